This is an optimization exercise on Yosys and OpenROAD, whose aim is small area and a short achievable clock period, not a production implementation.
Function was checked by simulation only, so behaviour that the tests miss may differ from the original.
The runs stand in the order in which they began. Some may have run side by side, so a run need not build on the results above it, and the first need not be the original design.
The series may have gaps, and a smaller design here may also do less where the tests do not look.
The clock cells of runs 9 to 17 come from the design's own scripts or RTL, not from TritonCTS.
The clock port is modelled as an ideal driver, which makes a skipped or thinned clock tree look cheaper than it is; a real chip needs a root buffer or a tree.
Power is estimated from default activity; no workload was simulated.

### design/flow/run.sh
#!/bin/bash
# synth_recipe.tcl (not shown) runs the flow's synth.tcl, then flattens the netlist and writes it again
# the make line also repeats each setting of config.mk as NAME=value (left out here)
make -C /OpenROAD-flow-scripts/flow DESIGN_CONFIG=/design/flow/config.mk WORK_HOME=/design/flow/orfs CLKGATE_MAP_FILE= SYNTH_SCRIPT=/design/flow/synth_recipe.tcl finish
### design/flow/config.mk
export PLATFORM = sky130hd
export DESIGN_NAME = matrix_alu
export DESIGN_NICKNAME = matrix_alu
export VERILOG_FILES = /design/flow/design.v
export SDC_FILE = /design/flow/constraint.sdc
export NUM_CORES = 4
export LEC_CHECK = 0
export CAP_MARGIN = 20
export CORE_MARGIN = 2
export CORE_UTILIZATION = 40
export SLEW_MARGIN = 20
### design/flow/constraint.sdc
create_clock -name core_clock -period 6.5 [get_ports {clk}]
set_input_delay 1.3000 -clock core_clock [delete_from_list [all_inputs] [get_ports {clk}]]
set_output_delay 1.3000 -clock core_clock [all_outputs]
set_load 0.01 [all_outputs]
### design/flow/design.v
module matrix_add_sub #(parameter word_size = 32,
                            parameter Amatrixrownum = 2,
                            parameter Amatrixcolnum = 2,
                            parameter Bmatrixrownum = 2,
                            parameter Bmatrixcolnum = 2)(
    input   wire        op,                            
    input   wire        [(Amatrixcolnum * Amatrixrownum) * word_size - 1 : 0]A,
    input   wire        [(Bmatrixcolnum * Bmatrixrownum) * word_size - 1 : 0]B,
    output  wire        [(Amatrixrownum *Bmatrixcolnum) * word_size - 1 : 0]ASP
);
    wire    [(word_size-1):0] Amatrix [0:Amatrixrownum - 1][0:Amatrixcolnum - 1];
    wire     [(word_size-1):0] Bmatrix [0:Bmatrixrownum - 1][0:Bmatrixcolnum - 1];
    wire    [(word_size-1):0] add_sub_wire[0:Amatrixrownum - 1][0:Bmatrixcolnum - 1];
genvar x, y;
genvar i, j;
genvar Amatrixrowindex, Amatrixcolindex;
genvar Bmatrixrowindex, Bmatrixcolindex;
generate
    for (Amatrixrowindex = 0; Amatrixrowindex < Amatrixrownum; Amatrixrowindex = Amatrixrowindex + 1) begin : add_sub_mat_A_gen_block_1
        for (Amatrixcolindex = 0; Amatrixcolindex < Amatrixcolnum; Amatrixcolindex = Amatrixcolindex + 1) begin : add_sub_mat_A_gen_block_2
                assign Amatrix[Amatrixrowindex][Amatrixcolindex] = A[(Amatrixcolnum * Amatrixrownum) * word_size - 1 - (Amatrixcolnum * Amatrixrowindex + Amatrixcolindex) * word_size : (Amatrixcolnum * Amatrixrownum) * word_size -1 - (Amatrixcolnum * Amatrixrowindex + Amatrixcolindex) * word_size  - (word_size-1)]; 
        end
    end
    for (Bmatrixrowindex = 0; Bmatrixrowindex < Bmatrixrownum; Bmatrixrowindex = Bmatrixrowindex + 1) begin : add_sub_mat_B_gen_block_1
        for (Bmatrixcolindex = 0; Bmatrixcolindex < Bmatrixcolnum; Bmatrixcolindex = Bmatrixcolindex + 1) begin : add_sub_mat_B_gen_block_2
                assign Bmatrix[Bmatrixrowindex][Bmatrixcolindex] = B[(Bmatrixcolnum * Bmatrixrownum) * word_size - 1 - (Bmatrixcolnum * Bmatrixrowindex + Bmatrixcolindex) * word_size : (Bmatrixcolnum * Bmatrixrownum) * word_size -1 - (Bmatrixcolnum * Bmatrixrowindex + Bmatrixcolindex) * word_size  - (word_size-1)];   
        end
    end
    for(x=0; x<Amatrixrownum; x=x+1) begin : add_sub_mat_abb_sub_wire_gen_block_1
        for(y=0; y<Amatrixcolnum; y=y+1) begin : add_sub_mat_abb_sub_wire_gen_block_2
            assign add_sub_wire[x][y] = (op == 1'b0) ? Amatrix[x][y] + Bmatrix[x][y] : Amatrix[x][y] - Bmatrix[x][y];
        end
    end
    for(i=0; i<Amatrixrownum; i=i+1)begin : add_sub_mat_ASP_gen_block_1
        for(j=0; j<Bmatrixcolnum; j=j+1)begin : add_sub_mat_ASP_gen_block_2
                assign ASP[(Amatrixrownum*Bmatrixcolnum*word_size-1)-(Bmatrixcolnum*i+j)*word_size:(Amatrixrownum*Bmatrixcolnum*word_size-1)-(Bmatrixcolnum*i+j) * word_size - (word_size-1)] = add_sub_wire[i][j];
        end
    end
endgenerate
endmodule
module matrix_mul #(parameter word_size = 32,
                        parameter Amatrixrownum = 2,
                        parameter Amatrixcolnum = 2,
                        parameter Bmatrixrownum = 2,
                        parameter Bmatrixcolnum = 1)(
    input   wire        [(Amatrixcolnum * Amatrixrownum) * word_size - 1 : 0]A,
    input   wire        [(Bmatrixcolnum * Bmatrixrownum) * word_size - 1 : 0]B,
    output  wire        [(Amatrixrownum * Bmatrixcolnum) * word_size - 1 : 0]MP
);
    wire    [(word_size-1):0] Amatrix [0:Amatrixrownum - 1][0:Amatrixcolnum - 1];
    wire    [(word_size-1):0] Bmatrix [0:Bmatrixrownum - 1][0:Bmatrixcolnum - 1];
    wire    [(word_size-1):0] matrixproduct_wire[0:Amatrixrownum - 1][0:Bmatrixcolnum - 1];   
genvar i, j;
genvar Amatrixrowindex, Amatrixcolindex;
genvar Bmatrixrowindex, Bmatrixcolindex;
genvar x, y, z, w; 
generate
    for (Amatrixrowindex = 0; Amatrixrowindex < Amatrixrownum; Amatrixrowindex = Amatrixrowindex + 1) begin : mul_mat_A_gen_block_1
        for (Amatrixcolindex = 0; Amatrixcolindex < Amatrixcolnum; Amatrixcolindex = Amatrixcolindex + 1) begin : mul_mat_A_gen_block_2
                assign Amatrix[Amatrixrowindex][Amatrixcolindex] = A[(Amatrixcolnum * Amatrixrownum) * word_size - 1 - (Amatrixcolnum * Amatrixrowindex + Amatrixcolindex) * word_size : (Amatrixcolnum * Amatrixrownum) * word_size -1 - (Amatrixcolnum * Amatrixrowindex + Amatrixcolindex) * word_size  - (word_size-1)]; 
        end
    end
    for (Bmatrixrowindex = 0; Bmatrixrowindex < Bmatrixrownum; Bmatrixrowindex = Bmatrixrowindex + 1) begin : mul_mat_B_gen_block_1
        for (Bmatrixcolindex = 0; Bmatrixcolindex < Bmatrixcolnum; Bmatrixcolindex = Bmatrixcolindex + 1) begin : mul_mat_B_gen_block_2
                assign Bmatrix[Bmatrixrowindex][Bmatrixcolindex] = B[(Bmatrixcolnum * Bmatrixrownum) * word_size - 1 - (Bmatrixcolnum * Bmatrixrowindex + Bmatrixcolindex) * word_size : (Bmatrixcolnum * Bmatrixrownum) * word_size -1 - (Bmatrixcolnum * Bmatrixrowindex + Bmatrixcolindex) * word_size  - (word_size-1)];   
        end
    end
    reg     [word_size-1 : 0] temp_res0 [Amatrixcolnum-1:0][Amatrixrownum*Bmatrixcolnum-1:0];
    wire    [word_size-1 : 0] temp_res1 [Amatrixcolnum-1:0][Amatrixrownum*Bmatrixcolnum-1:0];
    for(x=0; x<Amatrixrownum; x=x+1) begin : mul_mat_matrixproduct_wire_gen_block_1
        for(w=0; w<Bmatrixcolnum; w=w+1)begin : mul_mat_matrixproduct_wire_gen_block_2
            for(y=0; y<Amatrixcolnum; y=y+1) begin : mul_mat_matrixproduct_wire_gen_block_3
                wire    [word_size-1 : 0] temp_res0_w;
                assign temp_res0_w = Amatrix[x][y] * Bmatrix[y][w];
                always@(temp_res0_w) begin
                    temp_res0[y][Bmatrixcolnum*x+w] = temp_res0_w;
                end
            end
            for(z=0; z<Amatrixcolnum-1; z=z+1)begin : mul_mat_matrixproduct_wire_gen_block_4
                if (z == 0) begin : mul_mat_matrixproduct_wire_gen_block_5
                    assign temp_res1[0][Bmatrixcolnum*x+w] = temp_res0[0][Bmatrixcolnum*x+w] + temp_res0[1][Bmatrixcolnum*x+w];
                end else begin : mul_mat_matrixproduct_wire_gen_block_6
                    assign temp_res1[z][Bmatrixcolnum*x+w] = temp_res1[z-1][Bmatrixcolnum*x+w] + temp_res0[z+1][Bmatrixcolnum*x+w];
                end
            end
            assign matrixproduct_wire[x][w] = temp_res1[Amatrixcolnum-2][Bmatrixcolnum*x+w];
        end
    end    
    for(i=0; i<Amatrixrownum; i=i+1)begin : mul_mat_MP_gen_block_1
        for(j=0; j<Bmatrixcolnum; j=j+1)begin : mul_mat_MP_gen_block_2
                assign MP[(Amatrixrownum*Bmatrixcolnum*word_size-1)-(Bmatrixcolnum*i+j)*word_size:(Amatrixrownum*Bmatrixcolnum*word_size-1)-(Bmatrixcolnum*i+j)*word_size - (word_size-1)] = matrixproduct_wire[i][j];
        end
    end
endgenerate
endmodule
module matrix_kronecker #(parameter word_size = 32,
                        parameter Amatrixrownum = 2,
                        parameter Amatrixcolnum = 2,
                        parameter Bmatrixrownum = 2,
                        parameter Bmatrixcolnum = 2)(
    input   wire [(Amatrixcolnum * Amatrixrownum) * word_size - 1 : 0]A,
    input   wire [(Bmatrixcolnum * Bmatrixrownum) * word_size - 1 : 0]B,
    output  wire [(Amatrixcolnum * Amatrixrownum) * (Bmatrixcolnum * Bmatrixrownum) * word_size - 1 : 0]TP
);
    wire    [(word_size-1):0] Amatrix [0:Amatrixrownum - 1][0:Amatrixcolnum - 1];
    wire    [(word_size-1):0] Bmatrix [0:Bmatrixrownum - 1][0:Bmatrixcolnum - 1];
    wire    [(word_size-1):0] tensorproduct[Amatrixrownum * Bmatrixrownum - 1:0][ Bmatrixcolnum * Amatrixcolnum - 1:0];
genvar x, y, z, w;
genvar i, j;
genvar Amatrixrowindex, Amatrixcolindex;
genvar Bmatrixrowindex, Bmatrixcolindex;
generate
    for (Amatrixrowindex = 0; Amatrixrowindex < Amatrixrownum; Amatrixrowindex = Amatrixrowindex + 1) begin : kron_mat_A_gen_block_1
        for (Amatrixcolindex = 0; Amatrixcolindex < Amatrixcolnum; Amatrixcolindex = Amatrixcolindex + 1) begin : kron_mat_A_gen_block_2
                assign Amatrix[Amatrixrowindex][Amatrixcolindex] = A[(Amatrixcolnum * Amatrixrownum) * word_size - 1 - (Amatrixcolnum * Amatrixrowindex + Amatrixcolindex) * word_size : (Amatrixcolnum * Amatrixrownum) * word_size -1 - (Amatrixcolnum * Amatrixrowindex + Amatrixcolindex) * word_size  - (word_size-1)]; 
        end
    end
    for (Bmatrixrowindex = 0; Bmatrixrowindex < Bmatrixrownum; Bmatrixrowindex = Bmatrixrowindex + 1) begin : kron_mat_B_gen_block_1
        for (Bmatrixcolindex = 0; Bmatrixcolindex < Bmatrixcolnum; Bmatrixcolindex = Bmatrixcolindex + 1) begin : kron_mat_B_gen_block_2
                assign Bmatrix[Bmatrixrowindex][Bmatrixcolindex] = B[(Bmatrixcolnum * Bmatrixrownum) * word_size - 1 - (Bmatrixcolnum * Bmatrixrowindex + Bmatrixcolindex) * word_size : (Bmatrixcolnum * Bmatrixrownum) * word_size -1 - (Bmatrixcolnum * Bmatrixrowindex + Bmatrixcolindex) * word_size  - (word_size-1)];   
        end
    end
    for(x=0; x<Amatrixrownum; x=x+1) begin : kron_mat_tensorproduct_gen_block_1
        for(y=0; y<Amatrixcolnum; y=y+1) begin : kron_mat_tensorproduct_gen_block_2
            for(z=0; z<Bmatrixrownum; z=z+1) begin : kron_mat_tensorproduct_gen_block_3
                    for(w=0; w<Bmatrixcolnum; w=w+1)begin : kron_mat_tensorproduct_gen_block_4
                    assign tensorproduct[x*Bmatrixrownum+z][y*Bmatrixcolnum+w] = Amatrix[x][y] * Bmatrix[z][w]; 
                end
            end
        end
    end
    for(i=0; i<Amatrixrownum*Amatrixcolnum; i=i+1)begin : kron_mat_TP_gen_block_1
        for(j=0; j<Bmatrixrownum*Bmatrixcolnum; j=j+1)begin : kron_mat_TP_gen_block_2
            assign TP[(Amatrixcolnum * Bmatrixcolnum * Amatrixcolnum * Bmatrixcolnum * word_size - 1) - (((Amatrixcolnum * Bmatrixcolnum) * i) + j) * word_size : (Amatrixcolnum * Bmatrixcolnum * Amatrixcolnum * Bmatrixcolnum * word_size - 1) - (((Amatrixcolnum * Bmatrixcolnum) * i) + j) * word_size  - (word_size-1)] = tensorproduct[i][j];
        end
    end
endgenerate
endmodule
module matrix_alu #(parameter word_size = 8,
                    parameter Amatrixrownum = 2,
                    parameter Amatrixcolnum = 2,
                    parameter Bmatrixrownum = 2,
                    parameter Bmatrixcolnum = 2)(
input   wire        clk,
input   wire        resetn,                    
input   wire        [(Amatrixcolnum * Amatrixrownum) * word_size - 1 : 0]A,
input   wire        [(Bmatrixcolnum * Bmatrixrownum) * word_size - 1 : 0]B,
input   wire        [1:0] op,
output  wire        [(Amatrixcolnum * Amatrixrownum) * (Bmatrixcolnum * Bmatrixrownum) * word_size - 1 : 0] C 
);
wire    [(Amatrixrownum * Bmatrixcolnum) * word_size - 1 : 0] m_add, m_sub, m_mul;
wire    [(Amatrixcolnum * Amatrixrownum) * (Bmatrixcolnum * Bmatrixrownum) * word_size - 1 : 0] m_kro;
reg     [(Amatrixcolnum * Amatrixrownum) * (Bmatrixcolnum * Bmatrixrownum) * word_size - 1 : 0] C_reg;
always@(posedge clk or negedge resetn)begin
    if(!resetn)begin
        C_reg = 'd0;
    end else begin
        if(op==2'b00) begin
            C_reg = {{(((Amatrixcolnum * Amatrixrownum) * (Bmatrixcolnum * Bmatrixrownum) - 1)* word_size - 1){1'b0}},m_add};
        end else if (op==2'b01) begin
            C_reg = {{(((Amatrixcolnum * Amatrixrownum) * (Bmatrixcolnum * Bmatrixrownum) - 1)* word_size - 1){1'b0}},m_sub};
        end else if (op==2'b10) begin
            C_reg = {{(((Amatrixcolnum * Amatrixrownum) * (Bmatrixcolnum * Bmatrixrownum) - 1)* word_size - 1){1'b0}},m_mul};
        end else if (op==2'b11) begin
            C_reg = m_kro;
        end
    end
end
assign C = C_reg;
matrix_add_sub #(.word_size(word_size),
                 .Amatrixrownum(Amatrixrownum),
                 .Amatrixcolnum(Amatrixcolnum),
                 .Bmatrixrownum(Bmatrixrownum),
                 .Bmatrixcolnum(Bmatrixcolnum))mat_add(
.op(1'b0),                            
.A(A),
.B(B),
.ASP(m_add)
);
matrix_add_sub #(.word_size(word_size),
                 .Amatrixrownum(Amatrixrownum),
                 .Amatrixcolnum(Amatrixcolnum),
                 .Bmatrixrownum(Bmatrixrownum),
                 .Bmatrixcolnum(Bmatrixcolnum))mat_sub(
.op(1'b1),                            
.A(A),
.B(B),
.ASP(m_sub)
);
matrix_mul #(.word_size(word_size),
                 .Amatrixrownum(Amatrixrownum),
                 .Amatrixcolnum(Amatrixcolnum),
                 .Bmatrixrownum(Bmatrixrownum),
                 .Bmatrixcolnum(Bmatrixcolnum))mat_mul(
.A(A),
.B(B),
.MP(m_mul)
);
matrix_kronecker #(.word_size(word_size),
                 .Amatrixrownum(Amatrixrownum),
                 .Amatrixcolnum(Amatrixcolnum),
                 .Bmatrixrownum(Bmatrixrownum),
                 .Bmatrixcolnum(Bmatrixcolnum))mat_kron(
.A(A),
.B(B),
.TP(m_kro)
);                    
endmodule                 
==> results by group, run 1 <==
Outcome
  • Outcome: no timing/DRC/antenna violations

Setup path
  • CP Cell Sequence: clkdlybuf4s50_1, buf_4, nand2_1, fa_1, inv_1, ha_1, inv_1, fa_1, fa_1, inv_1, ha_1, xnor2_1, ha_1, a21oi_1, o21ai_0, xor2_1, o21ai_1, o21ai_1
  • Worst Setup End Kind: flop
  • WP data arrival: around 6.2 ns
  • Worst Setup Start Kind: input pin
  • CP max-delay cell: clkdlybuf4s50_1
  • CP Class: in -> reg
  • CP max FO: 13
  • CP peak stage delay: 0.72 ns
  • CP Data Required Time: about 6.8 ns

Timing
  • Final Slew Violations: 0
  • Slew margin rel.: 0.3430
  • Unrepaired setup endpoints after global routing: no
  • Worst-Margin Slew: slightly below 1 ns
  • Min Tclk post-route: approximately 6 ns
  • Total negative slack: 0 ns
  • Final Cycle Share: 0.9081
  • Fmax achieved: 169.4 MHz
  • Final hold slack: about 0.83 ns
  • Hold Vio Cnt, Final: 0
  • Setup violators final: 0

Power and ir drop
  • Total power: about 6.4 mW
  • Leakage: between 10 and 15 nW
  • Pwr/cell area: ~250 nW/um^2
  • IR Drop Worst-Case VDD: approximately 0.20 mV

Flow run
  • Max cap viols: 0

Finish
  • Nets: about 3300
  • Area Overhead vs Synth: 18.99%
  • Commonest non-fill, non-tap cell in the layout: inv_1
  • End-of-flow core utilization: 0.4829
  • FILL cells: 5061
  • Share of post-route cells with drive strength above 1: 0.06664
  • Max reg flops: between 100 and 150
  • Most frequent cells in the layout: inv_1, ha_1, nand2_1

GRT
  • Gr busiest metal: met2
  • Number of global-route vias before repair: about 19000
  • Global-route wire length before repair: 110500 um
  • Initial antenna violation count: 2
  • Total track usage: 0.2662
  • Largest net degree at the start of global routing: 96
  • M1 GR Usage: 0.3648
  • GR Layer Usage met3: 0.04620
  • GR Overflow Total: 0
  • Met2 Track Usage GR: 0.4179

Clocking
  • # resized after CTS: 0
  • Setup Fix Bufs, Post-CTS: 0
  • Hold buffer count at CTS: 0
  • Worst-path clk slew: 0.07 ns
  • Clock tree buffer depth: 2
  • Root buf cell: clkbuf_16
  • CTS tree: done
  • TritonCTS buffer count: 17
  • H-tree Lvls: 4
  • Clock Sinks: around 130

Routing
  • Routed wire per std cell: roughly 21 um
  • Via density per instance: slightly above 5
  • DRT iter0 DRCs: approximately 1200
  • 1st-pass router iterations: 5
  • Final wirelength: about 70000 um
  • Vias: around 18000
  • Final ANT Viol Nets: 0
  • Post-route DRC: 0

Logic synthesis
  • Primary FF master, synth: dfrtp_1
  • Post-Syn Nets: around 3100
  • Synth Cell Area: 21410 um^2
  • Synth Instances: between 2000 and 2500
  • Post-synth ARST share: 1.000
  • Syn Area/Cell: around 8.6 um^2
  • Synthesized flop and latch total: roughly 130
  • Synth Warn #: 5
  • Register area share after synthesis: 0.1496
  • Synth unique cells: 42
  • Post-synth EDFFs: 0

Floorplanning
  • Starting density of the core: 0.4058
  • Num rows: 84
  • Die Height: approximately 240 um
  • Core area: roughly 53000 um^2
  • Die Area: 55390 um^2
  • Die Wd: approximately 240 um
  • Ports: 196

Place
  • Final Wtd Congestion: around 0.96
  • Dpl hpwl: slightly below 60000 um
  • I/O Buffers: between 150 and 200

Worst hold path
  • HP Class: in -> async
==> critical path: cells and delay by family <==
kind                       cells  cell delay, ns
buffers and inverters          5            1.19
adders and majority gates      6            2.40
xor gates and xnor gates       2            0.75
and+or+nand+nor                1            0.12
AOI/OAI and AO/OA              4            0.49
==> metrics by stage <==
step | instances | setup slack [ns] | instance area [um^2]
floorplan | 2494 | 0.8629 | 21410
detailed placement | 3402 | 0.1437 | 24840
CTS | 3434 | 0.6486 | 25470
global route | 3434 | 0.3938 | 25470
global placement | 3401 | 0.2034 | 24820
finish | 3435 | 0.5976 | 25480
==> area by class of cell <==
| cell class | count | area (um^2) | share of cell area |
|---|---|---|---|
| Timing Repair Buffer | 330 | 2992 | 0.1174 |
| Tap cell | 688 | 860.8 | 0.03379 |
| Multi-Input combinational cell | 1860 | 16300 | 0.6399 |
| Antenna cell | 1 | 2.502 | 0.00009823 |
| Clock inverter | 13 | 186.4 | 0.007318 |
| Clock buffer | 19 | 442.9 | 0.01739 |
| Inverter | 396 | 1486 | 0.05835 |
| Sequential cell | 128 | 3203 | 0.1257 |
==> cells by family (layout without fill, tap and decap cells) <==
kind of cell             count (synthesis)  count (layout)  synth area share
multiplexers                            15              15          0.007422
AO/OA/AOI/OAI                          253             253           0.07077
AND/OR/NAND/NOR                        753             753            0.1656
XOR/XNOR                               295             295            0.1277
flip-flops                             128             128            0.1496
adder cells (fa/ha/maj)                544             544            0.3894
other                                    0               1                 0
buffers and inverters                  506             758           0.08947
==> worst max-delay path by stage <==
stage          startpoint                     to  slack (ns)  depth (start not counted)
3_3_place_gp         B[2]  C_reg[21]$_DFFE_PN0P_        0.20                         16
3_5_place_dp         B[2]  C_reg[21]$_DFFE_PN0P_        0.14                         16
2_1_floorplan        A[1]   C_reg[7]$_DFFE_PN0P_        0.86                         20
4_1_cts              B[2]  C_reg[21]$_DFFE_PN0P_        0.65                         16
5_1_grt             B[10]  C_reg[15]$_DFFE_PN0P_        0.39                         19
6_report            A[27]  C_reg[23]$_DFFE_PN0P_        0.60                         18
==> cell usage after synthesis (2+ instances only) <==
cell	count	share of area
inv_1	369	0.065
nand2b_1	11	0.0032
o211ai_1	6	0.0021
o21bai_1	13	0.0046
o21ai_1	14	0.0033
o31a_1	2	0.00082
o21ba_2	2	0.00094
mux2i_1	8	0.0037
fa_1	204	0.19
nor2_1	222	0.039
nor3_1	7	0.0016
and2_1	194	0.057
a21o_1	55	0.019
xor2_1	71	0.029
o21ai_0	50	0.012
inv_2	3	0.00053
clkinv_1	24	0.0042
and3_1	56	0.016
nor2b_1	20	0.0058
xnor3_1	11	0.012
a222oi_1	2	0.00094
mux2_2	7	0.0037
ha_1	340	0.20
a211oi_1	3	0.0011
xnor2_1	213	0.087
nand2_1	239	0.042
clkbuf_1	95	0.017
a31o_1	2	0.00082
buf_1	4	0.00070
dfrtp_1	128	0.15
nand3_1	3	0.00070
a21oi_1	97	0.023
buf_2	10	0.0023
==> report_power, final <==
group	leakage, nW	internal [mW]	switching, mW	total, mW
clock network	0.307	0.652	0.410	1.06
registers	1.68	0.959	0.0666	1.03
logic	11.1	2.02	2.31	4.33
==> per-layer routing <==
metal / share of wire / wire length [um]
met5: 0.00014 / 10
met2: 0.45 / 32100
met3: 0.069 / 4968
met1: 0.45 / 32240
met4: 0.039 / 2796
==> run 2: too many edits to list; what changed since run 1 <==
design/flow/design.v: 208 -> 2938 lines; modules unchanged: 0
  matrix_alu: edited, 70 -> 2930 lines, shown in part
  fa: new, 4 lines
  ha: new, 4 lines
  removed: matrix_add_sub, matrix_mul, matrix_kronecker
==> module matrix_alu, changes in run 2, first 35 of 2998 lines <==
@@ -1,70 +1,2930 @@
-module matrix_alu #(parameter word_size = 8,
-                    parameter Amatrixrownum = 2,
-                    parameter Amatrixcolnum = 2,
-                    parameter Bmatrixrownum = 2,
-                    parameter Bmatrixcolnum = 2)(
-input   wire        clk,
-input   wire        resetn,                    
-input   wire        [(Amatrixcolnum * Amatrixrownum) * word_size - 1 : 0]A,
-input   wire        [(Bmatrixcolnum * Bmatrixrownum) * word_size - 1 : 0]B,
-input   wire        [1:0] op,
-output  wire        [(Amatrixcolnum * Amatrixrownum) * (Bmatrixcolnum * Bmatrixrownum) * word_size - 1 : 0] C 
+module matrix_alu (
+    input  wire         clk,
+    input  wire         resetn,
+    input  wire [31:0]  A,
+    input  wire [31:0]  B,
+    input  wire [1:0]   op,
+    output wire [127:0] C
 );
-wire    [(Amatrixrownum * Bmatrixcolnum) * word_size - 1 : 0] m_add, m_sub, m_mul;
-wire    [(Amatrixcolnum * Amatrixrownum) * (Bmatrixcolnum * Bmatrixrownum) * word_size - 1 : 0] m_kro;
-reg     [(Amatrixcolnum * Amatrixrownum) * (Bmatrixcolnum * Bmatrixrownum) * word_size - 1 : 0] C_reg;
-always@(posedge clk or negedge resetn)begin
-    if(!resetn)begin
-        C_reg = 'd0;
-    end else begin
-        if(op==2'b00) begin
-            C_reg = {{(((Amatrixcolnum * Amatrixrownum) * (Bmatrixcolnum * Bmatrixrownum) - 1)* word_size - 1){1'b0}},m_add};
-        end else if (op==2'b01) begin
-            C_reg = {{(((Amatrixcolnum * Amatrixrownum) * (Bmatrixcolnum * Bmatrixrownum) - 1)* word_size - 1){1'b0}},m_sub};
-        end else if (op==2'b10) begin
-            C_reg = {{(((Amatrixcolnum * Amatrixrownum) * (Bmatrixcolnum * Bmatrixrownum) - 1)* word_size - 1){1'b0}},m_mul};
-        end else if (op==2'b11) begin
-            C_reg = m_kro;
==> module fa as of run 2 <==
module fa (input wire a, input wire b, input wire ci, output wire s, output wire co);
    assign s  = a ^ b ^ ci;
    assign co = (a & b) | (ci & (a ^ b));
endmodule
==> module ha as of run 2 <==
module ha (input wire a, input wire b, output wire s, output wire co);
    assign s  = a ^ b;
    assign co = a & b;
endmodule
--- a/design/flow/config.mk
+++ b/design/flow/config.mk
@@ -11 +11,3 @@
 export SLEW_MARGIN = 20
+export SYNTH_HIERARCHICAL = 1
+export SYNTH_MINIMUM_KEEP_SIZE = 0
==> run 2 against run 1 <==
  * Still clean
  * Core utilization grew 1.9 points
  * Area after synthesis shrank 29%
  * Setup slack lost 0.42 ns
  * Power shrank 14%
  * Non-clock buffer count shrank 14
  * Fmax shrank 6.7%
  * Worst hold slack gained 0.33 ns
  * Die area shrank 29%
  * First-iteration DRC count shrank 12%
  * Largest cell class unchanged
==> results by group, run 2 <==
Place
  • I/O Buffers: 195 (unchanged)
  • Placed cells: 2396 (-30%)
  • Dpl hpwl: 40350 um (-31%)
  • Final Wtd Congestion: 0.9050 (-5.6%)

Logic synthesis
  • Synth cell count leaders: nand2_1, fa_1, xnor2_1
  • Area contributors post-synth: fa_1, nand2_1, xnor2_1
  • Primary FF master, synth: dfxtp_1
  • Count leader, synth: nand2_1
  • Synth Instances: 1714 (-31%)
  • Syn Area/Cell: 8.852 um^2 (+3.1%)
  • Synth Warn #: 7 (+2)
  • Area share of the largest cell type after synthesis: 0.3853 (+0.1866)
  • Synth unique cells: 22 (-48%)
  • Post-synth EDFFs: 0 (unchanged)
  • Synth Cell Area: 15170 um^2 (-29%)
  • Post-Syn Nets: 2174 (-30%)
  • Synth area leader: fa_1
  • Register area share after synthesis: 0.09104 (-0.05856)
  • Post-synth ARST share: 0.05882 (-0.9412)
  • Synthesized flop and latch total: 68 (-47%)

Clocking
  • Worst-path clk slew: 0.07 ns (about the same)
  • Clock Sinks: 68 (-47%)
  • Hold buffer count at CTS: 0 (unchanged)
  • Root buf cell: clkbuf_16
  • H-tree Lvls: 3 (-1)
  • TritonCTS buffer count: 9 (-8)
  • Clock tree buffer depth: 2 (unchanged)
  • CTS tree: done

GRT
  • Number of global-route vias before repair: 13428 (-28%)
  • M1 GR Usage: 0.3633 (-0.001504)
  • GR Layer Usage met3: 0.04544 (-0.0007616)
  • Met2 Track Usage GR: 0.4346 (+0.01665)
  • Total track usage: 0.2654 (-0.0008088)
  • Global-route wire length before repair: 78230 um (-29%)
  • Gr busiest metal: met2
  • GR Overflow Total: 0 (unchanged)
  • Largest net degree at the start of global routing: 70 (-27%)
  • Initial antenna violation count: 0 (-2)

Power and ir drop
  • Switching power: 2.493 mW (-11%)
  • Pwr/cell area: 294.9 nW/um^2 (+17%)
  • Leakage: 8.025 nW (-39%)
  • Net Sw Frac: 0.4497 (+0.01472)
  • Logic pwr share: 0.810 (+0.135)
  • Clk network pwr share: 0.092 (-0.073)
  • IR Drop Worst-Case VDD: 0.2368 mV (+16%)
  • Int Power: 3.051 mW (-16%)
  • Total power: 5.545 mW (-14%)
  • Seq pwr share: 0.098 (-0.062)

Timing
  • Worst-Margin Slew: 1.046 ns (+0.06023 ns)
  • Fmax achieved: 158.1 MHz (-6.7%)
  • Final Cycle Share: 0.9732 (+0.06511)
  • Final Slew Violations: 0 (unchanged)
  • Unrepaired setup endpoints after global routing: yes
  • Final hold slack: 1.160 ns (+0.3253 ns)
  • Slew margin rel.: 0.3021 (-0.04092)
  • Hold Vio Cnt, Final: 0 (unchanged)
  • Min Tclk post-route: 6.326 ns (+0.4232 ns)
  • Setup violators final: 0 (unchanged)

Finish
  • Commonest non-fill, non-tap cell in the layout: nand2_1
  • Area Overhead vs Synth: 23.93%
  • Post-route insts no fill: 2415 (-30%)
  • Area occupied by multi-input gates: 12750 um^2 (-22%)
  • End-of-flow core utilization: 0.5016 (+0.01872)
  • Share of post-route cells with drive strength above 1: 0.09296 (+0.02632)
  • Most frequent cells in the layout: nand2_1, fa_1, xnor2_1
  • FILL cells: 3614 (-29%)
  • Nets: 2359 (-29%)
  • Reg area: 1454 um^2 (-55%)
  • Number of antenna diodes: 0 (-1)

Routing
  • Vias: 12448 (-30%)
  • DRT iter0 DRCs: 1060 (-12%)
  • Via density per instance: 5.154 (+0.18%)
  • Final ANT Viol Nets: 0 (unchanged)
  • 1st-pass router iterations: 5 (unchanged)
  • Routed wire per std cell: 20.88 um (-0.53%)
  • Final wirelength: 50430 um (-30%)
  • Post-route DRC: 0 (unchanged)

Setup path
  • CP peak stage delay: 0.62 ns (-0.10 ns)
  • CP max FO: 12 (-1)
  • CP Cell Sequence: buf_12, nand2_1, fa_1, inv_1, ha_1, inv_1, fa_1, fa_1, fa_1, fa_1, fa_1, o21ai_0, clkdlybuf4s50_1
  • CP max-delay cell: clkdlybuf4s50_1
  • Worst Setup End Kind: primary output
  • CP Data Required Time: 5.20 ns (-1.64 ns)
  • Worst Setup Start Kind: flop
  • CP Class: reg -> out
  • Worst path most repeated cell: fa_1
  • WP data arrival: 5.03 ns (-1.21 ns)

Floorplanning
  • Core area: 37490 um^2 (-29%)
  • Ports: 196 (unchanged)
  • Num rows: 71 (-15%)
  • Die Area: 39500 um^2 (-29%)
  • Starting density of the core: 0.4047 (-0.001093)
  • Die Height: 198.8 um (-16%)
  • Die Wd: 198.8 um (-16%)

Worst hold path
  • HP Class: in -> async

Outcome
  • Outcome: no timing/DRC/antenna violations

Flow run
  • Max cap viols: 0 (unchanged)
run 2: cell count changes in the layout (fill, tap and decap cells not counted), sizes merged, moves of 31 or more:
cell	previous run	this run
and3	56	12
dfrtp	128	4
fa	204	292
and2	194	125
ha	340	100
a21oi	97	0
a22oi	1	32
nor2	222	1
dfxtp	0	64
o21ai	64	28
inv	373	137
xor2	71	28
a21o	55	0
nand2	239	533
run 2: repair_timing:
item / 4_1_cts / 5_1_grt
cloned: 0 / 1
setup buffers: 0 / 3
gates resized for setup: 32 / 75
pin swaps: 2 / 14
endpoints found under the setup margin: 13 / 19
run 2: metrics by stage:
step / worst slack, ns / instance area (um^2) / TNS, ns
5_1_grt: -0.04160 / 18800 / -0.04160
6_report: 0.1744 / 18800 / 0
3_3_place_gp: 0.04160 / 18190 / 0
4_1_cts: 0.003415 / 18550 / 0
3_5_place_dp: 0.02735 / 18190 / 0
2_1_floorplan: 0.4524 / 15170 / 0
run 2: layer usage:
layer,wire length (um),vias to the layer above
met5,0,-
met4,1287,0
met3,4091,83
met2,23560,581
met1,21500,6309
li1,-,5475
run 2: modules after synthesis (local to each module, per instance):
module	flip-flops and latches	times used	cells inside	cell area, um^2
matrix_alu	68	1	1422	9326
fa	0	292	1	20.02
run 2: cell families (layout without fill, tap and decap cells):
family	after synthesis	count (layout)	share of synthesized area
and+or+nand+nor	675	675	0.1903
adders and majority gates	392	392	0.4678
buffers and inverters	277	467	0.07150
xor gates and xnor gates	242	242	0.1544
DFF	68	68	0.09104
AOI/OAI and AO/OA	60	60	0.02507
run 2: power groups by stage:
stage | logic, mW | registers [mW] | clock network [mW]
floorplan | 2.93 | 0.490 | 0
global placement | 4.39 | 0.543 | 0
detailed placement | 4.43 | 0.543 | 0
CTS | 4.47 | 0.536 | 0.516
global route | 5.02 | 0.543 | 0.537
finish | 4.49 | 0.541 | 0.510
run 2: critical path, delay by kind of cell, from the launching register on:
family,cells,cell delay [ns]
AND/OR/NAND/NOR,1,0.08
AO/OA/AOI/OAI,1,0.31
buffers and inverters,4,0.88
adder cells (fa/ha/maj),7,3.00
flip-flops,1,0.41
run 2: cell type report:
cell class | count | area share
timing repair buffer | 316 | 0.1676
sequential | 68 | 0.07732
multi-input combinational | 1369 | 0.6781
tap | 511 | 0.03400
clock buffer | 10 | 0.01218
clock inverter | 6 | 0.003859
inverter | 135 | 0.02695
run 2: path summary, 6_finish.rpt:
kind / slack [ns] / from / endpoint
min in group core_clock: 1.39 / A[25] / a_q[25]$_DFF_P_
max in group asynchronous: 5.13 / resetn / kro_q$_DFF_PN0_
hold / removal: 1.16 / resetn / sub_q$_DFF_PN0_
setup / recovery: 0.17 / b_q[16]$_DFF_P_ / C[22]
==> run 3: too many edits to list; what changed since run 2 <==
design/flow/design.v: 2938 -> 2084 lines; modules unchanged: 2
  matrix_alu: edited, 2930 -> 2051 lines, shown in part
  xnor2m: new, 3 lines
  or2m: new, 3 lines
  ao22m: new, 3 lines
  aoi21m: new, 3 lines
  add8: new, 13 lines
==> module matrix_alu, changes in run 3, first 43 of 4612 lines <==
@@ -8,8 +8,3 @@
 );
-    reg [31:0] a_q, b_q;
     reg        as_q, sub_q, mul_q, kro_q;
-    always @(posedge clk) begin
-        a_q <= A;
-        b_q <= (op == 2'b01) ? ~B : B;    
-    end
     always @(posedge clk or negedge resetn) begin
@@ -27,2904 +22,2030 @@
     end
-    wire [7:0] a0 = a_q[31:24], a1 = a_q[23:16], a2 = a_q[15:8], a3 = a_q[7:0];
-    wire [7:0] b0 = b_q[31:24], b1 = b_q[23:16], b2 = b_q[15:8], b3 = b_q[7:0];
+    wire [31:0] bx = (op == 2'b01) ? ~B : B;
+    reg [7:0] a_q [0:3];
+    reg [7:0] t_q [0:3];
+    reg [3:0] d1_q [0:3], d2_q [0:3], d3_q [0:3];
+    genvar gi, gk;
+    generate
+        for (gi = 0; gi < 4; gi = gi + 1) begin : g_in
+            wire [7:0] ai = A[31-8*gi -: 8];
+            wire [7:0] bi = bx[31-8*gi -: 8];
+            always @(posedge clk) begin
+                a_q[gi] <= ai;
+                t_q[gi] <= ai + {ai[6:0], 1'b0};
+            end
+            for (gk = 0; gk < 4; gk = gk + 1) begin : g_dig
+                always @(posedge clk) begin
+                    d1_q[gi][gk] <= (bi[2*gk+1 -: 2] == 2'd1);
+                    d2_q[gi][gk] <= (bi[2*gk+1 -: 2] == 2'd2);
+                    d3_q[gi][gk] <= (bi[2*gk+1 -: 2] == 2'd3);
+                end
+            end
+        end
+    endgenerate
+    wire [7:0] a0 = a_q[0], a1 = a_q[1], a2 = a_q[2], a3 = a_q[3];
+    wire [7:0] t0 = t_q[0], t1 = t_q[1], t2 = t_q[2], t3 = t_q[3];
+    wire [3:0] d1_0 = d1_q[0], d1_1 = d1_q[1], d1_2 = d1_q[2], d1_3 = d1_q[3];
+    wire [3:0] d2_0 = d2_q[0], d2_1 = d2_q[1], d2_2 = d2_q[2], d2_3 = d2_q[3];
+    wire [3:0] d3_0 = d3_q[0], d3_1 = d3_q[1], d3_2 = d3_q[2], d3_3 = d3_q[3];
+    wire [7:0] b0, b1, b2, b3;
+    generate
+        for (gk = 0; gk < 4; gk = gk + 1) begin : g_b
==> module xnor2m as of run 3 <==
module xnor2m (input wire a, input wire b, output wire y);
    assign y = ~(a ^ b);
endmodule
==> module or2m as of run 3 <==
module or2m (input wire a, input wire b, output wire y);
    assign y = a | b;
endmodule
==> module ao22m as of run 3 <==
module ao22m (input wire a1, input wire a2, input wire b1, input wire b2, output wire y);
    assign y = (a1 & a2) | (b1 & b2);
endmodule
==> module aoi21m as of run 3 <==
module aoi21m (input wire a1, input wire a2, input wire b, output wire y);
    assign y = ~((a1 & a2) | b);
endmodule
==> module add8 as of run 3 <==
module add8 (input wire [7:0] x, input wire [7:0] y, output wire [7:0] s);
    wire [7:0] g0 = x & y, p0 = x ^ y;
    wire [7:0] g1, p1, g2, p2, g3;
    assign g1[0] = g0[0]; assign p1[0] = p0[0];
    assign g1[7:1] = g0[7:1] | (p0[7:1] & g0[6:0]);
    assign p1[7:1] = p0[7:1] & p0[6:0];
    assign g2[1:0] = g1[1:0]; assign p2[1:0] = p1[1:0];
    assign g2[7:2] = g1[7:2] | (p1[7:2] & g1[5:0]);
    assign p2[7:2] = p1[7:2] & p1[5:0];
    assign g3[3:0] = g2[3:0];
    assign g3[7:4] = g2[7:4] | (p2[7:4] & g2[3:0]);
    assign s = p0 ^ {g3[6:0], 1'b0};
endmodule
removed: design/flow/run.sh
==> design/flow/flow/run.sh (new file) <==
#!/bin/bash
# Own layout flow: the standard ORFS flow (standard synthesis unchanged),
# with small, fast port buffers (buf_2 instead of the default delay buffer).
set -euo pipefail
bash standard.sh BUFFER_PORTS_ARGS="-buffer_cell sky130_fd_sc_hd__buf_2" finish > orfs_flow.log 2>&1
==> design/flow/standard.sh (new file) <==
#!/bin/bash
# synth_recipe.tcl (not shown) runs the flow's synth.tcl, then flattens the netlist and writes it again
# the make line also repeats each setting of config.mk as NAME=value (left out here)
make -C /OpenROAD-flow-scripts/flow DESIGN_CONFIG=/design/flow/config.mk WORK_HOME=/design/flow/orfs CLKGATE_MAP_FILE= SYNTH_SCRIPT=/design/flow/synth_recipe.tcl "${@:-finish}"
--- a/design/flow/config.mk
+++ b/design/flow/config.mk
@@ -10,2 +10,3 @@
 export CORE_UTILIZATION = 40
+export SETUP_SLACK_MARGIN = 1.0
 export SLEW_MARGIN = 20
==> run 3 against run 2 <==
  * Power down 9.7%
  * Core utilization is 2.3 points lower
  * Sequential share of layout area rose by 6.0 points
  * Via count grew 27%
  * Fmax increased by 16%
  * Routed wire length increased by 29%
  * Critical path type unchanged
  * Largest cell class unchanged
  * Largest power group unchanged
==> results by group, run 3 <==
Timing
  • Final Cycle Share: 0.8377 (-0.1354)
  • Final Slew Violations: 0 (unchanged)
  • Worst-Margin Slew: 0.9826 ns (-0.06314 ns)
  • Total negative slack: 0 ns (unchanged)
  • Unrepaired setup endpoints after global routing: yes
  • Setup violators final: 0 (unchanged)
  • Hold Vio Cnt, Final: 0 (unchanged)
  • Min Tclk post-route: 5.445 ns (-0.8803 ns)
  • Slew margin rel.: 0.3442 (+0.04214)
  • Fmax achieved: 183.6 MHz (+16%)

Setup path
  • CP Class: reg -> out
  • CP Cell Sequence: buf_4, a21oi_1, fa_1, fa_1, or2_1, xor2_1, xnor2_1, xnor2_1, xor2_1, xnor2_2, o221ai_2, buf_2
  • Worst Setup End Kind: primary output
  • CP Data Required Time: 5.20 ns (about the same)
  • Worst Setup Start Kind: flop
  • WP data arrival: 4.15 ns (-0.88 ns)
  • CP max FO: 7 (-5)
  • CP max-delay cell: dfxtp_1
  • CP peak stage delay: 0.68 ns (+0.06 ns)

Logic synthesis
  • Synth Cell Area: 14780 um^2 (-2.6%)
  • Synth area leader: a22o_1
  • Primary FF master, synth: dfxtp_1
  • Synth Warn #: 12 (+5)
  • Synth Instances: 1831 (+6.8%)
  • Post-synth ARST share: 0.03571 (-0.02311)
  • Syn Area/Cell: 8.070 um^2 (-8.8%)
  • Count leader, synth: a21oi_1
  • Post-synth EDFFs: 0 (unchanged)
  • Post-Syn Nets: 2087 (-4.0%)
  • Synth unique cells: 39 (+77%)
  • Register area share after synthesis: 0.1531 (+0.06206)
  • Synth cell count leaders: a21oi_1, a22o_1, xnor2_1
  • Area share of the largest cell type after synthesis: 0.1517 (-0.2335)
  • Area contributors post-synth: a22o_1, fa_1, dfxtp_1
  • Synthesized flop and latch total: 112 (+65%)

Floorplanning
  • Die Area: 38490 um^2 (-2.6%)
  • Die Height: 196.2 um (-1.3%)
  • Num rows: 70 (-1.4%)
  • Ports: 196 (unchanged)
  • Die Wd: 196.2 um (-1.3%)
  • Core area: 36520 um^2 (-2.6%)
  • Starting density of the core: 0.4046 (about the same)

Place
  • Final Wtd Congestion: 1.014 (+12%)
  • Dpl hpwl: 48200 um (+19%)
  • Placed cell areas: 16680 um^2 (-8.3%)
  • I/O Buffers: 195 (unchanged)

Finish
  • Most frequent cells in the layout: a21oi_1, a22o_1, buf_2
  • Max reg flops: 32
  • Area Overhead vs Synth: 18.22%
  • Cell area after layout: 17470 um^2 (-7.1%)
  • Number of antenna diodes: 0 (unchanged)
  • Share of post-route cells with drive strength above 1: 0.2104 (+0.1174)
  • End-of-flow core utilization: 0.4782 (-0.02332)
  • Commonest non-fill, non-tap cell in the layout: a21oi_1
  • Nets: 2314 (-1.9%)

Clocking
  • Worst-path clk slew: 0.08 ns (about the same)
  • Clock Sinks: 112 (+65%)
  • TritonCTS buffer count: 9 (unchanged)
  • Root buf cell: clkbuf_16
  • Hold buffer count at CTS: 0 (unchanged)
  • Clock tree buffer depth: 2 (unchanged)
  • H-tree Lvls: 3 (unchanged)
  • CTS tree: done

Routing
  • Final wirelength: 65300 um (+29%)
  • Post-route DRC: 0 (unchanged)
  • DR WL met3: 8372 um (+100%)
  • Wl on met1: 26500 um (+23%)
  • Metal2 WL: 26900 um (+14%)
  • Final ANT Viol Nets: 0 (unchanged)
  • Vias: 15749 (+27%)
  • Routed wire per std cell: 25.80 um (+24%)
  • DRT iter0 DRCs: 1742 (+64%)
  • Via density per instance: 6.222 (+21%)
  • 1st-pass router iterations: 6 (+1)
  • Max layer used: met4

GRT
  • GR Overflow Total: 0 (unchanged)
  • Number of global-route vias before repair: 15402 (+15%)
  • Largest net degree at the start of global routing: 66 (-5.7%)
  • Initial antenna violation count: 0 (unchanged)
  • Total track usage: 0.3336 (+0.06822)
  • Global-route wire length before repair: 96670 um (+24%)

Power and ir drop
  • Total power: 5.009 mW (-9.7%)
  • IR Drop Worst-Case VDD: 0.1555 mV (-34%)
  • Leakage: 7.630 nW (-4.9%)
  • Pwr/cell area: 286.7 nW/um^2 (-2.8%)

Worst hold path
  • HP Class: in -> async

Flow run
  • Max cap viols: 0 (unchanged)

Outcome
  • Outcome: no timing/DRC/antenna violations
## run 3: cell count changes in the layout (fill, tap and decap cells not counted), moves of 183 or more
cell             change
nand2_1            -380
a21oi_1            +283
a22o_1             +256
buf_2              +195
clkdlybuf4s50_1    -185
fa_1               -183
## run 3: stage by stage
stage / hold slack [ns] / cells / worst slack, ns
floorplan: 1.004 / 1831 / 1.572
global placement: 1.128 / 2497 / 0.9980
detailed placement: 1.131 / 2497 / 0.9097
CTS: 0.7292 / 2513 / 0.9899
global route: 0.7268 / 2531 / 0.9825
finish: 0.7417 / 2531 / 1.055
## run 3: power breakdown
part / total, mW / switching [mW] / internal, mW
sequential: 0.992 / 0.237 / 0.755
combinational: 3.46 / 1.93 / 1.53
clock: 0.558 / 0.291 / 0.267
total: 5.01 / 2.45 / 2.55
## run 3: layout make-up
class / instances / area, um^2
Fill cell: 3681 / 19060
Multi-Input combinational cell: 1533 / 11930
Sequential cell: 112 / 2402
Timing Repair Buffer: 308 / 1917
Tap cell: 468 / 585.6
Inverter: 94 / 352.8
Clock buffer: 10 / 229.0
Clock inverter: 6 / 52.55
## run 3: critical path: cells and delay by family (launching register included)
kind / cells / cell delay, ns
fa+ha+maj: 2 / 0.93
xor+xnor: 5 / 1.01
compound gates: 2 / 0.41
buf+inv: 2 / 0.48
flops: 1 / 0.68
simple gates: 1 / 0.25
## run 3: worst paths after layout
check | start | slack (ns) | depth (start not counted) | to
max | t_q[1][3]$_DFF_P_ | 1.05 | 12 | C[31]
min | resetn | 0.74 | 1 | kro_q$_DFF_PN0_
max in group asynchronous | resetn | 5.60 | 1 | sub_q$_DFF_PN0_
min in group core_clock | A[0] | 1.05 | 1 | t_q[3][0]$_DFF_P_
## run 3: layer usage
metal / vias up / global-route usage
li1: 6935 / -
met1: 7443 / 0.4496
met2: 1142 / 0.4932
met3: 229 / 0.08974
met4: 0 / 0.1619
met5: - / 0
## run 3: cells by family (layout without fill, tap and decap cells)
logic type | after synthesis | count (layout) | share of synthesized area
compound gates | 694 | 694 | 0.3201
flops | 112 | 112 | 0.1531
buf+inv | 186 | 418 | 0.04878
simple gates | 427 | 427 | 0.1281
xor+xnor | 224 | 224 | 0.1338
fa+ha+maj | 188 | 188 | 0.2161
## run 3: Yosys stat by module (local to each module, per instance)
module	area [um^2]	cells inside	copies in the design
fa	20.02	1	96
or2m	6.256	1	48
matrix_alu	9891	1383	1
xnor2m	8.758	1	48
ao22m	8.758	1	256
## run 3: repair_timing
action | CTS | global route
buffers inserted | 0 | 18
pin swaps | 4 | 14
endpoints found under the setup margin | 7 | 5
gates resized for setup | 52 | 88
==> run 4: changes to the inputs <==
--- a/design/flow/design.v
+++ b/design/flow/design.v
@@ -8,50 +8,34 @@
 );
-    reg        as_q, sub_q, mul_q, kro_q;
+    wire [127:0] c_d;
+    reg  [127:0] c_q;
+    assign C = c_q;
     always @(posedge clk or negedge resetn) begin
-        if (!resetn) begin
-            as_q  <= 1'b0;
-            sub_q <= 1'b0;
-            mul_q <= 1'b0;
-            kro_q <= 1'b0;
-        end else begin
-            as_q  <= ~op[1];
-            sub_q <= (op == 2'b01);
-            mul_q <= (op == 2'b10);
-            kro_q <= (op == 2'b11);
-        end
+        if (!resetn) c_q <= 128'd0;
+        else         c_q <= c_d;
     end
-    wire [31:0] bx = (op == 2'b01) ? ~B : B;
-    reg [7:0] a_q [0:3];
-    reg [7:0] t_q [0:3];
-    reg [3:0] d1_q [0:3], d2_q [0:3], d3_q [0:3];
-    genvar gi, gk;
-    generate
-        for (gi = 0; gi < 4; gi = gi + 1) begin : g_in
-            wire [7:0] ai = A[31-8*gi -: 8];
-            wire [7:0] bi = bx[31-8*gi -: 8];
-            always @(posedge clk) begin
-                a_q[gi] <= ai;
-                t_q[gi] <= ai + {ai[6:0], 1'b0};
-            end
-            for (gk = 0; gk < 4; gk = gk + 1) begin : g_dig
-                always @(posedge clk) begin
-                    d1_q[gi][gk] <= (bi[2*gk+1 -: 2] == 2'd1);
-                    d2_q[gi][gk] <= (bi[2*gk+1 -: 2] == 2'd2);
-                    d3_q[gi][gk] <= (bi[2*gk+1 -: 2] == 2'd3);
-                end
-            end
-        end
-    endgenerate
-    wire [7:0] a0 = a_q[0], a1 = a_q[1], a2 = a_q[2], a3 = a_q[3];
-    wire [7:0] t0 = t_q[0], t1 = t_q[1], t2 = t_q[2], t3 = t_q[3];
-    wire [3:0] d1_0 = d1_q[0], d1_1 = d1_q[1], d1_2 = d1_q[2], d1_3 = d1_q[3];
-    wire [3:0] d2_0 = d2_q[0], d2_1 = d2_q[1], d2_2 = d2_q[2], d2_3 = d2_q[3];
-    wire [3:0] d3_0 = d3_q[0], d3_1 = d3_q[1], d3_2 = d3_q[2], d3_3 = d3_q[3];
-    wire [7:0] b0, b1, b2, b3;
+    wire is_as  = ~op[1];
+    wire is_mul = (op == 2'b10);
+    wire is_kro = (op == 2'b11);
+    wire [7:0] a0 = A[31:24], a1 = A[23:16], a2 = A[15:8], a3 = A[7:0];
+    wire [7:0] b0 = B[31:24], b1 = B[23:16], b2 = B[15:8], b3 = B[7:0];
+    wire [7:0] t0 = a0 + {a0[6:0], 1'b0};
+    wire [7:0] t1 = a1 + {a1[6:0], 1'b0};
+    wire [7:0] t2 = a2 + {a2[6:0], 1'b0};
+    wire [7:0] t3 = a3 + {a3[6:0], 1'b0};
+    wire [3:0] d1_0, d2_0, d3_0, d1_1, d2_1, d3_1, d1_2, d2_2, d3_2, d1_3, d2_3, d3_3;
+    genvar gk;
     generate
-        for (gk = 0; gk < 4; gk = gk + 1) begin : g_b
-            assign b0[2*gk] = d1_0[gk] | d3_0[gk];  assign b0[2*gk+1] = d2_0[gk] | d3_0[gk];
-            assign b1[2*gk] = d1_1[gk] | d3_1[gk];  assign b1[2*gk+1] = d2_1[gk] | d3_1[gk];
-            assign b2[2*gk] = d1_2[gk] | d3_2[gk];  assign b2[2*gk+1] = d2_2[gk] | d3_2[gk];
-            assign b3[2*gk] = d1_3[gk] | d3_3[gk];  assign b3[2*gk+1] = d2_3[gk] | d3_3[gk];
+        for (gk = 0; gk < 4; gk = gk + 1) begin : g_dig
+            assign d1_0[gk] = b0[2*gk] & ~b0[2*gk+1];
+            assign d2_0[gk] = ~b0[2*gk] & b0[2*gk+1];
+            assign d3_0[gk] = b0[2*gk] & b0[2*gk+1];
+            assign d1_1[gk] = b1[2*gk] & ~b1[2*gk+1];
+            assign d2_1[gk] = ~b1[2*gk] & b1[2*gk+1];
+            assign d3_1[gk] = b1[2*gk] & b1[2*gk+1];
+            assign d1_2[gk] = b2[2*gk] & ~b2[2*gk+1];
+            assign d2_2[gk] = ~b2[2*gk] & b2[2*gk+1];
+            assign d3_2[gk] = b2[2*gk] & b2[2*gk+1];
+            assign d1_3[gk] = b3[2*gk] & ~b3[2*gk+1];
+            assign d2_3[gk] = ~b3[2*gk] & b3[2*gk+1];
+            assign d3_3[gk] = b3[2*gk] & b3[2*gk+1];
         end
@@ -140,17 +124,17 @@
     wire m00_k2;
-    xnor2m u_m00_h1 (.a(m00_pp0_2), .b(m00_pp1_0), .y(m00_h1));
-    or2m u_m00_k2 (.a(m00_pp0_2), .b(m00_pp1_0), .y(m00_k2));
+    xnor2m u_m00_h1 (.a(m00_pp1_0), .b(m00_pp0_2), .y(m00_h1));
+    or2m u_m00_k2 (.a(m00_pp1_0), .b(m00_pp0_2), .y(m00_k2));
     wire m00_s3;
     wire m00_c4;
-    fa u_m00_s3 (.a(m00_pp0_3), .b(m00_pp1_1), .ci(m00_k2), .s(m00_s3), .co(m00_c4));
+    fa u_m00_s3 (.a(m00_pp1_1), .b(m00_pp0_3), .ci(m00_k2), .s(m00_s3), .co(m00_c4));
     wire m00_s5;
     wire m00_c6;
-    fa u_m00_s5 (.a(m00_pp0_4), .b(m00_pp1_2), .ci(m00_pp2_0), .s(m00_s5), .co(m00_c6));
+    fa u_m00_s5 (.a(m00_pp2_0), .b(m00_pp1_2), .ci(m00_pp0_4), .s(m00_s5), .co(m00_c6));
     wire m00_h7;
     wire m00_k8;
-    xnor2m u_m00_h7 (.a(m00_s5), .b(m00_c4), .y(m00_h7));
-    or2m u_m00_k8 (.a(m00_s5), .b(m00_c4), .y(m00_k8));
+    xnor2m u_m00_h7 (.a(m00_c4), .b(m00_s5), .y(m00_h7));
+    or2m u_m00_k8 (.a(m00_c4), .b(m00_s5), .y(m00_k8));
     wire m00_s9;
     wire m00_c10;
-    fa u_m00_s9 (.a(m00_pp0_5), .b(m00_pp1_3), .ci(m00_pp2_1), .s(m00_s9), .co(m00_c10));
+    fa u_m00_s9 (.a(m00_pp2_1), .b(m00_pp1_3), .ci(m00_pp0_5), .s(m00_s9), .co(m00_c10));
     wire m00_s11;
@@ -160,6 +144,6 @@
     wire m00_c14;
-    fa u_m00_s13 (.a(m00_pp0_6), .b(m00_pp1_4), .ci(m00_pp2_2), .s(m00_s13), .co(m00_c14));
+    fa u_m00_s13 (.a(m00_pp3_0), .b(m00_pp2_2), .ci(m00_pp1_4), .s(m00_s13), .co(m00_c14));
     wire m00_s15;
     wire m00_c16;
-    fa u_m00_s15 (.a(m00_pp3_0), .b(m00_c10), .ci(m00_s13), .s(m00_s15), .co(m00_c16));
+    fa u_m00_s15 (.a(m00_pp0_6), .b(m00_s13), .ci(m00_c10), .s(m00_s15), .co(m00_c16));
     wire m00_h17;
@@ -169,9 +153,9 @@
     wire m00_x19;
-    assign m00_x19 = m00_pp0_7 ^ m00_pp1_5;
+    assign m00_x19 = m00_pp3_1 ^ m00_pp2_3;
     wire m00_x20;
-    assign m00_x20 = m00_pp2_3 ^ m00_pp3_1;
+    assign m00_x20 = m00_x19 ^ m00_pp1_5;
     wire m00_x21;
-    assign m00_x21 = m00_x19 ^ m00_x20;
+    assign m00_x21 = m00_x20 ^ m00_pp0_7;
     wire m00_x22;
-    assign m00_x22 = m00_x21 ^ m00_c14;
+    assign m00_x22 = m00_c14 ^ m00_x21;
     wire m00_x23;
@@ -263,17 +247,17 @@
     wire m01_k26;
-    xnor2m u_m01_h25 (.a(m01_pp0_2), .b(m01_pp1_0), .y(m01_h25));
-    or2m u_m01_k26 (.a(m01_pp0_2), .b(m01_pp1_0), .y(m01_k26));
+    xnor2m u_m01_h25 (.a(m01_pp1_0), .b(m01_pp0_2), .y(m01_h25));
+    or2m u_m01_k26 (.a(m01_pp1_0), .b(m01_pp0_2), .y(m01_k26));
     wire m01_s27;
     wire m01_c28;
-    fa u_m01_s27 (.a(m01_pp0_3), .b(m01_pp1_1), .ci(m01_k26), .s(m01_s27), .co(m01_c28));
+    fa u_m01_s27 (.a(m01_pp1_1), .b(m01_pp0_3), .ci(m01_k26), .s(m01_s27), .co(m01_c28));
     wire m01_s29;
     wire m01_c30;
-    fa u_m01_s29 (.a(m01_pp0_4), .b(m01_pp1_2), .ci(m01_pp2_0), .s(m01_s29), .co(m01_c30));
+    fa u_m01_s29 (.a(m01_pp2_0), .b(m01_pp1_2), .ci(m01_pp0_4), .s(m01_s29), .co(m01_c30));
     wire m01_h31;
     wire m01_k32;
-    xnor2m u_m01_h31 (.a(m01_s29), .b(m01_c28), .y(m01_h31));
-    or2m u_m01_k32 (.a(m01_s29), .b(m01_c28), .y(m01_k32));
+    xnor2m u_m01_h31 (.a(m01_c28), .b(m01_s29), .y(m01_h31));
+    or2m u_m01_k32 (.a(m01_c28), .b(m01_s29), .y(m01_k32));
     wire m01_s33;
     wire m01_c34;
-    fa u_m01_s33 (.a(m01_pp0_5), .b(m01_pp1_3), .ci(m01_pp2_1), .s(m01_s33), .co(m01_c34));
+    fa u_m01_s33 (.a(m01_pp2_1), .b(m01_pp1_3), .ci(m01_pp0_5), .s(m01_s33), .co(m01_c34));
     wire m01_s35;
@@ -283,6 +267,6 @@
     wire m01_c38;
-    fa u_m01_s37 (.a(m01_pp0_6), .b(m01_pp1_4), .ci(m01_pp2_2), .s(m01_s37), .co(m01_c38));
+    fa u_m01_s37 (.a(m01_pp3_0), .b(m01_pp2_2), .ci(m01_pp1_4), .s(m01_s37), .co(m01_c38));
     wire m01_s39;
     wire m01_c40;
-    fa u_m01_s39 (.a(m01_pp3_0), .b(m01_c34), .ci(m01_s37), .s(m01_s39), .co(m01_c40));
+    fa u_m01_s39 (.a(m01_pp0_6), .b(m01_s37), .ci(m01_c34), .s(m01_s39), .co(m01_c40));
     wire m01_h41;
@@ -292,9 +276,9 @@
     wire m01_x43;
-    assign m01_x43 = m01_pp0_7 ^ m01_pp1_5;
+    assign m01_x43 = m01_pp3_1 ^ m01_pp2_3;
     wire m01_x44;
-    assign m01_x44 = m01_pp2_3 ^ m01_pp3_1;
+    assign m01_x44 = m01_x43 ^ m01_pp1_5;
     wire m01_x45;
-    assign m01_x45 = m01_x43 ^ m01_x44;
+    assign m01_x45 = m01_x44 ^ m01_pp0_7;
     wire m01_x46;
-    assign m01_x46 = m01_x45 ^ m01_c38;
+    assign m01_x46 = m01_c38 ^ m01_x45;
     wire m01_x47;
@@ -386,17 +370,17 @@
     wire m02_k50;
-    xnor2m u_m02_h49 (.a(m02_pp0_2), .b(m02_pp1_0), .y(m02_h49));
-    or2m u_m02_k50 (.a(m02_pp0_2), .b(m02_pp1_0), .y(m02_k50));
+    xnor2m u_m02_h49 (.a(m02_pp1_0), .b(m02_pp0_2), .y(m02_h49));
+    or2m u_m02_k50 (.a(m02_pp1_0), .b(m02_pp0_2), .y(m02_k50));
     wire m02_s51;
     wire m02_c52;
-    fa u_m02_s51 (.a(m02_pp0_3), .b(m02_pp1_1), .ci(m02_k50), .s(m02_s51), .co(m02_c52));
+    fa u_m02_s51 (.a(m02_pp1_1), .b(m02_pp0_3), .ci(m02_k50), .s(m02_s51), .co(m02_c52));
     wire m02_s53;
     wire m02_c54;
-    fa u_m02_s53 (.a(m02_pp0_4), .b(m02_pp1_2), .ci(m02_pp2_0), .s(m02_s53), .co(m02_c54));
+    fa u_m02_s53 (.a(m02_pp2_0), .b(m02_pp1_2), .ci(m02_pp0_4), .s(m02_s53), .co(m02_c54));
     wire m02_h55;
     wire m02_k56;
-    xnor2m u_m02_h55 (.a(m02_s53), .b(m02_c52), .y(m02_h55));
-    or2m u_m02_k56 (.a(m02_s53), .b(m02_c52), .y(m02_k56));
+    xnor2m u_m02_h55 (.a(m02_c52), .b(m02_s53), .y(m02_h55));
+    or2m u_m02_k56 (.a(m02_c52), .b(m02_s53), .y(m02_k56));
     wire m02_s57;
     wire m02_c58;
-    fa u_m02_s57 (.a(m02_pp0_5), .b(m02_pp1_3), .ci(m02_pp2_1), .s(m02_s57), .co(m02_c58));
+    fa u_m02_s57 (.a(m02_pp2_1), .b(m02_pp1_3), .ci(m02_pp0_5), .s(m02_s57), .co(m02_c58));
     wire m02_s59;
@@ -406,6 +390,6 @@
     wire m02_c62;
-    fa u_m02_s61 (.a(m02_pp0_6), .b(m02_pp1_4), .ci(m02_pp2_2), .s(m02_s61), .co(m02_c62));
+    fa u_m02_s61 (.a(m02_pp3_0), .b(m02_pp2_2), .ci(m02_pp1_4), .s(m02_s61), .co(m02_c62));
     wire m02_s63;
     wire m02_c64;
-    fa u_m02_s63 (.a(m02_pp3_0), .b(m02_c58), .ci(m02_s61), .s(m02_s63), .co(m02_c64));
+    fa u_m02_s63 (.a(m02_pp0_6), .b(m02_s61), .ci(m02_c58), .s(m02_s63), .co(m02_c64));
     wire m02_h65;
@@ -415,9 +399,9 @@
     wire m02_x67;
-    assign m02_x67 = m02_pp0_7 ^ m02_pp1_5;
+    assign m02_x67 = m02_pp3_1 ^ m02_pp2_3;
     wire m02_x68;
-    assign m02_x68 = m02_pp2_3 ^ m02_pp3_1;
+    assign m02_x68 = m02_x67 ^ m02_pp1_5;
     wire m02_x69;
-    assign m02_x69 = m02_x67 ^ m02_x68;
+    assign m02_x69 = m02_x68 ^ m02_pp0_7;
     wire m02_x70;
-    assign m02_x70 = m02_x69 ^ m02_c62;
+    assign m02_x70 = m02_c62 ^ m02_x69;
     wire m02_x71;
@@ -509,17 +493,17 @@
     wire m03_k74;
-    xnor2m u_m03_h73 (.a(m03_pp0_2), .b(m03_pp1_0), .y(m03_h73));
-    or2m u_m03_k74 (.a(m03_pp0_2), .b(m03_pp1_0), .y(m03_k74));
+    xnor2m u_m03_h73 (.a(m03_pp1_0), .b(m03_pp0_2), .y(m03_h73));
+    or2m u_m03_k74 (.a(m03_pp1_0), .b(m03_pp0_2), .y(m03_k74));
     wire m03_s75;
     wire m03_c76;
-    fa u_m03_s75 (.a(m03_pp0_3), .b(m03_pp1_1), .ci(m03_k74), .s(m03_s75), .co(m03_c76));
+    fa u_m03_s75 (.a(m03_pp1_1), .b(m03_pp0_3), .ci(m03_k74), .s(m03_s75), .co(m03_c76));
     wire m03_s77;
     wire m03_c78;
-    fa u_m03_s77 (.a(m03_pp0_4), .b(m03_pp1_2), .ci(m03_pp2_0), .s(m03_s77), .co(m03_c78));
+    fa u_m03_s77 (.a(m03_pp2_0), .b(m03_pp1_2), .ci(m03_pp0_4), .s(m03_s77), .co(m03_c78));
     wire m03_h79;
     wire m03_k80;
-    xnor2m u_m03_h79 (.a(m03_s77), .b(m03_c76), .y(m03_h79));
-    or2m u_m03_k80 (.a(m03_s77), .b(m03_c76), .y(m03_k80));
+    xnor2m u_m03_h79 (.a(m03_c76), .b(m03_s77), .y(m03_h79));
+    or2m u_m03_k80 (.a(m03_c76), .b(m03_s77), .y(m03_k80));
     wire m03_s81;
     wire m03_c82;
-    fa u_m03_s81 (.a(m03_pp0_5), .b(m03_pp1_3), .ci(m03_pp2_1), .s(m03_s81), .co(m03_c82));
+    fa u_m03_s81 (.a(m03_pp2_1), .b(m03_pp1_3), .ci(m03_pp0_5), .s(m03_s81), .co(m03_c82));
     wire m03_s83;
@@ -529,6 +513,6 @@
     wire m03_c86;
-    fa u_m03_s85 (.a(m03_pp0_6), .b(m03_pp1_4), .ci(m03_pp2_2), .s(m03_s85), .co(m03_c86));
+    fa u_m03_s85 (.a(m03_pp3_0), .b(m03_pp2_2), .ci(m03_pp1_4), .s(m03_s85), .co(m03_c86));
     wire m03_s87;
     wire m03_c88;
-    fa u_m03_s87 (.a(m03_pp3_0), .b(m03_c82), .ci(m03_s85), .s(m03_s87), .co(m03_c88));
+    fa u_m03_s87 (.a(m03_pp0_6), .b(m03_s85), .ci(m03_c82), .s(m03_s87), .co(m03_c88));
     wire m03_h89;
@@ -538,9 +522,9 @@
     wire m03_x91;
-    assign m03_x91 = m03_pp0_7 ^ m03_pp1_5;
+    assign m03_x91 = m03_pp3_1 ^ m03_pp2_3;
     wire m03_x92;
-    assign m03_x92 = m03_pp2_3 ^ m03_pp3_1;
+    assign m03_x92 = m03_x91 ^ m03_pp1_5;
     wire m03_x93;
-    assign m03_x93 = m03_x91 ^ m03_x92;
+    assign m03_x93 = m03_x92 ^ m03_pp0_7;
     wire m03_x94;
-    assign m03_x94 = m03_x93 ^ m03_c86;
+    assign m03_x94 = m03_c86 ^ m03_x93;
     wire m03_x95;
@@ -632,17 +616,17 @@
     wire m10_k98;
-    xnor2m u_m10_h97 (.a(m10_pp0_2), .b(m10_pp1_0), .y(m10_h97));
-    or2m u_m10_k98 (.a(m10_pp0_2), .b(m10_pp1_0), .y(m10_k98));
+    xnor2m u_m10_h97 (.a(m10_pp1_0), .b(m10_pp0_2), .y(m10_h97));
+    or2m u_m10_k98 (.a(m10_pp1_0), .b(m10_pp0_2), .y(m10_k98));
     wire m10_s99;
     wire m10_c100;
-    fa u_m10_s99 (.a(m10_pp0_3), .b(m10_pp1_1), .ci(m10_k98), .s(m10_s99), .co(m10_c100));
+    fa u_m10_s99 (.a(m10_pp1_1), .b(m10_pp0_3), .ci(m10_k98), .s(m10_s99), .co(m10_c100));
     wire m10_s101;
     wire m10_c102;
-    fa u_m10_s101 (.a(m10_pp0_4), .b(m10_pp1_2), .ci(m10_pp2_0), .s(m10_s101), .co(m10_c102));
+    fa u_m10_s101 (.a(m10_pp2_0), .b(m10_pp1_2), .ci(m10_pp0_4), .s(m10_s101), .co(m10_c102));
     wire m10_h103;
     wire m10_k104;
-    xnor2m u_m10_h103 (.a(m10_s101), .b(m10_c100), .y(m10_h103));
-    or2m u_m10_k104 (.a(m10_s101), .b(m10_c100), .y(m10_k104));
+    xnor2m u_m10_h103 (.a(m10_c100), .b(m10_s101), .y(m10_h103));
+    or2m u_m10_k104 (.a(m10_c100), .b(m10_s101), .y(m10_k104));
     wire m10_s105;
     wire m10_c106;
-    fa u_m10_s105 (.a(m10_pp0_5), .b(m10_pp1_3), .ci(m10_pp2_1), .s(m10_s105), .co(m10_c106));
+    fa u_m10_s105 (.a(m10_pp2_1), .b(m10_pp1_3), .ci(m10_pp0_5), .s(m10_s105), .co(m10_c106));
     wire m10_s107;
@@ -652,6 +636,6 @@
     wire m10_c110;
-    fa u_m10_s109 (.a(m10_pp0_6), .b(m10_pp1_4), .ci(m10_pp2_2), .s(m10_s109), .co(m10_c110));
+    fa u_m10_s109 (.a(m10_pp3_0), .b(m10_pp2_2), .ci(m10_pp1_4), .s(m10_s109), .co(m10_c110));
     wire m10_s111;
     wire m10_c112;
-    fa u_m10_s111 (.a(m10_pp3_0), .b(m10_c106), .ci(m10_s109), .s(m10_s111), .co(m10_c112));
+    fa u_m10_s111 (.a(m10_pp0_6), .b(m10_s109), .ci(m10_c106), .s(m10_s111), .co(m10_c112));
     wire m10_h113;
@@ -661,9 +645,9 @@
     wire m10_x115;
-    assign m10_x115 = m10_pp0_7 ^ m10_pp1_5;
+    assign m10_x115 = m10_pp3_1 ^ m10_pp2_3;
     wire m10_x116;
-    assign m10_x116 = m10_pp2_3 ^ m10_pp3_1;
+    assign m10_x116 = m10_x115 ^ m10_pp1_5;
     wire m10_x117;
-    assign m10_x117 = m10_x115 ^ m10_x116;
+    assign m10_x117 = m10_x116 ^ m10_pp0_7;
     wire m10_x118;
-    assign m10_x118 = m10_x117 ^ m10_c110;
+    assign m10_x118 = m10_c110 ^ m10_x117;
     wire m10_x119;
@@ -755,17 +739,17 @@
     wire m11_k122;
-    xnor2m u_m11_h121 (.a(m11_pp0_2), .b(m11_pp1_0), .y(m11_h121));
-    or2m u_m11_k122 (.a(m11_pp0_2), .b(m11_pp1_0), .y(m11_k122));
+    xnor2m u_m11_h121 (.a(m11_pp1_0), .b(m11_pp0_2), .y(m11_h121));
+    or2m u_m11_k122 (.a(m11_pp1_0), .b(m11_pp0_2), .y(m11_k122));
     wire m11_s123;
     wire m11_c124;
-    fa u_m11_s123 (.a(m11_pp0_3), .b(m11_pp1_1), .ci(m11_k122), .s(m11_s123), .co(m11_c124));
+    fa u_m11_s123 (.a(m11_pp1_1), .b(m11_pp0_3), .ci(m11_k122), .s(m11_s123), .co(m11_c124));
     wire m11_s125;
     wire m11_c126;
-    fa u_m11_s125 (.a(m11_pp0_4), .b(m11_pp1_2), .ci(m11_pp2_0), .s(m11_s125), .co(m11_c126));
+    fa u_m11_s125 (.a(m11_pp2_0), .b(m11_pp1_2), .ci(m11_pp0_4), .s(m11_s125), .co(m11_c126));
     wire m11_h127;
     wire m11_k128;
-    xnor2m u_m11_h127 (.a(m11_s125), .b(m11_c124), .y(m11_h127));
-    or2m u_m11_k128 (.a(m11_s125), .b(m11_c124), .y(m11_k128));
+    xnor2m u_m11_h127 (.a(m11_c124), .b(m11_s125), .y(m11_h127));
+    or2m u_m11_k128 (.a(m11_c124), .b(m11_s125), .y(m11_k128));
     wire m11_s129;
     wire m11_c130;
-    fa u_m11_s129 (.a(m11_pp0_5), .b(m11_pp1_3), .ci(m11_pp2_1), .s(m11_s129), .co(m11_c130));
+    fa u_m11_s129 (.a(m11_pp2_1), .b(m11_pp1_3), .ci(m11_pp0_5), .s(m11_s129), .co(m11_c130));
     wire m11_s131;
@@ -775,6 +759,6 @@
     wire m11_c134;
-    fa u_m11_s133 (.a(m11_pp0_6), .b(m11_pp1_4), .ci(m11_pp2_2), .s(m11_s133), .co(m11_c134));
+    fa u_m11_s133 (.a(m11_pp3_0), .b(m11_pp2_2), .ci(m11_pp1_4), .s(m11_s133), .co(m11_c134));
     wire m11_s135;
     wire m11_c136;
-    fa u_m11_s135 (.a(m11_pp3_0), .b(m11_c130), .ci(m11_s133), .s(m11_s135), .co(m11_c136));
+    fa u_m11_s135 (.a(m11_pp0_6), .b(m11_s133), .ci(m11_c130), .s(m11_s135), .co(m11_c136));
     wire m11_h137;
@@ -784,9 +768,9 @@
     wire m11_x139;
-    assign m11_x139 = m11_pp0_7 ^ m11_pp1_5;
+    assign m11_x139 = m11_pp3_1 ^ m11_pp2_3;
     wire m11_x140;
-    assign m11_x140 = m11_pp2_3 ^ m11_pp3_1;
+    assign m11_x140 = m11_x139 ^ m11_pp1_5;
     wire m11_x141;
-    assign m11_x141 = m11_x139 ^ m11_x140;
+    assign m11_x141 = m11_x140 ^ m11_pp0_7;
     wire m11_x142;
-    assign m11_x142 = m11_x141 ^ m11_c134;
+    assign m11_x142 = m11_c134 ^ m11_x141;
     wire m11_x143;
@@ -878,17 +862,17 @@
     wire m12_k146;
-    xnor2m u_m12_h145 (.a(m12_pp0_2), .b(m12_pp1_0), .y(m12_h145));
-    or2m u_m12_k146 (.a(m12_pp0_2), .b(m12_pp1_0), .y(m12_k146));
+    xnor2m u_m12_h145 (.a(m12_pp1_0), .b(m12_pp0_2), .y(m12_h145));
+    or2m u_m12_k146 (.a(m12_pp1_0), .b(m12_pp0_2), .y(m12_k146));
     wire m12_s147;
     wire m12_c148;
-    fa u_m12_s147 (.a(m12_pp0_3), .b(m12_pp1_1), .ci(m12_k146), .s(m12_s147), .co(m12_c148));
+    fa u_m12_s147 (.a(m12_pp1_1), .b(m12_pp0_3), .ci(m12_k146), .s(m12_s147), .co(m12_c148));
     wire m12_s149;
     wire m12_c150;
-    fa u_m12_s149 (.a(m12_pp0_4), .b(m12_pp1_2), .ci(m12_pp2_0), .s(m12_s149), .co(m12_c150));
+    fa u_m12_s149 (.a(m12_pp2_0), .b(m12_pp1_2), .ci(m12_pp0_4), .s(m12_s149), .co(m12_c150));
     wire m12_h151;
     wire m12_k152;
-    xnor2m u_m12_h151 (.a(m12_s149), .b(m12_c148), .y(m12_h151));
-    or2m u_m12_k152 (.a(m12_s149), .b(m12_c148), .y(m12_k152));
+    xnor2m u_m12_h151 (.a(m12_c148), .b(m12_s149), .y(m12_h151));
+    or2m u_m12_k152 (.a(m12_c148), .b(m12_s149), .y(m12_k152));
     wire m12_s153;
     wire m12_c154;
-    fa u_m12_s153 (.a(m12_pp0_5), .b(m12_pp1_3), .ci(m12_pp2_1), .s(m12_s153), .co(m12_c154));
+    fa u_m12_s153 (.a(m12_pp2_1), .b(m12_pp1_3), .ci(m12_pp0_5), .s(m12_s153), .co(m12_c154));
     wire m12_s155;
@@ -898,6 +882,6 @@
     wire m12_c158;
-    fa u_m12_s157 (.a(m12_pp0_6), .b(m12_pp1_4), .ci(m12_pp2_2), .s(m12_s157), .co(m12_c158));
+    fa u_m12_s157 (.a(m12_pp3_0), .b(m12_pp2_2), .ci(m12_pp1_4), .s(m12_s157), .co(m12_c158));
     wire m12_s159;
     wire m12_c160;
-    fa u_m12_s159 (.a(m12_pp3_0), .b(m12_c154), .ci(m12_s157), .s(m12_s159), .co(m12_c160));
+    fa u_m12_s159 (.a(m12_pp0_6), .b(m12_s157), .ci(m12_c154), .s(m12_s159), .co(m12_c160));
     wire m12_h161;
@@ -907,9 +891,9 @@
     wire m12_x163;
-    assign m12_x163 = m12_pp0_7 ^ m12_pp1_5;
+    assign m12_x163 = m12_pp3_1 ^ m12_pp2_3;
     wire m12_x164;
-    assign m12_x164 = m12_pp2_3 ^ m12_pp3_1;
+    assign m12_x164 = m12_x163 ^ m12_pp1_5;
     wire m12_x165;
-    assign m12_x165 = m12_x163 ^ m12_x164;
+    assign m12_x165 = m12_x164 ^ m12_pp0_7;
     wire m12_x166;
-    assign m12_x166 = m12_x165 ^ m12_c158;
+    assign m12_x166 = m12_c158 ^ m12_x165;
     wire m12_x167;
@@ -1001,17 +985,17 @@
     wire m13_k170;
-    xnor2m u_m13_h169 (.a(m13_pp0_2), .b(m13_pp1_0), .y(m13_h169));
-    or2m u_m13_k170 (.a(m13_pp0_2), .b(m13_pp1_0), .y(m13_k170));
+    xnor2m u_m13_h169 (.a(m13_pp1_0), .b(m13_pp0_2), .y(m13_h169));
+    or2m u_m13_k170 (.a(m13_pp1_0), .b(m13_pp0_2), .y(m13_k170));
     wire m13_s171;
     wire m13_c172;
-    fa u_m13_s171 (.a(m13_pp0_3), .b(m13_pp1_1), .ci(m13_k170), .s(m13_s171), .co(m13_c172));
+    fa u_m13_s171 (.a(m13_pp1_1), .b(m13_pp0_3), .ci(m13_k170), .s(m13_s171), .co(m13_c172));
     wire m13_s173;
     wire m13_c174;
-    fa u_m13_s173 (.a(m13_pp0_4), .b(m13_pp1_2), .ci(m13_pp2_0), .s(m13_s173), .co(m13_c174));
+    fa u_m13_s173 (.a(m13_pp2_0), .b(m13_pp1_2), .ci(m13_pp0_4), .s(m13_s173), .co(m13_c174));
     wire m13_h175;
     wire m13_k176;
-    xnor2m u_m13_h175 (.a(m13_s173), .b(m13_c172), .y(m13_h175));
-    or2m u_m13_k176 (.a(m13_s173), .b(m13_c172), .y(m13_k176));
+    xnor2m u_m13_h175 (.a(m13_c172), .b(m13_s173), .y(m13_h175));
+    or2m u_m13_k176 (.a(m13_c172), .b(m13_s173), .y(m13_k176));
     wire m13_s177;
     wire m13_c178;
-    fa u_m13_s177 (.a(m13_pp0_5), .b(m13_pp1_3), .ci(m13_pp2_1), .s(m13_s177), .co(m13_c178));
+    fa u_m13_s177 (.a(m13_pp2_1), .b(m13_pp1_3), .ci(m13_pp0_5), .s(m13_s177), .co(m13_c178));
     wire m13_s179;
@@ -1021,6 +1005,6 @@
     wire m13_c182;
-    fa u_m13_s181 (.a(m13_pp0_6), .b(m13_pp1_4), .ci(m13_pp2_2), .s(m13_s181), .co(m13_c182));
+    fa u_m13_s181 (.a(m13_pp3_0), .b(m13_pp2_2), .ci(m13_pp1_4), .s(m13_s181), .co(m13_c182));
     wire m13_s183;
     wire m13_c184;
-    fa u_m13_s183 (.a(m13_pp3_0), .b(m13_c178), .ci(m13_s181), .s(m13_s183), .co(m13_c184));
+    fa u_m13_s183 (.a(m13_pp0_6), .b(m13_s181), .ci(m13_c178), .s(m13_s183), .co(m13_c184));
     wire m13_h185;
@@ -1030,9 +1014,9 @@
     wire m13_x187;
-    assign m13_x187 = m13_pp0_7 ^ m13_pp1_5;
+    assign m13_x187 = m13_pp3_1 ^ m13_pp2_3;
     wire m13_x188;
-    assign m13_x188 = m13_pp2_3 ^ m13_pp3_1;
+    assign m13_x188 = m13_x187 ^ m13_pp1_5;
     wire m13_x189;
-    assign m13_x189 = m13_x187 ^ m13_x188;
+    assign m13_x189 = m13_x188 ^ m13_pp0_7;
     wire m13_x190;
-    assign m13_x190 = m13_x189 ^ m13_c182;
+    assign m13_x190 = m13_c182 ^ m13_x189;
     wire m13_x191;
@@ -1124,17 +1108,17 @@
     wire m20_k194;
-    xnor2m u_m20_h193 (.a(m20_pp0_2), .b(m20_pp1_0), .y(m20_h193));
-    or2m u_m20_k194 (.a(m20_pp0_2), .b(m20_pp1_0), .y(m20_k194));
+    xnor2m u_m20_h193 (.a(m20_pp1_0), .b(m20_pp0_2), .y(m20_h193));
+    or2m u_m20_k194 (.a(m20_pp1_0), .b(m20_pp0_2), .y(m20_k194));
     wire m20_s195;
     wire m20_c196;
-    fa u_m20_s195 (.a(m20_pp0_3), .b(m20_pp1_1), .ci(m20_k194), .s(m20_s195), .co(m20_c196));
+    fa u_m20_s195 (.a(m20_pp1_1), .b(m20_pp0_3), .ci(m20_k194), .s(m20_s195), .co(m20_c196));
     wire m20_s197;
     wire m20_c198;
-    fa u_m20_s197 (.a(m20_pp0_4), .b(m20_pp1_2), .ci(m20_pp2_0), .s(m20_s197), .co(m20_c198));
+    fa u_m20_s197 (.a(m20_pp2_0), .b(m20_pp1_2), .ci(m20_pp0_4), .s(m20_s197), .co(m20_c198));
     wire m20_h199;
     wire m20_k200;
-    xnor2m u_m20_h199 (.a(m20_s197), .b(m20_c196), .y(m20_h199));
-    or2m u_m20_k200 (.a(m20_s197), .b(m20_c196), .y(m20_k200));
+    xnor2m u_m20_h199 (.a(m20_c196), .b(m20_s197), .y(m20_h199));
+    or2m u_m20_k200 (.a(m20_c196), .b(m20_s197), .y(m20_k200));
     wire m20_s201;
     wire m20_c202;
-    fa u_m20_s201 (.a(m20_pp0_5), .b(m20_pp1_3), .ci(m20_pp2_1), .s(m20_s201), .co(m20_c202));
+    fa u_m20_s201 (.a(m20_pp2_1), .b(m20_pp1_3), .ci(m20_pp0_5), .s(m20_s201), .co(m20_c202));
     wire m20_s203;
@@ -1144,6 +1128,6 @@
     wire m20_c206;
-    fa u_m20_s205 (.a(m20_pp0_6), .b(m20_pp1_4), .ci(m20_pp2_2), .s(m20_s205), .co(m20_c206));
+    fa u_m20_s205 (.a(m20_pp3_0), .b(m20_pp2_2), .ci(m20_pp1_4), .s(m20_s205), .co(m20_c206));
     wire m20_s207;
     wire m20_c208;
-    fa u_m20_s207 (.a(m20_pp3_0), .b(m20_c202), .ci(m20_s205), .s(m20_s207), .co(m20_c208));
+    fa u_m20_s207 (.a(m20_pp0_6), .b(m20_s205), .ci(m20_c202), .s(m20_s207), .co(m20_c208));
     wire m20_h209;
@@ -1153,9 +1137,9 @@
     wire m20_x211;
-    assign m20_x211 = m20_pp0_7 ^ m20_pp1_5;
+    assign m20_x211 = m20_pp3_1 ^ m20_pp2_3;
     wire m20_x212;
-    assign m20_x212 = m20_pp2_3 ^ m20_pp3_1;
+    assign m20_x212 = m20_x211 ^ m20_pp1_5;
     wire m20_x213;
-    assign m20_x213 = m20_x211 ^ m20_x212;
+    assign m20_x213 = m20_x212 ^ m20_pp0_7;
     wire m20_x214;
-    assign m20_x214 = m20_x213 ^ m20_c206;
+    assign m20_x214 = m20_c206 ^ m20_x213;
     wire m20_x215;
@@ -1247,17 +1231,17 @@
     wire m21_k218;
-    xnor2m u_m21_h217 (.a(m21_pp0_2), .b(m21_pp1_0), .y(m21_h217));
-    or2m u_m21_k218 (.a(m21_pp0_2), .b(m21_pp1_0), .y(m21_k218));
+    xnor2m u_m21_h217 (.a(m21_pp1_0), .b(m21_pp0_2), .y(m21_h217));
+    or2m u_m21_k218 (.a(m21_pp1_0), .b(m21_pp0_2), .y(m21_k218));
     wire m21_s219;
     wire m21_c220;
-    fa u_m21_s219 (.a(m21_pp0_3), .b(m21_pp1_1), .ci(m21_k218), .s(m21_s219), .co(m21_c220));
+    fa u_m21_s219 (.a(m21_pp1_1), .b(m21_pp0_3), .ci(m21_k218), .s(m21_s219), .co(m21_c220));
     wire m21_s221;
     wire m21_c222;
-    fa u_m21_s221 (.a(m21_pp0_4), .b(m21_pp1_2), .ci(m21_pp2_0), .s(m21_s221), .co(m21_c222));
+    fa u_m21_s221 (.a(m21_pp2_0), .b(m21_pp1_2), .ci(m21_pp0_4), .s(m21_s221), .co(m21_c222));
     wire m21_h223;
     wire m21_k224;
-    xnor2m u_m21_h223 (.a(m21_s221), .b(m21_c220), .y(m21_h223));
-    or2m u_m21_k224 (.a(m21_s221), .b(m21_c220), .y(m21_k224));
+    xnor2m u_m21_h223 (.a(m21_c220), .b(m21_s221), .y(m21_h223));
+    or2m u_m21_k224 (.a(m21_c220), .b(m21_s221), .y(m21_k224));
     wire m21_s225;
     wire m21_c226;
-    fa u_m21_s225 (.a(m21_pp0_5), .b(m21_pp1_3), .ci(m21_pp2_1), .s(m21_s225), .co(m21_c226));
+    fa u_m21_s225 (.a(m21_pp2_1), .b(m21_pp1_3), .ci(m21_pp0_5), .s(m21_s225), .co(m21_c226));
     wire m21_s227;
@@ -1267,6 +1251,6 @@
     wire m21_c230;
-    fa u_m21_s229 (.a(m21_pp0_6), .b(m21_pp1_4), .ci(m21_pp2_2), .s(m21_s229), .co(m21_c230));
+    fa u_m21_s229 (.a(m21_pp3_0), .b(m21_pp2_2), .ci(m21_pp1_4), .s(m21_s229), .co(m21_c230));
     wire m21_s231;
     wire m21_c232;
-    fa u_m21_s231 (.a(m21_pp3_0), .b(m21_c226), .ci(m21_s229), .s(m21_s231), .co(m21_c232));
+    fa u_m21_s231 (.a(m21_pp0_6), .b(m21_s229), .ci(m21_c226), .s(m21_s231), .co(m21_c232));
     wire m21_h233;
@@ -1276,9 +1260,9 @@
     wire m21_x235;
-    assign m21_x235 = m21_pp0_7 ^ m21_pp1_5;
+    assign m21_x235 = m21_pp3_1 ^ m21_pp2_3;
     wire m21_x236;
-    assign m21_x236 = m21_pp2_3 ^ m21_pp3_1;
+    assign m21_x236 = m21_x235 ^ m21_pp1_5;
     wire m21_x237;
-    assign m21_x237 = m21_x235 ^ m21_x236;
+    assign m21_x237 = m21_x236 ^ m21_pp0_7;
     wire m21_x238;
-    assign m21_x238 = m21_x237 ^ m21_c230;
+    assign m21_x238 = m21_c230 ^ m21_x237;
     wire m21_x239;
@@ -1370,17 +1354,17 @@
     wire m22_k242;
-    xnor2m u_m22_h241 (.a(m22_pp0_2), .b(m22_pp1_0), .y(m22_h241));
-    or2m u_m22_k242 (.a(m22_pp0_2), .b(m22_pp1_0), .y(m22_k242));
+    xnor2m u_m22_h241 (.a(m22_pp1_0), .b(m22_pp0_2), .y(m22_h241));
+    or2m u_m22_k242 (.a(m22_pp1_0), .b(m22_pp0_2), .y(m22_k242));
     wire m22_s243;
     wire m22_c244;
-    fa u_m22_s243 (.a(m22_pp0_3), .b(m22_pp1_1), .ci(m22_k242), .s(m22_s243), .co(m22_c244));
+    fa u_m22_s243 (.a(m22_pp1_1), .b(m22_pp0_3), .ci(m22_k242), .s(m22_s243), .co(m22_c244));
     wire m22_s245;
     wire m22_c246;
-    fa u_m22_s245 (.a(m22_pp0_4), .b(m22_pp1_2), .ci(m22_pp2_0), .s(m22_s245), .co(m22_c246));
+    fa u_m22_s245 (.a(m22_pp2_0), .b(m22_pp1_2), .ci(m22_pp0_4), .s(m22_s245), .co(m22_c246));
     wire m22_h247;
     wire m22_k248;
-    xnor2m u_m22_h247 (.a(m22_s245), .b(m22_c244), .y(m22_h247));
-    or2m u_m22_k248 (.a(m22_s245), .b(m22_c244), .y(m22_k248));
+    xnor2m u_m22_h247 (.a(m22_c244), .b(m22_s245), .y(m22_h247));
+    or2m u_m22_k248 (.a(m22_c244), .b(m22_s245), .y(m22_k248));
     wire m22_s249;
     wire m22_c250;
-    fa u_m22_s249 (.a(m22_pp0_5), .b(m22_pp1_3), .ci(m22_pp2_1), .s(m22_s249), .co(m22_c250));
+    fa u_m22_s249 (.a(m22_pp2_1), .b(m22_pp1_3), .ci(m22_pp0_5), .s(m22_s249), .co(m22_c250));
     wire m22_s251;
@@ -1390,6 +1374,6 @@
     wire m22_c254;
-    fa u_m22_s253 (.a(m22_pp0_6), .b(m22_pp1_4), .ci(m22_pp2_2), .s(m22_s253), .co(m22_c254));
+    fa u_m22_s253 (.a(m22_pp3_0), .b(m22_pp2_2), .ci(m22_pp1_4), .s(m22_s253), .co(m22_c254));
     wire m22_s255;
     wire m22_c256;
-    fa u_m22_s255 (.a(m22_pp3_0), .b(m22_c250), .ci(m22_s253), .s(m22_s255), .co(m22_c256));
+    fa u_m22_s255 (.a(m22_pp0_6), .b(m22_s253), .ci(m22_c250), .s(m22_s255), .co(m22_c256));
     wire m22_h257;
@@ -1399,9 +1383,9 @@
     wire m22_x259;
-    assign m22_x259 = m22_pp0_7 ^ m22_pp1_5;
+    assign m22_x259 = m22_pp3_1 ^ m22_pp2_3;
     wire m22_x260;
-    assign m22_x260 = m22_pp2_3 ^ m22_pp3_1;
+    assign m22_x260 = m22_x259 ^ m22_pp1_5;
     wire m22_x261;
-    assign m22_x261 = m22_x259 ^ m22_x260;
+    assign m22_x261 = m22_x260 ^ m22_pp0_7;
     wire m22_x262;
-    assign m22_x262 = m22_x261 ^ m22_c254;
+    assign m22_x262 = m22_c254 ^ m22_x261;
     wire m22_x263;
@@ -1493,17 +1477,17 @@
     wire m23_k266;
-    xnor2m u_m23_h265 (.a(m23_pp0_2), .b(m23_pp1_0), .y(m23_h265));
-    or2m u_m23_k266 (.a(m23_pp0_2), .b(m23_pp1_0), .y(m23_k266));
+    xnor2m u_m23_h265 (.a(m23_pp1_0), .b(m23_pp0_2), .y(m23_h265));
+    or2m u_m23_k266 (.a(m23_pp1_0), .b(m23_pp0_2), .y(m23_k266));
     wire m23_s267;
     wire m23_c268;
-    fa u_m23_s267 (.a(m23_pp0_3), .b(m23_pp1_1), .ci(m23_k266), .s(m23_s267), .co(m23_c268));
+    fa u_m23_s267 (.a(m23_pp1_1), .b(m23_pp0_3), .ci(m23_k266), .s(m23_s267), .co(m23_c268));
     wire m23_s269;
     wire m23_c270;
-    fa u_m23_s269 (.a(m23_pp0_4), .b(m23_pp1_2), .ci(m23_pp2_0), .s(m23_s269), .co(m23_c270));
+    fa u_m23_s269 (.a(m23_pp2_0), .b(m23_pp1_2), .ci(m23_pp0_4), .s(m23_s269), .co(m23_c270));
     wire m23_h271;
     wire m23_k272;
-    xnor2m u_m23_h271 (.a(m23_s269), .b(m23_c268), .y(m23_h271));
-    or2m u_m23_k272 (.a(m23_s269), .b(m23_c268), .y(m23_k272));
+    xnor2m u_m23_h271 (.a(m23_c268), .b(m23_s269), .y(m23_h271));
+    or2m u_m23_k272 (.a(m23_c268), .b(m23_s269), .y(m23_k272));
     wire m23_s273;
     wire m23_c274;
-    fa u_m23_s273 (.a(m23_pp0_5), .b(m23_pp1_3), .ci(m23_pp2_1), .s(m23_s273), .co(m23_c274));
+    fa u_m23_s273 (.a(m23_pp2_1), .b(m23_pp1_3), .ci(m23_pp0_5), .s(m23_s273), .co(m23_c274));
     wire m23_s275;
@@ -1513,6 +1497,6 @@
     wire m23_c278;
-    fa u_m23_s277 (.a(m23_pp0_6), .b(m23_pp1_4), .ci(m23_pp2_2), .s(m23_s277), .co(m23_c278));
+    fa u_m23_s277 (.a(m23_pp3_0), .b(m23_pp2_2), .ci(m23_pp1_4), .s(m23_s277), .co(m23_c278));
     wire m23_s279;
     wire m23_c280;
-    fa u_m23_s279 (.a(m23_pp3_0), .b(m23_c274), .ci(m23_s277), .s(m23_s279), .co(m23_c280));
+    fa u_m23_s279 (.a(m23_pp0_6), .b(m23_s277), .ci(m23_c274), .s(m23_s279), .co(m23_c280));
     wire m23_h281;
@@ -1522,9 +1506,9 @@
     wire m23_x283;
-    assign m23_x283 = m23_pp0_7 ^ m23_pp1_5;
+    assign m23_x283 = m23_pp3_1 ^ m23_pp2_3;
     wire m23_x284;
-    assign m23_x284 = m23_pp2_3 ^ m23_pp3_1;
+    assign m23_x284 = m23_x283 ^ m23_pp1_5;
     wire m23_x285;
-    assign m23_x285 = m23_x283 ^ m23_x284;
+    assign m23_x285 = m23_x284 ^ m23_pp0_7;
     wire m23_x286;
-    assign m23_x286 = m23_x285 ^ m23_c278;
+    assign m23_x286 = m23_c278 ^ m23_x285;
     wire m23_x287;
@@ -1616,17 +1600,17 @@
     wire m30_k290;
-    xnor2m u_m30_h289 (.a(m30_pp0_2), .b(m30_pp1_0), .y(m30_h289));
-    or2m u_m30_k290 (.a(m30_pp0_2), .b(m30_pp1_0), .y(m30_k290));
+    xnor2m u_m30_h289 (.a(m30_pp1_0), .b(m30_pp0_2), .y(m30_h289));
+    or2m u_m30_k290 (.a(m30_pp1_0), .b(m30_pp0_2), .y(m30_k290));
     wire m30_s291;
     wire m30_c292;
-    fa u_m30_s291 (.a(m30_pp0_3), .b(m30_pp1_1), .ci(m30_k290), .s(m30_s291), .co(m30_c292));
+    fa u_m30_s291 (.a(m30_pp1_1), .b(m30_pp0_3), .ci(m30_k290), .s(m30_s291), .co(m30_c292));
     wire m30_s293;
     wire m30_c294;
-    fa u_m30_s293 (.a(m30_pp0_4), .b(m30_pp1_2), .ci(m30_pp2_0), .s(m30_s293), .co(m30_c294));
+    fa u_m30_s293 (.a(m30_pp2_0), .b(m30_pp1_2), .ci(m30_pp0_4), .s(m30_s293), .co(m30_c294));
     wire m30_h295;
     wire m30_k296;
-    xnor2m u_m30_h295 (.a(m30_s293), .b(m30_c292), .y(m30_h295));
-    or2m u_m30_k296 (.a(m30_s293), .b(m30_c292), .y(m30_k296));
+    xnor2m u_m30_h295 (.a(m30_c292), .b(m30_s293), .y(m30_h295));
+    or2m u_m30_k296 (.a(m30_c292), .b(m30_s293), .y(m30_k296));
     wire m30_s297;
     wire m30_c298;
-    fa u_m30_s297 (.a(m30_pp0_5), .b(m30_pp1_3), .ci(m30_pp2_1), .s(m30_s297), .co(m30_c298));
+    fa u_m30_s297 (.a(m30_pp2_1), .b(m30_pp1_3), .ci(m30_pp0_5), .s(m30_s297), .co(m30_c298));
     wire m30_s299;
@@ -1636,6 +1620,6 @@
     wire m30_c302;
-    fa u_m30_s301 (.a(m30_pp0_6), .b(m30_pp1_4), .ci(m30_pp2_2), .s(m30_s301), .co(m30_c302));
+    fa u_m30_s301 (.a(m30_pp3_0), .b(m30_pp2_2), .ci(m30_pp1_4), .s(m30_s301), .co(m30_c302));
     wire m30_s303;
     wire m30_c304;
-    fa u_m30_s303 (.a(m30_pp3_0), .b(m30_c298), .ci(m30_s301), .s(m30_s303), .co(m30_c304));
+    fa u_m30_s303 (.a(m30_pp0_6), .b(m30_s301), .ci(m30_c298), .s(m30_s303), .co(m30_c304));
     wire m30_h305;
@@ -1645,9 +1629,9 @@
     wire m30_x307;
-    assign m30_x307 = m30_pp0_7 ^ m30_pp1_5;
+    assign m30_x307 = m30_pp3_1 ^ m30_pp2_3;
     wire m30_x308;
-    assign m30_x308 = m30_pp2_3 ^ m30_pp3_1;
+    assign m30_x308 = m30_x307 ^ m30_pp1_5;
     wire m30_x309;
-    assign m30_x309 = m30_x307 ^ m30_x308;
+    assign m30_x309 = m30_x308 ^ m30_pp0_7;
     wire m30_x310;
-    assign m30_x310 = m30_x309 ^ m30_c302;
+    assign m30_x310 = m30_c302 ^ m30_x309;
     wire m30_x311;
@@ -1739,17 +1723,17 @@
     wire m31_k314;
-    xnor2m u_m31_h313 (.a(m31_pp0_2), .b(m31_pp1_0), .y(m31_h313));
-    or2m u_m31_k314 (.a(m31_pp0_2), .b(m31_pp1_0), .y(m31_k314));
+    xnor2m u_m31_h313 (.a(m31_pp1_0), .b(m31_pp0_2), .y(m31_h313));
+    or2m u_m31_k314 (.a(m31_pp1_0), .b(m31_pp0_2), .y(m31_k314));
     wire m31_s315;
     wire m31_c316;
-    fa u_m31_s315 (.a(m31_pp0_3), .b(m31_pp1_1), .ci(m31_k314), .s(m31_s315), .co(m31_c316));
+    fa u_m31_s315 (.a(m31_pp1_1), .b(m31_pp0_3), .ci(m31_k314), .s(m31_s315), .co(m31_c316));
     wire m31_s317;
     wire m31_c318;
-    fa u_m31_s317 (.a(m31_pp0_4), .b(m31_pp1_2), .ci(m31_pp2_0), .s(m31_s317), .co(m31_c318));
+    fa u_m31_s317 (.a(m31_pp2_0), .b(m31_pp1_2), .ci(m31_pp0_4), .s(m31_s317), .co(m31_c318));
     wire m31_h319;
     wire m31_k320;
-    xnor2m u_m31_h319 (.a(m31_s317), .b(m31_c316), .y(m31_h319));
-    or2m u_m31_k320 (.a(m31_s317), .b(m31_c316), .y(m31_k320));
+    xnor2m u_m31_h319 (.a(m31_c316), .b(m31_s317), .y(m31_h319));
+    or2m u_m31_k320 (.a(m31_c316), .b(m31_s317), .y(m31_k320));
     wire m31_s321;
     wire m31_c322;
-    fa u_m31_s321 (.a(m31_pp0_5), .b(m31_pp1_3), .ci(m31_pp2_1), .s(m31_s321), .co(m31_c322));
+    fa u_m31_s321 (.a(m31_pp2_1), .b(m31_pp1_3), .ci(m31_pp0_5), .s(m31_s321), .co(m31_c322));
     wire m31_s323;
@@ -1759,6 +1743,6 @@
     wire m31_c326;
-    fa u_m31_s325 (.a(m31_pp0_6), .b(m31_pp1_4), .ci(m31_pp2_2), .s(m31_s325), .co(m31_c326));
+    fa u_m31_s325 (.a(m31_pp3_0), .b(m31_pp2_2), .ci(m31_pp1_4), .s(m31_s325), .co(m31_c326));
     wire m31_s327;
     wire m31_c328;
-    fa u_m31_s327 (.a(m31_pp3_0), .b(m31_c322), .ci(m31_s325), .s(m31_s327), .co(m31_c328));
+    fa u_m31_s327 (.a(m31_pp0_6), .b(m31_s325), .ci(m31_c322), .s(m31_s327), .co(m31_c328));
     wire m31_h329;
@@ -1768,9 +1752,9 @@
     wire m31_x331;
-    assign m31_x331 = m31_pp0_7 ^ m31_pp1_5;
+    assign m31_x331 = m31_pp3_1 ^ m31_pp2_3;
     wire m31_x332;
-    assign m31_x332 = m31_pp2_3 ^ m31_pp3_1;
+    assign m31_x332 = m31_x331 ^ m31_pp1_5;
     wire m31_x333;
-    assign m31_x333 = m31_x331 ^ m31_x332;
+    assign m31_x333 = m31_x332 ^ m31_pp0_7;
     wire m31_x334;
-    assign m31_x334 = m31_x333 ^ m31_c326;
+    assign m31_x334 = m31_c326 ^ m31_x333;
     wire m31_x335;
@@ -1862,17 +1846,17 @@
     wire m32_k338;
-    xnor2m u_m32_h337 (.a(m32_pp0_2), .b(m32_pp1_0), .y(m32_h337));
-    or2m u_m32_k338 (.a(m32_pp0_2), .b(m32_pp1_0), .y(m32_k338));
+    xnor2m u_m32_h337 (.a(m32_pp1_0), .b(m32_pp0_2), .y(m32_h337));
+    or2m u_m32_k338 (.a(m32_pp1_0), .b(m32_pp0_2), .y(m32_k338));
     wire m32_s339;
     wire m32_c340;
-    fa u_m32_s339 (.a(m32_pp0_3), .b(m32_pp1_1), .ci(m32_k338), .s(m32_s339), .co(m32_c340));
+    fa u_m32_s339 (.a(m32_pp1_1), .b(m32_pp0_3), .ci(m32_k338), .s(m32_s339), .co(m32_c340));
     wire m32_s341;
     wire m32_c342;
-    fa u_m32_s341 (.a(m32_pp0_4), .b(m32_pp1_2), .ci(m32_pp2_0), .s(m32_s341), .co(m32_c342));
+    fa u_m32_s341 (.a(m32_pp2_0), .b(m32_pp1_2), .ci(m32_pp0_4), .s(m32_s341), .co(m32_c342));
     wire m32_h343;
     wire m32_k344;
-    xnor2m u_m32_h343 (.a(m32_s341), .b(m32_c340), .y(m32_h343));
-    or2m u_m32_k344 (.a(m32_s341), .b(m32_c340), .y(m32_k344));
+    xnor2m u_m32_h343 (.a(m32_c340), .b(m32_s341), .y(m32_h343));
+    or2m u_m32_k344 (.a(m32_c340), .b(m32_s341), .y(m32_k344));
     wire m32_s345;
     wire m32_c346;
-    fa u_m32_s345 (.a(m32_pp0_5), .b(m32_pp1_3), .ci(m32_pp2_1), .s(m32_s345), .co(m32_c346));
+    fa u_m32_s345 (.a(m32_pp2_1), .b(m32_pp1_3), .ci(m32_pp0_5), .s(m32_s345), .co(m32_c346));
     wire m32_s347;
@@ -1882,6 +1866,6 @@
     wire m32_c350;
-    fa u_m32_s349 (.a(m32_pp0_6), .b(m32_pp1_4), .ci(m32_pp2_2), .s(m32_s349), .co(m32_c350));
+    fa u_m32_s349 (.a(m32_pp3_0), .b(m32_pp2_2), .ci(m32_pp1_4), .s(m32_s349), .co(m32_c350));
     wire m32_s351;
     wire m32_c352;
-    fa u_m32_s351 (.a(m32_pp3_0), .b(m32_c346), .ci(m32_s349), .s(m32_s351), .co(m32_c352));
+    fa u_m32_s351 (.a(m32_pp0_6), .b(m32_s349), .ci(m32_c346), .s(m32_s351), .co(m32_c352));
     wire m32_h353;
@@ -1891,9 +1875,9 @@
     wire m32_x355;
-    assign m32_x355 = m32_pp0_7 ^ m32_pp1_5;
+    assign m32_x355 = m32_pp3_1 ^ m32_pp2_3;
     wire m32_x356;
-    assign m32_x356 = m32_pp2_3 ^ m32_pp3_1;
+    assign m32_x356 = m32_x355 ^ m32_pp1_5;
     wire m32_x357;
-    assign m32_x357 = m32_x355 ^ m32_x356;
+    assign m32_x357 = m32_x356 ^ m32_pp0_7;
     wire m32_x358;
-    assign m32_x358 = m32_x357 ^ m32_c350;
+    assign m32_x358 = m32_c350 ^ m32_x357;
     wire m32_x359;
@@ -1985,17 +1969,17 @@
     wire m33_k362;
-    xnor2m u_m33_h361 (.a(m33_pp0_2), .b(m33_pp1_0), .y(m33_h361));
-    or2m u_m33_k362 (.a(m33_pp0_2), .b(m33_pp1_0), .y(m33_k362));
+    xnor2m u_m33_h361 (.a(m33_pp1_0), .b(m33_pp0_2), .y(m33_h361));
+    or2m u_m33_k362 (.a(m33_pp1_0), .b(m33_pp0_2), .y(m33_k362));
     wire m33_s363;
     wire m33_c364;
-    fa u_m33_s363 (.a(m33_pp0_3), .b(m33_pp1_1), .ci(m33_k362), .s(m33_s363), .co(m33_c364));
+    fa u_m33_s363 (.a(m33_pp1_1), .b(m33_pp0_3), .ci(m33_k362), .s(m33_s363), .co(m33_c364));
     wire m33_s365;
     wire m33_c366;
-    fa u_m33_s365 (.a(m33_pp0_4), .b(m33_pp1_2), .ci(m33_pp2_0), .s(m33_s365), .co(m33_c366));
+    fa u_m33_s365 (.a(m33_pp2_0), .b(m33_pp1_2), .ci(m33_pp0_4), .s(m33_s365), .co(m33_c366));
     wire m33_h367;
     wire m33_k368;
-    xnor2m u_m33_h367 (.a(m33_s365), .b(m33_c364), .y(m33_h367));
-    or2m u_m33_k368 (.a(m33_s365), .b(m33_c364), .y(m33_k368));
+    xnor2m u_m33_h367 (.a(m33_c364), .b(m33_s365), .y(m33_h367));
+    or2m u_m33_k368 (.a(m33_c364), .b(m33_s365), .y(m33_k368));
     wire m33_s369;
     wire m33_c370;
-    fa u_m33_s369 (.a(m33_pp0_5), .b(m33_pp1_3), .ci(m33_pp2_1), .s(m33_s369), .co(m33_c370));
+    fa u_m33_s369 (.a(m33_pp2_1), .b(m33_pp1_3), .ci(m33_pp0_5), .s(m33_s369), .co(m33_c370));
     wire m33_s371;
@@ -2005,6 +1989,6 @@
     wire m33_c374;
-    fa u_m33_s373 (.a(m33_pp0_6), .b(m33_pp1_4), .ci(m33_pp2_2), .s(m33_s373), .co(m33_c374));
+    fa u_m33_s373 (.a(m33_pp3_0), .b(m33_pp2_2), .ci(m33_pp1_4), .s(m33_s373), .co(m33_c374));
     wire m33_s375;
     wire m33_c376;
-    fa u_m33_s375 (.a(m33_pp3_0), .b(m33_c370), .ci(m33_s373), .s(m33_s375), .co(m33_c376));
+    fa u_m33_s375 (.a(m33_pp0_6), .b(m33_s373), .ci(m33_c370), .s(m33_s375), .co(m33_c376));
     wire m33_h377;
@@ -2014,9 +1998,9 @@
     wire m33_x379;
-    assign m33_x379 = m33_pp0_7 ^ m33_pp1_5;
+    assign m33_x379 = m33_pp3_1 ^ m33_pp2_3;
     wire m33_x380;
-    assign m33_x380 = m33_pp2_3 ^ m33_pp3_1;
+    assign m33_x380 = m33_x379 ^ m33_pp1_5;
     wire m33_x381;
-    assign m33_x381 = m33_x379 ^ m33_x380;
+    assign m33_x381 = m33_x380 ^ m33_pp0_7;
     wire m33_x382;
-    assign m33_x382 = m33_x381 ^ m33_c374;
+    assign m33_x382 = m33_c374 ^ m33_x381;
     wire m33_x383;
@@ -2030,22 +2014,22 @@
     wire [7:0] mm3 = p21 + p33;
-    assign C[127:120] = {8{kro_q}} & p00;
-    assign C[119:112] = {8{kro_q}} & p01;
-    assign C[111:104] = {8{kro_q}} & p10;
-    assign C[103:96] = {8{kro_q}} & p11;
-    assign C[95:88] = {8{kro_q}} & p02;
-    assign C[87:80] = {8{kro_q}} & p03;
-    assign C[79:72] = {8{kro_q}} & p12;
-    assign C[71:64] = {8{kro_q}} & p13;
-    assign C[63:56] = {8{kro_q}} & p20;
-    assign C[55:48] = {8{kro_q}} & p21;
-    assign C[47:40] = {8{kro_q}} & p30;
-    assign C[39:32] = {8{kro_q}} & p31;
-    wire [7:0] s0 = a0 + b0 + {7'd0, sub_q};
-    assign C[31:24] = ({8{as_q}} & s0) | ({8{mul_q}} & mm0) | ({8{kro_q}} & p22);
-    wire [7:0] s1 = a1 + b1 + {7'd0, sub_q};
-    assign C[23:16] = ({8{as_q}} & s1) | ({8{mul_q}} & mm1) | ({8{kro_q}} & p23);
-    wire [7:0] s2 = a2 + b2 + {7'd0, sub_q};
-    assign C[15:8] = ({8{as_q}} & s2) | ({8{mul_q}} & mm2) | ({8{kro_q}} & p32);
-    wire [7:0] s3 = a3 + b3 + {7'd0, sub_q};
-    assign C[7:0] = ({8{as_q}} & s3) | ({8{mul_q}} & mm3) | ({8{kro_q}} & p33);
+    assign c_d[127:120] = {8{is_kro}} & p00;
+    assign c_d[119:112] = {8{is_kro}} & p01;
+    assign c_d[111:104] = {8{is_kro}} & p10;
+    assign c_d[103:96] = {8{is_kro}} & p11;
+    assign c_d[95:88] = {8{is_kro}} & p02;
+    assign c_d[87:80] = {8{is_kro}} & p03;
+    assign c_d[79:72] = {8{is_kro}} & p12;
+    assign c_d[71:64] = {8{is_kro}} & p13;
+    assign c_d[63:56] = {8{is_kro}} & p20;
+    assign c_d[55:48] = {8{is_kro}} & p21;
+    assign c_d[47:40] = {8{is_kro}} & p30;
+    assign c_d[39:32] = {8{is_kro}} & p31;
+    wire [7:0] s0 = a0 + (b0 ^ {8{op[0]}}) + {7'd0, op[0]};
+    assign c_d[31:24] = ({8{is_as}} & s0) | ({8{is_mul}} & mm0) | ({8{is_kro}} & p22);
+    wire [7:0] s1 = a1 + (b1 ^ {8{op[0]}}) + {7'd0, op[0]};
+    assign c_d[23:16] = ({8{is_as}} & s1) | ({8{is_mul}} & mm1) | ({8{is_kro}} & p23);
+    wire [7:0] s2 = a2 + (b2 ^ {8{op[0]}}) + {7'd0, op[0]};
+    assign c_d[15:8] = ({8{is_as}} & s2) | ({8{is_mul}} & mm2) | ({8{is_kro}} & p32);
+    wire [7:0] s3 = a3 + (b3 ^ {8{op[0]}}) + {7'd0, op[0]};
+    assign c_d[7:0] = ({8{is_as}} & s3) | ({8{is_mul}} & mm3) | ({8{is_kro}} & p33);
 endmodule
==> run 4 against run 3 <==
  * Still clean on timing, DRC and antenna
  * First-iteration DRC count is 3.1% higher
  * Via count is 0.97% higher
  * Die area is 8.8% higher
  * Routed wire length is 0.34% higher
  * Area after synthesis is 9.0% higher
  * Count of clock-buffer cells in the layout is 7 higher
  * Largest cell class unchanged
==> results by group, run 4 <==
Logic synthesis
  • Syn Area/Cell: 8.802 um^2 (+9.1%)
  • Synth unique cells: 58 (+49%)
  • Post-synth ARST share: 1.000 (+0.9643)
  • Count leader, synth: a21oi_1
  • Area share of the largest cell type after synthesis: 0.1989 (+0.04710)
  • Synth area leader: dfrtp_1
  • Synth cell count leaders: a21oi_1, a22o_1, xnor2_1
  • Primary FF master, synth: dfrtp_1
  • Register area share after synthesis: 0.1989 (+0.04575)
  • Post-Syn Nets: 2082 (-0.24%)
  • Synthesized flop and latch total: 128 (+14%)
  • Synth Warn #: 7 (-5)
  • Synth Instances: 1830 (-0.055%)
  • Post-synth EDFFs: 0 (unchanged)
  • Area contributors post-synth: dfrtp_1, a22o_1, fa_1
  • Synth Cell Area: 16110 um^2 (+9.0%)

Clocking
  • Hold buffer count at CTS: 0 (unchanged)
  • TritonCTS buffer count: 17 (+8)
  • H-tree Lvls: 4 (+1)
  • Clock Sinks: 128 (+14%)
  • Worst-path clk slew: 0.08 ns (about the same)
  • Root buf cell: clkbuf_16
  • CTS tree: done
  • Clock tree buffer depth: 2 (unchanged)

GRT
  • Total track usage: 0.3126 (-0.02104)
  • GR Overflow Total: 0 (unchanged)
  • Global-route wire length before repair: 97210 um (+0.56%)
  • Number of global-route vias before repair: 15469 (+0.44%)
  • Largest net degree at the start of global routing: 81 (+23%)
  • Initial antenna violation count: 7 (+7)

Routing
  • Final wirelength: 65520 um (+0.34%)
  • Post-route DRC: 0 (unchanged)
  • DRT iter0 DRCs: 1796 (+3.1%)
  • Via density per instance: 6.120 (-1.6%)
  • Final ANT Viol Nets: 0 (unchanged)
  • Routed wire per std cell: 25.22 um (-2.3%)
  • 1st-pass router iterations: 5 (-1)
  • Vias: 15901 (+0.97%)

Worst hold path
  • HP Class: in -> async

Timing
  • Unrepaired setup endpoints after global routing: no
  • Fmax achieved: 187.4 MHz (+2.0%)
  • Final Slew Violations: 0 (unchanged)
  • Hold Vio Cnt, Final: 0 (unchanged)
  • Slew margin rel.: 0.3729 (+0.02870)
  • Total negative slack: 0 ns (unchanged)
  • Setup violators final: 0 (unchanged)
  • Min Tclk post-route: 5.338 ns (-0.1077 ns)
  • Final Cycle Share: 0.8212 (-0.01658)
  • Worst setup margin: 1.162 ns (+0.1077 ns)
  • Worst-Margin Slew: 0.9407 ns (-0.04198 ns)

Floorplanning
  • Starting density of the core: 0.4054 (+0.0008601)
  • Die Wd: 204.7 um (+4.3%)
  • Die Area: 41890 um^2 (+8.8%)
  • Ports: 196 (unchanged)
  • Core area: 39730 um^2 (+8.8%)
  • Num rows: 73 (+4.3%)
  • Die Height: 204.7 um (+4.3%)

Finish
  • Share of post-route cells with drive strength above 1: 0.1825 (-0.02785)
  • Area Overhead vs Synth: 17.34%
  • Most frequent cells in the layout: a22o_1, a21oi_1, buf_2
  • Max reg flops: 128 (+300%)
  • Commonest non-fill, non-tap cell in the layout: a22o_1
  • End-of-flow core utilization: 0.4757 (-0.002541)
  • Nets: 2310 (-0.17%)
  • FILL cells: 3940 (+7.0%)

Setup path
  • WP data arrival: 5.65 ns (+1.50 ns)
  • CP Data Required Time: 6.81 ns (+1.61 ns)
  • Worst Setup End Kind: flop
  • CP max FO: 5 (-2)
  • CP Class: in -> reg
  • Worst Setup Start Kind: input pin

Place
  • Dpl hpwl: 48040 um (-0.33%)
  • I/O Buffers: 195 (unchanged)
  • Pre-CTS worst setup slack: 0.4152 ns (-0.4946 ns)
  • Final Wtd Congestion: 1.028 (+1.4%)

Power and ir drop
  • Leakage: 8.609 nW (+13%)
  • IR Drop Worst-Case VDD: 0.2029 mV (+30%)
  • Pwr/cell area: 279.3 nW/um^2 (-2.6%)

Outcome
  • Outcome: no timing/DRC/antenna violations

Flow run
  • Max cap viols: 0 (unchanged)
==> run 4: cell types whose count changed after synthesis, sizes merged, moves of 24 or more <==
cell and change:
a21oi -33, dfrtp +124, dfxtp -108, inv -30, nand2 -62, nor2b +37, or2 -24
==> run 4: layout make-up <==
class | count | area (um^2) | share of cell area
Clock inverter | 15 | 176.4 | 0.009334
Clock buffer | 17 | 425.4 | 0.02251
Antenna cell | 2 | 5.005 | 0.0002648
Sequential cell | 128 | 3203 | 0.1695
Inverter | 65 | 244.0 | 0.01291
Tap cell | 525 | 656.9 | 0.03475
Timing Repair Buffer | 302 | 1844 | 0.09758
Multi-Input combinational cell | 1544 | 12350 | 0.6532
==> run 4: metal layers <==
layer  global-route usage  wire length, um  vias up
met5                    0               63        -
met4               0.1379             2854       10
met3              0.07461             7340      185
met2               0.4648            28250      973
met1               0.4301            27010     7695
li1                     -                -     7038
==> run 4: where the power goes <==
part           leakage, nW  total (mW)  switching (mW)  internal (mW)
combinational         6.64        3.29            1.86           1.43
clock                0.295        1.01           0.432          0.577
sequential            1.68       0.984          0.0473          0.936
total                 8.61        5.28            2.34           2.94
==> run 4: path summary, 6_finish.rpt <==
check / from / end / slack (ns) / depth (start not counted)
max: A[25] / c_q[31]$_DFF_PN0_ / 1.16 / 20
min: resetn / c_q[109]$_DFF_PN0_ / 0.82 / 1
max in group asynchronous: resetn / c_q[56]$_DFF_PN0_ / 4.44 / 2
min in group core_clock: B[8] / c_q[72]$_DFF_PN0_ / 1.24 / 2
==> run 4: cell families (layout without fill, tap and decap cells) <==
logic type	after synthesis	in the layout	synth area share
adders and majority gates	184	184	0.1933
buffers and inverters	158	399	0.04125
and+or+nand+nor	438	438	0.1338
other	0	2	0
DFF	128	128	0.1989
muxes	24	24	0.01585
xor gates and xnor gates	236	236	0.1339
AOI/OAI and AO/OA	662	662	0.2831
==> run 4: metrics by stage <==
| step | cells | power, mW | hold WS, ns | area [um^2] |
|---|---|---|---|---|
| after floorplan | 1830 | 3.165 | 1.004 | 16130 |
| after global placement | 2558 | 4.144 | 1.338 | 18160 |
| after detailed placement | 2558 | 4.192 | 1.347 | 18160 |
| after CTS | 2590 | 5.231 | 0.8371 | 18760 |
| after global routing | 2597 | 5.624 | 0.8850 | 18900 |
| final | 2598 | 5.279 | 0.8186 | 18900 |
==> run 4: critical path, cell delays in order <==
cell      delay (ns)
buf_2           0.14
ha_1            0.20
inv_1           0.08
fa_2            0.51
buf_4           0.19
nor2_1          0.11
nor2_1          0.08
or2_1           0.25
fa_1            0.41
or2_1           0.31
fa_1            0.42
xnor2_1         0.18
buf_4           0.17
inv_1           0.05
ha_1            0.31
o21ai_0         0.12
a21oi_2         0.23
xor2_1          0.23
mux2i_1         0.21
o221ai_1        0.12
==> run 4: what timing repair did <==
item                                    4_1_cts  5_1_grt
gates cloned                                  0        0
setup buffers                                 0        6
pin swaps                                     0        3
resized for setup                             2       21
endpoints found under the setup margin        2        7
hold endpoints to repair                      0        0
==> run 4: Yosys stat by module (local to each module, per instance) <==
module      area [um^2]  copies in the design  flip-flops and latches
or2m              6.256                    48                       0
fa                20.02                    96                       0
ao22m             8.758                   256                       0
xnor2m            8.758                    48                       0
matrix_alu        11220                     1                     128
==> run 5: changes to the inputs <==
--- a/design/flow/design.v
+++ b/design/flow/design.v
@@ -8,34 +8,50 @@
 );
-    wire [127:0] c_d;
-    reg  [127:0] c_q;
-    assign C = c_q;
+    reg        as_q, sub_q, mul_q, kro_q;
     always @(posedge clk or negedge resetn) begin
-        if (!resetn) c_q <= 128'd0;
-        else         c_q <= c_d;
+        if (!resetn) begin
+            as_q  <= 1'b0;
+            sub_q <= 1'b0;
+            mul_q <= 1'b0;
+            kro_q <= 1'b0;
+        end else begin
+            as_q  <= ~op[1];
+            sub_q <= (op == 2'b01);
+            mul_q <= (op == 2'b10);
+            kro_q <= (op == 2'b11);
+        end
     end
-    wire is_as  = ~op[1];
-    wire is_mul = (op == 2'b10);
-    wire is_kro = (op == 2'b11);
-    wire [7:0] a0 = A[31:24], a1 = A[23:16], a2 = A[15:8], a3 = A[7:0];
-    wire [7:0] b0 = B[31:24], b1 = B[23:16], b2 = B[15:8], b3 = B[7:0];
-    wire [7:0] t0 = a0 + {a0[6:0], 1'b0};
-    wire [7:0] t1 = a1 + {a1[6:0], 1'b0};
-    wire [7:0] t2 = a2 + {a2[6:0], 1'b0};
-    wire [7:0] t3 = a3 + {a3[6:0], 1'b0};
-    wire [3:0] d1_0, d2_0, d3_0, d1_1, d2_1, d3_1, d1_2, d2_2, d3_2, d1_3, d2_3, d3_3;
-    genvar gk;
+    wire [31:0] bx = (op == 2'b01) ? ~B : B;
+    reg [7:0] a_q [0:3];
+    reg [7:0] t_q [0:3];
+    reg [3:0] d1_q [0:3], d2_q [0:3], d3_q [0:3];
+    genvar gi, gk;
+    generate
+        for (gi = 0; gi < 4; gi = gi + 1) begin : g_in
+            wire [7:0] ai = A[31-8*gi -: 8];
+            wire [7:0] bi = bx[31-8*gi -: 8];
+            always @(posedge clk) begin
+                a_q[gi] <= ai;
+                t_q[gi] <= ai + {ai[6:0], 1'b0};
+            end
+            for (gk = 0; gk < 4; gk = gk + 1) begin : g_dig
+                always @(posedge clk) begin
+                    d1_q[gi][gk] <= (bi[2*gk+1 -: 2] == 2'd1);
+                    d2_q[gi][gk] <= (bi[2*gk+1 -: 2] == 2'd2);
+                    d3_q[gi][gk] <= (bi[2*gk+1 -: 2] == 2'd3);
+                end
+            end
+        end
+    endgenerate
+    wire [7:0] a0 = a_q[0], a1 = a_q[1], a2 = a_q[2], a3 = a_q[3];
+    wire [7:0] t0 = t_q[0], t1 = t_q[1], t2 = t_q[2], t3 = t_q[3];
+    wire [3:0] d1_0 = d1_q[0], d1_1 = d1_q[1], d1_2 = d1_q[2], d1_3 = d1_q[3];
+    wire [3:0] d2_0 = d2_q[0], d2_1 = d2_q[1], d2_2 = d2_q[2], d2_3 = d2_q[3];
+    wire [3:0] d3_0 = d3_q[0], d3_1 = d3_q[1], d3_2 = d3_q[2], d3_3 = d3_q[3];
+    wire [7:0] b0, b1, b2, b3;
     generate
-        for (gk = 0; gk < 4; gk = gk + 1) begin : g_dig
-            assign d1_0[gk] = b0[2*gk] & ~b0[2*gk+1];
-            assign d2_0[gk] = ~b0[2*gk] & b0[2*gk+1];
-            assign d3_0[gk] = b0[2*gk] & b0[2*gk+1];
-            assign d1_1[gk] = b1[2*gk] & ~b1[2*gk+1];
-            assign d2_1[gk] = ~b1[2*gk] & b1[2*gk+1];
-            assign d3_1[gk] = b1[2*gk] & b1[2*gk+1];
-            assign d1_2[gk] = b2[2*gk] & ~b2[2*gk+1];
-            assign d2_2[gk] = ~b2[2*gk] & b2[2*gk+1];
-            assign d3_2[gk] = b2[2*gk] & b2[2*gk+1];
-            assign d1_3[gk] = b3[2*gk] & ~b3[2*gk+1];
-            assign d2_3[gk] = ~b3[2*gk] & b3[2*gk+1];
-            assign d3_3[gk] = b3[2*gk] & b3[2*gk+1];
+        for (gk = 0; gk < 4; gk = gk + 1) begin : g_b
+            assign b0[2*gk] = d1_0[gk] | d3_0[gk];  assign b0[2*gk+1] = d2_0[gk] | d3_0[gk];
+            assign b1[2*gk] = d1_1[gk] | d3_1[gk];  assign b1[2*gk+1] = d2_1[gk] | d3_1[gk];
+            assign b2[2*gk] = d1_2[gk] | d3_2[gk];  assign b2[2*gk+1] = d2_2[gk] | d3_2[gk];
+            assign b3[2*gk] = d1_3[gk] | d3_3[gk];  assign b3[2*gk+1] = d2_3[gk] | d3_3[gk];
         end
@@ -124,17 +140,17 @@
     wire m00_k2;
-    xnor2m u_m00_h1 (.a(m00_pp1_0), .b(m00_pp0_2), .y(m00_h1));
-    or2m u_m00_k2 (.a(m00_pp1_0), .b(m00_pp0_2), .y(m00_k2));
+    xnor2m u_m00_h1 (.a(m00_pp0_2), .b(m00_pp1_0), .y(m00_h1));
+    or2m u_m00_k2 (.a(m00_pp0_2), .b(m00_pp1_0), .y(m00_k2));
     wire m00_s3;
     wire m00_c4;
-    fa u_m00_s3 (.a(m00_pp1_1), .b(m00_pp0_3), .ci(m00_k2), .s(m00_s3), .co(m00_c4));
+    fa u_m00_s3 (.a(m00_pp0_3), .b(m00_pp1_1), .ci(m00_k2), .s(m00_s3), .co(m00_c4));
     wire m00_s5;
     wire m00_c6;
-    fa u_m00_s5 (.a(m00_pp2_0), .b(m00_pp1_2), .ci(m00_pp0_4), .s(m00_s5), .co(m00_c6));
+    fa u_m00_s5 (.a(m00_pp0_4), .b(m00_pp1_2), .ci(m00_pp2_0), .s(m00_s5), .co(m00_c6));
     wire m00_h7;
     wire m00_k8;
-    xnor2m u_m00_h7 (.a(m00_c4), .b(m00_s5), .y(m00_h7));
-    or2m u_m00_k8 (.a(m00_c4), .b(m00_s5), .y(m00_k8));
+    xnor2m u_m00_h7 (.a(m00_s5), .b(m00_c4), .y(m00_h7));
+    or2m u_m00_k8 (.a(m00_s5), .b(m00_c4), .y(m00_k8));
     wire m00_s9;
     wire m00_c10;
-    fa u_m00_s9 (.a(m00_pp2_1), .b(m00_pp1_3), .ci(m00_pp0_5), .s(m00_s9), .co(m00_c10));
+    fa u_m00_s9 (.a(m00_pp0_5), .b(m00_pp1_3), .ci(m00_pp2_1), .s(m00_s9), .co(m00_c10));
     wire m00_s11;
@@ -144,6 +160,6 @@
     wire m00_c14;
-    fa u_m00_s13 (.a(m00_pp3_0), .b(m00_pp2_2), .ci(m00_pp1_4), .s(m00_s13), .co(m00_c14));
+    fa u_m00_s13 (.a(m00_pp0_6), .b(m00_pp1_4), .ci(m00_pp2_2), .s(m00_s13), .co(m00_c14));
     wire m00_s15;
     wire m00_c16;
-    fa u_m00_s15 (.a(m00_pp0_6), .b(m00_s13), .ci(m00_c10), .s(m00_s15), .co(m00_c16));
+    fa u_m00_s15 (.a(m00_pp3_0), .b(m00_c10), .ci(m00_s13), .s(m00_s15), .co(m00_c16));
     wire m00_h17;
@@ -153,9 +169,9 @@
     wire m00_x19;
-    assign m00_x19 = m00_pp3_1 ^ m00_pp2_3;
+    assign m00_x19 = m00_pp0_7 ^ m00_pp1_5;
     wire m00_x20;
-    assign m00_x20 = m00_x19 ^ m00_pp1_5;
+    assign m00_x20 = m00_pp2_3 ^ m00_pp3_1;
     wire m00_x21;
-    assign m00_x21 = m00_x20 ^ m00_pp0_7;
+    assign m00_x21 = m00_x19 ^ m00_x20;
     wire m00_x22;
-    assign m00_x22 = m00_c14 ^ m00_x21;
+    assign m00_x22 = m00_x21 ^ m00_c14;
     wire m00_x23;
@@ -247,17 +263,17 @@
     wire m01_k26;
-    xnor2m u_m01_h25 (.a(m01_pp1_0), .b(m01_pp0_2), .y(m01_h25));
-    or2m u_m01_k26 (.a(m01_pp1_0), .b(m01_pp0_2), .y(m01_k26));
+    xnor2m u_m01_h25 (.a(m01_pp0_2), .b(m01_pp1_0), .y(m01_h25));
+    or2m u_m01_k26 (.a(m01_pp0_2), .b(m01_pp1_0), .y(m01_k26));
     wire m01_s27;
     wire m01_c28;
-    fa u_m01_s27 (.a(m01_pp1_1), .b(m01_pp0_3), .ci(m01_k26), .s(m01_s27), .co(m01_c28));
+    fa u_m01_s27 (.a(m01_pp0_3), .b(m01_pp1_1), .ci(m01_k26), .s(m01_s27), .co(m01_c28));
     wire m01_s29;
     wire m01_c30;
-    fa u_m01_s29 (.a(m01_pp2_0), .b(m01_pp1_2), .ci(m01_pp0_4), .s(m01_s29), .co(m01_c30));
+    fa u_m01_s29 (.a(m01_pp0_4), .b(m01_pp1_2), .ci(m01_pp2_0), .s(m01_s29), .co(m01_c30));
     wire m01_h31;
     wire m01_k32;
-    xnor2m u_m01_h31 (.a(m01_c28), .b(m01_s29), .y(m01_h31));
-    or2m u_m01_k32 (.a(m01_c28), .b(m01_s29), .y(m01_k32));
+    xnor2m u_m01_h31 (.a(m01_s29), .b(m01_c28), .y(m01_h31));
+    or2m u_m01_k32 (.a(m01_s29), .b(m01_c28), .y(m01_k32));
     wire m01_s33;
     wire m01_c34;
-    fa u_m01_s33 (.a(m01_pp2_1), .b(m01_pp1_3), .ci(m01_pp0_5), .s(m01_s33), .co(m01_c34));
+    fa u_m01_s33 (.a(m01_pp0_5), .b(m01_pp1_3), .ci(m01_pp2_1), .s(m01_s33), .co(m01_c34));
     wire m01_s35;
@@ -267,6 +283,6 @@
     wire m01_c38;
-    fa u_m01_s37 (.a(m01_pp3_0), .b(m01_pp2_2), .ci(m01_pp1_4), .s(m01_s37), .co(m01_c38));
+    fa u_m01_s37 (.a(m01_pp0_6), .b(m01_pp1_4), .ci(m01_pp2_2), .s(m01_s37), .co(m01_c38));
     wire m01_s39;
     wire m01_c40;
-    fa u_m01_s39 (.a(m01_pp0_6), .b(m01_s37), .ci(m01_c34), .s(m01_s39), .co(m01_c40));
+    fa u_m01_s39 (.a(m01_pp3_0), .b(m01_c34), .ci(m01_s37), .s(m01_s39), .co(m01_c40));
     wire m01_h41;
@@ -276,9 +292,9 @@
     wire m01_x43;
-    assign m01_x43 = m01_pp3_1 ^ m01_pp2_3;
+    assign m01_x43 = m01_pp0_7 ^ m01_pp1_5;
     wire m01_x44;
-    assign m01_x44 = m01_x43 ^ m01_pp1_5;
+    assign m01_x44 = m01_pp2_3 ^ m01_pp3_1;
     wire m01_x45;
-    assign m01_x45 = m01_x44 ^ m01_pp0_7;
+    assign m01_x45 = m01_x43 ^ m01_x44;
     wire m01_x46;
-    assign m01_x46 = m01_c38 ^ m01_x45;
+    assign m01_x46 = m01_x45 ^ m01_c38;
     wire m01_x47;
@@ -370,17 +386,17 @@
     wire m02_k50;
-    xnor2m u_m02_h49 (.a(m02_pp1_0), .b(m02_pp0_2), .y(m02_h49));
-    or2m u_m02_k50 (.a(m02_pp1_0), .b(m02_pp0_2), .y(m02_k50));
+    xnor2m u_m02_h49 (.a(m02_pp0_2), .b(m02_pp1_0), .y(m02_h49));
+    or2m u_m02_k50 (.a(m02_pp0_2), .b(m02_pp1_0), .y(m02_k50));
     wire m02_s51;
     wire m02_c52;
-    fa u_m02_s51 (.a(m02_pp1_1), .b(m02_pp0_3), .ci(m02_k50), .s(m02_s51), .co(m02_c52));
+    fa u_m02_s51 (.a(m02_pp0_3), .b(m02_pp1_1), .ci(m02_k50), .s(m02_s51), .co(m02_c52));
     wire m02_s53;
     wire m02_c54;
-    fa u_m02_s53 (.a(m02_pp2_0), .b(m02_pp1_2), .ci(m02_pp0_4), .s(m02_s53), .co(m02_c54));
+    fa u_m02_s53 (.a(m02_pp0_4), .b(m02_pp1_2), .ci(m02_pp2_0), .s(m02_s53), .co(m02_c54));
     wire m02_h55;
     wire m02_k56;
-    xnor2m u_m02_h55 (.a(m02_c52), .b(m02_s53), .y(m02_h55));
-    or2m u_m02_k56 (.a(m02_c52), .b(m02_s53), .y(m02_k56));
+    xnor2m u_m02_h55 (.a(m02_s53), .b(m02_c52), .y(m02_h55));
+    or2m u_m02_k56 (.a(m02_s53), .b(m02_c52), .y(m02_k56));
     wire m02_s57;
     wire m02_c58;
-    fa u_m02_s57 (.a(m02_pp2_1), .b(m02_pp1_3), .ci(m02_pp0_5), .s(m02_s57), .co(m02_c58));
+    fa u_m02_s57 (.a(m02_pp0_5), .b(m02_pp1_3), .ci(m02_pp2_1), .s(m02_s57), .co(m02_c58));
     wire m02_s59;
@@ -390,6 +406,6 @@
     wire m02_c62;
-    fa u_m02_s61 (.a(m02_pp3_0), .b(m02_pp2_2), .ci(m02_pp1_4), .s(m02_s61), .co(m02_c62));
+    fa u_m02_s61 (.a(m02_pp0_6), .b(m02_pp1_4), .ci(m02_pp2_2), .s(m02_s61), .co(m02_c62));
     wire m02_s63;
     wire m02_c64;
-    fa u_m02_s63 (.a(m02_pp0_6), .b(m02_s61), .ci(m02_c58), .s(m02_s63), .co(m02_c64));
+    fa u_m02_s63 (.a(m02_pp3_0), .b(m02_c58), .ci(m02_s61), .s(m02_s63), .co(m02_c64));
     wire m02_h65;
@@ -399,9 +415,9 @@
     wire m02_x67;
-    assign m02_x67 = m02_pp3_1 ^ m02_pp2_3;
+    assign m02_x67 = m02_pp0_7 ^ m02_pp1_5;
     wire m02_x68;
-    assign m02_x68 = m02_x67 ^ m02_pp1_5;
+    assign m02_x68 = m02_pp2_3 ^ m02_pp3_1;
     wire m02_x69;
-    assign m02_x69 = m02_x68 ^ m02_pp0_7;
+    assign m02_x69 = m02_x67 ^ m02_x68;
     wire m02_x70;
-    assign m02_x70 = m02_c62 ^ m02_x69;
+    assign m02_x70 = m02_x69 ^ m02_c62;
     wire m02_x71;
@@ -493,17 +509,17 @@
     wire m03_k74;
-    xnor2m u_m03_h73 (.a(m03_pp1_0), .b(m03_pp0_2), .y(m03_h73));
-    or2m u_m03_k74 (.a(m03_pp1_0), .b(m03_pp0_2), .y(m03_k74));
+    xnor2m u_m03_h73 (.a(m03_pp0_2), .b(m03_pp1_0), .y(m03_h73));
+    or2m u_m03_k74 (.a(m03_pp0_2), .b(m03_pp1_0), .y(m03_k74));
     wire m03_s75;
     wire m03_c76;
-    fa u_m03_s75 (.a(m03_pp1_1), .b(m03_pp0_3), .ci(m03_k74), .s(m03_s75), .co(m03_c76));
+    fa u_m03_s75 (.a(m03_pp0_3), .b(m03_pp1_1), .ci(m03_k74), .s(m03_s75), .co(m03_c76));
     wire m03_s77;
     wire m03_c78;
-    fa u_m03_s77 (.a(m03_pp2_0), .b(m03_pp1_2), .ci(m03_pp0_4), .s(m03_s77), .co(m03_c78));
+    fa u_m03_s77 (.a(m03_pp0_4), .b(m03_pp1_2), .ci(m03_pp2_0), .s(m03_s77), .co(m03_c78));
     wire m03_h79;
     wire m03_k80;
-    xnor2m u_m03_h79 (.a(m03_c76), .b(m03_s77), .y(m03_h79));
-    or2m u_m03_k80 (.a(m03_c76), .b(m03_s77), .y(m03_k80));
+    xnor2m u_m03_h79 (.a(m03_s77), .b(m03_c76), .y(m03_h79));
+    or2m u_m03_k80 (.a(m03_s77), .b(m03_c76), .y(m03_k80));
     wire m03_s81;
     wire m03_c82;
-    fa u_m03_s81 (.a(m03_pp2_1), .b(m03_pp1_3), .ci(m03_pp0_5), .s(m03_s81), .co(m03_c82));
+    fa u_m03_s81 (.a(m03_pp0_5), .b(m03_pp1_3), .ci(m03_pp2_1), .s(m03_s81), .co(m03_c82));
     wire m03_s83;
@@ -513,6 +529,6 @@
     wire m03_c86;
-    fa u_m03_s85 (.a(m03_pp3_0), .b(m03_pp2_2), .ci(m03_pp1_4), .s(m03_s85), .co(m03_c86));
+    fa u_m03_s85 (.a(m03_pp0_6), .b(m03_pp1_4), .ci(m03_pp2_2), .s(m03_s85), .co(m03_c86));
     wire m03_s87;
     wire m03_c88;
-    fa u_m03_s87 (.a(m03_pp0_6), .b(m03_s85), .ci(m03_c82), .s(m03_s87), .co(m03_c88));
+    fa u_m03_s87 (.a(m03_pp3_0), .b(m03_c82), .ci(m03_s85), .s(m03_s87), .co(m03_c88));
     wire m03_h89;
@@ -522,9 +538,9 @@
     wire m03_x91;
-    assign m03_x91 = m03_pp3_1 ^ m03_pp2_3;
+    assign m03_x91 = m03_pp0_7 ^ m03_pp1_5;
     wire m03_x92;
-    assign m03_x92 = m03_x91 ^ m03_pp1_5;
+    assign m03_x92 = m03_pp2_3 ^ m03_pp3_1;
     wire m03_x93;
-    assign m03_x93 = m03_x92 ^ m03_pp0_7;
+    assign m03_x93 = m03_x91 ^ m03_x92;
     wire m03_x94;
-    assign m03_x94 = m03_c86 ^ m03_x93;
+    assign m03_x94 = m03_x93 ^ m03_c86;
     wire m03_x95;
@@ -616,17 +632,17 @@
     wire m10_k98;
-    xnor2m u_m10_h97 (.a(m10_pp1_0), .b(m10_pp0_2), .y(m10_h97));
-    or2m u_m10_k98 (.a(m10_pp1_0), .b(m10_pp0_2), .y(m10_k98));
+    xnor2m u_m10_h97 (.a(m10_pp0_2), .b(m10_pp1_0), .y(m10_h97));
+    or2m u_m10_k98 (.a(m10_pp0_2), .b(m10_pp1_0), .y(m10_k98));
     wire m10_s99;
     wire m10_c100;
-    fa u_m10_s99 (.a(m10_pp1_1), .b(m10_pp0_3), .ci(m10_k98), .s(m10_s99), .co(m10_c100));
+    fa u_m10_s99 (.a(m10_pp0_3), .b(m10_pp1_1), .ci(m10_k98), .s(m10_s99), .co(m10_c100));
     wire m10_s101;
     wire m10_c102;
-    fa u_m10_s101 (.a(m10_pp2_0), .b(m10_pp1_2), .ci(m10_pp0_4), .s(m10_s101), .co(m10_c102));
+    fa u_m10_s101 (.a(m10_pp0_4), .b(m10_pp1_2), .ci(m10_pp2_0), .s(m10_s101), .co(m10_c102));
     wire m10_h103;
     wire m10_k104;
-    xnor2m u_m10_h103 (.a(m10_c100), .b(m10_s101), .y(m10_h103));
-    or2m u_m10_k104 (.a(m10_c100), .b(m10_s101), .y(m10_k104));
+    xnor2m u_m10_h103 (.a(m10_s101), .b(m10_c100), .y(m10_h103));
+    or2m u_m10_k104 (.a(m10_s101), .b(m10_c100), .y(m10_k104));
     wire m10_s105;
     wire m10_c106;
-    fa u_m10_s105 (.a(m10_pp2_1), .b(m10_pp1_3), .ci(m10_pp0_5), .s(m10_s105), .co(m10_c106));
+    fa u_m10_s105 (.a(m10_pp0_5), .b(m10_pp1_3), .ci(m10_pp2_1), .s(m10_s105), .co(m10_c106));
     wire m10_s107;
@@ -636,6 +652,6 @@
     wire m10_c110;
-    fa u_m10_s109 (.a(m10_pp3_0), .b(m10_pp2_2), .ci(m10_pp1_4), .s(m10_s109), .co(m10_c110));
+    fa u_m10_s109 (.a(m10_pp0_6), .b(m10_pp1_4), .ci(m10_pp2_2), .s(m10_s109), .co(m10_c110));
     wire m10_s111;
     wire m10_c112;
-    fa u_m10_s111 (.a(m10_pp0_6), .b(m10_s109), .ci(m10_c106), .s(m10_s111), .co(m10_c112));
+    fa u_m10_s111 (.a(m10_pp3_0), .b(m10_c106), .ci(m10_s109), .s(m10_s111), .co(m10_c112));
     wire m10_h113;
@@ -645,9 +661,9 @@
     wire m10_x115;
-    assign m10_x115 = m10_pp3_1 ^ m10_pp2_3;
+    assign m10_x115 = m10_pp0_7 ^ m10_pp1_5;
     wire m10_x116;
-    assign m10_x116 = m10_x115 ^ m10_pp1_5;
+    assign m10_x116 = m10_pp2_3 ^ m10_pp3_1;
     wire m10_x117;
-    assign m10_x117 = m10_x116 ^ m10_pp0_7;
+    assign m10_x117 = m10_x115 ^ m10_x116;
     wire m10_x118;
-    assign m10_x118 = m10_c110 ^ m10_x117;
+    assign m10_x118 = m10_x117 ^ m10_c110;
     wire m10_x119;
@@ -739,17 +755,17 @@
     wire m11_k122;
-    xnor2m u_m11_h121 (.a(m11_pp1_0), .b(m11_pp0_2), .y(m11_h121));
-    or2m u_m11_k122 (.a(m11_pp1_0), .b(m11_pp0_2), .y(m11_k122));
+    xnor2m u_m11_h121 (.a(m11_pp0_2), .b(m11_pp1_0), .y(m11_h121));
+    or2m u_m11_k122 (.a(m11_pp0_2), .b(m11_pp1_0), .y(m11_k122));
     wire m11_s123;
     wire m11_c124;
-    fa u_m11_s123 (.a(m11_pp1_1), .b(m11_pp0_3), .ci(m11_k122), .s(m11_s123), .co(m11_c124));
+    fa u_m11_s123 (.a(m11_pp0_3), .b(m11_pp1_1), .ci(m11_k122), .s(m11_s123), .co(m11_c124));
     wire m11_s125;
     wire m11_c126;
-    fa u_m11_s125 (.a(m11_pp2_0), .b(m11_pp1_2), .ci(m11_pp0_4), .s(m11_s125), .co(m11_c126));
+    fa u_m11_s125 (.a(m11_pp0_4), .b(m11_pp1_2), .ci(m11_pp2_0), .s(m11_s125), .co(m11_c126));
     wire m11_h127;
     wire m11_k128;
-    xnor2m u_m11_h127 (.a(m11_c124), .b(m11_s125), .y(m11_h127));
-    or2m u_m11_k128 (.a(m11_c124), .b(m11_s125), .y(m11_k128));
+    xnor2m u_m11_h127 (.a(m11_s125), .b(m11_c124), .y(m11_h127));
+    or2m u_m11_k128 (.a(m11_s125), .b(m11_c124), .y(m11_k128));
     wire m11_s129;
     wire m11_c130;
-    fa u_m11_s129 (.a(m11_pp2_1), .b(m11_pp1_3), .ci(m11_pp0_5), .s(m11_s129), .co(m11_c130));
+    fa u_m11_s129 (.a(m11_pp0_5), .b(m11_pp1_3), .ci(m11_pp2_1), .s(m11_s129), .co(m11_c130));
     wire m11_s131;
@@ -759,6 +775,6 @@
     wire m11_c134;
-    fa u_m11_s133 (.a(m11_pp3_0), .b(m11_pp2_2), .ci(m11_pp1_4), .s(m11_s133), .co(m11_c134));
+    fa u_m11_s133 (.a(m11_pp0_6), .b(m11_pp1_4), .ci(m11_pp2_2), .s(m11_s133), .co(m11_c134));
     wire m11_s135;
     wire m11_c136;
-    fa u_m11_s135 (.a(m11_pp0_6), .b(m11_s133), .ci(m11_c130), .s(m11_s135), .co(m11_c136));
+    fa u_m11_s135 (.a(m11_pp3_0), .b(m11_c130), .ci(m11_s133), .s(m11_s135), .co(m11_c136));
     wire m11_h137;
@@ -768,9 +784,9 @@
     wire m11_x139;
-    assign m11_x139 = m11_pp3_1 ^ m11_pp2_3;
+    assign m11_x139 = m11_pp0_7 ^ m11_pp1_5;
     wire m11_x140;
-    assign m11_x140 = m11_x139 ^ m11_pp1_5;
+    assign m11_x140 = m11_pp2_3 ^ m11_pp3_1;
     wire m11_x141;
-    assign m11_x141 = m11_x140 ^ m11_pp0_7;
+    assign m11_x141 = m11_x139 ^ m11_x140;
     wire m11_x142;
-    assign m11_x142 = m11_c134 ^ m11_x141;
+    assign m11_x142 = m11_x141 ^ m11_c134;
     wire m11_x143;
@@ -862,17 +878,17 @@
     wire m12_k146;
-    xnor2m u_m12_h145 (.a(m12_pp1_0), .b(m12_pp0_2), .y(m12_h145));
-    or2m u_m12_k146 (.a(m12_pp1_0), .b(m12_pp0_2), .y(m12_k146));
+    xnor2m u_m12_h145 (.a(m12_pp0_2), .b(m12_pp1_0), .y(m12_h145));
+    or2m u_m12_k146 (.a(m12_pp0_2), .b(m12_pp1_0), .y(m12_k146));
     wire m12_s147;
     wire m12_c148;
-    fa u_m12_s147 (.a(m12_pp1_1), .b(m12_pp0_3), .ci(m12_k146), .s(m12_s147), .co(m12_c148));
+    fa u_m12_s147 (.a(m12_pp0_3), .b(m12_pp1_1), .ci(m12_k146), .s(m12_s147), .co(m12_c148));
     wire m12_s149;
     wire m12_c150;
-    fa u_m12_s149 (.a(m12_pp2_0), .b(m12_pp1_2), .ci(m12_pp0_4), .s(m12_s149), .co(m12_c150));
+    fa u_m12_s149 (.a(m12_pp0_4), .b(m12_pp1_2), .ci(m12_pp2_0), .s(m12_s149), .co(m12_c150));
     wire m12_h151;
     wire m12_k152;
-    xnor2m u_m12_h151 (.a(m12_c148), .b(m12_s149), .y(m12_h151));
-    or2m u_m12_k152 (.a(m12_c148), .b(m12_s149), .y(m12_k152));
+    xnor2m u_m12_h151 (.a(m12_s149), .b(m12_c148), .y(m12_h151));
+    or2m u_m12_k152 (.a(m12_s149), .b(m12_c148), .y(m12_k152));
     wire m12_s153;
     wire m12_c154;
-    fa u_m12_s153 (.a(m12_pp2_1), .b(m12_pp1_3), .ci(m12_pp0_5), .s(m12_s153), .co(m12_c154));
+    fa u_m12_s153 (.a(m12_pp0_5), .b(m12_pp1_3), .ci(m12_pp2_1), .s(m12_s153), .co(m12_c154));
     wire m12_s155;
@@ -882,6 +898,6 @@
     wire m12_c158;
-    fa u_m12_s157 (.a(m12_pp3_0), .b(m12_pp2_2), .ci(m12_pp1_4), .s(m12_s157), .co(m12_c158));
+    fa u_m12_s157 (.a(m12_pp0_6), .b(m12_pp1_4), .ci(m12_pp2_2), .s(m12_s157), .co(m12_c158));
     wire m12_s159;
     wire m12_c160;
-    fa u_m12_s159 (.a(m12_pp0_6), .b(m12_s157), .ci(m12_c154), .s(m12_s159), .co(m12_c160));
+    fa u_m12_s159 (.a(m12_pp3_0), .b(m12_c154), .ci(m12_s157), .s(m12_s159), .co(m12_c160));
     wire m12_h161;
@@ -891,9 +907,9 @@
     wire m12_x163;
-    assign m12_x163 = m12_pp3_1 ^ m12_pp2_3;
+    assign m12_x163 = m12_pp0_7 ^ m12_pp1_5;
     wire m12_x164;
-    assign m12_x164 = m12_x163 ^ m12_pp1_5;
+    assign m12_x164 = m12_pp2_3 ^ m12_pp3_1;
     wire m12_x165;
-    assign m12_x165 = m12_x164 ^ m12_pp0_7;
+    assign m12_x165 = m12_x163 ^ m12_x164;
     wire m12_x166;
-    assign m12_x166 = m12_c158 ^ m12_x165;
+    assign m12_x166 = m12_x165 ^ m12_c158;
     wire m12_x167;
@@ -985,17 +1001,17 @@
     wire m13_k170;
-    xnor2m u_m13_h169 (.a(m13_pp1_0), .b(m13_pp0_2), .y(m13_h169));
-    or2m u_m13_k170 (.a(m13_pp1_0), .b(m13_pp0_2), .y(m13_k170));
+    xnor2m u_m13_h169 (.a(m13_pp0_2), .b(m13_pp1_0), .y(m13_h169));
+    or2m u_m13_k170 (.a(m13_pp0_2), .b(m13_pp1_0), .y(m13_k170));
     wire m13_s171;
     wire m13_c172;
-    fa u_m13_s171 (.a(m13_pp1_1), .b(m13_pp0_3), .ci(m13_k170), .s(m13_s171), .co(m13_c172));
+    fa u_m13_s171 (.a(m13_pp0_3), .b(m13_pp1_1), .ci(m13_k170), .s(m13_s171), .co(m13_c172));
     wire m13_s173;
     wire m13_c174;
-    fa u_m13_s173 (.a(m13_pp2_0), .b(m13_pp1_2), .ci(m13_pp0_4), .s(m13_s173), .co(m13_c174));
+    fa u_m13_s173 (.a(m13_pp0_4), .b(m13_pp1_2), .ci(m13_pp2_0), .s(m13_s173), .co(m13_c174));
     wire m13_h175;
     wire m13_k176;
-    xnor2m u_m13_h175 (.a(m13_c172), .b(m13_s173), .y(m13_h175));
-    or2m u_m13_k176 (.a(m13_c172), .b(m13_s173), .y(m13_k176));
+    xnor2m u_m13_h175 (.a(m13_s173), .b(m13_c172), .y(m13_h175));
+    or2m u_m13_k176 (.a(m13_s173), .b(m13_c172), .y(m13_k176));
     wire m13_s177;
     wire m13_c178;
-    fa u_m13_s177 (.a(m13_pp2_1), .b(m13_pp1_3), .ci(m13_pp0_5), .s(m13_s177), .co(m13_c178));
+    fa u_m13_s177 (.a(m13_pp0_5), .b(m13_pp1_3), .ci(m13_pp2_1), .s(m13_s177), .co(m13_c178));
     wire m13_s179;
@@ -1005,6 +1021,6 @@
     wire m13_c182;
-    fa u_m13_s181 (.a(m13_pp3_0), .b(m13_pp2_2), .ci(m13_pp1_4), .s(m13_s181), .co(m13_c182));
+    fa u_m13_s181 (.a(m13_pp0_6), .b(m13_pp1_4), .ci(m13_pp2_2), .s(m13_s181), .co(m13_c182));
     wire m13_s183;
     wire m13_c184;
-    fa u_m13_s183 (.a(m13_pp0_6), .b(m13_s181), .ci(m13_c178), .s(m13_s183), .co(m13_c184));
+    fa u_m13_s183 (.a(m13_pp3_0), .b(m13_c178), .ci(m13_s181), .s(m13_s183), .co(m13_c184));
     wire m13_h185;
@@ -1014,9 +1030,9 @@
     wire m13_x187;
-    assign m13_x187 = m13_pp3_1 ^ m13_pp2_3;
+    assign m13_x187 = m13_pp0_7 ^ m13_pp1_5;
     wire m13_x188;
-    assign m13_x188 = m13_x187 ^ m13_pp1_5;
+    assign m13_x188 = m13_pp2_3 ^ m13_pp3_1;
     wire m13_x189;
-    assign m13_x189 = m13_x188 ^ m13_pp0_7;
+    assign m13_x189 = m13_x187 ^ m13_x188;
     wire m13_x190;
-    assign m13_x190 = m13_c182 ^ m13_x189;
+    assign m13_x190 = m13_x189 ^ m13_c182;
     wire m13_x191;
@@ -1108,17 +1124,17 @@
     wire m20_k194;
-    xnor2m u_m20_h193 (.a(m20_pp1_0), .b(m20_pp0_2), .y(m20_h193));
-    or2m u_m20_k194 (.a(m20_pp1_0), .b(m20_pp0_2), .y(m20_k194));
+    xnor2m u_m20_h193 (.a(m20_pp0_2), .b(m20_pp1_0), .y(m20_h193));
+    or2m u_m20_k194 (.a(m20_pp0_2), .b(m20_pp1_0), .y(m20_k194));
     wire m20_s195;
     wire m20_c196;
-    fa u_m20_s195 (.a(m20_pp1_1), .b(m20_pp0_3), .ci(m20_k194), .s(m20_s195), .co(m20_c196));
+    fa u_m20_s195 (.a(m20_pp0_3), .b(m20_pp1_1), .ci(m20_k194), .s(m20_s195), .co(m20_c196));
     wire m20_s197;
     wire m20_c198;
-    fa u_m20_s197 (.a(m20_pp2_0), .b(m20_pp1_2), .ci(m20_pp0_4), .s(m20_s197), .co(m20_c198));
+    fa u_m20_s197 (.a(m20_pp0_4), .b(m20_pp1_2), .ci(m20_pp2_0), .s(m20_s197), .co(m20_c198));
     wire m20_h199;
     wire m20_k200;
-    xnor2m u_m20_h199 (.a(m20_c196), .b(m20_s197), .y(m20_h199));
-    or2m u_m20_k200 (.a(m20_c196), .b(m20_s197), .y(m20_k200));
+    xnor2m u_m20_h199 (.a(m20_s197), .b(m20_c196), .y(m20_h199));
+    or2m u_m20_k200 (.a(m20_s197), .b(m20_c196), .y(m20_k200));
     wire m20_s201;
     wire m20_c202;
-    fa u_m20_s201 (.a(m20_pp2_1), .b(m20_pp1_3), .ci(m20_pp0_5), .s(m20_s201), .co(m20_c202));
+    fa u_m20_s201 (.a(m20_pp0_5), .b(m20_pp1_3), .ci(m20_pp2_1), .s(m20_s201), .co(m20_c202));
     wire m20_s203;
@@ -1128,6 +1144,6 @@
     wire m20_c206;
-    fa u_m20_s205 (.a(m20_pp3_0), .b(m20_pp2_2), .ci(m20_pp1_4), .s(m20_s205), .co(m20_c206));
+    fa u_m20_s205 (.a(m20_pp0_6), .b(m20_pp1_4), .ci(m20_pp2_2), .s(m20_s205), .co(m20_c206));
     wire m20_s207;
     wire m20_c208;
-    fa u_m20_s207 (.a(m20_pp0_6), .b(m20_s205), .ci(m20_c202), .s(m20_s207), .co(m20_c208));
+    fa u_m20_s207 (.a(m20_pp3_0), .b(m20_c202), .ci(m20_s205), .s(m20_s207), .co(m20_c208));
     wire m20_h209;
@@ -1137,9 +1153,9 @@
     wire m20_x211;
-    assign m20_x211 = m20_pp3_1 ^ m20_pp2_3;
+    assign m20_x211 = m20_pp0_7 ^ m20_pp1_5;
     wire m20_x212;
-    assign m20_x212 = m20_x211 ^ m20_pp1_5;
+    assign m20_x212 = m20_pp2_3 ^ m20_pp3_1;
     wire m20_x213;
-    assign m20_x213 = m20_x212 ^ m20_pp0_7;
+    assign m20_x213 = m20_x211 ^ m20_x212;
     wire m20_x214;
-    assign m20_x214 = m20_c206 ^ m20_x213;
+    assign m20_x214 = m20_x213 ^ m20_c206;
     wire m20_x215;
@@ -1231,17 +1247,17 @@
     wire m21_k218;
-    xnor2m u_m21_h217 (.a(m21_pp1_0), .b(m21_pp0_2), .y(m21_h217));
-    or2m u_m21_k218 (.a(m21_pp1_0), .b(m21_pp0_2), .y(m21_k218));
+    xnor2m u_m21_h217 (.a(m21_pp0_2), .b(m21_pp1_0), .y(m21_h217));
+    or2m u_m21_k218 (.a(m21_pp0_2), .b(m21_pp1_0), .y(m21_k218));
     wire m21_s219;
     wire m21_c220;
-    fa u_m21_s219 (.a(m21_pp1_1), .b(m21_pp0_3), .ci(m21_k218), .s(m21_s219), .co(m21_c220));
+    fa u_m21_s219 (.a(m21_pp0_3), .b(m21_pp1_1), .ci(m21_k218), .s(m21_s219), .co(m21_c220));
     wire m21_s221;
     wire m21_c222;
-    fa u_m21_s221 (.a(m21_pp2_0), .b(m21_pp1_2), .ci(m21_pp0_4), .s(m21_s221), .co(m21_c222));
+    fa u_m21_s221 (.a(m21_pp0_4), .b(m21_pp1_2), .ci(m21_pp2_0), .s(m21_s221), .co(m21_c222));
     wire m21_h223;
     wire m21_k224;
-    xnor2m u_m21_h223 (.a(m21_c220), .b(m21_s221), .y(m21_h223));
-    or2m u_m21_k224 (.a(m21_c220), .b(m21_s221), .y(m21_k224));
+    xnor2m u_m21_h223 (.a(m21_s221), .b(m21_c220), .y(m21_h223));
+    or2m u_m21_k224 (.a(m21_s221), .b(m21_c220), .y(m21_k224));
     wire m21_s225;
     wire m21_c226;
-    fa u_m21_s225 (.a(m21_pp2_1), .b(m21_pp1_3), .ci(m21_pp0_5), .s(m21_s225), .co(m21_c226));
+    fa u_m21_s225 (.a(m21_pp0_5), .b(m21_pp1_3), .ci(m21_pp2_1), .s(m21_s225), .co(m21_c226));
     wire m21_s227;
@@ -1251,6 +1267,6 @@
     wire m21_c230;
-    fa u_m21_s229 (.a(m21_pp3_0), .b(m21_pp2_2), .ci(m21_pp1_4), .s(m21_s229), .co(m21_c230));
+    fa u_m21_s229 (.a(m21_pp0_6), .b(m21_pp1_4), .ci(m21_pp2_2), .s(m21_s229), .co(m21_c230));
     wire m21_s231;
     wire m21_c232;
-    fa u_m21_s231 (.a(m21_pp0_6), .b(m21_s229), .ci(m21_c226), .s(m21_s231), .co(m21_c232));
+    fa u_m21_s231 (.a(m21_pp3_0), .b(m21_c226), .ci(m21_s229), .s(m21_s231), .co(m21_c232));
     wire m21_h233;
@@ -1260,9 +1276,9 @@
     wire m21_x235;
-    assign m21_x235 = m21_pp3_1 ^ m21_pp2_3;
+    assign m21_x235 = m21_pp0_7 ^ m21_pp1_5;
     wire m21_x236;
-    assign m21_x236 = m21_x235 ^ m21_pp1_5;
+    assign m21_x236 = m21_pp2_3 ^ m21_pp3_1;
     wire m21_x237;
-    assign m21_x237 = m21_x236 ^ m21_pp0_7;
+    assign m21_x237 = m21_x235 ^ m21_x236;
     wire m21_x238;
-    assign m21_x238 = m21_c230 ^ m21_x237;
+    assign m21_x238 = m21_x237 ^ m21_c230;
     wire m21_x239;
@@ -1354,17 +1370,17 @@
     wire m22_k242;
-    xnor2m u_m22_h241 (.a(m22_pp1_0), .b(m22_pp0_2), .y(m22_h241));
-    or2m u_m22_k242 (.a(m22_pp1_0), .b(m22_pp0_2), .y(m22_k242));
+    xnor2m u_m22_h241 (.a(m22_pp0_2), .b(m22_pp1_0), .y(m22_h241));
+    or2m u_m22_k242 (.a(m22_pp0_2), .b(m22_pp1_0), .y(m22_k242));
     wire m22_s243;
     wire m22_c244;
-    fa u_m22_s243 (.a(m22_pp1_1), .b(m22_pp0_3), .ci(m22_k242), .s(m22_s243), .co(m22_c244));
+    fa u_m22_s243 (.a(m22_pp0_3), .b(m22_pp1_1), .ci(m22_k242), .s(m22_s243), .co(m22_c244));
     wire m22_s245;
     wire m22_c246;
-    fa u_m22_s245 (.a(m22_pp2_0), .b(m22_pp1_2), .ci(m22_pp0_4), .s(m22_s245), .co(m22_c246));
+    fa u_m22_s245 (.a(m22_pp0_4), .b(m22_pp1_2), .ci(m22_pp2_0), .s(m22_s245), .co(m22_c246));
     wire m22_h247;
     wire m22_k248;
-    xnor2m u_m22_h247 (.a(m22_c244), .b(m22_s245), .y(m22_h247));
-    or2m u_m22_k248 (.a(m22_c244), .b(m22_s245), .y(m22_k248));
+    xnor2m u_m22_h247 (.a(m22_s245), .b(m22_c244), .y(m22_h247));
+    or2m u_m22_k248 (.a(m22_s245), .b(m22_c244), .y(m22_k248));
     wire m22_s249;
     wire m22_c250;
-    fa u_m22_s249 (.a(m22_pp2_1), .b(m22_pp1_3), .ci(m22_pp0_5), .s(m22_s249), .co(m22_c250));
+    fa u_m22_s249 (.a(m22_pp0_5), .b(m22_pp1_3), .ci(m22_pp2_1), .s(m22_s249), .co(m22_c250));
     wire m22_s251;
@@ -1374,6 +1390,6 @@
     wire m22_c254;
-    fa u_m22_s253 (.a(m22_pp3_0), .b(m22_pp2_2), .ci(m22_pp1_4), .s(m22_s253), .co(m22_c254));
+    fa u_m22_s253 (.a(m22_pp0_6), .b(m22_pp1_4), .ci(m22_pp2_2), .s(m22_s253), .co(m22_c254));
     wire m22_s255;
     wire m22_c256;
-    fa u_m22_s255 (.a(m22_pp0_6), .b(m22_s253), .ci(m22_c250), .s(m22_s255), .co(m22_c256));
+    fa u_m22_s255 (.a(m22_pp3_0), .b(m22_c250), .ci(m22_s253), .s(m22_s255), .co(m22_c256));
     wire m22_h257;
@@ -1383,9 +1399,9 @@
     wire m22_x259;
-    assign m22_x259 = m22_pp3_1 ^ m22_pp2_3;
+    assign m22_x259 = m22_pp0_7 ^ m22_pp1_5;
     wire m22_x260;
-    assign m22_x260 = m22_x259 ^ m22_pp1_5;
+    assign m22_x260 = m22_pp2_3 ^ m22_pp3_1;
     wire m22_x261;
-    assign m22_x261 = m22_x260 ^ m22_pp0_7;
+    assign m22_x261 = m22_x259 ^ m22_x260;
     wire m22_x262;
-    assign m22_x262 = m22_c254 ^ m22_x261;
+    assign m22_x262 = m22_x261 ^ m22_c254;
     wire m22_x263;
@@ -1477,17 +1493,17 @@
     wire m23_k266;
-    xnor2m u_m23_h265 (.a(m23_pp1_0), .b(m23_pp0_2), .y(m23_h265));
-    or2m u_m23_k266 (.a(m23_pp1_0), .b(m23_pp0_2), .y(m23_k266));
+    xnor2m u_m23_h265 (.a(m23_pp0_2), .b(m23_pp1_0), .y(m23_h265));
+    or2m u_m23_k266 (.a(m23_pp0_2), .b(m23_pp1_0), .y(m23_k266));
     wire m23_s267;
     wire m23_c268;
-    fa u_m23_s267 (.a(m23_pp1_1), .b(m23_pp0_3), .ci(m23_k266), .s(m23_s267), .co(m23_c268));
+    fa u_m23_s267 (.a(m23_pp0_3), .b(m23_pp1_1), .ci(m23_k266), .s(m23_s267), .co(m23_c268));
     wire m23_s269;
     wire m23_c270;
-    fa u_m23_s269 (.a(m23_pp2_0), .b(m23_pp1_2), .ci(m23_pp0_4), .s(m23_s269), .co(m23_c270));
+    fa u_m23_s269 (.a(m23_pp0_4), .b(m23_pp1_2), .ci(m23_pp2_0), .s(m23_s269), .co(m23_c270));
     wire m23_h271;
     wire m23_k272;
-    xnor2m u_m23_h271 (.a(m23_c268), .b(m23_s269), .y(m23_h271));
-    or2m u_m23_k272 (.a(m23_c268), .b(m23_s269), .y(m23_k272));
+    xnor2m u_m23_h271 (.a(m23_s269), .b(m23_c268), .y(m23_h271));
+    or2m u_m23_k272 (.a(m23_s269), .b(m23_c268), .y(m23_k272));
     wire m23_s273;
     wire m23_c274;
-    fa u_m23_s273 (.a(m23_pp2_1), .b(m23_pp1_3), .ci(m23_pp0_5), .s(m23_s273), .co(m23_c274));
+    fa u_m23_s273 (.a(m23_pp0_5), .b(m23_pp1_3), .ci(m23_pp2_1), .s(m23_s273), .co(m23_c274));
     wire m23_s275;
@@ -1497,6 +1513,6 @@
     wire m23_c278;
-    fa u_m23_s277 (.a(m23_pp3_0), .b(m23_pp2_2), .ci(m23_pp1_4), .s(m23_s277), .co(m23_c278));
+    fa u_m23_s277 (.a(m23_pp0_6), .b(m23_pp1_4), .ci(m23_pp2_2), .s(m23_s277), .co(m23_c278));
     wire m23_s279;
     wire m23_c280;
-    fa u_m23_s279 (.a(m23_pp0_6), .b(m23_s277), .ci(m23_c274), .s(m23_s279), .co(m23_c280));
+    fa u_m23_s279 (.a(m23_pp3_0), .b(m23_c274), .ci(m23_s277), .s(m23_s279), .co(m23_c280));
     wire m23_h281;
@@ -1506,9 +1522,9 @@
     wire m23_x283;
-    assign m23_x283 = m23_pp3_1 ^ m23_pp2_3;
+    assign m23_x283 = m23_pp0_7 ^ m23_pp1_5;
     wire m23_x284;
-    assign m23_x284 = m23_x283 ^ m23_pp1_5;
+    assign m23_x284 = m23_pp2_3 ^ m23_pp3_1;
     wire m23_x285;
-    assign m23_x285 = m23_x284 ^ m23_pp0_7;
+    assign m23_x285 = m23_x283 ^ m23_x284;
     wire m23_x286;
-    assign m23_x286 = m23_c278 ^ m23_x285;
+    assign m23_x286 = m23_x285 ^ m23_c278;
     wire m23_x287;
@@ -1600,17 +1616,17 @@
     wire m30_k290;
-    xnor2m u_m30_h289 (.a(m30_pp1_0), .b(m30_pp0_2), .y(m30_h289));
-    or2m u_m30_k290 (.a(m30_pp1_0), .b(m30_pp0_2), .y(m30_k290));
+    xnor2m u_m30_h289 (.a(m30_pp0_2), .b(m30_pp1_0), .y(m30_h289));
+    or2m u_m30_k290 (.a(m30_pp0_2), .b(m30_pp1_0), .y(m30_k290));
     wire m30_s291;
     wire m30_c292;
-    fa u_m30_s291 (.a(m30_pp1_1), .b(m30_pp0_3), .ci(m30_k290), .s(m30_s291), .co(m30_c292));
+    fa u_m30_s291 (.a(m30_pp0_3), .b(m30_pp1_1), .ci(m30_k290), .s(m30_s291), .co(m30_c292));
     wire m30_s293;
     wire m30_c294;
-    fa u_m30_s293 (.a(m30_pp2_0), .b(m30_pp1_2), .ci(m30_pp0_4), .s(m30_s293), .co(m30_c294));
+    fa u_m30_s293 (.a(m30_pp0_4), .b(m30_pp1_2), .ci(m30_pp2_0), .s(m30_s293), .co(m30_c294));
     wire m30_h295;
     wire m30_k296;
-    xnor2m u_m30_h295 (.a(m30_c292), .b(m30_s293), .y(m30_h295));
-    or2m u_m30_k296 (.a(m30_c292), .b(m30_s293), .y(m30_k296));
+    xnor2m u_m30_h295 (.a(m30_s293), .b(m30_c292), .y(m30_h295));
+    or2m u_m30_k296 (.a(m30_s293), .b(m30_c292), .y(m30_k296));
     wire m30_s297;
     wire m30_c298;
-    fa u_m30_s297 (.a(m30_pp2_1), .b(m30_pp1_3), .ci(m30_pp0_5), .s(m30_s297), .co(m30_c298));
+    fa u_m30_s297 (.a(m30_pp0_5), .b(m30_pp1_3), .ci(m30_pp2_1), .s(m30_s297), .co(m30_c298));
     wire m30_s299;
@@ -1620,6 +1636,6 @@
     wire m30_c302;
-    fa u_m30_s301 (.a(m30_pp3_0), .b(m30_pp2_2), .ci(m30_pp1_4), .s(m30_s301), .co(m30_c302));
+    fa u_m30_s301 (.a(m30_pp0_6), .b(m30_pp1_4), .ci(m30_pp2_2), .s(m30_s301), .co(m30_c302));
     wire m30_s303;
     wire m30_c304;
-    fa u_m30_s303 (.a(m30_pp0_6), .b(m30_s301), .ci(m30_c298), .s(m30_s303), .co(m30_c304));
+    fa u_m30_s303 (.a(m30_pp3_0), .b(m30_c298), .ci(m30_s301), .s(m30_s303), .co(m30_c304));
     wire m30_h305;
@@ -1629,9 +1645,9 @@
     wire m30_x307;
-    assign m30_x307 = m30_pp3_1 ^ m30_pp2_3;
+    assign m30_x307 = m30_pp0_7 ^ m30_pp1_5;
     wire m30_x308;
-    assign m30_x308 = m30_x307 ^ m30_pp1_5;
+    assign m30_x308 = m30_pp2_3 ^ m30_pp3_1;
     wire m30_x309;
-    assign m30_x309 = m30_x308 ^ m30_pp0_7;
+    assign m30_x309 = m30_x307 ^ m30_x308;
     wire m30_x310;
-    assign m30_x310 = m30_c302 ^ m30_x309;
+    assign m30_x310 = m30_x309 ^ m30_c302;
     wire m30_x311;
@@ -1723,17 +1739,17 @@
     wire m31_k314;
-    xnor2m u_m31_h313 (.a(m31_pp1_0), .b(m31_pp0_2), .y(m31_h313));
-    or2m u_m31_k314 (.a(m31_pp1_0), .b(m31_pp0_2), .y(m31_k314));
+    xnor2m u_m31_h313 (.a(m31_pp0_2), .b(m31_pp1_0), .y(m31_h313));
+    or2m u_m31_k314 (.a(m31_pp0_2), .b(m31_pp1_0), .y(m31_k314));
     wire m31_s315;
     wire m31_c316;
-    fa u_m31_s315 (.a(m31_pp1_1), .b(m31_pp0_3), .ci(m31_k314), .s(m31_s315), .co(m31_c316));
+    fa u_m31_s315 (.a(m31_pp0_3), .b(m31_pp1_1), .ci(m31_k314), .s(m31_s315), .co(m31_c316));
     wire m31_s317;
     wire m31_c318;
-    fa u_m31_s317 (.a(m31_pp2_0), .b(m31_pp1_2), .ci(m31_pp0_4), .s(m31_s317), .co(m31_c318));
+    fa u_m31_s317 (.a(m31_pp0_4), .b(m31_pp1_2), .ci(m31_pp2_0), .s(m31_s317), .co(m31_c318));
     wire m31_h319;
     wire m31_k320;
-    xnor2m u_m31_h319 (.a(m31_c316), .b(m31_s317), .y(m31_h319));
-    or2m u_m31_k320 (.a(m31_c316), .b(m31_s317), .y(m31_k320));
+    xnor2m u_m31_h319 (.a(m31_s317), .b(m31_c316), .y(m31_h319));
+    or2m u_m31_k320 (.a(m31_s317), .b(m31_c316), .y(m31_k320));
     wire m31_s321;
     wire m31_c322;
-    fa u_m31_s321 (.a(m31_pp2_1), .b(m31_pp1_3), .ci(m31_pp0_5), .s(m31_s321), .co(m31_c322));
+    fa u_m31_s321 (.a(m31_pp0_5), .b(m31_pp1_3), .ci(m31_pp2_1), .s(m31_s321), .co(m31_c322));
     wire m31_s323;
@@ -1743,6 +1759,6 @@
     wire m31_c326;
-    fa u_m31_s325 (.a(m31_pp3_0), .b(m31_pp2_2), .ci(m31_pp1_4), .s(m31_s325), .co(m31_c326));
+    fa u_m31_s325 (.a(m31_pp0_6), .b(m31_pp1_4), .ci(m31_pp2_2), .s(m31_s325), .co(m31_c326));
     wire m31_s327;
     wire m31_c328;
-    fa u_m31_s327 (.a(m31_pp0_6), .b(m31_s325), .ci(m31_c322), .s(m31_s327), .co(m31_c328));
+    fa u_m31_s327 (.a(m31_pp3_0), .b(m31_c322), .ci(m31_s325), .s(m31_s327), .co(m31_c328));
     wire m31_h329;
@@ -1752,9 +1768,9 @@
     wire m31_x331;
-    assign m31_x331 = m31_pp3_1 ^ m31_pp2_3;
+    assign m31_x331 = m31_pp0_7 ^ m31_pp1_5;
     wire m31_x332;
-    assign m31_x332 = m31_x331 ^ m31_pp1_5;
+    assign m31_x332 = m31_pp2_3 ^ m31_pp3_1;
     wire m31_x333;
-    assign m31_x333 = m31_x332 ^ m31_pp0_7;
+    assign m31_x333 = m31_x331 ^ m31_x332;
     wire m31_x334;
-    assign m31_x334 = m31_c326 ^ m31_x333;
+    assign m31_x334 = m31_x333 ^ m31_c326;
     wire m31_x335;
@@ -1846,17 +1862,17 @@
     wire m32_k338;
-    xnor2m u_m32_h337 (.a(m32_pp1_0), .b(m32_pp0_2), .y(m32_h337));
-    or2m u_m32_k338 (.a(m32_pp1_0), .b(m32_pp0_2), .y(m32_k338));
+    xnor2m u_m32_h337 (.a(m32_pp0_2), .b(m32_pp1_0), .y(m32_h337));
+    or2m u_m32_k338 (.a(m32_pp0_2), .b(m32_pp1_0), .y(m32_k338));
     wire m32_s339;
     wire m32_c340;
-    fa u_m32_s339 (.a(m32_pp1_1), .b(m32_pp0_3), .ci(m32_k338), .s(m32_s339), .co(m32_c340));
+    fa u_m32_s339 (.a(m32_pp0_3), .b(m32_pp1_1), .ci(m32_k338), .s(m32_s339), .co(m32_c340));
     wire m32_s341;
     wire m32_c342;
-    fa u_m32_s341 (.a(m32_pp2_0), .b(m32_pp1_2), .ci(m32_pp0_4), .s(m32_s341), .co(m32_c342));
+    fa u_m32_s341 (.a(m32_pp0_4), .b(m32_pp1_2), .ci(m32_pp2_0), .s(m32_s341), .co(m32_c342));
     wire m32_h343;
     wire m32_k344;
-    xnor2m u_m32_h343 (.a(m32_c340), .b(m32_s341), .y(m32_h343));
-    or2m u_m32_k344 (.a(m32_c340), .b(m32_s341), .y(m32_k344));
+    xnor2m u_m32_h343 (.a(m32_s341), .b(m32_c340), .y(m32_h343));
+    or2m u_m32_k344 (.a(m32_s341), .b(m32_c340), .y(m32_k344));
     wire m32_s345;
     wire m32_c346;
-    fa u_m32_s345 (.a(m32_pp2_1), .b(m32_pp1_3), .ci(m32_pp0_5), .s(m32_s345), .co(m32_c346));
+    fa u_m32_s345 (.a(m32_pp0_5), .b(m32_pp1_3), .ci(m32_pp2_1), .s(m32_s345), .co(m32_c346));
     wire m32_s347;
@@ -1866,6 +1882,6 @@
     wire m32_c350;
-    fa u_m32_s349 (.a(m32_pp3_0), .b(m32_pp2_2), .ci(m32_pp1_4), .s(m32_s349), .co(m32_c350));
+    fa u_m32_s349 (.a(m32_pp0_6), .b(m32_pp1_4), .ci(m32_pp2_2), .s(m32_s349), .co(m32_c350));
     wire m32_s351;
     wire m32_c352;
-    fa u_m32_s351 (.a(m32_pp0_6), .b(m32_s349), .ci(m32_c346), .s(m32_s351), .co(m32_c352));
+    fa u_m32_s351 (.a(m32_pp3_0), .b(m32_c346), .ci(m32_s349), .s(m32_s351), .co(m32_c352));
     wire m32_h353;
@@ -1875,9 +1891,9 @@
     wire m32_x355;
-    assign m32_x355 = m32_pp3_1 ^ m32_pp2_3;
+    assign m32_x355 = m32_pp0_7 ^ m32_pp1_5;
     wire m32_x356;
-    assign m32_x356 = m32_x355 ^ m32_pp1_5;
+    assign m32_x356 = m32_pp2_3 ^ m32_pp3_1;
     wire m32_x357;
-    assign m32_x357 = m32_x356 ^ m32_pp0_7;
+    assign m32_x357 = m32_x355 ^ m32_x356;
     wire m32_x358;
-    assign m32_x358 = m32_c350 ^ m32_x357;
+    assign m32_x358 = m32_x357 ^ m32_c350;
     wire m32_x359;
@@ -1969,17 +1985,17 @@
     wire m33_k362;
-    xnor2m u_m33_h361 (.a(m33_pp1_0), .b(m33_pp0_2), .y(m33_h361));
-    or2m u_m33_k362 (.a(m33_pp1_0), .b(m33_pp0_2), .y(m33_k362));
+    xnor2m u_m33_h361 (.a(m33_pp0_2), .b(m33_pp1_0), .y(m33_h361));
+    or2m u_m33_k362 (.a(m33_pp0_2), .b(m33_pp1_0), .y(m33_k362));
     wire m33_s363;
     wire m33_c364;
-    fa u_m33_s363 (.a(m33_pp1_1), .b(m33_pp0_3), .ci(m33_k362), .s(m33_s363), .co(m33_c364));
+    fa u_m33_s363 (.a(m33_pp0_3), .b(m33_pp1_1), .ci(m33_k362), .s(m33_s363), .co(m33_c364));
     wire m33_s365;
     wire m33_c366;
-    fa u_m33_s365 (.a(m33_pp2_0), .b(m33_pp1_2), .ci(m33_pp0_4), .s(m33_s365), .co(m33_c366));
+    fa u_m33_s365 (.a(m33_pp0_4), .b(m33_pp1_2), .ci(m33_pp2_0), .s(m33_s365), .co(m33_c366));
     wire m33_h367;
     wire m33_k368;
-    xnor2m u_m33_h367 (.a(m33_c364), .b(m33_s365), .y(m33_h367));
-    or2m u_m33_k368 (.a(m33_c364), .b(m33_s365), .y(m33_k368));
+    xnor2m u_m33_h367 (.a(m33_s365), .b(m33_c364), .y(m33_h367));
+    or2m u_m33_k368 (.a(m33_s365), .b(m33_c364), .y(m33_k368));
     wire m33_s369;
     wire m33_c370;
-    fa u_m33_s369 (.a(m33_pp2_1), .b(m33_pp1_3), .ci(m33_pp0_5), .s(m33_s369), .co(m33_c370));
+    fa u_m33_s369 (.a(m33_pp0_5), .b(m33_pp1_3), .ci(m33_pp2_1), .s(m33_s369), .co(m33_c370));
     wire m33_s371;
@@ -1989,6 +2005,6 @@
     wire m33_c374;
-    fa u_m33_s373 (.a(m33_pp3_0), .b(m33_pp2_2), .ci(m33_pp1_4), .s(m33_s373), .co(m33_c374));
+    fa u_m33_s373 (.a(m33_pp0_6), .b(m33_pp1_4), .ci(m33_pp2_2), .s(m33_s373), .co(m33_c374));
     wire m33_s375;
     wire m33_c376;
-    fa u_m33_s375 (.a(m33_pp0_6), .b(m33_s373), .ci(m33_c370), .s(m33_s375), .co(m33_c376));
+    fa u_m33_s375 (.a(m33_pp3_0), .b(m33_c370), .ci(m33_s373), .s(m33_s375), .co(m33_c376));
     wire m33_h377;
@@ -1998,9 +2014,9 @@
     wire m33_x379;
-    assign m33_x379 = m33_pp3_1 ^ m33_pp2_3;
+    assign m33_x379 = m33_pp0_7 ^ m33_pp1_5;
     wire m33_x380;
-    assign m33_x380 = m33_x379 ^ m33_pp1_5;
+    assign m33_x380 = m33_pp2_3 ^ m33_pp3_1;
     wire m33_x381;
-    assign m33_x381 = m33_x380 ^ m33_pp0_7;
+    assign m33_x381 = m33_x379 ^ m33_x380;
     wire m33_x382;
-    assign m33_x382 = m33_c374 ^ m33_x381;
+    assign m33_x382 = m33_x381 ^ m33_c374;
     wire m33_x383;
@@ -2010,26 +2026,26 @@
     wire [7:0] p33 = {~m33_x384, ~m33_h377, ~m33_s371, ~m33_h367, ~m33_s363, ~m33_h361, ~m33_pp0_1, ~m33_pp0_0};
-    wire [7:0] mm0 = p00 + p12;
-    wire [7:0] mm1 = p01 + p13;
-    wire [7:0] mm2 = p20 + p32;
-    wire [7:0] mm3 = p21 + p33;
-    assign c_d[127:120] = {8{is_kro}} & p00;
-    assign c_d[119:112] = {8{is_kro}} & p01;
-    assign c_d[111:104] = {8{is_kro}} & p10;
-    assign c_d[103:96] = {8{is_kro}} & p11;
-    assign c_d[95:88] = {8{is_kro}} & p02;
-    assign c_d[87:80] = {8{is_kro}} & p03;
-    assign c_d[79:72] = {8{is_kro}} & p12;
-    assign c_d[71:64] = {8{is_kro}} & p13;
-    assign c_d[63:56] = {8{is_kro}} & p20;
-    assign c_d[55:48] = {8{is_kro}} & p21;
-    assign c_d[47:40] = {8{is_kro}} & p30;
-    assign c_d[39:32] = {8{is_kro}} & p31;
-    wire [7:0] s0 = a0 + (b0 ^ {8{op[0]}}) + {7'd0, op[0]};
-    assign c_d[31:24] = ({8{is_as}} & s0) | ({8{is_mul}} & mm0) | ({8{is_kro}} & p22);
-    wire [7:0] s1 = a1 + (b1 ^ {8{op[0]}}) + {7'd0, op[0]};
-    assign c_d[23:16] = ({8{is_as}} & s1) | ({8{is_mul}} & mm1) | ({8{is_kro}} & p23);
-    wire [7:0] s2 = a2 + (b2 ^ {8{op[0]}}) + {7'd0, op[0]};
-    assign c_d[15:8] = ({8{is_as}} & s2) | ({8{is_mul}} & mm2) | ({8{is_kro}} & p32);
-    wire [7:0] s3 = a3 + (b3 ^ {8{op[0]}}) + {7'd0, op[0]};
-    assign c_d[7:0] = ({8{is_as}} & s3) | ({8{is_mul}} & mm3) | ({8{is_kro}} & p33);
+    assign C[127:120] = {8{kro_q}} & p00;
+    assign C[119:112] = {8{kro_q}} & p01;
+    assign C[111:104] = {8{kro_q}} & p10;
+    assign C[103:96] = {8{kro_q}} & p11;
+    assign C[95:88] = {8{kro_q}} & p02;
+    assign C[87:80] = {8{kro_q}} & p03;
+    assign C[79:72] = {8{kro_q}} & p12;
+    assign C[71:64] = {8{kro_q}} & p13;
+    assign C[63:56] = {8{kro_q}} & p20;
+    assign C[55:48] = {8{kro_q}} & p21;
+    assign C[47:40] = {8{kro_q}} & p30;
+    assign C[39:32] = {8{kro_q}} & p31;
+    wire [7:0] x0 = ({8{mul_q}} & p00) | ({8{as_q}} & a0);
+    wire [7:0] y0 = ({8{mul_q}} & p12) | ({8{kro_q}} & p22) | ({8{as_q}} & b0);
+    assign C[31:24] = x0 + y0 + {7'd0, sub_q};
+    wire [7:0] x1 = ({8{mul_q}} & p01) | ({8{as_q}} & a1);
+    wire [7:0] y1 = ({8{mul_q}} & p13) | ({8{kro_q}} & p23) | ({8{as_q}} & b1);
+    assign C[23:16] = x1 + y1 + {7'd0, sub_q};
+    wire [7:0] x2 = ({8{mul_q}} & p20) | ({8{as_q}} & a2);
+    wire [7:0] y2 = ({8{mul_q | kro_q}} & p32) | ({8{as_q}} & b2);
+    assign C[15:8] = x2 + y2 + {7'd0, sub_q};
+    wire [7:0] x3 = ({8{mul_q}} & p21) | ({8{as_q}} & a3);
+    wire [7:0] y3 = ({8{mul_q | kro_q}} & p33) | ({8{as_q}} & b3);
+    assign C[7:0] = x3 + y3 + {7'd0, sub_q};
 endmodule
==> run 5 against run 4 <==
  * Still clean
  * Die area is 13% lower
  * First-iteration DRC count is 23% higher
  * Sequential share of layout area is 2.5 points lower
  * Core utilization is 1.2 points higher
  * Flip-flop and latch count is 16 lower
  * Largest cell class unchanged
  * Largest power group unchanged
==> results by group, run 5 <==
Power and ir drop
  • Leakage: 7.074 nW (-18%)
  • Pwr/cell area: 254.3 nW/um^2 (-9.0%)
  • IR Drop Worst-Case VDD: 0.1624 mV (-20%)

Setup path
  • Worst path most repeated cell: or2_1
  • CP peak stage delay: 0.46 ns (-0.05 ns)
  • CP max-delay cell: fa_1
  • Worst Setup End Kind: primary output
  • WP data arrival: 4.20 ns (-1.45 ns)
  • CP Cell Sequence: buf_8, a22o_1, a21oi_2, fa_1, or2_1, fa_2, or2_1, xor2_1, xnor2_1, xnor3_1, and2_4, a2111o_1, nand3_4, xnor2_4, buf_2
  • CP max FO: 8 (+3)
  • CP Data Required Time: 5.20 ns (-1.61 ns)
  • Worst Setup Start Kind: flop
  • CP Class: reg -> out

Floorplanning
  • Starting density of the core: 0.4054 (about the same)
  • Die Area: 36440 um^2 (-13%)
  • Ports: 196 (unchanged)
  • Die Wd: 190.9 um (-6.7%)
  • Num rows: 68 (-6.8%)
  • Core area: 34460 um^2 (-13%)
  • Die Height: 190.9 um (-6.7%)

Routing
  • Post-route DRC: 0 (unchanged)
  • 1st-pass router iterations: 6 (+1)
  • Vias: 15183 (-4.5%)
  • Routed wire per std cell: 25.18 um (-0.14%)
  • Final wirelength: 60790 um (-7.2%)
  • DRT iter0 DRCs: 2208 (+23%)
  • Final ANT Viol Nets: 0 (unchanged)
  • Via density per instance: 6.290 (+2.8%)

Place
  • Final Wtd Congestion: 0.9417 (-8.4%)
  • Pre-CTS worst setup slack: 0.7707 ns (+0.3555 ns)
  • Placed cell areas: 15760 um^2 (-13%)
  • Dpl hpwl: 44090 um (-8.2%)
  • I/O Buffers: 195 (unchanged)

Logic synthesis
  • Count leader, synth: a21oi_1
  • Primary FF master, synth: dfxtp_1
  • Synth area leader: a22o_1
  • Synth unique cells: 43 (-26%)
  • Post-synth ARST share: 0.03571 (-0.9643)
  • Syn Area/Cell: 8.099 um^2 (-8.0%)
  • Post-Syn Nets: 1949 (-6.4%)
  • Post-synth EDFFs: 0 (unchanged)
  • Synth Warn #: 12 (+5)
  • Synth Cell Area: 13970 um^2 (-13%)
  • Synth Instances: 1725 (-5.7%)
  • Register area share after synthesis: 0.1619 (-0.03693)
  • Synthesized flop and latch total: 112 (-13%)
  • Area contributors post-synth: a22o_1, dfxtp_1, fa_1
  • Area share of the largest cell type after synthesis: 0.1630 (-0.03586)
  • Synth cell count leaders: a21oi_1, a22o_1, o21ai_0

Timing
  • Hold Vio Cnt, Final: 0 (unchanged)
  • Slew margin rel.: 0.4686 (+0.09575)
  • Worst-Margin Slew: 0.7970 ns (-0.1436 ns)
  • Unrepaired setup endpoints after global routing: yes
  • Worst setup margin: 0.9950 ns (-0.1675 ns)
  • Min Tclk post-route: 5.505 ns (+0.1675 ns)
  • Setup violators final: 0 (unchanged)
  • Final Slew Violations: 0 (unchanged)
  • Total negative slack: 0 ns (unchanged)
  • Fmax achieved: 181.7 MHz (-3.0%)
  • Final Cycle Share: 0.8469 (+0.02576)

Finish
  • End-of-flow core utilization: 0.4882 (+0.01249)
  • Number of antenna diodes: 0 (-2)
  • Share of post-route cells with drive strength above 1: 0.2226 (+0.04004)
  • Most frequent cells in the layout: a21oi_1, a22o_1, buf_2
  • Max reg flops: 32 (-75%)
  • Cell area after layout: 16820 um^2 (-11%)
  • Commonest non-fill, non-tap cell in the layout: a21oi_1
  • Nets: 2178 (-5.7%)
  • Area Overhead vs Synth: 20.41%

Clocking
  • Clock tree buffer depth: 2 (unchanged)
  • CTS tree: done
  • Worst-path clk slew: 0.08 ns (about the same)
  • Hold buffer count at CTS: 0 (unchanged)
  • TritonCTS buffer count: 9 (-8)
  • H-tree Lvls: 3 (-1)
  • Root buf cell: clkbuf_16
  • Clock Sinks: 112 (-13%)

GRT
  • Global-route wire length before repair: 87690 um (-9.8%)
  • Number of global-route vias before repair: 14036 (-9.3%)
  • Largest net degree at the start of global routing: 71 (-12%)
  • Total track usage: 0.3199 (+0.007292)
  • Initial antenna violation count: 1 (-6)
  • GR Overflow Total: 0 (unchanged)

Worst hold path
  • HP Class: in -> async

Outcome
  • Outcome: no timing/DRC/antenna violations

Flow run
  • Max cap viols: 0 (unchanged)
run 5: changes by cell type after synthesis, sizes merged, moves of 25 or more:
cell | before | now
nand2 | 89 | 123
ha | 76 | 48
nor2b | 39 | 8
nor2 | 154 | 129
dfrtp | 128 | 4
dfxtp | 0 | 108
xnor2 | 174 | 129
o21ai | 40 | 156
run 5: final cells by class:
type	count	area [um^2]
Multi-Input combinational cell	1466	11260
Clock inverter	7	67.56
Timing Repair Buffer	316	2093
Tap cell	455	569.3
Clock buffer	9	225.2
Sequential cell	112	2427
Inverter	49	183.9
Fill cell	3452	17640
run 5: final timing paths:
check                               endpoint          startpoint  slack (ns)
max                                    C[23]  d2_q[3][0]$_DFF_P_         1.0
min                          kro_q$_DFF_PN0_              resetn        0.75
max in group asynchronous     as_q$_DFF_PN0_              resetn        5.62
min in group core_clock    a_q[3][7]$_DFF_P_                A[7]        1.07
run 5: worst max-delay path, delay by kind of cell (launching register included):
kind | cells | cell delay, ns
AO/OA/AOI/OAI | 3 | 0.76
XOR/XNOR | 4 | 0.75
adder cells (fa/ha/maj) | 2 | 0.86
buffers and inverters | 2 | 0.29
flip-flops | 1 | 0.39
AND/OR/NAND/NOR | 4 | 0.80
run 5: logic make-up (layout without fill, tap and decap cells):
logic type | count (synthesis) | after routing | share of synthesized area
simple gates | 373 | 373 | 0.1207
compound gates | 755 | 755 | 0.3538
flops | 112 | 112 | 0.1619
xor+xnor | 182 | 182 | 0.1239
buf+inv | 147 | 381 | 0.04191
fa+ha+maj | 156 | 156 | 0.1977
run 5: stage by stage:
step	cells	power (mW)	hold slack [ns]
after floorplan	1725	2.611	1.004
after global placement	2358	3.470	1.112
after detailed placement	2358	3.483	1.112
after CTS	2388	4.090	0.7371
after global routing	2414	4.521	0.7348
final	2414	4.278	0.7471
run 5: power by group:
group          switching (mW)  internal, mW  total [mW]  leakage (nW)
combinational            1.43          1.26        2.69          5.95
sequential              0.274         0.755        1.03         0.975
clock                   0.288         0.274       0.562         0.146
total                    1.99          2.28        4.28          7.07
run 5: timing repair:
item | CTS | global route
gates resized for setup | 68 | 81
setup endpoints to repair | 6 | 5
buffers inserted | 12 | 24
cloned | 2 | 2
pin swaps | 1 | 12
run 5: modules after synthesis, one instance, submodules excluded:
module      flip-flops and latches  cells inside  times used
matrix_alu                     112          1277           1
fa                               0             1          96
ao22m                            0             1         256
xnor2m                           0             1          48
or2m                             0             1          48
run 5: per-layer routing:
layer  track usage  part of all wire  vias up
met5             0           0.00018        -
met4        0.1348             0.045        2
met3       0.09455              0.14      201
met2        0.4540              0.41     1102
met1        0.4481              0.41     7190
li1              -                 -     6688
==> run 6: changes to the inputs <==
--- a/design/flow/design.v
+++ b/design/flow/design.v
@@ -2026,2 +2026,6 @@
     wire [7:0] p33 = {~m33_x384, ~m33_h377, ~m33_s371, ~m33_h367, ~m33_s363, ~m33_h361, ~m33_pp0_1, ~m33_pp0_0};
+    wire [7:0] mm0 = p00 + p12;
+    wire [7:0] mm1 = p01 + p13;
+    wire [7:0] mm2 = p20 + p32;
+    wire [7:0] mm3 = p21 + p33;
     assign C[127:120] = {8{kro_q}} & p00;
@@ -2038,14 +2042,10 @@
     assign C[39:32] = {8{kro_q}} & p31;
-    wire [7:0] x0 = ({8{mul_q}} & p00) | ({8{as_q}} & a0);
-    wire [7:0] y0 = ({8{mul_q}} & p12) | ({8{kro_q}} & p22) | ({8{as_q}} & b0);
-    assign C[31:24] = x0 + y0 + {7'd0, sub_q};
-    wire [7:0] x1 = ({8{mul_q}} & p01) | ({8{as_q}} & a1);
-    wire [7:0] y1 = ({8{mul_q}} & p13) | ({8{kro_q}} & p23) | ({8{as_q}} & b1);
-    assign C[23:16] = x1 + y1 + {7'd0, sub_q};
-    wire [7:0] x2 = ({8{mul_q}} & p20) | ({8{as_q}} & a2);
-    wire [7:0] y2 = ({8{mul_q | kro_q}} & p32) | ({8{as_q}} & b2);
-    assign C[15:8] = x2 + y2 + {7'd0, sub_q};
-    wire [7:0] x3 = ({8{mul_q}} & p21) | ({8{as_q}} & a3);
-    wire [7:0] y3 = ({8{mul_q | kro_q}} & p33) | ({8{as_q}} & b3);
-    assign C[7:0] = x3 + y3 + {7'd0, sub_q};
+    wire [7:0] s0 = a0 + b0 + {7'd0, sub_q};
+    assign C[31:24] = ({8{as_q}} & s0) | ({8{mul_q}} & mm0) | ({8{kro_q}} & p22);
+    wire [7:0] s1 = a1 + b1 + {7'd0, sub_q};
+    assign C[23:16] = ({8{as_q}} & s1) | ({8{mul_q}} & mm1) | ({8{kro_q}} & p23);
+    wire [7:0] s2 = a2 + b2 + {7'd0, sub_q};
+    assign C[15:8] = ({8{as_q}} & s2) | ({8{mul_q}} & mm2) | ({8{kro_q}} & p32);
+    wire [7:0] s3 = a3 + b3 + {7'd0, sub_q};
+    assign C[7:0] = ({8{as_q}} & s3) | ({8{mul_q}} & mm3) | ({8{kro_q}} & p33);
 endmodule
--- a/design/flow/config.mk
+++ b/design/flow/config.mk
@@ -10,3 +10,3 @@
 export CORE_UTILIZATION = 40
-export SETUP_SLACK_MARGIN = 1.0
+export SETUP_SLACK_MARGIN = 1.6
 export SLEW_MARGIN = 20
==> run 6 against run 5 <==
  * Still clean
  * Power is 29% higher
  * Die area is 5.6% higher
  * Routed wire length is 11% higher
  * Cell area is 11% higher
  * Global-route usage is 2.3 points higher
  * Fmax is 3.9% higher
  * Sequential share of layout area is 1.4 points lower
  * Flip-flop and latch count stayed put
  * Clock power is about 10% higher
  * First-iteration DRC count is 2.5% lower
  * Sequential power is 7% lower
  * Setup slack better by 0.21 ns
  * Critical path type unchanged
  * Highest routed layer is now met4
==> results by group, run 6 <==
Outcome
  • Outcome: no timing/DRC/antenna violations

Routing
  • Max layer used: met4
  • Via density per instance: 6.218 (-1.1%)
  • Post-route DRC: 0 (unchanged)
  • Final wirelength: 67460 um (+11%)
  • DR WL met3: 8652 um (+4.5%)
  • DRT iter0 DRCs: 2153 (-2.5%)
  • 1st-pass router iterations: 5 (-1)
  • Final ANT Viol Nets: 0 (unchanged)
  • Routed wire per std cell: 25.89 um (+2.8%)
  • Metal2 WL: 27930 um (+12%)
  • Vias: 16204 (+6.7%)
  • Wl on met1: 27480 um (+10%)

Finish
  • Reg area: 2436 um^2 (+0.36%)
  • Area occupied by multi-input gates: 12300 um^2 (+9.3%)
  • Area Overhead vs Synth: 26.30%
  • Share of post-route cells with drive strength above 1: 0.2755 (+0.05293)
  • Commonest non-fill, non-tap cell in the layout: a22o_1
  • Most frequent cells in the layout: a22o_1, a21oi_1, buf_2
  • Post-route insts no fill: 2606 (+8.0%)
  • Max reg flops: 32 (unchanged)
  • Cell area after layout: 18660 um^2 (+11%)
  • FILL cells: 3535 (+2.4%)
  • Nets: 2389 (+9.7%)
  • Number of antenna diodes: 0 (unchanged)

Place
  • Placed cell areas: 16780 um^2 (+6.5%)
  • Dpl hpwl: 49800 um (+13%)
  • Pre-CTS worst setup slack: 0.8758 ns (+0.1051 ns)
  • Final Wtd Congestion: 1.008 (+7.0%)
  • Placed cells: 2507 (+6.3%)
  • I/O Buffers: 195 (unchanged)

Clocking
  • Root buf cell: clkbuf_16
  • TritonCTS buffer count: 9 (unchanged)
  • H-tree Lvls: 3 (unchanged)
  • Worst-path clk slew: 0.08 ns (about the same)
  • Hold buffer count at CTS: 0 (unchanged)
  • Clock tree buffer depth: 2 (unchanged)
  • Clock Sinks: 112 (unchanged)
  • CTS tree: done

Logic synthesis
  • Area contributors post-synth: a22o_1, fa_1, dfxtp_1
  • Synth Area in Compound Gates: 0.3201 (-0.03366)
  • XOR/XNOR Fraction of Synth Area: 0.1338 (+0.009849)
  • Synth unique cells: 39 (-9.3%)
  • Syn Area/Cell: 8.070 um^2 (-0.36%)
  • Adder-Cell Fraction of Synth Area: 0.2161 (+0.01836)
  • Synth Area in Simple Gates: 0.1281 (+0.007399)
  • Post-synthesis mux area share: 0 (unchanged)
  • Synth Cell Area: 14780 um^2 (+5.8%)
  • Post-Syn Nets: 2087 (+7.1%)
  • Synth Warn #: 12 (unchanged)
  • Post-synth ARST share: 0.03571 (unchanged)
  • Synthesized flop and latch total: 112 (unchanged)
  • Largest family of logic cells by synthesized area: compound AO/OA/AOI/OAI gates
  • Synth cell count leaders: a21oi_1, a22o_1, xnor2_1
  • Synth Instances: 1831 (+6.1%)
  • Count leader, synth: a21oi_1
  • Primary FF master, synth: dfxtp_1
  • Post-synth EDFFs: 0 (unchanged)
  • Register area share after synthesis: 0.1531 (-0.008817)
  • Area share of the largest cell type after synthesis: 0.1517 (-0.01125)
  • Synth area leader: a22o_1

Timing
  • Hold Vio Cnt, Final: 0 (unchanged)
  • Slew margin rel.: 0.3200 (-0.1486)
  • Min Tclk post-route: 5.298 ns (-0.2073 ns)
  • Worst setup margin: 1.202 ns (+0.2073 ns)
  • Final Slew Violations: 0 (unchanged)
  • Total negative slack: 0 ns (unchanged)
  • Final Cycle Share: 0.8150 (-0.03190)
  • Unrepaired setup endpoints after global routing: yes
  • Worst-Margin Slew: 1.019 ns (+0.2218 ns)
  • Setup violators final: 0 (unchanged)
  • Fmax achieved: 188.8 MHz (+3.9%)

GRT
  • Number of global-route vias before repair: 15479 (+10%)
  • Largest net degree at the start of global routing: 66 (-7.0%)
  • Total track usage: 0.3425 (+0.02261)
  • Initial antenna violation count: 1 (unchanged)
  • GR Overflow Total: 0 (unchanged)
  • Global-route wire length before repair: 98830 um (+13%)

Floorplanning
  • Ports: 196 (unchanged)
  • Starting density of the core: 0.4046 (-0.0008903)
  • Num rows: 70 (+2.9%)
  • Die Height: 196.2 um (+2.8%)
  • Core area: 36520 um^2 (+6.0%)
  • Die Area: 38490 um^2 (+5.6%)
  • Die Wd: 196.2 um (+2.8%)

Setup path
  • CP Data Required Time: 5.20 ns (about the same)
  • WP data arrival: 4.00 ns (-0.20 ns)
  • Worst Setup Start Kind: flop
  • Worst Setup End Kind: primary output
  • CP Class: reg -> out
  • Worst setup path startpoint: d2_q[1][0]$_DFF_P_
  • CP max FO: 5 (-3)

Power and ir drop
  • Leakage: 8.174 nW (+16%)
  • IR Drop Worst-Case VDD: 0.1522 mV (-6.3%)
  • Total power: 5.528 mW (+29%)
  • Pwr/cell area: 296.2 nW/um^2 (+16%)

Flow run
  • Max cap viols: 0 (unchanged)

Worst hold path
  • HP Class: in -> async
## run 6: cell count changes after synthesis, sizes merged, moves of 12 or more
cell / change
o21ai: -106
xnor2: +47
inv: +45
ha: +28
nand2: +28
or2: +20
nor2: +18
a22oi: +13
buf: -12
## run 6: through the flow
step | utilization | hold WS, ns
floorplan | - | 1.004
global placement | 0.4594 | 1.115
detailed placement | 0.4594 | 1.117
CTS | 0.4989 | 0.7278
global route | 0.5110 | 0.7224
finish | 0.5110 | 0.7294
## run 6: routing by layer
metal  vias up  track usage
met1      7700       0.4756
met4         0       0.1543
li1       7094            -
met3       206      0.08922
met5         -            0
met2      1204       0.4970
## run 6: worst max path at each step
stage	end	slack, ns
6_report	C[23]	1.20
4_1_cts	C[23]	1.30
3_5_place_dp	C[23]	0.88
2_1_floorplan	C[15]	1.60
3_3_place_gp	C[23]	0.93
5_1_grt	C[31]	1.13
## run 6: layout make-up
| class | count | share of cell area |
|---|---|---|
| Tap cell | 468 | 0.03138 |
| Timing Repair Buffer | 383 | 0.1427 |
| Clock inverter | 7 | 0.005364 |
| Sequential cell | 112 | 0.1305 |
| Clock buffer | 9 | 0.01207 |
| Inverter | 94 | 0.01891 |
| Multi-Input combinational cell | 1533 | 0.6591 |
## run 6: worst max-delay path, cell delays in order (launching register included)
cell	delay (ns)
dfxtp_2	0.36
buf_6	0.15
a22o_1	0.14
a21oi_1	0.06
or2_1	0.24
fa_1	0.40
or2_1	0.28
fa_2	0.39
xnor2_2	0.20
inv_1	0.08
ha_2	0.22
a2111oi_4	0.34
nor3_2	0.11
xnor2_1	0.16
o221ai_2	0.30
buf_2	0.20
## run 6: logic make-up (layout without fill, tap and decap cells)
| group | Yosys count | after routing |
|---|---|---|
| AOI/OAI and AO/OA | 694 | 694 |
| xor gates and xnor gates | 224 | 224 |
| DFF | 112 | 112 |
| buffers and inverters | 186 | 493 |
| and+or+nand+nor | 427 | 427 |
| adders and majority gates | 188 | 188 |
## run 6: modules after synthesis, one instance, submodules excluded
module      cells inside  cell area, um^2  flops+latches  copies in the design
matrix_alu          1383             9891            112                     1
fa                     1            20.02              0                    96
ao22m                  1            8.758              0                   256
xnor2m                 1            8.758              0                    48
or2m                   1            6.256              0                    48
## run 6: timing repair
item                                   CTS  global route
buffers inserted                        66            16
setup endpoints to repair               26            22
pin swaps                               54            44
resized for setup                      200            64
endpoints found under the hold margin    0             0
## run 6: report_power, final
part	leakage (nW)	internal [mW]	switching, mW
combinational	7.04	1.82	2.13
clock	0.161	0.343	0.278
sequential	0.977	0.754	0.204
==> run 7: changes to the inputs <==
--- a/design/flow/design.v
+++ b/design/flow/design.v
@@ -2026,6 +2026,2 @@
     wire [7:0] p33 = {~m33_x384, ~m33_h377, ~m33_s371, ~m33_h367, ~m33_s363, ~m33_h361, ~m33_pp0_1, ~m33_pp0_0};
-    wire [7:0] mm0 = p00 + p12;
-    wire [7:0] mm1 = p01 + p13;
-    wire [7:0] mm2 = p20 + p32;
-    wire [7:0] mm3 = p21 + p33;
     assign C[127:120] = {8{kro_q}} & p00;
@@ -2042,10 +2038,122 @@
     assign C[39:32] = {8{kro_q}} & p31;
-    wire [7:0] s0 = a0 + b0 + {7'd0, sub_q};
-    assign C[31:24] = ({8{as_q}} & s0) | ({8{mul_q}} & mm0) | ({8{kro_q}} & p22);
-    wire [7:0] s1 = a1 + b1 + {7'd0, sub_q};
-    assign C[23:16] = ({8{as_q}} & s1) | ({8{mul_q}} & mm1) | ({8{kro_q}} & p23);
-    wire [7:0] s2 = a2 + b2 + {7'd0, sub_q};
-    assign C[15:8] = ({8{as_q}} & s2) | ({8{mul_q}} & mm2) | ({8{kro_q}} & p32);
-    wire [7:0] s3 = a3 + b3 + {7'd0, sub_q};
-    assign C[7:0] = ({8{as_q}} & s3) | ({8{mul_q}} & mm3) | ({8{kro_q}} & p33);
+    wire [7:0] x0 = ({8{mul_q}} & p00) | ({8{as_q}} & a0);
+    wire [7:0] y0 = ({8{mul_q}} & p12) | ({8{kro_q}} & p22) | ({8{as_q}} & b0);
+    wire [7:0] rh0;
+    wire [7:0] rg0 = x0 & y0;
+    wire [8:0] rc0;
+    assign rc0[0] = sub_q;
+    xor2m u_rh0_0 (.a(x0[0]), .b(y0[0]), .y(rh0[0]));
+    assign rc0[1] = rg0[0] | (rh0[0] & rc0[0]);
+    xor2m u_rh0_1 (.a(x0[1]), .b(y0[1]), .y(rh0[1]));
+    assign rc0[2] = rg0[1] | (rh0[1] & rc0[1]);
+    xor2m u_rh0_2 (.a(x0[2]), .b(y0[2]), .y(rh0[2]));
+    assign rc0[3] = rg0[2] | (rh0[2] & rc0[2]);
+    xor2m u_rh0_3 (.a(x0[3]), .b(y0[3]), .y(rh0[3]));
+    assign rc0[4] = rg0[3] | (rh0[3] & rc0[3]);
+    xor2m u_rh0_4 (.a(x0[4]), .b(y0[4]), .y(rh0[4]));
+    assign rc0[5] = rg0[4] | (rh0[4] & rc0[4]);
+    xor2m u_rh0_5 (.a(x0[5]), .b(y0[5]), .y(rh0[5]));
+    assign rc0[6] = rg0[5] | (rh0[5] & rc0[5]);
+    xor2m u_rh0_6 (.a(x0[6]), .b(y0[6]), .y(rh0[6]));
+    assign rc0[7] = rg0[6] | (rh0[6] & rc0[6]);
+    xor2m u_rh0_7 (.a(x0[7]), .b(y0[7]), .y(rh0[7]));
+    assign rc0[8] = rg0[7] | (rh0[7] & rc0[7]);
+    xor2m u_rs0_0 (.a(rh0[0]), .b(rc0[0]), .y(C[24]));
+    xor2m u_rs0_1 (.a(rh0[1]), .b(rc0[1]), .y(C[25]));
+    xor2m u_rs0_2 (.a(rh0[2]), .b(rc0[2]), .y(C[26]));
+    xor2m u_rs0_3 (.a(rh0[3]), .b(rc0[3]), .y(C[27]));
+    xor2m u_rs0_4 (.a(rh0[4]), .b(rc0[4]), .y(C[28]));
+    xor2m u_rs0_5 (.a(rh0[5]), .b(rc0[5]), .y(C[29]));
+    xor2m u_rs0_6 (.a(rh0[6]), .b(rc0[6]), .y(C[30]));
+    xor2m u_rs0_7 (.a(rh0[7]), .b(rc0[7]), .y(C[31]));
+    wire [7:0] x1 = ({8{mul_q}} & p01) | ({8{as_q}} & a1);
+    wire [7:0] y1 = ({8{mul_q}} & p13) | ({8{kro_q}} & p23) | ({8{as_q}} & b1);
+    wire [7:0] rh1;
+    wire [7:0] rg1 = x1 & y1;
+    wire [8:0] rc1;
+    assign rc1[0] = sub_q;
+    xor2m u_rh1_0 (.a(x1[0]), .b(y1[0]), .y(rh1[0]));
+    assign rc1[1] = rg1[0] | (rh1[0] & rc1[0]);
+    xor2m u_rh1_1 (.a(x1[1]), .b(y1[1]), .y(rh1[1]));
+    assign rc1[2] = rg1[1] | (rh1[1] & rc1[1]);
+    xor2m u_rh1_2 (.a(x1[2]), .b(y1[2]), .y(rh1[2]));
+    assign rc1[3] = rg1[2] | (rh1[2] & rc1[2]);
+    xor2m u_rh1_3 (.a(x1[3]), .b(y1[3]), .y(rh1[3]));
+    assign rc1[4] = rg1[3] | (rh1[3] & rc1[3]);
+    xor2m u_rh1_4 (.a(x1[4]), .b(y1[4]), .y(rh1[4]));
+    assign rc1[5] = rg1[4] | (rh1[4] & rc1[4]);
+    xor2m u_rh1_5 (.a(x1[5]), .b(y1[5]), .y(rh1[5]));
+    assign rc1[6] = rg1[5] | (rh1[5] & rc1[5]);
+    xor2m u_rh1_6 (.a(x1[6]), .b(y1[6]), .y(rh1[6]));
+    assign rc1[7] = rg1[6] | (rh1[6] & rc1[6]);
+    xor2m u_rh1_7 (.a(x1[7]), .b(y1[7]), .y(rh1[7]));
+    assign rc1[8] = rg1[7] | (rh1[7] & rc1[7]);
+    xor2m u_rs1_0 (.a(rh1[0]), .b(rc1[0]), .y(C[16]));
+    xor2m u_rs1_1 (.a(rh1[1]), .b(rc1[1]), .y(C[17]));
+    xor2m u_rs1_2 (.a(rh1[2]), .b(rc1[2]), .y(C[18]));
+    xor2m u_rs1_3 (.a(rh1[3]), .b(rc1[3]), .y(C[19]));
+    xor2m u_rs1_4 (.a(rh1[4]), .b(rc1[4]), .y(C[20]));
+    xor2m u_rs1_5 (.a(rh1[5]), .b(rc1[5]), .y(C[21]));
+    xor2m u_rs1_6 (.a(rh1[6]), .b(rc1[6]), .y(C[22]));
+    xor2m u_rs1_7 (.a(rh1[7]), .b(rc1[7]), .y(C[23]));
+    wire [7:0] x2 = ({8{mul_q}} & p20) | ({8{as_q}} & a2);
+    wire [7:0] y2 = ({8{mul_q | kro_q}} & p32) | ({8{as_q}} & b2);
+    wire [7:0] rh2;
+    wire [7:0] rg2 = x2 & y2;
+    wire [8:0] rc2;
+    assign rc2[0] = sub_q;
+    xor2m u_rh2_0 (.a(x2[0]), .b(y2[0]), .y(rh2[0]));
+    assign rc2[1] = rg2[0] | (rh2[0] & rc2[0]);
+    xor2m u_rh2_1 (.a(x2[1]), .b(y2[1]), .y(rh2[1]));
+    assign rc2[2] = rg2[1] | (rh2[1] & rc2[1]);
+    xor2m u_rh2_2 (.a(x2[2]), .b(y2[2]), .y(rh2[2]));
+    assign rc2[3] = rg2[2] | (rh2[2] & rc2[2]);
+    xor2m u_rh2_3 (.a(x2[3]), .b(y2[3]), .y(rh2[3]));
+    assign rc2[4] = rg2[3] | (rh2[3] & rc2[3]);
+    xor2m u_rh2_4 (.a(x2[4]), .b(y2[4]), .y(rh2[4]));
+    assign rc2[5] = rg2[4] | (rh2[4] & rc2[4]);
+    xor2m u_rh2_5 (.a(x2[5]), .b(y2[5]), .y(rh2[5]));
+    assign rc2[6] = rg2[5] | (rh2[5] & rc2[5]);
+    xor2m u_rh2_6 (.a(x2[6]), .b(y2[6]), .y(rh2[6]));
+    assign rc2[7] = rg2[6] | (rh2[6] & rc2[6]);
+    xor2m u_rh2_7 (.a(x2[7]), .b(y2[7]), .y(rh2[7]));
+    assign rc2[8] = rg2[7] | (rh2[7] & rc2[7]);
+    xor2m u_rs2_0 (.a(rh2[0]), .b(rc2[0]), .y(C[8]));
+    xor2m u_rs2_1 (.a(rh2[1]), .b(rc2[1]), .y(C[9]));
+    xor2m u_rs2_2 (.a(rh2[2]), .b(rc2[2]), .y(C[10]));
+    xor2m u_rs2_3 (.a(rh2[3]), .b(rc2[3]), .y(C[11]));
+    xor2m u_rs2_4 (.a(rh2[4]), .b(rc2[4]), .y(C[12]));
+    xor2m u_rs2_5 (.a(rh2[5]), .b(rc2[5]), .y(C[13]));
+    xor2m u_rs2_6 (.a(rh2[6]), .b(rc2[6]), .y(C[14]));
+    xor2m u_rs2_7 (.a(rh2[7]), .b(rc2[7]), .y(C[15]));
+    wire [7:0] x3 = ({8{mul_q}} & p21) | ({8{as_q}} & a3);
+    wire [7:0] y3 = ({8{mul_q | kro_q}} & p33) | ({8{as_q}} & b3);
+    wire [7:0] rh3;
+    wire [7:0] rg3 = x3 & y3;
+    wire [8:0] rc3;
+    assign rc3[0] = sub_q;
+    xor2m u_rh3_0 (.a(x3[0]), .b(y3[0]), .y(rh3[0]));
+    assign rc3[1] = rg3[0] | (rh3[0] & rc3[0]);
+    xor2m u_rh3_1 (.a(x3[1]), .b(y3[1]), .y(rh3[1]));
+    assign rc3[2] = rg3[1] | (rh3[1] & rc3[1]);
+    xor2m u_rh3_2 (.a(x3[2]), .b(y3[2]), .y(rh3[2]));
+    assign rc3[3] = rg3[2] | (rh3[2] & rc3[2]);
+    xor2m u_rh3_3 (.a(x3[3]), .b(y3[3]), .y(rh3[3]));
+    assign rc3[4] = rg3[3] | (rh3[3] & rc3[3]);
+    xor2m u_rh3_4 (.a(x3[4]), .b(y3[4]), .y(rh3[4]));
+    assign rc3[5] = rg3[4] | (rh3[4] & rc3[4]);
+    xor2m u_rh3_5 (.a(x3[5]), .b(y3[5]), .y(rh3[5]));
+    assign rc3[6] = rg3[5] | (rh3[5] & rc3[5]);
+    xor2m u_rh3_6 (.a(x3[6]), .b(y3[6]), .y(rh3[6]));
+    assign rc3[7] = rg3[6] | (rh3[6] & rc3[6]);
+    xor2m u_rh3_7 (.a(x3[7]), .b(y3[7]), .y(rh3[7]));
+    assign rc3[8] = rg3[7] | (rh3[7] & rc3[7]);
+    xor2m u_rs3_0 (.a(rh3[0]), .b(rc3[0]), .y(C[0]));
+    xor2m u_rs3_1 (.a(rh3[1]), .b(rc3[1]), .y(C[1]));
+    xor2m u_rs3_2 (.a(rh3[2]), .b(rc3[2]), .y(C[2]));
+    xor2m u_rs3_3 (.a(rh3[3]), .b(rc3[3]), .y(C[3]));
+    xor2m u_rs3_4 (.a(rh3[4]), .b(rc3[4]), .y(C[4]));
+    xor2m u_rs3_5 (.a(rh3[5]), .b(rc3[5]), .y(C[5]));
+    xor2m u_rs3_6 (.a(rh3[6]), .b(rc3[6]), .y(C[6]));
+    xor2m u_rs3_7 (.a(rh3[7]), .b(rc3[7]), .y(C[7]));
 endmodule
@@ -2059,2 +2167,5 @@
 endmodule
+module xor2m (input wire a, input wire b, output wire y);
+    assign y = a ^ b;
+endmodule
 module xnor2m (input wire a, input wire b, output wire y);
--- a/design/flow/config.mk
+++ b/design/flow/config.mk
@@ -10,3 +10,3 @@
 export CORE_UTILIZATION = 40
-export SETUP_SLACK_MARGIN = 1.6
+export SETUP_SLACK_MARGIN = 1.0
 export SLEW_MARGIN = 20
==> run 7 against run 6 <==
  * Flip-flop and latch count did not move
  * Cell area fell by 13%
  * Count of clock-buffer cells in the layout rose by 1
  * Critical path depth fell by 4
  * Area after synthesis fell by 6.4%
  * Cell count fell by 8.6%
  * Core utilization fell by 3.9 points
  * Worst hold slack got worse by 0.031 ns
  * First-iteration DRC count fell by 23%
  * Die area fell by 6.3%
==> results by group, run 7 <==
Outcome
  • Outcome: no timing/DRC/antenna violations

Setup path
  • CP max-delay cell: dfxtp_1
  • Worst path bufs/invs: 1 (-2)
  • CP Cell Sequence: o21ai_0, fa_1, or2_1, fa_1, o21ai_1, xor2_1, and4_1, a221o_1, a22o_1, xor2_1, buf_2
  • WP data arrival: 4.16 ns (+0.16 ns)
  • CP Data Required Time: 5.20 ns (about the same)
  • Worst Setup Start Kind: flop
  • Cell count along the critical path: 11 (-4)
  • Delay-heaviest family, CP: compound AO/OA/AOI/OAI gates
  • CP Class: reg -> out
  • CP peak stage delay: 0.80 ns (+0.40 ns)
  • Worst Setup End Kind: primary output
  • CP max FO: 12 (+7)

Clocking
  • H-tree Lvls: 3 (unchanged)
  • Clock tree buffer depth: 2 (unchanged)
  • TritonCTS buffer count: 9 (unchanged)
  • Root buf cell: clkbuf_16
  • Clock Sinks: 112 (unchanged)
  • CTS tree: done
  • Worst-path clk slew: 0.09 ns (about the same)

Logic synthesis
  • Post-synth EDFFs: 0 (unchanged)
  • Area contributors post-synth: a22o_1, dfxtp_1, fa_1
  • Synth area leader: a22o_1
  • Synth unique cells: 52 (+33%)
  • Synth Warn #: 12 (unchanged)
  • Syn Area/Cell: 8.047 um^2 (-0.28%)
  • Register area share after synthesis: 0.1636 (+0.01053)
  • Primary FF master, synth: dfxtp_1
  • Synth Instances: 1718 (-6.2%)
  • Post-synth ARST share: 0.03571 (unchanged)
  • Area share of the largest cell type after synthesis: 0.1723 (+0.02057)
  • Count leader, synth: a21oi_1
  • Post-Syn Nets: 1910 (-8.5%)
  • Synthesized flop and latch total: 112 (unchanged)
  • Synth Cell Area: 13820 um^2 (-6.4%)
  • Synth cell count leaders: a21oi_1, a22o_1, xnor2_1

Finish
  • Commonest non-fill, non-tap cell in the layout: a21oi_1
  • Number of antenna diodes: 0 (unchanged)
  • Cell area after layout: 16170 um^2 (-13%)
  • Nets: 2115 (-11%)
  • Post-route insts no fill: 2383 (-8.6%)
  • Share of post-route cells with drive strength above 1: 0.1914 (-0.08410)
  • Area occupied by multi-input gates: 11020 um^2 (-10%)
  • Max reg flops: 32 (unchanged)
  • Most frequent cells in the layout: a21oi_1, a22o_1, buf_2
  • Area Overhead vs Synth: 17.00%
  • FILL cells: 3403 (-3.7%)
  • End-of-flow core utilization: 0.4717 (-0.03924)
  • Reg area: 2361 um^2 (-3.1%)

Routing
  • 1st-pass router iterations: 6 (+1)
  • Routed wire per std cell: 24.17 um (-6.6%)
  • Post-route DRC: 0 (unchanged)
  • Vias: 14909 (-8.0%)
  • Via density per instance: 6.256 (+0.62%)
  • Final wirelength: 57610 um (-15%)
  • DRT iter0 DRCs: 1659 (-23%)
  • Final ANT Viol Nets: 0 (unchanged)

Floorplanning
  • Ports: 196 (unchanged)
  • Die Area: 36060 um^2 (-6.3%)
  • Core area: 34290 um^2 (-6.1%)
  • Die Height: 189.9 um (-3.2%)
  • Num rows: 68 (-2.9%)
  • Die Wd: 189.9 um (-3.2%)
  • Starting density of the core: 0.4032 (-0.001367)

Power and ir drop
  • IR Drop Worst-Case VDD: 0.1424 mV (-6.4%)
  • Switching power: 1.935 mW (-26%)
  • Pwr/cell area: 254.1 nW/um^2 (-14%)
  • Total power: 4.109 mW (-26%)
  • Net Sw Frac: 0.4710 (-0.001903)
  • Int Power: 2.174 mW (-25%)
  • Seq pwr share: 0.244 (+0.071)
  • Logic pwr share: 0.602 (-0.112)
  • Leakage: 6.729 nW (-18%)
  • Clk network pwr share: 0.154 (+0.042)

Worst hold path
  • HP Class: in -> async

Timing
  • Unrepaired setup endpoints after global routing: yes
  • Worst setup margin: 1.040 ns (-0.1622 ns)
  • Setup violators final: 0 (unchanged)
  • Min Tclk post-route: 5.460 ns (+0.1622 ns)
  • Total negative slack: 0 ns (unchanged)
  • Worst-Margin Slew: 0.8678 ns (-0.1511 ns)
  • Hold Vio Cnt, Final: 0 (unchanged)
  • Final Slew Violations: 0 (unchanged)
  • Fmax achieved: 183.2 MHz (-3.0%)
  • Final Cycle Share: 0.8400 (+0.02495)
  • Slew margin rel.: 0.4207 (+0.1007)
  • Final hold slack: 0.6982 ns (-0.03121 ns)

Place
  • Placed cells: 2355 (-6.1%)
  • Pre-CTS worst setup slack: 1.084 ns (+0.2081 ns)
  • Placed cell areas: 15590 um^2 (-7.1%)
  • I/O Buffers: 195 (unchanged)
  • Dpl hpwl: 41780 um (-16%)
  • Final Wtd Congestion: 0.9548 (-5.2%)

GRT
  • Initial antenna violation count: 0 (-1)
  • Largest net degree at the start of global routing: 66 (unchanged)
  • Number of global-route vias before repair: 14018 (-9.4%)
  • Total track usage: 0.3114 (-0.03111)
  • Global-route wire length before repair: 85390 um (-14%)
  • GR Overflow Total: 0 (unchanged)

Flow run
  • Max cap viols: 0 (unchanged)
-- run 7: cell count changes after synthesis, sizes merged, moves of 24 or more --
cell   delta
inv      -55
o21ai    +93
or2      -24
ha       -52
xnor2    -34
xor2     +42
nand2    -31
-- run 7: kinds of logic after synthesis --
logic type	synth area share
AO/OA/AOI/OAI	0.3658
AND/OR/NAND/NOR	0.1156
XOR/XNOR	0.1470
buffers and inverters	0.04145
adder cells (fa/ha/maj)	0.1665
flip-flops	0.1636
-- run 7: final cells by class --
cell class | count | share of cell area
Timing Repair Buffer | 291 | 0.1084
Tap cell | 455 | 0.03520
Inverter | 39 | 0.009360
Clock buffer | 10 | 0.01478
Sequential cell | 112 | 0.1460
Clock inverter | 6 | 0.005106
Multi-Input combinational cell | 1470 | 0.6812
-- run 7: modules after synthesis, one instance, submodules excluded --
| module | flip-flops and latches | copies in the design |
|---|---|---|
| ao22m | 0 | 256 |
| fa | 0 | 96 |
| matrix_alu | 112 | 1 |
| or2m | 0 | 48 |
| xnor2m | 0 | 48 |
| xor2m | 0 | 64 |
-- run 7: final timing paths --
path                                     from           endpoint  slack, ns
max                        d3_q[3][2]$_DFF_P_               C[7]       1.04
min                                    resetn    kro_q$_DFF_PN0_       0.70
max in group asynchronous              resetn     as_q$_DFF_PN0_       5.68
min in group core_clock                 A[23]  a_q[1][7]$_DFF_P_       1.03
-- run 7: timing repair --
action / CTS / global route
pin swaps: 0 / 2
setup buffers: 0 / 11
gates resized for setup: 29 / 48
setup endpoints to repair: 9 / 8
gates cloned: 0 / 0
hold buffers: 0 / 0
-- run 7: power by group through the flow --
| stage | Combinational (mW) | Clock, mW | Sequential (mW) |
|---|---|---|---|
| after CTS | 2.41 | 0.639 | 0.991 |
| after global placement | 2.37 | 0 | 1.00 |
| final | 2.47 | 0.634 | 1.00 |
| after global routing | 2.68 | 0.665 | 1.00 |
| after detailed placement | 2.40 | 0 | 1.00 |
| after floorplan | 1.71 | 0 | 0.871 |
-- run 7: routing by layer --
metal  track usage  part of all wire  vias to the layer above
met2        0.4764              0.44                     1019
met4        0.1616             0.051                        0
met1        0.4117              0.40                     7057
met3       0.06844              0.11                      212
li1              -                 -                     6621
met5             0                 0                        -
==> run 8: changes to the inputs <==
--- a/design/flow/config.mk
+++ b/design/flow/config.mk
@@ -10,3 +10,3 @@
 export CORE_UTILIZATION = 40
-export SETUP_SLACK_MARGIN = 1.0
+export SETUP_SLACK_MARGIN = 0.7
 export SLEW_MARGIN = 20
==> run 8 against run 7 <==
  * Sequential power is essentially flat
  * Critical path depth grew 1
  * Via count shrank 0.69%
  * Flip-flop and latch count is the same
  * Routed wire length shrank 0.38%
  * First-iteration DRC count shrank 6.4%
  * Cell count shrank 0.46%
  * Critical path type unchanged
  * Largest cell class unchanged
==> results by group, run 8 <==
Outcome
  • Outcome: no timing/DRC/antenna violations

Routing
  • 1st-pass router iterations: 6 (unchanged)
  • DRT iter0 DRCs: 1553 (-6.4%)
  • Final ANT Viol Nets: 0 (unchanged)
  • Final wirelength: 57390 um (-0.38%)
  • Post-route DRC: 0 (unchanged)
  • Routed wire per std cell: 24.19 um (about the same)
  • Via density per instance: 6.242 (-0.23%)
  • Vias: 14806 (-0.69%)

Logic synthesis
  • Primary FF master, synth: dfxtp_1
  • Post-synth EDFFs: 0 (unchanged)
  • Synth Cell Area: 13820 um^2 (unchanged)
  • Post-synth ARST share: 0.03571 (unchanged)
  • Synthesized flop and latch total: 112 (unchanged)
  • Register area share after synthesis: 0.1636 (unchanged)
  • Area share of the largest cell type after synthesis: 0.1723 (unchanged)
  • Syn Area/Cell: 8.047 um^2 (unchanged)
  • Synth cell count leaders: a21oi_1, a22o_1, xnor2_1
  • Synth area leader: a22o_1
  • Synth Instances: 1718 (unchanged)
  • Count leader, synth: a21oi_1
  • Area contributors post-synth: a22o_1, dfxtp_1, fa_1
  • Post-Syn Nets: 1910 (unchanged)
  • Synth Warn #: 12 (unchanged)
  • Synth unique cells: 52 (unchanged)

Finish
  • Area occupied by multi-input gates: 10990 um^2 (-0.26%)
  • Nets: 2104 (-0.52%)
  • Share of post-route cells with drive strength above 1: 0.1753 (-0.01612)
  • Reg area: 2293 um^2 (-2.9%)
  • FILL cells: 3429 (+0.76%)
  • End-of-flow core utilization: 0.4654 (-0.006276)
  • Area Overhead vs Synth: 15.44%
  • Number of antenna diodes: 0 (unchanged)
  • Most frequent cells in the layout: a21oi_1, a22o_1, buf_2
  • Max reg flops: 32 (unchanged)
  • Commonest non-fill, non-tap cell in the layout: a21oi_1

Timing
  • Min Tclk post-route: 5.786 ns (+0.3265 ns)
  • Total negative slack: 0 ns (unchanged)
  • Final Slew Violations: 0 (unchanged)
  • Final Cycle Share: 0.8902 (+0.05023)
  • Slew margin rel.: 0.3558 (-0.06484)
  • Setup violators final: 0 (unchanged)
  • Fmax achieved: 172.8 MHz (-5.6%)
  • Unrepaired setup endpoints after global routing: yes
  • Hold Vio Cnt, Final: 0 (unchanged)
  • Worst-Margin Slew: 0.9649 ns (+0.09712 ns)

Setup path
  • Worst Setup End Kind: primary output
  • WP data arrival: 4.49 ns (+0.33 ns)
  • CP Data Required Time: 5.20 ns (about the same)
  • CP max FO: 13 (+1)
  • CP Class: reg -> out
  • Worst Setup Start Kind: flop

GRT
  • Total track usage: 0.3114 (about the same)
  • GR Overflow Total: 0 (unchanged)
  • Number of global-route vias before repair: 14000 (-0.13%)
  • Largest net degree at the start of global routing: 66 (unchanged)
  • Global-route wire length before repair: 85390 um (unchanged)
  • Initial antenna violation count: 0 (unchanged)

Clocking
  • Worst-path clk slew: 0.09 ns (about the same)
  • Clock Sinks: 112 (unchanged)
  • TritonCTS buffer count: 9 (unchanged)
  • Hold buffer count at CTS: 0 (unchanged)
  • CTS tree: done
  • Clock tree buffer depth: 2 (unchanged)
  • H-tree Lvls: 3 (unchanged)
  • Setup Fix Bufs, Post-CTS: 0 (unchanged)
  • Root buf cell: clkbuf_16

Floorplanning
  • Die Area: 36060 um^2 (unchanged)
  • Starting density of the core: 0.4032 (unchanged)
  • Num rows: 68 (unchanged)
  • Ports: 196 (unchanged)
  • Die Wd: 189.9 um (unchanged)
  • Die Height: 189.9 um (unchanged)
  • Core area: 34290 um^2 (unchanged)

Flow run
  • Max cap viols: 0 (unchanged)

Place
  • Dpl hpwl: 41780 um (unchanged)
  • Final Wtd Congestion: 0.9548 (unchanged)
  • I/O Buffers: 195 (unchanged)

Worst hold path
  • HP Class: in -> async

Power and ir drop
  • IR Drop Worst-Case VDD: 0.1430 mV (+0.41%)
  • Leakage: 6.645 nW (-1.3%)
  • Pwr/cell area: 255.6 nW/um^2 (+0.62%)
  • Total power: 4.080 mW (-0.72%)
run 8: cell counts after synthesis:
No cell type changed its count.
run 8: Yosys stat by module (local to each module, per instance):
module,copies in the design,flops+latches,cell area (um^2)
or2m,48,0,6.256
matrix_alu,1,112,8379
ao22m,256,0,8.758
fa,96,0,20.02
xor2m,64,0,8.758
xnor2m,48,0,8.758
run 8: repair_timing:
action	CTS	global route
cloned	0	0
gates resized for setup	3	21
pin swaps	0	0
endpoints found under the hold margin	0	0
endpoints found under the setup margin	2	7
run 8: routing by layer:
layer	vias up	track usage	part of all wire
met5	-	0	0
li1	6589	-	-
met1	7032	0.4120	0.41
met3	200	0.06844	0.11
met2	985	0.4757	0.44
met4	0	0.1625	0.049
run 8: cell families (layout without fill, tap and decap cells):
| logic type | after synthesis | in the layout | share of synthesized area |
|---|---|---|---|
| AO/OA/AOI/OAI | 758 | 758 | 0.3658 |
| XOR/XNOR | 232 | 232 | 0.1470 |
| buffers and inverters | 136 | 335 | 0.04145 |
| AND/OR/NAND/NOR | 356 | 356 | 0.1156 |
| adder cells (fa/ha/maj) | 124 | 124 | 0.1665 |
| flip-flops | 112 | 112 | 0.1636 |
run 8: power breakdown:
group / internal, mW / switching, mW
sequential: 0.755 / 0.255
clock: 0.320 / 0.314
combinational: 1.08 / 1.35
total: 2.16 / 1.92
run 8: path summary, 6_finish.rpt:
kind,start,to,slack (ns),depth (start not counted)
worst max-delay path,d1_q[1][2]$_DFF_P_,C[7],0.71,12
min in group core_clock,A[23],a_q[1][7]$_DFF_P_,1.03,1
max in group asynchronous,resetn,as_q$_DFF_PN0_,5.68,1
worst min-delay path,resetn,kro_q$_DFF_PN0_,0.70,1
run 8: per-stage QoR:
stage / area, um^2 / setup slack (ns) / hold slack (ns) / instances
detailed placement: 15590 / 1.084 / 1.109 / 2355
CTS: 15920 / 0.7149 / 0.6942 / 2371
finish: 15960 / 0.7137 / 0.6952 / 2372
global placement: 15590 / 1.064 / 1.106 / 2355
global route: 15960 / 0.6918 / 0.7108 / 2372
floorplan: 13820 / 1.483 / 1.004 / 1718
run 8: final cells by class:
type,instances,share of cell area
sequential,112,0.1437
tap,455,0.03567
clock inverter,6,0.005174
multi-input combinational,1470,0.6886
timing repair buffer,280,0.1024
clock buffer,10,0.01497
inverter,39,0.009486
run 8: critical path, stage by stage, from the launching register on:
cell     delay [ns]
dfxtp_1        0.87
o21ai_0        0.30
fa_1           0.53
or2_1          0.24
fa_1           0.40
or2_1          0.25
xor2_1         0.16
xnor2_1        0.14
xnor2_1        0.36
a22o_1         0.21
xor2_1         0.24
xor2_1         0.24
buf_2          0.17
==> run 9: changes to the inputs <==
==> design/flow/flow/run.sh (replaced) <==
#!/bin/bash
# Own layout flow: the standard ORFS flow (standard synthesis unchanged),
# with small, fast port buffers (buf_2 instead of the default delay buffer),
# after CTS a one-level clock tree (flow/clock_tree.tcl), and clock nets
# routed on met3 and up.
set -euo pipefail
bash standard.sh BUFFER_PORTS_ARGS="-buffer_cell sky130_fd_sc_hd__buf_2" \
  POST_CTS_TCL="$PWD/flow/clock_tree.tcl" MIN_CLK_ROUTING_LAYER=met3 \
  finish > orfs_flow.log 2>&1
==> design/flow/flow/clock_tree.tcl (new file) <==
# POST_CTS hook: replace the clock tree that CTS built with a single level of
# buffers: the clock port drives NBUF clkbuf_16 cells, each placed at the
# centre of its group of registers and driving that group directly. Every
# register gets the same one-buffer clock path, so the tree adds less
# insertion delay than the two-level tree.
set nbuf 4
if { [info exists ::env(CLK_NBUF)] } { set nbuf $::env(CLK_NBUF) }
set block [ord::get_db_block]
set clk_port_net [[$block findBTerm clk] getNet]

# registers: every instance with a CLK pin
set sinks {}
foreach inst [$block getInsts] {
  set it [$inst findITerm CLK]
  if { $it != "NULL" && $it != "" } { lappend sinks $it }
}
# old tree: clock nets other than the port net, and the cells driving them
set old_insts {}
set old_nets {}
foreach net [$block getNets] {
  if { [$net getSigType] != "CLOCK" } { continue }
  if { $net == $clk_port_net } { continue }
  lappend old_nets $net
}
foreach net $old_nets {
  foreach it [$net getITerms] {
    set inst [$it getInst]
    if { [[$inst getMaster] getName] ne "" && [$inst findITerm CLK] == "NULL" } {
      if { [lsearch $old_insts $inst] < 0 } { lappend old_insts $inst }
    }
  }
}
foreach it [$clk_port_net getITerms] {
  set inst [$it getInst]
  if { [$inst findITerm CLK] == "NULL" && [lsearch $old_insts $inst] < 0 } { lappend old_insts $inst }
}
puts "clock_tree: [llength $sinks] registers, removing [llength $old_insts] cells and [llength $old_nets] nets"
foreach it $sinks { $it disconnect }
foreach inst $old_insts { odb::dbInst_destroy $inst }
foreach net $old_nets { odb::dbNet_destroy $net }

# group registers by x into nbuf equal slices, sorted by x then y
set pts {}
foreach it $sinks {
  set bb [[$it getInst] getBBox]
  lappend pts [list [expr {([$bb xMin] + [$bb xMax]) / 2}] [expr {([$bb yMin] + [$bb yMax]) / 2}] $it]
}
# recursive bisection: split each group in half along its wider side
proc split_groups { pts parts } {
  if { $parts <= 1 } { return [list $pts] }
  set xs {}; set ys {}
  foreach p $pts { lappend xs [lindex $p 0]; lappend ys [lindex $p 1] }
  set xs [lsort -integer $xs]; set ys [lsort -integer $ys]
  set dx [expr { [lindex $xs end] - [lindex $xs 0] }]
  set dy [expr { [lindex $ys end] - [lindex $ys 0] }]
  set idx [expr { $dx >= $dy ? 0 : 1 }]
  set pts [lsort -integer -index $idx $pts]
  set h [expr { [llength $pts] / 2 }]
  set k [expr { $parts / 2 }]
  return [concat [split_groups [lrange $pts 0 [expr {$h - 1}]] $k] \
                 [split_groups [lrange $pts $h end] $k]]
}
set groups [split_groups $pts $nbuf]
set master [[ord::get_db] findMaster sky130_fd_sc_hd__clkbuf_16]
set g 0
foreach grp $groups {
  set sx 0; set sy 0
  foreach p $grp { incr sx [lindex $p 0]; incr sy [lindex $p 1] }
  set cx [expr { $sx / [llength $grp] }]
  set cy [expr { $sy / [llength $grp] }]
  set inst [odb::dbInst_create $block $master clkbuf_one_$g]
  $inst setLocation $cx $cy
  $inst setPlacementStatus PLACED
  set net [odb::dbNet_create $block clknet_one_$g]
  $net setSigType CLOCK
  [$inst findITerm A] connect $clk_port_net
  [$inst findITerm X] connect $net
  foreach p $grp { [lindex $p 2] connect $net }
  incr g
}
detailed_placement
check_placement -verbose
estimate_parasitics -placement
global_connect
report_clock_skew
report_worst_slack
report_check_types -max_slew -max_capacitance
--- a/design/flow/config.mk
+++ b/design/flow/config.mk
@@ -9,4 +9,4 @@
 export CORE_MARGIN = 2
-export CORE_UTILIZATION = 40
-export SETUP_SLACK_MARGIN = 0.7
+export CORE_UTILIZATION = 55
+export SETUP_SLACK_MARGIN = 1.0
 export SLEW_MARGIN = 20
==> run 9 against run 8 <==
  * Clock power shrank 52%
  * Global-route usage rose by 8.7 points
  * Sequential share of layout area increased by 0.46 points
  * First-iteration DRC count grew 35%
  * Sequential power hardly changed
  * Cell count fell by 6.0%
  * Synthesized cell count did not move
  * Power shrank 8.9%
  * Cell area is 2.4% lower
  * Critical path depth up 2
  * Critical path type unchanged
  * Largest power group unchanged
==> results by group, run 9 <==
Outcome
  • Outcome: no timing/DRC/antenna violations

Setup path
  • CP Class: reg -> out
  • CP Data Required Time: 5.20 ns (about the same)
  • Worst Setup End Kind: primary output
  • CP max FO: 27 (+14)
  • Worst Setup Start Kind: flop
  • WP data arrival: 4.08 ns (-0.41 ns)

Logic synthesis
  • Post-Syn Nets: 1910 (unchanged)
  • Area share of the largest cell type after synthesis: 0.1723 (unchanged)
  • Primary FF master, synth: dfxtp_1
  • Synth cell count leaders: a21oi_1, a22o_1, xnor2_1
  • Synth Warn #: 12 (unchanged)
  • Post-synth ARST share: 0.03571 (unchanged)
  • Synth Cell Area: 13820 um^2 (unchanged)
  • Post-synth EDFFs: 0 (unchanged)
  • Synth area leader: a22o_1
  • Area contributors post-synth: a22o_1, dfxtp_1, fa_1
  • Synth Instances: 1718 (unchanged)
  • Synthesized flop and latch total: 112 (unchanged)
  • Synth unique cells: 52 (unchanged)
  • Syn Area/Cell: 8.047 um^2 (unchanged)
  • Count leader, synth: a21oi_1
  • Register area share after synthesis: 0.1636 (unchanged)

Place
  • Placed cells: 2224 (-5.6%)
  • Final Wtd Congestion: 0.9862 (+3.3%)
  • Dpl hpwl: 39200 um (-6.2%)
  • Pre-CTS worst setup slack: 1.080 ns (-0.003670 ns)
  • I/O Buffers: 195 (unchanged)

Routing
  • Vias: 14896 (+0.61%)
  • Via density per instance: 6.680 (+7.0%)
  • DRT iter0 DRCs: 2090 (+35%)
  • Final wirelength: 54090 um (-5.7%)
  • Post-route DRC: 0 (unchanged)
  • Routed wire per std cell: 24.26 um (+0.26%)
  • 1st-pass router iterations: 9 (+3)
  • Final ANT Viol Nets: 0 (unchanged)

Floorplanning
  • Ports: 196 (unchanged)
  • Num rows: 58 (-15%)
  • Starting density of the core: 0.5538 (+0.1506)
  • Core area: 24960 um^2 (-27%)
  • Die Area: 26420 um^2 (-27%)
  • Die Wd: 162.5 um (-14%)
  • Die Height: 162.5 um (-14%)

Finish
  • Most frequent cells in the layout: a21oi_1, a22o_1, buf_2
  • Nets: 2093 (-0.52%)
  • FILL cells: 2292 (-33%)
  • Max reg flops: 32 (unchanged)
  • Area occupied by multi-input gates: 10990 um^2 (about the same)
  • Area Overhead vs Synth: 12.62%
  • Commonest non-fill, non-tap cell in the layout: a21oi_1
  • Share of post-route cells with drive strength above 1: 0.1701 (-0.005184)
  • Reg area: 2308 um^2 (+0.65%)
  • Post-route insts no fill: 2230 (-6.0%)
  • End-of-flow core utilization: 0.6236 (+0.1582)

Timing
  • Min Tclk post-route: 5.379 ns (-0.4077 ns)
  • Setup violators final: 0 (unchanged)
  • Final Cycle Share: 0.8275 (-0.06272)
  • Unrepaired setup endpoints after global routing: yes
  • Slew margin rel.: 0.4064 (+0.05057)
  • Fmax achieved: 185.9 MHz (+7.6%)
  • Total negative slack: 0 ns (unchanged)
  • Worst-Margin Slew: 0.8892 ns (-0.07575 ns)
  • Final Slew Violations: 0 (unchanged)
  • Worst setup margin: 1.121 ns (+0.4077 ns)
  • Hold Vio Cnt, Final: 0 (unchanged)

Power and ir drop
  • IR Drop Worst-Case VDD: 0.2275 mV (+59%)
  • Pwr/cell area: 238.8 nW/um^2 (-6.6%)
  • Total power: 3.717 mW (-8.9%)
  • Leakage: 6.518 nW (-1.9%)

Clocking
  • Clock Sinks: 112 (unchanged)
  • Worst-path clk slew: 0.12 ns (+0.03 ns)

GRT
  • Initial antenna violation count: 0 (unchanged)
  • Number of global-route vias before repair: 13881 (-0.85%)
  • GR Overflow Total: 0 (unchanged)
  • Global-route wire length before repair: 80620 um (-5.6%)
  • Largest net degree at the start of global routing: 66 (unchanged)
  • Total track usage: 0.3984 (+0.08702)

Flow run
  • Max cap viols: 0 (unchanged)

Worst hold path
  • HP Class: in -> async
==> run 9: cell counts after synthesis <==
No cell type changed its count.
==> run 9: metal layers <==
layer / vias up / GRT usage / part of all wire
li1: 6578 / - / -
met1: 6970 / 0.5314 / 0.39
met2: 1099 / 0.5948 / 0.42
met3: 249 / 0.1082 / 0.13
met4: 0 / 0.1999 / 0.060
met5: - / 0 / 0
==> run 9: path summary, 6_finish.rpt <==
check | startpoint | end | slack, ns | cells past startpoint
min in group core_clock | A[0] | t_q[3][0]$_DFF_P_ | 1.23 | 1
hold / removal | resetn | sub_q$_DFF_PN0_ | 0.89 | 1
setup / recovery | t_q[3][0]$_DFF_P_ | C[15] | 1.12 | 14
max in group asynchronous | resetn | as_q$_DFF_PN0_ | 5.49 | 1
==> run 9: worst max-delay path: stages (launching register included) <==
cell and delay (ns):
dfxtp_1 0.51, buf_4 0.37, a22o_1 0.18, a21oi_1 0.06, fa_1 0.44, or2_1 0.25, fa_1 0.40, or2_1 0.25
xnor2_1 0.18, xnor2_1 0.16, xnor2_1 0.09, o21ai_0 0.41, xor2_1 0.27, xor2_1 0.16, buf_2 0.14
==> run 9: through the flow <==
stage | area [um^2] | hold WS, ns
floorplan | 13820 | 1.004
global placement | 15400 | 1.108
detailed placement | 15400 | 1.114
global route | 15570 | 0.8885
finish | 15570 | 0.8944
==> run 9: cell type report <==
| class | instances | area share |
|---|---|---|
| well taps | 330 | 0.02652 |
| flip-flops and latches | 112 | 0.1483 |
| multi-input cells | 1470 | 0.7060 |
| inverters | 39 | 0.009724 |
| repair buffers | 274 | 0.1029 |
| plain buffers | 4 | 0.006429 |
| diodes | 1 | 0.0001607 |
==> run 9: logic make-up after synthesis <==
logic type / share of synthesized area
AO/OA/AOI/OAI: 0.3658
buffers and inverters: 0.04145
flip-flops: 0.1636
XOR/XNOR: 0.1470
AND/OR/NAND/NOR: 0.1156
adder cells (fa/ha/maj): 0.1665
==> run 9: power by group <==
group          switching [mW]  total, mW  internal, mW  leakage [nW]
Combinational            1.32       2.40          1.08          5.51
Clock                   0.190      0.305         0.115        0.0493
Sequential              0.259       1.01         0.755         0.963
==> run 9: Yosys stat by module, one instance, submodules excluded <==
module | cell area (um^2) | flops+latches | times used
ao22m | 8.758 | 0 | 256
fa | 20.02 | 0 | 96
matrix_alu | 8379 | 112 | 1
or2m | 6.256 | 0 | 48
xnor2m | 8.758 | 0 | 48
xor2m | 8.758 | 0 | 64
==> run 10: changes to the inputs <==
--- a/design/flow/flow/run.sh
+++ b/design/flow/flow/run.sh
@@ -3,5 +3,6 @@
 # with small, fast port buffers (buf_2 instead of the default delay buffer),
-# after CTS a one-level clock tree (flow/clock_tree.tcl), and clock nets
-# routed on met3 and up.
+# after CTS a two-level clock tree of 4 root and 8 leaf buffers
+# (flow/clock_tree.tcl), and clock nets routed on met3 and up.
 set -euo pipefail
+export CLK_NBUF=4 CLK_LEVELS=2
 bash standard.sh BUFFER_PORTS_ARGS="-buffer_cell sky130_fd_sc_hd__buf_2" \
--- a/design/flow/flow/clock_tree.tcl
+++ b/design/flow/flow/clock_tree.tcl
@@ -7,2 +7,4 @@
 if { [info exists ::env(CLK_NBUF)] } { set nbuf $::env(CLK_NBUF) }
+set levels 1
+if { [info exists ::env(CLK_LEVELS)] } { set levels $::env(CLK_LEVELS) }
 set block [ord::get_db_block]
@@ -64,2 +66,8 @@
 set master [[ord::get_db] findMaster sky130_fd_sc_hd__clkbuf_16]
+# nleaf groups of registers, each driven by a leaf buffer at its centre;
+# with two levels, the port drives nbuf buffers that each drive
+# nleaf/nbuf leaf buffers
+set nleaf [expr { $nbuf * $levels }]
+set groups [split_groups $pts $nleaf]
+set leaves {}
 set g 0
@@ -70,11 +78,29 @@
   set cy [expr { $sy / [llength $grp] }]
-  set inst [odb::dbInst_create $block $master clkbuf_one_$g]
+  set inst [odb::dbInst_create $block $master clkbuf_leaf_$g]
   $inst setLocation $cx $cy
   $inst setPlacementStatus PLACED
-  set net [odb::dbNet_create $block clknet_one_$g]
+  set net [odb::dbNet_create $block clknet_leaf_$g]
   $net setSigType CLOCK
-  [$inst findITerm A] connect $clk_port_net
   [$inst findITerm X] connect $net
   foreach p $grp { [lindex $p 2] connect $net }
+  lappend leaves [list $cx $cy $inst]
   incr g
+}
+if { $levels == 1 } {
+  foreach l $leaves { [[lindex $l 2] findITerm A] connect $clk_port_net }
+} else {
+  set g 0
+  foreach grp [split_groups $leaves $nbuf] {
+    set sx 0; set sy 0
+    foreach p $grp { incr sx [lindex $p 0]; incr sy [lindex $p 1] }
+    set inst [odb::dbInst_create $block $master clkbuf_root_$g]
+    $inst setLocation [expr { $sx / [llength $grp] }] [expr { $sy / [llength $grp] }]
+    $inst setPlacementStatus PLACED
+    set net [odb::dbNet_create $block clknet_root_$g]
+    $net setSigType CLOCK
+    [$inst findITerm A] connect $clk_port_net
+    [$inst findITerm X] connect $net
+    foreach p $grp { [[lindex $p 2] findITerm A] connect $net }
+    incr g
+  }
 }
==> run 10 against run 9 <==
  * Via count increased by 0.47%
  * Die area stayed put
  * Cell area rose by 1.4%
  * Core utilization is 0.87 points higher
  * Combinational power barely moved
  * Power up 7.4%
  * Fmax down 1.0%
==> results by group, run 10 <==
Finish
  • Most frequent cells in the layout: a21oi_1, a22o_1, buf_2
  • Post-route insts no fill: 2237 (+0.31%)
  • Nets: 2100 (+0.33%)
  • End-of-flow core utilization: 0.6323 (+0.008671)
  • Commonest non-fill, non-tap cell in the layout: a21oi_1
  • Area Overhead vs Synth: 14.18%
  • Share of post-route cells with drive strength above 1: 0.1763 (+0.006196)
  • Max reg flops: 32 (unchanged)

Setup path
  • Worst Setup End Kind: primary output
  • Worst Setup Start Kind: flop
  • CP max FO: 12 (-56%)
  • WP data arrival: 4.13 ns (+0.05 ns)
  • CP Data Required Time: 5.20 ns (about the same)
  • CP Class: reg -> out

Power and ir drop
  • Switching power: 1.830 mW (+3.3%)
  • Int Power: 2.163 mW (+11%)
  • IR Drop Worst-Case VDD: 0.1901 mV (-16%)
  • Leakage: 6.615 nW (+1.5%)
  • Net Sw Frac: 0.4583 (-0.01804)
  • Clk network pwr share: 0.143 (+0.061)
  • Seq pwr share: 0.254 (-0.019)
  • Logic pwr share: 0.603 (-0.042)
  • Pwr/cell area: 253.0 nW/um^2 (+5.9%)

Timing
  • Final hold slack: 0.7922 ns (-0.1022 ns)
  • Unrepaired setup endpoints after global routing: yes
  • Worst setup margin: 1.066 ns (-0.05517 ns)
  • Hold Vio Cnt, Final: 0 (unchanged)
  • Setup violators final: 0 (unchanged)
  • Slew margin rel.: 0.3185 (-0.08786)
  • Final Cycle Share: 0.8360 (+0.008488)
  • Final Slew Violations: 0 (unchanged)
  • Fmax achieved: 184.0 MHz (-1.0%)
  • Min Tclk post-route: 5.434 ns (+0.05517 ns)
  • Worst-Margin Slew: 1.021 ns (+0.1319 ns)
  • Total negative slack: 0 ns (unchanged)

Logic synthesis
  • Post-synth ARST share: 0.03571 (unchanged)
  • Adder-Cell Fraction of Synth Area: 0.1665 (unchanged)
  • Synth Instances: 1718 (unchanged)
  • Synth Area in Simple Gates: 0.1156 (unchanged)
  • Synth unique cells: 52 (unchanged)
  • XOR/XNOR Fraction of Synth Area: 0.1470 (unchanged)
  • Synth area leader: a22o_1
  • Syn Area/Cell: 8.047 um^2 (unchanged)
  • Primary FF master, synth: dfxtp_1
  • Synthesized flop and latch total: 112 (unchanged)
  • Count leader, synth: a21oi_1
  • Synth Warn #: 12 (unchanged)
  • Post-synth EDFFs: 0 (unchanged)
  • Synth cell count leaders: a21oi_1, a22o_1, xnor2_1
  • Post-synthesis mux area share: 0 (unchanged)
  • Area share of the largest cell type after synthesis: 0.1723 (unchanged)
  • Post-Syn Nets: 1910 (unchanged)
  • Largest family of logic cells by synthesized area: compound AO/OA/AOI/OAI gates
  • Synth Area in Compound Gates: 0.3658 (unchanged)
  • Area contributors post-synth: a22o_1, dfxtp_1, fa_1
  • Register area share after synthesis: 0.1636 (unchanged)
  • Synth Cell Area: 13820 um^2 (unchanged)

GRT
  • Number of global-route vias before repair: 13902 (+0.15%)
  • GR Overflow Total: 0 (unchanged)
  • Global-route wire length before repair: 81010 um (+0.49%)
  • Initial antenna violation count: 1 (+1)
  • Largest net degree at the start of global routing: 66 (unchanged)
  • Total track usage: 0.4007 (+0.002279)

Routing
  • Via density per instance: 6.690 (+0.16%)
  • Final ANT Viol Nets: 0 (unchanged)
  • Vias: 14966 (+0.47%)
  • Post-route DRC: 0 (unchanged)
  • DRT iter0 DRCs: 2057 (-1.6%)
  • Routed wire per std cell: 24.27 um (about the same)
  • Final wirelength: 54290 um (+0.36%)
  • 1st-pass router iterations: 6 (-3)

Clocking
  • Worst-path clk slew: 0.08 ns (-0.04 ns)
  • Clock Sinks: 112 (unchanged)

Place
  • I/O Buffers: 195 (unchanged)
  • Dpl hpwl: 39200 um (unchanged)
  • Placed cells: 2224 (unchanged)
  • Final Wtd Congestion: 0.9862 (unchanged)
  • Pre-CTS worst setup slack: 1.080 ns (unchanged)

Floorplanning
  • Die Wd: 162.5 um (unchanged)
  • Starting density of the core: 0.5538 (unchanged)
  • Core area: 24960 um^2 (unchanged)
  • Die Area: 26420 um^2 (unchanged)
  • Ports: 196 (unchanged)
  • Num rows: 58 (unchanged)
  • Die Height: 162.5 um (unchanged)

Flow run
  • Max cap viols: 0 (unchanged)

Outcome
  • Outcome: no timing/DRC/antenna violations

Worst hold path
  • HP Class: in -> async
run 10: changes by cell type in the layout (fill, tap and decap cells not counted), sizes merged:
cell / previous run / this run
buf: 274 / 273
clkbuf: 4 / 12
run 10: kinds of logic (layout without fill, tap and decap cells):
group / count (synthesis) / in the layout
AOI/OAI and AO/OA: 758 / 758
xor gates and xnor gates: 232 / 232
adders and majority gates: 124 / 124
buffers and inverters: 136 / 324
DFF: 112 / 112
other: 0 / 1
and+or+nand+nor: 356 / 356
run 10: critical path, cell delays in order (launching register included):
cell	delay, ns
dfxtp_1	0.83
o21ai_0	0.30
fa_1	0.51
or2_1	0.24
fa_1	0.49
o21ai_0	0.26
xor2_1	0.16
and4_1	0.23
a221o_1	0.32
a22o_1	0.20
xor2_1	0.16
buf_2	0.15
run 10: power by group through the flow:
stage / Sequential [mW] / Combinational, mW / Clock, mW
after floorplan: 0.871 / 1.71 / 0
after detailed placement: 1.00 / 2.35 / 0
final: 1.01 / 2.41 / 0.572
after global routing: 1.01 / 2.61 / 0.605
after global placement: 1.01 / 2.33 / 0
run 10: metrics by stage:
stage                     total power [mW]  instance area, um^2
final                                3.993                15790
after global routing                 4.222                15780
after detailed placement             3.359                15400
after global placement               3.337                15400
after floorplan                      2.580                13820
run 10: final cells by class:
class | instances | area [um^2]
Inverter | 39 | 151.4
Sequential cell | 112 | 2318
Multi-Input combinational cell | 1470 | 11000
Buffer | 12 | 300.3
Tap cell | 330 | 412.9
Timing Repair Buffer | 273 | 1598
Antenna cell | 1 | 2.502
Fill cell | 2264 | 9179
run 10: final timing paths:
| check | start | end | slack (ns) | cells past startpoint |
|---|---|---|---|---|
| setup / recovery | d3_q[1][2]$_DFF_P_ | C[7] | 1.07 | 11 |
| hold / removal | resetn | sub_q$_DFF_PN0_ | 0.79 | 1 |
| max in group asynchronous | resetn | mul_q$_DFF_PN0_ | 5.58 | 1 |
| min in group core_clock | A[0] | t_q[3][0]$_DFF_P_ | 1.12 | 1 |
run 10: routing by layer:
metal | wire, um | up-vias | GRT usage
met5 | 0 | - | 0
met4 | 3159 | 0 | 0.2128
met3 | 7130 | 228 | 0.1164
met2 | 23100 | 1111 | 0.5925
met1 | 20900 | 7038 | 0.5297
li1 | - | 6589 | -
run 10: per-module statistics from Yosys (local to each module, per instance):
module	flops+latches	times used	cells inside	area [um^2]
ao22m	0	256	1	8.758
xnor2m	0	48	1	8.758
or2m	0	48	1	6.256
fa	0	96	1	20.02
matrix_alu	112	1	1206	8379
xor2m	0	64	1	8.758
==> run 11: changes to the inputs <==
--- a/design/flow/config.mk
+++ b/design/flow/config.mk
@@ -9,3 +9,3 @@
 export CORE_MARGIN = 2
-export CORE_UTILIZATION = 55
+export CORE_UTILIZATION = 65
 export SETUP_SLACK_MARGIN = 1.0
==> run 11 against run 10 <==
  * Sequential power is essentially flat
  * Area after synthesis is the same
  * Flip-flop and latch count is the same
  * Core utilization grew 12 points
  * Die area shrank 15%
  * Clock power is essentially flat
  * First-iteration DRC count grew 32%
  * Global-route usage grew 7.5 points
  * Worst hold slack gained 0.0045 ns
  * Combinational power grew 2%
  * Critical path depth grew 3
  * Critical path type unchanged
==> results by group, run 11 <==
Outcome
  • Outcome: no timing/DRC/antenna violations

Timing
  • Hold Vio Cnt, Final: 0 (unchanged)
  • Slew margin rel.: 0.3052 (-0.01331)
  • Setup violators final: 0 (unchanged)
  • Worst-Margin Slew: 1.041 ns (+0.01994 ns)
  • Min Tclk post-route: 5.421 ns (-0.01250 ns)
  • Fmax achieved: 184.5 MHz (+0.23%)
  • Unrepaired setup endpoints after global routing: yes
  • Final Cycle Share: 0.8341 (-0.001923)
  • Total negative slack: 0 ns (unchanged)
  • Final Slew Violations: 0 (unchanged)

Setup path
  • CP Data Required Time: 5.20 ns (about the same)
  • WP data arrival: 4.12 ns (about the same)
  • Worst path most repeated cell: xnor2_1
  • CP max FO: 13 (+1)
  • CP peak stage delay: 0.60 ns (-0.23 ns)
  • Worst setup path startpoint: d2_q[2][1]$_DFF_P_
  • Worst path bufs/invs: 2 (+1)
  • CP Cell Sequence: buf_4, a22o_1, a21oi_1, fa_1, or2_1, fa_1, or2_1, xnor2_1, xnor2_1, xnor2_1, o21ai_0, xor2_1, xor2_1, buf_2
  • Worst Setup End Kind: primary output
  • Delay-heaviest family, CP: adder cells
  • Worst Setup Start Kind: flop
  • CP max-delay cell: dfxtp_1
  • CP Class: reg -> out

Power and ir drop
  • Seq pwr share: 0.253 (about the same)
  • Logic pwr share: 0.605 (+0.002)
  • Clk network pwr share: 0.142 (about the same)
  • Int Power: 2.167 mW (+0.17%)
  • Switching power: 1.878 mW (+2.6%)
  • IR Drop Worst-Case VDD: 0.1910 mV (+0.48%)
  • Pwr/cell area: 257.5 nW/um^2 (+1.8%)
  • Leakage: 6.616 nW (about the same)
  • Net Sw Frac: 0.4642 (+0.005947)

GRT
  • Global-route wire length before repair: 82210 um (+1.5%)
  • Initial antenna violation count: 1 (unchanged)
  • Number of global-route vias before repair: 14988 (+7.8%)
  • Largest net degree at the start of global routing: 66 (unchanged)
  • Total track usage: 0.4755 (+0.07485)
  • GR Overflow Total: 0 (unchanged)

Finish
  • Area occupied by multi-input gates: 11000 um^2 (about the same)
  • Commonest non-fill, non-tap cell in the layout: a21oi_1
  • Area Overhead vs Synth: 13.60%
  • End-of-flow core utilization: 0.7495 (+0.1171)
  • Nets: 2102 (+0.095%)
  • FILL cells: 1680 (-26%)
  • Share of post-route cells with drive strength above 1: 0.1771 (+0.0008634)
  • Max reg flops: 32 (unchanged)
  • Reg area: 2323 um^2 (+0.22%)
  • Most frequent cells in the layout: a21oi_1, a22o_1, buf_2

Logic synthesis
  • Primary FF master, synth: dfxtp_1
  • Synth Warn #: 12 (unchanged)
  • Area contributors post-synth: a22o_1, dfxtp_1, fa_1
  • Post-Syn Nets: 1910 (unchanged)
  • Synth Cell Area: 13820 um^2 (unchanged)
  • Synth area leader: a22o_1
  • Post-synth EDFFs: 0 (unchanged)
  • Register area share after synthesis: 0.1636 (unchanged)
  • Synth unique cells: 52 (unchanged)
  • Syn Area/Cell: 8.047 um^2 (unchanged)
  • Post-synth ARST share: 0.03571 (unchanged)
  • Synthesized flop and latch total: 112 (unchanged)
  • Count leader, synth: a21oi_1
  • Synth Instances: 1718 (unchanged)
  • Synth cell count leaders: a21oi_1, a22o_1, xnor2_1
  • Area share of the largest cell type after synthesis: 0.1723 (unchanged)

Routing
  • Final ANT Viol Nets: 0 (unchanged)
  • Wl on met1: 18810 um (-10%)
  • DR WL met3: 8814 um (+24%)
  • Final wirelength: 54800 um (+0.95%)
  • Vias: 15624 (+4.4%)
  • DRT iter0 DRCs: 2713 (+32%)
  • Post-route DRC: 0 (unchanged)
  • Max layer used: met5
  • Metal2 WL: 22780 um (-1.4%)
  • Via density per instance: 7.154 (+6.9%)
  • 1st-pass router iterations: 8 (+2)
  • Routed wire per std cell: 25.09 um (+3.4%)

Floorplanning
  • Num rows: 53 (-8.6%)
  • Die Area: 22450 um^2 (-15%)
  • Die Height: 149.8 um (-7.8%)
  • Die Wd: 149.8 um (-7.8%)
  • Ports: 196 (unchanged)
  • Starting density of the core: 0.6597 (+0.1059)
  • Core area: 20960 um^2 (-16%)

Flow run
  • Max cap viols: 0 (unchanged)

Place
  • Final Wtd Congestion: 1.019 (+3.4%)
  • I/O Buffers: 195 (unchanged)
  • Dpl hpwl: 38280 um (-2.3%)

Clocking
  • Clock Sinks: 112 (unchanged)
  • Worst-path clk slew: 0.08 ns (about the same)

Worst hold path
  • HP Class: in -> async
[run 11: path summary, 6_finish.rpt]
kind                                      to  cells after the start
setup / recovery                       C[15]                     14
max in group asynchronous     as_q$_DFF_PN0_                      1
hold / removal               kro_q$_DFF_PN0_                      1
min in group core_clock    a_q[0][7]$_DFF_P_                      1
[run 11: per-module statistics from Yosys (local to each module, per instance)]
module | cells inside | times used | area [um^2]
matrix_alu | 1206 | 1 | 8379
ao22m | 1 | 256 | 8.758
xnor2m | 1 | 48 | 8.758
fa | 1 | 96 | 20.02
or2m | 1 | 48 | 6.256
xor2m | 1 | 64 | 8.758
[run 11: cell families after synthesis]
logic type / after synthesis / synth area share
AO/OA/AOI/OAI: 758 / 0.3658
buffers and inverters: 136 / 0.04145
adder cells (fa/ha/maj): 124 / 0.1665
AND/OR/NAND/NOR: 356 / 0.1156
flip-flops: 112 / 0.1636
XOR/XNOR: 232 / 0.1470
[run 11: power groups by stage]
stage	registers (mW)	clock network (mW)	logic, mW
5_1_grt	1.01	0.589	2.63
6_report	1.02	0.575	2.45
3_5_place_dp	1.00	0	2.35
2_1_floorplan	0.871	0	1.71
3_3_place_gp	1.00	0	2.30
[run 11: layer usage]
metal  up-vias  track usage
li1       6586            -
met3       437       0.1683
met5         -      0.04773
met1      7160       0.5919
met4         4       0.3028
met2      1437       0.6943
[run 11: area by class of cell]
| class | count | share of cell area |
|---|---|---|
| Antenna cell | 1 | 0.0001593 |
| Tap cell | 275 | 0.02191 |
| Buffer | 12 | 0.01912 |
| Multi-Input combinational cell | 1470 | 0.7006 |
| Inverter | 39 | 0.009640 |
| Sequential cell | 112 | 0.1479 |
| Timing Repair Buffer | 275 | 0.1006 |
[run 11: per-stage QoR]
step / setup slack (ns) / std cells / area, um^2 / total power [mW] / hold slack, ns
global route: 0.9824 / 2183 / 15700 / 4.225 / 0.8081
global placement: 1.192 / 2171 / 15330 / 3.298 / 1.105
finish: 1.079 / 2184 / 15710 / 4.045 / 0.7968
floorplan: 1.483 / 1718 / 13820 / 2.580 / 1.004
detailed placement: 1.113 / 2171 / 15330 / 3.354 / 1.111
==> run 12: changes to the inputs <==
==> design/flow/flow/run.sh (replaced) <==
#!/bin/bash
# Own layout flow: the standard ORFS flow (standard synthesis unchanged),
# with small, fast port buffers (buf_2 instead of the default delay buffer),
# after CTS a one-level clock tree (flow/clock_tree.tcl), and clock nets
# routed on met3 and up.
set -euo pipefail
bash standard.sh BUFFER_PORTS_ARGS="-buffer_cell sky130_fd_sc_hd__buf_2" \
  POST_CTS_TCL="$PWD/flow/clock_tree.tcl" MIN_CLK_ROUTING_LAYER=met3 \
  finish > orfs_flow.log 2>&1
==> run 12 against run 11 <==
  * Die area unchanged
  * Cell count fell by 0.32%
  * Cell area decreased by 1.4%
  * Critical endpoint unchanged
  * Largest cell class unchanged
==> results by group, run 12 <==
Outcome
  • Outcome: no timing/DRC/antenna violations

Timing
  • Total negative slack: 0 ns (unchanged)
  • Unrepaired setup endpoints after global routing: yes
  • Final hold slack: 0.8980 ns (+0.1013 ns)
  • Min Tclk post-route: 5.377 ns (-0.04477 ns)
  • Slew margin rel.: 0.3127 (+0.007433)
  • Hold Vio Cnt, Final: 0 (unchanged)
  • Final Cycle Share: 0.8272 (-0.006888)
  • Final Slew Violations: 0 (unchanged)
  • Setup violators final: 0 (unchanged)
  • Worst-Margin Slew: 1.030 ns (-0.01114 ns)
  • Fmax achieved: 186.0 MHz (+0.83%)
  • Worst setup margin: 1.123 ns (+0.04477 ns)

Logic synthesis
  • Post-Syn Nets: 1910 (unchanged)
  • Post-synthesis mux area share: 0 (unchanged)
  • Synth Area in Simple Gates: 0.1156 (unchanged)
  • Largest family of logic cells by synthesized area: compound AO/OA/AOI/OAI gates
  • Synthesized flop and latch total: 112 (unchanged)
  • Synth Warn #: 12 (unchanged)
  • Area contributors post-synth: a22o_1, dfxtp_1, fa_1
  • Area share of the largest cell type after synthesis: 0.1723 (unchanged)
  • Primary FF master, synth: dfxtp_1
  • Synth Instances: 1718 (unchanged)
  • Synth Cell Area: 13820 um^2 (unchanged)
  • Register area share after synthesis: 0.1636 (unchanged)
  • XOR/XNOR Fraction of Synth Area: 0.1470 (unchanged)
  • Synth Area in Compound Gates: 0.3658 (unchanged)
  • Post-synth ARST share: 0.03571 (unchanged)
  • Count leader, synth: a21oi_1
  • Syn Area/Cell: 8.047 um^2 (unchanged)
  • Adder-Cell Fraction of Synth Area: 0.1665 (unchanged)
  • Synth area leader: a22o_1
  • Post-synth EDFFs: 0 (unchanged)
  • Synth cell count leaders: a21oi_1, a22o_1, xnor2_1
  • Synth unique cells: 52 (unchanged)

Clocking
  • Worst-path clk slew: 0.12 ns (+0.04 ns)
  • Clock Sinks: 112 (unchanged)

Setup path
  • CP Cell Sequence: a21oi_1, or2_1, fa_1, or2_1, fa_1, o21ai_0, xor2_1, or3_1, o21ai_0, a31oi_1, xor2_1, buf_2
  • WP data arrival: 4.08 ns (-0.04 ns)
  • Worst path bufs/invs: 1 (-1)
  • CP peak stage delay: 0.81 ns (+0.21 ns)
  • Worst Setup End Kind: primary output
  • CP max FO: 8 (-5)
  • Delay-heaviest family, CP: simple AND/OR/NAND/NOR gates
  • CP Data Required Time: 5.20 ns (about the same)
  • CP max-delay cell: dfxtp_1
  • Worst Setup Start Kind: flop
  • CP Class: reg -> out

Finish
  • Commonest non-fill, non-tap cell in the layout: a21oi_1
  • Most frequent cells in the layout: a21oi_1, a22o_1, buf_2
  • Reg area: 2306 um^2 (-0.75%)
  • Area Overhead vs Synth: 11.98%
  • FILL cells: 1714 (+2.0%)
  • Max reg flops: 32 (unchanged)
  • Area occupied by multi-input gates: 11000 um^2 (about the same)
  • Share of post-route cells with drive strength above 1: 0.1721 (-0.005044)
  • Post-route insts no fill: 2177 (-0.32%)
  • Nets: 2094 (-0.38%)

Routing
  • Post-route DRC: 0 (unchanged)
  • Final wirelength: 54010 um (-1.5%)
  • DRT iter0 DRCs: 2627 (-3.2%)
  • 1st-pass router iterations: 8 (unchanged)
  • Routed wire per std cell: 24.81 um (-1.1%)
  • Via density per instance: 7.088 (-0.92%)
  • Vias: 15430 (-1.2%)
  • Final ANT Viol Nets: 0 (unchanged)

Floorplanning
  • Ports: 196 (unchanged)
  • Die Area: 22450 um^2 (unchanged)
  • Starting density of the core: 0.6597 (unchanged)
  • Die Wd: 149.8 um (unchanged)
  • Die Height: 149.8 um (unchanged)
  • Core area: 20960 um^2 (unchanged)
  • Num rows: 53 (unchanged)

Worst hold path
  • HP Class: in -> async

GRT
  • GR Overflow Total: 0 (unchanged)
  • Global-route wire length before repair: 81310 um (-1.1%)
  • Total track usage: 0.4704 (-0.005099)
  • Initial antenna violation count: 2 (+1)
  • Largest net degree at the start of global routing: 66 (unchanged)
  • Number of global-route vias before repair: 14807 (-1.2%)

Power and ir drop
  • Total power: 3.758 mW (-7.1%)
  • Seq pwr share: 0.272 (+0.019)
  • IR Drop Worst-Case VDD: 0.2580 mV (+35%)
  • Logic pwr share: 0.648 (+0.043)
  • Clk network pwr share: 0.080 (-0.062)
  • Leakage: 6.513 nW (-1.5%)
  • Switching power: 1.805 mW (-3.8%)
  • Int Power: 1.952 mW (-9.9%)
  • Pwr/cell area: 242.7 nW/um^2 (-5.7%)
  • Net Sw Frac: 0.4805 (+0.01622)

Flow run
  • Max cap viols: 0 (unchanged)

Place
  • Dpl hpwl: 38280 um (unchanged)
  • Placed cells: 2171 (unchanged)
  • I/O Buffers: 195 (unchanged)
  • Final Wtd Congestion: 1.019 (unchanged)
  • Pre-CTS worst setup slack: 1.113 ns (unchanged)
==> run 12: cell counts after synthesis <==
No cell type changed its count.
==> run 12: power by group through the flow <==
stage | sequential [mW] | combinational (mW) | clock [mW]
after floorplan | 0.871 | 1.71 | 0
after global placement | 1.00 | 2.30 | 0
after detailed placement | 1.00 | 2.35 | 0
after global routing | 1.01 | 2.62 | 0.314
final | 1.02 | 2.44 | 0.300
==> run 12: worst paths after layout <==
check	endpoint	slack [ns]	from	depth (start not counted)
max	C[15]	1.12	d3_q[0][0]$_DFF_P_	12
min	sub_q$_DFF_PN0_	0.90	resetn	1
max in group asynchronous	as_q$_DFF_PN0_	5.48	resetn	1
min in group core_clock	a_q[0][7]$_DFF_P_	1.23	A[31]	1
==> run 12: modules after synthesis (local to each module, per instance) <==
module | times used | cells inside | flip-flops and latches
fa | 96 | 1 | 0
or2m | 48 | 1 | 0
xnor2m | 48 | 1 | 0
xor2m | 64 | 1 | 0
ao22m | 256 | 1 | 0
matrix_alu | 1 | 1206 | 112
==> run 12: logic make-up (layout without fill, tap and decap cells) <==
group / count (synthesis) / after routing
other: 0 / 2
buffers and inverters: 136 / 318
flip-flops: 112 / 112
AND/OR/NAND/NOR: 356 / 356
adder cells (fa/ha/maj): 124 / 124
XOR/XNOR: 232 / 232
AO/OA/AOI/OAI: 758 / 758
==> run 12: per-layer routing <==
metal,part of all wire,wire (um),track usage,up-vias
li1,-,-,-,6576
met1,0.35,19060,0.5909,7075
met2,0.42,22670,0.6872,1371
met3,0.16,8414,0.1692,406
met4,0.071,3821,0.2882,2
met5,0.00083,45,0.01591,-
==> run 12: metrics by stage <==
stage | area [um^2] | utilization
finish | 15480 | 0.7388
global route | 15480 | 0.7387
detailed placement | 15330 | 0.7314
global placement | 15330 | 0.7314
floorplan | 13820 | -
==> run 12: layout make-up <==
class,instances,area share
buffer,4,0.006466
inverter,39,0.009779
timing repair buffer,275,0.1018
antenna,2,0.0003233
tap,275,0.02223
sequential,112,0.1490
multi-input combinational,1470,0.7104
==> run 13: changes to the inputs <==
--- a/design/flow/config.mk
+++ b/design/flow/config.mk
@@ -10,3 +10,3 @@
 export CORE_UTILIZATION = 65
-export SETUP_SLACK_MARGIN = 1.0
+export SETUP_SLACK_MARGIN = 1.2
 export SLEW_MARGIN = 20
==> run 13 against run 12 <==
  * Critical path depth rose by 2
  * Cell count up 0.37%
  * Largest power group unchanged
  * Via count up 0.69%
  * Global-route usage up 0.19 points
  * Synthesized cell count unchanged
  * Still clean
  * Die area unchanged
  * Combinational power about the same
  * First-iteration DRC count is 8.3% higher
==> results by group, run 13 <==
Timing
  • Total negative slack: 0 ns (unchanged)
  • Final Cycle Share: 0.7974 (-0.02980)
  • Final Slew Violations: 0 (unchanged)
  • Worst-Margin Slew: 1.049 ns (+0.01956 ns)
  • Unrepaired setup endpoints after global routing: yes
  • Setup violators final: 0 (unchanged)
  • Min Tclk post-route: 5.183 ns (-0.1937 ns)
  • Fmax achieved: 192.9 MHz (+3.7%)
  • Final hold slack: 0.8995 ns (+0.001486 ns)
  • Hold Vio Cnt, Final: 0 (unchanged)
  • Slew margin rel.: 0.2996 (-0.01306)

Place
  • I/O Buffers: 195 (unchanged)
  • Final Wtd Congestion: 1.019 (unchanged)
  • Dpl hpwl: 38280 um (unchanged)

Floorplanning
  • Starting density of the core: 0.6597 (unchanged)
  • Die Area: 22450 um^2 (unchanged)
  • Core area: 20960 um^2 (unchanged)
  • Die Wd: 149.8 um (unchanged)
  • Die Height: 149.8 um (unchanged)
  • Ports: 196 (unchanged)
  • Num rows: 53 (unchanged)

Routing
  • 1st-pass router iterations: 9 (+1)
  • Via density per instance: 7.110 (+0.32%)
  • Vias: 15536 (+0.69%)
  • Routed wire per std cell: 24.97 um (+0.65%)
  • Post-route DRC: 0 (unchanged)
  • Final wirelength: 54560 um (+1.0%)
  • Final ANT Viol Nets: 0 (unchanged)
  • DRT iter0 DRCs: 2844 (+8.3%)

GRT
  • Gr busiest metal: met2
  • M1 GR Usage: 0.5994 (+0.008557)
  • Total track usage: 0.4723 (+0.001851)
  • Met2 Track Usage GR: 0.6938 (+0.006621)
  • Global-route wire length before repair: 81720 um (+0.50%)
  • Number of global-route vias before repair: 14858 (+0.34%)
  • GR Layer Usage met3: 0.1561 (-0.01311)
  • GR Overflow Total: 0 (unchanged)
  • Initial antenna violation count: 1 (-1)
  • Largest net degree at the start of global routing: 66 (unchanged)

Outcome
  • Outcome: no timing/DRC/antenna violations

Finish
  • Max reg flops: 32 (unchanged)
  • Commonest non-fill, non-tap cell in the layout: a21oi_1
  • Most frequent cells in the layout: a21oi_1, a22o_1, buf_2
  • FILL cells: 1677 (-2.2%)
  • Area Overhead vs Synth: 13.60%
  • End-of-flow core utilization: 0.7495 (+0.01069)
  • Nets: 2103 (+0.43%)
  • Share of post-route cells with drive strength above 1: 0.1865 (+0.01438)

Power and ir drop
  • Total power: 3.787 mW (+0.78%)
  • IR Drop Worst-Case VDD: 0.2527 mV (-2.1%)
  • Leakage: 6.593 nW (+1.2%)
  • Pwr/cell area: 241.1 nW/um^2 (-0.65%)

Logic synthesis
  • Post-synth ARST share: 0.03571 (unchanged)
  • Synth unique cells: 52 (unchanged)
  • XOR/XNOR Fraction of Synth Area: 0.1470 (unchanged)
  • Post-Syn Nets: 1910 (unchanged)
  • Synth Warn #: 12 (unchanged)
  • Synth Area in Compound Gates: 0.3658 (unchanged)
  • Synth Instances: 1718 (unchanged)
  • Primary FF master, synth: dfxtp_1
  • Area share of the largest cell type after synthesis: 0.1723 (unchanged)
  • Adder-Cell Fraction of Synth Area: 0.1665 (unchanged)
  • Synth area leader: a22o_1
  • Count leader, synth: a21oi_1
  • Area contributors post-synth: a22o_1, dfxtp_1, fa_1
  • Largest family of logic cells by synthesized area: compound AO/OA/AOI/OAI gates
  • Post-synth EDFFs: 0 (unchanged)
  • Syn Area/Cell: 8.047 um^2 (unchanged)
  • Post-synthesis mux area share: 0 (unchanged)
  • Synth Cell Area: 13820 um^2 (unchanged)
  • Synth Area in Simple Gates: 0.1156 (unchanged)
  • Register area share after synthesis: 0.1636 (unchanged)
  • Synth cell count leaders: a21oi_1, a22o_1, xnor2_1
  • Synthesized flop and latch total: 112 (unchanged)

Setup path
  • CP Cell Sequence: buf_4, a22o_1, a21oi_1, fa_1, or2_1, fa_1, or2_1, xnor2_1, xnor2_1, xnor2_1, o21ai_0, xor2_1, xor2_1, buf_2
  • Worst path bufs/invs: 2 (+1)
  • Delay-heaviest family, CP: adder cells
  • CP max-delay cell: fa_1
  • CP max FO: 13 (+5)
  • CP Data Required Time: 5.20 ns (about the same)
  • Worst Setup End Kind: primary output
  • CP Class: reg -> out
  • Worst path most repeated cell: xnor2_1
  • CP peak stage delay: 0.48 ns (-0.33 ns)
  • WP data arrival: 3.88 ns (-0.20 ns)
  • Worst setup path startpoint: d2_q[2][1]$_DFF_P_
  • Worst Setup Start Kind: flop

Flow run
  • Max cap viols: 0 (unchanged)

Worst hold path
  • HP Class: in -> async

Clocking
  • Worst-path clk slew: 0.12 ns (about the same)
  • Clock Sinks: 112 (unchanged)
[run 13: cell counts after synthesis]
Identical to the previous run, type by type.
[run 13: power breakdown]
| part | internal [mW] | switching (mW) |
|---|---|---|
| Clock | 0.114 | 0.181 |
| Sequential | 0.754 | 0.264 |
| Combinational | 1.11 | 1.37 |
| Total | 1.97 | 1.81 |
[run 13: final timing paths]
path	endpoint	slack, ns	depth (start not counted)
max in group asynchronous	as_q$_DFF_PN0_	5.48	1
max	C[15]	1.32	14
min	sub_q$_DFF_PN0_	0.90	1
min in group core_clock	a_q[0][7]$_DFF_P_	1.23	1
[run 13: kinds of logic (layout without fill, tap and decap cells)]
family          Yosys count  count (layout)
fa+ha+maj               124             124
simple gates            356             356
compound gates          758             758
buf+inv                 136             327
other cells               0               1
flops                   112             112
xor+xnor                232             232
[run 13: cell type report]
| class | instances | area (um^2) | area share |
|---|---|---|---|
| multi-input combinational | 1470 | 11030 | 0.7022 |
| tap | 275 | 344.1 | 0.02191 |
| timing repair buffer | 284 | 1708 | 0.1087 |
| antenna | 1 | 2.502 | 0.0001593 |
| buffer | 4 | 100.1 | 0.006373 |
| sequential | 112 | 2371 | 0.1510 |
| inverter | 39 | 151.4 | 0.009640 |
[run 13: Yosys stat by module, one instance, submodules excluded]
module | copies in the design | flops+latches | cells
matrix_alu | 1 | 112 | 1206
fa | 96 | 0 | 1
ao22m | 256 | 0 | 1
xnor2m | 48 | 0 | 1
xor2m | 64 | 0 | 1
or2m | 48 | 0 | 1
[run 13: per-layer routing]
metal	routed length [um]	share of wire	up-vias
li1	-	-	6592
met1	19150	0.35	7148
met2	23000	0.42	1434
met3	8404	0.15	362
met4	4004	0.073	0
met5	0	0	-
[run 13: metrics by stage]
stage	setup slack (ns)	cells	instance area, um^2
final	1.317	2185	15710
after global routing	1.195	2184	15700
after detailed placement	1.113	2171	15330
after global placement	1.192	2171	15330
after floorplan	1.483	1718	13820
==> run 14: changes to the inputs <==
==> design/flow/flow/run.sh (replaced) <==
#!/bin/bash
# Own layout flow: the standard ORFS flow (standard synthesis unchanged),
# with small, fast port buffers (buf_1 instead of the default delay buffer),
# after CTS a one-level clock tree (flow/clock_tree.tcl), and clock nets
# routed on met3 and up.
set -euo pipefail
bash standard.sh BUFFER_PORTS_ARGS="-buffer_cell sky130_fd_sc_hd__buf_1" \
  POST_CTS_TCL="$PWD/flow/clock_tree.tcl" MIN_CLK_ROUTING_LAYER=met3 \
  finish > orfs_flow.log 2>&1
--- a/design/flow/config.mk
+++ b/design/flow/config.mk
@@ -10,3 +10,3 @@
 export CORE_UTILIZATION = 65
-export SETUP_SLACK_MARGIN = 1.2
+export SETUP_SLACK_MARGIN = 1.0
 export SLEW_MARGIN = 20
==> run 14 against run 13 <==
  * Synthesized cell count unchanged
  * Still clean on timing, DRC and antenna
  * Sequential power is essentially flat
  * First-iteration DRC count is 21% lower
  * Cell count down 0.32%
  * Area after synthesis unchanged
  * Cell area decreased by 2.5%
  * Power shrank 2.9%
  * Worst hold slack improved by 0.016 ns
  * Combinational power down 4%
  * Routed wire length shrank 2.8%
  * Fmax is 4.5% lower
  * Critical path depth down 1
==> results by group, run 14 <==
Timing
  • Final Cycle Share: 0.8349 (+0.03751)
  • Final Slew Violations: 0 (unchanged)
  • Final hold slack: 0.9151 ns (+0.01563 ns)
  • Unrepaired setup endpoints after global routing: yes
  • Setup violators final: 0 (unchanged)
  • Slew margin rel.: 0.3150 (+0.01542)
  • Hold Vio Cnt, Final: 0 (unchanged)
  • Fmax achieved: 184.3 MHz (-4.5%)
  • Min Tclk post-route: 5.427 ns (+0.2438 ns)
  • Total negative slack: 0 ns (unchanged)
  • Worst-Margin Slew: 1.026 ns (-0.02338 ns)

Routing
  • Final ANT Viol Nets: 0 (unchanged)
  • 1st-pass router iterations: 8 (-1)
  • Routed wire per std cell: 24.36 um (-2.4%)
  • Via density per instance: 6.980 (-1.8%)
  • Post-route DRC: 0 (unchanged)
  • Final wirelength: 53050 um (-2.8%)
  • DRT iter0 DRCs: 2252 (-21%)
  • Vias: 15203 (-2.1%)

Clocking
  • Clock Sinks: 112 (unchanged)
  • Worst-path clk slew: 0.12 ns (about the same)

Worst hold path
  • HP Class: in -> async

Finish
  • Commonest non-fill, non-tap cell in the layout: a21oi_1
  • Reg area: 2322 um^2 (-2.1%)
  • Area Overhead vs Synth: 10.81%
  • Area occupied by multi-input gates: 11010 um^2 (-0.16%)
  • Nets: 2097 (-0.29%)
  • Share of post-route cells with drive strength above 1: 0.07252 (-0.1140)
  • FILL cells: 1722 (+2.7%)
  • Number of antenna diodes: 0 (-1)
  • Most frequent cells in the layout: a21oi_1, a22o_1, buf_1
  • Cell area after layout: 15320 um^2 (-2.5%)
  • Max reg flops: 32 (unchanged)

Floorplanning
  • Die Wd: 149.8 um (unchanged)
  • Ports: 196 (unchanged)
  • Num rows: 53 (unchanged)
  • Die Area: 22450 um^2 (unchanged)
  • Starting density of the core: 0.6597 (unchanged)
  • Core area: 20960 um^2 (unchanged)
  • Die Height: 149.8 um (unchanged)

Logic synthesis
  • Register area share after synthesis: 0.1636 (unchanged)
  • Syn Area/Cell: 8.047 um^2 (unchanged)
  • Synth Cell Area: 13820 um^2 (unchanged)
  • Primary FF master, synth: dfxtp_1
  • Synth Warn #: 12 (unchanged)
  • Synth cell count leaders: a21oi_1, a22o_1, xnor2_1
  • Synth area leader: a22o_1
  • Area contributors post-synth: a22o_1, dfxtp_1, fa_1
  • Count leader, synth: a21oi_1
  • Synthesized flop and latch total: 112 (unchanged)
  • Post-synth ARST share: 0.03571 (unchanged)
  • Area share of the largest cell type after synthesis: 0.1723 (unchanged)
  • Post-Syn Nets: 1910 (unchanged)
  • Synth Instances: 1718 (unchanged)
  • Synth unique cells: 52 (unchanged)
  • Post-synth EDFFs: 0 (unchanged)

Setup path
  • Worst path bufs/invs: 2 (unchanged)
  • CP max-delay cell: dfxtp_1
  • CP Class: reg -> out
  • Delay-heaviest family, CP: compound AO/OA/AOI/OAI gates
  • CP peak stage delay: 0.74 ns (+0.26 ns)
  • CP max FO: 12 (-1)
  • CP Data Required Time: 5.20 ns (about the same)
  • Worst Setup End Kind: primary output
  • Worst Setup Start Kind: flop
  • CP Cell Sequence: a21oi_1, or2_1, fa_1, or2_1, fa_1, a2bb2oi_1, inv_1, xor2_1, o21ai_0, a22oi_2, a22o_1, xor2_1, buf_1
  • WP data arrival: 4.13 ns (+0.25 ns)

GRT
  • Largest net degree at the start of global routing: 66 (unchanged)
  • Initial antenna violation count: 1 (unchanged)
  • Total track usage: 0.4621 (-0.01018)
  • Number of global-route vias before repair: 14074 (-5.3%)
  • Global-route wire length before repair: 79490 um (-2.7%)
  • GR Overflow Total: 0 (unchanged)

Power and ir drop
  • Leakage: 5.871 nW (-11%)
  • Int Power: 1.893 mW (-4.1%)
  • Seq pwr share: 0.272 (+0.003)
  • Switching power: 1.785 mW (-1.5%)
  • IR Drop Worst-Case VDD: 0.2054 mV (-19%)
  • Clk network pwr share: 0.083 (+0.005)
  • Logic pwr share: 0.646 (-0.007)
  • Net Sw Frac: 0.4853 (+0.006578)
  • Pwr/cell area: 240.1 nW/um^2 (-0.41%)

Outcome
  • Outcome: no timing/DRC/antenna violations

Place
  • Final Wtd Congestion: 1.038 (+1.8%)
  • I/O Buffers: 195 (unchanged)
  • Placed cell areas: 15080 um^2 (-1.6%)
  • Dpl hpwl: 37870 um (-1.1%)

Flow run
  • Max cap viols: 0 (unchanged)
-- run 14: logic make-up after synthesis --
family,share of synthesized area
AO/OA/AOI/OAI,0.3658
XOR/XNOR,0.1470
adder cells (fa/ha/maj),0.1665
buffers and inverters,0.04145
flip-flops,0.1636
AND/OR/NAND/NOR,0.1156
-- run 14: modules after synthesis, one instance, submodules excluded --
module	flip-flops and latches	times used	cell area (um^2)
or2m	0	48	6.256
ao22m	0	256	8.758
xor2m	0	64	8.758
xnor2m	0	48	8.758
fa	0	96	20.02
matrix_alu	112	1	8379
-- run 14: final timing paths --
kind | from | end | slack (ns) | depth (start not counted)
setup / recovery | t_q[0][2]$_DFF_P_ | C[23] | 1.07 | 13
hold / removal | resetn | kro_q$_DFF_PN0_ | 0.92 | 1
max in group asynchronous | resetn | sub_q$_DFF_PN0_ | 5.41 | 1
min in group core_clock | A[0] | t_q[3][0]$_DFF_P_ | 1.24 | 1
-- run 14: area by class of cell --
type                    instances  area share
repair buffers                278     0.09075
inverters                      39    0.009883
multi-input cells            1470      0.7188
flip-flops and latches        112      0.1516
plain buffers                   4    0.006534
well taps                     275     0.02246
-- run 14: stage by stage --
stage	util	worst slack (ns)	instances	total power [mW]
detailed placement	0.7197	1.149	2171	3.278
global route	0.7310	0.9928	2178	3.890
global placement	0.7197	1.197	2171	3.231
floorplan	-	1.483	1718	2.580
finish	0.7310	1.073	2178	3.679
-- run 14: metal layers --
layer / GRT usage / routed length, um / vias to the layer above / part of all wire
li1: - / - / 6575 / -
met1: 0.6032 / 19020 / 7039 / 0.36
met2: 0.6808 / 22380 / 1291 / 0.42
met3: 0.1485 / 8219 / 296 / 0.15
met4: 0.2467 / 3416 / 2 / 0.064
met5: 0 / 12 / - / 0.00023
-- run 14: power by group through the flow --
stage	combinational [mW]	sequential, mW	clock (mW)
2_1_floorplan	1.71	0.871	0
3_3_place_gp	2.24	0.986	0
3_5_place_dp	2.29	0.985	0
5_1_grt	2.57	0.991	0.325
6_report	2.38	1.00	0.303
==> run 15: changes to the inputs <==
==> design/flow/flow/run.sh (replaced) <==
#!/bin/bash
# Own layout flow: the standard ORFS flow (standard synthesis unchanged),
# with small, fast port buffers (buf_2 instead of the default delay buffer),
# after CTS a one-level clock tree (flow/clock_tree.tcl), and clock nets
# routed on met3 and up.
set -euo pipefail
bash standard.sh BUFFER_PORTS_ARGS="-buffer_cell sky130_fd_sc_hd__buf_2" \
  POST_CTS_TCL="$PWD/flow/clock_tree.tcl" MIN_CLK_ROUTING_LAYER=met3 \
  finish > orfs_flow.log 2>&1
--- a/design/flow/config.mk
+++ b/design/flow/config.mk
@@ -10,3 +10,3 @@
 export CORE_UTILIZATION = 65
-export SETUP_SLACK_MARGIN = 1.0
+export SETUP_SLACK_MARGIN = 1.4
 export SLEW_MARGIN = 20
==> run 15 against run 14 <==
  * Global-route usage rose by 3.3 points
  * Setup slack gained 0.33 ns
  * Cell count grew 3.3%
  * Area after synthesis unchanged
  * Sequential power hardly changed
  * Sequential share of layout area fell by 0.45 points
  * Worst hold slack got worse by 0.021 ns
  * Power increased by 8.4%
  * Core utilization rose by 5.7 points
  * Critical endpoint is now C[7]
  * Largest power group unchanged
==> results by group, run 15 <==
Setup path
  • CP max-delay cell: fa_1
  • CP max FO: 6 (-6)
  • Delay-heaviest family, CP: adder cells
  • CP Cell Sequence: buf_8, buf_4, a22o_1, a21oi_2, fa_1, fa_1, or2_1, xor2_2, xnor2_2, xnor2_2, a22o_1, xor2_1, xor2_1, buf_2
  • CP Data Required Time: 5.20 ns (about the same)
  • CP peak stage delay: 0.51 ns (-0.23 ns)
  • Worst path bufs/invs: 3 (+1)
  • CP Class: reg -> out
  • Worst Setup End Kind: primary output
  • WP data arrival: 3.80 ns (-0.33 ns)
  • Worst Setup Start Kind: flop
  • Worst setup path startpoint: d2_q[1][0]$_DFF_P_

Routing
  • Final ANT Viol Nets: 0 (unchanged)
  • 1st-pass router iterations: 13 (+5)
  • DRT iter0 DRCs: 2899 (+29%)
  • Routed wire per std cell: 25.55 um (+4.9%)
  • Via density per instance: 7.216 (+3.4%)
  • Vias: 16229 (+6.7%)
  • Post-route DRC: 0 (unchanged)
  • Final wirelength: 57460 um (+8.3%)

Floorplanning
  • Die Wd: 149.8 um (unchanged)
  • Core area: 20960 um^2 (unchanged)
  • Num rows: 53 (unchanged)
  • Die Area: 22450 um^2 (unchanged)
  • Starting density of the core: 0.6597 (unchanged)
  • Die Height: 149.8 um (unchanged)
  • Ports: 196 (unchanged)

GRT
  • Largest net degree at the start of global routing: 66 (unchanged)
  • Number of global-route vias before repair: 15470 (+9.9%)
  • GR Overflow Total: 0 (unchanged)
  • Total track usage: 0.4948 (+0.03270)
  • Initial antenna violation count: 3 (+2)
  • Global-route wire length before repair: 85360 um (+7.4%)

Power and ir drop
  • IR Drop Worst-Case VDD: 0.2395 mV (+17%)
  • Int Power: 2.086 mW (+10%)
  • Logic pwr share: 0.671 (+0.025)
  • Switching power: 1.902 mW (+6.5%)
  • Leakage: 6.992 nW (+19%)
  • Seq pwr share: 0.253 (-0.019)
  • Clk network pwr share: 0.076 (-0.007)
  • Net Sw Frac: 0.4768 (-0.008495)
  • Pwr/cell area: 241.4 nW/um^2 (+0.51%)

Timing
  • Slew margin rel.: 0.2919 (-0.02316)
  • Final Cycle Share: 0.7843 (-0.05058)
  • Final hold slack: 0.8938 ns (-0.02135 ns)
  • Min Tclk post-route: 5.098 ns (-0.3287 ns)
  • Setup violators final: 0 (unchanged)
  • Worst setup margin: 1.402 ns (+0.3287 ns)
  • Unrepaired setup endpoints after global routing: yes
  • Worst-Margin Slew: 1.061 ns (+0.03497 ns)
  • Hold Vio Cnt, Final: 0 (unchanged)
  • Fmax achieved: 196.2 MHz (+6.4%)
  • Total negative slack: 0 ns (unchanged)
  • Final Slew Violations: 0 (unchanged)

Logic synthesis
  • Post-synth ARST share: 0.03571 (unchanged)
  • Synth cell count leaders: a21oi_1, a22o_1, xnor2_1
  • Synth area leader: a22o_1
  • Synth unique cells: 52 (unchanged)
  • Syn Area/Cell: 8.047 um^2 (unchanged)
  • Primary FF master, synth: dfxtp_1
  • Area share of the largest cell type after synthesis: 0.1723 (unchanged)
  • Count leader, synth: a21oi_1
  • Synth Instances: 1718 (unchanged)
  • Synthesized flop and latch total: 112 (unchanged)
  • Synth Warn #: 12 (unchanged)
  • Post-Syn Nets: 1910 (unchanged)
  • Register area share after synthesis: 0.1636 (unchanged)
  • Area contributors post-synth: a22o_1, dfxtp_1, fa_1
  • Synth Cell Area: 13820 um^2 (unchanged)
  • Post-synth EDFFs: 0 (unchanged)

Place
  • Pre-CTS worst setup slack: 1.113 ns (-0.03652 ns)
  • Placed cells: 2171 (unchanged)
  • Dpl hpwl: 38280 um (+1.1%)
  • I/O Buffers: 195 (unchanged)
  • Final Wtd Congestion: 1.019 (-1.8%)

Clocking
  • Clock Sinks: 112 (unchanged)
  • Worst-path clk slew: 0.12 ns (about the same)

Outcome
  • Outcome: no timing/DRC/antenna violations

Finish
  • Area occupied by multi-input gates: 11190 um^2 (+1.7%)
  • Max reg flops: 32 (unchanged)
  • Commonest non-fill, non-tap cell in the layout: a22o_1
  • Most frequent cells in the layout: a22o_1, a21oi_1, buf_2
  • Reg area: 2431 um^2 (+4.7%)
  • Post-route insts no fill: 2249 (+3.3%)
  • Area Overhead vs Synth: 19.51%
  • Share of post-route cells with drive strength above 1: 0.2423 (+0.1698)
  • FILL cells: 1507 (-12%)
  • Nets: 2167 (+3.3%)

Flow run
  • Max cap viols: 0 (unchanged)

Worst hold path
  • HP Class: in -> async
==> run 15: cell counts after synthesis <==
No cell type changed its count.
==> run 15: layout make-up <==
type | count | share of cell area
diodes | 1 | 0.0001515
plain buffers | 4 | 0.006058
inverters | 39 | 0.009163
multi-input cells | 1470 | 0.6775
flip-flops and latches | 112 | 0.1471
well taps | 275 | 0.02083
repair buffers | 348 | 0.1392
==> run 15: final timing paths <==
kind                       slack, ns  depth (start not counted)           endpoint
max                             1.40                         14               C[7]
min                             0.89                          1    sub_q$_DFF_PN0_
max in group asynchronous       5.48                          1     as_q$_DFF_PN0_
min in group core_clock         1.23                          1  a_q[0][7]$_DFF_P_
==> run 15: logic make-up (layout without fill, tap and decap cells) <==
| logic type | after synthesis | after routing | synth area share |
|---|---|---|---|
| other cells | 0 | 1 | 0 |
| xor+xnor | 232 | 232 | 0.1470 |
| compound gates | 758 | 758 | 0.3658 |
| fa+ha+maj | 124 | 124 | 0.1665 |
| buf+inv | 136 | 391 | 0.04145 |
| flops | 112 | 112 | 0.1636 |
| simple gates | 356 | 356 | 0.1156 |
==> run 15: power by group through the flow <==
stage | registers [mW] | clock network (mW) | logic (mW)
after detailed placement | 1.00 | 0 | 2.35
after global routing | 0.995 | 0.316 | 2.85
after global placement | 1.00 | 0 | 2.30
after floorplan | 0.871 | 0 | 1.71
final | 1.01 | 0.304 | 2.68
==> run 15: metrics by stage <==
stage / power (mW) / area (um^2) / util
finish: 3.988 / 16520 / 0.7885
global route: 4.161 / 16520 / 0.7883
detailed placement: 3.354 / 15330 / 0.7314
global placement: 3.298 / 15330 / 0.7314
floorplan: 2.580 / 13820 / -
==> run 15: per-module statistics from Yosys, one instance, submodules excluded <==
module,copies in the design,flops+latches
xor2m,64,0
fa,96,0
or2m,48,0
xnor2m,48,0
ao22m,256,0
matrix_alu,1,112
==> run 15: per-layer routing <==
layer  track usage  share of wire  vias up
met5       0.06364         0.0033        -
met4        0.3292          0.083        6
met3        0.1893           0.17      475
met2        0.7142           0.41     1568
met1        0.6069           0.34     7463
li1              -              -     6717
==> run 16: changes to the inputs <==
--- a/design/flow/config.mk
+++ b/design/flow/config.mk
@@ -10,3 +10,3 @@
 export CORE_UTILIZATION = 65
-export SETUP_SLACK_MARGIN = 1.4
+export SETUP_SLACK_MARGIN = 1.6
 export SLEW_MARGIN = 20
==> run 16 against run 15 <==
  * Routed wire length is 1.8% higher
  * Flip-flop and latch count unchanged
  * Die area is the same
  * Cell count is 0.89% higher
  * Area after synthesis is the same
  * Power is 3.1% higher
  * Critical path depth fell by 2
  * Highest routed layer unchanged
==> results by group, run 16 <==
Outcome
  • Outcome: no timing/DRC/antenna violations

Setup path
  • WP data arrival: 3.77 ns (-0.03 ns)
  • Worst Setup End Kind: primary output
  • CP Data Required Time: 5.20 ns (about the same)
  • Delay-heaviest family, CP: simple AND/OR/NAND/NOR gates
  • CP Cell Sequence: a21oi_1, or2_1, fa_1, or2_1, fa_2, o21ai_1, xor2_2, or3_1, o21ai_0, a31oi_1, xor2_1, buf_2
  • Worst Setup Start Kind: flop
  • CP peak stage delay: 0.58 ns (+0.07 ns)
  • Worst path most repeated cell: or2_1
  • CP max FO: 12 (+6)
  • CP max-delay cell: dfxtp_2
  • Worst path bufs/invs: 1 (-2)
  • CP Class: reg -> out

Timing
  • Min Tclk post-route: 5.073 ns (-0.02530 ns)
  • Final hold slack: 0.8917 ns (-0.002107 ns)
  • Slew margin rel.: 0.3190 (+0.02716)
  • Hold Vio Cnt, Final: 0 (unchanged)
  • Total negative slack: 0 ns (unchanged)
  • Fmax achieved: 197.1 MHz (+0.50%)
  • Final Cycle Share: 0.7804 (-0.003892)
  • Setup violators final: 0 (unchanged)
  • Worst setup margin: 1.427 ns (+0.02530 ns)
  • Worst-Margin Slew: 1.020 ns (-0.04070 ns)
  • Final Slew Violations: 0 (unchanged)
  • Unrepaired setup endpoints after global routing: yes

Logic synthesis
  • Syn Area/Cell: 8.047 um^2 (unchanged)
  • Synth Instances: 1718 (unchanged)
  • Synth unique cells: 52 (unchanged)
  • Synth cell count leaders: a21oi_1, a22o_1, xnor2_1
  • Synth Cell Area: 13820 um^2 (unchanged)
  • Area contributors post-synth: a22o_1, dfxtp_1, fa_1
  • Post-synth ARST share: 0.03571 (unchanged)
  • Count leader, synth: a21oi_1
  • Post-Syn Nets: 1910 (unchanged)
  • Primary FF master, synth: dfxtp_1
  • Synth Warn #: 12 (unchanged)
  • Post-synth EDFFs: 0 (unchanged)
  • Area share of the largest cell type after synthesis: 0.1723 (unchanged)
  • Register area share after synthesis: 0.1636 (unchanged)
  • Synthesized flop and latch total: 112 (unchanged)
  • Synth area leader: a22o_1

Place
  • Placed cell areas: 15270 um^2 (-0.33%)
  • Dpl hpwl: 36920 um (-3.6%)
  • I/O Buffers: 195 (unchanged)
  • Pre-CTS worst setup slack: 1.150 ns (+0.03698 ns)
  • Final Wtd Congestion: 0.9998 (-1.9%)

Floorplanning
  • Starting density of the core: 0.6597 (unchanged)
  • Ports: 196 (unchanged)
  • Die Wd: 149.8 um (unchanged)
  • Num rows: 53 (unchanged)
  • Die Height: 149.8 um (unchanged)
  • Die Area: 22450 um^2 (unchanged)
  • Core area: 20960 um^2 (unchanged)

Finish
  • Commonest non-fill, non-tap cell in the layout: a22o_1
  • Area Overhead vs Synth: 22.69%
  • Cell area after layout: 16960 um^2 (+2.7%)
  • Most frequent cells in the layout: a22o_1, a21oi_1, buf_2
  • Share of post-route cells with drive strength above 1: 0.2631 (+0.02078)
  • FILL cells: 1447 (-4.0%)
  • Nets: 2186 (+0.88%)
  • Max reg flops: 32 (unchanged)

GRT
  • Largest net degree at the start of global routing: 66 (unchanged)
  • GR Overflow Total: 0 (unchanged)
  • Initial antenna violation count: 3 (unchanged)
  • Total track usage: 0.5050 (+0.01016)
  • Global-route wire length before repair: 86370 um (+1.2%)
  • Number of global-route vias before repair: 15280 (-1.2%)

Routing
  • Routed wire per std cell: 25.79 um (+0.95%)
  • Vias: 16327 (+0.60%)
  • 1st-pass router iterations: 12 (-1)
  • Final wirelength: 58520 um (+1.8%)
  • Post-route DRC: 0 (unchanged)
  • Via density per instance: 7.196 (-0.28%)
  • DRT iter0 DRCs: 2933 (+1.2%)
  • Final ANT Viol Nets: 0 (unchanged)

Worst hold path
  • HP Class: in -> async

Flow run
  • Max cap viols: 0 (unchanged)

Clocking
  • Clock Sinks: 112 (unchanged)
  • Worst-path clk slew: 0.12 ns (about the same)

Power and ir drop
  • IR Drop Worst-Case VDD: 0.2025 mV (-15%)
  • Leakage: 7.172 nW (+2.6%)
  • Pwr/cell area: 242.3 nW/um^2 (+0.40%)
run 16: stage by stage:
| step | utilization | total power [mW] | instances |
|---|---|---|---|
| floorplan | - | 2.581 | 1718 |
| global placement | 0.7289 | 3.301 | 2162 |
| detailed placement | 0.7289 | 3.354 | 2162 |
| global route | 0.8092 | 4.287 | 2267 |
| finish | 0.8094 | 4.110 | 2269 |
run 16: area by class of cell:
class	instances	area (um^2)	area share
multi-input cells	1470	11320	0.6672
plain buffers	4	100.1	0.005901
flip-flops and latches	112	2459	0.1450
repair buffers	367	2586	0.1525
inverters	39	151.4	0.008926
well taps	275	344.1	0.02029
diodes	2	5.005	0.0002951
run 16: Yosys stat by module (local to each module, per instance):
module | copies in the design | area [um^2]
xnor2m | 48 | 8.758
fa | 96 | 20.02
ao22m | 256 | 8.758
or2m | 48 | 6.256
matrix_alu | 1 | 8379
xor2m | 64 | 8.758
run 16: logic make-up (layout without fill, tap and decap cells):
group	count (synthesis)	count (layout)	synth area share
buffers and inverters	136	410	0.04145
XOR/XNOR	232	232	0.1470
adder cells (fa/ha/maj)	124	124	0.1665
AO/OA/AOI/OAI	758	758	0.3658
other	0	2	0
flip-flops	112	112	0.1636
AND/OR/NAND/NOR	356	356	0.1156
run 16: per-layer routing:
layer,track usage,part of all wire,up-vias
met4,0.3264,0.092,2
li1,-,-,6757
met3,0.2348,0.18,517
met1,0.6206,0.34,7393
met2,0.7075,0.39,1658
met5,0,0.00022,-
run 16: where the power goes:
part / internal [mW] / total [mW] / leakage [nW] / switching [mW]
registers: 0.753 / 1.02 / 0.980 / 0.270
clock network: 0.115 / 0.302 / 0.0493 / 0.187
logic: 1.28 / 2.79 / 6.14 / 1.51
run 16: final timing paths:
kind,startpoint,end,slack (ns),cells past startpoint
setup / recovery,t_q[3][2]$_DFF_P_,C[15],1.43,12
hold / removal,resetn,sub_q$_DFF_PN0_,0.89,1
min in group core_clock,A[0],t_q[3][0]$_DFF_P_,1.23,1
max in group asynchronous,resetn,kro_q$_DFF_PN0_,5.50,1
==> run 17: changes to the inputs <==
--- a/design/flow/config.mk
+++ b/design/flow/config.mk
@@ -10,3 +10,3 @@
 export CORE_UTILIZATION = 65
-export SETUP_SLACK_MARGIN = 1.6
+export SETUP_SLACK_MARGIN = 1.3
 export SLEW_MARGIN = 20
==> run 17 against run 16 <==
  * Cell count shrank 2.1%
  * Critical path depth shrank 2
  * Combinational power shrank 7.2%
  * Sequential power is essentially flat
  * Routed wire length shrank 4.5%
  * Sequential share of layout area grew 0.34 points
==> results by group, run 17 <==
Routing
  • Post-route DRC: 0 (unchanged)
  • Final ANT Viol Nets: 0 (unchanged)
  • Via density per instance: 7.208 (+0.17%)
  • DRT iter0 DRCs: 3011 (+2.7%)
  • Routed wire per std cell: 25.17 um (-2.4%)
  • 1st-pass router iterations: 10 (-2)
  • Vias: 16008 (-2.0%)
  • Final wirelength: 55910 um (-4.5%)

Clocking
  • Worst-path clk slew: 0.12 ns (about the same)
  • Clock Sinks: 112 (unchanged)

Place
  • Placed cell areas: 15330 um^2 (+0.34%)
  • Dpl hpwl: 38280 um (+3.7%)
  • I/O Buffers: 195 (unchanged)
  • Final Wtd Congestion: 1.019 (+2.0%)

Logic synthesis
  • Primary FF master, synth: dfxtp_1
  • Synth Warn #: 12 (unchanged)
  • Synth cell count leaders: a21oi_1, a22o_1, xnor2_1
  • Count leader, synth: a21oi_1
  • Register area share after synthesis: 0.1636 (unchanged)
  • Area share of the largest cell type after synthesis: 0.1723 (unchanged)
  • Area contributors post-synth: a22o_1, dfxtp_1, fa_1
  • Synth unique cells: 52 (unchanged)
  • Synth Instances: 1718 (unchanged)
  • Post-Syn Nets: 1910 (unchanged)
  • Post-synth ARST share: 0.03571 (unchanged)
  • Syn Area/Cell: 8.047 um^2 (unchanged)
  • Synthesized flop and latch total: 112 (unchanged)
  • Post-synth EDFFs: 0 (unchanged)
  • Synth area leader: a22o_1
  • Synth Cell Area: 13820 um^2 (unchanged)

Finish
  • Reg area: 2392 um^2 (-2.7%)
  • Most frequent cells in the layout: a22o_1, a21oi_1, buf_2
  • Area Overhead vs Synth: 16.62%
  • FILL cells: 1610 (+11%)
  • Share of post-route cells with drive strength above 1: 0.2139 (-0.04917)
  • Nets: 2139 (-2.2%)
  • Commonest non-fill, non-tap cell in the layout: a22o_1
  • Area occupied by multi-input gates: 11080 um^2 (-2.1%)
  • Cell area after layout: 16120 um^2 (-5.0%)
  • End-of-flow core utilization: 0.7693 (-0.04006)
  • Max reg flops: 32 (unchanged)

Timing
  • Hold Vio Cnt, Final: 0 (unchanged)
  • Total negative slack: 0 ns (unchanged)
  • Slew margin rel.: 0.3167 (-0.002317)
  • Final Cycle Share: 0.7902 (+0.009815)
  • Worst-Margin Slew: 1.025 ns (+0.004599 ns)
  • Unrepaired setup endpoints after global routing: yes
  • Min Tclk post-route: 5.136 ns (+0.06380 ns)
  • Setup violators final: 0 (unchanged)
  • Fmax achieved: 194.7 MHz (-1.2%)
  • Final Slew Violations: 0 (unchanged)

GRT
  • Number of global-route vias before repair: 15102 (-1.2%)
  • M1 GR Usage: 0.6044 (-0.01623)
  • Met2 Track Usage GR: 0.6954 (-0.01210)
  • GR Overflow Total: 0 (unchanged)
  • Total track usage: 0.4790 (-0.02596)
  • Initial antenna violation count: 2 (-1)
  • Largest net degree at the start of global routing: 66 (unchanged)
  • Gr busiest metal: met2
  • GR Layer Usage met3: 0.1662 (-0.06860)
  • Global-route wire length before repair: 82830 um (-4.1%)

Power and ir drop
  • Pwr/cell area: 241.9 nW/um^2 (-0.16%)
  • Leakage: 6.807 nW (-5.1%)
  • IR Drop Worst-Case VDD: 0.2295 mV (+13%)

Floorplanning
  • Ports: 196 (unchanged)
  • Die Height: 149.8 um (unchanged)
  • Starting density of the core: 0.6597 (unchanged)
  • Num rows: 53 (unchanged)
  • Die Wd: 149.8 um (unchanged)
  • Die Area: 22450 um^2 (unchanged)
  • Core area: 20960 um^2 (unchanged)

Setup path
  • Worst path most repeated cell: xor2_1
  • CP max-delay cell: dfrtp_1
  • CP Data Required Time: 5.20 ns (about the same)
  • CP max FO: 39 (+27)
  • CP Cell Sequence: buf_4, o21ai_0, o221ai_2, xor2_1, and3_1, a222oi_1, inv_1, a21o_1, xor2_1, buf_2
  • Worst Setup End Kind: primary output
  • CP peak stage delay: 0.95 ns (+0.37 ns)
  • WP data arrival: 3.84 ns (+0.07 ns)
  • CP Class: reg -> out
  • Worst Setup Start Kind: flop

Outcome
  • Outcome: no timing/DRC/antenna violations

Flow run
  • Max cap viols: 0 (unchanged)

Worst hold path
  • HP Class: in -> async
==> run 17: cell counts after synthesis <==
Identical to the previous run, type by type.
==> run 17: worst max-delay path, delay by kind of cell, from the launching register on <==
| family | cells | cell delay [ns] |
|---|---|---|
| xor gates and xnor gates | 2 | 0.35 |
| buffers and inverters | 3 | 0.84 |
| and+or+nand+nor | 1 | 0.18 |
| DFF | 1 | 0.95 |
| AOI/OAI and AO/OA | 4 | 1.31 |
==> run 17: cell type report <==
class | instances | area share
tap | 275 | 0.02134
buffer | 4 | 0.006209
inverter | 39 | 0.009391
multi-input combinational | 1470 | 0.6874
sequential | 112 | 0.1484
timing repair buffer | 320 | 0.1271
antenna | 1 | 0.0001552
==> run 17: path summary, 6_finish.rpt <==
path	from	endpoint	slack [ns]	cells past startpoint
setup / recovery	as_q$_DFF_PN0_	C[21]	1.36	10
hold / removal	resetn	sub_q$_DFF_PN0_	0.90	1
max in group asynchronous	resetn	as_q$_DFF_PN0_	5.48	1
min in group core_clock	A[31]	a_q[0][7]$_DFF_P_	1.23	1
==> run 17: kinds of logic after synthesis <==
family          count (synthesis)  synth area share
simple gates                  356            0.1156
xor+xnor                      232            0.1470
buf+inv                       136           0.04145
fa+ha+maj                     124            0.1665
compound gates                758            0.3658
flops                         112            0.1636
==> run 17: routing by layer <==
| layer | wire length, um | share of wire |
|---|---|---|
| met1 | 19150 | 0.34 |
| met3 | 9119 | 0.16 |
| met4 | 4655 | 0.083 |
| met2 | 22890 | 0.41 |
| met5 | 94 | 0.0017 |
==> run 17: through the flow <==
stage               cells  hold WS (ns)  setup slack, ns  total power, mW
finish               2221        0.8973            1.364            3.900
global route         2220        0.8972            1.272            4.088
detailed placement   2171         1.111            1.113            3.354
global placement     2171         1.105            1.192            3.298
floorplan            1718         1.004            1.483            2.580
==> run 17: modules after synthesis, one instance, submodules excluded <==
| module | flops+latches | cells |
|---|---|---|
| matrix_alu | 112 | 1206 |
| fa | 0 | 1 |
| ao22m | 0 | 1 |
| xnor2m | 0 | 1 |
| xor2m | 0 | 1 |
| or2m | 0 | 1 |
==> run 17: where the power goes <==
| group | switching (mW) | total, mW | internal (mW) |
|---|---|---|---|
| combinational | 1.41 | 2.59 | 1.18 |
| sequential | 0.258 | 1.01 | 0.755 |
| clock | 0.184 | 0.299 | 0.115 |
| total | 1.85 | 3.90 | 2.05 |

==> what the ideal ports hide <==
The results above use ideal ports. As a check the final layouts listed here were re-extracted and re-timed, cells and wires unchanged. Step 1 sets driving cells, clkbuf_16 on the clock port and buf_2 on the other inputs (assumed; they add their load-dependent delay and slew). Step 2 adds t to the input delays and takes it off the output delays; t is the mean of the earliest and latest rising clock arrival at the registers after step 1. Input paths then give back, and output paths get back, about the clock's delay inside the block. Three values: no drivers, after step 1, after step 2; two values: the first two.
run	shift t [ns]	setup WS [ns]	latest minus earliest clock arrival (ns)	pins driven straight from the clock port
run 1	0.524	0.598 / 0.615 / 0.091	0.030 / 0.030	1
run 2	0.386	0.174 / 0.128 / 0.513	0.010 / 0.011	1
run 3	0.416	1.055 / 1.004 / 1.420	0.018 / 0.018	1
run 4	0.522	1.162 / 1.197 / 0.675	0.017 / 0.017	1
run 5	0.392	0.995 / 0.949 / 1.341	0.014 / 0.014	1
run 6	0.407	1.202 / 1.155 / 1.563	0.021 / 0.021	1
run 7	0.427	1.040 / 0.988 / 1.416	0.022 / 0.021	1
run 8	0.429	0.714 / 0.662 / 1.091	0.019 / 0.020	1
run 9	0.273	1.121 / 1.019 / 1.292	0.028 / 0.028	4
run 10	0.379	1.066 / 0.962 / 1.341	0.044 / 0.044	4
run 11	0.374	1.079 / 0.978 / 1.352	0.038 / 0.038	4
run 12	0.268	1.123 / 1.024 / 1.292	0.022 / 0.022	4
run 13	0.268	1.317 / 1.217 / 1.484	0.023 / 0.023	4
run 14	0.270	1.073 / 0.974 / 1.244	0.027 / 0.027	4
run 15	0.274	1.402 / 1.298 / 1.573	0.025 / 0.025	4
run 16	0.270	1.427 / 1.328 / 1.598	0.025 / 0.025	4
run 17	0.270	1.364 / 1.262 / 1.532	0.024 / 0.024	4
After both steps setup and hold are still met in every run listed. The setup slack of run 1, which loses most, moves by +0.017 ns with the drivers and by -0.507 ns with both steps.
